Source: an optimization exercise on an open RTL-to-GDS flow (aim: small area, a short achievable clock period and few clock cycles). Production flows keep margins and buffers that such runs may drop. At most, simulation tests tie the RTL to the original design; equivalence was not proved. Runs are listed by start time; runs that overlapped did not see each other's results, and the first one shown may already differ from the original design. Some runs may be left out. An edit can pass the tests and still lose a function that they never use. The RTL of runs 1, 4 to 7, 9, 10, 13 to 20, 22, 23, 26 and 35 was laid out without a check of its function.

### design/flow/run.sh
#!/bin/bash
# synth_recipe.tcl (not shown) runs the flow's synth.tcl, then flattens the netlist and writes it again
# the make line also repeats each setting of config.mk as NAME=value (left out here)
make -C /OpenROAD-flow-scripts/flow DESIGN_CONFIG=/design/flow/config.mk WORK_HOME=/design/flow/orfs CLKGATE_MAP_FILE= SYNTH_SCRIPT=/design/flow/synth_recipe.tcl finish
### design/flow/config.mk
export PLATFORM = sky130hd
export DESIGN_NAME = JAM
export DESIGN_NICKNAME = JAM
export VERILOG_FILES = /design/flow/design.v
export SDC_FILE = /design/flow/constraint.sdc
export NUM_CORES = 4
export LEC_CHECK = 0
export CAP_MARGIN = 20
export CORE_MARGIN = 2
export CORE_UTILIZATION = 40
export SLEW_MARGIN = 20
### design/flow/constraint.sdc
create_clock -name core_clock -period 5.0 [get_ports {CLK}]
set_input_delay 1.0000 -clock core_clock [delete_from_list [all_inputs] [get_ports {CLK}]]
set_output_delay 1.0000 -clock core_clock [all_outputs]
set_load 0.01 [all_outputs]
### design/flow/design.v
module JAM (
input CLK,
input RST,
output reg [2:0] W,
output reg [2:0] J,
input [6:0] Cost,
output reg [3:0] MatchCount,
output reg [9:0] MinCost,
output reg Valid );
reg [3:0] change_point_index;
reg [2:0] bigger_min_index;
reg [2:0] temp;
integer i,j,p,u,q;
reg [2:0] ar [7:0] ; 
reg [9:0] sum;
reg [2:0] temp1 ;
reg [2:0] WJ_cnt;
reg [3:0] change_max_time;
reg change_state;
reg [3:0] cnt;
reg [3:0] ns,cs; 
parameter INIT =4'd0; 
parameter FIND_C=4'd1;
parameter FIND_M=4'd2;
parameter CHANGE=4'd3;
parameter FLIP=4'd4;
parameter COST=4'd5;
parameter COMPARE=4'd6;
parameter FINISH=4'd7;
parameter WAIT2=4'd9;
parameter WAIT3=4'd10;
parameter WAIT4=4'd11;
always@(posedge CLK or posedge RST)
begin
    if(RST)
        cs <= INIT ;
    else
        cs <= ns ;
end
always@(*)
begin
    case(cs)
        INIT:
             ns = COST;            
        FIND_C:
            if(change_point_index==8)
                ns = FINISH;
            else if(change_point_index==6)
                ns = CHANGE;
            else
                ns = FIND_M;
        FIND_M:
            if(cnt==8)
                ns = CHANGE;
            else
                ns = FIND_M;
        CHANGE:
            if(change_point_index ==6)
                ns = COST;
            else
                ns = FLIP;
        FLIP:
            ns = COST;
        COST:
            if(WJ_cnt == 3'd7)
                ns = WAIT3;
            else
                ns = COST;
        WAIT3:
            ns = WAIT4;
        WAIT4:
            ns = COMPARE;
        COMPARE:
            ns = FIND_C;
        FINISH:
            ns = FINISH;
        default:
            ns=INIT ;
    endcase
end
always@(posedge RST or posedge CLK) begin
    if (RST)begin
        change_max_time <= 0;
    end
    else if(ns == FIND_M)begin    
        change_max_time <= (4'd7-change_point_index)>>1;
    end
end
always@(posedge RST or posedge CLK) begin
    if (RST)begin
        Valid <= 1'd0;
    end
    else if(ns == FINISH)begin
        Valid <= 1'd1;
    end
end
always@(posedge RST or posedge CLK) begin
    if (RST)begin
        bigger_min_index <= 3'd0;
    end
    else if(ns == COMPARE)begin
        bigger_min_index <= 8;
    end
    else if(ns == FIND_C)begin
        for(q=0;q<7;q=q+1)begin
            if(ar[q+1]>ar[q])begin
                bigger_min_index <= q+1;
            end
        end
    end
    else if(ns==FIND_M && (ar[bigger_min_index] > ar[cnt])  && (ar[cnt] > ar[change_point_index]))begin  
        bigger_min_index <=  cnt;
    end
end
always@(posedge CLK or posedge RST) begin
    if (RST)begin
        cnt <= 0;
    end
    else if(ns == COMPARE)begin
        cnt <= 8; 
    end
    else if(ns == FIND_C)begin
        for(u=0;u<7;u=u+1)begin
            if(ar[u+1]>ar[u])begin
                cnt <= u+2;
            end
        end
    end
    else if(ns == FIND_M)begin
        cnt <= cnt +1;
    end 
end
always@(posedge CLK or posedge RST) begin
    if (RST)begin
        change_point_index <= 0;
    end
    else if(ns == COMPARE)begin
        change_point_index <= 8; 
    end
    else if(ns == FIND_C)begin
        for(p=0;p<7;p=p+1)begin
            if(ar[p+1]>ar[p])begin
                change_point_index <= p;
            end
        end
    end 
end
always@(posedge RST or posedge CLK) begin
    if (RST)begin
        for(i=0;i<8;i=i+1)begin
            ar[i] <= i;
        end 
    end
    else if (ns == CHANGE)begin  
        ar[bigger_min_index] <= ar[change_point_index];
        ar[change_point_index] <= ar[bigger_min_index];
    end
    else if(ns == FLIP)begin
        for(i=0;i<8;i=i+1)begin
            if(i<change_max_time)begin
                ar[change_point_index+1+i] <= ar[7-i]; 
                ar[7-i] <= ar[change_point_index+1+i];
            end
        end
    end
end
always@(posedge RST or posedge CLK) begin
    if (RST)begin
        WJ_cnt <= 0;
    end
    else if(ns == COMPARE)begin
        WJ_cnt <= 0;
    end
    else if(ns == COST)
        WJ_cnt <= WJ_cnt + 1;
    else
        WJ_cnt <= WJ_cnt;    
end
always@(posedge RST or posedge CLK) begin
    if (RST)begin
        W <= 3'd0;
    end
    else if(ns == COST || cs ==COST)begin
        W <= WJ_cnt;
    end
end
always@(posedge RST or posedge CLK) begin
    if (RST)begin
        J <= 3'd0;
    end
    else if(ns == COST || cs == COST)begin
        J <= ar[WJ_cnt];
    end
end
always@(posedge RST or posedge CLK) begin
    if (RST)begin
        sum <= 10'd0;
    end
    else if(WJ_cnt == 0 && ns == COST)begin  
        sum <= 0;
    end
    else if(ns == COST||cs == COST||ns==WAIT4)begin                  
        sum <= sum + Cost;
    end
end
always@(posedge RST or posedge CLK) begin
    if (RST)begin
        MinCost <= 10'd1023;
    end
    else if(ns == COMPARE && MinCost > sum)begin
        MinCost <= sum;
    end
end
always@(posedge RST or posedge CLK) begin
    if (RST)begin
        MatchCount <= 4'd0;
    end
    else if(ns == COMPARE && MinCost > sum)begin
        MatchCount <= 4'd1;
    end
    else if(ns == COMPARE && MinCost == sum)begin
        MatchCount <= MatchCount + 4'd1;
    end
end
endmodule
==> reports/results.tsv, run 1 <==
stage	metric	value	unit
finish	final net count	1280	
setup_path	critical path class	flop to flop	
finish	Non-Filler Instances	1523	
floorplanning	I/O pins	30	
sta	setup TNS	0	ps
cts	Root Buffer	clkbuf_16	
detailed_routing	DRT Pass-1 Iters	10	
synth	Commonest cells post-synth	nand2_1, nor2_1, o21ai_0, clkbuf_1, a21oi_1	
detailed_routing	Total Wirelength	39750	um
job	Max Cap Viol	0	
synth	Post-synth ARST share	100.0	%
synth	sequential cell area fraction in the yosys report	20.29	%
setup_path	CP arrival	4060	ps
finish	layout cell share with drive strength beyond 1	11.38	%
synth	top cell type by total area after synthesis	dfrtp_1	
grt	GRT overflow	0	
synth	area fraction in compound gates after synthesis	34.09	%
sta	clock skew	14.88	ps
setup_path	R2R cell count	11	
sta	relative slew slack	27.26	%
synth	combinational family with the most area after synthesis	compound AO/OA/AOI/OAI gates	
cts	H-tree levels	3	
synth	Post-Synth XOR/XNOR Area	1.171	%
sta	post-route minimum period	3759	ps
worst_hold_path	Hold Crit Class	flop to flop	
synth	Yosys cell types	86	
grt	grt met3 use	9.198	%
cts	CTS max path bufs	2	
synth	Ys Warns	2	
floorplanning	Die Span X	158.2	um
floorplanning	row count	56	
detailed_routing	DR WL/cell	26.10	um
detailed_routing	Post-route DRC	0	
detailed_routing	vias per cell	6.964	
sta	RSZ-0062 raised after global routing	false	
sta	Max Clock Freq	0.2660	GHz
synth	Synth Register Bits	76	
grt	met2 global-route usage	46.77	%
sta	Tcrit/Tclk final	75.18	%
synth	Adder-Cell Fraction of Synth Area	9.551	%
cts	Clock Sinks	76	
outcome	status	finished clean	
synth	Post-Synth Simple-Gate Area	17.83	%
cts	Reg clk slew, reported paths	80	ps
sta	worst-margin pin slew	1080	ps
floorplanning	DIE AREA	25030	sq um
sta	Fin. Hold Viols	0	
cts	CTS tree	built	
synth	post-synthesis cell count	1226	
setup_path	reg2reg start	change_point_index[1]$_DFFE_PP0P_	
setup_path	CP max FO	22	
worst_hold_path	hold path startpoint	J[2]$_DFFE_PP0P_	
cts	worst skew pair latency	370	ps
setup_path	Setup crit start kind	flop	
floorplanning	Die H	158.2	um
synth	share of the synthesized area in the top cell type	14.21	%
grt	met1 Resource Use GR	41.52	%
floorplanning	Starting Density	40.64	%
detailed_routing	Via Count	10610	
cts	post_cts resized	0	
synth	number of enable flip-flop cells after synthesis	0	
floorplanning	core area	23400	sq um
setup_path	WP data required	5300	ps
sta	Setup Viol. Count Final	0	
finish	Fill cells	2389	
setup_path	Reg2Reg Capture Point	ar[1][0]$_DFFE_PP1P_	
placement	placed insts	1507	
cts	CTS Hold Buffers Added	0	
setup_path	Worst setup EP type	flop	
grt	GRT Total Usage	32.04	%
detailed_routing	DR iter-0 viols	1761	
synth	Mapped Avg Cell Area	7.757	sq um
cts	CTS buffer count	9	
grt	vias in the first global route	9958	
finish	Antenna diodes	0	
placement	Port Buf Inserts	29	
worst_hold_path	Hold EP	J[2]$_DFFE_PP0P_	
grt	global routing's busiest layer	met2	
grt	largest net degree at the start of global routing	50	
synth	synthesized net count	1307	
placement	routability-driven placement congestion ratio	0.9956	
setup_path	R2R setup slack	1240	ps
synth	count leader, synth	nand2_1	
synth	Netlist Area Pre-Place	9510	sq um
sta	Max Slew Vio Count	0	
cts	# Post-CTS Setup Buffers	0	
detailed_routing	ANT nets after route	0	
placement	hpwl dp	26800	um
grt	global-route wire length before repair	60400	um
synth	top cells by area, synth	dfrtp_1, ha_1, dfstp_2	
grt	initial antenna violation count	1	
synth	Most used DFF post-synth	dfrtp_1	
worst_hold_path	WHS Path Cells	1	
synth	mux share of post-synthesis cell area	9.828	%
finish	Layout area overhead	9.209	%
==> final cells by class <==
class | count | area [sq um] | area share (%)
multi-input combinational | 978 | 6892 | 66.35
sequential | 76 | 1929 | 18.58
timing repair buffer | 69 | 590.6 | 5.686
tap | 319 | 399.1 | 3.843
inverter | 65 | 245.2 | 2.361
clock buffer | 9 | 225.2 | 2.168
clock inverter | 7 | 105.1 | 1.012
==> layer usage <==
| metal | wire, um | share of wire [%] |
|---|---|---|
| met5 | 13 | 0.033 |
| met2 | 16660 | 42 |
| met4 | 2644 | 6.7 |
| met1 | 14890 | 37 |
| met3 | 5541 | 14 |
==> logic make-up after synthesis <==
group,Yosys count
adders and majority gates,72
AOI/OAI and AO/OA,454
muxes,83
DFF,76
and+or+nand+nor,358
buffers and inverters,172
xor gates and xnor gates,11
==> placed cells by master, fill, tap and decap left out, drive strengths merged, types with 10 or more instances in the layout <==
| cell type | netlist | final |
|---|---|---|
| a2111oi | 11 | 11 |
| o21ai | 86 | 86 |
| nor2 | 84 | 84 |
| or3 | 12 | 12 |
| dfstp | 22 | 22 |
| a21oi | 73 | 73 |
| dfrtp | 54 | 54 |
| a221oi | 25 | 25 |
| o2111ai | 10 | 10 |
| mux2 | 39 | 39 |
| nor2b | 16 | 16 |
| a22o | 15 | 15 |
| a222oi | 23 | 23 |
| a22oi | 20 | 20 |
| nor3 | 32 | 32 |
| nand3 | 45 | 45 |
| inv | 64 | 66 |
| and3 | 15 | 15 |
| a211oi | 23 | 23 |
| a31oi | 20 | 20 |
| ha | 71 | 71 |
| buf | 31 | 40 |
| mux2i | 42 | 42 |
| o211ai | 32 | 32 |
| nand2 | 115 | 115 |
| a21o | 19 | 19 |
| a221o | 14 | 14 |
| clkdlybuf4s50 | 0 | 29 |
==> how the worst max path moves through the flow <==
stage / start / endpoint / slack (ps)
after detailed placement: change_point_index[1]$_DFFE_PP0P_ / ar[1][0]$_DFFE_PP1P_ / 1400
after global placement: change_point_index[0]$_DFFE_PP0P_ / ar[1][0]$_DFFE_PP1P_ / 1490
after floorplan: change_point_index[0]$_DFFE_PP0P_ / ar[6][1]$_DFFE_PP1P_ / 1640
after global routing: change_point_index[2]$_DFFE_PP0P_ / bigger_min_index[1]$_DFFE_PP0P_ / 910
after CTS: change_point_index[1]$_DFFE_PP0P_ / ar[1][0]$_DFFE_PP1P_ / 1380
final: change_point_index[1]$_DFFE_PP0P_ / ar[1][0]$_DFFE_PP1P_ / 1240
==> through the flow <==
step           utilization (%)  setup WS, ps  hold WS (ps)  area (sq um)
2_1_floorplan                -          1641         480.6          9510
3_3_place_gp             42.97          1488         491.7         10060
3_5_place_dp             42.97          1405         490.0         10060
4_1_cts                  44.38          1385         512.0         10390
5_1_grt                  44.38         905.5         521.2         10390
6_report                 44.38          1241         510.8         10390
==> flip-flops by register name, indices dropped and copies added (netlist names) <==
register / cells
J: 3
MatchCount: 4
MinCost: 10
Valid: 1
W: 3
WJ_cnt: 3
ar: 24
bigger_min_index: 3
change_max_time: 3
change_point_index: 4
cnt: 4
cs: 4
sum: 10
==> critical path, stage by stage, from the launching register on <==
cell	delay [ps]
dfrtp_1	440
ha_1	270
ha_1	390
buf_4	270
ha_1	790
nand4b_1	300
o21ai_1	150
a221oi_1	250
o21ai_1	100
a221oi_1	370
a21oi_1	70
mux2_2	270
Power of run 1 is not shown: the default activity estimate is doubtful for this run.
==> run 2: changes to the inputs <==
==> design/flow/design.v (replaced) <==
module JAM (
input CLK,
input RST,
output [2:0] W,
output [2:0] J,
input [6:0] Cost,
output reg [3:0] MatchCount,
output reg [9:0] MinCost,
output reg Valid );
reg [7:0] cnt;
assign W = cnt[5:3];
assign J = cnt[2:0];
wire reading = (cnt[7:6] == 2'd0);
always @(posedge CLK or posedge RST)
  if (RST) cnt <= 8'd0;
  else if (cnt != 8'd255) cnt <= cnt + 8'd1;
reg [6:0] R0_0;
reg [6:0] R0_1;
reg [6:0] R0_2;
reg [6:0] R0_3;
reg [6:0] R0_4;
reg [6:0] R0_5;
reg [6:0] R0_6;
reg [6:0] R0_7;
reg [6:0] R1_0;
reg [6:0] R1_1;
reg [6:0] R1_2;
reg [6:0] R1_3;
reg [6:0] R1_4;
reg [6:0] R1_5;
reg [6:0] R1_6;
reg [6:0] R1_7;
reg [6:0] R2_0;
reg [6:0] R2_1;
reg [6:0] R2_2;
reg [6:0] R2_3;
reg [6:0] R2_4;
reg [6:0] R2_5;
reg [6:0] R2_6;
reg [6:0] R2_7;
reg [6:0] R3_0;
reg [6:0] R3_1;
reg [6:0] R3_2;
reg [6:0] R3_3;
reg [6:0] R3_4;
reg [6:0] R3_5;
reg [6:0] R3_6;
reg [6:0] R3_7;
reg [6:0] R4_0;
reg [6:0] R4_1;
reg [6:0] R4_2;
reg [6:0] R4_3;
reg [6:0] R4_4;
reg [6:0] R4_5;
reg [6:0] R4_6;
reg [6:0] R4_7;
reg [6:0] R5_0;
reg [6:0] R5_1;
reg [6:0] R5_2;
reg [6:0] R5_3;
reg [6:0] R5_4;
reg [6:0] R5_5;
reg [6:0] R5_6;
reg [6:0] R5_7;
reg [6:0] R6_0;
reg [6:0] R6_1;
reg [6:0] R6_2;
reg [6:0] R6_3;
reg [6:0] R6_4;
reg [6:0] R6_5;
reg [6:0] R6_6;
reg [6:0] R6_7;
reg [6:0] R7_0;
reg [6:0] R7_1;
reg [6:0] R7_2;
reg [6:0] R7_3;
reg [6:0] R7_4;
reg [6:0] R7_5;
reg [6:0] R7_6;
reg [6:0] R7_7;
always @(posedge CLK) begin
  R0_0 <= R0_1;
  R0_1 <= R0_2;
  R0_2 <= R0_3;
  R0_3 <= R0_4;
  R0_4 <= R0_5;
  R0_5 <= R0_6;
  R0_6 <= R0_7;
  R0_7 <= (reading && W == 3'd0) ? Cost : R0_0;
  R1_0 <= R1_1;
  R1_1 <= R1_2;
  R1_2 <= R1_3;
  R1_3 <= R1_4;
  R1_4 <= R1_5;
  R1_5 <= R1_6;
  R1_6 <= R1_7;
  R1_7 <= (reading && W == 3'd1) ? Cost : R1_0;
  R2_0 <= R2_1;
  R2_1 <= R2_2;
  R2_2 <= R2_3;
  R2_3 <= R2_4;
  R2_4 <= R2_5;
  R2_5 <= R2_6;
  R2_6 <= R2_7;
  R2_7 <= (reading && W == 3'd2) ? Cost : R2_0;
  R3_0 <= R3_1;
  R3_1 <= R3_2;
  R3_2 <= R3_3;
  R3_3 <= R3_4;
  R3_4 <= R3_5;
  R3_5 <= R3_6;
  R3_6 <= R3_7;
  R3_7 <= (reading && W == 3'd3) ? Cost : R3_0;
  R4_0 <= R4_1;
  R4_1 <= R4_2;
  R4_2 <= R4_3;
  R4_3 <= R4_4;
  R4_4 <= R4_5;
  R4_5 <= R4_6;
  R4_6 <= R4_7;
  R4_7 <= (reading && W == 3'd4) ? Cost : R4_0;
  R5_0 <= R5_1;
  R5_1 <= R5_2;
  R5_2 <= R5_3;
  R5_3 <= R5_4;
  R5_4 <= R5_5;
  R5_5 <= R5_6;
  R5_6 <= R5_7;
  R5_7 <= (reading && W == 3'd5) ? Cost : R5_0;
  R6_0 <= R6_1;
  R6_1 <= R6_2;
  R6_2 <= R6_3;
  R6_3 <= R6_4;
  R6_4 <= R6_5;
  R6_5 <= R6_6;
  R6_6 <= R6_7;
  R6_7 <= (reading && W == 3'd6) ? Cost : R6_0;
  R7_0 <= R7_1;
  R7_1 <= R7_2;
  R7_2 <= R7_3;
  R7_3 <= R7_4;
  R7_4 <= R7_5;
  R7_5 <= R7_6;
  R7_6 <= R7_7;
  R7_7 <= (reading && W == 3'd7) ? Cost : R7_0;
end
wire eval0 = (cnt >= 8'd64) && (cnt < 8'd134);
wire last0 = (cnt == 8'd133);
wire [6:0] t = cnt[6:0] - 7'd64;
reg [3:0] pat;
always @(*) begin
  case (t)
    7'd0: pat = 4'd0;
    7'd1: pat = 4'd0;
    7'd2: pat = 4'd0;
    7'd3: pat = 4'd0;
    7'd4: pat = 4'd0;
    7'd5: pat = 4'd0;
    7'd6: pat = 4'd0;
    7'd7: pat = 4'd0;
    7'd8: pat = 4'd1;
    7'd9: pat = 4'd1;
    7'd10: pat = 4'd1;
    7'd11: pat = 4'd1;
    7'd12: pat = 4'd1;
    7'd13: pat = 4'd1;
    7'd14: pat = 4'd1;
    7'd15: pat = 4'd1;
    7'd16: pat = 4'd2;
    7'd17: pat = 4'd2;
    7'd18: pat = 4'd2;
    7'd19: pat = 4'd2;
    7'd20: pat = 4'd2;
    7'd21: pat = 4'd2;
    7'd22: pat = 4'd2;
    7'd23: pat = 4'd2;
    7'd24: pat = 4'd3;
    7'd25: pat = 4'd3;
    7'd26: pat = 4'd3;
    7'd27: pat = 4'd3;
    7'd28: pat = 4'd3;
    7'd29: pat = 4'd3;
    7'd30: pat = 4'd3;
    7'd31: pat = 4'd3;
    7'd32: pat = 4'd4;
    7'd33: pat = 4'd4;
    7'd34: pat = 4'd4;
    7'd35: pat = 4'd4;
    7'd36: pat = 4'd4;
    7'd37: pat = 4'd4;
    7'd38: pat = 4'd4;
    7'd39: pat = 4'd4;
    7'd40: pat = 4'd5;
    7'd41: pat = 4'd5;
    7'd42: pat = 4'd5;
    7'd43: pat = 4'd5;
    7'd44: pat = 4'd5;
    7'd45: pat = 4'd5;
    7'd46: pat = 4'd5;
    7'd47: pat = 4'd5;
    7'd48: pat = 4'd6;
    7'd49: pat = 4'd6;
    7'd50: pat = 4'd6;
    7'd51: pat = 4'd6;
    7'd52: pat = 4'd6;
    7'd53: pat = 4'd6;
    7'd54: pat = 4'd6;
    7'd55: pat = 4'd6;
    7'd56: pat = 4'd7;
    7'd57: pat = 4'd7;
    7'd58: pat = 4'd7;
    7'd59: pat = 4'd7;
    7'd60: pat = 4'd7;
    7'd61: pat = 4'd7;
    7'd62: pat = 4'd7;
    7'd63: pat = 4'd7;
    7'd64: pat = 4'd8;
    7'd65: pat = 4'd8;
    7'd66: pat = 4'd8;
    7'd67: pat = 4'd8;
    7'd68: pat = 4'd9;
    7'd69: pat = 4'd9;
    default: pat = 4'd0;
  endcase
end
wire [2:0] post0 = 3'd0;
wire [6:0] x0_0 = R0_0;
wire [6:0] x1_0 = R1_0;
wire [6:0] x2_0 = R2_0;
wire [6:0] x3_0 = R3_0;
reg [2:0] post1;
always @(*) begin
  case (pat)
    4'd0: post1 = 3'd1;
    4'd1: post1 = 3'd5;
    4'd2: post1 = 3'd1;
    4'd3: post1 = 3'd1;
    4'd4: post1 = 3'd1;
    4'd5: post1 = 3'd5;
    4'd6: post1 = 3'd5;
    4'd7: post1 = 3'd1;
    4'd8: post1 = 3'd1;
    4'd9: post1 = 3'd2;
    default: post1 = 3'd1;
  endcase
end
reg [6:0] x0_1;
always @(*) begin
  case (post1)
    3'd1: x0_1 = R0_1;
    3'd2: x0_1 = R0_2;
    3'd5: x0_1 = R0_5;
    default: x0_1 = R0_1;
  endcase
end
reg [6:0] x1_1;
always @(*) begin
  case (post1)
    3'd1: x1_1 = R1_1;
    3'd2: x1_1 = R1_2;
    3'd5: x1_1 = R1_5;
    default: x1_1 = R1_1;
  endcase
end
reg [6:0] x2_1;
always @(*) begin
  case (post1)
    3'd1: x2_1 = R2_1;
    3'd2: x2_1 = R2_2;
    3'd5: x2_1 = R2_5;
    default: x2_1 = R2_1;
  endcase
end
reg [6:0] x3_1;
always @(*) begin
  case (post1)
    3'd1: x3_1 = R3_1;
    3'd2: x3_1 = R3_2;
    3'd5: x3_1 = R3_5;
    default: x3_1 = R3_1;
  endcase
end
reg [2:0] post2;
always @(*) begin
  case (pat)
    4'd0: post2 = 3'd2;
    4'd1: post2 = 3'd4;
    4'd2: post2 = 3'd2;
    4'd3: post2 = 3'd2;
    4'd4: post2 = 3'd4;
    4'd5: post2 = 3'd2;
    4'd6: post2 = 3'd2;
    4'd7: post2 = 3'd4;
    4'd8: post2 = 3'd4;
    4'd9: post2 = 3'd4;
    default: post2 = 3'd2;
  endcase
end
reg [6:0] x0_2;
always @(*) begin
  case (post2)
    3'd2: x0_2 = R0_2;
    3'd4: x0_2 = R0_4;
    default: x0_2 = R0_2;
  endcase
end
reg [6:0] x1_2;
always @(*) begin
  case (post2)
    3'd2: x1_2 = R1_2;
    3'd4: x1_2 = R1_4;
    default: x1_2 = R1_2;
  endcase
end
reg [6:0] x2_2;
always @(*) begin
  case (post2)
    3'd2: x2_2 = R2_2;
    3'd4: x2_2 = R2_4;
    default: x2_2 = R2_2;
  endcase
end
reg [6:0] x3_2;
always @(*) begin
  case (post2)
    3'd2: x3_2 = R3_2;
    3'd4: x3_2 = R3_4;
    default: x3_2 = R3_2;
  endcase
end
reg [2:0] post3;
always @(*) begin
  case (pat)
    4'd0: post3 = 3'd3;
    4'd1: post3 = 3'd6;
    4'd2: post3 = 3'd5;
    4'd3: post3 = 3'd6;
    4'd4: post3 = 3'd3;
    4'd5: post3 = 3'd6;
    4'd6: post3 = 3'd3;
    4'd7: post3 = 3'd6;
    4'd8: post3 = 3'd5;
    4'd9: post3 = 3'd6;
    default: post3 = 3'd3;
  endcase
end
reg [6:0] x0_3;
always @(*) begin
  case (post3)
    3'd3: x0_3 = R0_3;
    3'd5: x0_3 = R0_5;
    3'd6: x0_3 = R0_6;
    default: x0_3 = R0_3;
  endcase
end
reg [6:0] x1_3;
always @(*) begin
  case (post3)
    3'd3: x1_3 = R1_3;
    3'd5: x1_3 = R1_5;
    3'd6: x1_3 = R1_6;
    default: x1_3 = R1_3;
  endcase
end
reg [6:0] x2_3;
always @(*) begin
  case (post3)
    3'd3: x2_3 = R2_3;
    3'd5: x2_3 = R2_5;
    3'd6: x2_3 = R2_6;
    default: x2_3 = R2_3;
  endcase
end
reg [6:0] x3_3;
always @(*) begin
  case (post3)
    3'd3: x3_3 = R3_3;
    3'd5: x3_3 = R3_5;
    3'd6: x3_3 = R3_6;
    default: x3_3 = R3_3;
  endcase
end
reg [2:0] posb0;
always @(*) begin
  case (pat)
    4'd0: posb0 = 3'd4;
    4'd1: posb0 = 3'd2;
    4'd2: posb0 = 3'd4;
    4'd3: posb0 = 3'd4;
    4'd4: posb0 = 3'd2;
    4'd5: posb0 = 3'd4;
    4'd6: posb0 = 3'd4;
    4'd7: posb0 = 3'd2;
    4'd8: posb0 = 3'd2;
    4'd9: posb0 = 3'd5;
    default: posb0 = 3'd4;
  endcase
end
reg [6:0] y0_0;
always @(*) begin
  case (posb0)
    3'd2: y0_0 = R4_2;
    3'd4: y0_0 = R4_4;
    3'd5: y0_0 = R4_5;
    default: y0_0 = R4_2;
  endcase
end
reg [6:0] y1_0;
always @(*) begin
  case (posb0)
    3'd2: y1_0 = R5_2;
    3'd4: y1_0 = R5_4;
    3'd5: y1_0 = R5_5;
    default: y1_0 = R5_2;
  endcase
end
reg [6:0] y2_0;
always @(*) begin
  case (posb0)
    3'd2: y2_0 = R6_2;
    3'd4: y2_0 = R6_4;
    3'd5: y2_0 = R6_5;
    default: y2_0 = R6_2;
  endcase
end
reg [6:0] y3_0;
always @(*) begin
  case (posb0)
    3'd2: y3_0 = R7_2;
    3'd4: y3_0 = R7_4;
    3'd5: y3_0 = R7_5;
    default: y3_0 = R7_2;
  endcase
end
reg [2:0] posb1;
always @(*) begin
  case (pat)
    4'd0: posb1 = 3'd5;
    4'd1: posb1 = 3'd1;
    4'd2: posb1 = 3'd3;
    4'd3: posb1 = 3'd5;
    4'd4: posb1 = 3'd5;
    4'd5: posb1 = 3'd1;
    4'd6: posb1 = 3'd1;
    4'd7: posb1 = 3'd5;
    4'd8: posb1 = 3'd3;
    4'd9: posb1 = 3'd1;
    default: posb1 = 3'd5;
  endcase
end
reg [6:0] y0_1;
always @(*) begin
  case (posb1)
    3'd1: y0_1 = R4_1;
    3'd3: y0_1 = R4_3;
    3'd5: y0_1 = R4_5;
    default: y0_1 = R4_1;
  endcase
end
reg [6:0] y1_1;
always @(*) begin
  case (posb1)
    3'd1: y1_1 = R5_1;
    3'd3: y1_1 = R5_3;
    3'd5: y1_1 = R5_5;
    default: y1_1 = R5_1;
  endcase
end
reg [6:0] y2_1;
always @(*) begin
  case (posb1)
    3'd1: y2_1 = R6_1;
    3'd3: y2_1 = R6_3;
    3'd5: y2_1 = R6_5;
    default: y2_1 = R6_1;
  endcase
end
reg [6:0] y3_1;
always @(*) begin
  case (posb1)
    3'd1: y3_1 = R7_1;
    3'd3: y3_1 = R7_3;
    3'd5: y3_1 = R7_5;
    default: y3_1 = R7_1;
  endcase
end
wire [2:0] posb2 = 3'd7;
wire [6:0] y0_2 = R4_7;
wire [6:0] y1_2 = R5_7;
wire [6:0] y2_2 = R6_7;
wire [6:0] y3_2 = R7_7;
reg [2:0] posb3;
always @(*) begin
  case (pat)
    4'd0: posb3 = 3'd6;
    4'd1: posb3 = 3'd3;
    4'd2: posb3 = 3'd6;
    4'd3: posb3 = 3'd3;
    4'd4: posb3 = 3'd6;
    4'd5: posb3 = 3'd3;
    4'd6: posb3 = 3'd6;
    4'd7: posb3 = 3'd3;
    4'd8: posb3 = 3'd6;
    4'd9: posb3 = 3'd3;
    default: posb3 = 3'd6;
  endcase
end
reg [6:0] y0_3;
always @(*) begin
  case (posb3)
    3'd3: y0_3 = R4_3;
    3'd6: y0_3 = R4_6;
    default: y0_3 = R4_3;
  endcase
end
reg [6:0] y1_3;
always @(*) begin
  case (posb3)
    3'd3: y1_3 = R5_3;
    3'd6: y1_3 = R5_6;
    default: y1_3 = R5_3;
  endcase
end
reg [6:0] y2_3;
always @(*) begin
  case (posb3)
    3'd3: y2_3 = R6_3;
    3'd6: y2_3 = R6_6;
    default: y2_3 = R6_3;
  endcase
end
reg [6:0] y3_3;
always @(*) begin
  case (posb3)
    3'd3: y3_3 = R7_3;
    3'd6: y3_3 = R7_6;
    default: y3_3 = R7_3;
  endcase
end
wire [7:0] pt0_01_s1 = x0_0 + x1_1;
wire [7:0] pt0_01_s2 = x0_1 + x1_0;
reg [7:0] pt0_01_v; reg pt0_01_e;
wire [7:0] pt0_02_s1 = x0_0 + x1_2;
wire [7:0] pt0_02_s2 = x0_2 + x1_0;
reg [7:0] pt0_02_v; reg pt0_02_e;
wire [7:0] pt0_03_s1 = x0_0 + x1_3;
wire [7:0] pt0_03_s2 = x0_3 + x1_0;
reg [7:0] pt0_03_v; reg pt0_03_e;
wire [7:0] pt0_12_s1 = x0_1 + x1_2;
wire [7:0] pt0_12_s2 = x0_2 + x1_1;
reg [7:0] pt0_12_v; reg pt0_12_e;
wire [7:0] pt0_13_s1 = x0_1 + x1_3;
wire [7:0] pt0_13_s2 = x0_3 + x1_1;
reg [7:0] pt0_13_v; reg pt0_13_e;
wire [7:0] pt0_23_s1 = x0_2 + x1_3;
wire [7:0] pt0_23_s2 = x0_3 + x1_2;
reg [7:0] pt0_23_v; reg pt0_23_e;
wire [7:0] pt1_01_s1 = x2_0 + x3_1;
wire [7:0] pt1_01_s2 = x2_1 + x3_0;
reg [7:0] pt1_01_v; reg pt1_01_e;
wire [7:0] pt1_02_s1 = x2_0 + x3_2;
wire [7:0] pt1_02_s2 = x2_2 + x3_0;
reg [7:0] pt1_02_v; reg pt1_02_e;
wire [7:0] pt1_03_s1 = x2_0 + x3_3;
wire [7:0] pt1_03_s2 = x2_3 + x3_0;
reg [7:0] pt1_03_v; reg pt1_03_e;
wire [7:0] pt1_12_s1 = x2_1 + x3_2;
wire [7:0] pt1_12_s2 = x2_2 + x3_1;
reg [7:0] pt1_12_v; reg pt1_12_e;
wire [7:0] pt1_13_s1 = x2_1 + x3_3;
wire [7:0] pt1_13_s2 = x2_3 + x3_1;
reg [7:0] pt1_13_v; reg pt1_13_e;
wire [7:0] pt1_23_s1 = x2_2 + x3_3;
wire [7:0] pt1_23_s2 = x2_3 + x3_2;
reg [7:0] pt1_23_v; reg pt1_23_e;
wire [7:0] pb0_01_s1 = y0_0 + y1_1;
wire [7:0] pb0_01_s2 = y0_1 + y1_0;
reg [7:0] pb0_01_v; reg pb0_01_e;
wire [7:0] pb0_02_s1 = y0_0 + y1_2;
wire [7:0] pb0_02_s2 = y0_2 + y1_0;
reg [7:0] pb0_02_v; reg pb0_02_e;
wire [7:0] pb0_03_s1 = y0_0 + y1_3;
wire [7:0] pb0_03_s2 = y0_3 + y1_0;
reg [7:0] pb0_03_v; reg pb0_03_e;
wire [7:0] pb0_12_s1 = y0_1 + y1_2;
wire [7:0] pb0_12_s2 = y0_2 + y1_1;
reg [7:0] pb0_12_v; reg pb0_12_e;
wire [7:0] pb0_13_s1 = y0_1 + y1_3;
wire [7:0] pb0_13_s2 = y0_3 + y1_1;
reg [7:0] pb0_13_v; reg pb0_13_e;
wire [7:0] pb0_23_s1 = y0_2 + y1_3;
wire [7:0] pb0_23_s2 = y0_3 + y1_2;
reg [7:0] pb0_23_v; reg pb0_23_e;
wire [7:0] pb1_01_s1 = y2_0 + y3_1;
wire [7:0] pb1_01_s2 = y2_1 + y3_0;
reg [7:0] pb1_01_v; reg pb1_01_e;
wire [7:0] pb1_02_s1 = y2_0 + y3_2;
wire [7:0] pb1_02_s2 = y2_2 + y3_0;
reg [7:0] pb1_02_v; reg pb1_02_e;
wire [7:0] pb1_03_s1 = y2_0 + y3_3;
wire [7:0] pb1_03_s2 = y2_3 + y3_0;
reg [7:0] pb1_03_v; reg pb1_03_e;
wire [7:0] pb1_12_s1 = y2_1 + y3_2;
wire [7:0] pb1_12_s2 = y2_2 + y3_1;
reg [7:0] pb1_12_v; reg pb1_12_e;
wire [7:0] pb1_13_s1 = y2_1 + y3_3;
wire [7:0] pb1_13_s2 = y2_3 + y3_1;
reg [7:0] pb1_13_v; reg pb1_13_e;
wire [7:0] pb1_23_s1 = y2_2 + y3_3;
wire [7:0] pb1_23_s2 = y2_3 + y3_2;
reg [7:0] pb1_23_v; reg pb1_23_e;
reg v1, l1;
always @(posedge CLK) begin
  pt0_01_v <= (pt0_01_s1 < pt0_01_s2) ? pt0_01_s1 : pt0_01_s2;
  pt0_01_e <= (pt0_01_s1 == pt0_01_s2);
  pt0_02_v <= (pt0_02_s1 < pt0_02_s2) ? pt0_02_s1 : pt0_02_s2;
  pt0_02_e <= (pt0_02_s1 == pt0_02_s2);
  pt0_03_v <= (pt0_03_s1 < pt0_03_s2) ? pt0_03_s1 : pt0_03_s2;
  pt0_03_e <= (pt0_03_s1 == pt0_03_s2);
  pt0_12_v <= (pt0_12_s1 < pt0_12_s2) ? pt0_12_s1 : pt0_12_s2;
  pt0_12_e <= (pt0_12_s1 == pt0_12_s2);
  pt0_13_v <= (pt0_13_s1 < pt0_13_s2) ? pt0_13_s1 : pt0_13_s2;
  pt0_13_e <= (pt0_13_s1 == pt0_13_s2);
  pt0_23_v <= (pt0_23_s1 < pt0_23_s2) ? pt0_23_s1 : pt0_23_s2;
  pt0_23_e <= (pt0_23_s1 == pt0_23_s2);
  pt1_01_v <= (pt1_01_s1 < pt1_01_s2) ? pt1_01_s1 : pt1_01_s2;
  pt1_01_e <= (pt1_01_s1 == pt1_01_s2);
  pt1_02_v <= (pt1_02_s1 < pt1_02_s2) ? pt1_02_s1 : pt1_02_s2;
  pt1_02_e <= (pt1_02_s1 == pt1_02_s2);
  pt1_03_v <= (pt1_03_s1 < pt1_03_s2) ? pt1_03_s1 : pt1_03_s2;
  pt1_03_e <= (pt1_03_s1 == pt1_03_s2);
  pt1_12_v <= (pt1_12_s1 < pt1_12_s2) ? pt1_12_s1 : pt1_12_s2;
  pt1_12_e <= (pt1_12_s1 == pt1_12_s2);
  pt1_13_v <= (pt1_13_s1 < pt1_13_s2) ? pt1_13_s1 : pt1_13_s2;
  pt1_13_e <= (pt1_13_s1 == pt1_13_s2);
  pt1_23_v <= (pt1_23_s1 < pt1_23_s2) ? pt1_23_s1 : pt1_23_s2;
  pt1_23_e <= (pt1_23_s1 == pt1_23_s2);
  pb0_01_v <= (pb0_01_s1 < pb0_01_s2) ? pb0_01_s1 : pb0_01_s2;
  pb0_01_e <= (pb0_01_s1 == pb0_01_s2);
  pb0_02_v <= (pb0_02_s1 < pb0_02_s2) ? pb0_02_s1 : pb0_02_s2;
  pb0_02_e <= (pb0_02_s1 == pb0_02_s2);
  pb0_03_v <= (pb0_03_s1 < pb0_03_s2) ? pb0_03_s1 : pb0_03_s2;
  pb0_03_e <= (pb0_03_s1 == pb0_03_s2);
  pb0_12_v <= (pb0_12_s1 < pb0_12_s2) ? pb0_12_s1 : pb0_12_s2;
  pb0_12_e <= (pb0_12_s1 == pb0_12_s2);
  pb0_13_v <= (pb0_13_s1 < pb0_13_s2) ? pb0_13_s1 : pb0_13_s2;
  pb0_13_e <= (pb0_13_s1 == pb0_13_s2);
  pb0_23_v <= (pb0_23_s1 < pb0_23_s2) ? pb0_23_s1 : pb0_23_s2;
  pb0_23_e <= (pb0_23_s1 == pb0_23_s2);
  pb1_01_v <= (pb1_01_s1 < pb1_01_s2) ? pb1_01_s1 : pb1_01_s2;
  pb1_01_e <= (pb1_01_s1 == pb1_01_s2);
  pb1_02_v <= (pb1_02_s1 < pb1_02_s2) ? pb1_02_s1 : pb1_02_s2;
  pb1_02_e <= (pb1_02_s1 == pb1_02_s2);
  pb1_03_v <= (pb1_03_s1 < pb1_03_s2) ? pb1_03_s1 : pb1_03_s2;
  pb1_03_e <= (pb1_03_s1 == pb1_03_s2);
  pb1_12_v <= (pb1_12_s1 < pb1_12_s2) ? pb1_12_s1 : pb1_12_s2;
  pb1_12_e <= (pb1_12_s1 == pb1_12_s2);
  pb1_13_v <= (pb1_13_s1 < pb1_13_s2) ? pb1_13_s1 : pb1_13_s2;
  pb1_13_e <= (pb1_13_s1 == pb1_13_s2);
  pb1_23_v <= (pb1_23_s1 < pb1_23_s2) ? pb1_23_s1 : pb1_23_s2;
  pb1_23_e <= (pb1_23_s1 == pb1_23_s2);
end
always @(posedge CLK or posedge RST)
  if (RST) begin v1 <= 1'b0; l1 <= 1'b0; end
  else begin v1 <= eval0; l1 <= last0; end
wire [8:0] ct0_v = pt0_01_v + pt1_23_v;
wire [3:0] ct0_n = (pt0_01_e & pt1_23_e) ? 4'd4 : (pt0_01_e | pt1_23_e) ? 4'd2 : 4'd1;
wire [8:0] ct1_v = pt0_02_v + pt1_13_v;
wire [3:0] ct1_n = (pt0_02_e & pt1_13_e) ? 4'd4 : (pt0_02_e | pt1_13_e) ? 4'd2 : 4'd1;
wire [8:0] ct2_v = pt0_03_v + pt1_12_v;
wire [3:0] ct2_n = (pt0_03_e & pt1_12_e) ? 4'd4 : (pt0_03_e | pt1_12_e) ? 4'd2 : 4'd1;
wire [8:0] ct3_v = pt0_12_v + pt1_03_v;
wire [3:0] ct3_n = (pt0_12_e & pt1_03_e) ? 4'd4 : (pt0_12_e | pt1_03_e) ? 4'd2 : 4'd1;
wire [8:0] ct4_v = pt0_13_v + pt1_02_v;
wire [3:0] ct4_n = (pt0_13_e & pt1_02_e) ? 4'd4 : (pt0_13_e | pt1_02_e) ? 4'd2 : 4'd1;
wire [8:0] ct5_v = pt0_23_v + pt1_01_v;
wire [3:0] ct5_n = (pt0_23_e & pt1_01_e) ? 4'd4 : (pt0_23_e | pt1_01_e) ? 4'd2 : 4'd1;
wire [8:0] mt01_v = (ct1_v < ct0_v) ? ct1_v : ct0_v;
wire [3:0] mt01_n = (ct1_v < ct0_v) ? ct1_n : (ct0_v < ct1_v) ? ct0_n : ct0_n + ct1_n;
wire [8:0] mt23_v = (ct3_v < ct2_v) ? ct3_v : ct2_v;
wire [3:0] mt23_n = (ct3_v < ct2_v) ? ct3_n : (ct2_v < ct3_v) ? ct2_n : ct2_n + ct3_n;
wire [8:0] mt45_v = (ct5_v < ct4_v) ? ct5_v : ct4_v;
wire [3:0] mt45_n = (ct5_v < ct4_v) ? ct5_n : (ct4_v < ct5_v) ? ct4_n : ct4_n + ct5_n;
wire [8:0] mt03_v = (mt23_v < mt01_v) ? mt23_v : mt01_v;
wire [3:0] mt03_n = (mt23_v < mt01_v) ? mt23_n : (mt01_v < mt23_v) ? mt01_n : mt01_n + mt23_n;
wire [8:0] mt05_v = (mt45_v < mt03_v) ? mt45_v : mt03_v;
wire [3:0] mt05_n = (mt45_v < mt03_v) ? mt45_n : (mt03_v < mt45_v) ? mt03_n : mt03_n + mt45_n;
wire [8:0] cb0_v = pb0_01_v + pb1_23_v;
wire [3:0] cb0_n = (pb0_01_e & pb1_23_e) ? 4'd4 : (pb0_01_e | pb1_23_e) ? 4'd2 : 4'd1;
wire [8:0] cb1_v = pb0_02_v + pb1_13_v;
wire [3:0] cb1_n = (pb0_02_e & pb1_13_e) ? 4'd4 : (pb0_02_e | pb1_13_e) ? 4'd2 : 4'd1;
wire [8:0] cb2_v = pb0_03_v + pb1_12_v;
wire [3:0] cb2_n = (pb0_03_e & pb1_12_e) ? 4'd4 : (pb0_03_e | pb1_12_e) ? 4'd2 : 4'd1;
wire [8:0] cb3_v = pb0_12_v + pb1_03_v;
wire [3:0] cb3_n = (pb0_12_e & pb1_03_e) ? 4'd4 : (pb0_12_e | pb1_03_e) ? 4'd2 : 4'd1;
wire [8:0] cb4_v = pb0_13_v + pb1_02_v;
wire [3:0] cb4_n = (pb0_13_e & pb1_02_e) ? 4'd4 : (pb0_13_e | pb1_02_e) ? 4'd2 : 4'd1;
wire [8:0] cb5_v = pb0_23_v + pb1_01_v;
wire [3:0] cb5_n = (pb0_23_e & pb1_01_e) ? 4'd4 : (pb0_23_e | pb1_01_e) ? 4'd2 : 4'd1;
wire [8:0] mb01_v = (cb1_v < cb0_v) ? cb1_v : cb0_v;
wire [3:0] mb01_n = (cb1_v < cb0_v) ? cb1_n : (cb0_v < cb1_v) ? cb0_n : cb0_n + cb1_n;
wire [8:0] mb23_v = (cb3_v < cb2_v) ? cb3_v : cb2_v;
wire [3:0] mb23_n = (cb3_v < cb2_v) ? cb3_n : (cb2_v < cb3_v) ? cb2_n : cb2_n + cb3_n;
wire [8:0] mb45_v = (cb5_v < cb4_v) ? cb5_v : cb4_v;
wire [3:0] mb45_n = (cb5_v < cb4_v) ? cb5_n : (cb4_v < cb5_v) ? cb4_n : cb4_n + cb5_n;
wire [8:0] mb03_v = (mb23_v < mb01_v) ? mb23_v : mb01_v;
wire [3:0] mb03_n = (mb23_v < mb01_v) ? mb23_n : (mb01_v < mb23_v) ? mb01_n : mb01_n + mb23_n;
wire [8:0] mb05_v = (mb45_v < mb03_v) ? mb45_v : mb03_v;
wire [3:0] mb05_n = (mb45_v < mb03_v) ? mb45_n : (mb03_v < mb45_v) ? mb03_n : mb03_n + mb45_n;
reg [8:0] F, G; reg [3:0] Fn, Gn;
reg v2, l2;
always @(posedge CLK) begin
  F <= mt05_v; Fn <= mt05_n;
  G <= mb05_v; Gn <= mb05_n;
end
always @(posedge CLK or posedge RST)
  if (RST) begin v2 <= 1'b0; l2 <= 1'b0; end
  else begin v2 <= v1; l2 <= l1; end
wire [9:0] tot = F + G;
wire [3:0] totn = Fn * Gn;
always @(posedge CLK or posedge RST) begin
  if (RST) begin
    MinCost <= 10'd1023;
    MatchCount <= 4'd0;
    Valid <= 1'b0;
  end else begin
    if (v2) begin
      if (tot < MinCost) begin
        MinCost <= tot;
        MatchCount <= totn;
      end else if (tot == MinCost) begin
        MatchCount <= MatchCount + totn;
      end
    end
    if (l2) Valid <= 1'b1;
  end
end
endmodule
==> run 2 against run 1 <==
  * The layout now fails its checks (setup timing)
  * Final area increased to 6.7 times the previous value
  * Register-to-register slack worse by 3200 ps
  * Utilization is 17 points higher
  * Critical path depth is 26 higher
  * Critical endpoint is now G[7]$_DFF_P_
==> reports/results.tsv, run 2 <==
stage	metric	value	unit	change
floorplanning	DIE AREA	117500	sq um	+370%
finish	commonest non-fill, non-tap cell in the layout	buf_4		
synth	Yosys cell types	81		-5.8%
detailed_routing	DRT Pass-1 Iters	7		-3
setup_path	slowest CP cell	or4b_4		
sta	Setup Viol. Count Final	185		+185
synth	Post-synth ARST share	3.766	%	-96 points
synth	synthesized net count	5726		+340%
placement	hpwl dp	116200	um	+330%
sta	Final WS setup	-1939	ps	-3180 ps
placement	placed insts	7496		+400%
grt	GRT overflow	0		unchanged
finish	final net count	7263		+470%
finish	Non-Filler Instances	7974		+420%
placement	Port Buf Inserts	29		unchanged
outcome	status	finished with violations		
cts	H-tree levels	3		unchanged
synth	post-synthesis cell count	4860		+300%
cts	CTS max path bufs	3		+1
setup_path	cell mode on critical path	o21a_1		
setup_path	critical path class	flop to flop		
sta	Tcrit/Tclk final	138.8	%	+64 points
cts	CTS tree	built		
sta	clock skew	28.54	ps	+13.65 ps
synth	Most used DFF post-synth	dfxtp_1		
detailed_routing	Total Wirelength	157000	um	+300%
sta	worst-margin pin slew	957.6	ps	-122.2 ps
floorplanning	Starting Density	40.27	%	-0.37 points
sta	post-route minimum period	6939	ps	+3180 ps
finish	max FFs per register	10		-58%
floorplanning	Die H	342.8	um	+120%
cts	Clock Sinks	717		+840%
setup_path	CP arrival	7490	ps	+3430 ps
synth	Commonest cells post-synth	ha_1, dfxtp_1, inv_1, a21oi_1, nand2_1		
detailed_routing	DR WL/cell	19.69	um	-25%
finish	layout cell share with drive strength beyond 1	44.15	%	+33 points
finish	most frequent cells in the layout	buf_4, dfxtp_1, ha_1, inv_1, a21oi_2		
finish	Top Registers	MinCost (10), F (9), G (9)		
finish	Fill cells	8919		+270%
floorplanning	row count	124		+120%
synth	top cell type by total area after synthesis	dfxtp_1		
synth	Netlist Area Pre-Place	45920	sq um	+380%
worst_hold_path	WHS Path Cells	0		-1
sta	hold slack	323.2	ps	-187.6 ps
synth	Ys Warns	1		-1
synth	sequential cell area fraction in the yosys report	31.58	%	+11 points
finish	design area	69430	sq um	+570%
sta	Max Clock Freq	0.1441	GHz	-46%
finish	Biggest register	MinCost		
detailed_routing	Via Count	40920		+290%
cts	Root Buffer	clkbuf_16		
grt	initial antenna violation count	7		+6
grt	vias in the first global route	41130		+310%
sta	relative slew slack	35.96	%	+8.7 points
detailed_routing	Post-route DRC	0		unchanged
setup_path	Worst setup EP type	flop		
sta	RSZ-0062 raised after global routing	true		
cts	Reg clk slew, reported paths	60	ps	-20 ps
setup_path	WP data required	5550	ps	+250 ps
finish	Layout area overhead	51.20	%	
worst_hold_path	Hold Crit Class	flop to flop		
setup_path	R2R cell count	37		+26
synth	top cells by area, synth	dfxtp_1, ha_1, a21oi_1		
cts	worst skew pair latency	680	ps	+310 ps
cts	CTS buffer count	76		+67
grt	GRT Total Usage	25.15	%	-6.9 points
placement	Placed Area	57220	sq um	+470%
detailed_routing	ANT nets after route	0		unchanged
detailed_routing	vias per cell	5.131		-26%
cts	CTS Hold Buffers Added	0		unchanged
job	Max Cap Viol	0		unchanged
synth	share of the synthesized area in the top cell type	30.08	%	+16 points
setup_path	Slowest Stage Delay on Critical Path	550	ps	-240 ps
placement	dpl ws	-2062	ps	-3467 ps
grt	largest net degree at the start of global routing	28		-44%
setup_path	Setup crit start kind	flop		
synth	number of enable flip-flop cells after synthesis	0		unchanged
floorplanning	I/O pins	30		unchanged
sta	Fin. Hold Viols	0		unchanged
floorplanning	core area	114000	sq um	+390%
synth	Mapped Avg Cell Area	9.448	sq um	+22%
grt	global-route wire length before repair	228400	um	+280%
synth	Synth Register Bits	717		+840%
sta	Max Slew Vio Count	0		unchanged
outcome	Blocking Checks	setup timing		
synth	count leader, synth	ha_1		
floorplanning	Die Span X	342.8	um	+120%
setup_path	CP max FO	7		-68%
placement	routability-driven placement congestion ratio	0.9459		-5.0%
detailed_routing	DR iter-0 viols	2024		+15%
run 2: changes by cell type after synthesis, moves of 185 or more:
cell and delta:
a21oi_1 +369, dfxtp_1 +690, ha_1 +714, inv_1 +453, o21bai_1 +185, xnor2_1 +231
run 2: final timing paths:
kind / start / end / slack, ps
max: pb0_01_v[0]$_DFF_P_ / G[7]$_DFF_P_ / -1940
min: R1_7[2]$_DFF_P_ / R1_6[2]$_DFF_P_ / 320
max reg2reg: pb0_01_v[0]$_DFF_P_ / G[7]$_DFF_P_ / -1940
min reg2reg: R1_7[2]$_DFF_P_ / R1_6[2]$_DFF_P_ / 320
max in group asynchronous: RST / cnt[5]$_DFFE_PP0P_ / 3920
min in group asynchronous: RST / MatchCount[3]$_DFFE_PP0P_ / 740
run 2: logic make-up (layout without fill, tap and decap cells):
family,after synthesis,in the layout,synth area share (%)
other,0,2,0
adders and majority gates,860,860,24.59
xor gates and xnor gates,334,334,6.371
buffers and inverters,606,2204,5.016
muxes,306,306,7.134
DFF,717,717,31.58
AOI/OAI and AO/OA,1221,1221,16.85
and+or+nand+nor,816,818,8.452
run 2: area by class of cell:
| type | instances | area, sq um | share of cell area (%) |
|---|---|---|---|
| antenna | 2 | 5.005 | 0.007208 |
| clock buffer | 103 | 2145 | 3.089 |
| clock inverter | 38 | 524.3 | 0.7551 |
| inverter | 516 | 1967 | 2.833 |
| multi-input combinational | 3539 | 35510 | 51.15 |
| sequential | 717 | 14510 | 20.89 |
| tap | 1512 | 1892 | 2.725 |
| timing repair buffer | 1547 | 12880 | 18.55 |
run 2: routing by layer:
metal,vias up,wire length (um),track usage (%)
li1,20100,-,-
met2,873,77220,45.01
met1,19580,65300,29.71
met3,361,5017,2.504
met4,4,9478,12.97
met5,-,25,0
run 2: critical path: cells and delay by family (launching register included):
family          cells  cell delay (ps)
compound gates     16             2320
simple gates        9             1690
fa+ha+maj           6             1560
buf+inv             4              500
flops               1              330
mux                 1              250
xor+xnor            1              180
run 2: through the flow:
step / utilization [%] / TNS, ps
final: 60.89 / -86550
after global routing: 60.88 / -128970
after CTS: 56.68 / -54020
after detailed placement: 50.18 / -106940
after global placement: 50.18 / -100040
after floorplan: - / -47630
run 2: what timing repair did:
item | CTS | global route
pin swaps | 354 | 580
setup endpoints to repair | 222 | 236
gates cloned | 13 | 1
gates resized for setup | 730 | 816
buffers inserted | 216 | 190
Testbench counts for the RTL of run 2, summed over its fixed seeds: cycles 5,472.
Power of run 2 is not shown: the default activity estimate is doubtful for this run.
--- run 3: outline of the changes from run 2 ---
design/flow/design.v: 738 -> 654 lines; modules unchanged: 0
  JAM: edited, 738 -> 654 lines, shown in part
==> module JAM, changes in run 3, first 94 of 1234 lines <==
@@ -1,83 +1,43 @@
 module JAM (
 input CLK,
 input RST,
-output [2:0] W,
-output [2:0] J,
+output reg [2:0] W,
+output reg [2:0] J,
 input [6:0] Cost,
 output reg [3:0] MatchCount,
 output reg [9:0] MinCost,
 output reg Valid );
 reg [7:0] cnt;
-assign W = cnt[5:3];
-assign J = cnt[2:0];
 wire reading = (cnt[7:6] == 2'd0);
 always @(posedge CLK or posedge RST)
   if (RST) cnt <= 8'd0;
   else if (cnt != 8'd255) cnt <= cnt + 8'd1;
-reg [6:0] R0_0;
-reg [6:0] R0_1;
-reg [6:0] R0_2;
-reg [6:0] R0_3;
-reg [6:0] R0_4;
-reg [6:0] R0_5;
-reg [6:0] R0_6;
-reg [6:0] R0_7;
-reg [6:0] R1_0;
-reg [6:0] R1_1;
-reg [6:0] R1_2;
-reg [6:0] R1_3;
-reg [6:0] R1_4;
-reg [6:0] R1_5;
-reg [6:0] R1_6;
-reg [6:0] R1_7;
-reg [6:0] R2_0;
-reg [6:0] R2_1;
-reg [6:0] R2_2;
-reg [6:0] R2_3;
-reg [6:0] R2_4;
-reg [6:0] R2_5;
-reg [6:0] R2_6;
-reg [6:0] R2_7;
-reg [6:0] R3_0;
-reg [6:0] R3_1;
-reg [6:0] R3_2;
-reg [6:0] R3_3;
-reg [6:0] R3_4;
-reg [6:0] R3_5;
-reg [6:0] R3_6;
-reg [6:0] R3_7;
-reg [6:0] R4_0;
-reg [6:0] R4_1;
-reg [6:0] R4_2;
-reg [6:0] R4_3;
-reg [6:0] R4_4;
-reg [6:0] R4_5;
-reg [6:0] R4_6;
-reg [6:0] R4_7;
-reg [6:0] R5_0;
-reg [6:0] R5_1;
-reg [6:0] R5_2;
-reg [6:0] R5_3;
-reg [6:0] R5_4;
-reg [6:0] R5_5;
-reg [6:0] R5_6;
-reg [6:0] R5_7;
-reg [6:0] R6_0;
-reg [6:0] R6_1;
-reg [6:0] R6_2;
-reg [6:0] R6_3;
-reg [6:0] R6_4;
-reg [6:0] R6_5;
-reg [6:0] R6_6;
-reg [6:0] R6_7;
-reg [6:0] R7_0;
-reg [6:0] R7_1;
-reg [6:0] R7_2;
-reg [6:0] R7_3;
-reg [6:0] R7_4;
-reg [6:0] R7_5;
-reg [6:0] R7_6;
-reg [6:0] R7_7;
+wire [7:0] cntn = cnt + 8'd1;
+reg [2:0] wnext;
+always @(*) begin
+  case (cntn[5:3])
+    3'd0: wnext = 3'd0;
+    3'd1: wnext = 3'd4;
+    3'd2: wnext = 3'd1;
+    3'd3: wnext = 3'd5;
+    3'd4: wnext = 3'd2;
+    3'd5: wnext = 3'd6;
+    3'd6: wnext = 3'd3;
==> run 3 against run 2 <==
  * The run now finishes clean
  * Global-route usage is 2.8 points lower
  * Setup slack better by 2200 ps
  * Clock-buffer cell count is 5 higher
  * Synthesized area is 6.8% higher
  * Flip-flop and latch count is 84 higher
  * Highest routed layer unchanged
==> reports/results.tsv, run 3 <==
stage	metric	value	unit	change
cts	H-tree levels	3		unchanged
grt	initial antenna violation count	10		+3
floorplanning	Die Span X	354.1	um	+3.3%
synth	Ys Warns	1		unchanged
grt	vias in the first global route	36440		-11%
finish	Layout area overhead	11.94	%	
setup_path	CP arrival	5240	ps	-2250 ps
detailed_routing	DRT Pass-1 Iters	10		+3
synth	Commonest cells post-synth	ha_1, dfxtp_1, inv_1, a21oi_1, xnor2_1		
outcome	status	finished clean		
grt	largest net degree at the start of global routing	38		+36%
placement	placed insts	6708		-11%
synth	count leader, synth	ha_1		
finish	final net count	6125		-16%
setup_path	Setup crit start kind	flop		
synth	Netlist Area Pre-Place	49040	sq um	+6.8%
worst_hold_path	hold path startpoint	R6_7[2]$_DFF_P_		
floorplanning	DIE AREA	125400	sq um	+6.7%
floorplanning	Die H	354.1	um	+3.3%
finish	commonest non-fill, non-tap cell in the layout	ha_1		
synth	synthesized net count	5969		+4.2%
placement	routability-driven placement congestion ratio	0.9489		+0.32%
sta	Tcrit/Tclk final	94.24	%	-45 points
sta	setup TNS	0	ps	+86,550 ps
cts	CTS buffer count	84		+11%
detailed_routing	Post-route DRC	0		unchanged
detailed_routing	vias per cell	5.397		+5.2%
grt	GRT overflow	0		unchanged
setup_path	WP data required	5530	ps	-20 ps
finish	most frequent cells in the layout	ha_1, dfxtp_1, inv_1, a21oi_1, xnor2_1		
synth	post-synthesis cell count	5018		+3.3%
sta	worst-margin pin slew	1020	ps	+62.26 ps
setup_path	Reg2Reg Capture Point	B3_023_V[5]$_DFF_P_		
sta	Setup Viol. Count Final	0		-100%
cts	Reg clk slew, reported paths	60	ps	about the same
setup_path	critical path class	flop to flop		
floorplanning	core area	121700	sq um	+6.7%
synth	share of the synthesized area in the top cell type	31.19	%	+1.1 points
finish	layout cell share with drive strength beyond 1	8.303	%	-36 points
setup_path	reg2reg start	selT3_6_1$_DFF_P_		
sta	Max Clock Freq	0.2122	GHz	+47%
synth	Synth Register Bits	801		+12%
sta	post-route minimum period	4712	ps	-2226 ps
floorplanning	Starting Density	40.29	%	about the same
setup_path	R2R cell count	14		-62%
sta	Fin. Hold Viols	0		unchanged
cts	Root Buffer	clkbuf_16		
detailed_routing	ANT nets after route	0		unchanged
cts	Clock Sinks	801		+12%
floorplanning	row count	128		+3.2%
detailed_routing	DR WL/cell	20.83	um	+5.8%
synth	number of enable flip-flop cells after synthesis	0		unchanged
placement	Port Buf Inserts	29		unchanged
detailed_routing	Total Wirelength	143100	um	-8.9%
cts	CTS tree	built		
synth	Post-synth ARST share	4.619	%	+0.85 points
synth	Mapped Avg Cell Area	9.773	sq um	+3.4%
synth	top cells by area, synth	dfxtp_1, ha_1, inv_1		
synth	Most used DFF post-synth	dfxtp_1		
worst_hold_path	Hold Crit Class	flop to flop		
synth	sequential cell area fraction in the yosys report	33.10	%	+1.5 points
placement	hpwl dp	118300	um	+1.8%
setup_path	Worst setup EP type	flop		
setup_path	R2R setup slack	290	ps	+2230 ps
setup_path	CP startpoint	selT3_6_1$_DFF_P_		
synth	top cell type by total area after synthesis	dfxtp_1		
setup_path	CP max FO	11		+4
worst_hold_path	Hold EP	R6_6[2]$_DFF_P_		
sta	Max Slew Vio Count	0		unchanged
cts	worst skew pair latency	660	ps	-20 ps
synth	Yosys cell types	93		+15%
sta	clock skew	25.13	ps	-3.405 ps
finish	Non-Filler Instances	6867		-14%
detailed_routing	DR iter-0 viols	3187		+57%
detailed_routing	Via Count	37060		-9.4%
sta	relative slew slack	31.80	%	-4.2 points
grt	global-route wire length before repair	216300	um	-5.3%
worst_hold_path	WHS Path Cells	0		unchanged
grt	GRT Total Usage	22.36	%	-2.8 points
cts	CTS max path bufs	3		unchanged
job	Max Cap Viol	0		unchanged
floorplanning	I/O pins	30		unchanged
## run 3: layer usage
metal / vias up / GRT usage [%] / part of all wire [%]
met5: - / 0 / 0.0091
met1: 17600 / 31.33 / 47
met4: 2 / 7.271 / 3.1
met3: 215 / 2.545 / 5.0
met2: 1015 / 35.82 / 44
li1: 18230 / - / -
## run 3: cells by family (layout without fill, tap and decap cells)
| family | Yosys count | in the layout | share of synthesized area [%] |
|---|---|---|---|
| other | 0 | 3 | 0 |
| adder cells (fa/ha/maj) | 946 | 946 | 25.44 |
| XOR/XNOR | 349 | 349 | 6.233 |
| AND/OR/NAND/NOR | 766 | 766 | 7.948 |
| flip-flops | 801 | 801 | 33.10 |
| multiplexers | 171 | 171 | 3.822 |
| AO/OA/AOI/OAI | 1285 | 1285 | 18.08 |
| buffers and inverters | 700 | 921 | 5.383 |
## run 3: how the worst max path moves through the flow
stage,end,depth (start not counted)
3_5_place_dp,B4_V[3]$_DFF_P_,20
4_1_cts,B4_V[3]$_DFF_P_,20
2_1_floorplan,T3_013_V[0]$_DFF_P_,18
3_3_place_gp,B4_V[3]$_DFF_P_,20
6_report,B3_023_V[5]$_DFF_P_,14
5_1_grt,B4_V[3]$_DFF_P_,20
## run 3: worst max-delay path, cell delays in order (launching register included)
cell and delay [ps]:
dfxtp_1 760, mux2_2 480, ha_1 230, fa_1 410, a21o_1 180, a21oi_1 220
o21bai_1 90, a21oi_1 220, nor2b_1 70, o21ai_0 400, ha_1 350, a21o_1 180
o21bai_1 580, nor2_1 120, a221o_1 290
## run 3: what timing repair did
| action | 4_1_cts | 5_1_grt |
|---|---|---|
| setup buffers | 0 | 5 |
| gates resized for setup | 0 | 16 |
| setup endpoints to repair | 0 | 48 |
| hold buffers | 0 | 0 |
## run 3: metrics by stage
stage / setup WS, ps / cell area [sq um] / hold WS [ps] / util (%)
floorplan: 544.2 / 49040 / 309.6 / -
global placement: 54.02 / 51860 / 310.0 / 42.61
detailed placement: 57.47 / 51870 / 312.1 / 42.61
CTS: 50.07 / 54800 / 323.0 / 45.02
global route: -8.018 / 54890 / 329.6 / 45.09
finish: 287.8 / 54900 / 322.1 / 45.10
## run 3: final cells by class
class | count | area, sq um
clock inverters | 43 | 528.0
fillers | 11650 | 66820
clock buffers | 108 | 2409
well taps | 1625 | 2033
diodes | 3 | 7.507
inverters | 636 | 2387
repair buffers | 134 | 1079
multi-input cells | 3517 | 30220
flip-flops and latches | 801 | 16240
Testbench counts for the RTL of run 3, summed over its fixed seeds: cycles 5,472.
Power of run 3 is not shown: the default activity estimate is doubtful for this run.
--- run 4: outline of the changes from run 3 ---
design/flow/design.v: 654 -> 1008 lines; modules unchanged: 0
  JAM: edited, 654 -> 1008 lines, shown in part
==> module JAM, changes in run 4, first 34 of 569 lines <==
@@ -183,7 +183,7 @@
 end
 wire ev0 = (cnt >= 8'd62) && (cnt < 8'd132);
 wire last0 = (cnt == 8'd131);
-wire [7:0] k0n = cntn - 8'd62;
+wire [7:0] k0n = cntn - 8'd61;
 reg [3:0] patn;
 always @(*) begin
   case (k0n)
@@ -260,66 +260,120 @@
     default: patn = 4'd0;
   endcase
 end
-wire selT1_1_n = patn == 4'd0 || patn == 4'd2 || patn == 4'd3 || patn == 4'd4 || patn == 4'd7 || patn == 4'd8;
-reg selT1_1_0, selT1_1_1, selT1_1_2;
-always @(posedge CLK) begin selT1_1_0 <= selT1_1_n; selT1_1_1 <= selT1_1_0; selT1_1_2 <= selT1_1_1; end
-wire selT1_2_n = patn == 4'd9;
-reg selT1_2_0, selT1_2_1, selT1_2_2;
-always @(posedge CLK) begin selT1_2_0 <= selT1_2_n; selT1_2_1 <= selT1_2_0; selT1_2_2 <= selT1_2_1; end
-wire selT1_5_n = patn == 4'd1 || patn == 4'd5 || patn == 4'd6;
-reg selT1_5_0, selT1_5_1, selT1_5_2;
-always @(posedge CLK) begin selT1_5_0 <= selT1_5_n; selT1_5_1 <= selT1_5_0; selT1_5_2 <= selT1_5_1; end
-wire selT2_2_n = patn == 4'd0 || patn == 4'd2 || patn == 4'd3 || patn == 4'd5 || patn == 4'd6;
-reg selT2_2_0, selT2_2_1, selT2_2_2;
-always @(posedge CLK) begin selT2_2_0 <= selT2_2_n; selT2_2_1 <= selT2_2_0; selT2_2_2 <= selT2_2_1; end
-wire selT2_4_n = patn == 4'd1 || patn == 4'd4 || patn == 4'd7 || patn == 4'd8 || patn == 4'd9;
-reg selT2_4_0, selT2_4_1, selT2_4_2;
-always @(posedge CLK) begin selT2_4_0 <= selT2_4_n; selT2_4_1 <= selT2_4_0; selT2_4_2 <= selT2_4_1; end
-wire selT3_3_n = patn == 4'd0 || patn == 4'd4 || patn == 4'd6;
-reg selT3_3_0, selT3_3_1, selT3_3_2;
-always @(posedge CLK) begin selT3_3_0 <= selT3_3_n; selT3_3_1 <= selT3_3_0; selT3_3_2 <= selT3_3_1; end
-wire selT3_5_n = patn == 4'd2 || patn == 4'd8;
-reg selT3_5_0, selT3_5_1, selT3_5_2;
-always @(posedge CLK) begin selT3_5_0 <= selT3_5_n; selT3_5_1 <= selT3_5_0; selT3_5_2 <= selT3_5_1; end
==> run 4 against run 3 <==
  * Synthesized cell count is 7.4% higher
  * Routed wire length is 3.1% higher
  * Die area is 7.8% higher
  * Critical path type unchanged
  * Utilization is 0.26 points lower
  * Setup slack better by 320 ps
  * Synthesized area is 7.9% higher
  * Flip-flop and latch count is 171 higher
  * Via count is 4.6% higher
  * Hold slack worse by 34 ps
  * Critical endpoint is now B4_V[8]$_DFF_P_
  * First-iteration DRC count is 16% lower
==> reports/results.tsv, run 4 <==
stage	metric	value	unit	change
floorplanning	row count	133		+3.9%
placement	dpl ws	687.8	ps	+630.3 ps
synth	top cell type by total area after synthesis	dfxtp_1		
cts	CTS buffer count	99		+18%
sta	Max Clock Freq	0.2276	GHz	+7.3%
sta	hold slack	288.6	ps	-33.51 ps
floorplanning	DIE AREA	135200	sq um	+7.8%
floorplanning	Starting Density	40.29	%	about the same
cts	H-tree levels	3		unchanged
sta	setup TNS	0	ps	unchanged
placement	hpwl dp	119100	um	+0.67%
sta	Tcrit/Tclk final	87.86	%	-6.4 points
cts	CTS tree	built		
setup_path	WP data required	5540	ps	about the same
synth	synthesized net count	6320		+5.9%
grt	largest net degree at the start of global routing	38		unchanged
synth	Synth Register Bits	972		+21%
setup_path	Worst setup EP type	flop		
synth	Netlist Area Pre-Place	52900	sq um	+7.9%
detailed_routing	Total Wirelength	147500	um	+3.1%
synth	Ys Warns	1		unchanged
setup_path	CP startpoint	B3_123_V[0]$_DFF_P_		
cts	Clock Sinks	972		+21%
grt	GRT overflow	0		unchanged
synth	number of enable flip-flop cells after synthesis	0		unchanged
sta	Fin. Hold Viols	0		unchanged
cts	worst skew pair latency	680	ps	+20 ps
worst_hold_path	hold path startpoint	R3_7[5]$_DFF_P_		
finish	commonest non-fill, non-tap cell in the layout	dfxtp_1		
outcome	status	finished clean		
cts	post_cts resized	0		unchanged
detailed_routing	DRT Pass-1 Iters	8		-2
finish	final net count	6407		+4.6%
cts	# Post-CTS Setup Buffers	0		unchanged
sta	Setup Viol. Count Final	0		unchanged
detailed_routing	Via Count	38770		+4.6%
synth	Commonest cells post-synth	dfxtp_1, ha_1, inv_1, nand2_1, a21oi_1		
synth	sequential cell area fraction in the yosys report	37.16	%	+4.1 points
sta	Max Slew Vio Count	0		unchanged
synth	Yosys cell types	85		-8.6%
detailed_routing	vias per cell	5.300		-1.8%
synth	post-synthesis cell count	5389		+7.4%
floorplanning	core area	131300	sq um	+7.9%
detailed_routing	Post-route DRC	0		unchanged
sta	Final WS setup	607.0	ps	+319.3 ps
setup_path	WP depth	18		+4
cts	CTS max path bufs	3		unchanged
job	Max Cap Viol	0		unchanged
setup_path	Setup crit start kind	flop		
synth	Mapped Avg Cell Area	9.816	sq um	+0.44%
placement	routability-driven placement congestion ratio	0.9141		-3.7%
setup_path	Largest delay share family, worst path	compound AO/OA/AOI/OAI gates		
setup_path	CP arrival	4930	ps	-310 ps
setup_path	critical path class	flop to flop		
cts	CTS Hold Buffers Added	0		unchanged
setup_path	CP cell instances	ha_1, fa_1, a211oi_1, nor2_1, a21oi_1, nor2_1, nor2_1, xor2_1, inv_1, ha_1, nand4_1, or4b_1, o221ai_1, o21ai_0, o21ai_0, a21o_1, inv_1, a221o_1		
floorplanning	Die Span X	367.6	um	+3.8%
synth	share of the synthesized area in the top cell type	35.39	%	+4.2 points
setup_path	slowest CP cell	or4b_1		
worst_hold_path	WHS Path Cells	0		unchanged
grt	global-route wire length before repair	224800	um	+3.9%
floorplanning	Die H	367.6	um	+3.8%
cts	Reg clk slew, reported paths	60	ps	about the same
setup_path	Slowest Stage Delay on Critical Path	540	ps	-220 ps
finish	Final Core Density	44.84	%	-0.26 points
detailed_routing	ANT nets after route	0		unchanged
setup_path	worst path bufs/invs	2		+2
grt	GRT Total Usage	21.48	%	-0.88 points
detailed_routing	DR WL/cell	20.17	um	-3.2%
sta	clock skew	44.82	ps	+19.69 ps
finish	Layout area overhead	11.30	%	
placement	Port Buf Inserts	29		unchanged
setup_path	reg2reg start	B3_123_V[0]$_DFF_P_		
sta	RSZ-0062 raised after global routing	false		
setup_path	cell mode on critical path	nor2_1		
setup_path	CP max FO	6		-5
sta	post-route minimum period	4393	ps	-319.3 ps
finish	layout cell share with drive strength beyond 1	6.783	%	-1.5 points
grt	vias in the first global route	38210		+4.9%
finish	most frequent cells in the layout	dfxtp_1, ha_1, inv_1, nand2_1, a21oi_1		
grt	initial antenna violation count	8		-2
synth	top cells by area, synth	dfxtp_1, ha_1, xnor2_1		
setup_path	R2R cell count	18		+4
floorplanning	I/O pins	30		unchanged
cts	Root Buffer	clkbuf_16		
detailed_routing	DR iter-0 viols	2674		-16%
synth	count leader, synth	dfxtp_1		
synth	Post-synth ARST share	3.807	%	-0.81 points
synth	Most used DFF post-synth	dfxtp_1		
worst_hold_path	Hold Crit Class	flop to flop		
sta	relative slew slack	26.50	%	-5.3 points
sta	worst-margin pin slew	1099	ps	+79.23 ps
-- run 4: cell count changes in the layout (fill, tap and decap cells not counted), moves of 45 or more --
cell      previous run  this run
a222oi_1           112        34
inv_1              634       478
nor2_1             168       224
a22oi_1             18       113
xnor2_1            238       283
buf_4              105        38
nand2_1            178       409
dfxtp_1            762       935
-- run 4: per-layer routing --
layer	track usage [%]	vias up	share of wire, %
met2	35.26	997	45
li1	-	19210	-
met4	6.352	2	2.6
met5	0	-	0.0047
met1	29.55	18370	47
met3	2.484	190	4.8
-- run 4: stage by stage --
stage          std cells  cell area (sq um)
2_1_floorplan       5389              52900
3_3_place_gp        7130              55390
3_5_place_dp        7130              55390
4_1_cts             7313              58870
5_1_grt             7313              58870
6_report            7314              58880
-- run 4: cell families after synthesis --
kind of cell / share of synthesized area, %
muxes: 3.231
buffers and inverters: 3.990
AOI/OAI and AO/OA: 16.32
DFF: 37.16
xor gates and xnor gates: 6.105
adders and majority gates: 23.20
and+or+nand+nor: 9.989
-- run 4: worst reg2reg max path, cell delays in order, from the launching register on --
cell and delay, ps:
dfxtp_1 300, ha_1 220, fa_1 400, a211oi_1 220, nor2_1 100, a21oi_1 250, nor2_1 70, nor2_1 120
xor2_1 230, inv_1 140, ha_1 310, nand4_1 110, or4b_1 540, o221ai_1 270, o21ai_0 160, o21ai_0 100
a21o_1 210, inv_1 150, a221o_1 380
-- run 4: layout make-up --
type,instances,area [sq um]
Antenna cell,1,2.502
Inverter,480,1802
Multi-Input combinational cell,3856,31160
Timing Repair Buffer,67,575.6
Fill cell,12410,72420
Clock buffer,141,2888
Tap cell,1755,2196
Clock inverter,42,594.3
Sequential cell,972,19660
-- run 4: path summary, 6_finish.rpt --
check	end	slack [ps]
setup reg to reg	B4_V[8]$_DFF_P_	610
max in group asynchronous	cnt[0]$_DFFE_PP0P_	3500
setup / recovery	B4_V[8]$_DFF_P_	610
hold / removal	R3_6[5]$_DFF_P_	290
min in group asynchronous	MatchCount[3]$_DFFE_PP0P_	850
hold reg to reg	R3_6[5]$_DFF_P_	290
Power of run 4 is not shown: the default activity estimate is doubtful for this run.
==> run 5: changes to the inputs <==
--- a/design/flow/config.mk
+++ b/design/flow/config.mk
@@ -8,4 +8,6 @@
 export CAP_MARGIN = 20
 export CORE_MARGIN = 2
 export CORE_UTILIZATION = 40
+export SETUP_SLACK_MARGIN = 1.5
 export SLEW_MARGIN = 20
+export TNS_END_PERCENT = 100
==> run 5 against run 4 <==
  * Utilization rose by 3.9 points
  * Final area rose by 8.8%
  * First-iteration DRC count fell by 11%
  * Register-to-register slack improved by 520 ps
  * Critical path depth did not move
  * Synthesized area did not move
  * Final cell count rose by 3.0%
  * Clock skew rose by 3.2 ps
  * Critical path type unchanged
  * Largest cell class unchanged
==> reports/results.tsv, run 5 <==
stage	metric	value	unit	change
detailed_routing	ANT nets after route	0		unchanged
sta	Fin. Hold Viols	0		unchanged
setup_path	slowest CP cell	or4b_4		
synth	post-synthesis cell count	5389		unchanged
sta	Setup Viol. Count Final	0		unchanged
floorplanning	row count	133		unchanged
synth	sequential cell area fraction in the yosys report	37.16	%	unchanged
cts	CTS tree	built		
setup_path	Largest delay share family, worst path	simple AND/OR/NAND/NOR gates		
setup_path	CP startpoint	X7_1[0]$_DFF_P_		
detailed_routing	DRT Pass-1 Iters	6		-2
synth	Most used DFF post-synth	dfxtp_1		
cts	worst skew pair latency	700	ps	+20 ps
sta	RSZ-0062 raised after global routing	true		
cts	CTS max path bufs	3		unchanged
finish	commonest non-fill, non-tap cell in the layout	dfxtp_1		
grt	initial antenna violation count	12		+4
cts	CTS Hold Buffers Added	0		unchanged
synth	Synth Register Bits	972		unchanged
synth	area fraction in compound gates after synthesis	16.32	%	unchanged
worst_hold_path	hold path startpoint	R3_7[6]$_DFF_P_		
setup_path	R2R cell count	18		unchanged
sta	Max Clock Freq	0.2584	GHz	+14%
outcome	status	finished clean		
grt	GRT Total Usage	22.11	%	+0.63 points
setup_path	worst path bufs/invs	3		+1
floorplanning	Die H	367.6	um	unchanged
floorplanning	core area	131300	sq um	unchanged
setup_path	WP depth	18		unchanged
synth	Post-Synth XOR/XNOR Area	6.105	%	unchanged
cts	H-tree levels	3		unchanged
sta	post-route minimum period	3869	ps	-523.6 ps
setup_path	critical path class	flop to flop		
synth	combinational family with the most area after synthesis	adder cells		
placement	placed insts	7127		-0.042%
sta	worst-margin pin slew	1069	ps	-29.86 ps
setup_path	Worst Setup EP	B4_V[3]$_DFF_P_		
grt	largest net degree at the start of global routing	38		unchanged
sta	setup TNS	0	ps	unchanged
cts	Root Buffer	clkbuf_16		
synth	Netlist Area Pre-Place	52900	sq um	unchanged
detailed_routing	vias per cell	5.306		+0.11%
sta	relative slew slack	28.49	%	+2.0 points
worst_hold_path	Hold Crit Class	flop to flop		
detailed_routing	Total Wirelength	155300	um	+5.3%
sta	Tcrit/Tclk final	77.39	%	-10 points
detailed_routing	DR WL/cell	20.63	um	+2.3%
synth	Post-Synth Simple-Gate Area	9.989	%	unchanged
finish	layout cell share with drive strength beyond 1	20.56	%	+14 points
floorplanning	Starting Density	40.29	%	unchanged
finish	most frequent cells in the layout	dfxtp_1, ha_1, inv_1, nand2_1, a21oi_1		
setup_path	Reg2Reg Capture Point	B4_V[3]$_DFF_P_		
setup_path	CP arrival	4420	ps	-510 ps
floorplanning	Die Span X	367.6	um	unchanged
placement	routability-driven placement congestion ratio	0.9337		+2.1%
synth	Ys Warns	1		unchanged
synth	Post-synth ARST share	3.807	%	unchanged
synth	number of enable flip-flop cells after synthesis	0		unchanged
job	Max Cap Viol	0		unchanged
synth	top cell type by total area after synthesis	dfxtp_1		
detailed_routing	DR iter-0 viols	2371		-11%
synth	Commonest cells post-synth	dfxtp_1, ha_1, inv_1, nand2_1, a21oi_1		
setup_path	WP data required	5550	ps	about the same
synth	share of the synthesized area in the top cell type	35.39	%	unchanged
setup_path	CP cell instances	ha_2, inv_2, fa_2, nor2b_1, o2111ai_1, and2_4, nor2b_4, xnor2_4, inv_1, ha_1, nand4_1, or4b_4, o221ai_2, o21ai_1, o21ai_1, a21o_1, inv_2, a221o_1		
grt	GRT overflow	0		unchanged
finish	final net count	6618		+3.3%
cts	Reg clk slew, reported paths	70	ps	about the same
cts	Clock Sinks	972		unchanged
placement	hpwl dp	120100	um	+0.80%
synth	mux share of post-synthesis cell area	3.231	%	unchanged
placement	Port Buf Inserts	29		unchanged
synth	Yosys cell types	85		unchanged
grt	global-route wire length before repair	231100	um	+2.8%
finish	Final Core Density	48.78	%	+3.9 points
setup_path	R2R setup slack	1130	ps	+520 ps
sta	hold slack	319.0	ps	+30.41 ps
finish	Non-Filler Instances	7530		+3.0%
worst_hold_path	WHS Path Cells	0		unchanged
synth	top cells by area, synth	dfxtp_1, ha_1, xnor2_1		
sta	Max Slew Vio Count	0		unchanged
setup_path	CP max FO	6		unchanged
sta	clock skew	48.03	ps	+3.212 ps
synth	Mapped Avg Cell Area	9.816	sq um	unchanged
grt	vias in the first global route	39280		+2.8%
setup_path	Slowest Stage Delay on Critical Path	500	ps	-40 ps
detailed_routing	Post-route DRC	0		unchanged
setup_path	Worst setup EP type	flop		
setup_path	reg2reg start	X7_1[0]$_DFF_P_		
synth	synthesized net count	6320		unchanged
floorplanning	I/O pins	30		unchanged
synth	Adder-Cell Fraction of Synth Area	23.20	%	unchanged
cts	CTS buffer count	100		+1.0%
floorplanning	DIE AREA	135200	sq um	unchanged
synth	count leader, synth	dfxtp_1		
setup_path	Setup crit start kind	flop		
detailed_routing	Via Count	39950		+3.1%
finish	Layout area overhead	21.09	%	
## run 5: cell counts after synthesis
No cell type changed its count.
## run 5: timing repair
item | 4_1_cts | 5_1_grt
endpoints found under the setup margin | 132 | 170
gates cloned | 4 | 5
pin swaps | 129 | 231
resized for setup | 373 | 426
setup buffers | 114 | 90
## run 5: worst min-delay path by stage
stage	end	slack, ps
after floorplan	B2E1[0]$_DFF_P_	310
after global placement	R2_6[0]$_DFF_P_	310
after detailed placement	R0_0[1]$_DFF_P_	310
after CTS	R1_0[4]$_DFF_P_	320
after global routing	X6_2[0]$_DFF_P_	320
final	R3_6[6]$_DFF_P_	320
## run 5: cell type report
class | count | area [sq um]
antenna | 3 | 7.507
clock buffer | 130 | 2838
clock inverter | 57 | 739.5
fill | 11900 | 67250
inverter | 480 | 1805
multi-input combinational | 3862 | 34440
sequential | 972 | 19800
tap | 1755 | 2196
timing repair buffer | 271 | 2228
## run 5: kinds of logic after synthesis
| kind of cell | count (synthesis) |
|---|---|
| AO/OA/AOI/OAI | 1302 |
| XOR/XNOR | 365 |
| flip-flops | 972 |
| buffers and inverters | 561 |
| adder cells (fa/ha/maj) | 931 |
| multiplexers | 156 |
| AND/OR/NAND/NOR | 1102 |
## run 5: layer usage
layer / global-route usage (%) / up-vias / share of wire, %
met5: 0 / - / 0
met4: 7.818 / 0 / 3.7
met3: 2.432 / 290 / 4.5
met2: 35.99 / 1023 / 46
met1: 30.27 / 19030 / 46
li1: - / 19610 / -
## run 5: per-stage QoR
stage	instance area, sq um	worst slack [ps]
final	64050	1131
after global routing	64040	929.2
after CTS	61410	1203
after detailed placement	55420	846.2
after global placement	55420	916.0
after floorplan	52950	1425
Power of run 5 is not shown: the default activity estimate is doubtful for this run.
## Run 6: large edit since run 5, in outline
design/flow/design.v: 1008 -> 682 lines; modules unchanged: 0
  JAM: edited, 1008 -> 682 lines, shown in part
==> module JAM, changes in run 6, first 83 of 1317 lines <==
@@ -7,6 +7,48 @@
 output reg [3:0] MatchCount,
 output reg [9:0] MinCost,
 output reg Valid );
+function [1:0] cmp8;
+  input [7:0] p;
+  input [7:0] q;
+  reg [7:0] x, g;
+  reg l;
+  integer k;
+  begin
+    x = p ^ q;
+    g = ~p & q;
+    l = 1'b0;
+    for (k = 0; k < 8; k = k + 1) l = g[k] | (~x[k] & l);
+    cmp8 = {l, ~|x};
+  end
+endfunction
+function [1:0] cmp9;
+  input [8:0] p;
+  input [8:0] q;
+  reg [8:0] x, g;
+  reg l;
+  integer k;
+  begin
+    x = p ^ q;
+    g = ~p & q;
+    l = 1'b0;
+    for (k = 0; k < 9; k = k + 1) l = g[k] | (~x[k] & l);
+    cmp9 = {l, ~|x};
+  end
+endfunction
+function [1:0] cmp10;
+  input [9:0] p;
+  input [9:0] q;
+  reg [9:0] x, g;
+  reg l;
+  integer k;
+  begin
+    x = p ^ q;
+    g = ~p & q;
+    l = 1'b0;
+    for (k = 0; k < 10; k = k + 1) l = g[k] | (~x[k] & l);
+    cmp10 = {l, ~|x};
+  end
+endfunction
 reg [7:0] cnt;
 wire reading = (cnt[7:6] == 2'd0);
 always @(posedge CLK or posedge RST)
@@ -104,89 +146,16 @@
   R7_6 <= R7_7;
   R7_7 <= (reading && W == 3'd7) ? Cost : R7_0;
 end
-wire [7:0] k0 = cnt - 8'd62;
-reg [3:0] pat0;
-always @(*) begin
-  case (k0)
-    8'd0: pat0 = 4'd0;
-    8'd1: pat0 = 4'd0;
-    8'd2: pat0 = 4'd0;
-    8'd3: pat0 = 4'd0;
-    8'd4: pat0 = 4'd0;
-    8'd5: pat0 = 4'd0;
-    8'd6: pat0 = 4'd0;
-    8'd7: pat0 = 4'd0;
-    8'd8: pat0 = 4'd1;
-    8'd9: pat0 = 4'd1;
-    8'd10: pat0 = 4'd1;
-    8'd11: pat0 = 4'd1;
-    8'd12: pat0 = 4'd1;
-    8'd13: pat0 = 4'd1;
-    8'd14: pat0 = 4'd1;
-    8'd15: pat0 = 4'd1;
-    8'd16: pat0 = 4'd2;
-    8'd17: pat0 = 4'd2;
-    8'd18: pat0 = 4'd2;
-    8'd19: pat0 = 4'd2;
-    8'd20: pat0 = 4'd2;
-    8'd21: pat0 = 4'd2;
-    8'd22: pat0 = 4'd2;
-    8'd23: pat0 = 4'd2;
-    8'd24: pat0 = 4'd3;
-    8'd25: pat0 = 4'd3;
--- a/design/flow/config.mk
+++ b/design/flow/config.mk
@@ -8,6 +8,6 @@
 export CAP_MARGIN = 20
 export CORE_MARGIN = 2
 export CORE_UTILIZATION = 40
-export SETUP_SLACK_MARGIN = 1.5
+export SETUP_SLACK_MARGIN = 2.5
 export SLEW_MARGIN = 20
 export TNS_END_PERCENT = 100
==> run 6 against run 5 <==
  * Hold slack worse by 12 ps
  * Utilization down 1.5 points
  * Final area up 11%
  * Final cell count up 6.3%
  * Setup slack better by 1200 ps
  * Flip-flop and latch count up 385
  * Maximum frequency up 48%
  * Via count up 2.9%
  * Highest routed layer unchanged
  * Largest cell class unchanged
  * Non-clock buffer count down 66
  * Critical path depth down 7
  * Critical endpoint is now TU3_013_1[8]$_DFF_P_
  * First-iteration DRC count up 37%
  * Global-route usage down 1.6 points
==> reports/results.tsv, run 6 <==
stage	metric	value	unit	change
setup_path	CP cell instances	a222oi_1, inv_1, buf_4, ha_4, fa_2, a21o_1, a21oi_2, o21bai_1, a21oi_2, nor2b_1, o21a_1		
synth	Post-synth ARST share	3.169	%	-0.64 points
floorplanning	Die Span X	392.3	um	+6.7%
sta	setup TNS	0	ps	unchanged
grt	GRT overflow	0		unchanged
cts	H-tree levels	4		+1
setup_path	reg2reg start	selT1_1_2$_DFF_P_		
setup_path	slowest CP cell	dfxtp_4		
synth	Post-Synth XOR/XNOR Area	5.156	%	-0.95 points
synth	synthesized net count	6578		+4.1%
synth	Yosys cell types	63		-26%
synth	Mapped Avg Cell Area	10.76	sq um	+9.6%
synth	post-synthesis cell count	5605		+4.0%
placement	routability-driven placement congestion ratio	0.9057		-3.0%
synth	Ys Warns	1		unchanged
detailed_routing	DR iter-0 viols	3259		+37%
synth	Adder-Cell Fraction of Synth Area	21.07	%	-2.1 points
finish	final net count	6844		+3.4%
grt	global-route wire length before repair	240300	um	+4.0%
finish	layout cell share with drive strength beyond 1	16.21	%	-4.4 points
placement	Port Buf Inserts	29		unchanged
setup_path	CP max FO	7		+1
setup_path	CP startpoint	selT1_1_2$_DFF_P_		
floorplanning	DIE AREA	153900	sq um	+14%
cts	Clock Sinks	1357		+40%
finish	commonest non-fill, non-tap cell in the layout	dfxtp_1		
detailed_routing	Total Wirelength	160900	um	+3.6%
synth	sequential cell area fraction in the yosys report	45.43	%	+8.3 points
floorplanning	I/O pins	30		unchanged
cts	CTS tree	built		
sta	clock skew	33.76	ps	-14.27 ps
grt	largest net degree at the start of global routing	44		+16%
synth	Commonest cells post-synth	dfxtp_1, ha_1, inv_1, a21oi_1, xnor2_1		
synth	Synth Register Bits	1357		+40%
finish	Layout area overhead	17.51	%	
setup_path	CP arrival	3260	ps	-1160 ps
sta	Max Clock Freq	0.3816	GHz	+48%
synth	mux share of post-synthesis cell area	2.648	%	-0.58 points
floorplanning	Starting Density	40.26	%	about the same
cts	CTS max path bufs	3		unchanged
sta	relative slew slack	26.64	%	-1.9 points
worst_hold_path	Hold Crit Class	flop to flop		
sta	Max Slew Vio Count	0		unchanged
detailed_routing	ANT nets after route	0		unchanged
outcome	status	finished clean		
sta	worst-margin pin slew	1097	ps	+27.75 ps
detailed_routing	Post-route DRC	0		unchanged
setup_path	Worst setup EP type	flop		
sta	Setup Viol. Count Final	0		unchanged
grt	initial antenna violation count	14		+2
sta	Final WS setup	2379	ps	+1249 ps
setup_path	WP data required	5640	ps	+90 ps
synth	top cells by area, synth	dfxtp_1, ha_1, inv_1		
cts	CTS Hold Buffers Added	0		unchanged
cts	worst skew pair latency	770	ps	+70 ps
worst_hold_path	hold path startpoint	R0_7[6]$_DFF_P_		
synth	Most used DFF post-synth	dfxtp_1		
synth	Netlist Area Pre-Place	60300	sq um	+14%
synth	Post-Synth Simple-Gate Area	6.061	%	-3.9 points
synth	count leader, synth	dfxtp_1		
job	Max Cap Viol	0		unchanged
synth	share of the synthesized area in the top cell type	43.62	%	+8.2 points
setup_path	critical path class	flop to flop		
synth	combinational family with the most area after synthesis	adder cells		
sta	RSZ-0062 raised after global routing	true		
finish	most frequent cells in the layout	dfxtp_1, ha_1, inv_1, a21oi_1, xnor2_1		
setup_path	cell mode on critical path	a21oi_2		
synth	number of enable flip-flop cells after synthesis	0		unchanged
detailed_routing	vias per cell	5.137		-3.2%
sta	Fin. Hold Viols	0		unchanged
placement	dpl ws	1767	ps	+920.9 ps
cts	Reg clk slew, reported paths	60	ps	about the same
synth	area fraction in compound gates after synthesis	14.92	%	-1.4 points
synth	top cell type by total area after synthesis	dfxtp_1		
cts	Root Buffer	clkbuf_16		
grt	GRT Total Usage	20.47	%	-1.6 points
sta	post-route minimum period	2621	ps	-1249 ps
detailed_routing	Via Count	41110		+2.9%
floorplanning	Die H	392.3	um	+6.7%
floorplanning	core area	149800	sq um	+14%
setup_path	Setup crit start kind	flop		
grt	vias in the first global route	40770		+3.8%
floorplanning	row count	142		+6.8%
sta	Tcrit/Tclk final	52.41	%	-25 points
setup_path	Largest delay share family, worst path	compound AO/OA/AOI/OAI gates		
setup_path	worst path bufs/invs	2		-1
setup_path	Slowest Stage Delay on Critical Path	380	ps	-120 ps
detailed_routing	DR WL/cell	20.11	um	-2.5%
detailed_routing	DRT Pass-1 Iters	11		+5
cts	CTS buffer count	140		+40%
placement	hpwl dp	123300	um	+2.7%
run 6: path summary, 6_finish.rpt:
path / end / slack [ps] / depth (start not counted)
max in group asynchronous: cnt[0]$_DFFE_PP0P_ / 3740 / 3
min in group asynchronous: MatchCount[0]$_DFFE_PP0P_ / 710 / 3
worst min register to register: R0_6[6]$_DFF_P_ / 310 / 0
worst max register to register: TU3_013_1[8]$_DFF_P_ / 2380 / 11
worst min-delay path: R0_6[6]$_DFF_P_ / 310 / 0
worst max-delay path: TU3_013_1[8]$_DFF_P_ / 2380 / 11
run 6: cell type report:
class | count | area, sq um
antenna | 2 | 5.005
clock buffer | 196 | 4030
clock inverter | 59 | 759.5
fill | 13530 | 78920
inverter | 670 | 2524
multi-input combinational | 3497 | 31780
sequential | 1357 | 27520
tap | 2016 | 2522
timing repair buffer | 205 | 1713
run 6: layer usage:
| layer | track usage, % | vias to the layer above | routed length (um) |
|---|---|---|---|
| met2 | 32.77 | 1051 | 72190 |
| met1 | 27.92 | 19500 | 75270 |
| met3 | 3.001 | 290 | 7886 |
| met5 | 0 | - | 0 |
| li1 | - | 20270 | - |
| met4 | 7.566 | 0 | 5564 |
run 6: logic make-up (layout without fill, tap and decap cells):
family,after synthesis,in the layout
xor gates and xnor gates,355,355
other,0,2
adders and majority gates,964,964
AOI/OAI and AO/OA,1313,1316
buffers and inverters,754,1130
muxes,142,142
DFF,1357,1357
and+or+nand+nor,720,720
run 6: per-stage QoR:
stage	cell area (sq um)	instances	util, %	hold WS, ps
after floorplan	60340	5605	-	309.6
after global routing	70850	8000	47.31	320.8
after detailed placement	62880	7573	41.98	312.1
after CTS	68840	7887	45.97	319.5
final	70860	8002	47.31	307.0
after global placement	62880	7573	41.98	310.0
run 6: what timing repair did:
action,CTS,global route
gates cloned,1,4
setup buffers,58,109
pin swaps,64,237
endpoints found under the setup margin,284,208
gates resized for setup,292,285
Power of run 6 is not shown: the default activity estimate is doubtful for this run.
==> run 7: too many edits to list; what changed since run 6 <==
design/flow/design.v: 682 -> 970 lines; modules unchanged: 0
  JAM: edited, 682 -> 970 lines, shown in part
==> module JAM, changes in run 7, first 40 of 565 lines <==
@@ -146,13 +146,13 @@
   R7_6 <= R7_7;
   R7_7 <= (reading && W == 3'd7) ? Cost : R7_0;
 end
-wire ev0 = (cnt >= 8'd60) && (cnt < 8'd130);
-wire last0 = (cnt == 8'd129);
+wire ev0 = (cnt >= 8'd61) && (cnt < 8'd131);
+wire last0 = (cnt == 8'd130);
 reg [7:1] ev, lst;
 always @(posedge CLK or posedge RST)
   if (RST) begin ev <= 7'd0; lst <= 7'd0; end
   else begin ev <= {ev[6:1], ev0}; lst <= {lst[6:1], last0}; end
-wire [7:0] kn = cntn - 8'd59;
+wire [7:0] kn = cntn - 8'd60;
 reg [3:0] patn;
 always @(*) begin
   case (kn)
@@ -239,68 +239,212 @@
 end
 wire [6:0] X0_0 = R0_0;
 wire [6:0] X1_0 = R1_0;
-reg selT1_1_0;
-always @(posedge CLK) selT1_1_0 <= patD0 == 4'd0 || patD0 == 4'd2 || patD0 == 4'd3 || patD0 == 4'd4 || patD0 == 4'd7 || patD0 == 4'd8;
-reg selT1_2_0;
-always @(posedge CLK) selT1_2_0 <= patD0 == 4'd9;
-reg selT1_5_0;
-always @(posedge CLK) selT1_5_0 <= patD0 == 4'd1 || patD0 == 4'd5 || patD0 == 4'd6;
-wire [6:0] X0_1 = ({7{selT1_1_0}} & R0_1) | ({7{selT1_2_0}} & R0_2) | ({7{selT1_5_0}} & R0_5);
-wire [6:0] X1_1 = ({7{selT1_1_0}} & R1_1) | ({7{selT1_2_0}} & R1_2) | ({7{selT1_5_0}} & R1_5);
-reg selT2_2_0;
-always @(posedge CLK) selT2_2_0 <= patD0 == 4'd0 || patD0 == 4'd2 || patD0 == 4'd3 || patD0 == 4'd5 || patD0 == 4'd6;
-reg selT2_4_0;
-always @(posedge CLK) selT2_4_0 <= patD0 == 4'd1 || patD0 == 4'd4 || patD0 == 4'd7 || patD0 == 4'd8 || patD0 == 4'd9;
-wire [6:0] X0_2 = ({7{selT2_2_0}} & R0_2) | ({7{selT2_4_0}} & R0_4);
-wire [6:0] X1_2 = ({7{selT2_2_0}} & R1_2) | ({7{selT2_4_0}} & R1_4);
-reg selT3_3_0;
-always @(posedge CLK) selT3_3_0 <= patD0 == 4'd0 || patD0 == 4'd4 || patD0 == 4'd6;
-reg selT3_5_0;
-always @(posedge CLK) selT3_5_0 <= patD0 == 4'd2 || patD0 == 4'd8;
-reg selT3_6_0;
==> run 7 against run 6 <==
  * Flip-flop and latch count up 132
  * Final area up 2.5%
  * Synthesized area is 5.8% higher
  * Register-to-register slack improved by 170 ps
  * Routed wire length increased by 3.6%
  * Sequential share of layout area up 2.6 points
  * Largest cell class unchanged
==> reports/results.tsv, run 7 <==
stage	metric	value	unit	change
outcome	status	finished clean		
floorplanning	DIE AREA	162700	sq um	+5.7%
placement	placed insts	8117		+7.2%
grt	largest net degree at the start of global routing	44		unchanged
setup_path	reg2reg start	TU3_013_3[1]$_DFF_P_		
detailed_routing	Total Wirelength	166700	um	+3.6%
sta	RSZ-0062 raised after global routing	true		
cts	CTS Hold Buffers Added	0		unchanged
cts	H-tree levels	4		unchanged
sta	post-route minimum period	2470	ps	-151.0 ps
detailed_routing	DRT Pass-1 Iters	9		-2
sta	Fin. Hold Viols	0		unchanged
detailed_routing	vias per cell	5.033		-2.0%
detailed_routing	Via Count	42510		+3.4%
sta	Max Clock Freq	0.4049	GHz	+6.1%
synth	Most used DFF post-synth	dfxtp_1		
synth	share of the synthesized area in the top cell type	45.39	%	+1.8 points
cts	Root Buffer	clkbuf_16		
job	Max Cap Viol	0		unchanged
setup_path	Reg2Reg Capture Point	TV3_013[0]$_DFF_P_		
synth	Synth Register Bits	1489		+9.7%
worst_hold_path	hold path startpoint	R7_4[6]$_DFF_P_		
finish	commonest non-fill, non-tap cell in the layout	dfxtp_1		
cts	CTS tree	built		
floorplanning	core area	158400	sq um	+5.7%
synth	Ys Warns	1		unchanged
detailed_routing	ANT nets after route	0		unchanged
setup_path	CP max FO	3		-4
synth	Netlist Area Pre-Place	63780	sq um	+5.8%
grt	initial antenna violation count	9		-5
placement	Port Buf Inserts	29		unchanged
grt	GRT Total Usage	20.26	%	-0.22 points
cts	Clock Sinks	1489		+9.7%
finish	final net count	7220		+5.5%
cts	Reg clk slew, reported paths	60	ps	about the same
synth	count leader, synth	dfxtp_1		
sta	clock skew	49.73	ps	+15.97 ps
grt	vias in the first global route	42680		+4.7%
synth	Post-synth ARST share	2.888	%	-0.28 points
cts	CTS max path bufs	3		unchanged
worst_hold_path	WHS Path Cells	0		unchanged
setup_path	Setup crit start kind	flop		
setup_path	critical path class	flop to output pin		
sta	Tcrit/Tclk final	49.39	%	-3.0 points
worst_hold_path	Hold Crit Class	flop to flop		
finish	layout cell share with drive strength beyond 1	9.714	%	-6.5 points
finish	Non-Filler Instances	8447		+5.6%
placement	routability-driven placement congestion ratio	0.9193		+1.5%
floorplanning	Die Span X	403.3	um	+2.8%
sta	setup TNS	0	ps	unchanged
finish	design area	72620	sq um	+2.5%
setup_path	R2R setup slack	2550	ps	+170 ps
floorplanning	I/O pins	30		unchanged
setup_path	CP cell instances	buf_6		
synth	Commonest cells post-synth	dfxtp_1, ha_1, inv_1, nand2_1, a21oi_1		
finish	Fill cells	14670		+8.5%
worst_hold_path	Hold EP	R7_3[6]$_DFF_P_		
synth	synthesized net count	7059		+7.3%
synth	Yosys cell types	71		+13%
setup_path	CP arrival	1470	ps	-1790 ps
grt	GRT overflow	0		unchanged
detailed_routing	DR iter-0 viols	2524		-23%
setup_path	WP data required	4000	ps	-1640 ps
cts	CTS buffer count	156		+11%
setup_path	Worst setup EP type	output pin		
sta	hold slack	294.4	ps	-12.62 ps
floorplanning	Die H	403.3	um	+2.8%
synth	top cell type by total area after synthesis	dfxtp_1		
placement	hpwl dp	131600	um	+6.8%
sta	Max Slew Vio Count	0		unchanged
synth	post-synthesis cell count	6085		+8.6%
detailed_routing	Post-route DRC	0		unchanged
cts	worst skew pair latency	800	ps	+30 ps
finish	most frequent cells in the layout	dfxtp_1, ha_1, inv_1, nand2_1, a21oi_1		
synth	Mapped Avg Cell Area	10.48	sq um	-2.6%
synth	sequential cell area fraction in the yosys report	47.09	%	+1.7 points
sta	Setup Viol. Count Final	0		unchanged
setup_path	worst path bufs/invs	1		-1
setup_path	CP startpoint	MinCost[8]$_DFFE_PP1P_		
synth	top cells by area, synth	dfxtp_1, ha_1, inv_1		
floorplanning	Starting Density	40.27	%	about the same
setup_path	R2R cell count	9		-2
placement	Placed Area	66480	sq um	+5.7%
synth	number of enable flip-flop cells after synthesis	0		unchanged
detailed_routing	DR WL/cell	19.74	um	-1.9%
setup_path	Slowest Stage Delay on Critical Path	560	ps	+180 ps
setup_path	Largest delay share family, worst path	flip-flops		
grt	global-route wire length before repair	252900	um	+5.2%
finish	Layout area overhead	13.85	%	
sta	worst-margin pin slew	1089	ps	-8.157 ps
setup_path	slowest CP cell	dfstp_2		
floorplanning	row count	146		+2.8%
sta	relative slew slack	27.18	%	+0.55 points
[run 7: metrics by stage]
| stage | utilization, % | setup WS [ps] |
|---|---|---|
| after floorplan | - | 2599 |
| final | 45.85 | 2530 |
| after CTS | 45.46 | 2316 |
| after global placement | 41.97 | 2218 |
| after detailed placement | 41.97 | 2156 |
| after global routing | 45.84 | 2376 |
[run 7: cell type report]
cell class | count | area, sq um | area share, %
Antenna cell | 3 | 7.507 | 0.01034
Tap cell | 2072 | 2592 | 3.570
Multi-Input combinational cell | 3814 | 31310 | 43.12
Inverter | 697 | 2620 | 3.608
Timing Repair Buffer | 88 | 738.2 | 1.017
Clock inverter | 71 | 848.3 | 1.168
Sequential cell | 1489 | 30080 | 41.42
Clock buffer | 213 | 4419 | 6.086
[run 7: logic make-up after synthesis]
kind of cell	after synthesis	share of synthesized area (%)
buffers and inverters	787	4.710
adders and majority gates	965	19.94
muxes	159	2.797
and+or+nand+nor	1124	8.280
xor gates and xnor gates	326	4.498
DFF	1489	47.09
AOI/OAI and AO/OA	1235	12.68
[run 7: worst max path at each step]
stage                                     to  slack, ps  cells past startpoint
after floorplan                Fn[3]$_DFF_P_       2600                      9
after detailed placement     X0_2[0]$_DFF_P_       2160                      7
after CTS                         MinCost[8]       2320                      1
after global routing        BU4_2[8]$_DFF_P_       2380                     10
after global placement    TV3_123[1]$_DFF_P_       2220                      8
final                             MinCost[8]       2530                      1
[run 7: layer usage]
metal	vias up	wire length, um	GRT usage (%)
met5	-	0	0
met4	0	4632	6.163
met3	263	6517	2.805
met2	832	76080	33.03
met1	20200	79490	27.78
li1	21220	-	-
[run 7: what timing repair did]
item	in CTS	in global routing
gates cloned	0	7
setup endpoints to repair	129	161
setup buffers	19	17
hold endpoints to repair	0	0
pin swaps	8	38
gates resized for setup	104	125
Power of run 7 is not shown: the default activity estimate is doubtful for this run.
==> run 8: changes to the inputs <==
--- a/design/flow/design.v
+++ b/design/flow/design.v
@@ -85,74 +85,75 @@
   R0_1 <= R0_2;
   R0_2 <= R0_3;
   R0_3 <= R0_4;
-  R0_4 <= R0_5;
   R0_5 <= R0_6;
   R0_6 <= R0_7;
-  R0_7 <= (reading && W == 3'd0) ? Cost : R0_0;
+  R0_7 <= R0_0;
+  R0_4 <= (reading && W == 3'd0) ? Cost : R0_5;
   R1_0 <= R1_1;
   R1_1 <= R1_2;
   R1_2 <= R1_3;
   R1_3 <= R1_4;
-  R1_4 <= R1_5;
   R1_5 <= R1_6;
   R1_6 <= R1_7;
-  R1_7 <= (reading && W == 3'd1) ? Cost : R1_0;
+  R1_7 <= R1_0;
+  R1_4 <= (reading && W == 3'd1) ? Cost : R1_5;
   R2_0 <= R2_1;
   R2_1 <= R2_2;
   R2_2 <= R2_3;
   R2_3 <= R2_4;
-  R2_4 <= R2_5;
   R2_5 <= R2_6;
   R2_6 <= R2_7;
-  R2_7 <= (reading && W == 3'd2) ? Cost : R2_0;
+  R2_7 <= R2_0;
+  R2_4 <= (reading && W == 3'd2) ? Cost : R2_5;
   R3_0 <= R3_1;
   R3_1 <= R3_2;
   R3_2 <= R3_3;
   R3_3 <= R3_4;
-  R3_4 <= R3_5;
   R3_5 <= R3_6;
   R3_6 <= R3_7;
-  R3_7 <= (reading && W == 3'd3) ? Cost : R3_0;
+  R3_7 <= R3_0;
+  R3_4 <= (reading && W == 3'd3) ? Cost : R3_5;
   R4_0 <= R4_1;
   R4_1 <= R4_2;
   R4_2 <= R4_3;
   R4_3 <= R4_4;
-  R4_4 <= R4_5;
   R4_5 <= R4_6;
   R4_6 <= R4_7;
-  R4_7 <= (reading && W == 3'd4) ? Cost : R4_0;
+  R4_7 <= R4_0;
+  R4_4 <= (reading && W == 3'd4) ? Cost : R4_5;
   R5_0 <= R5_1;
   R5_1 <= R5_2;
   R5_2 <= R5_3;
   R5_3 <= R5_4;
-  R5_4 <= R5_5;
   R5_5 <= R5_6;
   R5_6 <= R5_7;
-  R5_7 <= (reading && W == 3'd5) ? Cost : R5_0;
+  R5_7 <= R5_0;
+  R5_4 <= (reading && W == 3'd5) ? Cost : R5_5;
   R6_0 <= R6_1;
   R6_1 <= R6_2;
   R6_2 <= R6_3;
   R6_3 <= R6_4;
-  R6_4 <= R6_5;
   R6_5 <= R6_6;
   R6_6 <= R6_7;
-  R6_7 <= (reading && W == 3'd6) ? Cost : R6_0;
+  R6_7 <= R6_0;
+  R6_4 <= (reading && W == 3'd6) ? Cost : R6_5;
   R7_0 <= R7_1;
   R7_1 <= R7_2;
   R7_2 <= R7_3;
   R7_3 <= R7_4;
-  R7_4 <= R7_5;
   R7_5 <= R7_6;
   R7_6 <= R7_7;
-  R7_7 <= (reading && W == 3'd7) ? Cost : R7_0;
+  R7_7 <= R7_0;
+  R7_4 <= (reading && W == 3'd7) ? Cost : R7_5;
 end
-wire ev0 = (cnt >= 8'd61) && (cnt < 8'd131);
-wire last0 = (cnt == 8'd130);
-reg [7:1] ev, lst;
+wire ev0 = (cnt >= 8'd57) && (cnt < 8'd127);
+wire last0 = (cnt == 8'd126);
+wire first0 = (cnt == 8'd57);
+reg [7:1] ev, lst, fst;
 always @(posedge CLK or posedge RST)
-  if (RST) begin ev <= 7'd0; lst <= 7'd0; end
-  else begin ev <= {ev[6:1], ev0}; lst <= {lst[6:1], last0}; end
-wire [7:0] kn = cntn - 8'd60;
+  if (RST) begin ev <= 7'd0; lst <= 7'd0; fst <= 7'd0; end
+  else begin ev <= {ev[6:1], ev0}; lst <= {lst[6:1], last0}; fst <= {fst[6:1], first0}; end
+wire [7:0] kn = cntn - 8'd56;
 reg [3:0] patn;
 always @(*) begin
   case (kn)
@@ -950,21 +951,15 @@
 end
 wire [3:0] totn = Fn * Gn;
 wire [1:0] tc = cmp10(tot, MinCost);
-always @(posedge CLK or posedge RST) begin
-  if (RST) begin
-    MinCost <= 10'd1023;
-    MatchCount <= 4'd0;
-    Valid <= 1'b0;
-  end else begin
-    if (ev[7]) begin
-      if (tc[1]) begin
-        MinCost <= tot;
-        MatchCount <= totn;
-      end else if (tc[0]) begin
-        MatchCount <= MatchCount + totn;
-      end
-    end
-    if (lst[7]) Valid <= 1'b1;
+always @(posedge CLK) begin
+  if (fst[7] || (ev[7] && tc[1])) begin
+    MinCost <= tot;
+    MatchCount <= totn;
+  end else if (ev[7] && tc[0]) begin
+    MatchCount <= MatchCount + totn;
   end
 end
+always @(posedge CLK or posedge RST)
+  if (RST) Valid <= 1'b0;
+  else if (lst[7]) Valid <= 1'b1;
 endmodule
--- a/design/flow/config.mk
+++ b/design/flow/config.mk
@@ -8,6 +8,8 @@
 export CAP_MARGIN = 20
 export CORE_MARGIN = 2
 export CORE_UTILIZATION = 40
-export SETUP_SLACK_MARGIN = 2.5
+export CTS_CLUSTER_DIAMETER = 100
+export CTS_CLUSTER_SIZE = 30
+export SETUP_SLACK_MARGIN = 3.0
 export SLEW_MARGIN = 20
 export TNS_END_PERCENT = 100
==> run 8 against run 7 <==
  * Non-clock buffer count increased by 323
  * Register-to-register slack better by 40 ps
  * Synthesized cell count rose by 3.1%
  * Die area is 2.0% higher
  * Final cell count up 5.2%
==> reports/results.tsv, run 8 <==
stage	metric	value	unit	change
outcome	status	finished clean		
cts	CTS max path bufs	3		unchanged
setup_path	cell mode on critical path	fa_1		
finish	layout cell share with drive strength beyond 1	28.03	%	+18 points
setup_path	CP max FO	3		unchanged
sta	Fin. Hold Viols	0		unchanged
detailed_routing	Via Count	45890		+7.9%
detailed_routing	DRT met1 WL	86920	um	+9.4%
cts	CTS tree	built		
synth	Ys Warns	1		unchanged
setup_path	reg2reg start	BM4[2]$_DFF_P_		
detailed_routing	DR iter-0 viols	3002		+19%
floorplanning	Die Span X	407.4	um	+1.0%
setup_path	CP arrival	3010	ps	+1540 ps
floorplanning	I/O pins	30		unchanged
finish	Fill cells	14650		-0.20%
synth	synthesized net count	7248		+2.7%
synth	Most used DFF post-synth	dfxtp_1		
setup_path	Largest delay share family, worst path	adder cells		
detailed_routing	vias per cell	5.162		+2.6%
setup_path	Reg2Reg Capture Point	Gn[3]$_DFF_P_		
synth	count leader, synth	dfxtp_1		
worst_hold_path	Hold EP	R4_7[1]$_DFF_P_		
synth	Post-synth ARST share	2.406	%	-0.48 points
sta	Max Clock Freq	0.4154	GHz	+2.6%
cts	Reg clk slew, reported paths	120	ps	+60 ps
detailed_routing	Post-route DRC	0		unchanged
floorplanning	Starting Density	40.13	%	-0.14 points
detailed_routing	met2 wire len	84280	um	+11%
setup_path	WP data required	5600	ps	+1600 ps
synth	top cell type by total area after synthesis	dfxtp_1		
placement	routability-driven placement congestion ratio	0.9364		+1.9%
synth	sequential cell area fraction in the yosys report	46.50	%	-0.59 points
grt	vias in the first global route	45340		+6.2%
setup_path	Setup crit start kind	flop		
synth	Mapped Avg Cell Area	10.37	sq um	-1.0%
detailed_routing	ANT nets after route	0		unchanged
placement	Port Buf Inserts	29		unchanged
sta	worst-margin pin slew	875.2	ps	-213.6 ps
floorplanning	row count	148		+1.4%
setup_path	critical path class	flop to flop		
detailed_routing	DR WL/cell	20.78	um	+5.3%
setup_path	Worst setup EP type	flop		
finish	final net count	7661		+6.1%
floorplanning	Die H	407.4	um	+1.0%
sta	Max Slew Vio Count	0		unchanged
synth	share of the synthesized area in the top cell type	44.47	%	-0.91 points
cts	CTS buffer count	60		-62%
finish	Layout area overhead	21.47	%	
grt	largest net degree at the start of global routing	37		-16%
synth	Commonest cells post-synth	dfxtp_1, ha_1, inv_1, nand2_1, nor2_1		
cts	worst skew pair latency	730	ps	-70 ps
setup_path	R2R setup slack	2590	ps	+40 ps
finish	most frequent cells in the layout	dfxtp_1, ha_1, inv_1, nand2_1, nor2_1		
floorplanning	core area	162200	sq um	+2.4%
grt	initial antenna violation count	18		+9
setup_path	worst path bufs/invs	2		+1
detailed_routing	DRT Pass-1 Iters	6		-3
detailed_routing	Total Wirelength	184700	um	+11%
cts	Root Buffer	clkbuf_16		
setup_path	R2R cell count	9		unchanged
detailed_routing	met3 wire len	7355	um	+13%
synth	number of enable flip-flop cells after synthesis	14		+14
grt	global-route wire length before repair	274900	um	+8.7%
job	Max Cap Viol	0		unchanged
setup_path	Slowest Stage Delay on Critical Path	520	ps	-40 ps
finish	commonest non-fill, non-tap cell in the layout	dfxtp_1		
cts	Clock Sinks	1496		+0.47%
grt	GRT Total Usage	21.27	%	+1.0 points
synth	Yosys cell types	80		+13%
synth	post-synthesis cell count	6274		+3.1%
worst_hold_path	Hold Crit Class	flop to flop		
cts	CTS Hold Buffers Added	0		unchanged
synth	Netlist Area Pre-Place	65090	sq um	+2.1%
cts	H-tree levels	2		-2
worst_hold_path	hold path startpoint	R4_0[1]$_DFF_P_		
sta	RSZ-0062 raised after global routing	true		
synth	top cells by area, synth	dfxtp_1, ha_1, inv_1		
sta	clock skew	36.03	ps	-13.70 ps
synth	Synth Register Bits	1496		+0.47%
sta	setup TNS	0	ps	unchanged
sta	relative slew slack	41.65	%	+14 points
sta	Setup Viol. Count Final	0		unchanged
floorplanning	DIE AREA	166000	sq um	+2.0%
setup_path	CP cell instances	nand2_2, fa_1, inv_1, fa_1, ha_2, inv_2, fa_2, xnor2_2, xnor2_1		
grt	GRT overflow	0		unchanged
detailed_routing	highest routed layer	met5		
placement	hpwl dp	139700	um	+6.1%
worst_hold_path	WHS Path Cells	0		unchanged
sta	post-route minimum period	2407	ps	-62.42 ps
setup_path	slowest CP cell	fa_1		
sta	Tcrit/Tclk final	48.14	%	-1.2 points
run 8: cell count changes after synthesis, moves of 56 or more:
cell      previous run  this run
a21boi_0            35       109
a21o_1             208       141
a21oi_1            351       235
nor2_1             125       325
o211ai_1             4        68
o21a_1              13        69
xor2_1              89        18
run 8: cell families after synthesis:
| family | count (synthesis) | synth area share, % |
|---|---|---|
| compound gates | 1212 | 12.80 |
| buf+inv | 756 | 4.448 |
| fa+ha+maj | 965 | 19.54 |
| flops | 1496 | 46.50 |
| mux | 171 | 2.958 |
| xor+xnor | 278 | 3.741 |
| simple gates | 1396 | 10.01 |
run 8: what timing repair did:
item / CTS / global route
gates cloned: 16 / 4
setup buffers: 259 / 106
setup endpoints to repair: 522 / 477
pin swaps: 438 / 389
resized for setup: 1195 / 644
run 8: routing by layer:
layer,global-route usage (%),up-vias
met2,35.04,1081
li1,-,22450
met4,6.034,2
met1,29.80,22100
met3,1.724,267
met5,0,-
run 8: per-stage QoR:
| stage | setup WS [ps] | hold WS, ps | util, % | area (sq um) | cells |
|---|---|---|---|---|---|
| final | 2593 | 317.2 | 48.74 | 79060 | 8890 |
| after global routing | 2493 | 330.2 | 48.74 | 79060 | 8889 |
| after CTS | 2596 | 322.7 | 46.83 | 75960 | 8779 |
| after detailed placement | 2132 | 312.1 | 42.03 | 68170 | 8415 |
| after global placement | 2191 | 310.3 | 42.02 | 68170 | 8415 |
| after floorplan | 2662 | 309.6 | - | 65390 | 6274 |
run 8: layout make-up:
cell class | instances | area, sq um | share of cell area (%)
clock buffers | 74 | 1574 | 1.991
flip-flops and latches | 1496 | 30910 | 39.09
multi-input cells | 4039 | 37300 | 47.18
well taps | 2175 | 2721 | 3.442
repair buffers | 411 | 3675 | 4.648
inverters | 679 | 2624 | 3.319
clock inverters | 15 | 260.3 | 0.3292
diodes | 1 | 2.502 | 0.003165
run 8: how the worst max path moves through the flow:
stage / start / to / depth (start not counted)
floorplan: Gn[2]$_DFF_P_ / MatchCount[3]$_DFFE_PP_ / 10
global placement: BU3_012_0[6]$_DFF_P_ / BV3_012[0]$_DFF_P_ / 7
detailed placement: BU3_012_0[8]$_DFF_P_ / BV3_012[0]$_DFF_P_ / 7
CTS: BM4[2]$_DFF_P_ / Gn[3]$_DFF_P_ / 9
global route: BM4[2]$_DFF_P_ / Gn[3]$_DFF_P_ / 9
finish: BM4[2]$_DFF_P_ / Gn[3]$_DFF_P_ / 9
Testbench counts for the RTL of run 8, summed over its fixed seeds: cycles 5,392.
Power of run 8 is not shown: the default activity estimate is doubtful for this run.
==> run 9: changes to the inputs <==
--- a/design/flow/design.v
+++ b/design/flow/design.v
@@ -49,6 +49,271 @@
     cmp10 = {l, ~|x};
   end
 endfunction
+function [3:0] mul16;
+  input [3:0] a;
+  input [3:0] b;
+  begin
+    case ({a, b})
+      8'd0: mul16 = 4'd0;
+      8'd1: mul16 = 4'd0;
+      8'd2: mul16 = 4'd0;
+      8'd3: mul16 = 4'd0;
+      8'd4: mul16 = 4'd0;
+      8'd5: mul16 = 4'd0;
+      8'd6: mul16 = 4'd0;
+      8'd7: mul16 = 4'd0;
+      8'd8: mul16 = 4'd0;
+      8'd9: mul16 = 4'd0;
+      8'd10: mul16 = 4'd0;
+      8'd11: mul16 = 4'd0;
+      8'd12: mul16 = 4'd0;
+      8'd13: mul16 = 4'd0;
+      8'd14: mul16 = 4'd0;
+      8'd15: mul16 = 4'd0;
+      8'd16: mul16 = 4'd0;
+      8'd17: mul16 = 4'd1;
+      8'd18: mul16 = 4'd2;
+      8'd19: mul16 = 4'd3;
+      8'd20: mul16 = 4'd4;
+      8'd21: mul16 = 4'd5;
+      8'd22: mul16 = 4'd6;
+      8'd23: mul16 = 4'd7;
+      8'd24: mul16 = 4'd8;
+      8'd25: mul16 = 4'd9;
+      8'd26: mul16 = 4'd10;
+      8'd27: mul16 = 4'd11;
+      8'd28: mul16 = 4'd12;
+      8'd29: mul16 = 4'd13;
+      8'd30: mul16 = 4'd14;
+      8'd31: mul16 = 4'd15;
+      8'd32: mul16 = 4'd0;
+      8'd33: mul16 = 4'd2;
+      8'd34: mul16 = 4'd4;
+      8'd35: mul16 = 4'd6;
+      8'd36: mul16 = 4'd8;
+      8'd37: mul16 = 4'd10;
+      8'd38: mul16 = 4'd12;
+      8'd39: mul16 = 4'd14;
+      8'd40: mul16 = 4'd0;
+      8'd41: mul16 = 4'd2;
+      8'd42: mul16 = 4'd4;
+      8'd43: mul16 = 4'd6;
+      8'd44: mul16 = 4'd8;
+      8'd45: mul16 = 4'd10;
+      8'd46: mul16 = 4'd12;
+      8'd47: mul16 = 4'd14;
+      8'd48: mul16 = 4'd0;
+      8'd49: mul16 = 4'd3;
+      8'd50: mul16 = 4'd6;
+      8'd51: mul16 = 4'd9;
+      8'd52: mul16 = 4'd12;
+      8'd53: mul16 = 4'd15;
+      8'd54: mul16 = 4'd2;
+      8'd55: mul16 = 4'd5;
+      8'd56: mul16 = 4'd8;
+      8'd57: mul16 = 4'd11;
+      8'd58: mul16 = 4'd14;
+      8'd59: mul16 = 4'd1;
+      8'd60: mul16 = 4'd4;
+      8'd61: mul16 = 4'd7;
+      8'd62: mul16 = 4'd10;
+      8'd63: mul16 = 4'd13;
+      8'd64: mul16 = 4'd0;
+      8'd65: mul16 = 4'd4;
+      8'd66: mul16 = 4'd8;
+      8'd67: mul16 = 4'd12;
+      8'd68: mul16 = 4'd0;
+      8'd69: mul16 = 4'd4;
+      8'd70: mul16 = 4'd8;
+      8'd71: mul16 = 4'd12;
+      8'd72: mul16 = 4'd0;
+      8'd73: mul16 = 4'd4;
+      8'd74: mul16 = 4'd8;
+      8'd75: mul16 = 4'd12;
+      8'd76: mul16 = 4'd0;
+      8'd77: mul16 = 4'd4;
+      8'd78: mul16 = 4'd8;
+      8'd79: mul16 = 4'd12;
+      8'd80: mul16 = 4'd0;
+      8'd81: mul16 = 4'd5;
+      8'd82: mul16 = 4'd10;
+      8'd83: mul16 = 4'd15;
+      8'd84: mul16 = 4'd4;
+      8'd85: mul16 = 4'd9;
+      8'd86: mul16 = 4'd14;
+      8'd87: mul16 = 4'd3;
+      8'd88: mul16 = 4'd8;
+      8'd89: mul16 = 4'd13;
+      8'd90: mul16 = 4'd2;
+      8'd91: mul16 = 4'd7;
+      8'd92: mul16 = 4'd12;
+      8'd93: mul16 = 4'd1;
+      8'd94: mul16 = 4'd6;
+      8'd95: mul16 = 4'd11;
+      8'd96: mul16 = 4'd0;
+      8'd97: mul16 = 4'd6;
+      8'd98: mul16 = 4'd12;
+      8'd99: mul16 = 4'd2;
+      8'd100: mul16 = 4'd8;
+      8'd101: mul16 = 4'd14;
+      8'd102: mul16 = 4'd4;
+      8'd103: mul16 = 4'd10;
+      8'd104: mul16 = 4'd0;
+      8'd105: mul16 = 4'd6;
+      8'd106: mul16 = 4'd12;
+      8'd107: mul16 = 4'd2;
+      8'd108: mul16 = 4'd8;
+      8'd109: mul16 = 4'd14;
+      8'd110: mul16 = 4'd4;
+      8'd111: mul16 = 4'd10;
+      8'd112: mul16 = 4'd0;
+      8'd113: mul16 = 4'd7;
+      8'd114: mul16 = 4'd14;
+      8'd115: mul16 = 4'd5;
+      8'd116: mul16 = 4'd12;
+      8'd117: mul16 = 4'd3;
+      8'd118: mul16 = 4'd10;
+      8'd119: mul16 = 4'd1;
+      8'd120: mul16 = 4'd8;
+      8'd121: mul16 = 4'd15;
+      8'd122: mul16 = 4'd6;
+      8'd123: mul16 = 4'd13;
+      8'd124: mul16 = 4'd4;
+      8'd125: mul16 = 4'd11;
+      8'd126: mul16 = 4'd2;
+      8'd127: mul16 = 4'd9;
+      8'd128: mul16 = 4'd0;
+      8'd129: mul16 = 4'd8;
+      8'd130: mul16 = 4'd0;
+      8'd131: mul16 = 4'd8;
+      8'd132: mul16 = 4'd0;
+      8'd133: mul16 = 4'd8;
+      8'd134: mul16 = 4'd0;
+      8'd135: mul16 = 4'd8;
+      8'd136: mul16 = 4'd0;
+      8'd137: mul16 = 4'd8;
+      8'd138: mul16 = 4'd0;
+      8'd139: mul16 = 4'd8;
+      8'd140: mul16 = 4'd0;
+      8'd141: mul16 = 4'd8;
+      8'd142: mul16 = 4'd0;
+      8'd143: mul16 = 4'd8;
+      8'd144: mul16 = 4'd0;
+      8'd145: mul16 = 4'd9;
+      8'd146: mul16 = 4'd2;
+      8'd147: mul16 = 4'd11;
+      8'd148: mul16 = 4'd4;
+      8'd149: mul16 = 4'd13;
+      8'd150: mul16 = 4'd6;
+      8'd151: mul16 = 4'd15;
+      8'd152: mul16 = 4'd8;
+      8'd153: mul16 = 4'd1;
+      8'd154: mul16 = 4'd10;
+      8'd155: mul16 = 4'd3;
+      8'd156: mul16 = 4'd12;
+      8'd157: mul16 = 4'd5;
+      8'd158: mul16 = 4'd14;
+      8'd159: mul16 = 4'd7;
+      8'd160: mul16 = 4'd0;
+      8'd161: mul16 = 4'd10;
+      8'd162: mul16 = 4'd4;
+      8'd163: mul16 = 4'd14;
+      8'd164: mul16 = 4'd8;
+      8'd165: mul16 = 4'd2;
+      8'd166: mul16 = 4'd12;
+      8'd167: mul16 = 4'd6;
+      8'd168: mul16 = 4'd0;
+      8'd169: mul16 = 4'd10;
+      8'd170: mul16 = 4'd4;
+      8'd171: mul16 = 4'd14;
+      8'd172: mul16 = 4'd8;
+      8'd173: mul16 = 4'd2;
+      8'd174: mul16 = 4'd12;
+      8'd175: mul16 = 4'd6;
+      8'd176: mul16 = 4'd0;
+      8'd177: mul16 = 4'd11;
+      8'd178: mul16 = 4'd6;
+      8'd179: mul16 = 4'd1;
+      8'd180: mul16 = 4'd12;
+      8'd181: mul16 = 4'd7;
+      8'd182: mul16 = 4'd2;
+      8'd183: mul16 = 4'd13;
+      8'd184: mul16 = 4'd8;
+      8'd185: mul16 = 4'd3;
+      8'd186: mul16 = 4'd14;
+      8'd187: mul16 = 4'd9;
+      8'd188: mul16 = 4'd4;
+      8'd189: mul16 = 4'd15;
+      8'd190: mul16 = 4'd10;
+      8'd191: mul16 = 4'd5;
+      8'd192: mul16 = 4'd0;
+      8'd193: mul16 = 4'd12;
+      8'd194: mul16 = 4'd8;
+      8'd195: mul16 = 4'd4;
+      8'd196: mul16 = 4'd0;
+      8'd197: mul16 = 4'd12;
+      8'd198: mul16 = 4'd8;
+      8'd199: mul16 = 4'd4;
+      8'd200: mul16 = 4'd0;
+      8'd201: mul16 = 4'd12;
+      8'd202: mul16 = 4'd8;
+      8'd203: mul16 = 4'd4;
+      8'd204: mul16 = 4'd0;
+      8'd205: mul16 = 4'd12;
+      8'd206: mul16 = 4'd8;
+      8'd207: mul16 = 4'd4;
+      8'd208: mul16 = 4'd0;
+      8'd209: mul16 = 4'd13;
+      8'd210: mul16 = 4'd10;
+      8'd211: mul16 = 4'd7;
+      8'd212: mul16 = 4'd4;
+      8'd213: mul16 = 4'd1;
+      8'd214: mul16 = 4'd14;
+      8'd215: mul16 = 4'd11;
+      8'd216: mul16 = 4'd8;
+      8'd217: mul16 = 4'd5;
+      8'd218: mul16 = 4'd2;
+      8'd219: mul16 = 4'd15;
+      8'd220: mul16 = 4'd12;
+      8'd221: mul16 = 4'd9;
+      8'd222: mul16 = 4'd6;
+      8'd223: mul16 = 4'd3;
+      8'd224: mul16 = 4'd0;
+      8'd225: mul16 = 4'd14;
+      8'd226: mul16 = 4'd12;
+      8'd227: mul16 = 4'd10;
+      8'd228: mul16 = 4'd8;
+      8'd229: mul16 = 4'd6;
+      8'd230: mul16 = 4'd4;
+      8'd231: mul16 = 4'd2;
+      8'd232: mul16 = 4'd0;
+      8'd233: mul16 = 4'd14;
+      8'd234: mul16 = 4'd12;
+      8'd235: mul16 = 4'd10;
+      8'd236: mul16 = 4'd8;
+      8'd237: mul16 = 4'd6;
+      8'd238: mul16 = 4'd4;
+      8'd239: mul16 = 4'd2;
+      8'd240: mul16 = 4'd0;
+      8'd241: mul16 = 4'd15;
+      8'd242: mul16 = 4'd14;
+      8'd243: mul16 = 4'd13;
+      8'd244: mul16 = 4'd12;
+      8'd245: mul16 = 4'd11;
+      8'd246: mul16 = 4'd10;
+      8'd247: mul16 = 4'd9;
+      8'd248: mul16 = 4'd8;
+      8'd249: mul16 = 4'd7;
+      8'd250: mul16 = 4'd6;
+      8'd251: mul16 = 4'd5;
+      8'd252: mul16 = 4'd4;
+      8'd253: mul16 = 4'd3;
+      8'd254: mul16 = 4'd2;
+      8'd255: mul16 = 4'd1;
+      default: mul16 = 4'd0;
+    endcase
+  end
+endfunction
 reg [7:0] cnt;
 wire reading = (cnt[7:6] == 2'd0);
 always @(posedge CLK or posedge RST)
@@ -69,9 +334,14 @@
     default: wnext = 3'd0;
   endcase
 end
+reg [2:0] Wi;    
 always @(posedge CLK or posedge RST)
-  if (RST) begin W <= 3'd0; J <= 3'd0; end
-  else begin W <= wnext; J <= cntn[2:0]; end
+  if (RST) Wi <= 3'd0;
+  else Wi <= wnext;
+always @(posedge CLK) begin
+  W <= RST ? 3'd0 : wnext;
+  J <= RST ? 3'd0 : cntn[2:0];
+end
 reg [6:0] R0_0, R0_1, R0_2, R0_3, R0_4, R0_5, R0_6, R0_7;
 reg [6:0] R1_0, R1_1, R1_2, R1_3, R1_4, R1_5, R1_6, R1_7;
 reg [6:0] R2_0, R2_1, R2_2, R2_3, R2_4, R2_5, R2_6, R2_7;
@@ -88,7 +358,7 @@
   R0_5 <= R0_6;
   R0_6 <= R0_7;
   R0_7 <= R0_0;
-  R0_4 <= (reading && W == 3'd0) ? Cost : R0_5;
+  R0_4 <= (reading && Wi == 3'd0) ? Cost : R0_5;
   R1_0 <= R1_1;
   R1_1 <= R1_2;
   R1_2 <= R1_3;
@@ -96,7 +366,7 @@
   R1_5 <= R1_6;
   R1_6 <= R1_7;
   R1_7 <= R1_0;
-  R1_4 <= (reading && W == 3'd1) ? Cost : R1_5;
+  R1_4 <= (reading && Wi == 3'd1) ? Cost : R1_5;
   R2_0 <= R2_1;
   R2_1 <= R2_2;
   R2_2 <= R2_3;
@@ -104,7 +374,7 @@
   R2_5 <= R2_6;
   R2_6 <= R2_7;
   R2_7 <= R2_0;
-  R2_4 <= (reading && W == 3'd2) ? Cost : R2_5;
+  R2_4 <= (reading && Wi == 3'd2) ? Cost : R2_5;
   R3_0 <= R3_1;
   R3_1 <= R3_2;
   R3_2 <= R3_3;
@@ -112,7 +382,7 @@
   R3_5 <= R3_6;
   R3_6 <= R3_7;
   R3_7 <= R3_0;
-  R3_4 <= (reading && W == 3'd3) ? Cost : R3_5;
+  R3_4 <= (reading && Wi == 3'd3) ? Cost : R3_5;
   R4_0 <= R4_1;
   R4_1 <= R4_2;
   R4_2 <= R4_3;
@@ -120,7 +390,7 @@
   R4_5 <= R4_6;
   R4_6 <= R4_7;
   R4_7 <= R4_0;
-  R4_4 <= (reading && W == 3'd4) ? Cost : R4_5;
+  R4_4 <= (reading && Wi == 3'd4) ? Cost : R4_5;
   R5_0 <= R5_1;
   R5_1 <= R5_2;
   R5_2 <= R5_3;
@@ -128,7 +398,7 @@
   R5_5 <= R5_6;
   R5_6 <= R5_7;
   R5_7 <= R5_0;
-  R5_4 <= (reading && W == 3'd5) ? Cost : R5_5;
+  R5_4 <= (reading && Wi == 3'd5) ? Cost : R5_5;
   R6_0 <= R6_1;
   R6_1 <= R6_2;
   R6_2 <= R6_3;
@@ -136,7 +406,7 @@
   R6_5 <= R6_6;
   R6_6 <= R6_7;
   R6_7 <= R6_0;
-  R6_4 <= (reading && W == 3'd6) ? Cost : R6_5;
+  R6_4 <= (reading && Wi == 3'd6) ? Cost : R6_5;
   R7_0 <= R7_1;
   R7_1 <= R7_2;
   R7_2 <= R7_3;
@@ -144,7 +414,7 @@
   R7_5 <= R7_6;
   R7_6 <= R7_7;
   R7_7 <= R7_0;
-  R7_4 <= (reading && W == 3'd7) ? Cost : R7_5;
+  R7_4 <= (reading && Wi == 3'd7) ? Cost : R7_5;
 end
 wire ev0 = (cnt >= 8'd57) && (cnt < 8'd127);
 wire last0 = (cnt == 8'd126);
@@ -559,38 +829,36 @@
   TV3_123 <= ({9{TF3_123_m0}} & TU3_123_1) | ({9{TF3_123_m1}} & TU3_123_2) | ({9{TF3_123_m2}} & TU3_123_3);
   TM3_123 <= {TF3_123_m2, TF3_123_m1, TF3_123_m0};
 end
-reg [9:0] TU4_0, TU4_1, TU4_2, TU4_3;
+reg [8:0] TU4_0, TU4_1, TU4_2, TU4_3;
 reg [2:0] TN3_0, TN3_1, TN3_2, TN3_3;
 always @(posedge CLK) begin
-  TU4_0 <= {1'b0, TV3_123} + {3'b0, X3_0};
+  TU4_0 <= TV3_123 + {2'b0, X3_0};    
   TN3_0 <= ({3{TM3_123[0]}} & {1'b0, TE3[5], ~TE3[5]}) + ({3{TM3_123[1]}} & {1'b0, TE3[4], ~TE3[4]}) + ({3{TM3_123[2]}} & {1'b0, TE3[3], ~TE3[3]});
-  TU4_1 <= {1'b0, TV3_023} + {3'b0, X3_1};
+  TU4_1 <= TV3_023 + {2'b0, X3_1};    
   TN3_1 <= ({3{TM3_023[0]}} & {1'b0, TE3[5], ~TE3[5]}) + ({3{TM3_023[1]}} & {1'b0, TE3[2], ~TE3[2]}) + ({3{TM3_023[2]}} & {1'b0, TE3[1], ~TE3[1]});
-  TU4_2 <= {1'b0, TV3_013} + {3'b0, X3_2};
+  TU4_2 <= TV3_013 + {2'b0, X3_2};    
   TN3_2 <= ({3{TM3_013[0]}} & {1'b0, TE3[4], ~TE3[4]}) + ({3{TM3_013[1]}} & {1'b0, TE3[2], ~TE3[2]}) + ({3{TM3_013[2]}} & {1'b0, TE3[0], ~TE3[0]});
-  TU4_3 <= {1'b0, TV3_012} + {3'b0, X3_3};
+  TU4_3 <= TV3_012 + {2'b0, X3_3};    
   TN3_3 <= ({3{TM3_012[0]}} & {1'b0, TE3[3], ~TE3[3]}) + ({3{TM3_012[1]}} & {1'b0, TE3[1], ~TE3[1]}) + ({3{TM3_012[2]}} & {1'b0, TE3[0], ~TE3[0]});
 end
-wire [1:0] TF4_c01 = cmp10(TU4_0, TU4_1);
-wire [1:0] TF4_c02 = cmp10(TU4_0, TU4_2);
-wire [1:0] TF4_c03 = cmp10(TU4_0, TU4_3);
-wire [1:0] TF4_c12 = cmp10(TU4_1, TU4_2);
-wire [1:0] TF4_c13 = cmp10(TU4_1, TU4_3);
-wire [1:0] TF4_c23 = cmp10(TU4_2, TU4_3);
+wire [1:0] TF4_c01 = cmp9(TU4_0, TU4_1);
+wire [1:0] TF4_c02 = cmp9(TU4_0, TU4_2);
+wire [1:0] TF4_c03 = cmp9(TU4_0, TU4_3);
+wire [1:0] TF4_c12 = cmp9(TU4_1, TU4_2);
+wire [1:0] TF4_c13 = cmp9(TU4_1, TU4_3);
+wire [1:0] TF4_c23 = cmp9(TU4_2, TU4_3);
 wire TF4_m0 = ~(~TF4_c01[1] & ~TF4_c01[0]) & ~(~TF4_c02[1] & ~TF4_c02[0]) & ~(~TF4_c03[1] & ~TF4_c03[0]);
 wire TF4_m1 = ~TF4_c01[1] & ~(~TF4_c12[1] & ~TF4_c12[0]) & ~(~TF4_c13[1] & ~TF4_c13[0]);
 wire TF4_m2 = ~TF4_c02[1] & ~TF4_c12[1] & ~(~TF4_c23[1] & ~TF4_c23[0]);
 wire TF4_m3 = ~TF4_c03[1] & ~TF4_c13[1] & ~TF4_c23[1];
-reg [9:0] TV4; reg [3:0] TM4; reg [2:0] TN4_0, TN4_1, TN4_2, TN4_3;
-always @(posedge CLK) begin
-  TV4 <= ({10{TF4_m0}} & TU4_0) | ({10{TF4_m1}} & TU4_1) | ({10{TF4_m2}} & TU4_2) | ({10{TF4_m3}} & TU4_3);
-  TM4 <= {TF4_m3, TF4_m2, TF4_m1, TF4_m0};
-  TN4_0 <= TN3_0;
-  TN4_1 <= TN3_1;
-  TN4_2 <= TN3_2;
-  TN4_3 <= TN3_3;
+wire [3:0] TN01 = {1'b0, TN3_0} + {1'b0, TN3_1};
+wire [3:0] TN23 = {1'b0, TN3_2} + {1'b0, TN3_3};
+reg [8:0] TV4; reg [3:0] TCA, TCB;    
+always @(posedge CLK) begin
+  TV4 <= ({9{TF4_m0}} & TU4_0) | ({9{TF4_m1}} & TU4_1) | ({9{TF4_m2}} & TU4_2) | ({9{TF4_m3}} & TU4_3);
+  TCA <= (TF4_m0 & TF4_m1) ? TN01 : TF4_m0 ? {1'b0, TN3_0} : TF4_m1 ? {1'b0, TN3_1} : 4'd0;
+  TCB <= (TF4_m2 & TF4_m3) ? TN23 : TF4_m2 ? {1'b0, TN3_2} : TF4_m3 ? {1'b0, TN3_3} : 4'd0;
 end
-wire [3:0] Tn = ({4{TM4[0]}} & {1'b0, TN4_0}) + ({4{TM4[1]}} & {1'b0, TN4_1}) + ({4{TM4[2]}} & {1'b0, TN4_2}) + ({4{TM4[3]}} & {1'b0, TN4_3});
 reg [6:0] X4_0; reg [6:0] X4_0_d;
 always @(*) begin
   case (patD0)
@@ -912,54 +1180,53 @@
   BV3_123 <= ({9{BF3_123_m0}} & BU3_123_1) | ({9{BF3_123_m1}} & BU3_123_2) | ({9{BF3_123_m2}} & BU3_123_3);
   BM3_123 <= {BF3_123_m2, BF3_123_m1, BF3_123_m0};
 end
-reg [9:0] BU4_0, BU4_1, BU4_2, BU4_3;
+reg [8:0] BU4_0, BU4_1, BU4_2, BU4_3;
 reg [2:0] BN3_0, BN3_1, BN3_2, BN3_3;
 always @(posedge CLK) begin
-  BU4_0 <= {1'b0, BV3_123} + {3'b0, X7_0};
+  BU4_0 <= BV3_123 + {2'b0, X7_0};    
   BN3_0 <= ({3{BM3_123[0]}} & {1'b0, BE3[5], ~BE3[5]}) + ({3{BM3_123[1]}} & {1'b0, BE3[4], ~BE3[4]}) + ({3{BM3_123[2]}} & {1'b0, BE3[3], ~BE3[3]});
-  BU4_1 <= {1'b0, BV3_023} + {3'b0, X7_1};
+  BU4_1 <= BV3_023 + {2'b0, X7_1};    
   BN3_1 <= ({3{BM3_023[0]}} & {1'b0, BE3[5], ~BE3[5]}) + ({3{BM3_023[1]}} & {1'b0, BE3[2], ~BE3[2]}) + ({3{BM3_023[2]}} & {1'b0, BE3[1], ~BE3[1]});
-  BU4_2 <= {1'b0, BV3_013} + {3'b0, X7_2};
+  BU4_2 <= BV3_013 + {2'b0, X7_2};    
   BN3_2 <= ({3{BM3_013[0]}} & {1'b0, BE3[4], ~BE3[4]}) + ({3{BM3_013[1]}} & {1'b0, BE3[2], ~BE3[2]}) + ({3{BM3_013[2]}} & {1'b0, BE3[0], ~BE3[0]});
-  BU4_3 <= {1'b0, BV3_012} + {3'b0, X7_3};
+  BU4_3 <= BV3_012 + {2'b0, X7_3};    
   BN3_3 <= ({3{BM3_012[0]}} & {1'b0, BE3[3], ~BE3[3]}) + ({3{BM3_012[1]}} & {1'b0, BE3[1], ~BE3[1]}) + ({3{BM3_012[2]}} & {1'b0, BE3[0], ~BE3[0]});
 end
-wire [1:0] BF4_c01 = cmp10(BU4_0, BU4_1);
-wire [1:0] BF4_c02 = cmp10(BU4_0, BU4_2);
-wire [1:0] BF4_c03 = cmp10(BU4_0, BU4_3);
-wire [1:0] BF4_c12 = cmp10(BU4_1, BU4_2);
-wire [1:0] BF4_c13 = cmp10(BU4_1, BU4_3);
-wire [1:0] BF4_c23 = cmp10(BU4_2, BU4_3);
+wire [1:0] BF4_c01 = cmp9(BU4_0, BU4_1);
+wire [1:0] BF4_c02 = cmp9(BU4_0, BU4_2);
+wire [1:0] BF4_c03 = cmp9(BU4_0, BU4_3);
+wire [1:0] BF4_c12 = cmp9(BU4_1, BU4_2);
+wire [1:0] BF4_c13 = cmp9(BU4_1, BU4_3);
+wire [1:0] BF4_c23 = cmp9(BU4_2, BU4_3);
 wire BF4_m0 = ~(~BF4_c01[1] & ~BF4_c01[0]) & ~(~BF4_c02[1] & ~BF4_c02[0]) & ~(~BF4_c03[1] & ~BF4_c03[0]);
 wire BF4_m1 = ~BF4_c01[1] & ~(~BF4_c12[1] & ~BF4_c12[0]) & ~(~BF4_c13[1] & ~BF4_c13[0]);
 wire BF4_m2 = ~BF4_c02[1] & ~BF4_c12[1] & ~(~BF4_c23[1] & ~BF4_c23[0]);
 wire BF4_m3 = ~BF4_c03[1] & ~BF4_c13[1] & ~BF4_c23[1];
-reg [9:0] BV4; reg [3:0] BM4; reg [2:0] BN4_0, BN4_1, BN4_2, BN4_3;
-always @(posedge CLK) begin
-  BV4 <= ({10{BF4_m0}} & BU4_0) | ({10{BF4_m1}} & BU4_1) | ({10{BF4_m2}} & BU4_2) | ({10{BF4_m3}} & BU4_3);
-  BM4 <= {BF4_m3, BF4_m2, BF4_m1, BF4_m0};
-  BN4_0 <= BN3_0;
-  BN4_1 <= BN3_1;
-  BN4_2 <= BN3_2;
-  BN4_3 <= BN3_3;
-end
-wire [3:0] Bn = ({4{BM4[0]}} & {1'b0, BN4_0}) + ({4{BM4[1]}} & {1'b0, BN4_1}) + ({4{BM4[2]}} & {1'b0, BN4_2}) + ({4{BM4[3]}} & {1'b0, BN4_3});
-reg [9:0] tot; reg [3:0] Fn, Gn;
-always @(posedge CLK) begin
-  tot <= TV4 + BV4;
-  Fn <= Tn; Gn <= Bn;
-end
-wire [3:0] totn = Fn * Gn;
-wire [1:0] tc = cmp10(tot, MinCost);
-always @(posedge CLK) begin
-  if (fst[7] || (ev[7] && tc[1])) begin
-    MinCost <= tot;
-    MatchCount <= totn;
-  end else if (ev[7] && tc[0]) begin
-    MatchCount <= MatchCount + totn;
-  end
+wire [3:0] BN01 = {1'b0, BN3_0} + {1'b0, BN3_1};
+wire [3:0] BN23 = {1'b0, BN3_2} + {1'b0, BN3_3};
+reg [8:0] BV4; reg [3:0] BCA, BCB;    
+always @(posedge CLK) begin
+  BV4 <= ({9{BF4_m0}} & BU4_0) | ({9{BF4_m1}} & BU4_1) | ({9{BF4_m2}} & BU4_2) | ({9{BF4_m3}} & BU4_3);
+  BCA <= (BF4_m0 & BF4_m1) ? BN01 : BF4_m0 ? {1'b0, BN3_0} : BF4_m1 ? {1'b0, BN3_1} : 4'd0;
+  BCB <= (BF4_m2 & BF4_m3) ? BN23 : BF4_m2 ? {1'b0, BN3_2} : BF4_m3 ? {1'b0, BN3_3} : 4'd0;
+end
+wire [3:0] Fn = TCA + TCB;
+wire [3:0] Gn = BCA + BCB;
+reg [9:0] tot; reg [3:0] totn;
+always @(posedge CLK) begin
+  tot <= {1'b0, TV4} + {1'b0, BV4};
+  totn <= mul16(Fn, Gn);
+end
+reg [9:0] mc; reg [3:0] mn;
+wire [1:0] tc = cmp10(tot, mc);
+wire ld = fst[7] || (ev[7] && tc[1]);
+wire acc = ev[7] && tc[0];
+wire [9:0] mc_n = ld ? tot : mc;
+wire [3:0] mn_n = ld ? totn : acc ? mn + totn : mn;
+always @(posedge CLK) begin
+  mc <= mc_n; mn <= mn_n;
+  if (ld) MinCost <= tot;
+  if (ld) MatchCount <= totn; else if (acc) MatchCount <= MatchCount + totn;
+  Valid <= RST ? 1'b0 : (Valid | lst[7]);
 end
-always @(posedge CLK or posedge RST)
-  if (RST) Valid <= 1'b0;
-  else if (lst[7]) Valid <= 1'b1;
 endmodule
--- a/design/flow/config.mk
+++ b/design/flow/config.mk
@@ -8,8 +8,6 @@
 export CAP_MARGIN = 20
 export CORE_MARGIN = 2
 export CORE_UTILIZATION = 40
-export CTS_CLUSTER_DIAMETER = 100
-export CTS_CLUSTER_SIZE = 30
-export SETUP_SLACK_MARGIN = 3.0
+export SETUP_SLACK_MARGIN = 2.7
 export SLEW_MARGIN = 20
 export TNS_END_PERCENT = 100
==> run 9 against run 8 <==
  * Still clean
  * Clock skew down 4.0 ps
  * Non-clock buffer count fell by 275
  * Final cell count decreased by 3.9%
  * Clock-buffer cell count up 138
  * Critical endpoint is now BCA[0]$_DFF_P_
  * Highest routed layer is now met4
==> reports/results.tsv, run 9 <==
stage	metric	value	unit	change
grt	largest net degree at the start of global routing	32		-14%
sta	post-route minimum period	2510	ps	+102.6 ps
detailed_routing	Post-route DRC	0		unchanged
setup_path	CP cell instances	buf_4, ha_4, a2111oi_4, o21ai_1, a221oi_2, buf_4, buf_6, and3_4, buf_4, nor2b_1, a22o_1		
finish	most frequent cells in the layout	dfxtp_1, ha_1, inv_1, nand2_1, a21oi_1		
grt	global-route wire length before repair	256500	um	-6.7%
synth	number of enable flip-flop cells after synthesis	14		unchanged
synth	Post-synth ARST share	2.178	%	-0.23 points
cts	H-tree levels	4		+2
placement	routability-driven placement congestion ratio	0.9160		-2.2%
synth	Most used DFF post-synth	dfxtp_1		
detailed_routing	Total Wirelength	170100	um	-7.9%
sta	clock skew	32.04	ps	-3.985 ps
floorplanning	DIE AREA	162800	sq um	-1.9%
finish	Top Registers	MinCost (10), tot (10)		
setup_path	Worst setup EP type	flop		
synth	synthesized net count	7090		-2.2%
sta	relative slew slack	37.07	%	-4.6 points
detailed_routing	Via Count	43170		-5.9%
floorplanning	row count	146		-1.4%
synth	Commonest cells post-synth	dfxtp_1, ha_1, inv_1, nand2_1, a21oi_1		
synth	Yosys cell types	73		-8.8%
sta	Fin. Hold Viols	0		unchanged
sta	Setup Viol. Count Final	0		unchanged
synth	Mapped Avg Cell Area	10.44	sq um	+0.58%
grt	initial antenna violation count	8		-10
grt	grt met3 use	2.825	%	+1.1 points
finish	final net count	7317		-4.5%
worst_hold_path	hold path startpoint	R2_7[6]$_DFF_P_		
sta	Tcrit/Tclk final	50.20	%	+2.1 points
setup_path	Worst Setup EP	BCA[0]$_DFF_P_		
grt	global routing's busiest layer	met2		
setup_path	Slowest Stage Delay on Critical Path	360	ps	-160 ps
finish	layout cell share with drive strength beyond 1	14.02	%	-14 points
synth	count leader, synth	dfxtp_1		
floorplanning	Starting Density	40.30	%	+0.18 points
finish	Layout area overhead	17.08	%	
cts	Clock Sinks	1469		-1.8%
cts	CTS Hold Buffers Added	0		unchanged
placement	hpwl dp	131500	um	-5.8%
synth	Ys Warns	1		unchanged
outcome	status	finished clean		
grt	vias in the first global route	42940		-5.3%
setup_path	R2R setup slack	2490	ps	-100 ps
setup_path	critical path class	flop to flop		
setup_path	R2R cell count	11		+2
synth	Synth Register Bits	1469		-1.8%
placement	Port Buf Inserts	29		unchanged
grt	met1 Resource Use GR	28.35	%	-1.4 points
setup_path	reg2reg start	BU4_1[6]$_DFF_P_		
cts	CTS max path bufs	3		unchanged
synth	sequential cell area fraction in the yosys report	46.54	%	about the same
setup_path	cell mode on critical path	buf_4		
synth	top cell type by total area after synthesis	dfxtp_1		
sta	setup TNS	0	ps	unchanged
cts	CTS tree	built		
sta	worst-margin pin slew	941.0	ps	+65.78 ps
finish	Sequential Area	29840	sq um	-3.4%
grt	GRT overflow	0		unchanged
finish	Fill cells	14400		-1.7%
setup_path	CP startpoint	BU4_1[6]$_DFF_P_		
finish	footprint of the multi-input gates	32970	sq um	-12%
grt	met2 global-route usage	33.07	%	-2.0 points
setup_path	WP data required	5670	ps	+70 ps
floorplanning	I/O pins	30		unchanged
finish	Antenna diodes	0		-1
job	Max Cap Viol	0		unchanged
setup_path	Setup crit start kind	flop		
detailed_routing	ANT nets after route	0		unchanged
cts	Root Buffer	clkbuf_16		
synth	post-synthesis cell count	6117		-2.5%
floorplanning	core area	158400	sq um	-2.4%
cts	CTS buffer count	153		+160%
setup_path	Reg2Reg Capture Point	BCA[0]$_DFF_P_		
sta	Max Slew Vio Count	0		unchanged
detailed_routing	DRT Pass-1 Iters	6		unchanged
setup_path	CP arrival	3180	ps	+170 ps
detailed_routing	DR iter-0 viols	2898		-3.5%
cts	worst skew pair latency	780	ps	+50 ps
worst_hold_path	WHS Path Cells	0		unchanged
worst_hold_path	Hold Crit Class	flop to flop		
floorplanning	Die Span X	403.5	um	-0.96%
synth	share of the synthesized area in the top cell type	44.63	%	+0.16 points
synth	Netlist Area Pre-Place	63830	sq um	-1.9%
floorplanning	Die H	403.5	um	-0.96%
setup_path	CP max FO	6		+3
sta	RSZ-0062 raised after global routing	true		
synth	top cells by area, synth	dfxtp_1, ha_1, inv_1		
setup_path	slowest CP cell	a2111oi_4		
detailed_routing	vias per cell	5.055		-2.1%
cts	Reg clk slew, reported paths	60	ps	-60 ps
grt	GRT Total Usage	20.55	%	-0.71 points
detailed_routing	DR WL/cell	19.91	um	-4.2%
sta	Max Clock Freq	0.3984	GHz	-4.1%
finish	commonest non-fill, non-tap cell in the layout	dfxtp_1		
==> run 9: what timing repair did <==
| action | 4_1_cts | 5_1_grt |
|---|---|---|
| setup buffers | 53 | 42 |
| gates resized for setup | 291 | 279 |
| gates cloned | 13 | 5 |
| pin swaps | 42 | 109 |
| endpoints found under the hold margin | 0 | 0 |
| setup endpoints to repair | 210 | 227 |
==> run 9: area by class of cell <==
type / count / share of cell area, %
repair buffers: 136 / 1.428
clock inverters: 68 / 1.301
multi-input cells: 3840 / 44.12
well taps: 2072 / 3.469
inverters: 744 / 3.757
flip-flops and latches: 1469 / 39.93
clock buffers: 212 / 5.994
==> run 9: cells by family (layout without fill, tap and decap cells) <==
| family | count (synthesis) | in the layout | synth area share, % |
|---|---|---|---|
| flops | 1469 | 1469 | 46.54 |
| compound gates | 1242 | 1255 | 12.97 |
| simple gates | 1096 | 1101 | 7.811 |
| fa+ha+maj | 964 | 964 | 19.84 |
| buf+inv | 826 | 1160 | 4.971 |
| xor+xnor | 329 | 329 | 4.526 |
| mux | 191 | 191 | 3.338 |
==> run 9: per-layer routing <==
metal | vias up | part of all wire [%]
li1 | 21440 | -
met4 | 0 | 3.2
met1 | 20450 | 48
met2 | 983 | 45
met5 | - | 0
met3 | 300 | 4.2
==> run 9: stage by stage <==
stage	hold slack (ps)	cell area (sq um)	std cells	setup WS (ps)	utilization, %
after floorplan	309.6	63900	6117	2700	-
after global placement	310.1	66520	8148	2090	42.00
after detailed placement	312.1	66520	8148	2058	42.00
after CTS	318.7	73170	8494	2575	46.20
after global routing	318.7	74730	8541	2402	47.19
final	311.4	74730	8541	2490	47.19
==> run 9: critical path, delay by kind of cell (launching register included) <==
kind | cells | cell delay (ps)
AOI/OAI and AO/OA | 4 | 1000
buffers and inverters | 4 | 550
DFF | 1 | 350
and+or+nand+nor | 2 | 270
adders and majority gates | 1 | 240
==> run 9: worst min-delay path by stage <==
stage	to	slack [ps]
after floorplan	BE2[0]$_DFF_P_	310
after global placement	R0_0[1]$_DFF_P_	310
after detailed placement	R0_0[1]$_DFF_P_	310
after CTS	R5_0[4]$_DFF_P_	320
after global routing	R5_0[4]$_DFF_P_	320
final	R2_6[6]$_DFF_P_	310
Power of run 9 is not shown: the default activity estimate is doubtful for this run.
==> run 10: changes to the inputs <==
--- a/design/flow/config.mk
+++ b/design/flow/config.mk
@@ -8,6 +8,6 @@
 export CAP_MARGIN = 20
 export CORE_MARGIN = 2
 export CORE_UTILIZATION = 40
-export SETUP_SLACK_MARGIN = 2.7
+export SETUP_SLACK_MARGIN = 2.5
 export SLEW_MARGIN = 20
 export TNS_END_PERCENT = 100
==> run 10 against run 9 <==
  * Synthesized area unchanged
  * Die area unchanged
  * Maximum frequency up 2.2%
  * Critical path depth down 2
  * Final cell count down 0.74%
  * Clock skew down 1.4 ps
  * Via count down 1.3%
  * Non-clock buffer count down 59
  * Sequential share of layout area up 0.94 points
  * Register-to-register slack better by 50 ps
  * Still clean on timing, DRC and antenna
  * Critical path type unchanged
  * Clock-buffer cell count down 6
==> reports/results.tsv, run 10 <==
stage	metric	value	unit	change
outcome	status	finished clean		
detailed_routing	ANT nets after route	0		unchanged
synth	top cells by area, synth	dfxtp_1, ha_1, inv_1		
job	Max Cap Viol	0		unchanged
placement	dpl ws	2066	ps	+8.600 ps
finish	commonest non-fill, non-tap cell in the layout	dfxtp_1		
floorplanning	Die Span X	403.5	um	unchanged
setup_path	WP data required	5670	ps	about the same
cts	CTS buffer count	154		+0.65%
sta	Max Slew Vio Count	0		unchanged
sta	Final WS setup	2544	ps	+53.92 ps
finish	design area	72770	sq um	-2.6%
setup_path	CP max FO	7		+1
synth	top cell type by total area after synthesis	dfxtp_1		
setup_path	Slowest Stage Delay on Critical Path	430	ps	+70 ps
floorplanning	DIE AREA	162800	sq um	unchanged
sta	setup TNS	0	ps	unchanged
detailed_routing	DR iter-0 viols	2498		-14%
placement	routability-driven placement congestion ratio	0.9315		+1.7%
grt	largest net degree at the start of global routing	33		+3.1%
setup_path	CP arrival	3120	ps	-60 ps
placement	Placed Area	66500	sq um	about the same
finish	Final Core Density	45.95	%	-1.2 points
synth	Ys Warns	1		unchanged
sta	post-route minimum period	2456	ps	-53.92 ps
synth	sequential cell area fraction in the yosys report	46.54	%	unchanged
cts	CTS Hold Buffers Added	0		unchanged
cts	Clock Sinks	1469		unchanged
sta	relative slew slack	34.44	%	-2.6 points
finish	Fill cells	14610		+1.5%
worst_hold_path	WHS Path Cells	0		unchanged
cts	Reg clk slew, reported paths	60	ps	about the same
setup_path	Setup crit start kind	flop		
cts	CTS tree	built		
setup_path	worst path bufs/invs	1		-3
setup_path	Largest delay share family, worst path	compound AO/OA/AOI/OAI gates		
synth	Yosys cell types	73		unchanged
setup_path	Reg2Reg Capture Point	BCA[0]$_DFF_P_		
worst_hold_path	Hold Crit Class	flop to flop		
finish	Layout area overhead	14.01	%	
detailed_routing	Via Count	42610		-1.3%
sta	Max Clock Freq	0.4072	GHz	+2.2%
setup_path	WP depth	9		-2
sta	Setup Viol. Count Final	0		unchanged
worst_hold_path	hold path startpoint	patD3[3]$_DFF_P_		
finish	Top Registers	MinCost (10), tot (10)		
floorplanning	Die H	403.5	um	unchanged
setup_path	Worst setup EP type	flop		
synth	synthesized net count	7090		unchanged
synth	Synth Register Bits	1469		unchanged
synth	share of the synthesized area in the top cell type	44.63	%	unchanged
setup_path	slowest CP cell	a221oi_4		
detailed_routing	DR WL/cell	19.83	um	-0.41%
synth	Most used DFF post-synth	dfxtp_1		
cts	H-tree levels	4		unchanged
grt	GRT Total Usage	20.40	%	-0.16 points
setup_path	Worst Setup EP	BCA[0]$_DFF_P_		
sta	RSZ-0062 raised after global routing	true		
finish	final net count	7251		-0.90%
grt	GRT overflow	0		unchanged
detailed_routing	DRT Pass-1 Iters	6		unchanged
synth	Netlist Area Pre-Place	63830	sq um	unchanged
synth	post-synthesis cell count	6117		unchanged
setup_path	R2R cell count	9		-2
finish	layout cell share with drive strength beyond 1	10.15	%	-3.9 points
cts	Root Buffer	clkbuf_16		
finish	most frequent cells in the layout	dfxtp_1, ha_1, inv_1, nand2_1, a21oi_1		
placement	hpwl dp	131900	um	+0.29%
cts	CTS max path bufs	3		unchanged
sta	Fin. Hold Viols	0		unchanged
sta	worst-margin pin slew	980.3	ps	+39.29 ps
setup_path	CP startpoint	BU4_1[6]$_DFF_P_		
floorplanning	row count	146		unchanged
synth	count leader, synth	dfxtp_1		
floorplanning	I/O pins	30		unchanged
synth	Mapped Avg Cell Area	10.44	sq um	unchanged
setup_path	reg2reg start	BU4_1[6]$_DFF_P_		
synth	Post-synth ARST share	2.178	%	unchanged
placement	Port Buf Inserts	29		unchanged
setup_path	R2R setup slack	2540	ps	+50 ps
grt	global-route wire length before repair	254100	um	-0.93%
grt	vias in the first global route	42620		-0.73%
floorplanning	Starting Density	40.30	%	unchanged
floorplanning	core area	158400	sq um	unchanged
synth	number of enable flip-flop cells after synthesis	14		unchanged
detailed_routing	vias per cell	5.025		-0.58%
detailed_routing	Total Wirelength	168100	um	-1.1%
detailed_routing	Post-route DRC	0		unchanged
setup_path	critical path class	flop to flop		
sta	clock skew	30.63	ps	-1.415 ps
synth	Commonest cells post-synth	dfxtp_1, ha_1, inv_1, nand2_1, a21oi_1		
cts	worst skew pair latency	780	ps	about the same
sta	Tcrit/Tclk final	49.12	%	-1.1 points
setup_path	CP cell instances	buf_4, ha_4, o21ai_0, a211oi_2, a221oi_2, o31a_1, a221oi_4, mux2_4, a22o_1		
grt	initial antenna violation count	7		-1
## run 10: how the worst min path moves through the flow
stage                             to  slack (ps)
floorplan             BE2[0]$_DFF_P_         310
global placement     R4_7[3]$_DFF_P_         310
detailed placement   R0_0[0]$_DFF_P_         310
CTS                 patD4[3]$_DFF_P_         300
global route         R2_6[6]$_DFF_P_         300
finish              patD4[3]$_DFF_P_         310
## run 10: area by class of cell
type | instances | area (sq um) | area share (%)
diodes | 1 | 2.502 | 0.003439
clock inverters | 77 | 869.6 | 1.195
flip-flops and latches | 1469 | 29750 | 40.88
well taps | 2072 | 2592 | 3.562
inverters | 744 | 2798 | 3.844
clock buffers | 206 | 4403 | 6.050
repair buffers | 77 | 611.8 | 0.8407
multi-input cells | 3832 | 31750 | 43.62
## run 10: logic make-up after synthesis
| family | count (synthesis) | share of synthesized area (%) |
|---|---|---|
| adders and majority gates | 964 | 19.84 |
| xor gates and xnor gates | 329 | 4.526 |
| buffers and inverters | 826 | 4.971 |
| AOI/OAI and AO/OA | 1242 | 12.97 |
| DFF | 1469 | 46.54 |
| muxes | 191 | 3.338 |
| and+or+nand+nor | 1096 | 7.811 |
## run 10: repair_timing
action / 4_1_cts / 5_1_grt
pin swaps: 10 / 42
gates resized for setup: 106 / 136
cloned: 3 / 7
buffers inserted: 12 / 18
setup endpoints to repair: 105 / 137
## run 10: per-stage QoR
step | hold WS [ps] | std cells
finish | 307.2 | 8478
detailed placement | 312.1 | 8154
CTS | 302.2 | 8452
floorplan | 309.6 | 6117
global placement | 309.6 | 8153
global route | 303.2 | 8477
## run 10: routing by layer
metal	global-route usage, %	part of all wire, %	vias up
met4	6.853	3.1	0
met1	27.90	48	20080
met5	0	0	-
met3	2.951	4.1	278
li1	-	-	21330
met2	32.94	45	923
Power of run 10 is not shown: the default activity estimate is doubtful for this run.
==> run 11: changes to the inputs <==
==> design/flow/design.v: back to that of run 8 <==
==> run 11 against run 10 <==
  * Critical endpoint is now MinCost[5]
  * Flip-flop and latch count increased by 27
  * Via count up 3.5%
  * Critical path type is now flop to output pin
  * Non-clock buffer count fell by 19
  * Still clean on timing, DRC and antenna
  * Final cell count is 2.9% higher
==> reports/results.tsv, run 11 <==
stage	metric	value	unit	change
setup_path	R2R setup slack	2580	ps	+40 ps
setup_path	Worst setup EP type	output pin		
placement	dpl ws	2266	ps	+199.7 ps
setup_path	reg2reg start	BU3_023_2[8]$_DFF_P_		
floorplanning	Die Span X	407.4	um	+0.97%
cts	Clock Sinks	1496		+1.8%
finish	design area	73590	sq um	+1.1%
cts	CTS tree	built		
synth	Mapped Avg Cell Area	10.37	sq um	-0.58%
sta	relative slew slack	22.67	%	-12 points
placement	routability-driven placement congestion ratio	0.9292		-0.25%
worst_hold_path	Hold Crit Class	flop to flop		
setup_path	Reg2Reg Capture Point	BV3_023[1]$_DFF_P_		
floorplanning	core area	162200	sq um	+2.4%
worst_hold_path	hold path startpoint	R1_1[2]$_DFF_P_		
synth	Yosys cell types	80		+9.6%
synth	Ys Warns	1		unchanged
outcome	status	finished clean		
detailed_routing	DR WL/cell	19.85	um	+0.10%
sta	post-route minimum period	2444	ps	-11.71 ps
setup_path	R2R cell count	8		-1
cts	Root Buffer	clkbuf_16		
cts	CTS buffer count	156		+1.3%
detailed_routing	Post-route DRC	0		unchanged
synth	post-synthesis cell count	6274		+2.6%
setup_path	CP cell instances	clkdlybuf4s15_1		
sta	clock skew	29.64	ps	-0.9918 ps
setup_path	CP startpoint	MinCost[5]$_DFFE_PP_		
synth	sequential cell area fraction in the yosys report	46.50	%	about the same
sta	Max Slew Vio Count	0		unchanged
finish	most frequent cells in the layout	dfxtp_1, ha_1, inv_1, nand2_1, nor2_1		
setup_path	Slowest Stage Delay on Critical Path	420	ps	about the same
cts	H-tree levels	4		unchanged
sta	Tcrit/Tclk final	48.88	%	-0.23 points
detailed_routing	vias per cell	5.059		+0.66%
floorplanning	Starting Density	40.13	%	-0.18 points
job	Max Cap Viol	0		unchanged
grt	global-route wire length before repair	261900	um	+3.0%
detailed_routing	DRT Pass-1 Iters	6		unchanged
grt	initial antenna violation count	13		+6
finish	Non-Filler Instances	8721		+2.9%
synth	synthesized net count	7248		+2.2%
finish	commonest non-fill, non-tap cell in the layout	dfxtp_1		
synth	top cells by area, synth	dfxtp_1, ha_1, inv_1		
synth	Commonest cells post-synth	dfxtp_1, ha_1, inv_1, nand2_1, nor2_1		
sta	worst-margin pin slew	1156	ps	+176.0 ps
cts	worst skew pair latency	790	ps	about the same
setup_path	worst path bufs/invs	1		unchanged
sta	Fin. Hold Viols	0		unchanged
synth	number of enable flip-flop cells after synthesis	14		unchanged
synth	share of the synthesized area in the top cell type	44.47	%	-0.16 points
placement	placed insts	8415		+3.2%
floorplanning	row count	148		+1.4%
finish	Fill cells	15150		+3.7%
detailed_routing	Via Count	44120		+3.5%
detailed_routing	Total Wirelength	173100	um	+3.0%
placement	Port Buf Inserts	29		unchanged
synth	Netlist Area Pre-Place	65090	sq um	+2.0%
synth	top cell type by total area after synthesis	dfxtp_1		
finish	layout cell share with drive strength beyond 1	8.686	%	-1.5 points
placement	Placed Area	67880	sq um	+2.1%
synth	Most used DFF post-synth	dfxtp_1		
cts	CTS max path bufs	3		unchanged
setup_path	CP arrival	1440	ps	-1680 ps
sta	Setup Viol. Count Final	0		unchanged
floorplanning	Die H	407.4	um	+0.97%
setup_path	critical path class	flop to output pin		
synth	count leader, synth	dfxtp_1		
placement	hpwl dp	137300	um	+4.1%
grt	GRT Total Usage	20.46	%	+0.067 points
synth	Synth Register Bits	1496		+1.8%
finish	Layout area overhead	13.05	%	
finish	footprint of the multi-input gates	32180	sq um	+1.4%
sta	setup TNS	0	ps	unchanged
finish	Sequential Area	30290	sq um	+1.8%
setup_path	Setup crit start kind	flop		
detailed_routing	DR iter-0 viols	2643		+5.8%
grt	GRT overflow	0		unchanged
floorplanning	DIE AREA	166000	sq um	+2.0%
sta	Max Clock Freq	0.4091	GHz	+0.48%
setup_path	CP max FO	2		-5
setup_path	Largest delay share family, worst path	flip-flops		
setup_path	WP data required	4000	ps	-1670 ps
grt	vias in the first global route	44010		+3.2%
worst_hold_path	WHS Path Cells	0		unchanged
cts	Reg clk slew, reported paths	60	ps	about the same
worst_hold_path	Hold EP	R1_0[2]$_DFF_P_		
cts	CTS Hold Buffers Added	0		unchanged
detailed_routing	ANT nets after route	0		unchanged
grt	largest net degree at the start of global routing	37		+12%
floorplanning	I/O pins	30		unchanged
synth	Post-synth ARST share	2.406	%	+0.23 points
sta	RSZ-0062 raised after global routing	false		
finish	final net count	7389		+1.9%
sta	Final WS setup	2556	ps	+11.71 ps
setup_path	slowest CP cell	edfxtp_1		
run 11: changes by cell type after synthesis, moves of 65 or more:
cell,before,now
xor2_1,85,18
a21boi_0,41,109
o211ai_1,3,68
nor2_1,174,325
o221ai_1,80,7
nor3_1,43,113
inv_1,744,679
a21oi_1,315,235
run 11: kinds of logic (layout without fill, tap and decap cells):
logic type,after synthesis,count (layout),share of synthesized area [%]
muxes,171,171,2.958
adders and majority gates,965,965,19.54
DFF,1496,1496,46.50
other,0,7,0
and+or+nand+nor,1396,1397,10.01
buffers and inverters,756,1019,4.448
AOI/OAI and AO/OA,1212,1213,12.80
xor gates and xnor gates,278,278,3.741
run 11: timing repair:
| item | 4_1_cts | 5_1_grt |
|---|---|---|
| resized for setup | 61 | 62 |
| gates cloned | 1 | 1 |
| pin swaps | 4 | 8 |
| setup endpoints to repair | 99 | 141 |
| setup buffers | 12 | 3 |
run 11: worst max-delay path by stage:
stage / end / slack, ps / depth (start not counted)
2_1_floorplan: MatchCount[3]$_DFFE_PP_ / 2530 / 10
3_3_place_gp: BV3_123[0]$_DFF_P_ / 2180 / 8
3_5_place_dp: R7_4[6]$_DFF_P_ / 2270 / 2
4_1_cts: W[1] / 2240 / 1
5_1_grt: patD0[3]$_SDFF_PP0_ / 2500 / 8
6_report: MinCost[5] / 2560 / 1
run 11: area by class of cell:
type / instances / share of cell area, %
Inverter: 679 / 3.464
Clock buffer: 203 / 5.844
Clock inverter: 79 / 1.396
Sequential cell: 1496 / 41.16
Multi-Input combinational cell: 4024 / 43.74
Antenna cell: 7 / 0.02380
Timing Repair Buffer: 58 / 0.6784
Tap cell: 2175 / 3.698
run 11: routing by layer:
layer / track usage, % / part of all wire, %
met1: 27.82 / 47
met2: 33.37 / 45
met3: 2.785 / 4.5
met4: 6.916 / 3.2
met5: 0 / 0.016
run 11: through the flow:
stage	utilization (%)	hold slack (ps)
floorplan	-	309.6
global placement	41.84	309.9
detailed placement	41.85	312.1
CTS	45.22	319.1
global route	45.35	322.3
finish	45.36	315.0
Testbench counts for the RTL of run 11, summed over its fixed seeds: cycles 5,392.
Power of run 11 is not shown: the default activity estimate is doubtful for this run.
==> run 12: changes to the inputs <==
--- a/design/flow/config.mk
+++ b/design/flow/config.mk
@@ -7,7 +7,8 @@
 export LEC_CHECK = 0
 export CAP_MARGIN = 20
 export CORE_MARGIN = 2
-export CORE_UTILIZATION = 40
+export CORE_UTILIZATION = 60
+export PLACE_DENSITY = 0.75
 export SETUP_SLACK_MARGIN = 2.5
 export SLEW_MARGIN = 20
 export TNS_END_PERCENT = 100
==> run 12 against run 11 <==
  * Still clean
  * Clock-buffer cell count rose by 3
  * Synthesized cell count did not move
  * Sequential share of layout area rose by 0.83 points
  * Critical endpoint is now BS_23_1[6]$_DFF_P_
  * Highest routed layer unchanged
==> reports/results.tsv, run 12 <==
stage	metric	value	unit	change
setup_path	CP startpoint	R4_7[1]$_DFF_P_		
worst_hold_path	Hold EP	R6_6[0]$_DFF_P_		
sta	worst-margin pin slew	1159	ps	+3.106 ps
worst_hold_path	hold path startpoint	R6_7[0]$_DFF_P_		
sta	relative slew slack	22.11	%	-0.56 points
setup_path	reg2reg start	R4_7[1]$_DFF_P_		
setup_path	CP arrival	3110	ps	+1670 ps
detailed_routing	ANT nets after route	0		unchanged
grt	GRT overflow	0		unchanged
setup_path	Worst setup EP type	flop		
floorplanning	DIE AREA	111100	sq um	-33%
finish	layout cell share with drive strength beyond 1	8.005	%	-0.68 points
synth	sequential cell area fraction in the yosys report	46.50	%	unchanged
setup_path	Largest delay share family, worst path	compound AO/OA/AOI/OAI gates		
sta	setup TNS	0	ps	unchanged
synth	Mapped Avg Cell Area	10.37	sq um	unchanged
synth	Yosys cell types	80		unchanged
grt	vias in the first global route	44640		+1.4%
outcome	status	finished clean		
synth	synthesized net count	7248		unchanged
detailed_routing	DRT Pass-1 Iters	6		unchanged
grt	largest net degree at the start of global routing	37		unchanged
sta	Setup Viol. Count Final	0		unchanged
placement	routability-driven placement congestion ratio	0.9789		+5.3%
setup_path	CP cell instances	inv_1, fa_1, nor2b_1, o21ai_0, a21boi_0, o21a_1, nor2_1, xnor2_1		
placement	hpwl dp	128700	um	-6.2%
floorplanning	core area	107400	sq um	-34%
detailed_routing	Post-route DRC	0		unchanged
sta	clock skew	20.04	ps	-9.600 ps
detailed_routing	Total Wirelength	165700	um	-4.3%
synth	Netlist Area Pre-Place	65090	sq um	unchanged
synth	share of the synthesized area in the top cell type	44.47	%	unchanged
synth	top cell type by total area after synthesis	dfxtp_1		
setup_path	slowest CP cell	fa_1		
setup_path	R2R cell count	8		unchanged
job	Max Cap Viol	0		unchanged
cts	Root Buffer	clkbuf_16		
synth	top cells by area, synth	dfxtp_1, ha_1, inv_1		
finish	Layout area overhead	10.77	%	
cts	CTS tree	built		
cts	CTS buffer count	147		-5.8%
worst_hold_path	WHS Path Cells	0		unchanged
sta	Max Clock Freq	0.4060	GHz	-0.77%
floorplanning	Starting Density	60.63	%	+21 points
setup_path	Slowest Stage Delay on Critical Path	510	ps	+90 ps
grt	initial antenna violation count	9		-4
synth	count leader, synth	dfxtp_1		
setup_path	Reg2Reg Capture Point	BS_23_1[6]$_DFF_P_		
detailed_routing	Via Count	44900		+1.8%
synth	number of enable flip-flop cells after synthesis	14		unchanged
cts	Reg clk slew, reported paths	60	ps	about the same
detailed_routing	DR iter-0 viols	3500		+32%
cts	worst skew pair latency	750	ps	-40 ps
sta	RSZ-0062 raised after global routing	true		
synth	Synth Register Bits	1496		unchanged
finish	most frequent cells in the layout	dfxtp_1, ha_1, inv_1, nand2_1, nor2_1		
setup_path	CP max FO	5		+3
sta	Tcrit/Tclk final	49.26	%	+0.38 points
synth	Most used DFF post-synth	dfxtp_1		
cts	CTS max path bufs	3		unchanged
worst_hold_path	Hold Crit Class	flop to flop		
setup_path	critical path class	flop to flop		
finish	final net count	7372		-0.23%
sta	Max Slew Vio Count	0		unchanged
sta	Fin. Hold Viols	0		unchanged
synth	Ys Warns	1		unchanged
floorplanning	Die H	333.4	um	-18%
placement	Port Buf Inserts	29		unchanged
synth	post-synthesis cell count	6274		unchanged
synth	Commonest cells post-synth	dfxtp_1, ha_1, inv_1, nand2_1, nor2_1		
setup_path	Setup crit start kind	flop		
finish	commonest non-fill, non-tap cell in the layout	dfxtp_1		
grt	global-route wire length before repair	253700	um	-3.1%
setup_path	WP data required	5640	ps	+1640 ps
sta	post-route minimum period	2463	ps	+18.98 ps
synth	Post-synth ARST share	2.406	%	unchanged
floorplanning	row count	120		-19%
floorplanning	Die Span X	333.4	um	-18%
setup_path	R2R setup slack	2540	ps	-40 ps
detailed_routing	vias per cell	5.663		+12%
grt	GRT Total Usage	29.51	%	+9.1 points
cts	H-tree levels	4		unchanged
detailed_routing	DR WL/cell	20.91	um	+5.3%
setup_path	worst path bufs/invs	1		unchanged
floorplanning	I/O pins	30		unchanged
cts	Clock Sinks	1496		unchanged
run 12: logic make-up (layout without fill, tap and decap cells):
| kind of cell | count (synthesis) | in the layout | share of synthesized area, % |
|---|---|---|---|
| adders and majority gates | 965 | 965 | 19.54 |
| DFF | 1496 | 1496 | 46.50 |
| AOI/OAI and AO/OA | 1212 | 1212 | 12.80 |
| muxes | 171 | 171 | 2.958 |
| other | 0 | 4 | 0 |
| buffers and inverters | 756 | 1002 | 4.448 |
| and+or+nand+nor | 1396 | 1397 | 10.01 |
| xor gates and xnor gates | 278 | 278 | 3.741 |
run 12: repair_timing:
item | CTS | global route
setup buffers | 6 | 8
hold buffers | 0 | 0
pin swaps | 3 | 13
cloned | 1 | 0
setup endpoints to repair | 81 | 126
resized for setup | 36 | 58
run 12: worst register-to-register path, cell delays in order (launching register included):
cell      delay, ps
dfxtp_1         500
inv_1           250
fa_1            510
nor2b_1         140
o21ai_0         140
a21boi_0        350
o21a_1          170
nor2_1           50
xnor2_1         250
run 12: area by class of cell:
| class | instances | area, sq um |
|---|---|---|
| diodes | 4 | 10.01 |
| clock buffers | 206 | 4204 |
| clock inverters | 66 | 755.7 |
| fillers | 8218 | 35250 |
| inverters | 679 | 2549 |
| multi-input cells | 4023 | 32120 |
| flip-flops and latches | 1496 | 30280 |
| well taps | 1403 | 1755 |
| repair buffers | 51 | 432.9 |
run 12: per-stage QoR:
step / worst slack (ps) / instances / cell area (sq um) / util, % / hold slack, ps
2_1_floorplan: 2528 / 6274 / 65090 / - / 309.6
3_3_place_gp: 2196 / 7637 / 66860 / 62.28 / 309.5
3_5_place_dp: 2255 / 7637 / 66870 / 62.29 / 312.1
4_1_cts: 2314 / 7916 / 71920 / 66.99 / 321.8
5_1_grt: 2499 / 7924 / 72090 / 67.16 / 326.0
6_report: 2537 / 7928 / 72100 / 67.17 / 315.2
run 12: how the worst max path moves through the flow:
stage | endpoint | slack (ps) | depth (start not counted)
floorplan | MatchCount[3]$_DFFE_PP_ | 2530 | 10
global placement | TV3_012[2]$_DFF_P_ | 2200 | 8
detailed placement | BV4[2]$_DFF_P_ | 2250 | 9
CTS | MatchCount[1] | 2310 | 1
global route | MinCost[5] | 2500 | 1
finish | BS_23_1[6]$_DFF_P_ | 2540 | 8
run 12: layer usage:
layer / GRT usage, % / up-vias / wire length [um]
met5: 0 / - / 13
li1: - / 21950 / -
met4: 11.16 / 2 / 6106
met3: 3.994 / 329 / 9909
met2: 47.60 / 1419 / 74940
met1: 40.41 / 21190 / 74780
Power of run 12 is not shown: the default activity estimate is doubtful for this run.
==> run 13: too many edits to list; what changed since run 12 <==
design/flow/design.v: 965 -> 944 lines; modules unchanged: 0
  JAM: edited, 965 -> 944 lines, shown in part
==> module JAM, changes in run 13, first 67 of 1077 lines <==
@@ -49,6 +49,271 @@
     cmp10 = {l, ~|x};
   end
 endfunction
+function [3:0] mul16;
+  input [3:0] a;
+  input [3:0] b;
+  begin
+    case ({a, b})
+      8'd0: mul16 = 4'd0;
+      8'd1: mul16 = 4'd0;
+      8'd2: mul16 = 4'd0;
+      8'd3: mul16 = 4'd0;
+      8'd4: mul16 = 4'd0;
+      8'd5: mul16 = 4'd0;
+      8'd6: mul16 = 4'd0;
+      8'd7: mul16 = 4'd0;
+      8'd8: mul16 = 4'd0;
+      8'd9: mul16 = 4'd0;
+      8'd10: mul16 = 4'd0;
+      8'd11: mul16 = 4'd0;
+      8'd12: mul16 = 4'd0;
+      8'd13: mul16 = 4'd0;
+      8'd14: mul16 = 4'd0;
+      8'd15: mul16 = 4'd0;
+      8'd16: mul16 = 4'd0;
+      8'd17: mul16 = 4'd1;
+      8'd18: mul16 = 4'd2;
+      8'd19: mul16 = 4'd3;
+      8'd20: mul16 = 4'd4;
+      8'd21: mul16 = 4'd5;
+      8'd22: mul16 = 4'd6;
+      8'd23: mul16 = 4'd7;
+      8'd24: mul16 = 4'd8;
+      8'd25: mul16 = 4'd9;
+      8'd26: mul16 = 4'd10;
+      8'd27: mul16 = 4'd11;
+      8'd28: mul16 = 4'd12;
+      8'd29: mul16 = 4'd13;
+      8'd30: mul16 = 4'd14;
+      8'd31: mul16 = 4'd15;
+      8'd32: mul16 = 4'd0;
+      8'd33: mul16 = 4'd2;
+      8'd34: mul16 = 4'd4;
+      8'd35: mul16 = 4'd6;
+      8'd36: mul16 = 4'd8;
+      8'd37: mul16 = 4'd10;
+      8'd38: mul16 = 4'd12;
+      8'd39: mul16 = 4'd14;
+      8'd40: mul16 = 4'd0;
+      8'd41: mul16 = 4'd2;
+      8'd42: mul16 = 4'd4;
+      8'd43: mul16 = 4'd6;
+      8'd44: mul16 = 4'd8;
+      8'd45: mul16 = 4'd10;
+      8'd46: mul16 = 4'd12;
+      8'd47: mul16 = 4'd14;
+      8'd48: mul16 = 4'd0;
+      8'd49: mul16 = 4'd3;
+      8'd50: mul16 = 4'd6;
+      8'd51: mul16 = 4'd9;
+      8'd52: mul16 = 4'd12;
+      8'd53: mul16 = 4'd15;
+      8'd54: mul16 = 4'd2;
+      8'd55: mul16 = 4'd5;
+      8'd56: mul16 = 4'd8;
+      8'd57: mul16 = 4'd11;
--- a/design/flow/config.mk
+++ b/design/flow/config.mk
@@ -7,8 +7,7 @@
 export LEC_CHECK = 0
 export CAP_MARGIN = 20
 export CORE_MARGIN = 2
-export CORE_UTILIZATION = 60
-export PLACE_DENSITY = 0.75
+export CORE_UTILIZATION = 40
 export SETUP_SLACK_MARGIN = 2.5
 export SLEW_MARGIN = 20
 export TNS_END_PERCENT = 100
==> run 13 against run 12 <==
  * Still clean on timing, DRC and antenna
  * Via count decreased by 6.2%
  * Maximum frequency decreased by 7.4%
  * Utilization decreased by 19 points
  * Critical endpoint is now BS_03_1[6]$_DFF_P_
  * Largest cell class unchanged
  * Final area down 0.24%
  * Global-route usage down 8.5 points
  * Register-to-register slack got worse by 200 ps
==> reports/results.tsv, run 13 <==
stage	metric	value	unit	change
cts	CTS tree	built		
synth	Netlist Area Pre-Place	60370	sq um	-7.3%
cts	H-tree levels	4		unchanged
detailed_routing	vias per cell	5.206		-8.1%
sta	Max Clock Freq	0.3758	GHz	-7.4%
setup_path	CP cell instances	buf_12, a222oi_1, inv_1, buf_4, buf_6, ha_4, inv_2, fa_2, inv_1, a21oi_2, o21bai_1, a21o_1, a21oi_2, xnor2_1		
grt	initial antenna violation count	18		+9
sta	hold slack	320.9	ps	+5.633 ps
cts	Reg clk slew, reported paths	60	ps	about the same
detailed_routing	DRT Pass-1 Iters	7		+1
setup_path	CP startpoint	selT1_2_0$_DFF_P_		
synth	Post-synth ARST share	2.393	%	-0.013 points
synth	share of the synthesized area in the top cell type	42.81	%	-1.7 points
finish	Fill cells	13440		+64%
detailed_routing	Via Count	42100		-6.2%
grt	GRT Total Usage	20.99	%	-8.5 points
detailed_routing	ANT nets after route	0		unchanged
sta	Setup Viol. Count Final	0		unchanged
finish	Top Registers	mc (10), tot (10)		
cts	Clock Sinks	1337		-11%
detailed_routing	DR iter-0 viols	2877		-18%
setup_path	WP data required	5700	ps	+60 ps
sta	Final WS setup	2339	ps	-198.1 ps
finish	final net count	6927		-6.0%
setup_path	reg2reg start	selT1_2_0$_DFF_P_		
synth	Mapped Avg Cell Area	10.71	sq um	+3.2%
synth	Yosys cell types	81		+1.3%
cts	CTS Hold Buffers Added	0		unchanged
sta	relative slew slack	22.08	%	-0.033 points
finish	most frequent cells in the layout	dfxtp_1, ha_1, inv_1, xnor2_1, nand2_1		
cts	Root Buffer	clkbuf_16		
cts	worst skew pair latency	780	ps	+30 ps
synth	sequential cell area fraction in the yosys report	44.83	%	-1.7 points
detailed_routing	Post-route DRC	0		unchanged
placement	routability-driven placement congestion ratio	0.9201		-6.0%
placement	dpl ws	1714	ps	-540.8 ps
worst_hold_path	hold path startpoint	R1_7[2]$_DFF_P_		
sta	Fin. Hold Viols	0		unchanged
sta	post-route minimum period	2661	ps	+198.1 ps
floorplanning	Starting Density	40.31	%	-20 points
synth	top cell type by total area after synthesis	dfxtp_1		
setup_path	slowest CP cell	a222oi_1		
floorplanning	Die Span X	392.5	um	+18%
synth	Most used DFF post-synth	dfxtp_1		
placement	Port Buf Inserts	29		unchanged
grt	vias in the first global route	41590		-6.8%
setup_path	worst path bufs/invs	6		+5
synth	count leader, synth	dfxtp_1		
synth	Commonest cells post-synth	dfxtp_1, ha_1, inv_1, a21oi_1, xnor2_1		
sta	Max Slew Vio Count	0		unchanged
job	Max Cap Viol	0		unchanged
setup_path	CP max FO	8		+3
detailed_routing	Total Wirelength	165600	um	about the same
sta	worst-margin pin slew	1165	ps	+5.761 ps
grt	global-route wire length before repair	246100	um	-3.0%
grt	GRT overflow	0		unchanged
sta	clock skew	34.09	ps	+14.06 ps
synth	Synth Register Bits	1337		-11%
setup_path	critical path class	flop to flop		
synth	synthesized net count	6610		-8.8%
synth	Ys Warns	1		unchanged
synth	number of enable flip-flop cells after synthesis	14		unchanged
setup_path	Setup crit start kind	flop		
sta	Tcrit/Tclk final	53.23	%	+4.0 points
finish	footprint of the multi-input gates	32630	sq um	+1.6%
setup_path	Slowest Stage Delay on Critical Path	500	ps	about the same
setup_path	CP arrival	3360	ps	+250 ps
sta	setup TNS	0	ps	unchanged
finish	Sequential Area	27250	sq um	-10%
finish	Final Core Density	48.02	%	-19 points
sta	RSZ-0062 raised after global routing	true		
setup_path	Worst setup EP type	flop		
synth	post-synthesis cell count	5638		-10%
finish	layout cell share with drive strength beyond 1	18.15	%	+10 points
floorplanning	I/O pins	30		unchanged
detailed_routing	DR WL/cell	20.48	um	-2.1%
floorplanning	Die H	392.5	um	+18%
floorplanning	row count	142		+18%
cts	CTS max path bufs	3		unchanged
floorplanning	DIE AREA	154000	sq um	+39%
floorplanning	core area	149800	sq um	+40%
cts	CTS buffer count	141		-4.1%
finish	Layout area overhead	19.15	%	
grt	largest net degree at the start of global routing	33		-11%
setup_path	Largest delay share family, worst path	compound AO/OA/AOI/OAI gates		
outcome	status	finished clean		
synth	top cells by area, synth	dfxtp_1, ha_1, inv_1		
finish	commonest non-fill, non-tap cell in the layout	dfxtp_1		
worst_hold_path	Hold Crit Class	flop to flop		
placement	hpwl dp	125000	um	-2.9%
## run 13: cell type report
cell class / instances / area share (%)
clock buffer: 194 / 5.547
multi-input combinational: 3552 / 45.37
timing repair buffer: 249 / 2.926
tap: 2016 / 3.507
sequential: 1337 / 37.88
antenna: 2 / 0.006958
inverter: 674 / 3.531
clock inverter: 64 / 1.230
## run 13: routing by layer
metal | share of wire, % | wire [um] | global-route usage (%) | vias to the layer above
li1 | - | - | - | 20560
met1 | 46 | 76190 | 28.17 | 20050
met5 | 0 | 0 | 0 | -
met3 | 5.0 | 8257 | 3.371 | 340
met2 | 45 | 75320 | 34.08 | 1154
met4 | 3.5 | 5838 | 7.413 | 0
## run 13: logic make-up (layout without fill, tap and decap cells)
family                     after synthesis  in the layout  synth area share [%]
buffers and inverters                  755           1181                 4.734
AOI/OAI and AO/OA                     1300           1302                 14.80
and+or+nand+nor                        749            753                 6.268
xor gates and xnor gates               368            368                 5.364
muxes                                  166            166                 3.051
other                                    0              2                     0
DFF                                   1337           1337                 44.83
adders and majority gates              963            963                 20.95
## run 13: per-stage QoR
stage | instance area, sq um | cells
finish | 71930 | 8088
global route | 71920 | 8086
CTS | 69440 | 7964
detailed placement | 62940 | 7608
global placement | 62940 | 7608
floorplan | 60430 | 5638
## run 13: worst reg2reg max path, delay by kind of cell, from the launching register on
kind | cells | cell delay, ps
AOI/OAI and AO/OA | 5 | 1040
xor gates and xnor gates | 1 | 120
adders and majority gates | 2 | 360
buffers and inverters | 6 | 680
DFF | 1 | 360
## run 13: timing repair
item	4_1_cts	5_1_grt
setup endpoints to repair	323	216
setup buffers	96	117
hold endpoints to repair	0	0
cloned	2	5
pin swaps	94	241
gates resized for setup	299	371
## run 13: final timing paths
check / depth (start not counted) / to / slack [ps]
setup / recovery: 14 / BS_03_1[6]$_DFF_P_ / 2340
hold / removal: 0 / R1_6[2]$_DFF_P_ / 320
setup reg to reg: 14 / BS_03_1[6]$_DFF_P_ / 2340
hold reg to reg: 0 / R1_6[2]$_DFF_P_ / 320
max in group asynchronous: 3 / cnt[0]$_DFFE_PP0P_ / 3860
min in group asynchronous: 3 / cnt[5]$_DFFE_PP0P_ / 810
Power of run 13 is not shown: the default activity estimate is doubtful for this run.
==> run 14: changes to the inputs <==
--- a/design/flow/design.v
+++ b/design/flow/design.v
@@ -354,76 +354,76 @@
   R0_0 <= R0_1;
   R0_1 <= R0_2;
   R0_2 <= R0_3;
-  R0_4 <= R0_5;
+  R0_3 <= R0_4;
   R0_5 <= R0_6;
   R0_6 <= R0_7;
   R0_7 <= R0_0;
-  R0_3 <= (reading && Wi == 3'd0) ? Cost : R0_4;
+  R0_4 <= (reading && Wi == 3'd0) ? Cost : R0_5;
   R1_0 <= R1_1;
   R1_1 <= R1_2;
   R1_2 <= R1_3;
-  R1_4 <= R1_5;
+  R1_3 <= R1_4;
   R1_5 <= R1_6;
   R1_6 <= R1_7;
   R1_7 <= R1_0;
-  R1_3 <= (reading && Wi == 3'd1) ? Cost : R1_4;
+  R1_4 <= (reading && Wi == 3'd1) ? Cost : R1_5;
   R2_0 <= R2_1;
   R2_1 <= R2_2;
   R2_2 <= R2_3;
-  R2_4 <= R2_5;
+  R2_3 <= R2_4;
   R2_5 <= R2_6;
   R2_6 <= R2_7;
   R2_7 <= R2_0;
-  R2_3 <= (reading && Wi == 3'd2) ? Cost : R2_4;
+  R2_4 <= (reading && Wi == 3'd2) ? Cost : R2_5;
   R3_0 <= R3_1;
   R3_1 <= R3_2;
   R3_2 <= R3_3;
-  R3_4 <= R3_5;
+  R3_3 <= R3_4;
   R3_5 <= R3_6;
   R3_6 <= R3_7;
   R3_7 <= R3_0;
-  R3_3 <= (reading && Wi == 3'd3) ? Cost : R3_4;
+  R3_4 <= (reading && Wi == 3'd3) ? Cost : R3_5;
   R4_0 <= R4_1;
   R4_1 <= R4_2;
   R4_2 <= R4_3;
-  R4_4 <= R4_5;
+  R4_3 <= R4_4;
   R4_5 <= R4_6;
   R4_6 <= R4_7;
   R4_7 <= R4_0;
-  R4_3 <= (reading && Wi == 3'd4) ? Cost : R4_4;
+  R4_4 <= (reading && Wi == 3'd4) ? Cost : R4_5;
   R5_0 <= R5_1;
   R5_1 <= R5_2;
   R5_2 <= R5_3;
-  R5_4 <= R5_5;
+  R5_3 <= R5_4;
   R5_5 <= R5_6;
   R5_6 <= R5_7;
   R5_7 <= R5_0;
-  R5_3 <= (reading && Wi == 3'd5) ? Cost : R5_4;
+  R5_4 <= (reading && Wi == 3'd5) ? Cost : R5_5;
   R6_0 <= R6_1;
   R6_1 <= R6_2;
   R6_2 <= R6_3;
-  R6_4 <= R6_5;
+  R6_3 <= R6_4;
   R6_5 <= R6_6;
   R6_6 <= R6_7;
   R6_7 <= R6_0;
-  R6_3 <= (reading && Wi == 3'd6) ? Cost : R6_4;
+  R6_4 <= (reading && Wi == 3'd6) ? Cost : R6_5;
   R7_0 <= R7_1;
   R7_1 <= R7_2;
   R7_2 <= R7_3;
-  R7_4 <= R7_5;
+  R7_3 <= R7_4;
   R7_5 <= R7_6;
   R7_6 <= R7_7;
   R7_7 <= R7_0;
-  R7_3 <= (reading && Wi == 3'd7) ? Cost : R7_4;
+  R7_4 <= (reading && Wi == 3'd7) ? Cost : R7_5;
 end
-wire ev0 = (cnt >= 8'd56) && (cnt < 8'd126);
-wire last0 = (cnt == 8'd125);
-wire first0 = (cnt == 8'd56);
+wire ev0 = (cnt >= 8'd57) && (cnt < 8'd127);
+wire last0 = (cnt == 8'd126);
+wire first0 = (cnt == 8'd57);
 reg [7:1] ev, lst, fst;
 always @(posedge CLK or posedge RST)
   if (RST) begin ev <= 7'd0; lst <= 7'd0; fst <= 7'd0; end
   else begin ev <= {ev[6:1], ev0}; lst <= {lst[6:1], last0}; fst <= {fst[6:1], first0}; end
-wire [7:0] kn = cntn - 8'd55;
+wire [7:0] kn = cntn - 8'd56;
 reg [3:0] patn;
 always @(*) begin
   case (kn)
@@ -533,45 +533,109 @@
 wire [6:0] X0_3 = ({7{selT3_3_0}} & R0_3) | ({7{selT3_5_0}} & R0_5) | ({7{selT3_6_0}} & R0_6);
 wire [6:0] X1_3 = ({7{selT3_3_0}} & R1_3) | ({7{selT3_5_0}} & R1_5) | ({7{selT3_6_0}} & R1_6);
 wire [6:0] X2_0 = R2_6;
-reg selT1_1_2;
-always @(posedge CLK) selT1_1_2 <= patD2 == 4'd0 || patD2 == 4'd2 || patD2 == 4'd3 || patD2 == 4'd4 || patD2 == 4'd7 || patD2 == 4'd8;
-reg selT1_2_2;
-always @(posedge CLK) selT1_2_2 <= patD2 == 4'd9;
-reg selT1_5_2;
-always @(posedge CLK) selT1_5_2 <= patD2 == 4'd1 || patD2 == 4'd5 || patD2 == 4'd6;
-wire [6:0] X2_1 = ({7{selT1_1_2}} & R2_7) | ({7{selT1_2_2}} & R2_0) | ({7{selT1_5_2}} & R2_3);
-reg selT2_2_2;
-always @(posedge CLK) selT2_2_2 <= patD2 == 4'd0 || patD2 == 4'd2 || patD2 == 4'd3 || patD2 == 4'd5 || patD2 == 4'd6;
-reg selT2_4_2;
-always @(posedge CLK) selT2_4_2 <= patD2 == 4'd1 || patD2 == 4'd4 || patD2 == 4'd7 || patD2 == 4'd8 || patD2 == 4'd9;
-wire [6:0] X2_2 = ({7{selT2_2_2}} & R2_0) | ({7{selT2_4_2}} & R2_2);
-reg selT3_3_2;
-always @(posedge CLK) selT3_3_2 <= patD2 == 4'd0 || patD2 == 4'd4 || patD2 == 4'd6;
-reg selT3_5_2;
-always @(posedge CLK) selT3_5_2 <= patD2 == 4'd2 || patD2 == 4'd8;
-reg selT3_6_2;
-always @(posedge CLK) selT3_6_2 <= patD2 == 4'd1 || patD2 == 4'd3 || patD2 == 4'd5 || patD2 == 4'd7 || patD2 == 4'd9;
-wire [6:0] X2_3 = ({7{selT3_3_2}} & R2_1) | ({7{selT3_5_2}} & R2_3) | ({7{selT3_6_2}} & R2_4);
+reg [6:0] X2_1; reg [6:0] X2_1_d;
+always @(*) begin
+  case (patD2)
+    4'd0: X2_1_d = R2_0;
+    4'd1: X2_1_d = R2_4;
+    4'd2: X2_1_d = R2_0;
+    4'd3: X2_1_d = R2_0;
+    4'd4: X2_1_d = R2_0;
+    4'd5: X2_1_d = R2_4;
+    4'd6: X2_1_d = R2_4;
+    4'd7: X2_1_d = R2_0;
+    4'd8: X2_1_d = R2_0;
+    4'd9: X2_1_d = R2_1;
+    default: X2_1_d = R2_0;
+  endcase
+end
+always @(posedge CLK) X2_1 <= X2_1_d;
+reg [6:0] X2_2; reg [6:0] X2_2_d;
+always @(*) begin
+  case (patD2)
+    4'd0: X2_2_d = R2_1;
+    4'd1: X2_2_d = R2_3;
+    4'd2: X2_2_d = R2_1;
+    4'd3: X2_2_d = R2_1;
+    4'd4: X2_2_d = R2_3;
+    4'd5: X2_2_d = R2_1;
+    4'd6: X2_2_d = R2_1;
+    4'd7: X2_2_d = R2_3;
+    4'd8: X2_2_d = R2_3;
+    4'd9: X2_2_d = R2_3;
+    default: X2_2_d = R2_1;
+  endcase
+end
+always @(posedge CLK) X2_2 <= X2_2_d;
+reg [6:0] X2_3; reg [6:0] X2_3_d;
+always @(*) begin
+  case (patD2)
+    4'd0: X2_3_d = R2_2;
+    4'd1: X2_3_d = R2_5;
+    4'd2: X2_3_d = R2_4;
+    4'd3: X2_3_d = R2_5;
+    4'd4: X2_3_d = R2_2;
+    4'd5: X2_3_d = R2_5;
+    4'd6: X2_3_d = R2_2;
+    4'd7: X2_3_d = R2_5;
+    4'd8: X2_3_d = R2_4;
+    4'd9: X2_3_d = R2_5;
+    default: X2_3_d = R2_2;
+  endcase
+end
+always @(posedge CLK) X2_3 <= X2_3_d;
 wire [6:0] X3_0 = R3_4;
-reg selT1_1_4;
-always @(posedge CLK) selT1_1_4 <= patD4 == 4'd0 || patD4 == 4'd2 || patD4 == 4'd3 || patD4 == 4'd4 || patD4 == 4'd7 || patD4 == 4'd8;
-reg selT1_2_4;
-always @(posedge CLK) selT1_2_4 <= patD4 == 4'd9;
-reg selT1_5_4;
-always @(posedge CLK) selT1_5_4 <= patD4 == 4'd1 || patD4 == 4'd5 || patD4 == 4'd6;
-wire [6:0] X3_1 = ({7{selT1_1_4}} & R3_5) | ({7{selT1_2_4}} & R3_6) | ({7{selT1_5_4}} & R3_1);
-reg selT2_2_4;
-always @(posedge CLK) selT2_2_4 <= patD4 == 4'd0 || patD4 == 4'd2 || patD4 == 4'd3 || patD4 == 4'd5 || patD4 == 4'd6;
-reg selT2_4_4;
-always @(posedge CLK) selT2_4_4 <= patD4 == 4'd1 || patD4 == 4'd4 || patD4 == 4'd7 || patD4 == 4'd8 || patD4 == 4'd9;
-wire [6:0] X3_2 = ({7{selT2_2_4}} & R3_6) | ({7{selT2_4_4}} & R3_0);
-reg selT3_3_4;
-always @(posedge CLK) selT3_3_4 <= patD4 == 4'd0 || patD4 == 4'd4 || patD4 == 4'd6;
-reg selT3_5_4;
-always @(posedge CLK) selT3_5_4 <= patD4 == 4'd2 || patD4 == 4'd8;
-reg selT3_6_4;
-always @(posedge CLK) selT3_6_4 <= patD4 == 4'd1 || patD4 == 4'd3 || patD4 == 4'd5 || patD4 == 4'd7 || patD4 == 4'd9;
-wire [6:0] X3_3 = ({7{selT3_3_4}} & R3_7) | ({7{selT3_5_4}} & R3_1) | ({7{selT3_6_4}} & R3_2);
+reg [6:0] X3_1; reg [6:0] X3_1_d;
+always @(*) begin
+  case (patD4)
+    4'd0: X3_1_d = R3_6;
+    4'd1: X3_1_d = R3_2;
+    4'd2: X3_1_d = R3_6;
+    4'd3: X3_1_d = R3_6;
+    4'd4: X3_1_d = R3_6;
+    4'd5: X3_1_d = R3_2;
+    4'd6: X3_1_d = R3_2;
+    4'd7: X3_1_d = R3_6;
+    4'd8: X3_1_d = R3_6;
+    4'd9: X3_1_d = R3_7;
+    default: X3_1_d = R3_6;
+  endcase
+end
+always @(posedge CLK) X3_1 <= X3_1_d;
+reg [6:0] X3_2; reg [6:0] X3_2_d;
+always @(*) begin
+  case (patD4)
+    4'd0: X3_2_d = R3_7;
+    4'd1: X3_2_d = R3_1;
+    4'd2: X3_2_d = R3_7;
+    4'd3: X3_2_d = R3_7;
+    4'd4: X3_2_d = R3_1;
+    4'd5: X3_2_d = R3_7;
+    4'd6: X3_2_d = R3_7;
+    4'd7: X3_2_d = R3_1;
+    4'd8: X3_2_d = R3_1;
+    4'd9: X3_2_d = R3_1;
+    default: X3_2_d = R3_7;
+  endcase
+end
+always @(posedge CLK) X3_2 <= X3_2_d;
+reg [6:0] X3_3; reg [6:0] X3_3_d;
+always @(*) begin
+  case (patD4)
+    4'd0: X3_3_d = R3_0;
+    4'd1: X3_3_d = R3_3;
+    4'd2: X3_3_d = R3_2;
+    4'd3: X3_3_d = R3_3;
+    4'd4: X3_3_d = R3_0;
+    4'd5: X3_3_d = R3_3;
+    4'd6: X3_3_d = R3_0;
+    4'd7: X3_3_d = R3_3;
+    4'd8: X3_3_d = R3_2;
+    4'd9: X3_3_d = R3_3;
+    default: X3_3_d = R3_0;
+  endcase
+end
+always @(posedge CLK) X3_3 <= X3_3_d;
 reg [7:0] TS_01_1, TS_01_2;
 reg [7:0] TS_02_1, TS_02_2;
 reg [7:0] TS_03_1, TS_03_2;
@@ -739,46 +803,110 @@
 always @(posedge CLK) selB3_6_0 <= patD0 == 4'd0 || patD0 == 4'd2 || patD0 == 4'd4 || patD0 == 4'd6 || patD0 == 4'd8;
 wire [6:0] X4_3 = ({7{selB3_3_0}} & R4_3) | ({7{selB3_6_0}} & R4_6);
 wire [6:0] X5_3 = ({7{selB3_3_0}} & R5_3) | ({7{selB3_6_0}} & R5_6);
-reg selB0_2_2;
-always @(posedge CLK) selB0_2_2 <= patD2 == 4'd1 || patD2 == 4'd4 || patD2 == 4'd7 || patD2 == 4'd8;
-reg selB0_4_2;
-always @(posedge CLK) selB0_4_2 <= patD2 == 4'd0 || patD2 == 4'd2 || patD2 == 4'd3 || patD2 == 4'd5 || patD2 == 4'd6;
-reg selB0_5_2;
-always @(posedge CLK) selB0_5_2 <= patD2 == 4'd9;
-wire [6:0] X6_0 = ({7{selB0_2_2}} & R6_0) | ({7{selB0_4_2}} & R6_2) | ({7{selB0_5_2}} & R6_3);
-reg selB1_1_2;
-always @(posedge CLK) selB1_1_2 <= patD2 == 4'd1 || patD2 == 4'd5 || patD2 == 4'd6 || patD2 == 4'd9;
-reg selB1_3_2;
-always @(posedge CLK) selB1_3_2 <= patD2 == 4'd2 || patD2 == 4'd8;
-reg selB1_5_2;
-always @(posedge CLK) selB1_5_2 <= patD2 == 4'd0 || patD2 == 4'd3 || patD2 == 4'd4 || patD2 == 4'd7;
-wire [6:0] X6_1 = ({7{selB1_1_2}} & R6_7) | ({7{selB1_3_2}} & R6_1) | ({7{selB1_5_2}} & R6_3);
+reg [6:0] X6_0; reg [6:0] X6_0_d;
+always @(*) begin
+  case (patD2)
+    4'd0: X6_0_d = R6_3;
+    4'd1: X6_0_d = R6_1;
+    4'd2: X6_0_d = R6_3;
+    4'd3: X6_0_d = R6_3;
+    4'd4: X6_0_d = R6_1;
+    4'd5: X6_0_d = R6_3;
+    4'd6: X6_0_d = R6_3;
+    4'd7: X6_0_d = R6_1;
+    4'd8: X6_0_d = R6_1;
+    4'd9: X6_0_d = R6_4;
+    default: X6_0_d = R6_3;
+  endcase
+end
+always @(posedge CLK) X6_0 <= X6_0_d;
+reg [6:0] X6_1; reg [6:0] X6_1_d;
+always @(*) begin
+  case (patD2)
+    4'd0: X6_1_d = R6_4;
+    4'd1: X6_1_d = R6_0;
+    4'd2: X6_1_d = R6_2;
+    4'd3: X6_1_d = R6_4;
+    4'd4: X6_1_d = R6_4;
+    4'd5: X6_1_d = R6_0;
+    4'd6: X6_1_d = R6_0;
+    4'd7: X6_1_d = R6_4;
+    4'd8: X6_1_d = R6_2;
+    4'd9: X6_1_d = R6_0;
+    default: X6_1_d = R6_4;
+  endcase
+end
+always @(posedge CLK) X6_1 <= X6_1_d;
 wire [6:0] X6_2 = R6_5;
-reg selB3_3_2;
-always @(posedge CLK) selB3_3_2 <= patD2 == 4'd1 || patD2 == 4'd3 || patD2 == 4'd5 || patD2 == 4'd7 || patD2 == 4'd9;
-reg selB3_6_2;
-always @(posedge CLK) selB3_6_2 <= patD2 == 4'd0 || patD2 == 4'd2 || patD2 == 4'd4 || patD2 == 4'd6 || patD2 == 4'd8;
-wire [6:0] X6_3 = ({7{selB3_3_2}} & R6_1) | ({7{selB3_6_2}} & R6_4);
-reg selB0_2_4;
-always @(posedge CLK) selB0_2_4 <= patD4 == 4'd1 || patD4 == 4'd4 || patD4 == 4'd7 || patD4 == 4'd8;
-reg selB0_4_4;
-always @(posedge CLK) selB0_4_4 <= patD4 == 4'd0 || patD4 == 4'd2 || patD4 == 4'd3 || patD4 == 4'd5 || patD4 == 4'd6;
-reg selB0_5_4;
-always @(posedge CLK) selB0_5_4 <= patD4 == 4'd9;
-wire [6:0] X7_0 = ({7{selB0_2_4}} & R7_6) | ({7{selB0_4_4}} & R7_0) | ({7{selB0_5_4}} & R7_1);
-reg selB1_1_4;
-always @(posedge CLK) selB1_1_4 <= patD4 == 4'd1 || patD4 == 4'd5 || patD4 == 4'd6 || patD4 == 4'd9;
-reg selB1_3_4;
-always @(posedge CLK) selB1_3_4 <= patD4 == 4'd2 || patD4 == 4'd8;
-reg selB1_5_4;
-always @(posedge CLK) selB1_5_4 <= patD4 == 4'd0 || patD4 == 4'd3 || patD4 == 4'd4 || patD4 == 4'd7;
-wire [6:0] X7_1 = ({7{selB1_1_4}} & R7_5) | ({7{selB1_3_4}} & R7_7) | ({7{selB1_5_4}} & R7_1);
+reg [6:0] X6_3; reg [6:0] X6_3_d;
+always @(*) begin
+  case (patD2)
+    4'd0: X6_3_d = R6_5;
+    4'd1: X6_3_d = R6_2;
+    4'd2: X6_3_d = R6_5;
+    4'd3: X6_3_d = R6_2;
+    4'd4: X6_3_d = R6_5;
+    4'd5: X6_3_d = R6_2;
+    4'd6: X6_3_d = R6_5;
+    4'd7: X6_3_d = R6_2;
+    4'd8: X6_3_d = R6_5;
+    4'd9: X6_3_d = R6_2;
+    default: X6_3_d = R6_5;
+  endcase
+end
+always @(posedge CLK) X6_3 <= X6_3_d;
+reg [6:0] X7_0; reg [6:0] X7_0_d;
+always @(*) begin
+  case (patD4)
+    4'd0: X7_0_d = R7_1;
+    4'd1: X7_0_d = R7_7;
+    4'd2: X7_0_d = R7_1;
+    4'd3: X7_0_d = R7_1;
+    4'd4: X7_0_d = R7_7;
+    4'd5: X7_0_d = R7_1;
+    4'd6: X7_0_d = R7_1;
+    4'd7: X7_0_d = R7_7;
+    4'd8: X7_0_d = R7_7;
+    4'd9: X7_0_d = R7_2;
+    default: X7_0_d = R7_1;
+  endcase
+end
+always @(posedge CLK) X7_0 <= X7_0_d;
+reg [6:0] X7_1; reg [6:0] X7_1_d;
+always @(*) begin
+  case (patD4)
+    4'd0: X7_1_d = R7_2;
+    4'd1: X7_1_d = R7_6;
+    4'd2: X7_1_d = R7_0;
+    4'd3: X7_1_d = R7_2;
+    4'd4: X7_1_d = R7_2;
+    4'd5: X7_1_d = R7_6;
+    4'd6: X7_1_d = R7_6;
+    4'd7: X7_1_d = R7_2;
+    4'd8: X7_1_d = R7_0;
+    4'd9: X7_1_d = R7_6;
+    default: X7_1_d = R7_2;
+  endcase
+end
+always @(posedge CLK) X7_1 <= X7_1_d;
 wire [6:0] X7_2 = R7_3;
-reg selB3_3_4;
-always @(posedge CLK) selB3_3_4 <= patD4 == 4'd1 || patD4 == 4'd3 || patD4 == 4'd5 || patD4 == 4'd7 || patD4 == 4'd9;
-reg selB3_6_4;
-always @(posedge CLK) selB3_6_4 <= patD4 == 4'd0 || patD4 == 4'd2 || patD4 == 4'd4 || patD4 == 4'd6 || patD4 == 4'd8;
-wire [6:0] X7_3 = ({7{selB3_3_4}} & R7_7) | ({7{selB3_6_4}} & R7_2);
+reg [6:0] X7_3; reg [6:0] X7_3_d;
+always @(*) begin
+  case (patD4)
+    4'd0: X7_3_d = R7_3;
+    4'd1: X7_3_d = R7_0;
+    4'd2: X7_3_d = R7_3;
+    4'd3: X7_3_d = R7_0;
+    4'd4: X7_3_d = R7_3;
+    4'd5: X7_3_d = R7_0;
+    4'd6: X7_3_d = R7_3;
+    4'd7: X7_3_d = R7_0;
+    4'd8: X7_3_d = R7_3;
+    4'd9: X7_3_d = R7_0;
+    default: X7_3_d = R7_3;
+  endcase
+end
+always @(posedge CLK) X7_3 <= X7_3_d;
 reg [7:0] BS_01_1, BS_01_2;
 reg [7:0] BS_02_1, BS_02_2;
 reg [7:0] BS_03_1, BS_03_2;
==> run 14 against run 13 <==
  * Still clean
  * Via count increased by 0.95%
  * Die area increased by 2.5%
  * Non-clock buffer count decreased by 78
  * Critical path type unchanged
  * Highest routed layer unchanged
==> reports/results.tsv, run 14 <==
stage	metric	value	unit	change
outcome	status	finished clean		
sta	Fin. Hold Viols	0		unchanged
sta	clock skew	40.69	ps	+6.592 ps
worst_hold_path	WHS Path Cells	0		unchanged
cts	worst skew pair latency	790	ps	about the same
grt	largest net degree at the start of global routing	20		-39%
synth	top cell type by total area after synthesis	dfxtp_1		
grt	global-route wire length before repair	251100	um	+2.1%
cts	H-tree levels	4		unchanged
floorplanning	DIE AREA	157900	sq um	+2.5%
synth	Commonest cells post-synth	dfxtp_1, ha_1, inv_1, nand2_1, a21oi_1		
setup_path	critical path class	flop to flop		
placement	Port Buf Inserts	29		unchanged
sta	Setup Viol. Count Final	0		unchanged
grt	GRT overflow	0		unchanged
sta	Final WS setup	2420	ps	+80.77 ps
synth	count leader, synth	dfxtp_1		
finish	most frequent cells in the layout	dfxtp_1, ha_1, inv_1, nand2_1, a21oi_1		
setup_path	CP max FO	14		+6
setup_path	Setup crit start kind	flop		
setup_path	CP arrival	3240	ps	-120 ps
detailed_routing	ANT nets after route	0		unchanged
setup_path	Reg2Reg Capture Point	BS_02_2[7]$_DFF_P_		
grt	vias in the first global route	41440		-0.34%
detailed_routing	Post-route DRC	0		unchanged
sta	hold slack	318.9	ps	-1.915 ps
synth	Synth Register Bits	1397		+4.5%
sta	relative slew slack	30.33	%	+8.2 points
worst_hold_path	hold path startpoint	R7_4[3]$_DFF_P_		
detailed_routing	DRT Pass-1 Iters	8		+1
synth	Post-synth ARST share	2.291	%	-0.10 points
worst_hold_path	Hold Crit Class	flop to flop		
setup_path	R2R setup slack	2420	ps	+80 ps
synth	Ys Warns	1		unchanged
cts	Reg clk slew, reported paths	60	ps	about the same
cts	CTS tree	built		
floorplanning	Die H	397.3	um	+1.2%
sta	Max Slew Vio Count	0		unchanged
cts	Clock Sinks	1397		+4.5%
setup_path	reg2reg start	selT2_2_0$_DFF_P_		
sta	Tcrit/Tclk final	51.61	%	-1.6 points
synth	share of the synthesized area in the top cell type	43.70	%	+0.89 points
floorplanning	core area	153900	sq um	+2.7%
cts	CTS Hold Buffers Added	0		unchanged
detailed_routing	DR iter-0 viols	3137		+9.0%
finish	Top Registers	mc (10), tot (10)		
job	Max Cap Viol	0		unchanged
floorplanning	Die Span X	397.3	um	+1.2%
sta	worst-margin pin slew	1042	ps	-123.3 ps
synth	Yosys cell types	71		-12%
floorplanning	I/O pins	30		unchanged
synth	number of enable flip-flop cells after synthesis	14		unchanged
setup_path	R2R cell count	12		-2
finish	Final Core Density	47.12	%	-0.91 points
finish	final net count	7073		+2.1%
placement	dpl ws	1619	ps	-94.34 ps
synth	post-synthesis cell count	5851		+3.8%
cts	CTS max path bufs	3		unchanged
synth	Most used DFF post-synth	dfxtp_1		
finish	layout cell share with drive strength beyond 1	14.24	%	-3.9 points
sta	setup TNS	0	ps	unchanged
placement	routability-driven placement congestion ratio	0.9195		about the same
synth	Netlist Area Pre-Place	61890	sq um	+2.5%
detailed_routing	DR WL/cell	20.44	um	-0.17%
cts	Root Buffer	clkbuf_16		
setup_path	Worst setup EP type	flop		
detailed_routing	vias per cell	5.144		-1.2%
sta	post-route minimum period	2580	ps	-80.77 ps
grt	GRT Total Usage	20.94	%	-0.050 points
grt	initial antenna violation count	16		-2
synth	top cells by area, synth	dfxtp_1, ha_1, inv_1		
detailed_routing	Total Wirelength	168900	um	+2.0%
detailed_routing	Via Count	42510		+0.95%
floorplanning	Starting Density	40.22	%	-0.085 points
floorplanning	row count	144		+1.4%
synth	sequential cell area fraction in the yosys report	45.68	%	+0.84 points
sta	RSZ-0062 raised after global routing	true		
sta	Max Clock Freq	0.3875	GHz	+3.1%
finish	Layout area overhead	17.15	%	
setup_path	WP data required	5660	ps	-40 ps
synth	synthesized net count	6824		+3.2%
finish	commonest non-fill, non-tap cell in the layout	dfxtp_1		
synth	Mapped Avg Cell Area	10.58	sq um	-1.2%
placement	hpwl dp	130900	um	+4.8%
worst_hold_path	Hold EP	R7_3[3]$_DFF_P_		
cts	CTS buffer count	145		+2.8%
-- run 14: cell types whose count changed in the layout (fill, tap and decap cells not counted), sizes merged, moves of 47 or more --
| cell | before | now |
|---|---|---|
| and2 | 12 | 79 |
| dfxtp | 1291 | 1351 |
| a22oi | 12 | 78 |
| nor2 | 120 | 180 |
| buf | 219 | 140 |
| nand2 | 250 | 346 |
| o221ai | 71 | 1 |
| a221o | 10 | 77 |
| o21bai | 100 | 53 |
-- run 14: what timing repair did --
item / 4_1_cts / 5_1_grt
pin swaps: 49 / 173
resized for setup: 193 / 281
buffers inserted: 60 / 64
cloned: 5 / 6
endpoints found under the setup margin: 260 / 176
-- run 14: worst max-delay path: stages, from the launching register on --
cell      delay [ps]
dfxtp_4          340
buf_6            150
a222oi_1         450
inv_1            210
buf_4            180
ha_1             260
a21o_1           160
a21oi_2          140
o21bai_1         100
a21oi_2          180
nor2b_1           60
o21ai_0          150
nand2b_1          70
-- run 14: routing by layer --
| metal | wire length (um) | track usage (%) | vias up |
|---|---|---|---|
| met5 | 0 | 0 | - |
| met4 | 5211 | 6.845 | 0 |
| met3 | 9247 | 3.076 | 262 |
| met2 | 76080 | 33.31 | 1135 |
| met1 | 78360 | 29.11 | 20230 |
| li1 | - | - | 20880 |
-- run 14: final cells by class --
| class | count | area (sq um) |
|---|---|---|
| Antenna cell | 3 | 7.507 |
| Sequential cell | 1397 | 28380 |
| Timing Repair Buffer | 171 | 1494 |
| Inverter | 681 | 2561 |
| Tap cell | 2044 | 2557 |
| Multi-Input combinational cell | 3704 | 32370 |
| Clock buffer | 193 | 4050 |
| Clock inverter | 70 | 1084 |
| Fill cell | 14130 | 81370 |
-- run 14: metrics by stage --
| stage | instances | instance area, sq um |
|---|---|---|
| 6_report | 8263 | 72500 |
| 5_1_grt | 8260 | 72490 |
| 4_1_cts | 8190 | 70920 |
| 3_5_place_dp | 7862 | 64640 |
| 3_3_place_gp | 7862 | 64630 |
| 2_1_floorplan | 5851 | 61930 |
-- run 14: cell families (layout without fill, tap and decap cells) --
family                     Yosys count  in the layout  synth area share (%)
AOI/OAI and AO/OA                 1245           1253                 13.66
other                                0              3                     0
adders and majority gates          964            964                 20.46
xor gates and xnor gates           333            333                 4.725
muxes                              178            178                 3.227
buffers and inverters              758           1115                 4.618
DFF                               1397           1397                 45.68
and+or+nand+nor                    976            976                 7.632
-- run 14: worst max-delay path by stage --
stage / start / slack, ps / end
after floorplan: selT3_5_0$_DFF_P_ / 2510 / TS_13_2[7]$_DFF_P_
after global placement: selT3_5_0$_DFF_P_ / 1720 / TS_23_2[7]$_DFF_P_
after detailed placement: selT3_5_0$_DFF_P_ / 1620 / TS_23_2[7]$_DFF_P_
after CTS: cnt[0]$_DFFE_PP0P_ / 2410 / patD0[2]$_SDFF_PP0_
after global routing: selT2_2_0$_DFF_P_ / 2350 / BS_02_1[7]$_DFF_P_
final: selT2_2_0$_DFF_P_ / 2420 / BS_02_2[7]$_DFF_P_
Power of run 14 is not shown: the default activity estimate is doubtful for this run.
==> run 15: changes to the inputs <==
--- a/design/flow/design.v
+++ b/design/flow/design.v
@@ -510,28 +510,108 @@
 end
 wire [6:0] X0_0 = R0_0;
 wire [6:0] X1_0 = R1_0;
-reg selT1_1_0;
-always @(posedge CLK) selT1_1_0 <= patD0 == 4'd0 || patD0 == 4'd2 || patD0 == 4'd3 || patD0 == 4'd4 || patD0 == 4'd7 || patD0 == 4'd8;
-reg selT1_2_0;
-always @(posedge CLK) selT1_2_0 <= patD0 == 4'd9;
-reg selT1_5_0;
-always @(posedge CLK) selT1_5_0 <= patD0 == 4'd1 || patD0 == 4'd5 || patD0 == 4'd6;
-wire [6:0] X0_1 = ({7{selT1_1_0}} & R0_1) | ({7{selT1_2_0}} & R0_2) | ({7{selT1_5_0}} & R0_5);
-wire [6:0] X1_1 = ({7{selT1_1_0}} & R1_1) | ({7{selT1_2_0}} & R1_2) | ({7{selT1_5_0}} & R1_5);
-reg selT2_2_0;
-always @(posedge CLK) selT2_2_0 <= patD0 == 4'd0 || patD0 == 4'd2 || patD0 == 4'd3 || patD0 == 4'd5 || patD0 == 4'd6;
-reg selT2_4_0;
-always @(posedge CLK) selT2_4_0 <= patD0 == 4'd1 || patD0 == 4'd4 || patD0 == 4'd7 || patD0 == 4'd8 || patD0 == 4'd9;
-wire [6:0] X0_2 = ({7{selT2_2_0}} & R0_2) | ({7{selT2_4_0}} & R0_4);
-wire [6:0] X1_2 = ({7{selT2_2_0}} & R1_2) | ({7{selT2_4_0}} & R1_4);
-reg selT3_3_0;
-always @(posedge CLK) selT3_3_0 <= patD0 == 4'd0 || patD0 == 4'd4 || patD0 == 4'd6;
-reg selT3_5_0;
-always @(posedge CLK) selT3_5_0 <= patD0 == 4'd2 || patD0 == 4'd8;
-reg selT3_6_0;
-always @(posedge CLK) selT3_6_0 <= patD0 == 4'd1 || patD0 == 4'd3 || patD0 == 4'd5 || patD0 == 4'd7 || patD0 == 4'd9;
-wire [6:0] X0_3 = ({7{selT3_3_0}} & R0_3) | ({7{selT3_5_0}} & R0_5) | ({7{selT3_6_0}} & R0_6);
-wire [6:0] X1_3 = ({7{selT3_3_0}} & R1_3) | ({7{selT3_5_0}} & R1_5) | ({7{selT3_6_0}} & R1_6);
+reg [6:0] X0_1; reg [6:0] X0_1_d;
+always @(*) begin
+  case (patD0)
+    4'd0: X0_1_d = R0_2;
+    4'd1: X0_1_d = R0_6;
+    4'd2: X0_1_d = R0_2;
+    4'd3: X0_1_d = R0_2;
+    4'd4: X0_1_d = R0_2;
+    4'd5: X0_1_d = R0_6;
+    4'd6: X0_1_d = R0_6;
+    4'd7: X0_1_d = R0_2;
+    4'd8: X0_1_d = R0_2;
+    4'd9: X0_1_d = R0_3;
+    default: X0_1_d = R0_2;
+  endcase
+end
+always @(posedge CLK) X0_1 <= X0_1_d;
+reg [6:0] X1_1; reg [6:0] X1_1_d;
+always @(*) begin
+  case (patD0)
+    4'd0: X1_1_d = R1_2;
+    4'd1: X1_1_d = R1_6;
+    4'd2: X1_1_d = R1_2;
+    4'd3: X1_1_d = R1_2;
+    4'd4: X1_1_d = R1_2;
+    4'd5: X1_1_d = R1_6;
+    4'd6: X1_1_d = R1_6;
+    4'd7: X1_1_d = R1_2;
+    4'd8: X1_1_d = R1_2;
+    4'd9: X1_1_d = R1_3;
+    default: X1_1_d = R1_2;
+  endcase
+end
+always @(posedge CLK) X1_1 <= X1_1_d;
+reg [6:0] X0_2; reg [6:0] X0_2_d;
+always @(*) begin
+  case (patD0)
+    4'd0: X0_2_d = R0_3;
+    4'd1: X0_2_d = R0_5;
+    4'd2: X0_2_d = R0_3;
+    4'd3: X0_2_d = R0_3;
+    4'd4: X0_2_d = R0_5;
+    4'd5: X0_2_d = R0_3;
+    4'd6: X0_2_d = R0_3;
+    4'd7: X0_2_d = R0_5;
+    4'd8: X0_2_d = R0_5;
+    4'd9: X0_2_d = R0_5;
+    default: X0_2_d = R0_3;
+  endcase
+end
+always @(posedge CLK) X0_2 <= X0_2_d;
+reg [6:0] X1_2; reg [6:0] X1_2_d;
+always @(*) begin
+  case (patD0)
+    4'd0: X1_2_d = R1_3;
+    4'd1: X1_2_d = R1_5;
+    4'd2: X1_2_d = R1_3;
+    4'd3: X1_2_d = R1_3;
+    4'd4: X1_2_d = R1_5;
+    4'd5: X1_2_d = R1_3;
+    4'd6: X1_2_d = R1_3;
+    4'd7: X1_2_d = R1_5;
+    4'd8: X1_2_d = R1_5;
+    4'd9: X1_2_d = R1_5;
+    default: X1_2_d = R1_3;
+  endcase
+end
+always @(posedge CLK) X1_2 <= X1_2_d;
+reg [6:0] X0_3; reg [6:0] X0_3_d;
+always @(*) begin
+  case (patD0)
+    4'd0: X0_3_d = R0_4;
+    4'd1: X0_3_d = R0_7;
+    4'd2: X0_3_d = R0_6;
+    4'd3: X0_3_d = R0_7;
+    4'd4: X0_3_d = R0_4;
+    4'd5: X0_3_d = R0_7;
+    4'd6: X0_3_d = R0_4;
+    4'd7: X0_3_d = R0_7;
+    4'd8: X0_3_d = R0_6;
+    4'd9: X0_3_d = R0_7;
+    default: X0_3_d = R0_4;
+  endcase
+end
+always @(posedge CLK) X0_3 <= X0_3_d;
+reg [6:0] X1_3; reg [6:0] X1_3_d;
+always @(*) begin
+  case (patD0)
+    4'd0: X1_3_d = R1_4;
+    4'd1: X1_3_d = R1_7;
+    4'd2: X1_3_d = R1_6;
+    4'd3: X1_3_d = R1_7;
+    4'd4: X1_3_d = R1_4;
+    4'd5: X1_3_d = R1_7;
+    4'd6: X1_3_d = R1_4;
+    4'd7: X1_3_d = R1_7;
+    4'd8: X1_3_d = R1_6;
+    4'd9: X1_3_d = R1_7;
+    default: X1_3_d = R1_4;
+  endcase
+end
+always @(posedge CLK) X1_3 <= X1_3_d;
 wire [6:0] X2_0 = R2_6;
 reg [6:0] X2_1; reg [6:0] X2_1_d;
 always @(*) begin
@@ -779,30 +859,110 @@
   TCA <= (TF4_m0 & TF4_m1) ? TN01 : TF4_m0 ? {1'b0, TN3_0} : TF4_m1 ? {1'b0, TN3_1} : 4'd0;
   TCB <= (TF4_m2 & TF4_m3) ? TN23 : TF4_m2 ? {1'b0, TN3_2} : TF4_m3 ? {1'b0, TN3_3} : 4'd0;
 end
-reg selB0_2_0;
-always @(posedge CLK) selB0_2_0 <= patD0 == 4'd1 || patD0 == 4'd4 || patD0 == 4'd7 || patD0 == 4'd8;
-reg selB0_4_0;
-always @(posedge CLK) selB0_4_0 <= patD0 == 4'd0 || patD0 == 4'd2 || patD0 == 4'd3 || patD0 == 4'd5 || patD0 == 4'd6;
-reg selB0_5_0;
-always @(posedge CLK) selB0_5_0 <= patD0 == 4'd9;
-wire [6:0] X4_0 = ({7{selB0_2_0}} & R4_2) | ({7{selB0_4_0}} & R4_4) | ({7{selB0_5_0}} & R4_5);
-wire [6:0] X5_0 = ({7{selB0_2_0}} & R5_2) | ({7{selB0_4_0}} & R5_4) | ({7{selB0_5_0}} & R5_5);
-reg selB1_1_0;
-always @(posedge CLK) selB1_1_0 <= patD0 == 4'd1 || patD0 == 4'd5 || patD0 == 4'd6 || patD0 == 4'd9;
-reg selB1_3_0;
-always @(posedge CLK) selB1_3_0 <= patD0 == 4'd2 || patD0 == 4'd8;
-reg selB1_5_0;
-always @(posedge CLK) selB1_5_0 <= patD0 == 4'd0 || patD0 == 4'd3 || patD0 == 4'd4 || patD0 == 4'd7;
-wire [6:0] X4_1 = ({7{selB1_1_0}} & R4_1) | ({7{selB1_3_0}} & R4_3) | ({7{selB1_5_0}} & R4_5);
-wire [6:0] X5_1 = ({7{selB1_1_0}} & R5_1) | ({7{selB1_3_0}} & R5_3) | ({7{selB1_5_0}} & R5_5);
+reg [6:0] X4_0; reg [6:0] X4_0_d;
+always @(*) begin
+  case (patD0)
+    4'd0: X4_0_d = R4_5;
+    4'd1: X4_0_d = R4_3;
+    4'd2: X4_0_d = R4_5;
+    4'd3: X4_0_d = R4_5;
+    4'd4: X4_0_d = R4_3;
+    4'd5: X4_0_d = R4_5;
+    4'd6: X4_0_d = R4_5;
+    4'd7: X4_0_d = R4_3;
+    4'd8: X4_0_d = R4_3;
+    4'd9: X4_0_d = R4_6;
+    default: X4_0_d = R4_5;
+  endcase
+end
+always @(posedge CLK) X4_0 <= X4_0_d;
+reg [6:0] X5_0; reg [6:0] X5_0_d;
+always @(*) begin
+  case (patD0)
+    4'd0: X5_0_d = R5_5;
+    4'd1: X5_0_d = R5_3;
+    4'd2: X5_0_d = R5_5;
+    4'd3: X5_0_d = R5_5;
+    4'd4: X5_0_d = R5_3;
+    4'd5: X5_0_d = R5_5;
+    4'd6: X5_0_d = R5_5;
+    4'd7: X5_0_d = R5_3;
+    4'd8: X5_0_d = R5_3;
+    4'd9: X5_0_d = R5_6;
+    default: X5_0_d = R5_5;
+  endcase
+end
+always @(posedge CLK) X5_0 <= X5_0_d;
+reg [6:0] X4_1; reg [6:0] X4_1_d;
+always @(*) begin
+  case (patD0)
+    4'd0: X4_1_d = R4_6;
+    4'd1: X4_1_d = R4_2;
+    4'd2: X4_1_d = R4_4;
+    4'd3: X4_1_d = R4_6;
+    4'd4: X4_1_d = R4_6;
+    4'd5: X4_1_d = R4_2;
+    4'd6: X4_1_d = R4_2;
+    4'd7: X4_1_d = R4_6;
+    4'd8: X4_1_d = R4_4;
+    4'd9: X4_1_d = R4_2;
+    default: X4_1_d = R4_6;
+  endcase
+end
+always @(posedge CLK) X4_1 <= X4_1_d;
+reg [6:0] X5_1; reg [6:0] X5_1_d;
+always @(*) begin
+  case (patD0)
+    4'd0: X5_1_d = R5_6;
+    4'd1: X5_1_d = R5_2;
+    4'd2: X5_1_d = R5_4;
+    4'd3: X5_1_d = R5_6;
+    4'd4: X5_1_d = R5_6;
+    4'd5: X5_1_d = R5_2;
+    4'd6: X5_1_d = R5_2;
+    4'd7: X5_1_d = R5_6;
+    4'd8: X5_1_d = R5_4;
+    4'd9: X5_1_d = R5_2;
+    default: X5_1_d = R5_6;
+  endcase
+end
+always @(posedge CLK) X5_1 <= X5_1_d;
 wire [6:0] X4_2 = R4_7;
 wire [6:0] X5_2 = R5_7;
-reg selB3_3_0;
-always @(posedge CLK) selB3_3_0 <= patD0 == 4'd1 || patD0 == 4'd3 || patD0 == 4'd5 || patD0 == 4'd7 || patD0 == 4'd9;
-reg selB3_6_0;
-always @(posedge CLK) selB3_6_0 <= patD0 == 4'd0 || patD0 == 4'd2 || patD0 == 4'd4 || patD0 == 4'd6 || patD0 == 4'd8;
-wire [6:0] X4_3 = ({7{selB3_3_0}} & R4_3) | ({7{selB3_6_0}} & R4_6);
-wire [6:0] X5_3 = ({7{selB3_3_0}} & R5_3) | ({7{selB3_6_0}} & R5_6);
+reg [6:0] X4_3; reg [6:0] X4_3_d;
+always @(*) begin
+  case (patD0)
+    4'd0: X4_3_d = R4_7;
+    4'd1: X4_3_d = R4_4;
+    4'd2: X4_3_d = R4_7;
+    4'd3: X4_3_d = R4_4;
+    4'd4: X4_3_d = R4_7;
+    4'd5: X4_3_d = R4_4;
+    4'd6: X4_3_d = R4_7;
+    4'd7: X4_3_d = R4_4;
+    4'd8: X4_3_d = R4_7;
+    4'd9: X4_3_d = R4_4;
+    default: X4_3_d = R4_7;
+  endcase
+end
+always @(posedge CLK) X4_3 <= X4_3_d;
+reg [6:0] X5_3; reg [6:0] X5_3_d;
+always @(*) begin
+  case (patD0)
+    4'd0: X5_3_d = R5_7;
+    4'd1: X5_3_d = R5_4;
+    4'd2: X5_3_d = R5_7;
+    4'd3: X5_3_d = R5_4;
+    4'd4: X5_3_d = R5_7;
+    4'd5: X5_3_d = R5_4;
+    4'd6: X5_3_d = R5_7;
+    4'd7: X5_3_d = R5_4;
+    4'd8: X5_3_d = R5_7;
+    4'd9: X5_3_d = R5_4;
+    default: X5_3_d = R5_7;
+  endcase
+end
+always @(posedge CLK) X5_3 <= X5_3_d;
 reg [6:0] X6_0; reg [6:0] X6_0_d;
 always @(*) begin
   case (patD2)
@@ -1050,13 +1210,13 @@
   BCA <= (BF4_m0 & BF4_m1) ? BN01 : BF4_m0 ? {1'b0, BN3_0} : BF4_m1 ? {1'b0, BN3_1} : 4'd0;
   BCB <= (BF4_m2 & BF4_m3) ? BN23 : BF4_m2 ? {1'b0, BN3_2} : BF4_m3 ? {1'b0, BN3_3} : 4'd0;
 end
-wire [3:0] Fn = TCA + TCB;
-wire [3:0] Gn = BCA + BCB;
-reg [9:0] tot; reg [3:0] totn;
+reg [9:0] tot; reg [3:0] Fn, Gn;
 always @(posedge CLK) begin
   tot <= {1'b0, TV4} + {1'b0, BV4};
-  totn <= mul16(Fn, Gn);
+  Fn <= TCA + TCB;
+  Gn <= BCA + BCB;
 end
+wire [3:0] totn = mul16(Fn, Gn);
 reg [9:0] mc; reg [3:0] mn;
 wire [1:0] tc = cmp10(tot, mc);
 wire ld = fst[7] || (ev[7] && tc[1]);
--- a/design/flow/config.mk
+++ b/design/flow/config.mk
@@ -5,6 +5,7 @@
 export SDC_FILE = /design/flow/constraint.sdc
 export NUM_CORES = 4
 export LEC_CHECK = 0
+export ABC_AREA = 1
 export CAP_MARGIN = 20
 export CORE_MARGIN = 2
 export CORE_UTILIZATION = 40
==> run 15 against run 14 <==
  * First-iteration DRC count up 6.2%
  * Sequential share of layout area up 2.0 points
  * Highest routed layer unchanged
  * Final area down 0.30%
  * Routed wire length increased by 0.43%
  * Still clean on timing, DRC and antenna
  * Register-to-register slack gained 230 ps
  * Clock-buffer cell count is 10 higher
  * Critical path type is now flop to output pin
  * Setup slack improved by 130 ps
  * Utilization down 1.5 points
  * Clock skew fell by 7.6 ps
  * Flip-flop and latch count is 72 higher
  * Non-clock buffer count shrank 106
  * Global-route usage fell by 0.35 points
==> reports/results.tsv, run 15 <==
stage	metric	value	unit	change
outcome	status	finished clean		
worst_hold_path	hold path startpoint	R2_7[6]$_DFF_P_		
synth	number of enable flip-flop cells after synthesis	14		unchanged
detailed_routing	DRT met1 WL	77920	um	-0.57%
setup_path	Slowest Stage Delay on Critical Path	400	ps	-50 ps
job	Max Cap Viol	0		unchanged
synth	post-synthesis cell count	7017		+20%
placement	routability-driven placement congestion ratio	0.9045		-1.6%
synth	top cells by area, synth	dfxtp_1, ha_1, nand2_1		
synth	synthesized net count	7990		+17%
setup_path	reg2reg start	TU3_123_3[2]$_DFF_P_		
detailed_routing	highest routed layer	met4		
finish	footprint of the multi-input gates	30560	sq um	-5.6%
sta	post-route minimum period	2448	ps	-132.4 ps
detailed_routing	vias per cell	4.869		-5.3%
finish	Layout area overhead	13.05	%	
setup_path	CP max FO	2		-12
setup_path	critical path class	flop to output pin		
synth	Mapped Avg Cell Area	9.112	sq um	-14%
synth	Most used DFF post-synth	dfxtp_1		
setup_path	CP arrival	1450	ps	-1790 ps
setup_path	Worst setup EP type	output pin		
synth	Netlist Area Pre-Place	63940	sq um	+3.3%
finish	Sequential Area	29710	sq um	+4.7%
sta	Max Clock Freq	0.4085	GHz	+5.4%
setup_path	CP cell instances	clkdlybuf4s15_1		
setup_path	slowest CP cell	edfxtp_1		
placement	Port Buf Inserts	29		unchanged
synth	count leader, synth	nand2_1		
synth	sequential cell area fraction in the yosys report	46.46	%	+0.79 points
floorplanning	row count	146		+1.4%
cts	CTS buffer count	152		+4.8%
detailed_routing	Total Wirelength	169600	um	+0.43%
worst_hold_path	Hold EP	R2_6[6]$_DFF_P_		
setup_path	Setup crit start kind	flop		
setup_path	Reg2Reg Capture Point	TV3_123[7]$_DFF_P_		
finish	layout cell share with drive strength beyond 1	5.051	%	-9.2 points
detailed_routing	DR WL/cell	18.08	um	-12%
synth	Post-synth ARST share	2.178	%	-0.11 points
cts	worst skew pair latency	790	ps	about the same
sta	relative slew slack	41.48	%	+11 points
detailed_routing	met3 wire len	7315	um	-21%
synth	Commonest cells post-synth	nand2_1, dfxtp_1, inv_1, ha_1, a21oi_1		
synth	Ys Warns	1		unchanged
grt	GRT overflow	0		unchanged
finish	commonest non-fill, non-tap cell in the layout	nand2_1		
sta	Tcrit/Tclk final	48.96	%	-2.6 points
floorplanning	Starting Density	40.32	%	+0.10 points
grt	GRT Total Usage	20.59	%	-0.35 points
grt	largest net degree at the start of global routing	33		+65%
worst_hold_path	Hold Crit Class	flop to flop		
floorplanning	DIE AREA	163100	sq um	+3.3%
sta	Max Slew Vio Count	0		unchanged
detailed_routing	DR iter-0 viols	3331		+6.2%
synth	Synth Register Bits	1469		+5.2%
floorplanning	I/O pins	30		unchanged
cts	CTS max path bufs	3		unchanged
detailed_routing	Post-route DRC	0		unchanged
cts	Clock Sinks	1469		+5.2%
detailed_routing	Via Count	45670		+7.4%
sta	clock skew	33.08	ps	-7.610 ps
cts	Reg clk slew, reported paths	60	ps	about the same
sta	Fin. Hold Viols	0		unchanged
worst_hold_path	WHS Path Cells	0		unchanged
placement	hpwl dp	133600	um	+2.1%
setup_path	R2R setup slack	2650	ps	+230 ps
synth	top cell type by total area after synthesis	dfxtp_1		
setup_path	WP depth	1		-11
synth	share of the synthesized area in the top cell type	44.55	%	+0.85 points
setup_path	Largest delay share family, worst path	flip-flops		
finish	Top Registers	MinCost (10), tot (10)		
setup_path	R2R cell count	11		-1
synth	Yosys cell types	51		-28%
finish	most frequent cells in the layout	nand2_1, dfxtp_1, inv_1, ha_1, a21oi_1		
cts	CTS tree	built		
cts	H-tree levels	4		unchanged
sta	setup TNS	0	ps	unchanged
floorplanning	Die H	403.8	um	+1.6%
setup_path	worst path bufs/invs	1		-2
floorplanning	Die Span X	403.8	um	+1.6%
setup_path	WP data required	4000	ps	-1660 ps
sta	Setup Viol. Count Final	0		unchanged
sta	RSZ-0062 raised after global routing	true		
detailed_routing	ANT nets after route	0		unchanged
finish	Fill cells	15070		+6.7%
detailed_routing	DRT Pass-1 Iters	5		-3
sta	worst-margin pin slew	877.7	ps	-164.1 ps
grt	initial antenna violation count	16		unchanged
floorplanning	core area	158600	sq um	+3.1%
finish	final net count	8155		+15%
cts	Root Buffer	clkbuf_16		
detailed_routing	met2 wire len	79710	um	+4.8%
grt	vias in the first global route	44660		+7.8%
grt	global-route wire length before repair	258100	um	+2.8%
[run 15: cell count changes after synthesis, moves of 72 or more]
cell,change
dfxtp_1,+72
xor2_1,+167
a21o_1,-162
nand2_1,+1115
a21oi_1,+232
a221o_1,-77
nor2_1,+133
and2_1,-72
a222oi_1,-77
nand3_1,+302
nor2b_1,-109
inv_1,+239
mux2_2,-158
xnor2_1,-144
[run 15: worst max path at each step]
stage / startpoint / to / slack (ps)
3_5_place_dp: patD2[3]$_DFF_P_ / X2_3[6]$_DFF_P_ / 2100
3_3_place_gp: patD2[3]$_DFF_P_ / X2_3[2]$_DFF_P_ / 2090
4_1_cts: MinCost[8]$_DFFE_PP_ / MinCost[8] / 2510
6_report: MinCost[8]$_DFFE_PP_ / MinCost[8] / 2550
2_1_floorplan: BCA[0]$_DFF_P_ / flop / 2780
5_1_grt: BU3_012_0[2]$_DFF_P_ / BV3_012[7]$_DFF_P_ / 2450
[run 15: metrics by stage]
step	utilization (%)	hold slack (ps)	cells	worst slack (ps)	area, sq um
2_1_floorplan	-	309.6	7017	2783	63940
3_3_place_gp	42.01	309.8	9066	2088	66610
3_5_place_dp	42.01	312.1	9066	2104	66620
4_1_cts	45.37	319.1	9354	2505	71940
5_1_grt	45.59	322.4	9378	2451	72280
6_report	45.59	310.3	9379	2552	72280
[run 15: worst register-to-register path, stage by stage (launching register included)]
cell and delay (ps):
dfxtp_1 450, ha_1 310, a21oi_1 140, nand2_1 90
nand2_1 60, nand2_1 40, nand2_1 50, nand2_1 50
a31oi_1 240, nand2_1 340, nand3_1 170, nand3_1 220
[run 15: layout make-up]
class                   instances  share of cell area (%)
clock inverters                75                   1.305
well taps                    2072                   3.587
inverters                     946                   4.973
flip-flops and latches       1469                   41.10
repair inverters                3                 0.02423
clock buffers                 203                   5.934
repair buffers                 65                  0.7962
diodes                          1                0.003462
multi-input cells            4545                   42.28
[run 15: repair_timing]
item / in CTS / in global routing
cloned: 0 / 4
setup endpoints to repair: 84 / 158
hold buffers: 0 / 0
pin swaps: 0 / 6
setup buffers: 10 / 20
resized for setup: 49 / 42
[run 15: cells by family (layout without fill, tap and decap cells)]
logic type / Yosys count / in the layout / share of synthesized area [%]
AO/OA/AOI/OAI: 981 / 981 / 8.587
XOR/XNOR: 355 / 355 / 4.863
adder cells (fa/ha/maj): 964 / 964 / 19.80
buffers and inverters: 1004 / 1292 / 5.957
flip-flops: 1469 / 1469 / 46.46
other: 0 / 1 / 0
AND/OR/NAND/NOR: 2244 / 2245 / 14.33
[run 15: metal layers]
metal	up-vias	track usage, %
li1	23180	-
met1	21230	27.25
met2	985	34.96
met3	270	2.585
met4	0	6.291
met5	-	0
Power of run 15 is not shown: the default activity estimate is doubtful for this run.
==> run 16: changes to the inputs <==
--- a/design/flow/config.mk
+++ b/design/flow/config.mk
@@ -9,6 +9,6 @@
 export CAP_MARGIN = 20
 export CORE_MARGIN = 2
 export CORE_UTILIZATION = 40
-export SETUP_SLACK_MARGIN = 2.5
+export SETUP_SLACK_MARGIN = 2.6
 export SLEW_MARGIN = 20
 export TNS_END_PERCENT = 100
==> run 16 against run 15 <==
  * Still clean on timing, DRC and antenna
  * Clock skew shrank 3.7 ps
  * Synthesized cell count stayed put
  * First-iteration DRC count shrank 1.5%
  * Critical path type unchanged
==> reports/results.tsv, run 16 <==
stage	metric	value	unit	change
outcome	status	finished clean		
finish	layout cell share with drive strength beyond 1	5.799	%	+0.75 points
setup_path	worst path bufs/invs	1		unchanged
synth	Yosys cell types	51		unchanged
grt	met1 Resource Use GR	27.25	%	unchanged
placement	routability-driven placement congestion ratio	0.9045		unchanged
grt	GRT Total Usage	20.60	%	about the same
detailed_routing	DR WL/cell	18.16	um	+0.41%
floorplanning	Starting Density	40.32	%	unchanged
floorplanning	I/O pins	30		unchanged
synth	Mapped Avg Cell Area	9.112	sq um	unchanged
synth	synthesized net count	7990		unchanged
synth	Synth Register Bits	1469		unchanged
cts	H-tree levels	4		unchanged
floorplanning	DIE AREA	163100	sq um	unchanged
synth	Netlist Area Pre-Place	63940	sq um	unchanged
sta	post-route minimum period	2355	ps	-93.10 ps
grt	initial antenna violation count	16		unchanged
floorplanning	row count	146		unchanged
sta	setup TNS	0	ps	unchanged
sta	clock skew	29.33	ps	-3.749 ps
finish	final net count	8160		+0.061%
setup_path	WP data required	4000	ps	about the same
sta	Fin. Hold Viols	0		unchanged
grt	grt met3 use	2.589	%	+0.0040 points
grt	GRT overflow	0		unchanged
detailed_routing	Post-route DRC	0		unchanged
grt	vias in the first global route	44700		+0.096%
sta	Setup Viol. Count Final	0		unchanged
grt	largest net degree at the start of global routing	33		unchanged
setup_path	Setup crit start kind	flop		
placement	dpl ws	2104	ps	unchanged
finish	design area	72430	sq um	+0.21%
floorplanning	Die H	403.8	um	unchanged
grt	global routing's busiest layer	met2		
sta	relative slew slack	41.15	%	-0.33 points
synth	top cells by area, synth	dfxtp_1, ha_1, nand2_1		
cts	CTS buffer count	152		unchanged
detailed_routing	DRT Pass-1 Iters	6		+1
synth	count leader, synth	nand2_1		
placement	Placed Area	66620	sq um	unchanged
sta	Max Clock Freq	0.4246	GHz	+4.0%
setup_path	Largest delay share family, worst path	flip-flops		
placement	Port Buf Inserts	29		unchanged
detailed_routing	Total Wirelength	170400	um	+0.46%
cts	Root Buffer	clkbuf_16		
grt	global-route wire length before repair	258200	um	about the same
setup_path	Slowest Stage Delay on Critical Path	400	ps	about the same
worst_hold_path	Hold Crit Class	flop to flop		
sta	worst-margin pin slew	878.8	ps	+1.109 ps
setup_path	CP arrival	1350	ps	-100 ps
cts	Reg clk slew, reported paths	60	ps	about the same
synth	post-synthesis cell count	7017		unchanged
sta	RSZ-0062 raised after global routing	true		
setup_path	Worst setup EP type	output pin		
synth	Commonest cells post-synth	nand2_1, dfxtp_1, inv_1, ha_1, a21oi_1		
setup_path	critical path class	flop to output pin		
synth	sequential cell area fraction in the yosys report	46.46	%	unchanged
detailed_routing	Via Count	45830		+0.35%
synth	top cell type by total area after synthesis	dfxtp_1		
sta	Tcrit/Tclk final	47.10	%	-1.9 points
finish	Top Registers	MinCost (10), tot (10)		
detailed_routing	DR iter-0 viols	3281		-1.5%
cts	CTS Hold Buffers Added	0		unchanged
detailed_routing	vias per cell	4.884		+0.30%
synth	Most used DFF post-synth	dfxtp_1		
finish	commonest non-fill, non-tap cell in the layout	nand2_1		
cts	CTS tree	built		
sta	Final WS setup	2645	ps	+93.10 ps
cts	worst skew pair latency	790	ps	about the same
cts	CTS max path bufs	3		unchanged
setup_path	slowest CP cell	edfxtp_1		
synth	number of enable flip-flop cells after synthesis	14		unchanged
synth	share of the synthesized area in the top cell type	44.55	%	unchanged
sta	Max Slew Vio Count	0		unchanged
cts	Clock Sinks	1469		unchanged
floorplanning	Die Span X	403.8	um	unchanged
setup_path	CP max FO	2		unchanged
detailed_routing	ANT nets after route	0		unchanged
synth	Ys Warns	1		unchanged
job	Max Cap Viol	0		unchanged
finish	most frequent cells in the layout	nand2_1, dfxtp_1, inv_1, ha_1, a21oi_1		
floorplanning	core area	158600	sq um	unchanged
synth	Post-synth ARST share	2.178	%	unchanged
grt	met2 global-route usage	34.99	%	about the same
setup_path	CP cell instances	buf_2		
placement	hpwl dp	133600	um	unchanged
finish	Layout area overhead	13.28	%	
run 16: cell counts after synthesis:
Identical to the previous run, type by type.
run 16: stage by stage:
step | util [%] | std cells | hold slack [ps]
floorplan | - | 7017 | 309.6
global placement | 42.01 | 9066 | 309.8
detailed placement | 42.01 | 9066 | 312.1
CTS | 45.37 | 9357 | 319.1
global route | 45.68 | 9383 | 322.4
finish | 45.68 | 9384 | 309.7
run 16: cell families (layout without fill, tap and decap cells):
family	count (synthesis)	count (layout)	share of synthesized area, %
buffers and inverters	1004	1297	5.957
flip-flops	1469	1469	46.46
XOR/XNOR	355	355	4.863
AND/OR/NAND/NOR	2244	2245	14.33
adder cells (fa/ha/maj)	964	964	19.80
other	0	1	0
AO/OA/AOI/OAI	981	981	8.587
run 16: area by class of cell:
cell class	count	area, sq um
Inverter	946	3606
Clock inverter	75	943.4
Antenna cell	1	2.502
Timing Repair inverter	6	42.54
Multi-Input combinational cell	4545	30700
Fill cell	15080	86130
Sequential cell	1469	29710
Tap cell	2072	2592
Timing Repair Buffer	67	545.5
Clock buffer	203	4289
run 16: timing repair:
item                                    in CTS  in global routing
cloned                                       0                  7
resized for setup                           88                 93
pin swaps                                    2                 12
endpoints found under the setup margin     106                169
setup buffers                               13                 19
run 16: final timing paths:
check / cells past startpoint / slack, ps / endpoint / from
setup reg to reg: 6 / 2670 / X2_2[5]$_DFF_P_ / patD2[0]$_DFF_P_
setup / recovery: 1 / 2650 / MinCost[9] / MinCost[9]$_DFFE_PP_
max in group asynchronous: 3 / 3860 / fst[4]$_DFF_PP0_ / RST
hold / removal: 0 / 310 / R2_6[6]$_DFF_P_ / R2_7[6]$_DFF_P_
min in group asynchronous: 3 / 820 / lst[4]$_DFF_PP0_ / RST
hold reg to reg: 0 / 310 / R2_6[6]$_DFF_P_ / R2_7[6]$_DFF_P_
run 16: metal layers:
layer | routed length [um] | vias to the layer above
met5 | 0 | -
met4 | 4688 | 0
met1 | 78430 | 21370
met3 | 7101 | 270
met2 | 80170 | 1001
li1 | - | 23190
Power of run 16 is not shown: the default activity estimate is doubtful for this run.
==> run 17: changes to the inputs <==
--- a/design/flow/config.mk
+++ b/design/flow/config.mk
@@ -9,6 +9,6 @@
 export CAP_MARGIN = 20
 export CORE_MARGIN = 2
 export CORE_UTILIZATION = 40
-export SETUP_SLACK_MARGIN = 2.6
+export SETUP_SLACK_MARGIN = 2.7
 export SLEW_MARGIN = 20
 export TNS_END_PERCENT = 100
==> run 17 against run 16 <==
  * Largest cell class unchanged
  * Global-route usage barely moved
  * Routed wire length barely moved
  * First-iteration DRC count fell by 1.9%
  * Non-clock buffer count rose by 22
  * Critical endpoint unchanged
  * Clock-buffer cell count did not move
  * Still clean on timing, DRC and antenna
==> reports/results.tsv, run 17 <==
stage	metric	value	unit	change
setup_path	WP data required	4000	ps	about the same
floorplanning	Starting Density	40.32	%	unchanged
detailed_routing	Post-route DRC	0		unchanged
placement	routability-driven placement congestion ratio	0.9045		unchanged
synth	area fraction in compound gates after synthesis	8.587	%	unchanged
synth	Synth Register Bits	1469		unchanged
setup_path	Worst setup EP type	output pin		
sta	hold slack	310.7	ps	+1.034 ps
sta	clock skew	31.85	ps	+2.527 ps
synth	post-synthesis cell count	7017		unchanged
cts	worst skew pair latency	790	ps	about the same
finish	commonest non-fill, non-tap cell in the layout	nand2_1		
synth	Post-Synth XOR/XNOR Area	4.863	%	unchanged
finish	Layout area overhead	13.91	%	
grt	largest net degree at the start of global routing	33		unchanged
sta	Tcrit/Tclk final	47.05	%	-0.054 points
placement	hpwl dp	133600	um	unchanged
floorplanning	Die H	403.8	um	unchanged
synth	Ys Warns	1		unchanged
synth	Most used DFF post-synth	dfxtp_1		
finish	Final Core Density	45.93	%	+0.25 points
setup_path	Largest delay share family, worst path	flip-flops		
cts	CTS tree	built		
finish	most frequent cells in the layout	nand2_1, dfxtp_1, inv_1, ha_1, a21oi_1		
cts	CTS buffer count	152		unchanged
synth	top cells by area, synth	dfxtp_1, ha_1, nand2_1		
synth	number of enable flip-flop cells after synthesis	14		unchanged
sta	Max Clock Freq	0.4251	GHz	+0.11%
setup_path	CP arrival	1350	ps	about the same
setup_path	slowest CP cell	edfxtp_1		
synth	top cell type by total area after synthesis	dfxtp_1		
synth	mux share of post-synthesis cell area	0	%	unchanged
floorplanning	row count	146		unchanged
synth	share of the synthesized area in the top cell type	44.55	%	unchanged
sta	Max Slew Vio Count	0		unchanged
outcome	status	finished clean		
floorplanning	core area	158600	sq um	unchanged
setup_path	R2R setup slack	2770	ps	+100 ps
synth	sequential cell area fraction in the yosys report	46.46	%	unchanged
job	Max Cap Viol	0		unchanged
finish	Top Registers	MinCost (10), tot (10)		
synth	synthesized net count	7990		unchanged
sta	Setup Viol. Count Final	0		unchanged
floorplanning	I/O pins	30		unchanged
cts	CTS max path bufs	3		unchanged
synth	Yosys cell types	51		unchanged
synth	Post-synth ARST share	2.178	%	unchanged
cts	Clock Sinks	1469		unchanged
synth	Mapped Avg Cell Area	9.112	sq um	unchanged
setup_path	CP max FO	2		unchanged
grt	initial antenna violation count	15		-1
synth	count leader, synth	nand2_1		
grt	global-route wire length before repair	258600	um	+0.13%
setup_path	Slowest Stage Delay on Critical Path	400	ps	about the same
synth	Adder-Cell Fraction of Synth Area	19.80	%	unchanged
detailed_routing	vias per cell	4.881		about the same
detailed_routing	DRT Pass-1 Iters	6		unchanged
synth	Commonest cells post-synth	nand2_1, dfxtp_1, inv_1, ha_1, a21oi_1		
sta	Fin. Hold Viols	0		unchanged
placement	Placed Area	66620	sq um	unchanged
sta	relative slew slack	41.93	%	+0.78 points
finish	layout cell share with drive strength beyond 1	6.943	%	+1.1 points
cts	Reg clk slew, reported paths	60	ps	about the same
floorplanning	Die Span X	403.8	um	unchanged
grt	GRT Total Usage	20.63	%	+0.030 points
setup_path	critical path class	flop to output pin		
sta	post-route minimum period	2352	ps	-2.700 ps
detailed_routing	Via Count	45900		+0.16%
sta	worst-margin pin slew	871.1	ps	-7.774 ps
sta	RSZ-0062 raised after global routing	true		
sta	setup TNS	0	ps	unchanged
cts	H-tree levels	4		unchanged
synth	Netlist Area Pre-Place	63940	sq um	unchanged
placement	Port Buf Inserts	29		unchanged
setup_path	Setup crit start kind	flop		
grt	vias in the first global route	44810		+0.23%
detailed_routing	ANT nets after route	0		unchanged
grt	GRT overflow	0		unchanged
detailed_routing	DR WL/cell	18.13	um	-0.18%
setup_path	worst path bufs/invs	1		unchanged
synth	Post-Synth Simple-Gate Area	14.33	%	unchanged
floorplanning	DIE AREA	163100	sq um	unchanged
setup_path	CP cell instances	buf_2		
detailed_routing	DR iter-0 viols	3218		-1.9%
finish	design area	72830	sq um	+0.55%
worst_hold_path	Hold Crit Class	flop to flop		
synth	combinational family with the most area after synthesis	adder cells		
cts	Root Buffer	clkbuf_16		
finish	final net count	8180		+0.25%
detailed_routing	Total Wirelength	170500	um	about the same
[run 17: repair_timing]
| item | in CTS | in global routing |
|---|---|---|
| buffers inserted | 19 | 35 |
| hold endpoints to repair | 0 | 0 |
| hold buffers | 0 | 0 |
| gates cloned | 0 | 5 |
| resized for setup | 128 | 154 |
| pin swaps | 5 | 33 |
| endpoints found under the setup margin | 170 | 254 |
[run 17: cells by family after synthesis]
kind of cell	Yosys count
compound gates	981
xor+xnor	355
fa+ha+maj	964
buf+inv	1004
simple gates	2244
flops	1469
[run 17: area by class of cell]
class	count	area, sq um
Fill cell	15030	85730
Clock buffer	203	4289
Clock inverter	75	943.4
Inverter	946	3613
Sequential cell	1469	29730
Timing Repair Buffer	89	699.4
Timing Repair inverter	4	30.03
Tap cell	2072	2592
Multi-Input combinational cell	4545	30930
Antenna cell	1	2.502
[run 17: per-stage QoR]
step | setup slack, ps | std cells
4_1_cts | 2583 | 9363
3_3_place_gp | 2088 | 9066
6_report | 2648 | 9404
3_5_place_dp | 2104 | 9066
5_1_grt | 2575 | 9403
2_1_floorplan | 2783 | 7017
[run 17: path summary, 6_finish.rpt]
path,from,end,cells after the start
worst max-delay path,MinCost[9]$_DFFE_PP_,MinCost[9],1
worst min-delay path,R2_7[6]$_DFF_P_,R2_6[6]$_DFF_P_,0
worst max register to register,BCB[0]$_DFF_P_,flop,12
worst min register to register,R2_7[6]$_DFF_P_,R2_6[6]$_DFF_P_,0
max in group asynchronous,RST,cnt[0]$_DFFE_PP0P_,3
min in group asynchronous,RST,lst[4]$_DFF_PP0_,3
[run 17: per-layer routing]
| metal | vias to the layer above | wire, um | track usage, % |
|---|---|---|---|
| met3 | 292 | 7367 | 2.612 |
| met1 | 21340 | 77880 | 27.24 |
| met5 | - | 0 | 0 |
| li1 | 23240 | - | - |
| met2 | 1042 | 80110 | 34.98 |
| met4 | 0 | 5093 | 6.520 |
Power of run 17 is not shown: the default activity estimate is doubtful for this run.
==> run 18: changes to the inputs <==
--- a/design/flow/config.mk
+++ b/design/flow/config.mk
@@ -9,6 +9,6 @@
 export CAP_MARGIN = 20
 export CORE_MARGIN = 2
 export CORE_UTILIZATION = 40
-export SETUP_SLACK_MARGIN = 2.7
+export SETUP_SLACK_MARGIN = 2.9
 export SLEW_MARGIN = 20
 export TNS_END_PERCENT = 100
==> run 18 against run 17 <==
  * Clock-buffer cell count up 2
  * Synthesized area unchanged
  * Final cell count up 0.48%
  * Clock skew up 5.0 ps
  * Hold slack worse by 6.8 ps
  * Global-route usage up 0.060 points
  * Die area unchanged
  * Utilization up 1.1 points
  * Final area up 2.5%
  * First-iteration DRC count down 7.3%
  * Synthesized cell count unchanged
  * Setup slack worse by 17 ps
  * Highest routed layer unchanged
==> reports/results.tsv, run 18 <==
stage	metric	value	unit	change
finish	most frequent cells in the layout	nand2_1, dfxtp_1, inv_1, ha_1, a21oi_1		
finish	final net count	8221		+0.50%
synth	share of the synthesized area in the top cell type	44.55	%	unchanged
detailed_routing	DRT met1 WL	79010	um	+1.4%
detailed_routing	met3 wire len	7683	um	+4.3%
detailed_routing	DR iter-0 viols	2983		-7.3%
worst_hold_path	hold path startpoint	R2_7[6]$_DFF_P_		
setup_path	worst path bufs/invs	1		unchanged
synth	Mapped Avg Cell Area	9.112	sq um	unchanged
synth	sequential cell area fraction in the yosys report	46.46	%	unchanged
cts	CTS tree	built		
sta	setup TNS	0	ps	unchanged
sta	relative slew slack	45.15	%	+3.2 points
cts	CTS buffer count	155		+2.0%
floorplanning	DIE AREA	163100	sq um	unchanged
setup_path	Setup crit start kind	flop		
finish	Top Registers	MinCost (10), tot (10)		
synth	number of enable flip-flop cells after synthesis	14		unchanged
placement	hpwl dp	134100	um	+0.37%
setup_path	Worst setup EP type	output pin		
floorplanning	Die Span X	403.8	um	unchanged
cts	Clock Sinks	1469		unchanged
job	Max Cap Viol	0		unchanged
detailed_routing	DR WL/cell	18.33	um	+1.1%
sta	Max Slew Vio Count	0		unchanged
sta	hold slack	303.9	ps	-6.826 ps
synth	top cell type by total area after synthesis	dfxtp_1		
synth	count leader, synth	nand2_1		
finish	layout cell share with drive strength beyond 1	10.89	%	+3.9 points
placement	Port Buf Inserts	29		unchanged
synth	post-synthesis cell count	7017		unchanged
synth	Most used DFF post-synth	dfxtp_1		
floorplanning	row count	146		unchanged
detailed_routing	Total Wirelength	173200	um	+1.6%
setup_path	Slowest Stage Delay on Critical Path	410	ps	about the same
detailed_routing	ANT nets after route	0		unchanged
grt	GRT Total Usage	20.69	%	+0.060 points
setup_path	R2R setup slack	2760	ps	about the same
setup_path	slowest CP cell	edfxtp_1		
synth	Netlist Area Pre-Place	63940	sq um	unchanged
floorplanning	Die H	403.8	um	unchanged
cts	Reg clk slew, reported paths	60	ps	about the same
synth	Ys Warns	1		unchanged
detailed_routing	highest routed layer	met4		
setup_path	critical path class	flop to output pin		
grt	GRT overflow	0		unchanged
cts	worst skew pair latency	800	ps	about the same
setup_path	CP max FO	2		unchanged
cts	H-tree levels	4		unchanged
sta	Fin. Hold Viols	0		unchanged
worst_hold_path	Hold EP	R2_6[6]$_DFF_P_		
sta	post-route minimum period	2369	ps	+16.79 ps
cts	Root Buffer	clkbuf_16		
cts	CTS max path bufs	3		unchanged
floorplanning	Starting Density	40.32	%	unchanged
synth	Yosys cell types	51		unchanged
grt	global-route wire length before repair	259400	um	+0.33%
detailed_routing	vias per cell	4.887		+0.11%
sta	Tcrit/Tclk final	47.38	%	+0.34 points
sta	Setup Viol. Count Final	0		unchanged
finish	Layout area overhead	16.70	%	
sta	worst-margin pin slew	822.8	ps	-48.26 ps
detailed_routing	Via Count	46180		+0.59%
synth	Post-synth ARST share	2.178	%	unchanged
grt	initial antenna violation count	15		unchanged
setup_path	CP arrival	1370	ps	+20 ps
floorplanning	I/O pins	30		unchanged
placement	routability-driven placement congestion ratio	0.9337		+3.2%
sta	Max Clock Freq	0.4221	GHz	-0.71%
floorplanning	core area	158600	sq um	unchanged
synth	top cells by area, synth	dfxtp_1, ha_1, nand2_1		
synth	synthesized net count	7990		unchanged
worst_hold_path	Hold Crit Class	flop to flop		
synth	Commonest cells post-synth	nand2_1, dfxtp_1, inv_1, ha_1, a21oi_1		
grt	vias in the first global route	44970		+0.36%
outcome	status	finished clean		
finish	commonest non-fill, non-tap cell in the layout	nand2_1		
synth	Synth Register Bits	1469		unchanged
setup_path	CP cell instances	buf_2		
setup_path	WP data required	4000	ps	about the same
worst_hold_path	WHS Path Cells	0		unchanged
detailed_routing	Post-route DRC	0		unchanged
sta	clock skew	36.88	ps	+5.028 ps
setup_path	reg2reg start	BCB[0]$_DFF_P_		
detailed_routing	DRT Pass-1 Iters	7		+1
detailed_routing	met2 wire len	80480	um	+0.46%
grt	largest net degree at the start of global routing	33		unchanged
cts	CTS Hold Buffers Added	0		unchanged
setup_path	Largest delay share family, worst path	flip-flops		
sta	RSZ-0062 raised after global routing	true		
setup_path	R2R cell count	12		unchanged
[run 18: cell types whose count changed in the layout (fill, tap and decap cells not counted), sizes merged]
| cell | delta |
|---|---|
| inv | +1 |
| diode | +2 |
| bufinv | +3 |
| o21ai | +2 |
| buf | +30 |
| and2 | +1 |
| clkinv | +7 |
| clkinvlp | -7 |
| nand2 | +2 |
| clkbuf | +3 |
| o31ai | +1 |
[run 18: cell type report]
cell class                 count  area [sq um]
clock buffer                 205          4441
multi-input combinational   4551         31950
inverter                     946          3641
timing repair buffer         120          1015
timing repair inverter         5         27.53
tap                         2072          2592
fill                       14800         83940
clock inverter                78          1102
antenna                        3         7.507
sequential                  1469         29840
[run 18: logic make-up after synthesis]
group | Yosys count | synth area share, %
xor gates and xnor gates | 355 | 4.863
buffers and inverters | 1004 | 5.957
DFF | 1469 | 46.46
and+or+nand+nor | 2244 | 14.33
adders and majority gates | 964 | 19.80
AOI/OAI and AO/OA | 981 | 8.587
[run 18: routing by layer]
| metal | up-vias | global-route usage [%] |
|---|---|---|
| met2 | 1086 | 34.39 |
| met4 | 0 | 7.646 |
| li1 | 23340 | - |
| met1 | 21460 | 27.45 |
| met5 | - | 0 |
| met3 | 291 | 2.664 |
[run 18: worst max path at each step]
| stage | cells past startpoint | endpoint | startpoint | slack (ps) |
|---|---|---|---|---|
| finish | 1 | MatchCount[3] | MatchCount[3]$_DFFE_PP_ | 2630 |
| floorplan | 11 | MatchCount[0]$_DFFE_PP_ | MinCost[4]$_DFFE_PP_ | 2910 |
| global route | 1 | MatchCount[3] | MatchCount[3]$_DFFE_PP_ | 2580 |
| CTS | 1 | MatchCount[3] | MatchCount[3]$_DFFE_PP_ | 2570 |
| global placement | 6 | X2_3[2]$_DFF_P_ | patD2[3]$_DFF_P_ | 2180 |
| detailed placement | 14 | BCA[1]$_DFF_P_ | BU4_0[2]$_DFF_P_ | 2230 |
[run 18: what timing repair did]
item,CTS,global route
cloned,1,12
pin swaps,27,75
setup endpoints to repair,298,350
buffers inserted,37,46
gates resized for setup,250,378
[run 18: per-stage QoR]
| step | cell area (sq um) | setup WS [ps] | util (%) | std cells |
|---|---|---|---|---|
| 6_report | 74620 | 2631 | 47.06 | 9449 |
| 5_1_grt | 74610 | 2581 | 47.06 | 9446 |
| 4_1_cts | 72860 | 2567 | 45.95 | 9388 |
| 3_5_place_dp | 66630 | 2232 | 42.02 | 9067 |
| 3_3_place_gp | 66630 | 2175 | 42.02 | 9067 |
| 2_1_floorplan | 63950 | 2912 | - | 7017 |
Power of run 18 is not shown: the default activity estimate is doubtful for this run.
==> run 19: changes to the inputs <==
--- a/design/flow/config.mk
+++ b/design/flow/config.mk
@@ -9,6 +9,6 @@
 export CAP_MARGIN = 20
 export CORE_MARGIN = 2
 export CORE_UTILIZATION = 40
-export SETUP_SLACK_MARGIN = 2.9
+export SETUP_SLACK_MARGIN = 3.2
 export SLEW_MARGIN = 20
 export TNS_END_PERCENT = 100
==> run 19 against run 18 <==
  * Global-route usage grew 0.94 points
  * Via count grew 5.8%
  * Die area is the same
  * Clock skew is essentially flat
  * Utilization grew 6.1 points
  * Synthesized area is the same
  * Setup slack lost 12 ps
  * Non-clock buffer count grew 309
  * Register-to-register slack gained 30 ps
  * Maximum frequency shrank 0.50%
  * Hold slack gained 2.6 ps
  * Flip-flop and latch count is the same
  * Critical endpoint is now MinCost[7]
==> reports/results.tsv, run 19 <==
stage	metric	value	unit	change
outcome	status	finished clean		
placement	Port Buf Inserts	29		unchanged
synth	Synth Register Bits	1469		unchanged
sta	RSZ-0062 raised after global routing	true		
setup_path	Worst setup EP type	output pin		
grt	vias in the first global route	47800		+6.3%
sta	Max Clock Freq	0.4200	GHz	-0.50%
detailed_routing	Via Count	48840		+5.8%
detailed_routing	ANT nets after route	0		unchanged
cts	CTS tree	built		
synth	count leader, synth	nand2_1		
sta	Max Slew Vio Count	0		unchanged
synth	Ys Warns	1		unchanged
floorplanning	Starting Density	40.32	%	unchanged
detailed_routing	vias per cell	4.996		+2.2%
cts	H-tree levels	4		unchanged
sta	setup TNS	0	ps	unchanged
floorplanning	I/O pins	30		unchanged
cts	CTS Hold Buffers Added	0		unchanged
floorplanning	Die H	403.8	um	unchanged
cts	Clock Sinks	1469		unchanged
cts	Root Buffer	clkbuf_16		
grt	GRT overflow	0		unchanged
floorplanning	row count	146		unchanged
synth	Commonest cells post-synth	nand2_1, dfxtp_1, inv_1, ha_1, a21oi_1		
setup_path	slowest CP cell	edfxtp_1		
setup_path	CP max FO	2		unchanged
sta	worst-margin pin slew	821.7	ps	-1.083 ps
sta	Final WS setup	2619	ps	-12.01 ps
cts	Reg clk slew, reported paths	70	ps	about the same
setup_path	CP cell instances	buf_2		
cts	CTS max path bufs	3		unchanged
job	Max Cap Viol	0		unchanged
setup_path	Setup crit start kind	flop		
synth	top cells by area, synth	dfxtp_1, ha_1, nand2_1		
setup_path	CP arrival	1380	ps	about the same
worst_hold_path	Hold Crit Class	flop to flop		
synth	Netlist Area Pre-Place	63940	sq um	unchanged
setup_path	critical path class	flop to output pin		
synth	Post-synth ARST share	2.178	%	unchanged
synth	synthesized net count	7990		unchanged
floorplanning	DIE AREA	163100	sq um	unchanged
finish	Layout area overhead	31.90	%	
synth	Yosys cell types	51		unchanged
cts	CTS buffer count	150		-3.2%
finish	commonest non-fill, non-tap cell in the layout	nand2_1		
synth	share of the synthesized area in the top cell type	44.55	%	unchanged
detailed_routing	DR WL/cell	19.13	um	+4.4%
synth	number of enable flip-flop cells after synthesis	14		unchanged
finish	design area	84340	sq um	+13%
grt	global-route wire length before repair	271900	um	+4.8%
setup_path	worst path bufs/invs	1		unchanged
placement	dpl ws	2157	ps	-74.81 ps
synth	sequential cell area fraction in the yosys report	46.46	%	unchanged
sta	post-route minimum period	2381	ps	+12.01 ps
setup_path	Slowest Stage Delay on Critical Path	420	ps	about the same
finish	final net count	8547		+4.0%
sta	clock skew	36.68	ps	-0.2065 ps
finish	layout cell share with drive strength beyond 1	31.08	%	+20 points
synth	Mapped Avg Cell Area	9.112	sq um	unchanged
synth	top cell type by total area after synthesis	dfxtp_1		
floorplanning	core area	158600	sq um	unchanged
setup_path	WP data required	4000	ps	about the same
sta	Tcrit/Tclk final	47.62	%	+0.24 points
floorplanning	Die Span X	403.8	um	unchanged
setup_path	Largest delay share family, worst path	flip-flops		
grt	GRT Total Usage	21.64	%	+0.94 points
finish	Top Registers	MinCost (10), tot (10)		
placement	routability-driven placement congestion ratio	0.9172		-1.8%
grt	initial antenna violation count	19		+4
finish	most frequent cells in the layout	nand2_1, dfxtp_1, inv_1, ha_1, a21oi_1		
placement	hpwl dp	133800	um	-0.22%
detailed_routing	DR iter-0 viols	3218		+7.9%
detailed_routing	Post-route DRC	0		unchanged
placement	Placed Area	66780	sq um	+0.22%
synth	post-synthesis cell count	7017		unchanged
sta	relative slew slack	45.16	%	about the same
cts	worst skew pair latency	810	ps	about the same
grt	largest net degree at the start of global routing	33		unchanged
sta	Fin. Hold Viols	0		unchanged
detailed_routing	Total Wirelength	187000	um	+8.0%
detailed_routing	DRT Pass-1 Iters	15		+8
synth	Most used DFF post-synth	dfxtp_1		
sta	Setup Viol. Count Final	0		unchanged
==> run 19: cells by family (layout without fill, tap and decap cells) <==
group	after synthesis	in the layout	share of synthesized area, %
AND/OR/NAND/NOR	2244	2257	14.33
flip-flops	1469	1469	46.46
adder cells (fa/ha/maj)	964	964	19.80
other	0	3	0
buffers and inverters	1004	1669	5.957
XOR/XNOR	355	355	4.863
AO/OA/AOI/OAI	981	986	8.587
==> run 19: worst paths after layout <==
kind                                       from                  to  slack [ps]  cells after the start
max                        MinCost[7]$_DFFE_PP_          MinCost[7]        2620                      1
min reg2reg                     R4_0[3]$_DFF_P_     R4_7[3]$_DFF_P_         310                      0
min                             R4_0[3]$_DFF_P_     R4_7[3]$_DFF_P_         310                      0
min in group asynchronous                   RST  cnt[3]$_DFFE_PP0P_         850                      2
max reg2reg                      BCA[0]$_DFF_P_                flop        2790                     12
max in group asynchronous                   RST  cnt[0]$_DFFE_PP0P_        3730                      2
==> run 19: layout make-up <==
cell class / instances / area (sq um)
repair inverters: 16 / 146.4
flip-flops and latches: 1469 / 30410
clock inverters: 72 / 1169
multi-input cells: 4562 / 38120
well taps: 2072 / 2592
inverters: 946 / 3785
fillers: 13590 / 74220
repair buffers: 429 / 3877
diodes: 3 / 7.507
clock buffers: 206 / 4225
==> run 19: repair_timing <==
| item | in CTS | in global routing |
|---|---|---|
| gates cloned | 22 | 18 |
| setup buffers | 227 | 163 |
| setup endpoints to repair | 616 | 555 |
| pin swaps | 346 | 619 |
| resized for setup | 1290 | 1087 |
==> run 19: routing by layer <==
| metal | routed length [um] | track usage (%) | share of wire (%) |
|---|---|---|---|
| met1 | 81180 | 27.58 | 43 |
| met4 | 7058 | 8.274 | 3.8 |
| met3 | 8506 | 2.731 | 4.5 |
| met5 | 13 | 0 | 0.0070 |
| met2 | 90280 | 37.22 | 48 |
==> run 19: metrics by stage <==
stage	instances	hold WS, ps	util, %
final	9775	306.4	53.19
after global routing	9772	318.1	53.18
after CTS	9591	306.5	49.49
after detailed placement	9064	312.1	42.11
after global placement	9064	309.8	42.11
after floorplan	7017	309.6	-
Power of run 19 is not shown: the default activity estimate is doubtful for this run.
==> run 20: changes to the inputs <==
--- a/design/flow/design.v
+++ b/design/flow/design.v
@@ -354,76 +354,76 @@
   R0_0 <= R0_1;
   R0_1 <= R0_2;
   R0_2 <= R0_3;
-  R0_3 <= R0_4;
+  R0_4 <= R0_5;
   R0_5 <= R0_6;
   R0_6 <= R0_7;
   R0_7 <= R0_0;
-  R0_4 <= (reading && Wi == 3'd0) ? Cost : R0_5;
+  R0_3 <= (reading && Wi == 3'd0) ? Cost : R0_4;
   R1_0 <= R1_1;
   R1_1 <= R1_2;
   R1_2 <= R1_3;
-  R1_3 <= R1_4;
+  R1_4 <= R1_5;
   R1_5 <= R1_6;
   R1_6 <= R1_7;
   R1_7 <= R1_0;
-  R1_4 <= (reading && Wi == 3'd1) ? Cost : R1_5;
+  R1_3 <= (reading && Wi == 3'd1) ? Cost : R1_4;
   R2_0 <= R2_1;
   R2_1 <= R2_2;
   R2_2 <= R2_3;
-  R2_3 <= R2_4;
+  R2_4 <= R2_5;
   R2_5 <= R2_6;
   R2_6 <= R2_7;
   R2_7 <= R2_0;
-  R2_4 <= (reading && Wi == 3'd2) ? Cost : R2_5;
+  R2_3 <= (reading && Wi == 3'd2) ? Cost : R2_4;
   R3_0 <= R3_1;
   R3_1 <= R3_2;
   R3_2 <= R3_3;
-  R3_3 <= R3_4;
+  R3_4 <= R3_5;
   R3_5 <= R3_6;
   R3_6 <= R3_7;
   R3_7 <= R3_0;
-  R3_4 <= (reading && Wi == 3'd3) ? Cost : R3_5;
+  R3_3 <= (reading && Wi == 3'd3) ? Cost : R3_4;
   R4_0 <= R4_1;
   R4_1 <= R4_2;
   R4_2 <= R4_3;
-  R4_3 <= R4_4;
+  R4_4 <= R4_5;
   R4_5 <= R4_6;
   R4_6 <= R4_7;
   R4_7 <= R4_0;
-  R4_4 <= (reading && Wi == 3'd4) ? Cost : R4_5;
+  R4_3 <= (reading && Wi == 3'd4) ? Cost : R4_4;
   R5_0 <= R5_1;
   R5_1 <= R5_2;
   R5_2 <= R5_3;
-  R5_3 <= R5_4;
+  R5_4 <= R5_5;
   R5_5 <= R5_6;
   R5_6 <= R5_7;
   R5_7 <= R5_0;
-  R5_4 <= (reading && Wi == 3'd5) ? Cost : R5_5;
+  R5_3 <= (reading && Wi == 3'd5) ? Cost : R5_4;
   R6_0 <= R6_1;
   R6_1 <= R6_2;
   R6_2 <= R6_3;
-  R6_3 <= R6_4;
+  R6_4 <= R6_5;
   R6_5 <= R6_6;
   R6_6 <= R6_7;
   R6_7 <= R6_0;
-  R6_4 <= (reading && Wi == 3'd6) ? Cost : R6_5;
+  R6_3 <= (reading && Wi == 3'd6) ? Cost : R6_4;
   R7_0 <= R7_1;
   R7_1 <= R7_2;
   R7_2 <= R7_3;
-  R7_3 <= R7_4;
+  R7_4 <= R7_5;
   R7_5 <= R7_6;
   R7_6 <= R7_7;
   R7_7 <= R7_0;
-  R7_4 <= (reading && Wi == 3'd7) ? Cost : R7_5;
+  R7_3 <= (reading && Wi == 3'd7) ? Cost : R7_4;
 end
-wire ev0 = (cnt >= 8'd57) && (cnt < 8'd127);
-wire last0 = (cnt == 8'd126);
-wire first0 = (cnt == 8'd57);
+wire ev0 = (cnt >= 8'd56) && (cnt < 8'd126);
+wire last0 = (cnt == 8'd125);
+wire first0 = (cnt == 8'd56);
 reg [7:1] ev, lst, fst;
 always @(posedge CLK or posedge RST)
   if (RST) begin ev <= 7'd0; lst <= 7'd0; fst <= 7'd0; end
   else begin ev <= {ev[6:1], ev0}; lst <= {lst[6:1], last0}; fst <= {fst[6:1], first0}; end
-wire [7:0] kn = cntn - 8'd56;
+wire [7:0] kn = cntn - 8'd55;
 reg [3:0] patn;
 always @(*) begin
   case (kn)
@@ -613,109 +613,45 @@
 end
 always @(posedge CLK) X1_3 <= X1_3_d;
 wire [6:0] X2_0 = R2_6;
-reg [6:0] X2_1; reg [6:0] X2_1_d;
-always @(*) begin
-  case (patD2)
-    4'd0: X2_1_d = R2_0;
-    4'd1: X2_1_d = R2_4;
-    4'd2: X2_1_d = R2_0;
-    4'd3: X2_1_d = R2_0;
-    4'd4: X2_1_d = R2_0;
-    4'd5: X2_1_d = R2_4;
-    4'd6: X2_1_d = R2_4;
-    4'd7: X2_1_d = R2_0;
-    4'd8: X2_1_d = R2_0;
-    4'd9: X2_1_d = R2_1;
-    default: X2_1_d = R2_0;
-  endcase
-end
-always @(posedge CLK) X2_1 <= X2_1_d;
-reg [6:0] X2_2; reg [6:0] X2_2_d;
-always @(*) begin
-  case (patD2)
-    4'd0: X2_2_d = R2_1;
-    4'd1: X2_2_d = R2_3;
-    4'd2: X2_2_d = R2_1;
-    4'd3: X2_2_d = R2_1;
-    4'd4: X2_2_d = R2_3;
-    4'd5: X2_2_d = R2_1;
-    4'd6: X2_2_d = R2_1;
-    4'd7: X2_2_d = R2_3;
-    4'd8: X2_2_d = R2_3;
-    4'd9: X2_2_d = R2_3;
-    default: X2_2_d = R2_1;
-  endcase
-end
-always @(posedge CLK) X2_2 <= X2_2_d;
-reg [6:0] X2_3; reg [6:0] X2_3_d;
-always @(*) begin
-  case (patD2)
-    4'd0: X2_3_d = R2_2;
-    4'd1: X2_3_d = R2_5;
-    4'd2: X2_3_d = R2_4;
-    4'd3: X2_3_d = R2_5;
-    4'd4: X2_3_d = R2_2;
-    4'd5: X2_3_d = R2_5;
-    4'd6: X2_3_d = R2_2;
-    4'd7: X2_3_d = R2_5;
-    4'd8: X2_3_d = R2_4;
-    4'd9: X2_3_d = R2_5;
-    default: X2_3_d = R2_2;
-  endcase
-end
-always @(posedge CLK) X2_3 <= X2_3_d;
+reg selT1_1_2;
+always @(posedge CLK) selT1_1_2 <= patD2 == 4'd0 || patD2 == 4'd2 || patD2 == 4'd3 || patD2 == 4'd4 || patD2 == 4'd7 || patD2 == 4'd8;
+reg selT1_2_2;
+always @(posedge CLK) selT1_2_2 <= patD2 == 4'd9;
+reg selT1_5_2;
+always @(posedge CLK) selT1_5_2 <= patD2 == 4'd1 || patD2 == 4'd5 || patD2 == 4'd6;
+wire [6:0] X2_1 = ({7{selT1_1_2}} & R2_7) | ({7{selT1_2_2}} & R2_0) | ({7{selT1_5_2}} & R2_3);
+reg selT2_2_2;
+always @(posedge CLK) selT2_2_2 <= patD2 == 4'd0 || patD2 == 4'd2 || patD2 == 4'd3 || patD2 == 4'd5 || patD2 == 4'd6;
+reg selT2_4_2;
+always @(posedge CLK) selT2_4_2 <= patD2 == 4'd1 || patD2 == 4'd4 || patD2 == 4'd7 || patD2 == 4'd8 || patD2 == 4'd9;
+wire [6:0] X2_2 = ({7{selT2_2_2}} & R2_0) | ({7{selT2_4_2}} & R2_2);
+reg selT3_3_2;
+always @(posedge CLK) selT3_3_2 <= patD2 == 4'd0 || patD2 == 4'd4 || patD2 == 4'd6;
+reg selT3_5_2;
+always @(posedge CLK) selT3_5_2 <= patD2 == 4'd2 || patD2 == 4'd8;
+reg selT3_6_2;
+always @(posedge CLK) selT3_6_2 <= patD2 == 4'd1 || patD2 == 4'd3 || patD2 == 4'd5 || patD2 == 4'd7 || patD2 == 4'd9;
+wire [6:0] X2_3 = ({7{selT3_3_2}} & R2_1) | ({7{selT3_5_2}} & R2_3) | ({7{selT3_6_2}} & R2_4);
 wire [6:0] X3_0 = R3_4;
-reg [6:0] X3_1; reg [6:0] X3_1_d;
-always @(*) begin
-  case (patD4)
-    4'd0: X3_1_d = R3_6;
-    4'd1: X3_1_d = R3_2;
-    4'd2: X3_1_d = R3_6;
-    4'd3: X3_1_d = R3_6;
-    4'd4: X3_1_d = R3_6;
-    4'd5: X3_1_d = R3_2;
-    4'd6: X3_1_d = R3_2;
-    4'd7: X3_1_d = R3_6;
-    4'd8: X3_1_d = R3_6;
-    4'd9: X3_1_d = R3_7;
-    default: X3_1_d = R3_6;
-  endcase
-end
-always @(posedge CLK) X3_1 <= X3_1_d;
-reg [6:0] X3_2; reg [6:0] X3_2_d;
-always @(*) begin
-  case (patD4)
-    4'd0: X3_2_d = R3_7;
-    4'd1: X3_2_d = R3_1;
-    4'd2: X3_2_d = R3_7;
-    4'd3: X3_2_d = R3_7;
-    4'd4: X3_2_d = R3_1;
-    4'd5: X3_2_d = R3_7;
-    4'd6: X3_2_d = R3_7;
-    4'd7: X3_2_d = R3_1;
-    4'd8: X3_2_d = R3_1;
-    4'd9: X3_2_d = R3_1;
-    default: X3_2_d = R3_7;
-  endcase
-end
-always @(posedge CLK) X3_2 <= X3_2_d;
-reg [6:0] X3_3; reg [6:0] X3_3_d;
-always @(*) begin
-  case (patD4)
-    4'd0: X3_3_d = R3_0;
-    4'd1: X3_3_d = R3_3;
-    4'd2: X3_3_d = R3_2;
-    4'd3: X3_3_d = R3_3;
-    4'd4: X3_3_d = R3_0;
-    4'd5: X3_3_d = R3_3;
-    4'd6: X3_3_d = R3_0;
-    4'd7: X3_3_d = R3_3;
-    4'd8: X3_3_d = R3_2;
-    4'd9: X3_3_d = R3_3;
-    default: X3_3_d = R3_0;
-  endcase
-end
-always @(posedge CLK) X3_3 <= X3_3_d;
+reg selT1_1_4;
+always @(posedge CLK) selT1_1_4 <= patD4 == 4'd0 || patD4 == 4'd2 || patD4 == 4'd3 || patD4 == 4'd4 || patD4 == 4'd7 || patD4 == 4'd8;
+reg selT1_2_4;
+always @(posedge CLK) selT1_2_4 <= patD4 == 4'd9;
+reg selT1_5_4;
+always @(posedge CLK) selT1_5_4 <= patD4 == 4'd1 || patD4 == 4'd5 || patD4 == 4'd6;
+wire [6:0] X3_1 = ({7{selT1_1_4}} & R3_5) | ({7{selT1_2_4}} & R3_6) | ({7{selT1_5_4}} & R3_1);
+reg selT2_2_4;
+always @(posedge CLK) selT2_2_4 <= patD4 == 4'd0 || patD4 == 4'd2 || patD4 == 4'd3 || patD4 == 4'd5 || patD4 == 4'd6;
+reg selT2_4_4;
+always @(posedge CLK) selT2_4_4 <= patD4 == 4'd1 || patD4 == 4'd4 || patD4 == 4'd7 || patD4 == 4'd8 || patD4 == 4'd9;
+wire [6:0] X3_2 = ({7{selT2_2_4}} & R3_6) | ({7{selT2_4_4}} & R3_0);
+reg selT3_3_4;
+always @(posedge CLK) selT3_3_4 <= patD4 == 4'd0 || patD4 == 4'd4 || patD4 == 4'd6;
+reg selT3_5_4;
+always @(posedge CLK) selT3_5_4 <= patD4 == 4'd2 || patD4 == 4'd8;
+reg selT3_6_4;
+always @(posedge CLK) selT3_6_4 <= patD4 == 4'd1 || patD4 == 4'd3 || patD4 == 4'd5 || patD4 == 4'd7 || patD4 == 4'd9;
+wire [6:0] X3_3 = ({7{selT3_3_4}} & R3_7) | ({7{selT3_5_4}} & R3_1) | ({7{selT3_6_4}} & R3_2);
 reg [7:0] TS_01_1, TS_01_2;
 reg [7:0] TS_02_1, TS_02_2;
 reg [7:0] TS_03_1, TS_03_2;
@@ -963,110 +899,46 @@
   endcase
 end
 always @(posedge CLK) X5_3 <= X5_3_d;
-reg [6:0] X6_0; reg [6:0] X6_0_d;
-always @(*) begin
-  case (patD2)
-    4'd0: X6_0_d = R6_3;
-    4'd1: X6_0_d = R6_1;
-    4'd2: X6_0_d = R6_3;
-    4'd3: X6_0_d = R6_3;
-    4'd4: X6_0_d = R6_1;
-    4'd5: X6_0_d = R6_3;
-    4'd6: X6_0_d = R6_3;
-    4'd7: X6_0_d = R6_1;
-    4'd8: X6_0_d = R6_1;
-    4'd9: X6_0_d = R6_4;
-    default: X6_0_d = R6_3;
-  endcase
-end
-always @(posedge CLK) X6_0 <= X6_0_d;
-reg [6:0] X6_1; reg [6:0] X6_1_d;
-always @(*) begin
-  case (patD2)
-    4'd0: X6_1_d = R6_4;
-    4'd1: X6_1_d = R6_0;
-    4'd2: X6_1_d = R6_2;
-    4'd3: X6_1_d = R6_4;
-    4'd4: X6_1_d = R6_4;
-    4'd5: X6_1_d = R6_0;
-    4'd6: X6_1_d = R6_0;
-    4'd7: X6_1_d = R6_4;
-    4'd8: X6_1_d = R6_2;
-    4'd9: X6_1_d = R6_0;
-    default: X6_1_d = R6_4;
-  endcase
-end
-always @(posedge CLK) X6_1 <= X6_1_d;
+reg selB0_2_2;
+always @(posedge CLK) selB0_2_2 <= patD2 == 4'd1 || patD2 == 4'd4 || patD2 == 4'd7 || patD2 == 4'd8;
+reg selB0_4_2;
+always @(posedge CLK) selB0_4_2 <= patD2 == 4'd0 || patD2 == 4'd2 || patD2 == 4'd3 || patD2 == 4'd5 || patD2 == 4'd6;
+reg selB0_5_2;
+always @(posedge CLK) selB0_5_2 <= patD2 == 4'd9;
+wire [6:0] X6_0 = ({7{selB0_2_2}} & R6_0) | ({7{selB0_4_2}} & R6_2) | ({7{selB0_5_2}} & R6_3);
+reg selB1_1_2;
+always @(posedge CLK) selB1_1_2 <= patD2 == 4'd1 || patD2 == 4'd5 || patD2 == 4'd6 || patD2 == 4'd9;
+reg selB1_3_2;
+always @(posedge CLK) selB1_3_2 <= patD2 == 4'd2 || patD2 == 4'd8;
+reg selB1_5_2;
+always @(posedge CLK) selB1_5_2 <= patD2 == 4'd0 || patD2 == 4'd3 || patD2 == 4'd4 || patD2 == 4'd7;
+wire [6:0] X6_1 = ({7{selB1_1_2}} & R6_7) | ({7{selB1_3_2}} & R6_1) | ({7{selB1_5_2}} & R6_3);
 wire [6:0] X6_2 = R6_5;
-reg [6:0] X6_3; reg [6:0] X6_3_d;
-always @(*) begin
-  case (patD2)
-    4'd0: X6_3_d = R6_5;
-    4'd1: X6_3_d = R6_2;
-    4'd2: X6_3_d = R6_5;
-    4'd3: X6_3_d = R6_2;
-    4'd4: X6_3_d = R6_5;
-    4'd5: X6_3_d = R6_2;
-    4'd6: X6_3_d = R6_5;
-    4'd7: X6_3_d = R6_2;
-    4'd8: X6_3_d = R6_5;
-    4'd9: X6_3_d = R6_2;
-    default: X6_3_d = R6_5;
-  endcase
-end
-always @(posedge CLK) X6_3 <= X6_3_d;
-reg [6:0] X7_0; reg [6:0] X7_0_d;
-always @(*) begin
-  case (patD4)
-    4'd0: X7_0_d = R7_1;
-    4'd1: X7_0_d = R7_7;
-    4'd2: X7_0_d = R7_1;
-    4'd3: X7_0_d = R7_1;
-    4'd4: X7_0_d = R7_7;
-    4'd5: X7_0_d = R7_1;
-    4'd6: X7_0_d = R7_1;
-    4'd7: X7_0_d = R7_7;
-    4'd8: X7_0_d = R7_7;
-    4'd9: X7_0_d = R7_2;
-    default: X7_0_d = R7_1;
-  endcase
-end
-always @(posedge CLK) X7_0 <= X7_0_d;
-reg [6:0] X7_1; reg [6:0] X7_1_d;
-always @(*) begin
-  case (patD4)
-    4'd0: X7_1_d = R7_2;
-    4'd1: X7_1_d = R7_6;
-    4'd2: X7_1_d = R7_0;
-    4'd3: X7_1_d = R7_2;
-    4'd4: X7_1_d = R7_2;
-    4'd5: X7_1_d = R7_6;
-    4'd6: X7_1_d = R7_6;
-    4'd7: X7_1_d = R7_2;
-    4'd8: X7_1_d = R7_0;
-    4'd9: X7_1_d = R7_6;
-    default: X7_1_d = R7_2;
-  endcase
-end
-always @(posedge CLK) X7_1 <= X7_1_d;
+reg selB3_3_2;
+always @(posedge CLK) selB3_3_2 <= patD2 == 4'd1 || patD2 == 4'd3 || patD2 == 4'd5 || patD2 == 4'd7 || patD2 == 4'd9;
+reg selB3_6_2;
+always @(posedge CLK) selB3_6_2 <= patD2 == 4'd0 || patD2 == 4'd2 || patD2 == 4'd4 || patD2 == 4'd6 || patD2 == 4'd8;
+wire [6:0] X6_3 = ({7{selB3_3_2}} & R6_1) | ({7{selB3_6_2}} & R6_4);
+reg selB0_2_4;
+always @(posedge CLK) selB0_2_4 <= patD4 == 4'd1 || patD4 == 4'd4 || patD4 == 4'd7 || patD4 == 4'd8;
+reg selB0_4_4;
+always @(posedge CLK) selB0_4_4 <= patD4 == 4'd0 || patD4 == 4'd2 || patD4 == 4'd3 || patD4 == 4'd5 || patD4 == 4'd6;
+reg selB0_5_4;
+always @(posedge CLK) selB0_5_4 <= patD4 == 4'd9;
+wire [6:0] X7_0 = ({7{selB0_2_4}} & R7_6) | ({7{selB0_4_4}} & R7_0) | ({7{selB0_5_4}} & R7_1);
+reg selB1_1_4;
+always @(posedge CLK) selB1_1_4 <= patD4 == 4'd1 || patD4 == 4'd5 || patD4 == 4'd6 || patD4 == 4'd9;
+reg selB1_3_4;
+always @(posedge CLK) selB1_3_4 <= patD4 == 4'd2 || patD4 == 4'd8;
+reg selB1_5_4;
+always @(posedge CLK) selB1_5_4 <= patD4 == 4'd0 || patD4 == 4'd3 || patD4 == 4'd4 || patD4 == 4'd7;
+wire [6:0] X7_1 = ({7{selB1_1_4}} & R7_5) | ({7{selB1_3_4}} & R7_7) | ({7{selB1_5_4}} & R7_1);
 wire [6:0] X7_2 = R7_3;
-reg [6:0] X7_3; reg [6:0] X7_3_d;
-always @(*) begin
-  case (patD4)
-    4'd0: X7_3_d = R7_3;
-    4'd1: X7_3_d = R7_0;
-    4'd2: X7_3_d = R7_3;
-    4'd3: X7_3_d = R7_0;
-    4'd4: X7_3_d = R7_3;
-    4'd5: X7_3_d = R7_0;
-    4'd6: X7_3_d = R7_3;
-    4'd7: X7_3_d = R7_0;
-    4'd8: X7_3_d = R7_3;
-    4'd9: X7_3_d = R7_0;
-    default: X7_3_d = R7_3;
-  endcase
-end
-always @(posedge CLK) X7_3 <= X7_3_d;
+reg selB3_3_4;
+always @(posedge CLK) selB3_3_4 <= patD4 == 4'd1 || patD4 == 4'd3 || patD4 == 4'd5 || patD4 == 4'd7 || patD4 == 4'd9;
+reg selB3_6_4;
+always @(posedge CLK) selB3_6_4 <= patD4 == 4'd0 || patD4 == 4'd2 || patD4 == 4'd4 || patD4 == 4'd6 || patD4 == 4'd8;
+wire [6:0] X7_3 = ({7{selB3_3_4}} & R7_7) | ({7{selB3_6_4}} & R7_2);
 reg [7:0] BS_01_1, BS_01_2;
 reg [7:0] BS_02_1, BS_02_2;
 reg [7:0] BS_03_1, BS_03_2;
@@ -1225,8 +1097,8 @@
 wire [3:0] mn_n = ld ? totn : acc ? mn + totn : mn;
 always @(posedge CLK) begin
   mc <= mc_n; mn <= mn_n;
-  if (ld) MinCost <= tot;
-  if (ld) MatchCount <= totn; else if (acc) MatchCount <= MatchCount + totn;
+  MinCost <= RST ? 10'd0 : mc_n;
+  MatchCount <= RST ? 4'd0 : mn_n;
   Valid <= RST ? 1'b0 : (Valid | lst[7]);
 end
 endmodule
--- a/design/flow/config.mk
+++ b/design/flow/config.mk
@@ -9,6 +9,6 @@
 export CAP_MARGIN = 20
 export CORE_MARGIN = 2
 export CORE_UTILIZATION = 40
-export SETUP_SLACK_MARGIN = 3.2
+export SETUP_SLACK_MARGIN = 2.7
 export SLEW_MARGIN = 20
 export TNS_END_PERCENT = 100
==> run 20 against run 19 <==
  * Still clean on timing, DRC and antenna
  * Maximum frequency up 2.3%
  * Register-to-register slack worse by 120 ps
  * Routed wire length down 9.7%
  * Flip-flop and latch count down 46
  * Final area down 15%
  * Die area down 1.5%
  * Utilization down 7.2 points
  * Non-clock buffer count down 337
  * Via count down 6.3%
  * First-iteration DRC count down 8.9%
==> reports/results.tsv, run 20 <==
stage	metric	value	unit	change
setup_path	Setup crit start kind	flop		
synth	Commonest cells post-synth	nand2_1, dfxtp_1, ha_1, inv_1, a21oi_1		
setup_path	CP max FO	14		+12
finish	layout cell share with drive strength beyond 1	7.676	%	-23 points
floorplanning	Die Span X	400.9	um	-0.73%
synth	count leader, synth	nand2_1		
sta	Max Slew Vio Count	0		unchanged
floorplanning	DIE AREA	160700	sq um	-1.5%
detailed_routing	ANT nets after route	0		unchanged
setup_path	critical path class	flop to flop		
cts	Clock Sinks	1423		-3.1%
detailed_routing	met3 wire len	7824	um	-8.0%
placement	hpwl dp	132500	um	-1.0%
synth	Synth Register Bits	1423		-3.1%
detailed_routing	DRT Pass-1 Iters	7		-8
synth	post-synthesis cell count	6983		-0.48%
job	Max Cap Viol	0		unchanged
synth	Most used DFF post-synth	dfxtp_1		
cts	CTS max path bufs	3		unchanged
synth	share of the synthesized area in the top cell type	44.20	%	-0.35 points
cts	worst skew pair latency	770	ps	-40 ps
floorplanning	core area	156400	sq um	-1.4%
sta	clock skew	23.91	ps	-12.76 ps
synth	top cells by area, synth	dfxtp_1, ha_1, nand2_1		
floorplanning	Die H	400.9	um	-0.73%
floorplanning	I/O pins	30		unchanged
synth	Ys Warns	1		unchanged
synth	number of enable flip-flop cells after synthesis	0		-14
outcome	status	finished clean		
detailed_routing	highest routed layer	met5		
cts	Root Buffer	clkbuf_16		
cts	H-tree levels	4		unchanged
detailed_routing	vias per cell	4.905		-1.8%
grt	global-route wire length before repair	257400	um	-5.3%
placement	Port Buf Inserts	29		unchanged
finish	Top Registers	MinCost (10), mc (10), tot (10)		
detailed_routing	DRT met1 WL	76550	um	-5.7%
sta	Setup Viol. Count Final	0		unchanged
grt	vias in the first global route	44970		-5.9%
sta	Max Clock Freq	0.4298	GHz	+2.3%
finish	final net count	8128		-4.9%
setup_path	Worst setup EP type	flop		
synth	synthesized net count	7955		-0.44%
sta	setup TNS	0	ps	unchanged
detailed_routing	met2 wire len	78360	um	-13%
synth	sequential cell area fraction in the yosys report	45.47	%	-0.99 points
synth	Netlist Area Pre-Place	63000	sq um	-1.5%
detailed_routing	DR iter-0 viols	2932		-8.9%
floorplanning	Starting Density	40.28	%	about the same
sta	post-route minimum period	2326	ps	-54.63 ps
synth	Post-synth ARST share	2.249	%	+0.070 points
sta	Fin. Hold Viols	0		unchanged
synth	top cell type by total area after synthesis	dfxtp_1		
detailed_routing	Total Wirelength	168900	um	-9.7%
cts	CTS tree	built		
detailed_routing	Post-route DRC	0		unchanged
worst_hold_path	Hold Crit Class	flop to flop		
detailed_routing	DR WL/cell	18.11	um	-5.4%
cts	CTS Hold Buffers Added	0		unchanged
setup_path	CP arrival	2930	ps	+1550 ps
cts	CTS buffer count	146		-2.7%
sta	RSZ-0062 raised after global routing	true		
synth	Mapped Avg Cell Area	9.022	sq um	-0.99%
grt	largest net degree at the start of global routing	33		unchanged
finish	commonest non-fill, non-tap cell in the layout	nand2_1		
sta	Tcrit/Tclk final	46.53	%	-1.1 points
finish	most frequent cells in the layout	nand2_1, dfxtp_1, inv_1, ha_1, a21oi_1		
sta	worst-margin pin slew	1010	ps	+187.9 ps
setup_path	WP data required	5610	ps	+1610 ps
grt	GRT overflow	0		unchanged
placement	routability-driven placement congestion ratio	0.9495		+3.5%
grt	initial antenna violation count	9		-10
floorplanning	row count	145		-0.68%
sta	relative slew slack	32.62	%	-13 points
cts	Reg clk slew, reported paths	60	ps	about the same
finish	Layout area overhead	14.20	%	
grt	GRT Total Usage	20.66	%	-0.98 points
detailed_routing	Via Count	45760		-6.3%
synth	Yosys cell types	49		-3.9%
-- run 20: changes by cell type after synthesis, sizes merged, moves of 14 or more --
cell,before,now
nand3,344,442
inv,930,874
a22oi,69,35
dfxtp,1423,1391
a22o,0,28
nand2,1464,1441
xor2,258,277
xnor2,97,79
edfxtp,14,0
-- run 20: repair_timing --
action | 4_1_cts | 5_1_grt
setup endpoints to repair | 270 | 252
pin swaps | 6 | 32
resized for setup | 167 | 204
setup buffers | 7 | 46
gates cloned | 0 | 6
-- run 20: through the flow --
| stage | utilization, % | hold slack, ps | setup WS [ps] | instance area (sq um) | std cells |
|---|---|---|---|---|---|
| after floorplan | - | 309.6 | 2855 | 63000 | 6983 |
| after global placement | 41.97 | 310.4 | 2155 | 65640 | 9007 |
| after detailed placement | 41.97 | 312.1 | 2135 | 65640 | 9007 |
| after CTS | 45.23 | 318.3 | 2675 | 70740 | 9275 |
| after global routing | 46.00 | 326.7 | 2602 | 71940 | 9327 |
| final | 46.01 | 323.1 | 2674 | 71950 | 9329 |
-- run 20: final timing paths --
path	slack [ps]	to	startpoint	cells past startpoint
min reg2reg	320	R2_4[4]$_DFF_P_	R2_5[4]$_DFF_P_	0
max in group asynchronous	3490	cnt[1]$_DFFE_PP0P_	RST	3
min in group asynchronous	1180	fst[7]$_DFF_PP0_	RST	3
min	320	R2_4[4]$_DFF_P_	R2_5[4]$_DFF_P_	0
max reg2reg	2670	R7_3[4]$_DFF_P_	cnt[6]$_DFFE_PP0P_	6
max	2670	R7_3[4]$_DFF_P_	cnt[6]$_DFFE_PP0P_	6
-- run 20: kinds of logic after synthesis --
kind of cell,Yosys count,synth area share (%)
AO/OA/AOI/OAI,948,8.355
XOR/XNOR,356,4.985
adder cells (fa/ha/maj),963,20.08
buffers and inverters,961,5.787
flip-flops,1423,45.47
multiplexers,6,0.1072
AND/OR/NAND/NOR,2326,15.21
-- run 20: layout make-up --
cell class              count  area (sq um)
fillers                 14800         84440
multi-input cells        4600         31600
flip-flops and latches   1423         28730
clock buffers             200          4149
inverters                 888          3386
well taps                2058          2575
clock inverters            61         750.7
repair buffers             92         720.7
repair inverters            5         35.03
diodes                      2         5.005
-- run 20: per-layer routing --
layer	GRT usage (%)	vias to the layer above
met5	0	-
met4	7.680	2
met3	2.943	328
met2	34.96	1079
met1	26.68	21150
li1	-	23200
-- run 20: critical path, stage by stage (launching register included) --
cell,delay [ps]
dfrtp_1,390
nor2_1,210
inv_1,80
nor2_1,620
nand3_2,490
nand2_1,260
o21ai_0,110
Power of run 20 is not shown: the default activity estimate is doubtful for this run.
==> run 21: changes to the inputs <==
--- a/design/flow/design.v
+++ b/design/flow/design.v
@@ -354,76 +354,76 @@
   R0_0 <= R0_1;
   R0_1 <= R0_2;
   R0_2 <= R0_3;
-  R0_4 <= R0_5;
+  R0_3 <= R0_4;
   R0_5 <= R0_6;
   R0_6 <= R0_7;
   R0_7 <= R0_0;
-  R0_3 <= (reading && Wi == 3'd0) ? Cost : R0_4;
+  R0_4 <= (reading && Wi == 3'd0) ? Cost : R0_5;
   R1_0 <= R1_1;
   R1_1 <= R1_2;
   R1_2 <= R1_3;
-  R1_4 <= R1_5;
+  R1_3 <= R1_4;
   R1_5 <= R1_6;
   R1_6 <= R1_7;
   R1_7 <= R1_0;
-  R1_3 <= (reading && Wi == 3'd1) ? Cost : R1_4;
+  R1_4 <= (reading && Wi == 3'd1) ? Cost : R1_5;
   R2_0 <= R2_1;
   R2_1 <= R2_2;
   R2_2 <= R2_3;
-  R2_4 <= R2_5;
+  R2_3 <= R2_4;
   R2_5 <= R2_6;
   R2_6 <= R2_7;
   R2_7 <= R2_0;
-  R2_3 <= (reading && Wi == 3'd2) ? Cost : R2_4;
+  R2_4 <= (reading && Wi == 3'd2) ? Cost : R2_5;
   R3_0 <= R3_1;
   R3_1 <= R3_2;
   R3_2 <= R3_3;
-  R3_4 <= R3_5;
+  R3_3 <= R3_4;
   R3_5 <= R3_6;
   R3_6 <= R3_7;
   R3_7 <= R3_0;
-  R3_3 <= (reading && Wi == 3'd3) ? Cost : R3_4;
+  R3_4 <= (reading && Wi == 3'd3) ? Cost : R3_5;
   R4_0 <= R4_1;
   R4_1 <= R4_2;
   R4_2 <= R4_3;
-  R4_4 <= R4_5;
+  R4_3 <= R4_4;
   R4_5 <= R4_6;
   R4_6 <= R4_7;
   R4_7 <= R4_0;
-  R4_3 <= (reading && Wi == 3'd4) ? Cost : R4_4;
+  R4_4 <= (reading && Wi == 3'd4) ? Cost : R4_5;
   R5_0 <= R5_1;
   R5_1 <= R5_2;
   R5_2 <= R5_3;
-  R5_4 <= R5_5;
+  R5_3 <= R5_4;
   R5_5 <= R5_6;
   R5_6 <= R5_7;
   R5_7 <= R5_0;
-  R5_3 <= (reading && Wi == 3'd5) ? Cost : R5_4;
+  R5_4 <= (reading && Wi == 3'd5) ? Cost : R5_5;
   R6_0 <= R6_1;
   R6_1 <= R6_2;
   R6_2 <= R6_3;
-  R6_4 <= R6_5;
+  R6_3 <= R6_4;
   R6_5 <= R6_6;
   R6_6 <= R6_7;
   R6_7 <= R6_0;
-  R6_3 <= (reading && Wi == 3'd6) ? Cost : R6_4;
+  R6_4 <= (reading && Wi == 3'd6) ? Cost : R6_5;
   R7_0 <= R7_1;
   R7_1 <= R7_2;
   R7_2 <= R7_3;
-  R7_4 <= R7_5;
+  R7_3 <= R7_4;
   R7_5 <= R7_6;
   R7_6 <= R7_7;
   R7_7 <= R7_0;
-  R7_3 <= (reading && Wi == 3'd7) ? Cost : R7_4;
+  R7_4 <= (reading && Wi == 3'd7) ? Cost : R7_5;
 end
-wire ev0 = (cnt >= 8'd56) && (cnt < 8'd126);
-wire last0 = (cnt == 8'd125);
-wire first0 = (cnt == 8'd56);
+wire ev0 = (cnt >= 8'd57) && (cnt < 8'd127);
+wire last0 = (cnt == 8'd126);
+wire first0 = (cnt == 8'd57);
 reg [7:1] ev, lst, fst;
 always @(posedge CLK or posedge RST)
   if (RST) begin ev <= 7'd0; lst <= 7'd0; fst <= 7'd0; end
   else begin ev <= {ev[6:1], ev0}; lst <= {lst[6:1], last0}; fst <= {fst[6:1], first0}; end
-wire [7:0] kn = cntn - 8'd55;
+wire [7:0] kn = cntn - 8'd56;
 reg [3:0] patn;
 always @(*) begin
   case (kn)
@@ -613,45 +613,109 @@
 end
 always @(posedge CLK) X1_3 <= X1_3_d;
 wire [6:0] X2_0 = R2_6;
-reg selT1_1_2;
-always @(posedge CLK) selT1_1_2 <= patD2 == 4'd0 || patD2 == 4'd2 || patD2 == 4'd3 || patD2 == 4'd4 || patD2 == 4'd7 || patD2 == 4'd8;
-reg selT1_2_2;
-always @(posedge CLK) selT1_2_2 <= patD2 == 4'd9;
-reg selT1_5_2;
-always @(posedge CLK) selT1_5_2 <= patD2 == 4'd1 || patD2 == 4'd5 || patD2 == 4'd6;
-wire [6:0] X2_1 = ({7{selT1_1_2}} & R2_7) | ({7{selT1_2_2}} & R2_0) | ({7{selT1_5_2}} & R2_3);
-reg selT2_2_2;
-always @(posedge CLK) selT2_2_2 <= patD2 == 4'd0 || patD2 == 4'd2 || patD2 == 4'd3 || patD2 == 4'd5 || patD2 == 4'd6;
-reg selT2_4_2;
-always @(posedge CLK) selT2_4_2 <= patD2 == 4'd1 || patD2 == 4'd4 || patD2 == 4'd7 || patD2 == 4'd8 || patD2 == 4'd9;
-wire [6:0] X2_2 = ({7{selT2_2_2}} & R2_0) | ({7{selT2_4_2}} & R2_2);
-reg selT3_3_2;
-always @(posedge CLK) selT3_3_2 <= patD2 == 4'd0 || patD2 == 4'd4 || patD2 == 4'd6;
-reg selT3_5_2;
-always @(posedge CLK) selT3_5_2 <= patD2 == 4'd2 || patD2 == 4'd8;
-reg selT3_6_2;
-always @(posedge CLK) selT3_6_2 <= patD2 == 4'd1 || patD2 == 4'd3 || patD2 == 4'd5 || patD2 == 4'd7 || patD2 == 4'd9;
-wire [6:0] X2_3 = ({7{selT3_3_2}} & R2_1) | ({7{selT3_5_2}} & R2_3) | ({7{selT3_6_2}} & R2_4);
+reg [6:0] X2_1; reg [6:0] X2_1_d;
+always @(*) begin
+  case (patD2)
+    4'd0: X2_1_d = R2_0;
+    4'd1: X2_1_d = R2_4;
+    4'd2: X2_1_d = R2_0;
+    4'd3: X2_1_d = R2_0;
+    4'd4: X2_1_d = R2_0;
+    4'd5: X2_1_d = R2_4;
+    4'd6: X2_1_d = R2_4;
+    4'd7: X2_1_d = R2_0;
+    4'd8: X2_1_d = R2_0;
+    4'd9: X2_1_d = R2_1;
+    default: X2_1_d = R2_0;
+  endcase
+end
+always @(posedge CLK) X2_1 <= X2_1_d;
+reg [6:0] X2_2; reg [6:0] X2_2_d;
+always @(*) begin
+  case (patD2)
+    4'd0: X2_2_d = R2_1;
+    4'd1: X2_2_d = R2_3;
+    4'd2: X2_2_d = R2_1;
+    4'd3: X2_2_d = R2_1;
+    4'd4: X2_2_d = R2_3;
+    4'd5: X2_2_d = R2_1;
+    4'd6: X2_2_d = R2_1;
+    4'd7: X2_2_d = R2_3;
+    4'd8: X2_2_d = R2_3;
+    4'd9: X2_2_d = R2_3;
+    default: X2_2_d = R2_1;
+  endcase
+end
+always @(posedge CLK) X2_2 <= X2_2_d;
+reg [6:0] X2_3; reg [6:0] X2_3_d;
+always @(*) begin
+  case (patD2)
+    4'd0: X2_3_d = R2_2;
+    4'd1: X2_3_d = R2_5;
+    4'd2: X2_3_d = R2_4;
+    4'd3: X2_3_d = R2_5;
+    4'd4: X2_3_d = R2_2;
+    4'd5: X2_3_d = R2_5;
+    4'd6: X2_3_d = R2_2;
+    4'd7: X2_3_d = R2_5;
+    4'd8: X2_3_d = R2_4;
+    4'd9: X2_3_d = R2_5;
+    default: X2_3_d = R2_2;
+  endcase
+end
+always @(posedge CLK) X2_3 <= X2_3_d;
 wire [6:0] X3_0 = R3_4;
-reg selT1_1_4;
-always @(posedge CLK) selT1_1_4 <= patD4 == 4'd0 || patD4 == 4'd2 || patD4 == 4'd3 || patD4 == 4'd4 || patD4 == 4'd7 || patD4 == 4'd8;
-reg selT1_2_4;
-always @(posedge CLK) selT1_2_4 <= patD4 == 4'd9;
-reg selT1_5_4;
-always @(posedge CLK) selT1_5_4 <= patD4 == 4'd1 || patD4 == 4'd5 || patD4 == 4'd6;
-wire [6:0] X3_1 = ({7{selT1_1_4}} & R3_5) | ({7{selT1_2_4}} & R3_6) | ({7{selT1_5_4}} & R3_1);
-reg selT2_2_4;
-always @(posedge CLK) selT2_2_4 <= patD4 == 4'd0 || patD4 == 4'd2 || patD4 == 4'd3 || patD4 == 4'd5 || patD4 == 4'd6;
-reg selT2_4_4;
-always @(posedge CLK) selT2_4_4 <= patD4 == 4'd1 || patD4 == 4'd4 || patD4 == 4'd7 || patD4 == 4'd8 || patD4 == 4'd9;
-wire [6:0] X3_2 = ({7{selT2_2_4}} & R3_6) | ({7{selT2_4_4}} & R3_0);
-reg selT3_3_4;
-always @(posedge CLK) selT3_3_4 <= patD4 == 4'd0 || patD4 == 4'd4 || patD4 == 4'd6;
-reg selT3_5_4;
-always @(posedge CLK) selT3_5_4 <= patD4 == 4'd2 || patD4 == 4'd8;
-reg selT3_6_4;
-always @(posedge CLK) selT3_6_4 <= patD4 == 4'd1 || patD4 == 4'd3 || patD4 == 4'd5 || patD4 == 4'd7 || patD4 == 4'd9;
-wire [6:0] X3_3 = ({7{selT3_3_4}} & R3_7) | ({7{selT3_5_4}} & R3_1) | ({7{selT3_6_4}} & R3_2);
+reg [6:0] X3_1; reg [6:0] X3_1_d;
+always @(*) begin
+  case (patD4)
+    4'd0: X3_1_d = R3_6;
+    4'd1: X3_1_d = R3_2;
+    4'd2: X3_1_d = R3_6;
+    4'd3: X3_1_d = R3_6;
+    4'd4: X3_1_d = R3_6;
+    4'd5: X3_1_d = R3_2;
+    4'd6: X3_1_d = R3_2;
+    4'd7: X3_1_d = R3_6;
+    4'd8: X3_1_d = R3_6;
+    4'd9: X3_1_d = R3_7;
+    default: X3_1_d = R3_6;
+  endcase
+end
+always @(posedge CLK) X3_1 <= X3_1_d;
+reg [6:0] X3_2; reg [6:0] X3_2_d;
+always @(*) begin
+  case (patD4)
+    4'd0: X3_2_d = R3_7;
+    4'd1: X3_2_d = R3_1;
+    4'd2: X3_2_d = R3_7;
+    4'd3: X3_2_d = R3_7;
+    4'd4: X3_2_d = R3_1;
+    4'd5: X3_2_d = R3_7;
+    4'd6: X3_2_d = R3_7;
+    4'd7: X3_2_d = R3_1;
+    4'd8: X3_2_d = R3_1;
+    4'd9: X3_2_d = R3_1;
+    default: X3_2_d = R3_7;
+  endcase
+end
+always @(posedge CLK) X3_2 <= X3_2_d;
+reg [6:0] X3_3; reg [6:0] X3_3_d;
+always @(*) begin
+  case (patD4)
+    4'd0: X3_3_d = R3_0;
+    4'd1: X3_3_d = R3_3;
+    4'd2: X3_3_d = R3_2;
+    4'd3: X3_3_d = R3_3;
+    4'd4: X3_3_d = R3_0;
+    4'd5: X3_3_d = R3_3;
+    4'd6: X3_3_d = R3_0;
+    4'd7: X3_3_d = R3_3;
+    4'd8: X3_3_d = R3_2;
+    4'd9: X3_3_d = R3_3;
+    default: X3_3_d = R3_0;
+  endcase
+end
+always @(posedge CLK) X3_3 <= X3_3_d;
 reg [7:0] TS_01_1, TS_01_2;
 reg [7:0] TS_02_1, TS_02_2;
 reg [7:0] TS_03_1, TS_03_2;
@@ -899,46 +963,110 @@
   endcase
 end
 always @(posedge CLK) X5_3 <= X5_3_d;
-reg selB0_2_2;
-always @(posedge CLK) selB0_2_2 <= patD2 == 4'd1 || patD2 == 4'd4 || patD2 == 4'd7 || patD2 == 4'd8;
-reg selB0_4_2;
-always @(posedge CLK) selB0_4_2 <= patD2 == 4'd0 || patD2 == 4'd2 || patD2 == 4'd3 || patD2 == 4'd5 || patD2 == 4'd6;
-reg selB0_5_2;
-always @(posedge CLK) selB0_5_2 <= patD2 == 4'd9;
-wire [6:0] X6_0 = ({7{selB0_2_2}} & R6_0) | ({7{selB0_4_2}} & R6_2) | ({7{selB0_5_2}} & R6_3);
-reg selB1_1_2;
-always @(posedge CLK) selB1_1_2 <= patD2 == 4'd1 || patD2 == 4'd5 || patD2 == 4'd6 || patD2 == 4'd9;
-reg selB1_3_2;
-always @(posedge CLK) selB1_3_2 <= patD2 == 4'd2 || patD2 == 4'd8;
-reg selB1_5_2;
-always @(posedge CLK) selB1_5_2 <= patD2 == 4'd0 || patD2 == 4'd3 || patD2 == 4'd4 || patD2 == 4'd7;
-wire [6:0] X6_1 = ({7{selB1_1_2}} & R6_7) | ({7{selB1_3_2}} & R6_1) | ({7{selB1_5_2}} & R6_3);
+reg [6:0] X6_0; reg [6:0] X6_0_d;
+always @(*) begin
+  case (patD2)
+    4'd0: X6_0_d = R6_3;
+    4'd1: X6_0_d = R6_1;
+    4'd2: X6_0_d = R6_3;
+    4'd3: X6_0_d = R6_3;
+    4'd4: X6_0_d = R6_1;
+    4'd5: X6_0_d = R6_3;
+    4'd6: X6_0_d = R6_3;
+    4'd7: X6_0_d = R6_1;
+    4'd8: X6_0_d = R6_1;
+    4'd9: X6_0_d = R6_4;
+    default: X6_0_d = R6_3;
+  endcase
+end
+always @(posedge CLK) X6_0 <= X6_0_d;
+reg [6:0] X6_1; reg [6:0] X6_1_d;
+always @(*) begin
+  case (patD2)
+    4'd0: X6_1_d = R6_4;
+    4'd1: X6_1_d = R6_0;
+    4'd2: X6_1_d = R6_2;
+    4'd3: X6_1_d = R6_4;
+    4'd4: X6_1_d = R6_4;
+    4'd5: X6_1_d = R6_0;
+    4'd6: X6_1_d = R6_0;
+    4'd7: X6_1_d = R6_4;
+    4'd8: X6_1_d = R6_2;
+    4'd9: X6_1_d = R6_0;
+    default: X6_1_d = R6_4;
+  endcase
+end
+always @(posedge CLK) X6_1 <= X6_1_d;
 wire [6:0] X6_2 = R6_5;
-reg selB3_3_2;
-always @(posedge CLK) selB3_3_2 <= patD2 == 4'd1 || patD2 == 4'd3 || patD2 == 4'd5 || patD2 == 4'd7 || patD2 == 4'd9;
-reg selB3_6_2;
-always @(posedge CLK) selB3_6_2 <= patD2 == 4'd0 || patD2 == 4'd2 || patD2 == 4'd4 || patD2 == 4'd6 || patD2 == 4'd8;
-wire [6:0] X6_3 = ({7{selB3_3_2}} & R6_1) | ({7{selB3_6_2}} & R6_4);
-reg selB0_2_4;
-always @(posedge CLK) selB0_2_4 <= patD4 == 4'd1 || patD4 == 4'd4 || patD4 == 4'd7 || patD4 == 4'd8;
-reg selB0_4_4;
-always @(posedge CLK) selB0_4_4 <= patD4 == 4'd0 || patD4 == 4'd2 || patD4 == 4'd3 || patD4 == 4'd5 || patD4 == 4'd6;
-reg selB0_5_4;
-always @(posedge CLK) selB0_5_4 <= patD4 == 4'd9;
-wire [6:0] X7_0 = ({7{selB0_2_4}} & R7_6) | ({7{selB0_4_4}} & R7_0) | ({7{selB0_5_4}} & R7_1);
-reg selB1_1_4;
-always @(posedge CLK) selB1_1_4 <= patD4 == 4'd1 || patD4 == 4'd5 || patD4 == 4'd6 || patD4 == 4'd9;
-reg selB1_3_4;
-always @(posedge CLK) selB1_3_4 <= patD4 == 4'd2 || patD4 == 4'd8;
-reg selB1_5_4;
-always @(posedge CLK) selB1_5_4 <= patD4 == 4'd0 || patD4 == 4'd3 || patD4 == 4'd4 || patD4 == 4'd7;
-wire [6:0] X7_1 = ({7{selB1_1_4}} & R7_5) | ({7{selB1_3_4}} & R7_7) | ({7{selB1_5_4}} & R7_1);
+reg [6:0] X6_3; reg [6:0] X6_3_d;
+always @(*) begin
+  case (patD2)
+    4'd0: X6_3_d = R6_5;
+    4'd1: X6_3_d = R6_2;
+    4'd2: X6_3_d = R6_5;
+    4'd3: X6_3_d = R6_2;
+    4'd4: X6_3_d = R6_5;
+    4'd5: X6_3_d = R6_2;
+    4'd6: X6_3_d = R6_5;
+    4'd7: X6_3_d = R6_2;
+    4'd8: X6_3_d = R6_5;
+    4'd9: X6_3_d = R6_2;
+    default: X6_3_d = R6_5;
+  endcase
+end
+always @(posedge CLK) X6_3 <= X6_3_d;
+reg [6:0] X7_0; reg [6:0] X7_0_d;
+always @(*) begin
+  case (patD4)
+    4'd0: X7_0_d = R7_1;
+    4'd1: X7_0_d = R7_7;
+    4'd2: X7_0_d = R7_1;
+    4'd3: X7_0_d = R7_1;
+    4'd4: X7_0_d = R7_7;
+    4'd5: X7_0_d = R7_1;
+    4'd6: X7_0_d = R7_1;
+    4'd7: X7_0_d = R7_7;
+    4'd8: X7_0_d = R7_7;
+    4'd9: X7_0_d = R7_2;
+    default: X7_0_d = R7_1;
+  endcase
+end
+always @(posedge CLK) X7_0 <= X7_0_d;
+reg [6:0] X7_1; reg [6:0] X7_1_d;
+always @(*) begin
+  case (patD4)
+    4'd0: X7_1_d = R7_2;
+    4'd1: X7_1_d = R7_6;
+    4'd2: X7_1_d = R7_0;
+    4'd3: X7_1_d = R7_2;
+    4'd4: X7_1_d = R7_2;
+    4'd5: X7_1_d = R7_6;
+    4'd6: X7_1_d = R7_6;
+    4'd7: X7_1_d = R7_2;
+    4'd8: X7_1_d = R7_0;
+    4'd9: X7_1_d = R7_6;
+    default: X7_1_d = R7_2;
+  endcase
+end
+always @(posedge CLK) X7_1 <= X7_1_d;
 wire [6:0] X7_2 = R7_3;
-reg selB3_3_4;
-always @(posedge CLK) selB3_3_4 <= patD4 == 4'd1 || patD4 == 4'd3 || patD4 == 4'd5 || patD4 == 4'd7 || patD4 == 4'd9;
-reg selB3_6_4;
-always @(posedge CLK) selB3_6_4 <= patD4 == 4'd0 || patD4 == 4'd2 || patD4 == 4'd4 || patD4 == 4'd6 || patD4 == 4'd8;
-wire [6:0] X7_3 = ({7{selB3_3_4}} & R7_7) | ({7{selB3_6_4}} & R7_2);
+reg [6:0] X7_3; reg [6:0] X7_3_d;
+always @(*) begin
+  case (patD4)
+    4'd0: X7_3_d = R7_3;
+    4'd1: X7_3_d = R7_0;
+    4'd2: X7_3_d = R7_3;
+    4'd3: X7_3_d = R7_0;
+    4'd4: X7_3_d = R7_3;
+    4'd5: X7_3_d = R7_0;
+    4'd6: X7_3_d = R7_3;
+    4'd7: X7_3_d = R7_0;
+    4'd8: X7_3_d = R7_3;
+    4'd9: X7_3_d = R7_0;
+    default: X7_3_d = R7_3;
+  endcase
+end
+always @(posedge CLK) X7_3 <= X7_3_d;
 reg [7:0] BS_01_1, BS_01_2;
 reg [7:0] BS_02_1, BS_02_2;
 reg [7:0] BS_03_1, BS_03_2;
==> run 21 against run 20 <==
  * Global-route usage increased by 0.11 points
  * Largest cell class unchanged
  * Flip-flop and latch count increased by 60
  * Sequential share of layout area up 0.72 points
==> reports/results.tsv, run 21 <==
stage	metric	value	unit	change
detailed_routing	vias per cell	4.825		-1.6%
synth	Synth Register Bits	1483		+4.2%
grt	GRT Total Usage	20.76	%	+0.11 points
floorplanning	Starting Density	40.21	%	-0.073 points
synth	synthesized net count	8073		+1.5%
worst_hold_path	WHS Path Cells	0		unchanged
finish	Top Registers	MinCost (10), mc (10), tot (10)		
cts	H-tree levels	4		unchanged
sta	Setup Viol. Count Final	0		unchanged
setup_path	critical path class	flop to flop		
synth	top cell type by total area after synthesis	dfxtp_1		
synth	count leader, synth	nand2_1		
cts	Reg clk slew, reported paths	60	ps	about the same
setup_path	R2R cell count	7		+1
setup_path	CP arrival	3000	ps	+70 ps
sta	clock skew	36.04	ps	+12.13 ps
worst_hold_path	Hold Crit Class	flop to flop		
placement	routability-driven placement congestion ratio	0.9157		-3.6%
floorplanning	I/O pins	30		unchanged
floorplanning	Die H	405.3	um	+1.1%
detailed_routing	DR iter-0 viols	2987		+1.9%
synth	Most used DFF post-synth	dfxtp_1		
setup_path	reg2reg start	R6_5[1]$_DFF_P_		
detailed_routing	DRT Pass-1 Iters	6		-1
setup_path	CP max FO	5		-9
detailed_routing	Via Count	46120		+0.77%
synth	top cells by area, synth	dfxtp_1, ha_1, nand2_1		
sta	RSZ-0062 raised after global routing	true		
outcome	status	finished clean		
sta	Max Slew Vio Count	0		unchanged
detailed_routing	Post-route DRC	0		unchanged
floorplanning	DIE AREA	164300	sq um	+2.2%
finish	Antenna diodes	0		-2
setup_path	Setup crit start kind	flop		
sta	Tcrit/Tclk final	45.20	%	-1.3 points
finish	Sequential Area	29890	sq um	+4.0%
synth	Netlist Area Pre-Place	64420	sq um	+2.3%
synth	Mapped Avg Cell Area	9.073	sq um	+0.57%
setup_path	WP data required	5740	ps	+130 ps
synth	Commonest cells post-synth	nand2_1, dfxtp_1, inv_1, ha_1, a21oi_1		
detailed_routing	met3 wire len	7044	um	-10%
detailed_routing	DR WL/cell	17.94	um	-0.96%
detailed_routing	ANT nets after route	0		unchanged
detailed_routing	Total Wirelength	171400	um	+1.5%
synth	share of the synthesized area in the top cell type	45.09	%	+0.89 points
grt	initial antenna violation count	11		+2
cts	worst skew pair latency	810	ps	+40 ps
sta	relative slew slack	33.40	%	+0.79 points
sta	post-route minimum period	2260	ps	-66.55 ps
setup_path	R2R setup slack	2740	ps	+70 ps
finish	Fill cells	15140		+2.3%
finish	most frequent cells in the layout	nand2_1, dfxtp_1, inv_1, ha_1, a21oi_1		
worst_hold_path	hold path startpoint	R7_4[3]$_DFF_P_		
finish	commonest non-fill, non-tap cell in the layout	nand2_1		
grt	vias in the first global route	45280		+0.71%
synth	number of enable flip-flop cells after synthesis	0		unchanged
grt	largest net degree at the start of global routing	30		-9.1%
floorplanning	row count	147		+1.4%
cts	CTS max path bufs	3		unchanged
finish	layout cell share with drive strength beyond 1	7.016	%	-0.66 points
grt	global-route wire length before repair	262700	um	+2.1%
synth	sequential cell area fraction in the yosys report	46.33	%	+0.86 points
sta	Max Clock Freq	0.4425	GHz	+2.9%
setup_path	CP startpoint	R6_5[1]$_DFF_P_		
cts	CTS Hold Buffers Added	0		unchanged
finish	final net count	8248		+1.5%
setup_path	Worst setup EP type	flop		
sta	worst-margin pin slew	998.3	ps	-11.35 ps
placement	hpwl dp	135100	um	+2.0%
synth	Post-synth ARST share	2.158	%	-0.091 points
floorplanning	core area	160200	sq um	+2.4%
synth	Ys Warns	1		unchanged
synth	Yosys cell types	49		unchanged
finish	Final Core Density	45.91	%	-0.10 points
detailed_routing	DRT met1 WL	81150	um	+6.0%
sta	Fin. Hold Viols	0		unchanged
setup_path	Reg2Reg Capture Point	BU3_012_2[8]$_DFF_P_		
finish	Layout area overhead	14.16	%	about the same
cts	Root Buffer	clkbuf_16		
cts	Clock Sinks	1483		+4.2%
cts	CTS tree	built		
worst_hold_path	Hold EP	R7_3[3]$_DFF_P_		
detailed_routing	highest routed layer	met4		
detailed_routing	met2 wire len	78180	um	-0.23%
job	Max Cap Viol	0		unchanged
floorplanning	Die Span X	405.3	um	+1.1%
sta	setup TNS	0	ps	unchanged
synth	post-synthesis cell count	7100		+1.7%
finish	footprint of the multi-input gates	31270	sq um	-1.1%
cts	CTS buffer count	152		+4.1%
placement	Port Buf Inserts	29		unchanged
grt	GRT overflow	0		unchanged
## run 21: cell type report
cell class                      count  share of cell area (%)
Clock buffer                      206                   5.831
Clock inverter                     70                   1.433
Inverter                          949                   4.932
Multi-Input combinational cell   4600                   42.52
Sequential cell                  1483                   40.64
Tap cell                         2160                   3.675
Timing Repair Buffer               83                  0.9119
Timing Repair inverter              6                 0.05785
## run 21: what timing repair did
item / 4_1_cts / 5_1_grt
endpoints found under the hold margin: 0 / 0
gates cloned: 0 / 6
endpoints found under the setup margin: 205 / 251
pin swaps: 7 / 19
setup buffers: 14 / 27
resized for setup: 151 / 156
## run 21: routing by layer
layer  vias up  track usage [%]
met5         -                0
met4         0            6.932
met3       257            2.651
met2       983            34.00
met1     21400            28.22
li1      23480                -
## run 21: worst max-delay path by stage
stage                                 endpoint  cells past startpoint
after floorplan                totn[3]$_DFF_P_                     10
after global placement         ev[7]$_DFF_PP0_                      4
after detailed placement       X5_1[5]$_DFF_P_                      9
after CTS                      X0_3[2]$_DFF_P_                      6
after global routing      BU3_012_2[8]$_DFF_P_                      7
final                     BU3_012_2[8]$_DFF_P_                      7
## run 21: stage by stage
step	worst slack, ps	hold WS [ps]	area, sq um	std cells
2_1_floorplan	2858	309.6	64420	7100
3_3_place_gp	1884	310.0	67230	9234
3_5_place_dp	2108	312.1	67230	9234
4_1_cts	2691	307.2	72830	9524
5_1_grt	2636	307.1	73540	9557
6_report	2740	299.0	73540	9557
## run 21: worst max-delay path, stage by stage, from the launching register on
cell        delay (ps)
dfxtp_2            510
clkinvlp_4         290
buf_4              200
fa_1               450
o211a_1            270
o21ai_0            270
nand2_1             80
a21oi_1            120
## run 21: cells by family (layout without fill, tap and decap cells)
logic type      after synthesis  count (layout)  share of synthesized area (%)
compound gates              981             981                          8.513
xor+xnor                    354             354                          4.825
fa+ha+maj                   964             964                          19.66
buf+inv                    1017            1314                          5.978
flops                      1483            1483                          46.33
mux                           6               6                         0.1049
simple gates               2295            2295                          14.59
Testbench counts for the RTL of run 21, summed over its fixed seeds: cycles 5,392.
Power of run 21 is not shown: the default activity estimate is doubtful for this run.
==> run 22: changes to the inputs <==
==> design/flow/design.v: back to that of run 20 <==
--- a/design/flow/config.mk
+++ b/design/flow/config.mk
@@ -6,9 +6,9 @@
 export NUM_CORES = 4
 export LEC_CHECK = 0
 export ABC_AREA = 1
-export CAP_MARGIN = 20
+export CAP_MARGIN = 0
 export CORE_MARGIN = 2
 export CORE_UTILIZATION = 40
 export SETUP_SLACK_MARGIN = 2.7
-export SLEW_MARGIN = 20
+export SLEW_MARGIN = 0
 export TNS_END_PERCENT = 100
==> run 22 against run 21 <==
  * Still clean on timing, DRC and antenna
  * Register-to-register slack worse by 70 ps
  * Flip-flop and latch count shrank 60
  * Synthesized cell count is 1.6% lower
  * Clock-buffer cell count shrank 6
  * Final cell count fell by 2.4%
  * Synthesized area decreased by 2.2%
  * Routed wire length down 1.4%
  * Setup slack lost 67 ps
  * Critical path depth is 1 lower
  * Clock skew decreased by 12 ps
  * Hold slack improved by 24 ps
  * Non-clock buffer count grew 9
  * Critical path type unchanged
  * Critical endpoint is now R7_3[4]$_DFF_P_
==> reports/results.tsv, run 22 <==
stage	metric	value	unit	change
grt	met2 global-route usage	34.96	%	+0.96 points
detailed_routing	DR WL/cell	18.11	um	+0.97%
floorplanning	Die H	400.9	um	-1.1%
sta	Max Clock Freq	0.4298	GHz	-2.9%
finish	Layout area overhead	14.20	%	about the same
finish	most frequent cells in the layout	nand2_1, dfxtp_1, inv_1, ha_1, a21oi_1		
placement	routability-driven placement congestion ratio	0.9495		+3.7%
synth	Ys Warns	1		unchanged
synth	Most used DFF post-synth	dfxtp_1		
detailed_routing	vias per cell	4.905		+1.7%
synth	Yosys cell types	49		unchanged
synth	sequential cell area fraction in the yosys report	45.47	%	-0.86 points
synth	number of enable flip-flop cells after synthesis	0		unchanged
cts	CTS tree	built		
synth	post-synthesis cell count	6983		-1.6%
setup_path	Worst Setup EP	R7_3[4]$_DFF_P_		
cts	worst skew pair latency	770	ps	-40 ps
grt	global-route wire length before repair	257400	um	-2.0%
grt	largest net degree at the start of global routing	33		+10%
setup_path	CP max FO	14		+9
detailed_routing	ANT nets after route	0		unchanged
synth	Post-synth ARST share	2.249	%	+0.091 points
synth	count leader, synth	nand2_1		
setup_path	Reg2Reg Capture Point	R7_3[4]$_DFF_P_		
cts	CTS max path bufs	3		unchanged
synth	top cells by area, synth	dfxtp_1, ha_1, nand2_1		
sta	Max Slew Vio Count	0		unchanged
synth	top cell type by total area after synthesis	dfxtp_1		
setup_path	CP arrival	2930	ps	-70 ps
grt	met1 Resource Use GR	26.68	%	-1.5 points
floorplanning	Starting Density	40.28	%	+0.073 points
sta	Fin. Hold Viols	0		unchanged
grt	global routing's busiest layer	met2		
sta	Setup Viol. Count Final	0		unchanged
synth	synthesized net count	7955		-1.5%
finish	Top Registers	MinCost (10), mc (10), tot (10)		
setup_path	CP startpoint	cnt[6]$_DFFE_PP0P_		
cts	Reg clk slew, reported paths	60	ps	about the same
floorplanning	I/O pins	30		unchanged
floorplanning	row count	145		-1.4%
setup_path	Worst setup EP type	flop		
synth	Synth Register Bits	1423		-4.0%
setup_path	WP data required	5610	ps	-130 ps
sta	RSZ-0062 raised after global routing	true		
cts	Root Buffer	clkbuf_16		
sta	worst-margin pin slew	1010	ps	+11.35 ps
sta	relative slew slack	32.62	%	-0.79 points
sta	setup TNS	0	ps	unchanged
synth	Netlist Area Pre-Place	63000	sq um	-2.2%
grt	GRT Total Usage	20.66	%	-0.11 points
synth	Commonest cells post-synth	nand2_1, dfxtp_1, ha_1, inv_1, a21oi_1		
placement	hpwl dp	132500	um	-1.9%
grt	GRT overflow	0		unchanged
finish	Non-Filler Instances	9329		-2.4%
sta	Tcrit/Tclk final	46.53	%	+1.3 points
setup_path	R2R setup slack	2670	ps	-70 ps
grt	initial antenna violation count	9		-2
grt	grt met3 use	2.943	%	+0.29 points
finish	footprint of the multi-input gates	31600	sq um	+1.1%
finish	layout cell share with drive strength beyond 1	7.676	%	+0.66 points
setup_path	reg2reg start	cnt[6]$_DFFE_PP0P_		
floorplanning	Die Span X	400.9	um	-1.1%
sta	post-route minimum period	2326	ps	+66.55 ps
detailed_routing	Via Count	45760		-0.77%
job	Max Cap Viol	0		unchanged
sta	clock skew	23.91	ps	-12.13 ps
placement	placed insts	9007		-2.5%
finish	Fill cells	14800		-2.2%
synth	Mapped Avg Cell Area	9.022	sq um	-0.56%
floorplanning	DIE AREA	160700	sq um	-2.2%
setup_path	critical path class	flop to flop		
cts	CTS buffer count	146		-3.9%
synth	share of the synthesized area in the top cell type	44.20	%	-0.89 points
detailed_routing	DRT Pass-1 Iters	7		+1
detailed_routing	Post-route DRC	0		unchanged
setup_path	Setup crit start kind	flop		
detailed_routing	Total Wirelength	168900	um	-1.4%
cts	H-tree levels	4		unchanged
detailed_routing	DR iter-0 viols	2932		-1.8%
setup_path	R2R cell count	6		-1
finish	Sequential Area	28730	sq um	-3.9%
worst_hold_path	Hold Crit Class	flop to flop		
cts	Clock Sinks	1423		-4.0%
grt	vias in the first global route	44970		-0.70%
finish	final net count	8128		-1.5%
outcome	status	finished clean		
placement	Port Buf Inserts	29		unchanged
finish	commonest non-fill, non-tap cell in the layout	nand2_1		
floorplanning	core area	156400	sq um	-2.4%
## run 22: cell type report
class / instances / area share, %
inverters: 888 / 4.706
clock inverters: 61 / 1.043
repair inverters: 5 / 0.04869
diodes: 2 / 0.006956
multi-input cells: 4600 / 43.92
repair buffers: 92 / 1.002
clock buffers: 200 / 5.767
flip-flops and latches: 1423 / 39.93
well taps: 2058 / 3.579
## run 22: cells by family (layout without fill, tap and decap cells)
group,after synthesis,after routing,synth area share [%]
simple gates,2326,2327,15.21
flops,1423,1423,45.47
fa+ha+maj,963,963,20.08
buf+inv,961,1246,5.787
compound gates,948,948,8.355
xor+xnor,356,356,4.985
mux,6,6,0.1072
other cells,0,2,0
## run 22: repair_timing
action | 4_1_cts | 5_1_grt
buffers inserted | 7 | 46
resized for setup | 167 | 204
hold buffers | 0 | 0
pin swaps | 6 | 32
setup endpoints to repair | 270 | 252
gates cloned | 0 | 6
## run 22: worst max-delay path: stages (launching register included)
cell and delay, ps:
dfrtp_1 390, nor2_1 210, inv_1 80, nor2_1 620
nand3_2 490, nand2_1 260, o21ai_0 110
## run 22: metal layers
| metal | part of all wire, % | vias up |
|---|---|---|
| li1 | - | 23200 |
| met1 | 45 | 21150 |
| met2 | 46 | 1079 |
| met3 | 4.6 | 328 |
| met4 | 3.7 | 2 |
| met5 | 0.0077 | - |
## run 22: through the flow
| stage | setup slack (ps) | area [sq um] | hold WS, ps | utilization (%) |
|---|---|---|---|---|
| 6_report | 2674 | 71950 | 323.1 | 46.01 |
| 5_1_grt | 2602 | 71940 | 326.7 | 46.00 |
| 4_1_cts | 2675 | 70740 | 318.3 | 45.23 |
| 3_5_place_dp | 2135 | 65640 | 312.1 | 41.97 |
| 3_3_place_gp | 2155 | 65640 | 310.4 | 41.97 |
| 2_1_floorplan | 2855 | 63000 | 309.6 | - |
## run 22: how the worst min path moves through the flow
stage                     cells after the start             from  slack [ps]              end
final                                         0  R2_5[4]$_DFF_P_         320  R2_4[4]$_DFF_P_
after global routing                          0  R6_6[0]$_DFF_P_         330  R6_5[0]$_DFF_P_
after CTS                                     0  R2_5[4]$_DFF_P_         320  R2_4[4]$_DFF_P_
after detailed placement                      0  R0_1[1]$_DFF_P_         310  R0_0[1]$_DFF_P_
after global placement                        0  R4_0[6]$_DFF_P_         310  R4_7[6]$_DFF_P_
after floorplan                               0  BP_01_e$_DFF_P_         310   BE2[0]$_DFF_P_
Power of run 22 is not shown: the default activity estimate is doubtful for this run.
==> run 23: changes to the inputs <==
--- a/design/flow/config.mk
+++ b/design/flow/config.mk
@@ -6,9 +6,10 @@
 export NUM_CORES = 4
 export LEC_CHECK = 0
 export ABC_AREA = 1
-export CAP_MARGIN = 0
+export CAP_MARGIN = 20
 export CORE_MARGIN = 2
 export CORE_UTILIZATION = 40
+export PLACE_DENSITY = 0.7
 export SETUP_SLACK_MARGIN = 2.7
-export SLEW_MARGIN = 0
+export SLEW_MARGIN = 20
 export TNS_END_PERCENT = 100
==> run 23 against run 22 <==
  * Non-clock buffer count fell by 1
  * Clock skew shrank 0.62 ps
  * Hold slack is essentially flat
  * Sequential share of layout area decreased by 0.15 points
  * Synthesized cell count is the same
  * Flip-flop and latch count did not move
  * Routed wire length shrank 0.52%
  * Final cell count about the same
  * Critical endpoint is now W[1]
  * Via count is 1.6% higher
  * Die area unchanged
  * Synthesized area unchanged
  * Setup slack gained 49 ps
==> reports/results.tsv, run 23 <==
stage	metric	value	unit	change
sta	Setup Viol. Count Final	0		unchanged
floorplanning	Die H	400.9	um	unchanged
sta	post-route minimum period	2277	ps	-49.01 ps
synth	number of enable flip-flop cells after synthesis	0		unchanged
sta	RSZ-0062 raised after global routing	true		
grt	GRT Total Usage	20.39	%	-0.27 points
synth	Most used DFF post-synth	dfxtp_1		
job	Max Cap Viol	0		unchanged
floorplanning	Starting Density	40.28	%	unchanged
placement	routability-driven placement congestion ratio	0.9404		-0.96%
sta	relative slew slack	31.72	%	-0.89 points
detailed_routing	Total Wirelength	168100	um	-0.52%
setup_path	CP cell instances	buf_6		
setup_path	WP depth	1		-5
floorplanning	row count	145		unchanged
finish	commonest non-fill, non-tap cell in the layout	nand2_1		
detailed_routing	DR iter-0 viols	3062		+4.4%
synth	Synth Register Bits	1423		unchanged
sta	Tcrit/Tclk final	45.55	%	-0.98 points
sta	setup TNS	0	ps	unchanged
detailed_routing	DRT Pass-1 Iters	6		-1
synth	sequential cell area fraction in the yosys report	45.47	%	unchanged
synth	top cells by area, synth	dfxtp_1, ha_1, nand2_1		
setup_path	critical path class	flop to output pin		
cts	worst skew pair latency	780	ps	about the same
cts	CTS max path bufs	3		unchanged
synth	Netlist Area Pre-Place	63000	sq um	unchanged
cts	CTS Hold Buffers Added	0		unchanged
grt	GRT overflow	0		unchanged
synth	Post-synth ARST share	2.249	%	unchanged
synth	share of the synthesized area in the top cell type	44.20	%	unchanged
synth	Yosys cell types	49		unchanged
setup_path	worst path bufs/invs	1		unchanged
finish	layout cell share with drive strength beyond 1	7.840	%	+0.16 points
cts	CTS buffer count	146		unchanged
finish	final net count	8124		-0.049%
placement	hpwl dp	131800	um	-0.47%
grt	largest net degree at the start of global routing	37		+12%
floorplanning	DIE AREA	160700	sq um	unchanged
finish	Sequential Area	28720	sq um	about the same
finish	Fill cells	14510		-2.0%
cts	CTS tree	built		
grt	initial antenna violation count	13		+4
setup_path	Setup crit start kind	flop		
setup_path	Worst setup EP type	output pin		
worst_hold_path	Hold Crit Class	flop to flop		
finish	footprint of the multi-input gates	31690	sq um	+0.29%
synth	Mapped Avg Cell Area	9.022	sq um	unchanged
synth	count leader, synth	nand2_1		
sta	Fin. Hold Viols	0		unchanged
setup_path	slowest CP cell	dfxtp_4		
setup_path	CP arrival	1280	ps	-1650 ps
setup_path	R2R cell count	9		+3
cts	Clock Sinks	1423		unchanged
setup_path	Slowest Stage Delay on Critical Path	390	ps	-230 ps
synth	Commonest cells post-synth	nand2_1, dfxtp_1, ha_1, inv_1, a21oi_1		
finish	Layout area overhead	14.60	%	
finish	most frequent cells in the layout	nand2_1, dfxtp_1, inv_1, ha_1, a21oi_1		
sta	Max Slew Vio Count	0		unchanged
synth	synthesized net count	7955		unchanged
grt	global-route wire length before repair	256300	um	-0.40%
detailed_routing	ANT nets after route	0		unchanged
synth	post-synthesis cell count	6983		unchanged
placement	Port Buf Inserts	29		unchanged
cts	Reg clk slew, reported paths	60	ps	about the same
detailed_routing	vias per cell	4.981		+1.5%
worst_hold_path	WHS Path Cells	0		unchanged
floorplanning	core area	156400	sq um	unchanged
detailed_routing	Post-route DRC	0		unchanged
grt	vias in the first global route	46010		+2.3%
cts	H-tree levels	4		unchanged
detailed_routing	DR WL/cell	18.01	um	-0.56%
sta	worst-margin pin slew	1023	ps	+13.40 ps
detailed_routing	Via Count	46490		+1.6%
outcome	status	finished clean		
floorplanning	I/O pins	30		unchanged
synth	Ys Warns	1		unchanged
cts	Root Buffer	clkbuf_16		
sta	Max Clock Freq	0.4391	GHz	+2.2%
floorplanning	Die Span X	400.9	um	unchanged
finish	Top Registers	MinCost (10), mc (10), tot (10)		
setup_path	WP data required	4000	ps	-1610 ps
setup_path	Largest delay share family, worst path	flip-flops		
sta	clock skew	23.29	ps	-0.6173 ps
synth	top cell type by total area after synthesis	dfxtp_1		
setup_path	CP max FO	1		-13
-- run 23: routing by layer --
layer / share of wire [%] / track usage, % / vias up
li1: - / - / 23170
met1: 44 / 26.19 / 21620
met2: 46 / 33.94 / 1295
met3: 5.3 / 2.939 / 402
met4: 4.3 / 9.116 / 6
met5: 0.027 / 0 / -
-- run 23: logic make-up (layout without fill, tap and decap cells) --
kind of cell	after synthesis	after routing	synth area share, %
AOI/OAI and AO/OA	948	948	8.355
other	0	5	0
DFF	1423	1423	45.47
muxes	6	6	0.1072
buffers and inverters	961	1248	5.787
and+or+nand+nor	2326	2326	15.21
xor gates and xnor gates	356	356	4.985
adders and majority gates	963	963	20.08
-- run 23: worst paths after layout --
check                             startpoint                   end  slack (ps)
max                          W[1]$_SDFF_PP0_                  W[1]        2720
min                          R4_1[0]$_DFF_P_       R4_0[0]$_DFF_P_         320
max reg2reg                selB0_5_2$_DFF_P_  TU3_013_1[6]$_DFF_P_        2720
min reg2reg                  R4_1[0]$_DFF_P_       R4_0[0]$_DFF_P_         320
max in group asynchronous                RST    cnt[2]$_DFFE_PP0P_        3270
min in group asynchronous                RST    cnt[5]$_DFFE_PP0P_        1280
-- run 23: repair_timing --
| action | 4_1_cts | 5_1_grt |
|---|---|---|
| endpoints found under the setup margin | 261 | 213 |
| setup buffers | 10 | 40 |
| cloned | 0 | 5 |
| pin swaps | 6 | 29 |
| hold endpoints to repair | 0 | 0 |
| gates resized for setup | 170 | 205 |
-- run 23: layout make-up --
| class | instances | area share, % |
|---|---|---|
| tap | 2058 | 3.566 |
| antenna | 5 | 0.01733 |
| timing repair inverter | 3 | 0.03119 |
| clock inverter | 71 | 1.251 |
| clock buffer | 195 | 5.793 |
| inverter | 888 | 4.693 |
| multi-input combinational | 4599 | 43.90 |
| sequential | 1423 | 39.77 |
| timing repair buffer | 91 | 0.9791 |
-- run 23: through the flow --
step | hold WS [ps] | util, % | cells | worst slack (ps) | area, sq um
floorplan | 309.6 | - | 6983 | 2855 | 63000
global placement | 309.9 | 41.97 | 9007 | 2059 | 65640
detailed placement | 312.1 | 41.97 | 9007 | 2159 | 65640
CTS | 323.3 | 45.38 | 9283 | 2540 | 70970
global route | 327.8 | 46.16 | 9328 | 2636 | 72190
finish | 322.8 | 46.17 | 9333 | 2723 | 72200
Power of run 23 is not shown: the default activity estimate is doubtful for this run.
==> run 24: changes to the inputs <==
==> design/flow/design.v: back to that of run 21 <==
==> run 24 against run 23 <==
  * Via count hardly changed
  * Critical path depth unchanged
  * Final area grew 1.3%
==> reports/results.tsv, run 24 <==
stage	metric	value	unit	change
placement	Port Buf Inserts	29		unchanged
synth	post-synthesis cell count	7100		+1.7%
cts	CTS buffer count	145		-0.68%
finish	layout cell share with drive strength beyond 1	6.451	%	-1.4 points
synth	Post-synth ARST share	2.158	%	-0.091 points
detailed_routing	vias per cell	4.871		-2.2%
synth	Commonest cells post-synth	nand2_1, dfxtp_1, inv_1, ha_1, a21oi_1		
finish	Layout area overhead	13.54	%	
setup_path	WP data required	4000	ps	about the same
placement	hpwl dp	131300	um	-0.40%
floorplanning	I/O pins	30		unchanged
grt	global-route wire length before repair	257800	um	+0.57%
grt	global routing's busiest layer	met2		
detailed_routing	ANT nets after route	0		unchanged
setup_path	CP arrival	1260	ps	-20 ps
placement	routability-driven placement congestion ratio	0.9411		about the same
synth	number of enable flip-flop cells after synthesis	0		unchanged
synth	count leader, synth	nand2_1		
cts	Root Buffer	clkbuf_16		
cts	CTS max path bufs	3		unchanged
setup_path	CP cell instances	buf_2		
synth	Ys Warns	1		unchanged
sta	Tcrit/Tclk final	45.11	%	-0.44 points
setup_path	Worst setup EP type	output pin		
sta	worst-margin pin slew	947.9	ps	-75.13 ps
cts	Reg clk slew, reported paths	60	ps	about the same
setup_path	slowest CP cell	dfxtp_1		
detailed_routing	Total Wirelength	167900	um	about the same
synth	Most used DFF post-synth	dfxtp_1		
synth	share of the synthesized area in the top cell type	45.09	%	+0.89 points
synth	Mapped Avg Cell Area	9.073	sq um	+0.57%
sta	relative slew slack	36.43	%	+4.7 points
sta	Max Slew Vio Count	0		unchanged
synth	sequential cell area fraction in the yosys report	46.33	%	+0.86 points
sta	clock skew	44.23	ps	+20.93 ps
grt	vias in the first global route	45540		-1.0%
floorplanning	Die H	405.3	um	+1.1%
detailed_routing	DRT Pass-1 Iters	6		unchanged
floorplanning	core area	160200	sq um	+2.4%
grt	met1 Resource Use GR	27.53	%	+1.3 points
sta	Setup Viol. Count Final	0		unchanged
grt	initial antenna violation count	12		-1
detailed_routing	Post-route DRC	0		unchanged
worst_hold_path	Hold Crit Class	flop to flop		
synth	Yosys cell types	49		unchanged
floorplanning	DIE AREA	164300	sq um	+2.2%
finish	commonest non-fill, non-tap cell in the layout	nand2_1		
cts	H-tree levels	4		unchanged
sta	Fin. Hold Viols	0		unchanged
detailed_routing	Via Count	46480		-0.026%
synth	Synth Register Bits	1483		+4.2%
finish	most frequent cells in the layout	nand2_1, dfxtp_1, inv_1, ha_1, a21oi_1		
grt	GRT overflow	0		unchanged
setup_path	worst path bufs/invs	1		unchanged
outcome	status	finished clean		
grt	grt met3 use	2.521	%	-0.42 points
setup_path	critical path class	flop to output pin		
cts	Clock Sinks	1483		+4.2%
finish	Final Core Density	45.66	%	-0.51 points
finish	Top Registers	MinCost (10), mc (10), tot (10)		
cts	worst skew pair latency	800	ps	+20 ps
floorplanning	Die Span X	405.3	um	+1.1%
synth	top cell type by total area after synthesis	dfxtp_1		
setup_path	Setup crit start kind	flop		
setup_path	Largest delay share family, worst path	flip-flops		
sta	setup TNS	0	ps	unchanged
detailed_routing	DR WL/cell	17.60	um	-2.3%
synth	Netlist Area Pre-Place	64420	sq um	+2.3%
sta	Max Clock Freq	0.4434	GHz	+0.97%
cts	CTS tree	built		
grt	met2 global-route usage	33.12	%	-0.82 points
grt	GRT Total Usage	20.23	%	-0.16 points
job	Max Cap Viol	0		unchanged
finish	final net count	8237		+1.4%
floorplanning	row count	147		+1.4%
cts	CTS Hold Buffers Added	0		unchanged
sta	post-route minimum period	2256	ps	-21.90 ps
synth	top cells by area, synth	dfxtp_1, ha_1, nand2_1		
setup_path	Slowest Stage Delay on Critical Path	340	ps	-50 ps
detailed_routing	DR iter-0 viols	3712		+21%
setup_path	CP max FO	1		unchanged
sta	RSZ-0062 raised after global routing	true		
grt	largest net degree at the start of global routing	33		-11%
synth	synthesized net count	8073		+1.5%
floorplanning	Starting Density	40.21	%	-0.073 points
[run 24: kinds of logic after synthesis]
family / after synthesis / synth area share [%]
AO/OA/AOI/OAI: 981 / 8.513
XOR/XNOR: 354 / 4.825
adder cells (fa/ha/maj): 964 / 19.66
buffers and inverters: 1017 / 5.978
flip-flops: 1483 / 46.33
multiplexers: 6 / 0.1049
AND/OR/NAND/NOR: 2295 / 14.59
[run 24: layout make-up]
class                           count  area [sq um]
Antenna cell                        3         7.507
Clock buffer                      196          4151
Clock inverter                     66         945.9
Fill cell                       15040         87060
Inverter                          949          3632
Multi-Input combinational cell   4600         31130
Sequential cell                  1483         29880
Tap cell                         2160          2703
Timing Repair Buffer               79         644.4
Timing Repair inverter              6         45.04
[run 24: routing by layer]
metal	routed length [um]	vias to the layer above
met5	0	-
met1	78540	21590
met2	76300	1197
met3	8235	265
li1	-	23420
met4	4852	0
[run 24: final timing paths]
path | start | endpoint | slack, ps | cells after the start
worst max-delay path | MinCost[1]$_SDFF_PP0_ | MinCost[1] | 2740 | 1
min in group asynchronous | RST | cnt[4]$_DFFE_PP0P_ | 1000 | 4
worst max register to register | patD2[1]$_DFF_P_ | X2_2[4]$_DFF_P_ | 2770 | 8
worst min-delay path | R7_4[0]$_DFF_P_ | R7_3[0]$_DFF_P_ | 320 | 0
max in group asynchronous | RST | lst[7]$_DFF_PP0_ | 3590 | 4
worst min register to register | R7_4[0]$_DFF_P_ | R7_3[0]$_DFF_P_ | 320 | 0
[run 24: repair_timing]
| action | CTS | global route |
|---|---|---|
| gates resized for setup | 136 | 133 |
| pin swaps | 5 | 19 |
| endpoints found under the setup margin | 170 | 237 |
| buffers inserted | 12 | 23 |
| gates cloned | 0 | 6 |
[run 24: through the flow]
stage	instances	hold slack [ps]	setup WS (ps)	instance area (sq um)
3_3_place_gp	9235	309.8	2258	67240
2_1_floorplan	7100	309.6	2858	64420
6_report	9542	320.6	2744	73140
4_1_cts	9510	312.1	2700	72520
3_5_place_dp	9236	312.1	2239	67250
5_1_grt	9540	317.2	2634	73140
Testbench counts for the RTL of run 24, summed over its fixed seeds: cycles 5,392.
Power of run 24 is not shown: the default activity estimate is doubtful for this run.
==> run 25: changes to the inputs <==
--- a/design/flow/config.mk
+++ b/design/flow/config.mk
@@ -10,6 +10,6 @@
 export CORE_MARGIN = 2
 export CORE_UTILIZATION = 40
 export PLACE_DENSITY = 0.7
-export SETUP_SLACK_MARGIN = 2.7
+export SETUP_SLACK_MARGIN = 2.9
 export SLEW_MARGIN = 20
 export TNS_END_PERCENT = 100
==> run 25 against run 24 <==
  * Largest cell class unchanged
  * Synthesized area did not move
  * Still clean on timing, DRC and antenna
  * Register-to-register slack improved by 50 ps
  * Setup slack got worse by 14 ps
  * Final cell count rose by 0.62%
  * Flip-flop and latch count did not move
  * Sequential share of layout area fell by 0.79 points
  * Die area did not move
  * Non-clock buffer count rose by 49
==> reports/results.tsv, run 25 <==
stage	metric	value	unit	change
outcome	status	finished clean		
sta	post-route minimum period	2270	ps	+14.49 ps
job	Max Cap Viol	0		unchanged
setup_path	Setup crit start kind	flop		
detailed_routing	DR WL/cell	17.90	um	+1.7%
synth	number of enable flip-flop cells after synthesis	0		unchanged
synth	synthesized net count	8073		unchanged
sta	RSZ-0062 raised after global routing	true		
synth	share of the synthesized area in the top cell type	45.09	%	unchanged
floorplanning	I/O pins	30		unchanged
finish	layout cell share with drive strength beyond 1	10.47	%	+4.0 points
setup_path	R2R cell count	15		+7
synth	Yosys cell types	49		unchanged
setup_path	CP cell instances	buf_6		
synth	Most used DFF post-synth	dfxtp_1		
setup_path	slowest CP cell	dfxtp_4		
sta	Max Slew Vio Count	0		unchanged
synth	mux share of post-synthesis cell area	0.1049	%	unchanged
synth	sequential cell area fraction in the yosys report	46.33	%	unchanged
setup_path	WP depth	1		unchanged
placement	routability-driven placement congestion ratio	0.9690		+3.0%
detailed_routing	Total Wirelength	171800	um	+2.3%
detailed_routing	vias per cell	4.935		+1.3%
cts	Clock Sinks	1483		unchanged
setup_path	worst path bufs/invs	1		unchanged
worst_hold_path	Hold Crit Class	flop to flop		
detailed_routing	Via Count	47380		+1.9%
sta	worst-margin pin slew	1047	ps	+98.62 ps
synth	Ys Warns	1		unchanged
synth	Post-Synth XOR/XNOR Area	4.825	%	unchanged
synth	top cells by area, synth	dfxtp_1, ha_1, nand2_1		
finish	most frequent cells in the layout	nand2_1, dfxtp_1, inv_1, ha_1, a21oi_1		
setup_path	CP arrival	1270	ps	about the same
setup_path	Largest delay share family, worst path	flip-flops		
finish	commonest non-fill, non-tap cell in the layout	nand2_1		
synth	Adder-Cell Fraction of Synth Area	19.66	%	unchanged
cts	CTS tree	built		
setup_path	WP data required	4000	ps	about the same
floorplanning	row count	147		unchanged
cts	Reg clk slew, reported paths	70	ps	about the same
cts	Root Buffer	clkbuf_16		
floorplanning	core area	160200	sq um	unchanged
grt	met1 Resource Use GR	26.73	%	-0.79 points
worst_hold_path	WHS Path Cells	0		unchanged
finish	final net count	8295		+0.70%
grt	GRT overflow	0		unchanged
finish	Antenna diodes	0		-3
grt	vias in the first global route	46550		+2.2%
synth	Mapped Avg Cell Area	9.073	sq um	unchanged
synth	Commonest cells post-synth	nand2_1, dfxtp_1, inv_1, ha_1, a21oi_1		
cts	worst skew pair latency	790	ps	about the same
cts	CTS buffer count	150		+3.4%
floorplanning	Die Span X	405.3	um	unchanged
setup_path	CP max FO	1		unchanged
sta	Fin. Hold Viols	0		unchanged
sta	Tcrit/Tclk final	45.40	%	+0.29 points
cts	CTS Hold Buffers Added	0		unchanged
detailed_routing	Post-route DRC	0		unchanged
synth	count leader, synth	nand2_1		
finish	Fill cells	14780		-1.8%
grt	global-route wire length before repair	260800	um	+1.2%
placement	Port Buf Inserts	29		unchanged
setup_path	critical path class	flop to output pin		
sta	setup TNS	0	ps	unchanged
finish	Layout area overhead	16.34	%	
setup_path	Slowest Stage Delay on Critical Path	360	ps	+20 ps
synth	Synth Register Bits	1483		unchanged
floorplanning	Die H	405.3	um	unchanged
sta	Setup Viol. Count Final	0		unchanged
detailed_routing	DR iter-0 viols	3417		-7.9%
sta	relative slew slack	30.01	%	-6.4 points
cts	H-tree levels	4		unchanged
cts	CTS max path bufs	3		unchanged
sta	Max Clock Freq	0.4405	GHz	-0.64%
placement	hpwl dp	132100	um	+0.63%
grt	grt met3 use	3.068	%	+0.55 points
synth	combinational family with the most area after synthesis	adder cells		
setup_path	Worst setup EP type	output pin		
synth	Post-synth ARST share	2.158	%	unchanged
grt	initial antenna violation count	10		-2
grt	global routing's busiest layer	met2		
synth	area fraction in compound gates after synthesis	8.513	%	unchanged
floorplanning	Starting Density	40.21	%	unchanged
sta	clock skew	31.84	ps	-12.38 ps
synth	post-synthesis cell count	7100		unchanged
synth	top cell type by total area after synthesis	dfxtp_1		
grt	largest net degree at the start of global routing	33		unchanged
synth	Netlist Area Pre-Place	64420	sq um	unchanged
detailed_routing	DRT Pass-1 Iters	8		+2
detailed_routing	ANT nets after route	0		unchanged
floorplanning	DIE AREA	164300	sq um	unchanged
grt	GRT Total Usage	20.48	%	+0.25 points
synth	Post-Synth Simple-Gate Area	14.59	%	unchanged
grt	met2 global-route usage	34.32	%	+1.2 points
finish	Top Registers	MinCost (10), mc (10), tot (10)		
run 25: changes by cell type in the layout (fill, tap and decap cells not counted), moves of 35 or more:
cell	delta
o21ai_0	-35
dfxtp_2	+58
nand2_2	+39
nand2_1	-43
buf_4	+41
dfxtp_1	-77
run 25: final cells by class:
| class | count | area (sq um) | area share [%] |
|---|---|---|---|
| Clock buffer | 194 | 4253 | 5.675 |
| Sequential cell | 1483 | 30020 | 40.06 |
| Timing Repair inverter | 5 | 32.53 | 0.04341 |
| Clock inverter | 77 | 1141 | 1.523 |
| Timing Repair Buffer | 128 | 1135 | 1.514 |
| Inverter | 949 | 3649 | 4.868 |
| Tap cell | 2160 | 2703 | 3.606 |
| Multi-Input combinational cell | 4605 | 32010 | 42.71 |
run 25: stage by stage:
| step | instance area, sq um | std cells | utilization [%] | worst slack, ps | hold WS, ps |
|---|---|---|---|---|---|
| after floorplan | 64420 | 7100 | - | 2913 | 309.6 |
| after global routing | 74940 | 9601 | 46.78 | 2674 | 329.2 |
| after CTS | 73360 | 9537 | 45.80 | 2672 | 321.9 |
| final | 74940 | 9601 | 46.78 | 2730 | 321.9 |
| after global placement | 67240 | 9235 | 41.97 | 2194 | 310.0 |
| after detailed placement | 67240 | 9235 | 41.98 | 2198 | 312.1 |
run 25: what timing repair did:
item                       4_1_cts  5_1_grt
setup buffers                   31       54
gates cloned                     0       10
pin swaps                       21       78
resized for setup              285      347
setup endpoints to repair      298      345
run 25: worst paths after layout:
| path | start | to | slack [ps] |
|---|---|---|---|
| min reg2reg | R5_0[0]$_DFF_P_ | R5_7[0]$_DFF_P_ | 320 |
| max in group asynchronous | RST | cnt[0]$_DFFE_PP0P_ | 3270 |
| min | R5_0[0]$_DFF_P_ | R5_7[0]$_DFF_P_ | 320 |
| min in group asynchronous | RST | fst[2]$_DFF_PP0_ | 1380 |
| max | J[0]$_SDFF_PP0_ | J[0] | 2730 |
| max reg2reg | BCA[0]$_DFF_P_ | totn[3]$_DFF_P_ | 2820 |
run 25: logic make-up after synthesis:
group           Yosys count
compound gates          981
xor+xnor                354
fa+ha+maj               964
buf+inv                1017
flops                  1483
mux                       6
simple gates           2295
run 25: per-layer routing:
layer	vias up	share of wire, %	wire length (um)
met2	1401	47	79920
li1	23560	-	-
met1	22080	45	76670
met5	-	0	0
met4	0	3.3	5704
met3	344	5.5	9524
Power of run 25 is not shown: the default activity estimate is doubtful for this run.
==> run 26: changes to the inputs <==
==> design/flow/design.v: back to that of run 20 <==
--- a/design/flow/config.mk
+++ b/design/flow/config.mk
@@ -10,6 +10,6 @@
 export CORE_MARGIN = 2
 export CORE_UTILIZATION = 40
 export PLACE_DENSITY = 0.7
-export SETUP_SLACK_MARGIN = 2.9
+export SETUP_SLACK_MARGIN = 2.8
 export SLEW_MARGIN = 20
 export TNS_END_PERCENT = 100
==> run 26 against run 25 <==
  * Routed wire length fell by 0.97%
  * Synthesized area is 2.2% lower
  * Maximum frequency is 0.49% lower
  * Critical endpoint is now W[1]
  * Largest cell class unchanged
==> reports/results.tsv, run 26 <==
stage	metric	value	unit	change
outcome	status	finished clean		
job	Max Cap Viol	0		unchanged
synth	count leader, synth	nand2_1		
detailed_routing	DR WL/cell	18.17	um	+1.5%
sta	relative slew slack	32.61	%	+2.6 points
detailed_routing	DR iter-0 viols	3215		-5.9%
cts	worst skew pair latency	770	ps	-20 ps
synth	Netlist Area Pre-Place	63000	sq um	-2.2%
synth	synthesized net count	7955		-1.5%
synth	Adder-Cell Fraction of Synth Area	20.08	%	+0.42 points
sta	Tcrit/Tclk final	45.62	%	+0.22 points
setup_path	R2R setup slack	2790	ps	-30 ps
detailed_routing	DRT Pass-1 Iters	5		-3
floorplanning	Die Span X	400.9	um	-1.1%
synth	Post-Synth XOR/XNOR Area	4.985	%	+0.16 points
synth	Commonest cells post-synth	nand2_1, dfxtp_1, ha_1, inv_1, a21oi_1		
setup_path	critical path class	flop to output pin		
placement	routability-driven placement congestion ratio	0.9404		-3.0%
grt	GRT Total Usage	20.49	%	about the same
setup_path	CP max FO	1		unchanged
sta	Max Clock Freq	0.4384	GHz	-0.49%
synth	top cells by area, synth	dfxtp_1, ha_1, nand2_1		
sta	clock skew	23.05	ps	-8.796 ps
synth	combinational family with the most area after synthesis	adder cells		
sta	Max Slew Vio Count	0		unchanged
sta	RSZ-0062 raised after global routing	true		
finish	Layout area overhead	16.32	%	about the same
finish	final net count	8156		-1.7%
synth	Synth Register Bits	1423		-4.0%
finish	Fill cells	14360		-2.8%
grt	vias in the first global route	46340		-0.44%
floorplanning	I/O pins	30		unchanged
setup_path	Worst setup EP type	output pin		
cts	CTS Hold Buffers Added	0		unchanged
synth	Post-Synth Simple-Gate Area	15.21	%	+0.63 points
cts	CTS buffer count	146		-2.7%
synth	share of the synthesized area in the top cell type	44.20	%	-0.89 points
setup_path	Setup crit start kind	flop		
detailed_routing	Post-route DRC	0		unchanged
setup_path	slowest CP cell	dfxtp_4		
sta	post-route minimum period	2281	ps	+11.11 ps
sta	worst-margin pin slew	1010	ps	-36.79 ps
synth	top cell type by total area after synthesis	dfxtp_1		
sta	setup TNS	0	ps	unchanged
grt	GRT overflow	0		unchanged
synth	number of enable flip-flop cells after synthesis	0		unchanged
synth	Post-synth ARST share	2.249	%	+0.091 points
sta	Fin. Hold Viols	0		unchanged
setup_path	CP arrival	1280	ps	about the same
cts	H-tree levels	4		unchanged
cts	Clock Sinks	1423		-4.0%
floorplanning	Die H	400.9	um	-1.1%
cts	Reg clk slew, reported paths	60	ps	about the same
cts	CTS max path bufs	3		unchanged
synth	Mapped Avg Cell Area	9.022	sq um	-0.56%
grt	initial antenna violation count	12		+2
synth	Yosys cell types	49		unchanged
floorplanning	core area	156400	sq um	-2.4%
synth	mux share of post-synthesis cell area	0.1072	%	+0.0024 points
detailed_routing	Via Count	46930		-0.96%
sta	Setup Viol. Count Final	0		unchanged
finish	Top Registers	MinCost (10), mc (10), tot (10)		
cts	CTS tree	built		
setup_path	Largest delay share family, worst path	flip-flops		
finish	commonest non-fill, non-tap cell in the layout	nand2_1		
synth	area fraction in compound gates after synthesis	8.355	%	-0.16 points
floorplanning	Starting Density	40.28	%	+0.073 points
setup_path	Slowest Stage Delay on Critical Path	390	ps	+30 ps
worst_hold_path	Hold Crit Class	flop to flop		
setup_path	WP data required	4000	ps	about the same
cts	Root Buffer	clkbuf_16		
setup_path	CP cell instances	buf_6		
setup_path	worst path bufs/invs	1		unchanged
placement	hpwl dp	131800	um	-0.23%
detailed_routing	vias per cell	5.010		+1.5%
grt	global-route wire length before repair	257500	um	-1.3%
detailed_routing	Total Wirelength	170200	um	-0.97%
floorplanning	DIE AREA	160700	sq um	-2.2%
synth	post-synthesis cell count	6983		-1.6%
synth	sequential cell area fraction in the yosys report	45.47	%	-0.86 points
synth	Most used DFF post-synth	dfxtp_1		
detailed_routing	ANT nets after route	0		unchanged
placement	Port Buf Inserts	29		unchanged
grt	largest net degree at the start of global routing	37		+12%
floorplanning	row count	145		-1.4%
finish	layout cell share with drive strength beyond 1	10.27	%	-0.20 points
synth	Ys Warns	1		unchanged
finish	most frequent cells in the layout	nand2_1, dfxtp_1, inv_1, ha_1, a21oi_1		
## run 26: cell count changes after synthesis, sizes merged, moves of 8 or more
cell,before,now
nand2,1483,1441
xnor2,97,79
nand3,359,442
a22o,0,28
inv,932,874
o211ai,16,26
xor2,257,277
dfxtp,1451,1391
o21ai,201,191
a22oi,83,35
nor2,336,328
## run 26: layout make-up
type | count | area [sq um] | share of cell area (%)
timing repair inverter | 5 | 36.28 | 0.04952
inverter | 888 | 3400 | 4.639
sequential | 1423 | 28770 | 39.26
tap | 2058 | 2575 | 3.514
clock buffer | 195 | 4183 | 5.708
antenna | 6 | 15.01 | 0.02049
clock inverter | 71 | 903.4 | 1.233
multi-input combinational | 4602 | 32420 | 44.24
timing repair buffer | 118 | 982.2 | 1.340
## run 26: final timing paths
path / startpoint / endpoint / cells after the start
setup / recovery: W[1]$_SDFF_PP0_ / W[1] / 1
hold / removal: R2_5[0]$_DFF_P_ / R2_4[0]$_DFF_P_ / 0
setup reg to reg: selT3_5_2$_DFF_P_ / BU3_012_1[7]$_DFF_P_ / 12
hold reg to reg: R2_5[0]$_DFF_P_ / R2_4[0]$_DFF_P_ / 0
max in group asynchronous: RST / cnt[1]$_DFFE_PP0P_ / 2
min in group asynchronous: RST / cnt[5]$_DFFE_PP0P_ / 2
## run 26: stage by stage
stage	setup WS, ps	std cells	hold slack, ps	cell area, sq um	util, %
CTS	2610	9307	323.3	71590	45.78
global placement	2059	9007	309.9	65640	41.97
global route	2660	9360	326.5	73260	46.85
floorplan	2855	6983	309.6	63000	-
detailed placement	2159	9007	312.1	65640	41.97
finish	2719	9366	321.9	73280	46.86
## run 26: logic make-up (layout without fill, tap and decap cells)
family | after synthesis | count (layout)
muxes | 6 | 6
xor gates and xnor gates | 356 | 356
other | 0 | 6
DFF | 1423 | 1423
buffers and inverters | 961 | 1277
adders and majority gates | 963 | 963
and+or+nand+nor | 2326 | 2329
AOI/OAI and AO/OA | 948 | 948
## run 26: timing repair
item                       in CTS  in global routing
pin swaps                      22                 57
gates resized for setup       274                325
gates cloned                    0                  8
buffers inserted               34                 45
setup endpoints to repair     361                290
## run 26: metal layers
metal | share of wire, % | vias to the layer above | global-route usage, %
li1 | - | 23240 | -
met1 | 44 | 21940 | 26.05
met2 | 47 | 1344 | 34.10
met3 | 5.4 | 400 | 3.202
met4 | 4.4 | 2 | 9.454
met5 | 0.011 | - | 0
Power of run 26 is not shown: the default activity estimate is doubtful for this run.
==> run 27: changes to the inputs <==
==> design/flow/design.v: back to that of run 21 <==
--- a/design/flow/config.mk
+++ b/design/flow/config.mk
@@ -8,7 +8,7 @@
 export ABC_AREA = 1
 export CAP_MARGIN = 20
 export CORE_MARGIN = 2
-export CORE_UTILIZATION = 40
+export CORE_UTILIZATION = 60
 export PLACE_DENSITY = 0.7
 export SETUP_SLACK_MARGIN = 2.8
 export SLEW_MARGIN = 20
==> run 27 against run 26 <==
  * Flip-flop and latch count is 60 higher
  * Largest cell class unchanged
  * Register-to-register slack improved by 60 ps
  * Synthesized cell count increased by 1.7%
  * Critical path depth is the same
  * Critical path type unchanged
  * Global-route usage grew 9.3 points
  * Utilization is 21 points higher
==> reports/results.tsv, run 27 <==
stage	metric	value	unit	change
outcome	status	finished clean		
cts	Reg clk slew, reported paths	70	ps	about the same
setup_path	WP data required	4000	ps	about the same
finish	Layout area overhead	13.24	%	
worst_hold_path	WHS Path Cells	0		unchanged
detailed_routing	ANT nets after route	0		unchanged
setup_path	R2R cell count	6		-6
grt	GRT Total Usage	29.79	%	+9.3 points
floorplanning	DIE AREA	110000	sq um	-32%
synth	top cells by area, synth	dfxtp_1, ha_1, nand2_1		
floorplanning	Starting Density	60.34	%	+20 points
sta	Fin. Hold Viols	0		unchanged
grt	initial antenna violation count	12		unchanged
detailed_routing	DR iter-0 viols	3296		+2.5%
setup_path	R2R setup slack	2850	ps	+60 ps
setup_path	Reg2Reg Capture Point	BU3_012_1[8]$_DFF_P_		
finish	commonest non-fill, non-tap cell in the layout	nand2_1		
placement	hpwl dp	128900	um	-2.2%
cts	Clock Sinks	1483		+4.2%
sta	Tcrit/Tclk final	45.17	%	-0.46 points
floorplanning	Die H	331.7	um	-17%
detailed_routing	DRT Pass-1 Iters	6		+1
synth	synthesized net count	8073		+1.5%
setup_path	Worst setup EP type	output pin		
setup_path	Slowest Stage Delay on Critical Path	380	ps	about the same
synth	number of enable flip-flop cells after synthesis	0		unchanged
cts	CTS tree	built		
detailed_routing	Via Count	47050		+0.27%
cts	CTS buffer count	148		+1.4%
sta	Max Clock Freq	0.4428	GHz	+1.0%
sta	relative slew slack	38.12	%	+5.5 points
grt	GRT overflow	0		unchanged
sta	Setup Viol. Count Final	0		unchanged
cts	H-tree levels	4		unchanged
synth	Netlist Area Pre-Place	64420	sq um	+2.3%
finish	Fill cells	8407		-41%
grt	global-route wire length before repair	254700	um	-1.1%
setup_path	slowest CP cell	dfxtp_4		
cts	worst skew pair latency	770	ps	about the same
synth	count leader, synth	nand2_1		
placement	routability-driven placement congestion ratio	0.9821		+4.4%
detailed_routing	Post-route DRC	0		unchanged
finish	layout cell share with drive strength beyond 1	7.879	%	-2.4 points
setup_path	critical path class	flop to output pin		
sta	clock skew	33.12	ps	+10.07 ps
cts	CTS max path bufs	3		unchanged
synth	Mapped Avg Cell Area	9.073	sq um	+0.57%
setup_path	worst path bufs/invs	1		unchanged
finish	Top Registers	MinCost (10), mc (10), tot (10)		
floorplanning	core area	106800	sq um	-32%
synth	Commonest cells post-synth	nand2_1, dfxtp_1, inv_1, ha_1, a21oi_1		
synth	Post-synth ARST share	2.158	%	-0.091 points
floorplanning	row count	120		-17%
synth	Yosys cell types	49		unchanged
grt	vias in the first global route	45750		-1.3%
detailed_routing	DR WL/cell	18.85	um	+3.8%
floorplanning	Die Span X	331.7	um	-17%
setup_path	CP cell instances	buf_6		
job	Max Cap Viol	0		unchanged
grt	largest net degree at the start of global routing	33		-11%
cts	Root Buffer	clkbuf_16		
worst_hold_path	Hold Crit Class	flop to flop		
setup_path	Largest delay share family, worst path	flip-flops		
synth	sequential cell area fraction in the yosys report	46.33	%	+0.86 points
worst_hold_path	hold path startpoint	R4_0[4]$_DFF_P_		
finish	final net count	8244		+1.1%
floorplanning	I/O pins	30		unchanged
sta	Max Slew Vio Count	0		unchanged
synth	Ys Warns	1		unchanged
synth	post-synthesis cell count	7100		+1.7%
sta	RSZ-0062 raised after global routing	true		
setup_path	Setup crit start kind	flop		
synth	Synth Register Bits	1483		+4.2%
finish	most frequent cells in the layout	nand2_1, dfxtp_1, inv_1, ha_1, a21oi_1		
detailed_routing	vias per cell	5.352		+6.8%
placement	Port Buf Inserts	29		unchanged
detailed_routing	Total Wirelength	165700	um	-2.6%
setup_path	reg2reg start	X6_1[1]$_DFF_P_		
worst_hold_path	Hold EP	R4_7[4]$_DFF_P_		
sta	post-route minimum period	2258	ps	-22.75 ps
sta	setup TNS	0	ps	unchanged
synth	share of the synthesized area in the top cell type	45.09	%	+0.89 points
setup_path	CP arrival	1260	ps	-20 ps
setup_path	CP max FO	2		+1
synth	top cell type by total area after synthesis	dfxtp_1		
sta	worst-margin pin slew	927.6	ps	-82.11 ps
synth	Most used DFF post-synth	dfxtp_1		
[run 27: changes by cell type after synthesis, moves of 28 or more]
cell,before,now
a22o_1,28,0
a22oi_1,35,83
dfxtp_1,1391,1451
inv_1,869,920
nand2_1,1438,1481
nand3_1,442,358
[run 27: metal layers]
| layer | GRT usage, % | up-vias | share of wire (%) |
|---|---|---|---|
| li1 | - | 23470 | - |
| met1 | 40.17 | 21870 | 45 |
| met2 | 48.99 | 1380 | 46 |
| met3 | 3.667 | 335 | 5.3 |
| met4 | 11.40 | 4 | 3.6 |
| met5 | 0 | - | 0.013 |
[run 27: final cells by class]
cell class | instances | area [sq um] | area share [%]
multi-input cells | 4602 | 31620 | 43.34
flip-flops and latches | 1483 | 29920 | 41.02
clock buffers | 208 | 4327 | 5.931
inverters | 949 | 3637 | 4.986
well taps | 1403 | 1755 | 2.406
clock inverters | 58 | 923.4 | 1.266
repair buffers | 84 | 739.5 | 1.014
repair inverters | 3 | 22.52 | 0.03087
diodes | 1 | 2.502 | 0.003430
[run 27: stage by stage]
| step | util (%) | cells | setup slack, ps | hold slack (ps) | instance area (sq um) |
|---|---|---|---|---|---|
| 2_1_floorplan | - | 7100 | 2858 | 309.6 | 64420 |
| 3_3_place_gp | 62.06 | 8472 | 2171 | 309.7 | 66250 |
| 3_5_place_dp | 62.07 | 8472 | 2185 | 312.1 | 66260 |
| 4_1_cts | 67.42 | 8762 | 2529 | 319.2 | 71970 |
| 5_1_grt | 68.33 | 8790 | 2704 | 322.6 | 72950 |
| 6_report | 68.33 | 8791 | 2742 | 317.1 | 72950 |
[run 27: cells by family (layout without fill, tap and decap cells)]
kind of cell,after synthesis,after routing,synth area share (%)
muxes,6,6,0.1049
DFF,1483,1483,46.33
other,0,1,0
buffers and inverters,1017,1302,5.978
and+or+nand+nor,2295,2296,14.59
AOI/OAI and AO/OA,981,982,8.513
adders and majority gates,964,964,19.66
xor gates and xnor gates,354,354,4.825
[run 27: repair_timing]
| action | 4_1_cts | 5_1_grt |
|---|---|---|
| endpoints found under the setup margin | 230 | 282 |
| hold buffers | 0 | 0 |
| setup buffers | 23 | 24 |
| pin swaps | 15 | 51 |
| endpoints found under the hold margin | 0 | 0 |
| cloned | 1 | 4 |
| resized for setup | 194 | 240 |
[run 27: how the worst max path moves through the flow]
stage	start	to	slack, ps	depth (start not counted)
after floorplan	BCA[0]$_DFF_P_	totn[3]$_DFF_P_	2860	10
after global placement	patD0[0]$_SDFF_PP0_	X5_1[5]$_DFF_P_	2170	9
after detailed placement	BU4_2[2]$_DFF_P_	BCB[0]$_DFF_P_	2190	15
after CTS	Valid$_SDFF_PP0_	Valid	2530	1
after global routing	BU4_0[4]$_DFF_P_	BCB[0]$_DFF_P_	2700	14
final	Valid$_SDFF_PP0_	Valid	2740	1
Testbench counts for the RTL of run 27, summed over its fixed seeds: cycles 5,392.
Power of run 27 is not shown: the default activity estimate is doubtful for this run.
==> run 28: changes to the inputs <==
--- a/design/flow/config.mk
+++ b/design/flow/config.mk
@@ -8,7 +8,7 @@
 export ABC_AREA = 1
 export CAP_MARGIN = 20
 export CORE_MARGIN = 2
-export CORE_UTILIZATION = 60
+export CORE_UTILIZATION = 40
 export PLACE_DENSITY = 0.7
 export SETUP_SLACK_MARGIN = 2.8
 export SLEW_MARGIN = 20
==> run 28 against run 27 <==
  * Non-clock buffer count is 6 higher
  * Utilization decreased by 22 points
  * Critical path depth did not move
  * Register-to-register slack worse by 40 ps
  * Routed wire length grew 2.1%
  * Flip-flop and latch count did not move
  * Hold slack better by 4.4 ps
  * Die area rose by 49%
  * Critical path type unchanged
  * Largest cell class unchanged
==> reports/results.tsv, run 28 <==
stage	metric	value	unit	change
outcome	status	finished clean		
cts	Clock Sinks	1483		unchanged
grt	GRT Total Usage	20.27	%	-9.5 points
synth	synthesized net count	8073		unchanged
setup_path	slowest CP cell	dfxtp_2		
detailed_routing	DRT Pass-1 Iters	8		+2
sta	Tcrit/Tclk final	44.97	%	-0.20 points
cts	CTS max path bufs	3		unchanged
grt	GRT overflow	0		unchanged
finish	Top Registers	MinCost (10), mc (10), tot (10)		
synth	top cell type by total area after synthesis	dfxtp_1		
synth	Most used DFF post-synth	dfxtp_1		
finish	final net count	8249		+0.061%
setup_path	Setup crit start kind	flop		
detailed_routing	ANT nets after route	0		unchanged
placement	dpl ws	2239	ps	+53.37 ps
synth	Post-Synth Simple-Gate Area	14.59	%	unchanged
synth	top cells by area, synth	dfxtp_1, ha_1, nand2_1		
synth	count leader, synth	nand2_1		
setup_path	WP data required	4000	ps	about the same
setup_path	R2R setup slack	2810	ps	-40 ps
placement	hpwl dp	131300	um	+1.9%
synth	share of the synthesized area in the top cell type	45.09	%	unchanged
sta	Final WS setup	2751	ps	+9.840 ps
grt	initial antenna violation count	12		unchanged
finish	Fill cells	14970		+78%
synth	post-synthesis cell count	7100		unchanged
finish	commonest non-fill, non-tap cell in the layout	nand2_1		
cts	Reg clk slew, reported paths	70	ps	about the same
cts	Root Buffer	clkbuf_16		
finish	most frequent cells in the layout	nand2_1, dfxtp_1, inv_1, ha_1, a21oi_1		
finish	design area	73750	sq um	+1.1%
setup_path	CP cell instances	buf_6		
sta	Fin. Hold Viols	0		unchanged
synth	Post-Synth XOR/XNOR Area	4.825	%	unchanged
synth	Post-synth ARST share	2.158	%	unchanged
placement	Placed Area	67250	sq um	+1.5%
sta	Setup Viol. Count Final	0		unchanged
synth	number of enable flip-flop cells after synthesis	0		unchanged
synth	Mapped Avg Cell Area	9.073	sq um	unchanged
floorplanning	I/O pins	30		unchanged
placement	placed insts	9236		+9.0%
grt	largest net degree at the start of global routing	33		unchanged
detailed_routing	DR iter-0 viols	3686		+12%
finish	layout cell share with drive strength beyond 1	7.996	%	+0.12 points
grt	global-route wire length before repair	258200	um	+1.4%
synth	Ys Warns	1		unchanged
placement	routability-driven placement congestion ratio	0.9411		-4.2%
setup_path	Worst setup EP type	output pin		
sta	setup TNS	0	ps	unchanged
cts	worst skew pair latency	800	ps	+30 ps
floorplanning	Starting Density	40.21	%	-20 points
synth	combinational family with the most area after synthesis	adder cells		
finish	Layout area overhead	14.49	%	
synth	Adder-Cell Fraction of Synth Area	19.66	%	unchanged
sta	Max Slew Vio Count	0		unchanged
job	Max Cap Viol	0		unchanged
synth	Netlist Area Pre-Place	64420	sq um	unchanged
synth	Synth Register Bits	1483		unchanged
sta	worst-margin pin slew	842.8	ps	-84.84 ps
finish	Non-Filler Instances	9556		+8.7%
sta	relative slew slack	43.75	%	+5.6 points
cts	CTS tree	built		
setup_path	Largest delay share family, worst path	flip-flops		
synth	Commonest cells post-synth	nand2_1, dfxtp_1, inv_1, ha_1, a21oi_1		
sta	post-route minimum period	2249	ps	-9.840 ps
sta	RSZ-0062 raised after global routing	true		
setup_path	critical path class	flop to output pin		
cts	H-tree levels	4		unchanged
synth	mux share of post-synthesis cell area	0.1049	%	unchanged
synth	area fraction in compound gates after synthesis	8.513	%	unchanged
grt	vias in the first global route	45650		-0.22%
placement	Port Buf Inserts	29		unchanged
detailed_routing	Via Count	46750		-0.64%
floorplanning	core area	160200	sq um	+50%
sta	Max Clock Freq	0.4447	GHz	+0.44%
cts	CTS Hold Buffers Added	0		unchanged
detailed_routing	Post-route DRC	0		unchanged
floorplanning	row count	147		+23%
synth	sequential cell area fraction in the yosys report	46.33	%	unchanged
setup_path	CP max FO	1		-1
synth	Yosys cell types	49		unchanged
floorplanning	Die Span X	405.3	um	+22%
setup_path	Slowest Stage Delay on Critical Path	330	ps	-50 ps
sta	clock skew	48.10	ps	+14.98 ps
worst_hold_path	Hold Crit Class	flop to flop		
setup_path	worst path bufs/invs	1		unchanged
floorplanning	Die H	405.3	um	+22%
floorplanning	DIE AREA	164300	sq um	+49%
detailed_routing	DR WL/cell	17.71	um	-6.0%
setup_path	CP arrival	1250	ps	about the same
cts	CTS buffer count	145		-2.0%
detailed_routing	vias per cell	4.892		-8.6%
detailed_routing	Total Wirelength	169300	um	+2.1%
==> run 28: changes by cell type in the layout (fill, tap and decap cells not counted), sizes merged <==
cell           before   now
buf                76    82
bufinv             18    13
clkbuf            209   196
clkdlybuf4s50       7     8
clkinv             33    41
clkinvlp           12    17
diode               1     5
inv               947   948
nand2            1484  1486
o31ai               4     3
==> run 28: layout make-up <==
type	instances	area (sq um)	share of cell area, %
Antenna cell	5	12.51	0.01697
Sequential cell	1483	29930	40.58
Tap cell	2160	2703	3.664
Timing Repair inverter	4	28.78	0.03902
Timing Repair Buffer	90	797.0	1.081
Clock inverter	66	945.9	1.283
Multi-Input combinational cell	4603	31540	42.77
Clock buffer	196	4151	5.629
Inverter	949	3638	4.933
==> run 28: worst paths after layout <==
kind,from,endpoint,cells after the start
min,R7_4[2]$_DFF_P_,R7_3[2]$_DFF_P_,0
min in group asynchronous,RST,cnt[4]$_DFFE_PP0P_,4
max reg2reg,R0_0[0]$_DFF_P_,TS_01_1[6]$_DFF_P_,8
max in group asynchronous,RST,fst[7]$_DFF_PP0_,4
min reg2reg,R7_4[2]$_DFF_P_,R7_3[2]$_DFF_P_,0
max,MinCost[0]$_SDFF_PP0_,MinCost[0],1
==> run 28: logic make-up after synthesis <==
logic type,count (synthesis)
AOI/OAI and AO/OA,981
muxes,6
xor gates and xnor gates,354
adders and majority gates,964
buffers and inverters,1017
and+or+nand+nor,2295
DFF,1483
==> run 28: layer usage <==
layer  GRT usage, %  vias up  share of wire (%)  wire length (um)
met5              0        -                  0                 0
li1               -    23470                  -                 -
met1          27.57    21720                 46             77870
met4          6.926        0                3.1              5196
met2          33.17     1270                 45             77000
met3          2.469      292                5.4              9180
==> run 28: through the flow <==
| stage | utilization (%) | hold WS, ps |
|---|---|---|
| final | 46.04 | 321.5 |
| after global routing | 46.03 | 317.2 |
| after CTS | 45.43 | 312.1 |
| after detailed placement | 41.98 | 312.1 |
| after global placement | 41.97 | 309.8 |
| after floorplan | - | 309.6 |
==> run 28: timing repair <==
item / CTS / global route
setup endpoints to repair: 243 / 292
cloned: 0 / 7
setup buffers: 19 / 27
pin swaps: 20 / 41
gates resized for setup: 202 / 234
Power of run 28 is not shown: the default activity estimate is doubtful for this run.
==> run 29: changes to the inputs <==
--- a/design/flow/config.mk
+++ b/design/flow/config.mk
@@ -9,7 +9,7 @@
 export CAP_MARGIN = 20
 export CORE_MARGIN = 2
 export CORE_UTILIZATION = 40
-export PLACE_DENSITY = 0.7
+export PLACE_DENSITY = 0.75
 export SETUP_SLACK_MARGIN = 2.8
 export SLEW_MARGIN = 20
 export TNS_END_PERCENT = 100
==> run 29 against run 28 <==
  * Still clean on timing, DRC and antenna
  * Critical path depth did not move
  * Maximum frequency barely moved
  * Non-clock buffer count down 5
  * Global-route usage increased by 0.076 points
==> reports/results.tsv, run 29 <==
stage	metric	value	unit	change
outcome	status	finished clean		
floorplanning	Die Span X	405.3	um	unchanged
setup_path	CP arrival	1250	ps	about the same
synth	Post-Synth Simple-Gate Area	14.59	%	unchanged
detailed_routing	Via Count	47260		+1.1%
floorplanning	Die H	405.3	um	unchanged
sta	Max Clock Freq	0.4444	GHz	about the same
setup_path	Setup crit start kind	flop		
synth	share of the synthesized area in the top cell type	45.09	%	unchanged
synth	synthesized net count	8073		unchanged
setup_path	CP cell instances	buf_6		
sta	RSZ-0062 raised after global routing	true		
setup_path	worst path bufs/invs	1		unchanged
finish	layout cell share with drive strength beyond 1	7.580	%	-0.42 points
synth	number of enable flip-flop cells after synthesis	0		unchanged
sta	worst-margin pin slew	914.6	ps	+71.80 ps
detailed_routing	ANT nets after route	0		unchanged
detailed_routing	vias per cell	4.949		+1.2%
finish	Fill cells	14790		-1.2%
setup_path	WP data required	4000	ps	about the same
setup_path	R2R setup slack	2760	ps	-50 ps
sta	Final WS setup	2750	ps	-1.890 ps
floorplanning	row count	147		unchanged
setup_path	slowest CP cell	dfxtp_4		
synth	top cell type by total area after synthesis	dfxtp_1		
grt	GRT Total Usage	20.34	%	+0.076 points
detailed_routing	DR WL/cell	17.83	um	+0.65%
detailed_routing	DRT Pass-1 Iters	5		-3
sta	relative slew slack	38.66	%	-5.1 points
setup_path	Largest delay share family, worst path	flip-flops		
synth	Yosys cell types	49		unchanged
detailed_routing	Total Wirelength	170200	um	+0.59%
synth	Commonest cells post-synth	nand2_1, dfxtp_1, inv_1, ha_1, a21oi_1		
cts	worst skew pair latency	800	ps	about the same
cts	CTS max path bufs	3		unchanged
worst_hold_path	Hold Crit Class	flop to flop		
placement	Placed Area	67240	sq um	about the same
synth	post-synthesis cell count	7100		unchanged
synth	Netlist Area Pre-Place	64420	sq um	unchanged
synth	Adder-Cell Fraction of Synth Area	19.66	%	unchanged
placement	routability-driven placement congestion ratio	0.9606		+2.1%
floorplanning	DIE AREA	164300	sq um	unchanged
sta	Max Slew Vio Count	0		unchanged
cts	Root Buffer	clkbuf_16		
synth	Post-Synth XOR/XNOR Area	4.825	%	unchanged
grt	initial antenna violation count	12		unchanged
finish	design area	73660	sq um	-0.12%
finish	final net count	8242		-0.085%
synth	mux share of post-synthesis cell area	0.1049	%	unchanged
floorplanning	I/O pins	30		unchanged
synth	Ys Warns	1		unchanged
synth	Most used DFF post-synth	dfxtp_1		
sta	Setup Viol. Count Final	0		unchanged
synth	sequential cell area fraction in the yosys report	46.33	%	unchanged
synth	combinational family with the most area after synthesis	adder cells		
floorplanning	Starting Density	40.21	%	unchanged
sta	hold slack	292.4	ps	-29.07 ps
finish	Top Registers	MinCost (10), mc (10), tot (10)		
job	Max Cap Viol	0		unchanged
synth	Synth Register Bits	1483		unchanged
sta	Fin. Hold Viols	0		unchanged
placement	Port Buf Inserts	29		unchanged
sta	setup TNS	0	ps	unchanged
finish	Layout area overhead	14.35	%	
cts	H-tree levels	4		unchanged
synth	Post-synth ARST share	2.158	%	unchanged
sta	clock skew	44.62	ps	-3.482 ps
synth	top cells by area, synth	dfxtp_1, ha_1, nand2_1		
finish	most frequent cells in the layout	nand2_1, dfxtp_1, inv_1, ha_1, a21oi_1		
setup_path	Worst setup EP type	output pin		
cts	Clock Sinks	1483		unchanged
grt	vias in the first global route	46600		+2.1%
sta	Tcrit/Tclk final	45.01	%	about the same
finish	commonest non-fill, non-tap cell in the layout	nand2_1		
sta	post-route minimum period	2250	ps	+1.890 ps
cts	Reg clk slew, reported paths	60	ps	about the same
synth	area fraction in compound gates after synthesis	8.513	%	unchanged
cts	CTS buffer count	143		-1.4%
setup_path	CP max FO	2		+1
cts	CTS tree	built		
grt	GRT overflow	0		unchanged
setup_path	Slowest Stage Delay on Critical Path	360	ps	+30 ps
synth	count leader, synth	nand2_1		
synth	Mapped Avg Cell Area	9.073	sq um	unchanged
setup_path	critical path class	flop to output pin		
placement	dpl ws	1996	ps	-243.1 ps
grt	global-route wire length before repair	259200	um	+0.40%
detailed_routing	Post-route DRC	0		unchanged
placement	hpwl dp	131700	um	+0.29%
grt	largest net degree at the start of global routing	33		unchanged
floorplanning	core area	160200	sq um	unchanged
detailed_routing	DR iter-0 viols	3241		-12%
run 29: cell counts after synthesis:
Identical to the previous run, type by type.
run 29: stage by stage:
| stage | std cells | util (%) |
|---|---|---|
| floorplan | 7100 | - |
| global placement | 9234 | 41.97 |
| detailed placement | 9234 | 41.97 |
| CTS | 9519 | 45.44 |
| global route | 9548 | 45.98 |
| finish | 9550 | 45.98 |
run 29: final cells by class:
type	instances	area [sq um]	area share, %
Sequential cell	1483	29930	40.63
Timing Repair Buffer	85	757.0	1.028
Timing Repair inverter	4	27.53	0.03737
Inverter	949	3628	4.926
Clock inverter	75	1205	1.636
Antenna cell	2	5.005	0.006794
Clock buffer	189	3981	5.405
Tap cell	2160	2703	3.669
Multi-Input combinational cell	4603	31420	42.66
run 29: layer usage:
layer / track usage [%] / vias to the layer above / wire length, um
met5: 0 / - / 11
met4: 8.641 / 2 / 6814
met3: 3.206 / 350 / 10620
met2: 32.88 / 1432 / 76460
met1: 26.91 / 22040 / 76340
li1: - / 23440 / -
run 29: timing repair:
action                                  in CTS  in global routing
hold buffers                                 0                  0
gates resized for setup                    186                210
setup buffers                               21                 21
endpoints found under the setup margin     246                313
pin swaps                                   16                 27
cloned                                       0                  8
run 29: kinds of logic (layout without fill, tap and decap cells):
group                      count (synthesis)  after routing
adders and majority gates                964            964
DFF                                     1483           1483
other                                      0              2
buffers and inverters                   1017           1302
AOI/OAI and AO/OA                        981            981
xor gates and xnor gates                 354            354
and+or+nand+nor                         2295           2298
muxes                                      6              6
run 29: worst paths after layout:
| kind | start | to | cells after the start |
|---|---|---|---|
| worst max-delay path | Valid$_SDFF_PP0_ | Valid | 1 |
| worst min-delay path | R7_4[5]$_DFF_P_ | R7_3[5]$_DFF_P_ | 0 |
| worst max register to register | X5_0[0]$_DFF_P_ | BS_03_2[6]$_DFF_P_ | 8 |
| worst min register to register | R7_4[5]$_DFF_P_ | R7_3[5]$_DFF_P_ | 0 |
| max in group asynchronous | RST | fst[5]$_DFF_PP0_ | 4 |
| min in group asynchronous | RST | cnt[5]$_DFFE_PP0P_ | 4 |
Power of run 29 is not shown: the default activity estimate is doubtful for this run.
==> run 30: changes to the inputs <==
--- a/design/flow/config.mk
+++ b/design/flow/config.mk
@@ -9,7 +9,9 @@
 export CAP_MARGIN = 20
 export CORE_MARGIN = 2
 export CORE_UTILIZATION = 40
-export PLACE_DENSITY = 0.75
+export CTS_CLUSTER_DIAMETER = 60
+export CTS_CLUSTER_SIZE = 10
+export PLACE_DENSITY = 0.7
 export SETUP_SLACK_MARGIN = 2.8
 export SLEW_MARGIN = 20
 export TNS_END_PERCENT = 100
==> run 30 against run 29 <==
  * Still clean on timing, DRC and antenna
  * Die area unchanged
  * Sequential share of layout area about the same
  * Clock-buffer cell count rose by 8
  * Routed wire length down 0.27%
  * Critical path depth is the same
  * Via count is 0.67% lower
  * Global-route usage hardly changed
  * Clock skew shrank 6.3 ps
  * Utilization hardly changed
  * Maximum frequency down 0.46%
==> reports/results.tsv, run 30 <==
stage	metric	value	unit	change
cts	worst skew pair latency	810	ps	about the same
placement	dpl ws	2239	ps	+243.1 ps
finish	Antenna diodes	0		-2
floorplanning	row count	147		unchanged
outcome	status	finished clean		
floorplanning	Die H	405.3	um	unchanged
sta	Final WS setup	2739	ps	-10.37 ps
job	Max Cap Viol	0		unchanged
setup_path	CP cell instances	buf_6		
placement	hpwl dp	131300	um	-0.29%
cts	CTS buffer count	175		+22%
synth	sequential cell area fraction in the yosys report	46.33	%	unchanged
detailed_routing	DRT Pass-1 Iters	6		+1
finish	most frequent cells in the layout	nand2_1, dfxtp_1, inv_1, ha_1, a21oi_1		
synth	synthesized net count	8073		unchanged
synth	Netlist Area Pre-Place	64420	sq um	unchanged
sta	hold slack	302.6	ps	+10.20 ps
grt	vias in the first global route	45990		-1.3%
detailed_routing	ANT nets after route	0		unchanged
synth	Yosys cell types	49		unchanged
synth	number of enable flip-flop cells after synthesis	0		unchanged
finish	Top Registers	MinCost (10), mc (10), tot (10)		
synth	top cell type by total area after synthesis	dfxtp_1		
finish	layout cell share with drive strength beyond 1	7.574	%	about the same
detailed_routing	DR iter-0 viols	3548		+9.5%
placement	routability-driven placement congestion ratio	0.9411		-2.0%
floorplanning	I/O pins	30		unchanged
detailed_routing	Via Count	46940		-0.67%
setup_path	WP data required	4000	ps	about the same
sta	Setup Viol. Count Final	0		unchanged
grt	global routing's busiest layer	met2		
setup_path	Worst setup EP type	output pin		
setup_path	CP arrival	1260	ps	about the same
setup_path	CP max FO	2		unchanged
cts	Reg clk slew, reported paths	50	ps	about the same
floorplanning	DIE AREA	164300	sq um	unchanged
grt	met2 global-route usage	33.05	%	+0.16 points
grt	met1 Resource Use GR	27.61	%	+0.69 points
grt	global-route wire length before repair	259300	um	about the same
cts	Clock Sinks	1483		unchanged
setup_path	Largest delay share family, worst path	flip-flops		
cts	CTS Hold Buffers Added	0		unchanged
cts	CTS tree	built		
sta	worst-margin pin slew	849.2	ps	-65.41 ps
grt	initial antenna violation count	12		unchanged
finish	Fill cells	14980		+1.3%
placement	placed insts	9236		+0.022%
setup_path	slowest CP cell	dfxtp_4		
detailed_routing	Total Wirelength	169800	um	-0.27%
synth	count leader, synth	nand2_1		
sta	clock skew	38.31	ps	-6.312 ps
detailed_routing	Post-route DRC	0		unchanged
synth	top cells by area, synth	dfxtp_1, ha_1, nand2_1		
finish	Layout area overhead	14.33	%	about the same
synth	post-synthesis cell count	7100		unchanged
sta	Max Slew Vio Count	0		unchanged
setup_path	Setup crit start kind	flop		
grt	GRT Total Usage	20.35	%	about the same
setup_path	critical path class	flop to output pin		
floorplanning	core area	160200	sq um	unchanged
cts	Root Buffer	clkbuf_16		
synth	Ys Warns	1		unchanged
sta	post-route minimum period	2261	ps	+10.37 ps
floorplanning	Die Span X	405.3	um	unchanged
grt	grt met3 use	2.859	%	-0.35 points
sta	RSZ-0062 raised after global routing	true		
floorplanning	Starting Density	40.21	%	unchanged
cts	H-tree levels	4		unchanged
detailed_routing	DR WL/cell	17.85	um	+0.11%
cts	CTS max path bufs	3		unchanged
synth	Most used DFF post-synth	dfxtp_1		
grt	GRT overflow	0		unchanged
worst_hold_path	Hold Crit Class	flop to flop		
finish	commonest non-fill, non-tap cell in the layout	nand2_1		
finish	Non-Filler Instances	9514		-0.38%
setup_path	Slowest Stage Delay on Critical Path	360	ps	about the same
synth	Synth Register Bits	1483		unchanged
sta	relative slew slack	43.33	%	+4.7 points
placement	Port Buf Inserts	29		unchanged
sta	Tcrit/Tclk final	45.22	%	+0.21 points
sta	setup TNS	0	ps	unchanged
finish	Sequential Area	29920	sq um	about the same
synth	Post-synth ARST share	2.158	%	unchanged
detailed_routing	vias per cell	4.934		-0.29%
sta	Fin. Hold Viols	0		unchanged
finish	footprint of the multi-input gates	31560	sq um	+0.43%
synth	Commonest cells post-synth	nand2_1, dfxtp_1, inv_1, ha_1, a21oi_1		
synth	Mapped Avg Cell Area	9.073	sq um	unchanged
sta	Max Clock Freq	0.4423	GHz	-0.46%
grt	largest net degree at the start of global routing	33		unchanged
synth	share of the synthesized area in the top cell type	45.09	%	unchanged
setup_path	worst path bufs/invs	1		unchanged
finish	final net count	8281		+0.47%
run 30: cell counts after synthesis:
No cell type changed its count.
run 30: kinds of logic after synthesis:
| logic type | count (synthesis) | share of synthesized area [%] |
|---|---|---|
| compound gates | 981 | 8.513 |
| buf+inv | 1017 | 5.978 |
| mux | 6 | 0.1049 |
| xor+xnor | 354 | 4.825 |
| simple gates | 2295 | 14.59 |
| fa+ha+maj | 964 | 19.66 |
| flops | 1483 | 46.33 |
run 30: metrics by stage:
stage | util [%] | cell area [sq um]
finish | 45.97 | 73650
global route | 45.97 | 73650
CTS | 45.36 | 72670
detailed placement | 41.98 | 67250
global placement | 41.97 | 67240
floorplan | - | 64420
run 30: per-layer routing:
metal	part of all wire (%)	wire length [um]	up-vias
met5	0	0	-
met4	3.2	5486	0
met3	5.7	9694	309
met2	45	76960	1315
met1	46	77640	21860
li1	-	-	23470
run 30: final cells by class:
class | instances | area share, %
repair inverters | 5 | 0.04417
flip-flops and latches | 1483 | 40.63
clock buffers | 197 | 6.199
repair buffers | 92 | 1.092
multi-input cells | 4602 | 42.85
well taps | 2160 | 3.670
clock inverters | 26 | 0.5691
inverters | 949 | 4.947
run 30: worst paths after layout:
path	from	endpoint	slack [ps]	cells past startpoint
setup / recovery	Valid$_SDFF_PP0_	Valid	2740	1
hold / removal	R7_4[2]$_DFF_P_	R7_3[2]$_DFF_P_	300	0
setup reg to reg	BCA[0]$_DFF_P_	totn[3]$_DFF_P_	2790	10
hold reg to reg	R7_4[2]$_DFF_P_	R7_3[2]$_DFF_P_	300	0
max in group asynchronous	RST	lst[7]$_DFF_PP0_	3650	4
min in group asynchronous	RST	cnt[4]$_DFFE_PP0P_	960	4
run 30: worst reg2reg max path, stage by stage, from the launching register on:
cell     delay [ps]
dfxtp_2         330
ha_4            160
fa_2            690
inv_4            70
ha_1            250
xnor2_2         170
nand3_1         100
nand3_1         100
nand3_1          70
nand3_1         100
nand2_1          60
run 30: what timing repair did:
| action | in CTS | in global routing |
|---|---|---|
| gates resized for setup | 205 | 234 |
| setup endpoints to repair | 244 | 291 |
| cloned | 0 | 7 |
| pin swaps | 20 | 43 |
| setup buffers | 18 | 30 |
Power of run 30 is not shown: the default activity estimate is doubtful for this run.
==> run 31: changes to the inputs <==
--- a/design/flow/config.mk
+++ b/design/flow/config.mk
@@ -9,8 +9,8 @@
 export CAP_MARGIN = 20
 export CORE_MARGIN = 2
 export CORE_UTILIZATION = 40
-export CTS_CLUSTER_DIAMETER = 60
-export CTS_CLUSTER_SIZE = 10
+export CTS_CLUSTER_DIAMETER = 100
+export CTS_CLUSTER_SIZE = 25
 export PLACE_DENSITY = 0.7
 export SETUP_SLACK_MARGIN = 2.8
 export SLEW_MARGIN = 20
==> run 31 against run 30 <==
  * Final area down 3.9%
  * Critical endpoint unchanged
  * Setup slack better by 84 ps
  * Clock skew down 4.8 ps
  * Still clean on timing, DRC and antenna
  * First-iteration DRC count up 1.6%
  * Routed wire length down 2.0%
  * Synthesized area unchanged
  * Clock-buffer cell count down 114
  * Global-route usage down 0.51 points
==> reports/results.tsv, run 31 <==
stage	metric	value	unit	change
setup_path	WP data required	4000	ps	about the same
cts	worst skew pair latency	730	ps	-80 ps
synth	Post-synth ARST share	2.158	%	unchanged
floorplanning	Die Span X	405.3	um	unchanged
synth	top cell type by total area after synthesis	dfxtp_1		
sta	setup TNS	0	ps	unchanged
worst_hold_path	Hold Crit Class	flop to flop		
sta	post-route minimum period	2176	ps	-84.38 ps
grt	GRT overflow	0		unchanged
grt	initial antenna violation count	12		unchanged
detailed_routing	Post-route DRC	0		unchanged
placement	hpwl dp	131300	um	unchanged
setup_path	Reg2Reg Capture Point	BS_13_1[6]$_DFF_P_		
sta	Max Clock Freq	0.4595	GHz	+3.9%
setup_path	CP cell instances	buf_6		
cts	CTS Hold Buffers Added	0		unchanged
floorplanning	Die H	405.3	um	unchanged
cts	CTS tree	built		
synth	area fraction in compound gates after synthesis	8.513	%	unchanged
synth	share of the synthesized area in the top cell type	45.09	%	unchanged
sta	Max Slew Vio Count	0		unchanged
detailed_routing	vias per cell	4.918		-0.34%
setup_path	Slowest Stage Delay on Critical Path	370	ps	about the same
grt	GRT Total Usage	19.84	%	-0.51 points
floorplanning	DIE AREA	164300	sq um	unchanged
grt	vias in the first global route	44670		-2.9%
finish	commonest non-fill, non-tap cell in the layout	nand2_1		
floorplanning	row count	147		unchanged
finish	most frequent cells in the layout	nand2_1, dfxtp_1, inv_1, ha_1, a21oi_1		
synth	number of enable flip-flop cells after synthesis	0		unchanged
detailed_routing	DRT Pass-1 Iters	6		unchanged
detailed_routing	DR iter-0 viols	3606		+1.6%
synth	Synth Register Bits	1483		unchanged
cts	CTS max path bufs	3		unchanged
synth	top cells by area, synth	dfxtp_1, ha_1, nand2_1		
floorplanning	Starting Density	40.21	%	unchanged
detailed_routing	DR WL/cell	17.70	um	-0.80%
cts	CTS buffer count	70		-60%
synth	combinational family with the most area after synthesis	adder cells		
floorplanning	I/O pins	30		unchanged
setup_path	CP arrival	1180	ps	-80 ps
sta	Setup Viol. Count Final	0		unchanged
synth	synthesized net count	8073		unchanged
cts	H-tree levels	3		-1
floorplanning	core area	160200	sq um	unchanged
cts	Reg clk slew, reported paths	90	ps	+40 ps
setup_path	Worst setup EP type	output pin		
placement	dpl ws	2239	ps	unchanged
cts	Clock Sinks	1483		unchanged
setup_path	R2R setup slack	2850	ps	+60 ps
detailed_routing	Total Wirelength	166300	um	-2.0%
finish	Top Registers	MinCost (10), mc (10), tot (10)		
setup_path	critical path class	flop to output pin		
synth	count leader, synth	nand2_1		
finish	final net count	8187		-1.1%
placement	routability-driven placement congestion ratio	0.9411		unchanged
synth	Post-Synth XOR/XNOR Area	4.825	%	unchanged
setup_path	R2R cell count	7		-3
detailed_routing	Via Count	46200		-1.6%
placement	Port Buf Inserts	29		unchanged
finish	Layout area overhead	9.894	%	
grt	global-route wire length before repair	253500	um	-2.2%
synth	Commonest cells post-synth	nand2_1, dfxtp_1, inv_1, ha_1, a21oi_1		
sta	Final WS setup	2824	ps	+84.38 ps
setup_path	Setup crit start kind	flop		
finish	Antenna diodes	0		unchanged
synth	Yosys cell types	49		unchanged
synth	sequential cell area fraction in the yosys report	46.33	%	unchanged
sta	Fin. Hold Viols	0		unchanged
synth	Mapped Avg Cell Area	9.073	sq um	unchanged
job	Max Cap Viol	0		unchanged
detailed_routing	ANT nets after route	0		unchanged
setup_path	Largest delay share family, worst path	flip-flops		
synth	post-synthesis cell count	7100		unchanged
setup_path	slowest CP cell	dfxtp_4		
synth	Adder-Cell Fraction of Synth Area	19.66	%	unchanged
synth	Netlist Area Pre-Place	64420	sq um	unchanged
worst_hold_path	WHS Path Cells	0		unchanged
sta	RSZ-0062 raised after global routing	true		
worst_hold_path	Hold EP	R5_0[0]$_DFF_P_		
setup_path	CP max FO	2		unchanged
synth	Most used DFF post-synth	dfxtp_1		
sta	worst-margin pin slew	826.0	ps	-23.15 ps
sta	clock skew	33.51	ps	-4.798 ps
synth	Post-Synth Simple-Gate Area	14.59	%	unchanged
sta	Tcrit/Tclk final	43.53	%	-1.7 points
cts	Root Buffer	clkbuf_16		
setup_path	reg2reg start	X4_1[1]$_DFF_P_		
synth	mux share of post-synthesis cell area	0.1049	%	unchanged
finish	layout cell share with drive strength beyond 1	6.247	%	-1.3 points
worst_hold_path	hold path startpoint	R5_1[0]$_DFF_P_		
grt	largest net degree at the start of global routing	33		unchanged
setup_path	CP startpoint	Valid$_SDFF_PP0_		
setup_path	worst path bufs/invs	1		unchanged
outcome	status	finished clean		
sta	relative slew slack	44.87	%	+1.5 points
synth	Ys Warns	1		unchanged
## run 31: logic make-up after synthesis
group / after synthesis
muxes: 6
AOI/OAI and AO/OA: 981
buffers and inverters: 1017
xor gates and xnor gates: 354
DFF: 1483
adders and majority gates: 964
and+or+nand+nor: 2295
## run 31: area by class of cell
| type | instances | area [sq um] |
|---|---|---|
| timing repair inverter | 4 | 27.53 |
| timing repair buffer | 103 | 915.9 |
| multi-input combinational | 4603 | 31590 |
| clock inverter | 10 | 146.4 |
| sequential | 1483 | 29940 |
| tap | 2160 | 2703 |
| clock buffer | 83 | 1832 |
| inverter | 949 | 3635 |
| fill | 15330 | 89410 |
## run 31: worst max path at each step
stage	to	depth (start not counted)
final	Valid	1
after global routing	TV3_023[6]$_DFF_P_	14
after CTS	Valid	1
after detailed placement	TCB[1]$_DFF_P_	16
after global placement	BCB[1]$_DFF_P_	14
after floorplan	totn[3]$_DFF_P_	10
## run 31: repair_timing
item / CTS / global route
pin swaps: 19 / 59
setup buffers: 18 / 41
endpoints found under the setup margin: 244 / 289
hold endpoints to repair: 0 / 0
resized for setup: 201 / 250
cloned: 0 / 7
## run 31: worst register-to-register path, stage by stage, from the launching register on
cell	delay [ps]
dfxtp_1	480
inv_1	220
fa_1	490
o21ai_0	440
a21oi_1	130
nor2_1	120
nor2_1	60
xor2_1	130
## run 31: routing by layer
layer | part of all wire, % | global-route usage [%]
met1 | 47 | 27.37
met2 | 45 | 32.63
met3 | 4.8 | 2.210
met4 | 3.1 | 5.761
met5 | 0 | 0
## run 31: stage by stage
stage	utilization, %	hold WS (ps)	instance area [sq um]	std cells
after detailed placement	41.98	312.1	67250	9236
after global placement	41.97	309.8	67240	9235
final	44.19	318.1	70790	9395
after global routing	44.19	326.5	70790	9395
after CTS	43.47	321.5	69630	9347
after floorplan	-	309.6	64420	7100
Power of run 31 is not shown: the default activity estimate is doubtful for this run.
==> run 32: changes to the inputs <==
--- a/design/flow/config.mk
+++ b/design/flow/config.mk
@@ -9,8 +9,8 @@
 export CAP_MARGIN = 20
 export CORE_MARGIN = 2
 export CORE_UTILIZATION = 40
-export CTS_CLUSTER_DIAMETER = 100
-export CTS_CLUSTER_SIZE = 25
+export CTS_CLUSTER_DIAMETER = 150
+export CTS_CLUSTER_SIZE = 20
 export PLACE_DENSITY = 0.7
 export SETUP_SLACK_MARGIN = 2.8
 export SLEW_MARGIN = 20
==> run 32 against run 31 <==
  * Critical path depth unchanged
  * Synthesized cell count unchanged
  * First-iteration DRC count fell by 2.7%
  * Largest cell class unchanged
  * Still clean on timing, DRC and antenna
  * Clock-buffer cell count grew 13
  * Sequential share of layout area down 0.18 points
  * Maximum frequency decreased by 0.19%
  * Hold slack better by 3.3 ps
  * Setup slack got worse by 4.2 ps
==> reports/results.tsv, run 32 <==
stage	metric	value	unit	change
setup_path	WP data required	4000	ps	about the same
detailed_routing	ANT nets after route	0		unchanged
grt	global-route wire length before repair	254200	um	+0.27%
floorplanning	core area	160200	sq um	unchanged
floorplanning	DIE AREA	164300	sq um	unchanged
synth	top cell type by total area after synthesis	dfxtp_1		
placement	placed insts	9236		unchanged
sta	relative slew slack	45.81	%	+0.94 points
cts	Clock Sinks	1483		unchanged
synth	sequential cell area fraction in the yosys report	46.33	%	unchanged
finish	commonest non-fill, non-tap cell in the layout	nand2_1		
cts	Reg clk slew, reported paths	90	ps	about the same
finish	Layout area overhead	10.36	%	
synth	top cells by area, synth	dfxtp_1, ha_1, nand2_1		
sta	post-route minimum period	2181	ps	+4.220 ps
floorplanning	Die H	405.3	um	unchanged
sta	Setup Viol. Count Final	0		unchanged
job	Max Cap Viol	0		unchanged
detailed_routing	DR WL/cell	17.68	um	-0.12%
setup_path	CP arrival	1180	ps	about the same
finish	Non-Filler Instances	9408		+0.14%
grt	largest net degree at the start of global routing	33		unchanged
synth	Ys Warns	1		unchanged
detailed_routing	Total Wirelength	166400	um	about the same
outcome	status	finished clean		
detailed_routing	met2 wire len	74910	um	-0.57%
synth	Yosys cell types	49		unchanged
sta	Tcrit/Tclk final	43.61	%	+0.084 points
sta	RSZ-0062 raised after global routing	true		
synth	post-synthesis cell count	7100		unchanged
sta	Max Clock Freq	0.4586	GHz	-0.19%
synth	Netlist Area Pre-Place	64420	sq um	unchanged
setup_path	Slowest Stage Delay on Critical Path	370	ps	about the same
floorplanning	Starting Density	40.21	%	unchanged
placement	Port Buf Inserts	29		unchanged
synth	share of the synthesized area in the top cell type	45.09	%	unchanged
setup_path	worst path bufs/invs	1		unchanged
sta	Max Slew Vio Count	0		unchanged
worst_hold_path	WHS Path Cells	0		unchanged
synth	Commonest cells post-synth	nand2_1, dfxtp_1, inv_1, ha_1, a21oi_1		
floorplanning	Die Span X	405.3	um	unchanged
cts	CTS max path bufs	3		unchanged
detailed_routing	DR iter-0 viols	3510		-2.7%
setup_path	Reg2Reg Capture Point	TS_01_1[6]$_DFF_P_		
setup_path	slowest CP cell	dfxtp_4		
cts	CTS tree	built		
sta	setup TNS	0	ps	unchanged
cts	worst skew pair latency	730	ps	about the same
detailed_routing	DRT Pass-1 Iters	8		+2
worst_hold_path	hold path startpoint	R4_1[6]$_DFF_P_		
detailed_routing	DRT met1 WL	77710	um	-0.19%
synth	Most used DFF post-synth	dfxtp_1		
cts	H-tree levels	3		unchanged
floorplanning	row count	147		unchanged
setup_path	R2R setup slack	2830	ps	-20 ps
grt	GRT overflow	0		unchanged
setup_path	R2R cell count	8		+1
detailed_routing	vias per cell	4.902		-0.32%
grt	initial antenna violation count	12		unchanged
setup_path	CP cell instances	buf_6		
finish	Top Registers	MinCost (10), mc (10), tot (10)		
worst_hold_path	Hold Crit Class	flop to flop		
cts	CTS Hold Buffers Added	0		unchanged
synth	Mapped Avg Cell Area	9.073	sq um	unchanged
sta	clock skew	44.55	ps	+11.04 ps
grt	GRT Total Usage	19.90	%	+0.064 points
synth	synthesized net count	8073		unchanged
sta	Fin. Hold Viols	0		unchanged
setup_path	CP max FO	2		unchanged
placement	hpwl dp	131300	um	unchanged
synth	Synth Register Bits	1483		unchanged
grt	vias in the first global route	44780		+0.26%
floorplanning	I/O pins	30		unchanged
setup_path	Setup crit start kind	flop		
finish	design area	71090	sq um	+0.42%
detailed_routing	Via Count	46120		-0.18%
finish	layout cell share with drive strength beyond 1	6.293	%	+0.046 points
placement	routability-driven placement congestion ratio	0.9411		unchanged
finish	final net count	8202		+0.18%
detailed_routing	Post-route DRC	0		unchanged
synth	Post-synth ARST share	2.158	%	unchanged
setup_path	reg2reg start	R0_0[0]$_DFF_P_		
detailed_routing	met3 wire len	8194	um	+2.1%
placement	Placed Area	67250	sq um	unchanged
setup_path	Worst setup EP type	output pin		
detailed_routing	highest routed layer	met5		
sta	worst-margin pin slew	812.0	ps	-14.02 ps
cts	CTS buffer count	84		+20%
setup_path	critical path class	flop to output pin		
synth	count leader, synth	nand2_1		
cts	Root Buffer	clkbuf_16		
worst_hold_path	Hold EP	R4_0[6]$_DFF_P_		
finish	most frequent cells in the layout	nand2_1, dfxtp_1, inv_1, ha_1, a21oi_1		
setup_path	Largest delay share family, worst path	flip-flops		
synth	number of enable flip-flop cells after synthesis	0		unchanged
run 32: cell counts after synthesis:
No cell type changed its count.
run 32: kinds of logic after synthesis:
kind of cell	after synthesis	share of synthesized area, %
and+or+nand+nor	2295	14.59
muxes	6	0.1049
buffers and inverters	1017	5.978
xor gates and xnor gates	354	4.825
DFF	1483	46.33
adders and majority gates	964	19.66
AOI/OAI and AO/OA	981	8.513
run 32: what timing repair did:
item                                    4_1_cts  5_1_grt
endpoints found under the hold margin         0        0
pin swaps                                    17       58
buffers inserted                             19       41
gates resized for setup                     197      240
endpoints found under the setup margin      244      287
cloned                                        0        7
run 32: routing by layer:
| metal | global-route usage (%) | vias up |
|---|---|---|
| li1 | - | 23270 |
| met1 | 27.37 | 21420 |
| met2 | 32.39 | 1135 |
| met3 | 2.517 | 288 |
| met4 | 6.265 | 4 |
| met5 | 0 | - |
run 32: worst max-delay path by stage:
stage	start	to	slack, ps	depth (start not counted)
6_report	Valid$_SDFF_PP0_	Valid	2820	1
3_3_place_gp	BU4_0[2]$_DFF_P_	BCB[1]$_DFF_P_	2260	14
5_1_grt	BU3_123_2[2]$_DFF_P_	BV3_123[3]$_DFF_P_	2740	14
2_1_floorplan	BCA[0]$_DFF_P_	totn[3]$_DFF_P_	2860	10
3_5_place_dp	TU4_1[2]$_DFF_P_	TCB[1]$_DFF_P_	2240	16
4_1_cts	Valid$_SDFF_PP0_	Valid	2770	1
run 32: through the flow:
stage | util [%] | worst slack (ps) | hold WS, ps
4_1_cts | 43.66 | 2769 | 319.2
6_report | 44.38 | 2819 | 321.4
2_1_floorplan | - | 2858 | 309.6
3_5_place_dp | 41.98 | 2239 | 312.1
3_3_place_gp | 41.97 | 2258 | 309.8
5_1_grt | 44.37 | 2737 | 329.6
run 32: area by class of cell:
type                            count  area [sq um]
Tap cell                         2160          2703
Multi-Input combinational cell   4602         31550
Timing Repair inverter              5         32.53
Clock inverter                      7         126.4
Antenna cell                        2         5.005
Timing Repair Buffer              104         932.1
Fill cell                       15270         89110
Sequential cell                  1483         29940
Clock buffer                       96          2168
Inverter                          949          3641
Power of run 32 is not shown: the default activity estimate is doubtful for this run.
==> run 33: changes to the inputs <==
--- a/design/flow/config.mk
+++ b/design/flow/config.mk
@@ -10,7 +10,7 @@
 export CORE_MARGIN = 2
 export CORE_UTILIZATION = 40
 export CTS_CLUSTER_DIAMETER = 150
-export CTS_CLUSTER_SIZE = 20
+export CTS_CLUSTER_SIZE = 28
 export PLACE_DENSITY = 0.7
 export SETUP_SLACK_MARGIN = 2.8
 export SLEW_MARGIN = 20
==> run 33 against run 32 <==
  * Critical path depth unchanged
  * Clock skew grew 15 ps
  * Non-clock buffer count is 6 lower
  * Flip-flop and latch count unchanged
  * Final cell count fell by 0.44%
  * Routed wire length fell by 0.60%
  * Synthesized area is the same
  * Maximum frequency down 0.53%
  * Setup slack lost 12 ps
  * First-iteration DRC count down 1.8%
  * Final area fell by 1.2%
  * Utilization down 0.51 points
  * Largest cell class unchanged
==> reports/results.tsv, run 33 <==
stage	metric	value	unit	change
sta	Max Slew Vio Count	0		unchanged
grt	largest net degree at the start of global routing	33		unchanged
synth	top cells by area, synth	dfxtp_1, ha_1, nand2_1		
grt	met2 global-route usage	32.37	%	about the same
synth	Ys Warns	1		unchanged
placement	Port Buf Inserts	29		unchanged
job	Max Cap Viol	0		unchanged
setup_path	Slowest Stage Delay on Critical Path	330	ps	-40 ps
finish	final net count	8168		-0.41%
finish	Layout area overhead	9.082	%	
grt	global-route wire length before repair	252400	um	-0.71%
synth	share of the synthesized area in the top cell type	45.09	%	unchanged
floorplanning	core area	160200	sq um	unchanged
finish	Top Registers	MinCost (10), mc (10), tot (10)		
synth	sequential cell area fraction in the yosys report	46.33	%	unchanged
cts	worst skew pair latency	740	ps	about the same
setup_path	WP data required	4000	ps	about the same
worst_hold_path	WHS Path Cells	0		unchanged
setup_path	R2R cell count	8		unchanged
finish	most frequent cells in the layout	nand2_1, dfxtp_1, inv_1, ha_1, a21oi_1		
grt	GRT Total Usage	19.70	%	-0.20 points
outcome	status	finished clean		
floorplanning	Starting Density	40.21	%	unchanged
floorplanning	I/O pins	30		unchanged
detailed_routing	DR iter-0 viols	3448		-1.8%
cts	CTS max path bufs	3		unchanged
sta	Fin. Hold Viols	0		unchanged
synth	Netlist Area Pre-Place	64420	sq um	unchanged
setup_path	Largest delay share family, worst path	flip-flops		
worst_hold_path	Hold EP	R4_7[1]$_DFF_P_		
worst_hold_path	Hold Crit Class	flop to flop		
floorplanning	Die Span X	405.3	um	unchanged
setup_path	slowest CP cell	dfxtp_1		
grt	vias in the first global route	44360		-0.94%
synth	count leader, synth	nand2_1		
detailed_routing	DRT Pass-1 Iters	6		-2
setup_path	Worst setup EP type	output pin		
floorplanning	DIE AREA	164300	sq um	unchanged
detailed_routing	ANT nets after route	0		unchanged
setup_path	reg2reg start	R0_0[0]$_DFF_P_		
sta	post-route minimum period	2192	ps	+11.73 ps
finish	footprint of the multi-input gates	31540	sq um	about the same
sta	Max Clock Freq	0.4561	GHz	-0.53%
sta	RSZ-0062 raised after global routing	true		
grt	global routing's busiest layer	met2		
synth	Post-synth ARST share	2.158	%	unchanged
sta	clock skew	59.52	ps	+14.96 ps
grt	GRT overflow	0		unchanged
sta	Tcrit/Tclk final	43.85	%	+0.23 points
setup_path	worst path bufs/invs	1		unchanged
grt	met1 Resource Use GR	27.25	%	-0.13 points
synth	post-synthesis cell count	7100		unchanged
synth	Mapped Avg Cell Area	9.073	sq um	unchanged
setup_path	Reg2Reg Capture Point	TS_01_1[6]$_DFF_P_		
synth	number of enable flip-flop cells after synthesis	0		unchanged
synth	synthesized net count	8073		unchanged
detailed_routing	DR WL/cell	17.65	um	-0.16%
grt	initial antenna violation count	13		+1
finish	Antenna diodes	0		-2
detailed_routing	vias per cell	4.907		about the same
placement	hpwl dp	131300	um	unchanged
grt	grt met3 use	1.871	%	-0.65 points
setup_path	Setup crit start kind	flop		
sta	worst-margin pin slew	829.0	ps	+17.00 ps
cts	H-tree levels	2		-1
sta	setup TNS	0	ps	unchanged
cts	CTS Hold Buffers Added	0		unchanged
finish	Sequential Area	29930	sq um	about the same
placement	routability-driven placement congestion ratio	0.9411		unchanged
detailed_routing	Total Wirelength	165400	um	-0.60%
setup_path	CP arrival	1190	ps	about the same
sta	Setup Viol. Count Final	0		unchanged
worst_hold_path	hold path startpoint	R4_0[1]$_DFF_P_		
finish	commonest non-fill, non-tap cell in the layout	nand2_1		
sta	relative slew slack	44.67	%	-1.1 points
setup_path	CP max FO	1		-1
setup_path	CP cell instances	buf_2		
setup_path	critical path class	flop to output pin		
synth	Yosys cell types	49		unchanged
floorplanning	Die H	405.3	um	unchanged
synth	Commonest cells post-synth	nand2_1, dfxtp_1, inv_1, ha_1, a21oi_1		
synth	Most used DFF post-synth	dfxtp_1		
cts	Root Buffer	clkbuf_16		
cts	CTS tree	built		
synth	top cell type by total area after synthesis	dfxtp_1		
finish	layout cell share with drive strength beyond 1	5.703	%	-0.59 points
detailed_routing	Via Count	45960		-0.34%
cts	Reg clk slew, reported paths	110	ps	+20 ps
finish	Fill cells	15340		+0.45%
synth	Synth Register Bits	1483		unchanged
floorplanning	row count	147		unchanged
cts	Clock Sinks	1483		unchanged
cts	CTS buffer count	58		-31%
setup_path	R2R setup slack	2810	ps	-20 ps
detailed_routing	Post-route DRC	0		unchanged
==> run 33: cell counts after synthesis <==
No cell type changed its count.
==> run 33: worst max-delay path by stage <==
stage                              start                  to  slack [ps]  cells after the start
floorplan                 BCA[0]$_DFF_P_     totn[3]$_DFF_P_        2860                     10
global placement        BU4_0[2]$_DFF_P_      BCB[1]$_DFF_P_        2260                     14
detailed placement      TU4_1[2]$_DFF_P_      TCB[1]$_DFF_P_        2240                     16
CTS                      W[1]$_SDFF_PP0_                W[1]        2770                      1
global route        TU3_023_2[2]$_DFF_P_  TV3_023[6]$_DFF_P_        2720                     14
finish                   W[0]$_SDFF_PP0_                W[0]        2810                      1
==> run 33: layout make-up <==
class / instances / share of cell area (%)
clock inverter: 2 / 0.08547
timing repair buffer: 98 / 1.268
multi-input combinational: 4602 / 44.88
timing repair inverter: 3 / 0.03027
clock buffer: 70 / 2.130
inverter: 949 / 5.165
tap: 2160 / 3.846
sequential: 1483 / 42.60
==> run 33: repair_timing <==
action / CTS / global route
buffers inserted: 17 / 37
cloned: 0 / 5
pin swaps: 16 / 55
setup endpoints to repair: 251 / 300
resized for setup: 203 / 231
==> run 33: logic make-up after synthesis <==
logic type,after synthesis,synth area share (%)
compound gates,981,8.513
xor+xnor,354,4.825
fa+ha+maj,964,19.66
buf+inv,1017,5.978
flops,1483,46.33
mux,6,0.1049
simple gates,2295,14.59
==> run 33: worst reg2reg max path, delay by kind of cell (launching register included) <==
family | cells | cell delay [ps]
compound gates | 2 | 510
xor+xnor | 1 | 150
fa+ha+maj | 2 | 640
buf+inv | 1 | 60
flops | 1 | 550
simple gates | 2 | 180
==> run 33: metrics by stage <==
stage,setup WS [ps],util (%),std cells,area (sq um),hold slack (ps)
5_1_grt,2720,43.86,9367,70270,334.7
4_1_cts,2766,43.20,9325,69210,327.7
3_3_place_gp,2258,41.97,9235,67240,309.8
2_1_floorplan,2858,-,7100,64420,309.6
6_report,2808,43.86,9367,70270,327.0
3_5_place_dp,2239,41.98,9236,67250,312.1
==> run 33: per-layer routing <==
metal / wire length, um / vias to the layer above
li1: - / 23190
met1: 77420 / 21390
met2: 74840 / 1130
met3: 7934 / 252
met4: 5161 / 0
met5: 0 / -
Power of run 33 is not shown: the default activity estimate is doubtful for this run.
==> run 34: changes to the inputs <==
--- a/design/flow/config.mk
+++ b/design/flow/config.mk
@@ -10,8 +10,8 @@
 export CORE_MARGIN = 2
 export CORE_UTILIZATION = 40
 export CTS_CLUSTER_DIAMETER = 150
-export CTS_CLUSTER_SIZE = 28
+export CTS_CLUSTER_SIZE = 25
 export PLACE_DENSITY = 0.7
-export SETUP_SLACK_MARGIN = 2.8
+export SETUP_SLACK_MARGIN = 2.9
 export SLEW_MARGIN = 20
 export TNS_END_PERCENT = 100
==> run 34 against run 33 <==
  * Still clean
  * Via count increased by 1.1%
  * Register-to-register slack gained 60 ps
  * Clock-buffer cell count grew 11
  * Sequential share of layout area down 0.64 points
==> reports/results.tsv, run 34 <==
stage	metric	value	unit	change
floorplanning	Die Span X	405.3	um	unchanged
setup_path	WP data required	4000	ps	about the same
setup_path	Slowest Stage Delay on Critical Path	370	ps	+40 ps
synth	sequential cell area fraction in the yosys report	46.33	%	unchanged
setup_path	CP max FO	1		unchanged
outcome	status	finished clean		
placement	routability-driven placement congestion ratio	0.9690		+3.0%
cts	worst skew pair latency	720	ps	-20 ps
detailed_routing	Total Wirelength	168300	um	+1.8%
grt	initial antenna violation count	13		unchanged
placement	dpl ws	2198	ps	-40.65 ps
cts	H-tree levels	3		+1
detailed_routing	vias per cell	4.934		+0.57%
detailed_routing	DRT Pass-1 Iters	6		unchanged
floorplanning	core area	160200	sq um	unchanged
setup_path	CP arrival	1210	ps	+20 ps
detailed_routing	DR iter-0 viols	3284		-4.8%
setup_path	critical path class	flop to output pin		
sta	Tcrit/Tclk final	44.12	%	+0.27 points
placement	Port Buf Inserts	29		unchanged
sta	post-route minimum period	2206	ps	+13.48 ps
grt	vias in the first global route	45120		+1.7%
job	Max Cap Viol	0		unchanged
finish	design area	71580	sq um	+1.9%
sta	Max Clock Freq	0.4533	GHz	-0.61%
sta	setup TNS	0	ps	unchanged
setup_path	Largest delay share family, worst path	flip-flops		
sta	Max Slew Vio Count	0		unchanged
synth	synthesized net count	8073		unchanged
sta	relative slew slack	29.16	%	-16 points
detailed_routing	Post-route DRC	0		unchanged
setup_path	Worst setup EP type	output pin		
detailed_routing	ANT nets after route	0		unchanged
cts	CTS Hold Buffers Added	0		unchanged
floorplanning	Die H	405.3	um	unchanged
synth	Synth Register Bits	1483		unchanged
cts	Reg clk slew, reported paths	100	ps	about the same
cts	Root Buffer	clkbuf_16		
sta	clock skew	36.63	ps	-22.89 ps
detailed_routing	DR WL/cell	17.87	um	+1.2%
finish	Sequential Area	30040	sq um	+0.35%
setup_path	worst path bufs/invs	1		unchanged
synth	top cells by area, synth	dfxtp_1, ha_1, nand2_1		
sta	RSZ-0062 raised after global routing	true		
synth	Commonest cells post-synth	nand2_1, dfxtp_1, inv_1, ha_1, a21oi_1		
synth	Yosys cell types	49		unchanged
floorplanning	Starting Density	40.21	%	unchanged
cts	CTS tree	built		
floorplanning	DIE AREA	164300	sq um	unchanged
floorplanning	row count	147		unchanged
sta	Fin. Hold Viols	0		unchanged
sta	worst-margin pin slew	1059	ps	+230.2 ps
grt	largest net degree at the start of global routing	33		unchanged
finish	Final Core Density	44.68	%	+0.82 points
finish	Fill cells	15160		-1.1%
synth	share of the synthesized area in the top cell type	45.09	%	unchanged
finish	layout cell share with drive strength beyond 1	8.380	%	+2.7 points
floorplanning	I/O pins	30		unchanged
setup_path	Setup crit start kind	flop		
finish	footprint of the multi-input gates	32100	sq um	+1.8%
cts	Clock Sinks	1483		unchanged
finish	most frequent cells in the layout	nand2_1, dfxtp_1, inv_1, ha_1, a21oi_1		
synth	post-synthesis cell count	7100		unchanged
sta	Final WS setup	2794	ps	-13.48 ps
setup_path	slowest CP cell	dfxtp_4		
synth	Post-synth ARST share	2.158	%	unchanged
placement	Placed Area	67240	sq um	about the same
setup_path	CP cell instances	buf_6		
synth	top cell type by total area after synthesis	dfxtp_1		
synth	Most used DFF post-synth	dfxtp_1		
worst_hold_path	Hold Crit Class	flop to flop		
cts	CTS max path bufs	3		unchanged
grt	GRT Total Usage	20.00	%	+0.30 points
grt	GRT overflow	0		unchanged
detailed_routing	Via Count	46470		+1.1%
finish	Layout area overhead	11.12	%	
placement	hpwl dp	132100	um	+0.63%
sta	Setup Viol. Count Final	0		unchanged
finish	final net count	8211		+0.53%
finish	commonest non-fill, non-tap cell in the layout	nand2_1		
synth	Netlist Area Pre-Place	64420	sq um	unchanged
synth	Mapped Avg Cell Area	9.073	sq um	unchanged
grt	global-route wire length before repair	254900	um	+0.99%
synth	count leader, synth	nand2_1		
cts	CTS buffer count	70		+21%
finish	Top Registers	MinCost (10), mc (10), tot (10)		
synth	Ys Warns	1		unchanged
synth	number of enable flip-flop cells after synthesis	0		unchanged
## run 34: changes by cell type in the layout (fill, tap and decap cells not counted), sizes merged, moves of 2 or more
cell / previous run / this run
inv: 941 / 945
diode: 0 / 2
clkbuf: 70 / 81
clkinvlp: 6 / 8
buf: 90 / 117
## run 34: path summary, 6_finish.rpt
kind / endpoint / cells past startpoint / from / slack, ps
max: W[0] / 1 / W[0]$_SDFF_PP0_ / 2790
min: R2_6[1]$_DFF_P_ / 0 / R2_7[1]$_DFF_P_ / 320
max reg2reg: totn[3]$_DFF_P_ / 12 / BCA[0]$_DFF_P_ / 2870
min reg2reg: R2_6[1]$_DFF_P_ / 0 / R2_7[1]$_DFF_P_ / 320
max in group asynchronous: cnt[0]$_DFFE_PP0P_ / 3 / RST / 3200
min in group asynchronous: ev[2]$_DFF_PP0_ / 3 / RST / 1450
## run 34: logic make-up after synthesis
| group | count (synthesis) | synth area share, % |
|---|---|---|
| and+or+nand+nor | 2295 | 14.59 |
| DFF | 1483 | 46.33 |
| buffers and inverters | 1017 | 5.978 |
| AOI/OAI and AO/OA | 981 | 8.513 |
| adders and majority gates | 964 | 19.66 |
| xor gates and xnor gates | 354 | 4.825 |
| muxes | 6 | 0.1049 |
## run 34: per-layer routing
metal	vias to the layer above	wire, um	track usage (%)
met2	1193	77810	33.52
met4	0	5579	6.782
met3	273	8140	2.107
met1	21730	76740	26.80
li1	23270	-	-
met5	-	0	0
## run 34: final cells by class
class	instances	area share, %
repair inverters	4	0.03670
diodes	2	0.006991
clock buffers	81	2.534
clock inverters	8	0.1940
inverters	949	5.114
repair buffers	125	1.542
flip-flops and latches	1483	41.96
multi-input cells	4605	44.84
well taps	2160	3.775
## run 34: through the flow
step,hold slack (ps),instances
final,320.5,9417
after global routing,331.7,9415
after CTS,326.8,9350
after detailed placement,312.1,9235
after global placement,310.0,9235
after floorplan,309.6,7100
## run 34: repair_timing
action                     CTS  global route
buffers inserted            26            56
cloned                       0             9
pin swaps                   21            85
gates resized for setup    290           362
setup endpoints to repair  303           331
Power of run 34 is not shown: the default activity estimate is doubtful for this run.
==> run 35: changes to the inputs <==
==> design/flow/design.v: back to that of run 20 <==
--- a/design/flow/config.mk
+++ b/design/flow/config.mk
@@ -12,6 +12,6 @@
 export CTS_CLUSTER_DIAMETER = 150
 export CTS_CLUSTER_SIZE = 25
 export PLACE_DENSITY = 0.7
-export SETUP_SLACK_MARGIN = 2.9
+export SETUP_SLACK_MARGIN = 2.8
 export SLEW_MARGIN = 20
 export TNS_END_PERCENT = 100
==> run 35 against run 34 <==
  * Flip-flop and latch count is 60 lower
  * Routed wire length is 0.92% lower
  * Clock skew is 11 ps lower
  * Maximum frequency hardly changed
==> reports/results.tsv, run 35 <==
stage	metric	value	unit	change
floorplanning	row count	145		-1.4%
finish	Layout area overhead	10.95	%	
floorplanning	DIE AREA	160700	sq um	-2.2%
setup_path	reg2reg start	selB3_3_2$_DFF_P_		
cts	Clock Sinks	1423		-4.0%
synth	count leader, synth	nand2_1		
finish	Top Registers	MinCost (10), mc (10), tot (10)		
cts	Root Buffer	clkbuf_16		
synth	Ys Warns	1		unchanged
floorplanning	Die Span X	400.9	um	-1.1%
cts	H-tree levels	3		unchanged
setup_path	CP max FO	14		+13
synth	number of enable flip-flop cells after synthesis	0		unchanged
worst_hold_path	Hold Crit Class	flop to flop		
detailed_routing	DRT Pass-1 Iters	10		+4
floorplanning	Starting Density	40.28	%	+0.073 points
sta	setup TNS	0	ps	unchanged
grt	vias in the first global route	45090		-0.069%
placement	hpwl dp	131800	um	-0.23%
detailed_routing	ANT nets after route	0		unchanged
setup_path	CP startpoint	selB3_3_2$_DFF_P_		
cts	CTS tree	built		
worst_hold_path	hold path startpoint	R1_1[1]$_DFF_P_		
finish	commonest non-fill, non-tap cell in the layout	nand2_1		
synth	post-synthesis cell count	6983		-1.6%
finish	final net count	8073		-1.7%
cts	worst skew pair latency	690	ps	-30 ps
placement	routability-driven placement congestion ratio	0.9404		-3.0%
setup_path	Worst setup EP type	flop		
placement	placed insts	9007		-2.5%
synth	Yosys cell types	49		unchanged
sta	Max Slew Vio Count	0		unchanged
sta	post-route minimum period	2208	ps	+2.160 ps
synth	Mapped Avg Cell Area	9.022	sq um	-0.56%
synth	Post-synth ARST share	2.249	%	+0.091 points
synth	Synth Register Bits	1423		-4.0%
outcome	status	finished clean		
setup_path	WP data required	5570	ps	+1570 ps
cts	CTS Hold Buffers Added	0		unchanged
cts	CTS max path bufs	3		unchanged
synth	Netlist Area Pre-Place	63000	sq um	-2.2%
grt	largest net degree at the start of global routing	37		+12%
setup_path	Setup crit start kind	flop		
sta	Tcrit/Tclk final	44.16	%	about the same
cts	Reg clk slew, reported paths	100	ps	about the same
setup_path	CP arrival	2780	ps	+1570 ps
grt	initial antenna violation count	11		-2
detailed_routing	Via Count	45940		-1.1%
sta	Setup Viol. Count Final	0		unchanged
setup_path	critical path class	flop to flop		
synth	sequential cell area fraction in the yosys report	45.47	%	-0.86 points
grt	global-route wire length before repair	252800	um	-0.84%
grt	GRT overflow	0		unchanged
detailed_routing	DR iter-0 viols	3155		-3.9%
finish	Final Core Density	44.70	%	about the same
sta	clock skew	25.24	ps	-11.39 ps
detailed_routing	Total Wirelength	166700	um	-0.92%
detailed_routing	vias per cell	5.008		+1.5%
detailed_routing	DR WL/cell	18.17	um	+1.7%
synth	Most used DFF post-synth	dfxtp_1		
sta	relative slew slack	33.36	%	+4.2 points
finish	layout cell share with drive strength beyond 1	7.918	%	-0.46 points
synth	top cell type by total area after synthesis	dfxtp_1		
grt	GRT Total Usage	20.04	%	+0.033 points
floorplanning	I/O pins	30		unchanged
placement	Placed Area	65640	sq um	-2.4%
finish	design area	69900	sq um	-2.4%
sta	RSZ-0062 raised after global routing	true		
synth	Commonest cells post-synth	nand2_1, dfxtp_1, ha_1, inv_1, a21oi_1		
synth	synthesized net count	7955		-1.5%
detailed_routing	Post-route DRC	0		unchanged
sta	Fin. Hold Viols	0		unchanged
finish	most frequent cells in the layout	nand2_1, dfxtp_1, inv_1, ha_1, a21oi_1		
placement	Port Buf Inserts	29		unchanged
floorplanning	core area	156400	sq um	-2.4%
sta	Max Clock Freq	0.4529	GHz	about the same
job	Max Cap Viol	0		unchanged
sta	worst-margin pin slew	998.6	ps	-60.66 ps
synth	share of the synthesized area in the top cell type	44.20	%	-0.89 points
synth	top cells by area, synth	dfxtp_1, ha_1, nand2_1		
finish	Non-Filler Instances	9173		-2.6%
finish	Fill cells	14740		-2.8%
floorplanning	Die H	400.9	um	-1.1%
cts	CTS buffer count	66		-5.7%
[run 35: stage by stage]
stage	hold WS, ps	setup WS, ps
2_1_floorplan	309.6	2855
3_3_place_gp	309.9	2059
3_5_place_dp	312.1	2159
4_1_cts	321.1	2641
5_1_grt	326.5	2697
6_report	323.0	2792
[run 35: logic make-up after synthesis]
logic type,count (synthesis),synth area share [%]
simple gates,2326,15.21
flops,1423,45.47
fa+ha+maj,963,20.08
buf+inv,961,5.787
compound gates,948,8.355
xor+xnor,356,4.985
mux,6,0.1072
[run 35: timing repair]
action / 4_1_cts / 5_1_grt
pin swaps: 23 / 58
endpoints found under the setup margin: 355 / 271
resized for setup: 273 / 305
buffers inserted: 35 / 43
cloned: 0 / 6
[run 35: final cells by class]
type,instances,area (sq um),share of cell area (%)
multi-input cells,4602,32380,46.32
flip-flops and latches,1423,28770,41.16
inverters,888,3401,4.865
well taps,2058,2575,3.684
clock buffers,72,1727,2.470
repair buffers,117,943.4,1.350
clock inverters,5,66.31,0.09487
repair inverters,3,21.27,0.03043
diodes,5,12.51,0.01790
[run 35: critical path, stage by stage, from the launching register on]
cell and delay, ps:
dfxtp_4 490, nand2_1 130, nand3_4 190, ha_4 240, a21oi_1 150, nand2_1 100, nand2_1 70, nand2_1 50
a21oi_1 230, nor2_1 60, o21ai_0 160, nand2_1 80, xor2_1 140
[run 35: routing by layer]
layer	up-vias	GRT usage, %	wire [um]
met4	0	7.865	7063
met5	-	0	0
met2	1162	33.68	77300
met1	21500	26.39	74700
li1	22950	-	-
met3	326	2.102	7661
[run 35: worst paths after layout]
check	depth (start not counted)	endpoint	slack, ps
worst min register to register	0	R1_0[1]$_DFF_P_	320
worst max-delay path	12	TU3_123_3[7]$_DFF_P_	2790
worst min-delay path	0	R1_0[1]$_DFF_P_	320
worst max register to register	12	TU3_123_3[7]$_DFF_P_	2790
min in group asynchronous	2	fst[5]$_DFF_PP0_	1350
max in group asynchronous	2	cnt[4]$_DFFE_PP0P_	3190
Power of run 35 is not shown: the default activity estimate is doubtful for this run.
==> run 36: changes to the inputs <==
==> design/flow/design.v: back to that of run 21 <==
--- a/design/flow/config.mk
+++ b/design/flow/config.mk
@@ -12,6 +12,6 @@
 export CTS_CLUSTER_DIAMETER = 150
 export CTS_CLUSTER_SIZE = 25
 export PLACE_DENSITY = 0.7
-export SETUP_SLACK_MARGIN = 2.8
+export SETUP_SLACK_MARGIN = 2.75
 export SLEW_MARGIN = 20
 export TNS_END_PERCENT = 100
==> run 36 against run 35 <==
  * Via count down 0.12%
  * Critical path depth shrank 3
  * Routed wire length decreased by 0.73%
  * Critical path type unchanged
  * First-iteration DRC count increased by 19%
  * Utilization fell by 1.0 points
  * Die area is 2.2% higher
  * Largest cell class unchanged
  * Clock skew up 6.0 ps
  * Sequential share of layout area increased by 1.6 points
  * Flip-flop and latch count is 60 higher
==> reports/results.tsv, run 36 <==
stage	metric	value	unit	change
setup_path	critical path class	flop to flop		
worst_hold_path	hold path startpoint	R4_0[5]$_DFF_P_		
sta	setup TNS	0	ps	unchanged
synth	post-synthesis cell count	7100		+1.7%
setup_path	WP data required	5630	ps	+60 ps
cts	CTS Hold Buffers Added	0		unchanged
setup_path	worst path bufs/invs	3		+3
setup_path	reg2reg start	patD4[1]$_DFF_P_		
sta	RSZ-0062 raised after global routing	true		
cts	CTS max path bufs	3		unchanged
finish	commonest non-fill, non-tap cell in the layout	nand2_1		
sta	Max Slew Vio Count	0		unchanged
outcome	status	finished clean		
setup_path	Worst setup EP type	flop		
sta	Max Clock Freq	0.4472	GHz	-1.3%
worst_hold_path	WHS Path Cells	0		unchanged
detailed_routing	vias per cell	4.901		-2.1%
grt	grt met3 use	2.379	%	+0.28 points
detailed_routing	ANT nets after route	0		unchanged
floorplanning	Die H	405.3	um	+1.1%
worst_hold_path	Hold EP	R4_7[5]$_DFF_P_		
synth	share of the synthesized area in the top cell type	45.09	%	+0.89 points
setup_path	Slowest Stage Delay on Critical Path	660	ps	+170 ps
synth	Post-synth ARST share	2.158	%	-0.091 points
grt	vias in the first global route	44520		-1.3%
cts	Reg clk slew, reported paths	100	ps	about the same
setup_path	CP max FO	10		-4
sta	Fin. Hold Viols	0		unchanged
detailed_routing	Via Count	45890		-0.12%
grt	largest net degree at the start of global routing	33		-11%
detailed_routing	DRT Pass-1 Iters	6		-4
placement	Port Buf Inserts	29		unchanged
grt	initial antenna violation count	15		+4
floorplanning	row count	147		+1.4%
grt	met2 global-route usage	32.53	%	-1.1 points
floorplanning	I/O pins	30		unchanged
floorplanning	Starting Density	40.21	%	-0.073 points
detailed_routing	DR iter-0 viols	3754		+19%
synth	Commonest cells post-synth	nand2_1, dfxtp_1, inv_1, ha_1, a21oi_1		
floorplanning	Die Span X	405.3	um	+1.1%
cts	Root Buffer	clkbuf_16		
synth	synthesized net count	8073		+1.5%
finish	most frequent cells in the layout	nand2_1, dfxtp_1, inv_1, ha_1, a21oi_1		
sta	post-route minimum period	2236	ps	+27.95 ps
synth	Mapped Avg Cell Area	9.073	sq um	+0.57%
setup_path	Largest delay share family, worst path	compound AO/OA/AOI/OAI gates		
finish	layout cell share with drive strength beyond 1	4.792	%	-3.1 points
detailed_routing	DR WL/cell	17.68	um	-2.7%
cts	Clock Sinks	1483		+4.2%
setup_path	slowest CP cell	o31ai_2		
synth	Yosys cell types	49		unchanged
setup_path	Setup crit start kind	flop		
finish	Layout area overhead	8.676	%	
finish	Fill cells	15340		+4.1%
synth	top cells by area, synth	dfxtp_1, ha_1, nand2_1		
cts	H-tree levels	3		unchanged
synth	count leader, synth	nand2_1		
synth	Netlist Area Pre-Place	64420	sq um	+2.3%
grt	GRT overflow	0		unchanged
setup_path	cell mode on critical path	nand2_1		
sta	Tcrit/Tclk final	44.72	%	+0.56 points
finish	final net count	8154		+1.0%
detailed_routing	Post-route DRC	0		unchanged
cts	CTS tree	built		
worst_hold_path	Hold Crit Class	flop to flop		
floorplanning	DIE AREA	164300	sq um	+2.2%
cts	CTS buffer count	69		+4.5%
finish	Top Registers	MinCost (10), mc (10), tot (10)		
synth	Synth Register Bits	1483		+4.2%
grt	global-route wire length before repair	253300	um	+0.21%
sta	worst-margin pin slew	818.0	ps	-180.6 ps
cts	worst skew pair latency	700	ps	about the same
sta	relative slew slack	45.41	%	+12 points
synth	top cell type by total area after synthesis	dfxtp_1		
detailed_routing	Total Wirelength	165500	um	-0.73%
floorplanning	core area	160200	sq um	+2.4%
grt	met1 Resource Use GR	27.34	%	+0.96 points
sta	clock skew	31.24	ps	+6.009 ps
synth	sequential cell area fraction in the yosys report	46.33	%	+0.86 points
job	Max Cap Viol	0		unchanged
setup_path	R2R cell count	9		-3
setup_path	R2R setup slack	2760	ps	-30 ps
placement	hpwl dp	131300	um	-0.40%
setup_path	Reg2Reg Capture Point	X3_2[4]$_DFF_P_		
synth	number of enable flip-flop cells after synthesis	0		unchanged
sta	Setup Viol. Count Final	0		unchanged
synth	Most used DFF post-synth	dfxtp_1		
grt	GRT Total Usage	19.83	%	-0.21 points
grt	global routing's busiest layer	met2		
setup_path	CP arrival	2870	ps	+90 ps
placement	routability-driven placement congestion ratio	0.9411		about the same
setup_path	CP cell instances	nor2_1, inv_2, nand2_1, o31ai_2, nor2_1, buf_4, inv_2, nand2_1, nand2_1		
synth	Ys Warns	1		unchanged
==> run 36: kinds of logic (layout without fill, tap and decap cells) <==
kind of cell | Yosys count | in the layout | synth area share (%)
buffers and inverters | 1017 | 1117 | 5.978
AND/OR/NAND/NOR | 2295 | 2295 | 14.59
other | 0 | 2 | 0
flip-flops | 1483 | 1483 | 46.33
multiplexers | 6 | 6 | 0.1049
AO/OA/AOI/OAI | 981 | 981 | 8.513
XOR/XNOR | 354 | 354 | 4.825
adder cells (fa/ha/maj) | 964 | 964 | 19.66
==> run 36: timing repair <==
item	in CTS	in global routing
setup buffers	15	15
setup endpoints to repair	209	259
resized for setup	159	163
cloned	0	4
hold endpoints to repair	0	0
pin swaps	15	31
==> run 36: worst max path at each step <==
stage                                   start         endpoint  slack, ps  depth (start not counted)
after floorplan                BCA[0]$_DFF_P_  totn[3]$_DFF_P_       2860                         10
after global placement       BU4_0[2]$_DFF_P_   BCB[1]$_DFF_P_       2260                         14
after detailed placement     TU4_1[2]$_DFF_P_   TCB[1]$_DFF_P_       2240                         16
after CTS                 patD0[0]$_SDFF_PP0_  X5_1[5]$_DFF_P_       2750                         10
after global routing         patD4[1]$_DFF_P_  X3_2[3]$_DFF_P_       2670                          9
final                        patD4[1]$_DFF_P_  X3_2[4]$_DFF_P_       2760                          9
==> run 36: cell type report <==
class	count	area (sq um)	area share (%)
flip-flops and latches	1483	29900	42.72
diodes	2	5.005	0.007149
repair inverters	4	30.03	0.04289
multi-input cells	4600	31280	44.67
repair buffers	74	575.6	0.8221
well taps	2160	2703	3.860
clock buffers	84	1804	2.577
inverters	949	3630	5.185
clock inverters	6	81.33	0.1162
==> run 36: per-layer routing <==
layer | wire (um) | vias to the layer above
met5 | 34 | -
met4 | 4965 | 4
met3 | 7835 | 261
met2 | 74710 | 1138
met1 | 77950 | 21310
li1 | - | 23170
==> run 36: metrics by stage <==
stage                     hold slack (ps)  instance area, sq um  util [%]  setup WS (ps)  cells
after floorplan                     309.6                 64420         -           2858   7100
after global placement              309.8                 67240     41.97           2258   9235
after detailed placement            312.1                 67250     41.98           2239   9236
after CTS                           327.2                 69370     43.30           2751   9341
after global routing                337.3                 70000     43.70           2667   9360
final                               329.6                 70010     43.70           2764   9362
Testbench counts for the RTL of run 36, summed over its fixed seeds: cycles 5,392.
Power of run 36 is not shown: the default activity estimate is doubtful for this run.
==> run 37: changes to the inputs <==
--- a/design/flow/config.mk
+++ b/design/flow/config.mk
@@ -12,6 +12,6 @@
 export CTS_CLUSTER_DIAMETER = 150
 export CTS_CLUSTER_SIZE = 25
 export PLACE_DENSITY = 0.7
-export SETUP_SLACK_MARGIN = 2.75
+export SETUP_SLACK_MARGIN = 2.8
 export SLEW_MARGIN = 20
 export TNS_END_PERCENT = 100
==> run 37 against run 36 <==
  * Still clean on timing, DRC and antenna
  * Flip-flop and latch count did not move
  * Utilization is 0.39 points higher
  * Maximum frequency grew 3.1%
  * Synthesized cell count did not move
==> reports/results.tsv, run 37 <==
stage	metric	value	unit	change
finish	final net count	8180		+0.32%
synth	Commonest cells post-synth	nand2_1, dfxtp_1, inv_1, ha_1, a21oi_1		
setup_path	Worst setup EP type	output pin		
cts	Root Buffer	clkbuf_16		
finish	commonest non-fill, non-tap cell in the layout	nand2_1		
job	Max Cap Viol	0		unchanged
finish	Top Registers	MinCost (10), mc (10), tot (10)		
detailed_routing	Post-route DRC	0		unchanged
floorplanning	I/O pins	30		unchanged
synth	number of enable flip-flop cells after synthesis	0		unchanged
synth	share of the synthesized area in the top cell type	45.09	%	unchanged
setup_path	CP arrival	1170	ps	-1700 ps
worst_hold_path	Hold EP	R6_5[0]$_DFF_P_		
sta	Tcrit/Tclk final	43.37	%	-1.3 points
sta	RSZ-0062 raised after global routing	true		
setup_path	R2R cell count	13		+4
setup_path	reg2reg start	BCB[0]$_DFF_P_		
finish	Layout area overhead	9.643	%	
setup_path	CP cell instances	buf_6		
worst_hold_path	hold path startpoint	R6_6[0]$_DFF_P_		
grt	GRT overflow	0		unchanged
sta	Fin. Hold Viols	0		unchanged
setup_path	Reg2Reg Capture Point	totn[3]$_DFF_P_		
setup_path	CP max FO	2		-8
sta	post-route minimum period	2168	ps	-67.48 ps
floorplanning	row count	147		unchanged
setup_path	Slowest Stage Delay on Critical Path	370	ps	-290 ps
detailed_routing	DR WL/cell	17.74	um	+0.35%
grt	global-route wire length before repair	253600	um	+0.12%
cts	worst skew pair latency	700	ps	about the same
synth	Netlist Area Pre-Place	64420	sq um	unchanged
detailed_routing	DRT Pass-1 Iters	6		unchanged
setup_path	WP data required	4000	ps	-1630 ps
sta	Max Clock Freq	0.4612	GHz	+3.1%
synth	synthesized net count	8073		unchanged
sta	Setup Viol. Count Final	0		unchanged
cts	CTS tree	built		
finish	most frequent cells in the layout	nand2_1, dfxtp_1, inv_1, ha_1, a21oi_1		
grt	vias in the first global route	44630		+0.24%
detailed_routing	ANT nets after route	0		unchanged
synth	Post-synth ARST share	2.158	%	unchanged
setup_path	worst path bufs/invs	1		-2
sta	setup TNS	0	ps	unchanged
setup_path	CP startpoint	Valid$_SDFF_PP0_		
synth	Yosys cell types	49		unchanged
floorplanning	Starting Density	40.21	%	unchanged
synth	top cell type by total area after synthesis	dfxtp_1		
synth	top cells by area, synth	dfxtp_1, ha_1, nand2_1		
detailed_routing	vias per cell	4.914		+0.26%
placement	hpwl dp	131300	um	unchanged
sta	worst-margin pin slew	798.8	ps	-19.12 ps
setup_path	R2R setup slack	2840	ps	+80 ps
setup_path	Largest delay share family, worst path	flip-flops		
cts	Clock Sinks	1483		unchanged
synth	Synth Register Bits	1483		unchanged
worst_hold_path	Hold Crit Class	flop to flop		
floorplanning	Die H	405.3	um	unchanged
cts	CTS max path bufs	3		unchanged
floorplanning	core area	160200	sq um	unchanged
finish	layout cell share with drive strength beyond 1	6.006	%	+1.2 points
setup_path	critical path class	flop to output pin		
detailed_routing	Via Count	46140		+0.54%
grt	GRT Total Usage	19.85	%	+0.024 points
synth	Ys Warns	1		unchanged
cts	CTS Hold Buffers Added	0		unchanged
grt	initial antenna violation count	15		unchanged
worst_hold_path	WHS Path Cells	0		unchanged
synth	count leader, synth	nand2_1		
setup_path	Setup crit start kind	flop		
synth	Mapped Avg Cell Area	9.073	sq um	unchanged
detailed_routing	Total Wirelength	166500	um	+0.63%
floorplanning	DIE AREA	164300	sq um	unchanged
sta	clock skew	28.12	ps	-3.122 ps
synth	post-synthesis cell count	7100		unchanged
outcome	status	finished clean		
placement	routability-driven placement congestion ratio	0.9411		unchanged
synth	Most used DFF post-synth	dfxtp_1		
sta	Max Slew Vio Count	0		unchanged
cts	CTS buffer count	69		unchanged
sta	relative slew slack	46.68	%	+1.3 points
synth	sequential cell area fraction in the yosys report	46.33	%	unchanged
floorplanning	Die Span X	405.3	um	unchanged
grt	largest net degree at the start of global routing	33		unchanged
setup_path	slowest CP cell	dfxtp_4		
cts	H-tree levels	3		unchanged
detailed_routing	DR iter-0 viols	3641		-3.0%
placement	Port Buf Inserts	29		unchanged
cts	Reg clk slew, reported paths	100	ps	about the same
## run 37: cell counts after synthesis
Identical to the previous run, type by type.
## run 37: per-stage QoR
stage / utilization [%] / cell area, sq um / worst slack [ps] / cells / hold WS, ps
CTS: 43.40 / 69530 / 2777 / 9343 / 327.2
global placement: 41.97 / 67240 / 2258 / 9235 / 309.8
detailed placement: 41.98 / 67250 / 2239 / 9236 / 312.1
finish: 44.09 / 70630 / 2832 / 9388 / 328.8
floorplan: - / 64420 / 2858 / 7100 / 309.6
global route: 44.09 / 70630 / 2722 / 9386 / 337.4
## run 37: timing repair
item,CTS,global route
pin swaps,18,56
cloned,0,7
buffers inserted,17,36
setup endpoints to repair,249,290
gates resized for setup,200,239
## run 37: logic make-up after synthesis
group | Yosys count | synth area share [%]
xor+xnor | 354 | 4.825
compound gates | 981 | 8.513
mux | 6 | 0.1049
buf+inv | 1017 | 5.978
fa+ha+maj | 964 | 19.66
flops | 1483 | 46.33
simple gates | 2295 | 14.59
## run 37: worst max-delay path by stage
stage,end,slack (ps),cells past startpoint
6_report,Valid,2830,1
3_3_place_gp,BCB[1]$_DFF_P_,2260,14
3_5_place_dp,TCB[1]$_DFF_P_,2240,16
5_1_grt,TV3_023[6]$_DFF_P_,2720,14
4_1_cts,totn[3]$_DFF_P_,2780,12
2_1_floorplan,totn[3]$_DFF_P_,2860,10
## run 37: routing by layer
metal,global-route usage (%),vias to the layer above,share of wire (%)
li1,-,23220,-
met1,27.33,21490,47
met2,32.51,1155,45
met3,2.430,272,5.0
met4,5.918,4,3.1
met5,0,-,0.020
## run 37: final cells by class
type	count	area [sq um]
Timing Repair Buffer	97	870.8
Clock inverter	6	81.33
Fill cell	15300	89570
Clock buffer	84	1804
Inverter	949	3632
Timing Repair inverter	4	27.53
Tap cell	2160	2703
Antenna cell	2	5.005
Sequential cell	1483	29940
Multi-Input combinational cell	4603	31570
Power of run 37 is not shown: the default activity estimate is doubtful for this run.
==> run 38: changes to the inputs <==
--- a/design/flow/config.mk
+++ b/design/flow/config.mk
@@ -11,6 +11,7 @@
 export CORE_UTILIZATION = 40
 export CTS_CLUSTER_DIAMETER = 150
 export CTS_CLUSTER_SIZE = 25
+export GPL_ROUTABILITY_DRIVEN = 0
 export PLACE_DENSITY = 0.7
 export SETUP_SLACK_MARGIN = 2.8
 export SLEW_MARGIN = 20
==> run 38 against run 37 <==
  * Clock-buffer cell count did not move
  * Final area fell by 0.10%
  * Maximum frequency fell by 3.3%
  * Largest cell class unchanged
  * Flip-flop and latch count did not move
  * Final cell count barely moved
  * Critical endpoint is now BV3_012[4]$_DFF_P_
  * Setup slack got worse by 73 ps
  * Synthesized area did not move
==> reports/results.tsv, run 38 <==
stage	metric	value	unit	change
grt	global-route wire length before repair	249900	um	-1.4%
detailed_routing	DR WL/cell	17.42	um	-1.8%
grt	GRT Total Usage	19.43	%	-0.43 points
sta	RSZ-0062 raised after global routing	true		
detailed_routing	Total Wirelength	163500	um	-1.8%
sta	Fin. Hold Viols	0		unchanged
floorplanning	I/O pins	30		unchanged
cts	Clock Sinks	1483		unchanged
floorplanning	core area	160200	sq um	unchanged
finish	Layout area overhead	9.529	%	
detailed_routing	Post-route DRC	0		unchanged
setup_path	slowest CP cell	dfxtp_2		
sta	Tcrit/Tclk final	44.84	%	+1.5 points
cts	H-tree levels	3		unchanged
grt	GRT overflow	0		unchanged
setup_path	worst path bufs/invs	2		+1
sta	worst-margin pin slew	996.0	ps	+197.2 ps
outcome	status	finished clean		
floorplanning	Starting Density	40.21	%	unchanged
worst_hold_path	Hold Crit Class	flop to flop		
synth	synthesized net count	8073		unchanged
setup_path	Worst setup EP type	flop		
finish	layout cell share with drive strength beyond 1	5.872	%	-0.13 points
setup_path	CP max FO	5		+3
sta	Max Slew Vio Count	0		unchanged
sta	relative slew slack	33.52	%	-13 points
job	Max Cap Viol	0		unchanged
synth	number of enable flip-flop cells after synthesis	0		unchanged
detailed_routing	ANT nets after route	0		unchanged
sta	clock skew	30.00	ps	+1.874 ps
finish	Top Registers	MinCost (10), mc (10), tot (10)		
finish	most frequent cells in the layout	nand2_1, dfxtp_1, inv_1, ha_1, a21oi_1		
sta	Max Clock Freq	0.4461	GHz	-3.3%
synth	Post-synth ARST share	2.158	%	unchanged
detailed_routing	DRT Pass-1 Iters	6		unchanged
setup_path	Slowest Stage Delay on Critical Path	380	ps	about the same
synth	Synth Register Bits	1483		unchanged
placement	hpwl dp	127700	um	-2.8%
grt	initial antenna violation count	12		-3
finish	final net count	8175		-0.061%
synth	Most used DFF post-synth	dfxtp_1		
setup_path	Setup crit start kind	flop		
synth	top cells by area, synth	dfxtp_1, ha_1, nand2_1		
floorplanning	DIE AREA	164300	sq um	unchanged
floorplanning	Die H	405.3	um	unchanged
synth	Ys Warns	1		unchanged
cts	CTS tree	built		
detailed_routing	Via Count	47180		+2.3%
setup_path	CP cell instances	inv_1, ha_4, a21oi_2, nand2_1, nand2_1, nand2_1, nand2_1, nand2_1, a21boi_2, o21ai_0, nand2_1, clkinv_4, nand2_1, nand3_1		
cts	CTS Hold Buffers Added	0		unchanged
synth	Commonest cells post-synth	nand2_1, dfxtp_1, inv_1, ha_1, a21oi_1		
detailed_routing	vias per cell	5.029		+2.3%
synth	Yosys cell types	49		unchanged
cts	worst skew pair latency	710	ps	about the same
detailed_routing	DRT met1 WL	73480	um	-5.4%
placement	Placed Area	67220	sq um	about the same
setup_path	Largest delay share family, worst path	simple AND/OR/NAND/NOR gates		
synth	share of the synthesized area in the top cell type	45.09	%	unchanged
setup_path	WP data required	5510	ps	+1510 ps
floorplanning	row count	147		unchanged
setup_path	critical path class	flop to flop		
synth	sequential cell area fraction in the yosys report	46.33	%	unchanged
detailed_routing	DR iter-0 viols	3999		+9.8%
sta	hold slack	310.1	ps	-18.72 ps
setup_path	CP arrival	2750	ps	+1580 ps
sta	Setup Viol. Count Final	0		unchanged
setup_path	cell mode on critical path	nand2_1		
grt	vias in the first global route	45240		+1.4%
sta	post-route minimum period	2242	ps	+73.36 ps
synth	Mapped Avg Cell Area	9.073	sq um	unchanged
sta	setup TNS	0	ps	unchanged
cts	Reg clk slew, reported paths	100	ps	about the same
finish	design area	70560	sq um	-0.10%
placement	Port Buf Inserts	29		unchanged
cts	CTS buffer count	69		unchanged
grt	largest net degree at the start of global routing	33		unchanged
synth	Netlist Area Pre-Place	64420	sq um	unchanged
detailed_routing	met2 wire len	72460	um	-3.9%
cts	Root Buffer	clkbuf_16		
finish	commonest non-fill, non-tap cell in the layout	nand2_1		
synth	count leader, synth	nand2_1		
floorplanning	Die Span X	405.3	um	unchanged
synth	post-synthesis cell count	7100		unchanged
cts	CTS max path bufs	3		unchanged
detailed_routing	highest routed layer	met4		
synth	top cell type by total area after synthesis	dfxtp_1		
finish	Final Core Density	44.04	%	-0.046 points
detailed_routing	met3 wire len	11000	um	+33%
## run 38: cells by family after synthesis
| family | share of synthesized area (%) |
|---|---|
| DFF | 46.33 |
| buffers and inverters | 5.978 |
| and+or+nand+nor | 14.59 |
| adders and majority gates | 19.66 |
| xor gates and xnor gates | 4.825 |
| AOI/OAI and AO/OA | 8.513 |
| muxes | 0.1049 |
## run 38: layout make-up
class	count	area (sq um)
Antenna cell	2	5.005
Clock buffer	84	1826
Clock inverter	6	105.1
Fill cell	15050	89640
Inverter	949	3628
Multi-Input combinational cell	4605	31550
Sequential cell	1483	29940
Tap cell	2160	2703
Timing Repair Buffer	91	783.3
Timing Repair inverter	3	20.02
## run 38: final timing paths
kind	start	cells after the start	end	slack, ps
max	BU3_012_1[2]$_DFF_P_	14	BV3_012[4]$_DFF_P_	2760
min reg2reg	R1_1[5]$_DFF_P_	0	R1_0[5]$_DFF_P_	310
min in group asynchronous	RST	4	cnt[3]$_DFFE_PP0P_	850
max in group asynchronous	RST	4	lst[7]$_DFF_PP0_	3780
min	R1_1[5]$_DFF_P_	0	R1_0[5]$_DFF_P_	310
max reg2reg	BU3_012_1[2]$_DFF_P_	14	BV3_012[4]$_DFF_P_	2760
## run 38: what timing repair did
| action | in CTS | in global routing |
|---|---|---|
| setup endpoints to repair | 254 | 300 |
| buffers inserted | 16 | 34 |
| resized for setup | 217 | 221 |
| pin swaps | 16 | 42 |
| cloned | 0 | 8 |
## run 38: per-stage QoR
| stage | setup slack [ps] | instances |
|---|---|---|
| after floorplan | 2858 | 7100 |
| after global placement | 2122 | 9233 |
| after detailed placement | 2000 | 9233 |
| after CTS | 2766 | 9339 |
| after global routing | 2697 | 9381 |
| final | 2758 | 9383 |
## run 38: worst reg2reg max path, cell delays in order (launching register included)
cell      delay (ps)
dfxtp_2          380
inv_1             80
ha_4             250
a21oi_2          110
nand2_1           60
nand2_1           50
nand2_1           50
nand2_1           50
nand2_1           70
a21boi_2         210
o21ai_0          130
nand2_1          210
clkinv_4         120
nand2_1           70
nand3_1          220
## run 38: layer usage
metal  GRT usage [%]  vias up
met5               0        -
met4           7.332        0
met3           2.493      346
met2           31.25     1608
met1           26.56    22010
li1                -    23220
Power of run 38 is not shown: the default activity estimate is doubtful for this run.
==> run 39: changes to the inputs <==
--- a/design/flow/config.mk
+++ b/design/flow/config.mk
@@ -11,8 +11,7 @@
 export CORE_UTILIZATION = 40
 export CTS_CLUSTER_DIAMETER = 150
 export CTS_CLUSTER_SIZE = 25
-export GPL_ROUTABILITY_DRIVEN = 0
-export PLACE_DENSITY = 0.7
+export PLACE_DENSITY = 0.65
 export SETUP_SLACK_MARGIN = 2.8
 export SLEW_MARGIN = 20
 export TNS_END_PERCENT = 100
==> run 39 against run 38 <==
  * Critical path depth shrank 2
  * Die area is the same
  * Non-clock buffer count grew 3
  * Still clean
==> reports/results.tsv, run 39 <==
stage	metric	value	unit	change
outcome	status	finished clean		
finish	Top Registers	MinCost (10), mc (10), tot (10)		
placement	hpwl dp	134200	um	+5.1%
sta	relative slew slack	42.91	%	+9.4 points
floorplanning	Die H	405.3	um	unchanged
detailed_routing	Total Wirelength	168300	um	+2.9%
synth	Synth Register Bits	1483		unchanged
grt	GRT overflow	0		unchanged
floorplanning	Starting Density	40.21	%	unchanged
detailed_routing	DR WL/cell	17.94	um	+2.9%
floorplanning	row count	147		unchanged
finish	commonest non-fill, non-tap cell in the layout	nand2_1		
cts	worst skew pair latency	710	ps	about the same
grt	largest net degree at the start of global routing	33		unchanged
sta	worst-margin pin slew	851.2	ps	-144.9 ps
finish	Fill cells	15350		+2.0%
grt	initial antenna violation count	10		-2
synth	Netlist Area Pre-Place	64420	sq um	unchanged
grt	global-route wire length before repair	255600	um	+2.3%
finish	most frequent cells in the layout	nand2_1, dfxtp_1, inv_1, ha_1, a21oi_1		
finish	layout cell share with drive strength beyond 1	5.983	%	+0.11 points
synth	Commonest cells post-synth	nand2_1, dfxtp_1, inv_1, ha_1, a21oi_1		
floorplanning	DIE AREA	164300	sq um	unchanged
synth	sequential cell area fraction in the yosys report	46.33	%	unchanged
sta	Setup Viol. Count Final	0		unchanged
detailed_routing	DR iter-0 viols	3034		-24%
finish	Antenna diodes	0		-2
sta	RSZ-0062 raised after global routing	true		
setup_path	Worst setup EP type	flop		
cts	CTS Hold Buffers Added	0		unchanged
synth	share of the synthesized area in the top cell type	45.09	%	unchanged
synth	Most used DFF post-synth	dfxtp_1		
grt	vias in the first global route	44130		-2.5%
placement	Port Buf Inserts	29		unchanged
job	Max Cap Viol	0		unchanged
sta	Fin. Hold Viols	0		unchanged
floorplanning	I/O pins	30		unchanged
synth	Post-synth ARST share	2.158	%	unchanged
sta	setup TNS	0	ps	unchanged
synth	Yosys cell types	49		unchanged
finish	Layout area overhead	9.566	%	about the same
setup_path	Setup crit start kind	flop		
synth	top cells by area, synth	dfxtp_1, ha_1, nand2_1		
floorplanning	Die Span X	405.3	um	unchanged
setup_path	CP arrival	2790	ps	+40 ps
cts	H-tree levels	3		unchanged
sta	post-route minimum period	2179	ps	-63.25 ps
finish	Sequential Area	29950	sq um	about the same
cts	Clock Sinks	1483		unchanged
cts	CTS tree	built		
sta	Max Clock Freq	0.4590	GHz	+2.9%
synth	Mapped Avg Cell Area	9.073	sq um	unchanged
finish	footprint of the multi-input gates	31530	sq um	about the same
setup_path	WP data required	5610	ps	+100 ps
detailed_routing	Post-route DRC	0		unchanged
synth	number of enable flip-flop cells after synthesis	0		unchanged
cts	CTS buffer count	69		unchanged
sta	clock skew	26.00	ps	-4.001 ps
synth	synthesized net count	8073		unchanged
synth	top cell type by total area after synthesis	dfxtp_1		
sta	Max Slew Vio Count	0		unchanged
cts	CTS max path bufs	3		unchanged
finish	final net count	8176		+0.012%
cts	Root Buffer	clkbuf_16		
synth	post-synthesis cell count	7100		unchanged
synth	count leader, synth	nand2_1		
floorplanning	core area	160200	sq um	unchanged
setup_path	CP max FO	4		-1
cts	Reg clk slew, reported paths	100	ps	about the same
detailed_routing	ANT nets after route	0		unchanged
detailed_routing	vias per cell	4.869		-3.2%
synth	Ys Warns	1		unchanged
detailed_routing	DRT Pass-1 Iters	6		unchanged
grt	GRT Total Usage	20.13	%	+0.70 points
worst_hold_path	Hold Crit Class	flop to flop		
sta	Tcrit/Tclk final	43.57	%	-1.3 points
setup_path	critical path class	flop to flop		
detailed_routing	Via Count	45670		-3.2%
placement	routability-driven placement congestion ratio	0.9363		
run 39: cell types whose count changed in the layout (fill, tap and decap cells not counted), moves of 5 or more:
cell        delta
o21ai_1       +14
ha_1           -6
nand3_1        +6
dfxtp_1        -9
clkinvlp_4     +5
nand2_1        -6
nand2_2        +6
o21ai_0       -12
nand3_2        -7
dfxtp_2        +9
inv_4          -6
ha_4           +5
run 39: repair_timing:
| action | CTS | global route |
|---|---|---|
| gates resized for setup | 209 | 235 |
| pin swaps | 18 | 35 |
| setup buffers | 17 | 35 |
| endpoints found under the setup margin | 277 | 285 |
| cloned | 0 | 6 |
run 39: cells by family after synthesis:
family / Yosys count / share of synthesized area [%]
buffers and inverters: 1017 / 5.978
multiplexers: 6 / 0.1049
AND/OR/NAND/NOR: 2295 / 14.59
XOR/XNOR: 354 / 4.825
adder cells (fa/ha/maj): 964 / 19.66
AO/OA/AOI/OAI: 981 / 8.513
flip-flops: 1483 / 46.33
run 39: per-layer routing:
metal | wire length [um] | part of all wire [%] | vias to the layer above | GRT usage, %
met2 | 76490 | 45 | 979 | 32.96
met3 | 6819 | 4.1 | 218 | 2.131
met5 | 0 | 0 | - | 0
met1 | 80150 | 48 | 21280 | 28.19
met4 | 4792 | 2.8 | 0 | 5.302
li1 | - | - | 23200 | -
run 39: stage by stage:
step	util (%)	hold WS [ps]	setup slack, ps	std cells	cell area, sq um
floorplan	-	309.6	2858	7100	64420
global placement	41.97	310.1	2219	9234	67230
detailed placement	41.97	312.1	2099	9234	67230
CTS	43.42	311.2	2749	9340	69560
global route	44.06	321.7	2731	9381	70580
finish	44.06	312.5	2821	9381	70580
run 39: final timing paths:
kind | startpoint | depth (start not counted) | slack [ps] | to
min in group asynchronous | RST | 4 | 1540 | cnt[2]$_DFFE_PP0P_
setup reg to reg | BCA[0]$_DFF_P_ | 12 | 2820 | totn[3]$_DFF_P_
hold reg to reg | R5_0[0]$_DFF_P_ | 0 | 310 | R5_7[0]$_DFF_P_
setup / recovery | BCA[0]$_DFF_P_ | 12 | 2820 | totn[3]$_DFF_P_
hold / removal | R5_0[0]$_DFF_P_ | 0 | 310 | R5_7[0]$_DFF_P_
max in group asynchronous | RST | 4 | 3120 | lst[6]$_DFF_PP0_
run 39: layout make-up:
class	instances	area share (%)
repair inverters	4	0.03545
inverters	949	5.162
clock inverters	8	0.1613
repair buffers	94	1.172
well taps	2160	3.829
clock buffers	81	2.540
multi-input cells	4602	44.67
flip-flops and latches	1483	42.43
run 39: critical path: stages (launching register included):
cell     delay [ps]
dfxtp_2         340
ha_4            160
fa_2            660
buf_6           150
ha_4            190
nand2_2          60
nand2_1          50
nand2_1          60
nand3_1          70
nand3_1         100
nand3_1          90
nand3_1          90
nand2_1          60
Power of run 39 is not shown: the default activity estimate is doubtful for this run.
==> run 40: changes to the inputs <==
--- a/design/flow/config.mk
+++ b/design/flow/config.mk
@@ -8,10 +8,10 @@
 export ABC_AREA = 1
 export CAP_MARGIN = 20
 export CORE_MARGIN = 2
-export CORE_UTILIZATION = 40
+export CORE_UTILIZATION = 50
 export CTS_CLUSTER_DIAMETER = 150
 export CTS_CLUSTER_SIZE = 25
-export PLACE_DENSITY = 0.65
+export PLACE_DENSITY = 0.7
 export SETUP_SLACK_MARGIN = 2.8
 export SLEW_MARGIN = 20
 export TNS_END_PERCENT = 100
==> run 40 against run 39 <==
  * Still clean on timing, DRC and antenna
  * Maximum frequency is essentially flat
  * Synthesized cell count is the same
  * Clock skew grew 3.6 ps
  * Flip-flop and latch count is the same
  * Global-route usage grew 4.2 points
  * First-iteration DRC count grew 8.6%
  * Utilization grew 10 points
  * Critical path depth grew 1
  * Routed wire length shrank 3.6%
  * Critical path type unchanged
==> reports/results.tsv, run 40 <==
stage	metric	value	unit	change
outcome	status	finished clean		
sta	clock skew	29.61	ps	+3.614 ps
finish	layout cell share with drive strength beyond 1	5.286	%	-0.70 points
synth	Post-Synth Simple-Gate Area	14.59	%	unchanged
cts	Clock Sinks	1483		unchanged
placement	hpwl dp	129500	um	-3.5%
synth	mux share of post-synthesis cell area	0.1049	%	unchanged
detailed_routing	DR iter-0 viols	3296		+8.6%
cts	CTS Hold Buffers Added	0		unchanged
synth	Post-synth ARST share	2.158	%	unchanged
synth	Yosys cell types	49		unchanged
synth	sequential cell area fraction in the yosys report	46.33	%	unchanged
placement	routability-driven placement congestion ratio	0.9631		+2.9%
setup_path	WP data required	5560	ps	-50 ps
setup_path	Setup crit start kind	flop		
worst_hold_path	Hold Crit Class	flop to flop		
synth	Commonest cells post-synth	nand2_1, dfxtp_1, inv_1, ha_1, a21oi_1		
sta	Setup Viol. Count Final	0		unchanged
finish	Top Registers	MinCost (10), mc (10), tot (10)		
cts	CTS buffer count	69		unchanged
grt	largest net degree at the start of global routing	33		unchanged
setup_path	Worst setup EP type	flop		
setup_path	CP max FO	5		+1
floorplanning	I/O pins	30		unchanged
grt	GRT overflow	0		unchanged
synth	area fraction in compound gates after synthesis	8.513	%	unchanged
setup_path	reg2reg start	BCA[0]$_DFF_P_		
detailed_routing	ANT nets after route	0		unchanged
job	Max Cap Viol	0		unchanged
sta	Tcrit/Tclk final	43.60	%	about the same
worst_hold_path	WHS Path Cells	0		unchanged
synth	Mapped Avg Cell Area	9.073	sq um	unchanged
detailed_routing	DRT met1 WL	74340	um	-7.2%
synth	post-synthesis cell count	7100		unchanged
sta	Max Slew Vio Count	0		unchanged
cts	Root Buffer	clkbuf_16		
floorplanning	Die Span X	362.9	um	-10%
sta	relative slew slack	32.85	%	-10 points
setup_path	CP cell instances	ha_4, fa_2, buf_12, buf_6, ha_4, nand2_2, nand2_1, nand2_1, nand3_1, nand3_1, nand3_1, nand3_1, nand2_1		
detailed_routing	met2 wire len	74880	um	-2.1%
detailed_routing	met3 wire len	8124	um	+19%
setup_path	R2R cell count	13		+1
setup_path	critical path class	flop to flop		
sta	Final WS setup	2820	ps	-1.520 ps
sta	RSZ-0062 raised after global routing	true		
setup_path	R2R setup slack	2820	ps	about the same
floorplanning	row count	131		-11%
cts	Reg clk slew, reported paths	100	ps	about the same
synth	Most used DFF post-synth	dfxtp_1		
finish	Sequential Area	29930	sq um	about the same
placement	Port Buf Inserts	29		unchanged
setup_path	cell mode on critical path	nand3_1		
synth	count leader, synth	nand2_1		
cts	CTS tree	built		
detailed_routing	vias per cell	5.189		+6.6%
finish	most frequent cells in the layout	nand2_1, dfxtp_1, inv_1, ha_1, a21oi_1		
setup_path	slowest CP cell	fa_2		
grt	GRT Total Usage	24.31	%	+4.2 points
synth	combinational family with the most area after synthesis	adder cells		
synth	Netlist Area Pre-Place	64420	sq um	unchanged
floorplanning	core area	127700	sq um	-20%
setup_path	CP arrival	2740	ps	-50 ps
placement	dpl ws	2172	ps	+72.63 ps
cts	worst skew pair latency	680	ps	-30 ps
grt	global-route wire length before repair	249300	um	-2.4%
synth	synthesized net count	8073		unchanged
detailed_routing	highest routed layer	met5		
synth	Synth Register Bits	1483		unchanged
setup_path	Reg2Reg Capture Point	totn[3]$_DFF_P_		
cts	H-tree levels	3		unchanged
synth	number of enable flip-flop cells after synthesis	0		unchanged
setup_path	Slowest Stage Delay on Critical Path	540	ps	-120 ps
synth	share of the synthesized area in the top cell type	45.09	%	unchanged
floorplanning	Starting Density	50.45	%	+10 points
grt	initial antenna violation count	9		-1
synth	top cell type by total area after synthesis	dfxtp_1		
synth	Post-Synth XOR/XNOR Area	4.825	%	unchanged
synth	Ys Warns	1		unchanged
synth	Adder-Cell Fraction of Synth Area	19.66	%	unchanged
sta	worst-margin pin slew	1007	ps	+155.5 ps
detailed_routing	Post-route DRC	0		unchanged
detailed_routing	Via Count	45940		+0.58%
sta	setup TNS	0	ps	unchanged
worst_hold_path	hold path startpoint	patD3[1]$_DFF_P_		
floorplanning	DIE AREA	131700	sq um	-20%
finish	footprint of the multi-input gates	31490	sq um	-0.13%
detailed_routing	DR WL/cell	18.32	um	+2.2%
detailed_routing	DRT Pass-1 Iters	8		+2
worst_hold_path	Hold EP	patD4[1]$_DFF_P_		
floorplanning	Die H	362.9	um	-10%
sta	Max Clock Freq	0.4587	GHz	about the same
finish	final net count	8150		-0.32%
detailed_routing	Total Wirelength	162200	um	-3.6%
finish	Layout area overhead	7.990	%	
sta	post-route minimum period	2180	ps	+1.520 ps
finish	Fill cells	11330		-26%
sta	Fin. Hold Viols	0		unchanged
synth	top cells by area, synth	dfxtp_1, ha_1, nand2_1		
grt	vias in the first global route	44240		+0.25%
finish	commonest non-fill, non-tap cell in the layout	nand2_1		
cts	CTS max path bufs	3		unchanged
==> run 40: cell counts after synthesis <==
Identical to the previous run, type by type.
==> run 40: layout make-up <==
type | count | share of cell area, %
multi-input combinational | 4602 | 45.26
sequential | 1483 | 43.02
inverter | 949 | 5.214
tap | 1662 | 2.989
clock buffer | 78 | 2.561
timing repair buffer | 71 | 0.8417
clock inverter | 5 | 0.1007
timing repair inverter | 1 | 0.01079
antenna | 1 | 0.003597
==> run 40: worst max-delay path: cells and delay by family (launching register included) <==
family	cells	cell delay (ps)
simple gates	8	600
buf+inv	2	230
flops	1	340
fa+ha+maj	3	900
==> run 40: worst max-delay path by stage <==
stage | start | end | slack, ps | cells after the start
floorplan | BCA[0]$_DFF_P_ | totn[3]$_DFF_P_ | 2860 | 10
global placement | patD0[0]$_SDFF_PP0_ | X4_1[5]$_DFF_P_ | 2060 | 9
detailed placement | BU4_2[2]$_DFF_P_ | BCB[0]$_DFF_P_ | 2170 | 15
CTS | patD4[1]$_DFF_P_ | X3_3[6]$_DFF_P_ | 2780 | 8
global route | BCA[0]$_DFF_P_ | totn[3]$_DFF_P_ | 2700 | 13
finish | BCA[0]$_DFF_P_ | totn[3]$_DFF_P_ | 2820 | 13
==> run 40: cells by family (layout without fill, tap and decap cells) <==
kind of cell / count (synthesis) / count (layout)
flip-flops: 1483 / 1483
XOR/XNOR: 354 / 354
adder cells (fa/ha/maj): 964 / 964
multiplexers: 6 / 6
AND/OR/NAND/NOR: 2295 / 2296
AO/OA/AOI/OAI: 981 / 982
buffers and inverters: 1017 / 1104
other: 0 / 1
==> run 40: per-layer routing <==
metal | global-route usage [%] | vias to the layer above
li1 | - | 23130
met1 | 33.30 | 21360
met2 | 40.61 | 1193
met3 | 2.546 | 247
met4 | 6.981 | 2
met5 | 0 | -
==> run 40: per-stage QoR <==
stage | utilization [%] | cell area [sq um] | std cells | hold WS, ps
6_report | 54.48 | 69570 | 8852 | 326.7
5_1_grt | 54.48 | 69560 | 8851 | 336.6
4_1_cts | 53.86 | 68770 | 8833 | 327.4
3_5_place_dp | 52.16 | 66600 | 8734 | 312.1
3_3_place_gp | 52.16 | 66590 | 8734 | 309.8
2_1_floorplan | - | 64420 | 7100 | 309.6
==> run 40: repair_timing <==
item | CTS | global route
gates cloned | 0 | 3
endpoints found under the setup margin | 241 | 288
resized for setup | 183 | 221
setup buffers | 16 | 15
pin swaps | 17 | 32
Power of run 40 is not shown: the default activity estimate is doubtful for this run.

what the ideal ports hide:
How much do the figures lean on ideal ports? The routed layouts below were timed once more, with nothing changed but the port constraints. Step 1 sets driving cells, clkbuf_16 on the clock port and buf_2 on the other inputs (assumed; they add their load-dependent delay and slew). Step 2 adds t to the input delays and takes it off the output delays; t is the mean of the earliest and latest rising clock arrival at the registers after step 1. Input paths then give back, and output paths get back, about the clock's delay inside the block. Slacks: ideal / step 1 / step 2; pairs: ideal / step 1.
run | t, ns | setup WS [ns] | hold slack, ns
run 1 | 0.411 | 1.241 / 1.241 / 1.241 | 0.511 / 0.511 / 0.511
run 2 | 0.741 | -1.939 / -1.939 / -1.939 | 0.323 / 0.323 / 0.323
run 3 | 0.720 | 0.288 / 0.288 / 0.288 | 0.322 / 0.322 / 0.322
run 4 | 0.732 | 0.607 / 0.607 / 0.607 | 0.289 / 0.289 / 0.289
run 5 | 0.752 | 1.131 / 1.131 / 1.131 | 0.319 / 0.319 / 0.319
run 6 | 0.834 | 2.379 / 2.379 / 2.260 | 0.307 / 0.307 / 0.307
run 7 | 0.856 | 2.530 / 2.454 / 2.275 | 0.294 / 0.294 / 0.294
run 8 | 0.786 | 2.593 / 2.593 / 2.497 | 0.317 / 0.317 / 0.317
run 9 | 0.843 | 2.490 / 2.490 / 2.393 | 0.311 / 0.311 / 0.311
run 10 | 0.841 | 2.544 / 2.507 / 2.357 | 0.307 / 0.307 / 0.307
run 11 | 0.857 | 2.556 / 2.477 / 2.229 | 0.315 / 0.315 / 0.315
run 12 | 0.820 | 2.537 / 2.475 / 2.318 | 0.315 / 0.315 / 0.315
run 13 | 0.845 | 2.339 / 2.339 / 2.225 | 0.321 / 0.321 / 0.321
run 14 | 0.845 | 2.420 / 2.420 / 2.319 | 0.319 / 0.319 / 0.319
run 15 | 0.851 | 2.552 / 2.478 / 2.523 | 0.310 / 0.310 / 0.310
run 16 | 0.847 | 2.645 / 2.571 / 2.526 | 0.310 / 0.310 / 0.310
run 17 | 0.847 | 2.648 / 2.575 / 2.541 | 0.311 / 0.311 / 0.311
run 18 | 0.851 | 2.631 / 2.558 / 2.577 | 0.304 / 0.304 / 0.304
run 19 | 0.865 | 2.619 / 2.544 / 2.566 | 0.306 / 0.306 / 0.306
run 20 | 0.842 | 2.674 / 2.674 / 2.370 | 0.323 / 0.323 / 0.323
run 21 | 0.861 | 2.740 / 2.671 / 2.546 | 0.299 / 0.299 / 0.299
run 22 | 0.842 | 2.674 / 2.674 / 2.370 | 0.323 / 0.323 / 0.323
run 23 | 0.843 | 2.723 / 2.644 / 2.404 | 0.323 / 0.323 / 0.323
run 24 | 0.857 | 2.744 / 2.671 / 2.584 | 0.321 / 0.321 / 0.321
run 25 | 0.853 | 2.730 / 2.652 / 2.299 | 0.322 / 0.322 / 0.322
run 26 | 0.839 | 2.719 / 2.641 / 2.412 | 0.322 / 0.322 / 0.322
run 27 | 0.840 | 2.742 / 2.662 / 2.577 | 0.317 / 0.317 / 0.317
run 28 | 0.858 | 2.751 / 2.676 / 2.615 | 0.321 / 0.321 / 0.321
run 29 | 0.855 | 2.750 / 2.671 / 2.604 | 0.292 / 0.292 / 0.292
run 30 | 0.863 | 2.739 / 2.663 / 2.605 | 0.303 / 0.303 / 0.303
run 31 | 0.778 | 2.824 / 2.751 / 2.607 | 0.318 / 0.318 / 0.318
run 32 | 0.788 | 2.819 / 2.740 / 2.587 | 0.321 / 0.321 / 0.321
run 33 | 0.787 | 2.808 / 2.730 / 2.629 | 0.327 / 0.327 / 0.327
run 34 | 0.780 | 2.794 / 2.716 / 2.301 | 0.320 / 0.320 / 0.320
run 35 | 0.753 | 2.792 / 2.723 / 2.372 | 0.323 / 0.323 / 0.323
run 36 | 0.769 | 2.764 / 2.739 / 2.619 | 0.330 / 0.330 / 0.330
run 37 | 0.769 | 2.832 / 2.751 / 2.622 | 0.329 / 0.329 / 0.329
run 38 | 0.771 | 2.758 / 2.746 / 2.477 | 0.310 / 0.310 / 0.310
run 39 | 0.783 | 2.821 / 2.744 / 2.385 | 0.312 / 0.312 / 0.312
run 40 | 0.747 | 2.820 / 2.767 / 2.650 | 0.327 / 0.327 / 0.327
The setup slack of run 34, which loses most, moves by -0.078 ns with the drivers and by -0.493 ns with both steps. Setup slack includes reset recovery checks.
